Context: an optimization exercise on an open-source flow, tuned for small area. The choices shown serve that exercise and are no tape-out recipe.
In this exercise RTL edits were held to simulation tests only and were not proved equivalent to the original.
The runs stand in the order in which they began. Some may have run side by side, so a run need not build on the results above it, and the first need not be the original design.
Not every run is shown, and edits may drop behaviour that the tests do not exercise.
No activity file was given, so power comes from the tool's default toggle rates.

$ cat flow/design.v
`timescale 1ns/10ps
module ff #(parameter WIDTH = 8) (
    input clk,
    input n_reset,
    input we,
    input [WIDTH-1:0] d,
    output reg [WIDTH-1:0] q
);
always @(posedge clk, negedge n_reset) begin
    if (n_reset == 1'b0)
        q <= {WIDTH{1'b0}};
    else if (we)
        q <= d;
end
endmodule
`timescale 1ns/10ps
module alu (
    input [37-1:0] mode,
    input [15:0] op_a,
    input [15:0] op_b,
    input [5:0] flags_in,
    input iff2,
    input [2:0] bitselect,
    output reg [15:0] data_out,
    output reg [5:0] flags_out
);
localparam ALU_MODE_ADD       = 37'h0000000000;
localparam ALU_MODE_ADC       = 37'h0000000001;
localparam ALU_MODE_SUB       = 37'h0000000002;
localparam ALU_MODE_SBC       = 37'h0000000004;
localparam ALU_MODE_ADD_16BIT = 37'h0000000008;
localparam ALU_MODE_ADC_16BIT = 37'h0000000010;
localparam ALU_MODE_SBC_16BIT = 37'h0000000020;
localparam ALU_MODE_AND       = 37'h0000000040;
localparam ALU_MODE_OR        = 37'h0000000080;
localparam ALU_MODE_XOR       = 37'h0000000100;
localparam ALU_MODE_CP        = 37'h0000000200;
localparam ALU_MODE_INC       = 37'h0000000400;
localparam ALU_MODE_DEC       = 37'h0000000800;
localparam ALU_MODE_CPL       = 37'h0000001000;
localparam ALU_MODE_NEG       = 37'h0000002000;
localparam ALU_MODE_CCF       = 37'h0000004000;
localparam ALU_MODE_SCF       = 37'h0000008000;
localparam ALU_MODE_RLCA      = 37'h0000010000;
localparam ALU_MODE_RLA       = 37'h0000020000;
localparam ALU_MODE_RRCA      = 37'h0000040000;
localparam ALU_MODE_RRA       = 37'h0000080000;
localparam ALU_MODE_RLC       = 37'h0000100000;
localparam ALU_MODE_RL        = 37'h0000200000;
localparam ALU_MODE_RRC       = 37'h0000400000;
localparam ALU_MODE_RR        = 37'h0000800000;
localparam ALU_MODE_SLA       = 37'h0001000000;
localparam ALU_MODE_SRA       = 37'h0002000000;
localparam ALU_MODE_SRL       = 37'h0004000000;
localparam ALU_MODE_RLD       = 37'h0008000000;
localparam ALU_MODE_RRD       = 37'h0010000000;
localparam ALU_MODE_BIT       = 37'h0020000000;
localparam ALU_MODE_SET       = 37'h0040000000;
localparam ALU_MODE_RES       = 37'h0080000000;
localparam ALU_MODE_IN        = 37'h0100000000;
localparam ALU_MODE_INI       = 37'h0200000000;
localparam ALU_MODE_LDAI      = 37'h0400000000;
localparam ALU_MODE_CPB       = 37'h0800000000;
localparam ALU_MODE_DAA       = 37'h1000000000;
localparam FLAG_IDX_S  = 5;
localparam FLAG_IDX_Z  = 4;
localparam FLAG_IDX_H  = 3;
localparam FLAG_IDX_PV = 2;
localparam FLAG_IDX_N  = 1;
localparam FLAG_IDX_C  = 0;
reg [15:0] a, b;
reg sub, carry;
reg cin, cin0, cout3, cin7, cout7, cout11, cin15, cout15;
reg [15:0] daa_tmp;
always @* begin
    a = op_a;
    b = op_b;
    case (mode)
        ALU_MODE_SUB,
        ALU_MODE_SBC,
        ALU_MODE_SBC_16BIT,
        ALU_MODE_CP,
        ALU_MODE_CPB: begin
            b = ~op_b;
        end
        ALU_MODE_INC: begin
            b = 16'h0001;
        end
        ALU_MODE_DEC,
        ALU_MODE_INI: begin
            b = 16'hFFFF;
        end
        ALU_MODE_NEG: begin
            a = 16'h00;
            b = ~op_b;
        end
        default: begin
            a = op_a;
            b = op_b;
        end
    endcase
    daa_tmp = op_a;
    data_out = op_a;
    flags_out[FLAG_IDX_S]  = flags_in[FLAG_IDX_S];
    flags_out[FLAG_IDX_Z]  = flags_in[FLAG_IDX_Z];
    flags_out[FLAG_IDX_H]  = flags_in[FLAG_IDX_H];
    flags_out[FLAG_IDX_PV] = flags_in[FLAG_IDX_PV];
    flags_out[FLAG_IDX_N]  = flags_in[FLAG_IDX_N];
    flags_out[FLAG_IDX_C]  = flags_in[FLAG_IDX_C];
    sub = ((mode == ALU_MODE_SUB)       || (mode == ALU_MODE_SBC) ||
           (mode == ALU_MODE_SBC_16BIT) || (mode == ALU_MODE_CP)  ||
           (mode == ALU_MODE_NEG)       || (mode == ALU_MODE_CPB));
    carry = ((mode == ALU_MODE_ADC) || (mode == ALU_MODE_ADC_16BIT) ||
             (mode == ALU_MODE_SBC) || (mode == ALU_MODE_SBC_16BIT));
    cin    = flags_in[FLAG_IDX_C];
    cin0   = sub ^ (carry && cin);
    cout3  = 1'b0;
    cin7   = 1'b0;
    cout7  = 1'b0;
    cout11 = 1'b0;
    cin15  = 1'b0;
    cout15 = 1'b0;
    case (mode)
        default: begin
            { cout3, data_out[3:0] } =
                { 1'b0, a[3:0] } + { 1'b0, b[3:0] } + { 4'b0000, cin0 };
            { cin7, data_out[6:4] } =
                { 1'b0, a[6:4] } + { 1'b0, b[6:4] } + { 3'b000, cout3 };
            data_out[7] = (a[7] ^ b[7]) ^ cin7;
            cout7 = (cin7 & (a[7] ^ b[7])) | (a[7] & b[7]);
            { cout11, data_out[11:8] } =
                { 1'b0, a[11:8] } + { 1'b0, b[11:8] } + { 4'b0000, cout7 };
            { cin15, data_out[14:12] } =
                { 1'b0, a[14:12] } + { 1'b0, b[14:12] } + { 3'b000, cout11 };
            data_out[15] = (a[15] ^ b[15]) ^ cin15;
            cout15 = (cin15 & (a[15] ^ b[15])) | (a[15] & b[15]);
        end
        ALU_MODE_AND:
            data_out = a & b;
        ALU_MODE_OR:
            data_out = a | b;
        ALU_MODE_XOR:
            data_out = a ^ b;
        ALU_MODE_RLCA,
        ALU_MODE_RLC:
            data_out = { a[6:0], a[7] };
        ALU_MODE_RLA,
        ALU_MODE_RL:
            data_out = { a[6:0], cin };
        ALU_MODE_RRCA,
        ALU_MODE_RRC:
            data_out = { a[0], a[7:1] };
        ALU_MODE_RRA,
        ALU_MODE_RR:
            data_out = { cin, a[7:1] };
        ALU_MODE_SLA:
            data_out = { a[6:0], 1'b0 };
        ALU_MODE_SRA:
            data_out = { a[7], a[7:1] };
        ALU_MODE_SRL:
            data_out = { 1'b0, a[7:1] };
        ALU_MODE_SET: begin
            case (bitselect)
                3'b000: data_out = a | 16'h0001;
                3'b001: data_out = a | 16'h0002;
                3'b010: data_out = a | 16'h0004;
                3'b011: data_out = a | 16'h0008;
                3'b100: data_out = a | 16'h0010;
                3'b101: data_out = a | 16'h0020;
                3'b110: data_out = a | 16'h0040;
                3'b111: data_out = a | 16'h0080;
            endcase
        end
        ALU_MODE_RES: begin
            case (bitselect)
                3'b000: data_out = a & ~16'h0001;
                3'b001: data_out = a & ~16'h0002;
                3'b010: data_out = a & ~16'h0004;
                3'b011: data_out = a & ~16'h0008;
                3'b100: data_out = a & ~16'h0010;
                3'b101: data_out = a & ~16'h0020;
                3'b110: data_out = a & ~16'h0040;
                3'b111: data_out = a & ~16'h0080;
            endcase
        end
        ALU_MODE_CPL:
            data_out = a ^ 16'hFFFF;
        ALU_MODE_RLD:
            data_out = { b[3:0], a[3:0], a[7:4], b[7:4] };
        ALU_MODE_RRD:
            data_out = { a[3:0], b[7:4], a[7:4], b[3:0] };
        ALU_MODE_DAA: begin
            if (flags_in[FLAG_IDX_N]) begin
                if (a[3:0] > 4'h9 || flags_in[FLAG_IDX_H]) begin
                    flags_out[FLAG_IDX_H] = (a[3:0] < 4'h6);
                    daa_tmp = a + 16'hfffa;
                end
                else begin
                    daa_tmp = a;
                end
                if (daa_tmp[7:4] > 4'h9 || flags_in[FLAG_IDX_C]) begin
                    data_out = daa_tmp + 16'hffa0;
                    if (daa_tmp[15] || daa_tmp[7:0] < 8'h60)
                        flags_out[FLAG_IDX_C] = 1'b1;
                end
                else begin
                    data_out = daa_tmp;
                end
            end
            else begin
                if (a[3:0] > 4'h9 || flags_in[FLAG_IDX_H]) begin
                    flags_out[FLAG_IDX_H] = (a[3:0] > 4'h9);
                    daa_tmp = a + 16'h0006;
                end
                else begin
                    daa_tmp = a;
                end
                if (daa_tmp[7:4] > 4'h9 || flags_in[FLAG_IDX_C]) begin
                    data_out = daa_tmp + 16'h0060;
                    if (daa_tmp[8] || daa_tmp[7:4] > 4'h9)
                        flags_out[FLAG_IDX_C] = 1'b1;
                end
                else begin
                    data_out = daa_tmp;
                end
            end
        end
    endcase
    case (mode)
        default: begin
            flags_out[FLAG_IDX_S]  = data_out[7];
            flags_out[FLAG_IDX_Z]  = ~|data_out[7:0];
            flags_out[FLAG_IDX_H]  = cout3;
            flags_out[FLAG_IDX_PV] = cin7 ^ cout7;
            flags_out[FLAG_IDX_N]  = 1'b0;
            flags_out[FLAG_IDX_C]  = cout7;
        end
        ALU_MODE_INC: begin
            flags_out[FLAG_IDX_S]  = data_out[7];
            flags_out[FLAG_IDX_Z]  = ~|data_out[7:0];
            flags_out[FLAG_IDX_H]  = cout3;
            flags_out[FLAG_IDX_PV] = cin7 ^ cout7;
            flags_out[FLAG_IDX_N]  = 1'b0;
        end
        ALU_MODE_SUB,
        ALU_MODE_CP,
        ALU_MODE_NEG,
        ALU_MODE_SBC: begin
            flags_out[FLAG_IDX_S]  = data_out[7];
            flags_out[FLAG_IDX_Z]  = ~|data_out[7:0];
            flags_out[FLAG_IDX_H]  = ~cout3;
            flags_out[FLAG_IDX_PV] = cin7 ^ cout7;
            flags_out[FLAG_IDX_N]  = 1'b1;
            flags_out[FLAG_IDX_C]  = ~cout7;
        end
        ALU_MODE_DEC: begin
            flags_out[FLAG_IDX_S]  = data_out[7];
            flags_out[FLAG_IDX_Z]  = ~|data_out[7:0];
            flags_out[FLAG_IDX_H]  = (a[3:0] == 4'h0);
            flags_out[FLAG_IDX_PV] = cin7 ^ cout7;
            flags_out[FLAG_IDX_N]  = 1'b1;
        end
        ALU_MODE_ADD_16BIT: begin
            flags_out[FLAG_IDX_H] = cout11;
            flags_out[FLAG_IDX_N] = 1'b0;
            flags_out[FLAG_IDX_C] = cout15;
        end
        ALU_MODE_ADC_16BIT: begin
            flags_out[FLAG_IDX_S]  = data_out[15];
            flags_out[FLAG_IDX_Z]  = ~|data_out;
            flags_out[FLAG_IDX_H]  = cout11;
            flags_out[FLAG_IDX_PV] = cin15 ^ cout15;
            flags_out[FLAG_IDX_N]  = 1'b0;
            flags_out[FLAG_IDX_C]  = cout15;
        end
        ALU_MODE_SBC_16BIT: begin
            flags_out[FLAG_IDX_S]  = data_out[15];
            flags_out[FLAG_IDX_Z]  = ~|data_out;
            flags_out[FLAG_IDX_H]  = ~cout11;
            flags_out[FLAG_IDX_PV] = cin15 ^ cout15;
            flags_out[FLAG_IDX_N]  = 1'b1;
            flags_out[FLAG_IDX_C]  = ~cout15;
        end
        ALU_MODE_AND: begin
            flags_out[FLAG_IDX_S]  = data_out[7];
            flags_out[FLAG_IDX_Z]  = ~|data_out[7:0];
            flags_out[FLAG_IDX_H]  = 1'b1;
            flags_out[FLAG_IDX_PV] = ~^data_out[7:0];
            flags_out[FLAG_IDX_N]  = 1'b0;
            flags_out[FLAG_IDX_C]  = 1'b0;
        end
        ALU_MODE_OR,
        ALU_MODE_XOR: begin
            flags_out[FLAG_IDX_S]  = data_out[7];
            flags_out[FLAG_IDX_Z]  = ~|data_out[7:0];
            flags_out[FLAG_IDX_H]  = 1'b0;
            flags_out[FLAG_IDX_PV] = ~^data_out[7:0];
            flags_out[FLAG_IDX_N]  = 1'b0;
            flags_out[FLAG_IDX_C]  = 1'b0;
        end
        ALU_MODE_RLCA,
        ALU_MODE_RLA: begin
            flags_out[FLAG_IDX_H] = 1'b0;
            flags_out[FLAG_IDX_N] = 1'b0;
            flags_out[FLAG_IDX_C] = a[7];
        end
        ALU_MODE_RRCA,
        ALU_MODE_RRA: begin
            flags_out[FLAG_IDX_H] = 1'b0;
            flags_out[FLAG_IDX_N] = 1'b0;
            flags_out[FLAG_IDX_C] = a[0];
        end
        ALU_MODE_RLC,
        ALU_MODE_RL,
        ALU_MODE_SLA: begin
            flags_out[FLAG_IDX_S]  = data_out[7];
            flags_out[FLAG_IDX_Z]  = ~|data_out[7:0];
            flags_out[FLAG_IDX_H]  = 1'b0;
            flags_out[FLAG_IDX_PV] = ~^data_out[7:0];
            flags_out[FLAG_IDX_N]  = 1'b0;
            flags_out[FLAG_IDX_C]  = a[7];
        end
        ALU_MODE_RRC,
        ALU_MODE_RR,
        ALU_MODE_SRA,
        ALU_MODE_SRL: begin
            flags_out[FLAG_IDX_S]  = data_out[7];
            flags_out[FLAG_IDX_Z]  = ~|data_out[7:0];
            flags_out[FLAG_IDX_H]  = 1'b0;
            flags_out[FLAG_IDX_PV] = ~^data_out[7:0];
            flags_out[FLAG_IDX_N]  = 1'b0;
            flags_out[FLAG_IDX_C]  = a[0];
        end
        ALU_MODE_BIT: begin
            flags_out[FLAG_IDX_Z] = (a[{ 1'b0, bitselect }] == 1'b0);
            flags_out[FLAG_IDX_H] = 1'b1;
            flags_out[FLAG_IDX_N] = 1'b0;
        end
        ALU_MODE_DAA: begin
            flags_out[FLAG_IDX_S] = data_out[7];
            flags_out[FLAG_IDX_Z] = ~|data_out[7:0];
            flags_out[FLAG_IDX_PV] = ~^data_out[7:0];
        end
        ALU_MODE_LDAI: begin
            flags_out[FLAG_IDX_S]  = a[7];
            flags_out[FLAG_IDX_Z]  = ~|a[7:0];
            flags_out[FLAG_IDX_H]  = 1'b0;
            flags_out[FLAG_IDX_PV] = iff2;
            flags_out[FLAG_IDX_N]  = 1'b0;
        end
        ALU_MODE_CPB: begin
            flags_out[FLAG_IDX_S] = data_out[7];
            flags_out[FLAG_IDX_Z] = ~|data_out[7:0];
            flags_out[FLAG_IDX_H] = ~cout3;
            flags_out[FLAG_IDX_N] = 1'b1;
        end
        ALU_MODE_CPL: begin
            flags_out[FLAG_IDX_H] = 1'b1;
            flags_out[FLAG_IDX_N] = 1'b1;
        end
        ALU_MODE_CCF: begin
            flags_out[FLAG_IDX_H] = flags_in[FLAG_IDX_C];
            flags_out[FLAG_IDX_N] = 1'b0;
            flags_out[FLAG_IDX_C] = ~flags_in[FLAG_IDX_C];
        end
        ALU_MODE_SCF: begin
            flags_out[FLAG_IDX_H] = 1'b0;
            flags_out[FLAG_IDX_N] = 1'b0;
            flags_out[FLAG_IDX_C] = 1'b1;
        end
        ALU_MODE_RLD,
        ALU_MODE_RRD: begin
            flags_out[FLAG_IDX_S]  = data_out[7];
            flags_out[FLAG_IDX_Z]  = ~|data_out[7:0];
            flags_out[FLAG_IDX_H]  = 1'b0;
            flags_out[FLAG_IDX_PV] = ~^data_out[7:0];
            flags_out[FLAG_IDX_N]  = 1'b0;
        end
        ALU_MODE_IN: begin
            flags_out[FLAG_IDX_S]  = a[7];
            flags_out[FLAG_IDX_Z]  = ~|a[7:0];
            flags_out[FLAG_IDX_H]  = 1'b0;
            flags_out[FLAG_IDX_PV] = ~^a[7:0];
            flags_out[FLAG_IDX_N]  = 1'b0;
        end
        ALU_MODE_INI: begin
            flags_out[FLAG_IDX_Z] = ~|data_out;
            flags_out[FLAG_IDX_N] = 1'b1;
        end
    endcase
end
endmodule
`timescale 1ns/10ps
module regfile (
    input clk,
    input n_reset,
    input [1:0] bc_dec,
    input [2:0] ex,
    input [5:0] flags_in,
    input flags_we,
    input [15:0] reg_in,
    input [7-1:0] reg_read_addr_8bit_a,
    input [7-1:0] reg_read_addr_16bit_a,
    input [7-1:0] reg_read_addr_8bit_b,
    input [7-1:0] reg_read_addr_16bit_b,
    input reg_we,
    input [14-1:0] reg_write_addr,
    output b_zero,
    output bc_zero,
    output [5:0] flags_out,
    output reg [7:0] reg_out_8bit_a,
    output reg [7:0] reg_out_8bit_b,
    output reg [15:0] reg_out_16bit_a,
    output reg [15:0] reg_out_16bit_b
);
localparam REG_SELECT_8BIT_IDX_A  = 0;
localparam REG_SELECT_8BIT_IDX_B  = 1;
localparam REG_SELECT_8BIT_IDX_C  = 2;
localparam REG_SELECT_8BIT_IDX_D  = 3;
localparam REG_SELECT_8BIT_IDX_E  = 4;
localparam REG_SELECT_8BIT_IDX_H  = 5;
localparam REG_SELECT_8BIT_IDX_L  = 6;
localparam REG_SELECT_16BIT_IDX_BC = 0;
localparam REG_SELECT_16BIT_IDX_DE = 1;
localparam REG_SELECT_16BIT_IDX_HL = 2;
localparam REG_SELECT_16BIT_IDX_AF = 3;
localparam REG_SELECT_16BIT_IDX_IX = 4;
localparam REG_SELECT_16BIT_IDX_IY = 5;
localparam REG_SELECT_16BIT_IDX_SP = 6;
localparam REG_SELECT_IDX_A  = 0;
localparam REG_SELECT_IDX_B  = 1;
localparam REG_SELECT_IDX_C  = 2;
localparam REG_SELECT_IDX_D  = 3;
localparam REG_SELECT_IDX_E  = 4;
localparam REG_SELECT_IDX_H  = 5;
localparam REG_SELECT_IDX_L  = 6;
localparam REG_SELECT_IDX_AF = 7;
localparam REG_SELECT_IDX_BC = 8;
localparam REG_SELECT_IDX_DE = 9;
localparam REG_SELECT_IDX_HL = 10;
localparam REG_SELECT_IDX_IX = 11;
localparam REG_SELECT_IDX_IY = 12;
localparam REG_SELECT_IDX_SP = 13;
localparam BC_DEC_IDX_LD = 0;
localparam BC_DEC_IDX_CP = 1;
localparam EX_IDX_DE_HL = 0;
localparam EX_IDX_AF    = 1;
localparam EX_IDX_EXX   = 2;
reg [7:0] a, ap;
reg [7:0] f, fp;
reg [7:0] b, c, bp, cp;
reg [7:0] d, e, dp, ep;
reg [7:0] h, l, hp, lp;
reg [15:0] ix;
reg [15:0] iy;
reg [15:0] sp;
reg [7:0] reg_out_8bit_a_1, reg_out_8bit_b_1;
reg [7:0] reg_out_8bit_a_2, reg_out_8bit_b_2;
reg [7:0] reg_out_8bit_a_3, reg_out_8bit_b_3;
reg [7:0] reg_out_8bit_a_4, reg_out_8bit_b_4;
reg [7:0] reg_out_8bit_a_5, reg_out_8bit_b_5;
reg [7:0] reg_out_8bit_a_6, reg_out_8bit_b_6;
reg [7:0] reg_out_8bit_a_7, reg_out_8bit_b_7;
reg [15:0] reg_out_16bit_a_1, reg_out_16bit_b_1;
reg [15:0] reg_out_16bit_a_2, reg_out_16bit_b_2;
reg [15:0] reg_out_16bit_a_3, reg_out_16bit_b_3;
reg [15:0] reg_out_16bit_a_4, reg_out_16bit_b_4;
reg [15:0] reg_out_16bit_a_5, reg_out_16bit_b_5;
reg [15:0] reg_out_16bit_a_6, reg_out_16bit_b_6;
reg [15:0] reg_out_16bit_a_7, reg_out_16bit_b_7;
assign b_zero = ~|b;
assign bc_zero = ~|{ b, c };
assign flags_out = { f[7:6], f[4], f[2:0] };
always @* begin
    reg_out_8bit_a = reg_out_8bit_a_1 | reg_out_8bit_a_2 |
                     reg_out_8bit_a_3 | reg_out_8bit_a_4 |
                     reg_out_8bit_a_5 | reg_out_8bit_a_6 |
                     reg_out_8bit_a_7;
end
always @* begin
    reg_out_8bit_b = reg_out_8bit_b_1 | reg_out_8bit_b_2 |
                     reg_out_8bit_b_3 | reg_out_8bit_b_4 |
                     reg_out_8bit_b_5 | reg_out_8bit_b_6 |
                     reg_out_8bit_b_7;
end
always @* begin
    reg_out_16bit_a = reg_out_16bit_a_1 | reg_out_16bit_a_2 |
                      reg_out_16bit_a_3 | reg_out_16bit_a_4 |
                      reg_out_16bit_a_5 | reg_out_16bit_a_6 |
                      reg_out_16bit_a_7;
end
always @* begin
    reg_out_16bit_b = reg_out_16bit_b_1 | reg_out_16bit_b_2 |
                      reg_out_16bit_b_3 | reg_out_16bit_b_4 |
                      reg_out_16bit_b_5 | reg_out_16bit_b_6 |
                      reg_out_16bit_b_7;
end
always @* begin
    reg_out_8bit_a_1 = 8'h00;
    reg_out_8bit_a_2 = 8'h00;
    reg_out_8bit_a_3 = 8'h00;
    reg_out_8bit_a_4 = 8'h00;
    reg_out_8bit_a_5 = 8'h00;
    reg_out_8bit_a_6 = 8'h00;
    reg_out_8bit_a_7 = 8'h00;
    if (reg_read_addr_8bit_a[REG_SELECT_8BIT_IDX_A])
        reg_out_8bit_a_1 = a;
    if (reg_read_addr_8bit_a[REG_SELECT_8BIT_IDX_B])
        reg_out_8bit_a_2 = b;
    if (reg_read_addr_8bit_a[REG_SELECT_8BIT_IDX_C])
        reg_out_8bit_a_3 = c;
    if (reg_read_addr_8bit_a[REG_SELECT_8BIT_IDX_D])
        reg_out_8bit_a_4 = d;
    if (reg_read_addr_8bit_a[REG_SELECT_8BIT_IDX_E])
        reg_out_8bit_a_5 = e;
    if (reg_read_addr_8bit_a[REG_SELECT_8BIT_IDX_H])
        reg_out_8bit_a_6 = h;
    if (reg_read_addr_8bit_a[REG_SELECT_8BIT_IDX_L])
        reg_out_8bit_a_7 = l;
end
always @* begin
    reg_out_16bit_a_1 = 16'h0000;
    reg_out_16bit_a_2 = 16'h0000;
    reg_out_16bit_a_3 = 16'h0000;
    reg_out_16bit_a_4 = 16'h0000;
    reg_out_16bit_a_5 = 16'h0000;
    reg_out_16bit_a_6 = 16'h0000;
    reg_out_16bit_a_7 = 16'h0000;
    if (reg_read_addr_16bit_a[REG_SELECT_16BIT_IDX_BC])
        reg_out_16bit_a_1 = { b, c };
    if (reg_read_addr_16bit_a[REG_SELECT_16BIT_IDX_DE])
        reg_out_16bit_a_2 = { d, e };
    if (reg_read_addr_16bit_a[REG_SELECT_16BIT_IDX_HL])
        reg_out_16bit_a_3 = { h, l };
    if (reg_read_addr_16bit_a[REG_SELECT_16BIT_IDX_IX])
        reg_out_16bit_a_5 = ix;
    if (reg_read_addr_16bit_a[REG_SELECT_16BIT_IDX_IY])
        reg_out_16bit_a_6 = iy;
    if (reg_read_addr_16bit_a[REG_SELECT_16BIT_IDX_SP])
        reg_out_16bit_a_7 = sp;
end
always @* begin
    reg_out_8bit_b_1 = 8'h00;
    reg_out_8bit_b_2 = 8'h00;
    reg_out_8bit_b_3 = 8'h00;
    reg_out_8bit_b_4 = 8'h00;
    reg_out_8bit_b_5 = 8'h00;
    reg_out_8bit_b_6 = 8'h00;
    reg_out_8bit_b_7 = 8'h00;
    if (reg_read_addr_8bit_b[REG_SELECT_8BIT_IDX_A])
        reg_out_8bit_b_1 = a;
    if (reg_read_addr_8bit_b[REG_SELECT_8BIT_IDX_B])
        reg_out_8bit_b_2 = b;
    if (reg_read_addr_8bit_b[REG_SELECT_8BIT_IDX_C])
        reg_out_8bit_b_3 = c;
    if (reg_read_addr_8bit_b[REG_SELECT_8BIT_IDX_D])
        reg_out_8bit_b_4 = d;
    if (reg_read_addr_8bit_b[REG_SELECT_8BIT_IDX_E])
        reg_out_8bit_b_5 = e;
    if (reg_read_addr_8bit_b[REG_SELECT_8BIT_IDX_H])
        reg_out_8bit_b_6 = h;
    if (reg_read_addr_8bit_b[REG_SELECT_8BIT_IDX_L])
        reg_out_8bit_b_7 = l;
end
always @* begin
    reg_out_16bit_b_1 = 16'h0000;
    reg_out_16bit_b_2 = 16'h0000;
    reg_out_16bit_b_3 = 16'h0000;
    reg_out_16bit_b_4 = 16'h0000;
    reg_out_16bit_b_5 = 16'h0000;
    reg_out_16bit_b_6 = 16'h0000;
    reg_out_16bit_b_7 = 16'h0000;
    if (reg_read_addr_16bit_b[REG_SELECT_16BIT_IDX_AF])
        reg_out_16bit_b_4 = { a, f };
    if (reg_read_addr_16bit_b[REG_SELECT_16BIT_IDX_BC])
         reg_out_16bit_b_1 = { b, c };
    if (reg_read_addr_16bit_b[REG_SELECT_16BIT_IDX_DE])
        reg_out_16bit_b_2 = { d, e };
    if (reg_read_addr_16bit_b[REG_SELECT_16BIT_IDX_HL])
        reg_out_16bit_b_3 = { h, l };
    if (reg_read_addr_16bit_b[REG_SELECT_16BIT_IDX_IX])
        reg_out_16bit_b_5 = ix;
    if (reg_read_addr_16bit_b[REG_SELECT_16BIT_IDX_IY])
        reg_out_16bit_b_6 = iy;
    if (reg_read_addr_16bit_b[REG_SELECT_16BIT_IDX_SP])
        reg_out_16bit_b_7 = sp;
end
always @(posedge clk or negedge n_reset) begin
    if (n_reset == 1'b0) begin
        a  <= 8'h00;
        ap <= 8'h00;
        f  <= 8'h00;
        fp <= 8'h00;
        b  <= 8'h00;
        bp <= 8'h00;
        c  <= 8'h00;
        cp <= 8'h00;
        d  <= 8'h00;
        dp <= 8'h00;
        e  <= 8'h00;
        ep <= 8'h00;
        h  <= 8'h00;
        hp <= 8'h00;
        l  <= 8'h00;
        lp <= 8'h00;
        ix <= 16'h0000;
        iy <= 16'h0000;
        sp <= 16'h0000;
    end
    else begin
        if (flags_we) begin
            f <= { flags_in[5:4], 1'b0, flags_in[3], 1'b0, flags_in[2:0] };
        end
        if (reg_we && reg_write_addr[REG_SELECT_IDX_A])
            a <= reg_in[7:0];
        if (reg_we && reg_write_addr[REG_SELECT_IDX_B])
            b <= reg_in[7:0];
        if (reg_we && reg_write_addr[REG_SELECT_IDX_C])
            c <= reg_in[7:0];
        if (reg_we && reg_write_addr[REG_SELECT_IDX_D])
            d <= reg_in[7:0];
        if (reg_we && reg_write_addr[REG_SELECT_IDX_E])
            e <= reg_in[7:0];
        if (reg_we && reg_write_addr[REG_SELECT_IDX_H])
            h <= reg_in[7:0];
        if (reg_we && reg_write_addr[REG_SELECT_IDX_L])
            l <= reg_in[7:0];
        if (reg_we && reg_write_addr[REG_SELECT_IDX_AF])
            { a, f } <= reg_in;
        if (reg_we && reg_write_addr[REG_SELECT_IDX_BC])
            { b, c } <= reg_in;
        if (reg_we && reg_write_addr[REG_SELECT_IDX_DE])
            { d, e } <= reg_in;
        if (reg_we && reg_write_addr[REG_SELECT_IDX_HL])
            { h, l } <= reg_in;
        if (reg_we && reg_write_addr[REG_SELECT_IDX_IX])
            ix <= reg_in;
        if (reg_we && reg_write_addr[REG_SELECT_IDX_IY])
            iy <= reg_in;
        if (reg_we && reg_write_addr[REG_SELECT_IDX_SP])
            sp <= reg_in;
        if (bc_dec[BC_DEC_IDX_LD]) begin
            f[4] <= 1'b0;
            f[2] <= ~({ b, c } == 16'h0001);
            f[1] <= 1'b0;
            { b, c } <= { b, c } - 16'h0001;
        end
        if (bc_dec[BC_DEC_IDX_CP]) begin
            f[2] <= ~({ b, c } == 16'h0001);
            { b, c } <= { b, c } - 16'h0001;
        end
        if (ex[EX_IDX_DE_HL]) begin
            { d, e } <= { h, l };
            { h, l } <= { d, e };
        end
        if (ex[EX_IDX_AF]) begin
            a  <= ap;
            f  <= fp;
            ap <= a;
            fp <= f;
        end
        if (ex[EX_IDX_EXX]) begin
            b  <= bp;
            c  <= cp;
            bp <= b;
            cp <= c;
            d  <= dp;
            e  <= ep;
            dp <= d;
            ep <= e;
            h  <= hp;
            l  <= lp;
            hp <= h;
            lp <= l;
        end
    end
end
endmodule
`timescale 1ns/10ps
module mux_alu_op_a (
    input [5-1:0] data_select,
    input [7:0] regfile_out_8bit_a,
    input [15:0] regfile_out_16bit_a,
    input [15:0] reg_mem_addr,
    input [7:0] reg_mem_din_hi,
    input [7:0] reg_mem_din_lo,
    input [15:0] reg_pc,
    input [7:0] reg_int_ctrl,
    output reg [15:0] data_out
);
localparam MUX_ALU_OP_A_IDX_REGFILE_OUT_16BIT_A  = 0;
localparam MUX_ALU_OP_A_IDX_REG_MEM_ADDR         = 1;
localparam MUX_ALU_OP_A_IDX_REG_MEM_DIN          = 2;
localparam MUX_ALU_OP_A_IDX_REG_PC               = 3;
localparam MUX_ALU_OP_A_IDX_REG_INT_CTRL         = 4;
always @* begin
    data_out = { 8'h00, regfile_out_8bit_a };
    if (data_select[MUX_ALU_OP_A_IDX_REGFILE_OUT_16BIT_A])
        data_out = regfile_out_16bit_a;
    if (data_select[MUX_ALU_OP_A_IDX_REG_MEM_ADDR])
        data_out = reg_mem_addr;
    if (data_select[MUX_ALU_OP_A_IDX_REG_MEM_DIN])
        data_out = { reg_mem_din_hi, reg_mem_din_lo };
    if (data_select[MUX_ALU_OP_A_IDX_REG_PC])
        data_out = reg_pc;
    if (data_select[MUX_ALU_OP_A_IDX_REG_INT_CTRL])
        data_out = { 8'h00, reg_int_ctrl };
end
endmodule
`timescale 1ns/10ps
module mux_alu_op_b (
    input [4-1:0] data_select,
    input [7:0] regfile_out_8bit_b,
    input [15:0] regfile_out_16bit_b,
    input [7:0] reg_mem_din_hi,
    input [7:0] reg_mem_din_lo,
    output reg [15:0] data_out
);
localparam MUX_ALU_OP_B_IDX_REGFILE_OUT_16BIT_B    = 0;
localparam MUX_ALU_OP_B_IDX_REG_MEM_DIN            = 1;
localparam MUX_ALU_OP_B_IDX_REG_MEM_DIN_LO_SGN_EXT = 2;
localparam MUX_ALU_OP_B_IDX_CONST2                 = 3;
always @* begin
    data_out = { 8'h00, regfile_out_8bit_b };
    if (data_select[MUX_ALU_OP_B_IDX_REGFILE_OUT_16BIT_B])
        data_out = regfile_out_16bit_b;
    if (data_select[MUX_ALU_OP_B_IDX_REG_MEM_DIN])
        data_out = { reg_mem_din_hi, reg_mem_din_lo };
    if (data_select[MUX_ALU_OP_B_IDX_REG_MEM_DIN_LO_SGN_EXT])
        data_out = { {8{reg_mem_din_lo[7]}}, reg_mem_din_lo };
    if (data_select[MUX_ALU_OP_B_IDX_CONST2])
        data_out = 16'h0002;
end
endmodule
`timescale 1ns/10ps
module mux_int_bus (
    input [7-1:0] data_select,
    input [15:0] alu_out,
    input [7:0] reg_int_ctrl,
    input [7:0] reg_mem_din_lo,
    input [7:0] reg_mem_din_hi,
    input [15:0] reg_pc,
    input [7:0] reg_pc_lo_direct,
    input [7:0] regfile_out_8bit_a,
    input [15:0] regfile_out_16bit_a,
    input [15:0] regfile_out_16bit_b,
    output reg [15:0] data_out
);
localparam MUX_INT_BUS_IDX_REG_INT_CTRL        = 0;
localparam MUX_INT_BUS_IDX_REG_MEM_DIN         = 1;
localparam MUX_INT_BUS_IDX_REG_PC              = 2;
localparam MUX_INT_BUS_IDX_REG_PC_DIRECT       = 3;
localparam MUX_INT_BUS_IDX_REGFILE_OUT_8BIT_A  = 4;
localparam MUX_INT_BUS_IDX_REGFILE_OUT_16BIT_A = 5;
localparam MUX_INT_BUS_IDX_REGFILE_OUT_16BIT_B = 6;
always @* begin
    data_out = alu_out;
    if (data_select[MUX_INT_BUS_IDX_REG_INT_CTRL])
        data_out = { 8'h00, reg_int_ctrl };
    if (data_select[MUX_INT_BUS_IDX_REG_MEM_DIN])
        data_out = { reg_mem_din_hi, reg_mem_din_lo };
    if (data_select[MUX_INT_BUS_IDX_REG_PC])
        data_out = reg_pc;
    if (data_select[MUX_INT_BUS_IDX_REG_PC_DIRECT])
        data_out = { 8'h00, reg_pc_lo_direct };
    if (data_select[MUX_INT_BUS_IDX_REGFILE_OUT_8BIT_A])
        data_out = regfile_out_8bit_a;
    if (data_select[MUX_INT_BUS_IDX_REGFILE_OUT_16BIT_A])
        data_out = regfile_out_16bit_a;
    if (data_select[MUX_INT_BUS_IDX_REGFILE_OUT_16BIT_B])
        data_out = regfile_out_16bit_b;
end
endmodule
`timescale 1ns/10ps
module mux_mem_addr (
    input [6-1:0] data_select,
    input [15:0] alu_out,
    input [7:0] reg_int_ctrl,
    input [15:0] reg_mem_addr,
    input [7:0] reg_mem_din_hi,
    input [7:0] reg_mem_din_lo,
    input [15:0] reg_pc,
    input [7:0] regfile_out_8bit_b,
    input [15:0] regfile_out_16bit_b,
    output reg [15:0] data_out
);
localparam MUX_MEM_ADDR_IDX_INT_ADDR            = 0;
localparam MUX_MEM_ADDR_IDX_REG_IMM             = 1;
localparam MUX_MEM_ADDR_IDX_REG_MEM_DIN         = 2;
localparam MUX_MEM_ADDR_IDX_REG_MEM_ADDR        = 3;
localparam MUX_MEM_ADDR_IDX_REG_PC              = 4;
localparam MUX_MEM_ADDR_IDX_REGFILE_OUT_16BIT_B = 5;
always @* begin
    data_out = alu_out;
    if (data_select[MUX_MEM_ADDR_IDX_INT_ADDR])
        data_out = { reg_int_ctrl, reg_mem_din_lo[7:1], 1'b0 };
    if (data_select[MUX_MEM_ADDR_IDX_REG_IMM])
        data_out = { regfile_out_8bit_b, reg_mem_din_lo };
    if (data_select[MUX_MEM_ADDR_IDX_REG_MEM_ADDR])
        data_out = reg_mem_addr;
    if (data_select[MUX_MEM_ADDR_IDX_REG_MEM_DIN])
        data_out = { reg_mem_din_hi, reg_mem_din_lo };
    if (data_select[MUX_MEM_ADDR_IDX_REG_PC])
        data_out = reg_pc;
    if (data_select[MUX_MEM_ADDR_IDX_REGFILE_OUT_16BIT_B])
        data_out = regfile_out_16bit_b;
end
endmodule
`timescale 1ns/10ps
module mux_mem_dout (
    input [6-1:0] data_select,
    input [15:0] reg_mem_dout,
    input [7:0] reg_mem_din_lo,
    input [15:0] reg_pc,
    input [7:0] regfile_out_8bit_a,
    input [15:0] regfile_out_16bit_a,
    output reg [7:0] data_out
);
localparam MUX_MEM_DOUT_IDX_REG_MEM_DOUT_HI        = 0;
localparam MUX_MEM_DOUT_IDX_REG_MEM_DIN_LO         = 1;
localparam MUX_MEM_DOUT_IDX_REG_PC_LO              = 2;
localparam MUX_MEM_DOUT_IDX_REG_PC_HI              = 3;
localparam MUX_MEM_DOUT_IDX_REGFILE_OUT_8BIT_A     = 4;
localparam MUX_MEM_DOUT_IDX_REGFILE_OUT_16BIT_A_LO = 5;
always @* begin
    data_out = reg_mem_dout[7:0];
    if (data_select[MUX_MEM_DOUT_IDX_REG_MEM_DOUT_HI])
        data_out = reg_mem_dout[15:8];
    if (data_select[MUX_MEM_DOUT_IDX_REG_MEM_DIN_LO])
        data_out = reg_mem_din_lo;
    if (data_select[MUX_MEM_DOUT_IDX_REG_PC_LO])
        data_out = reg_pc[7:0];
    if (data_select[MUX_MEM_DOUT_IDX_REG_PC_HI])
        data_out = reg_pc[15:8];
    if (data_select[MUX_MEM_DOUT_IDX_REGFILE_OUT_8BIT_A])
        data_out = regfile_out_8bit_a;
    if (data_select[MUX_MEM_DOUT_IDX_REGFILE_OUT_16BIT_A_LO])
        data_out = regfile_out_16bit_a[7:0];
end
endmodule
`timescale 1ns/10ps
module datapath (
    input clk,
    input n_reset,
    input [2:0] alu_bitselect,
    input alu_iff2,
    input [37-1:0] alu_mode,
    input [7:0] mem_din,
    input [5-1:0] mux_alu_op_a_sel,
    input [4-1:0] mux_alu_op_b_sel,
    input [7-1:0] mux_int_bus_sel,
    input [6-1:0] mux_mem_addr_sel,
    input [6-1:0] mux_mem_dout_sel,
    input reg_alu_addr_we,
    input reg_int_ctrl_we,
    input reg_instr_we,
    input reg_mem_addr_we,
    input reg_mem_din_hi_we,
    input reg_mem_din_lo_we,
    input reg_mem_dout_we,
    input [7-1:0] reg_op_prefix_next,
    input reg_op_prefix_we,
    input [7:0] reg_pc_lo_direct,
    input reg_pc_we,
    input [1:0] regfile_bc_dec,
    input [2:0] regfile_ex,
    input regfile_flags_we,
    input [7-1:0] regfile_read_addr_8bit_a,
    input [7-1:0] regfile_read_addr_16bit_a,
    input [7-1:0] regfile_read_addr_8bit_b,
    input [7-1:0] regfile_read_addr_16bit_b,
    input regfile_we,
    input [14-1:0] regfile_write_addr,
    output regfile_b_zero,
    output regfile_bc_zero,
    output regfile_flag_s,
    output regfile_flag_z,
    output regfile_flag_pv,
    output regfile_flag_c,
    output [15:0] mem_addr,
    output [7:0] mem_dout,
    output [7:0] reg_instr,
    output [7-1:0] reg_op_prefix
);
localparam FLAG_IDX_S  = 5;
localparam FLAG_IDX_Z  = 4;
localparam FLAG_IDX_H  = 3;
localparam FLAG_IDX_PV = 2;
localparam FLAG_IDX_N  = 1;
localparam FLAG_IDX_C  = 0;
wire [5:0] alu_flags;
wire [15:0] alu_op_a;
wire [15:0] alu_op_b;
wire [15:0] alu_out;
wire [15:0] int_bus;
wire [7:0] reg_int_ctrl;
wire [15:0] reg_mem_addr;
wire [15:0] reg_alu_addr;
wire [7:0] reg_mem_din_hi;
wire [7:0] reg_mem_din_lo;
wire [15:0] reg_mem_dout;
wire [15:0] reg_pc;
wire [5:0] regfile_flags;
wire [7:0] regfile_out_8bit_a;
wire [7:0] regfile_out_8bit_b;
wire [15:0] regfile_out_16bit_a;
wire [15:0] regfile_out_16bit_b;
assign regfile_flag_s  = regfile_flags[FLAG_IDX_S];
assign regfile_flag_z  = regfile_flags[FLAG_IDX_Z];
assign regfile_flag_pv = regfile_flags[FLAG_IDX_PV];
assign regfile_flag_c  = regfile_flags[FLAG_IDX_C];
mux_int_bus mux_int_bus_i (
    .data_select(mux_int_bus_sel),
    .alu_out(alu_out),
    .reg_int_ctrl(reg_int_ctrl),
    .reg_mem_din_hi(reg_mem_din_hi),
    .reg_mem_din_lo(reg_mem_din_lo),
    .reg_pc(reg_pc),
    .reg_pc_lo_direct(reg_pc_lo_direct),
    .regfile_out_8bit_a(regfile_out_8bit_a),
    .regfile_out_16bit_a(regfile_out_16bit_a),
    .regfile_out_16bit_b(regfile_out_16bit_b),
    .data_out(int_bus)
);
ff #(.WIDTH(16)) reg_mem_addr_i (
    .clk(clk),
    .n_reset(n_reset),
    .we(reg_mem_addr_we),
    .d(mem_addr),
    .q(reg_mem_addr)
);
ff #(.WIDTH(8)) reg_mem_din_hi_i (
    .clk(clk),
    .n_reset(n_reset),
    .we(reg_mem_din_hi_we),
    .d(mem_din),
    .q(reg_mem_din_hi)
);
ff #(.WIDTH(8)) reg_mem_din_lo_i (
    .clk(clk),
    .n_reset(n_reset),
    .we(reg_mem_din_lo_we),
    .d(mem_din),
    .q(reg_mem_din_lo)
);
ff #(.WIDTH(16)) reg_mem_dout_i (
    .clk(clk),
    .n_reset(n_reset),
    .we(reg_mem_dout_we),
    .d(int_bus),
    .q(reg_mem_dout)
);
ff #(.WIDTH(16)) reg_alu_addr_i (
    .clk(clk),
    .n_reset(n_reset),
    .we(reg_alu_addr_we),
    .d(alu_out),
    .q(reg_alu_addr)
);
mux_mem_addr mux_mem_addr_i (
    .data_select(mux_mem_addr_sel),
    .alu_out(reg_alu_addr),
    .reg_int_ctrl(reg_int_ctrl),
    .reg_mem_addr(reg_mem_addr),
    .reg_mem_din_hi(reg_mem_din_hi),
    .reg_mem_din_lo(reg_mem_din_lo),
    .reg_pc(reg_pc),
    .regfile_out_8bit_b(regfile_out_8bit_b),
    .regfile_out_16bit_b(regfile_out_16bit_b),
    .data_out(mem_addr)
);
mux_mem_dout mux_mem_dout_i (
    .data_select(mux_mem_dout_sel),
    .reg_mem_dout(reg_mem_dout),
    .reg_mem_din_lo(reg_mem_din_lo),
    .reg_pc(reg_pc),
    .regfile_out_8bit_a(regfile_out_8bit_a),
    .regfile_out_16bit_a(regfile_out_16bit_a),
    .data_out(mem_dout)
);
ff #(.WIDTH(16)) reg_pc_i (
    .clk(clk),
    .n_reset(n_reset),
    .we(reg_pc_we),
    .d(int_bus),
    .q(reg_pc)
);
ff #(.WIDTH(7)) reg_op_prefix_i (
    .clk(clk),
    .n_reset(n_reset),
    .we(reg_op_prefix_we),
    .d(reg_op_prefix_next),
    .q(reg_op_prefix)
);
ff #(.WIDTH(8)) reg_instr_i (
    .clk(clk),
    .n_reset(n_reset),
    .we(reg_instr_we),
    .d(mem_din),
    .q(reg_instr)
);
ff #(.WIDTH(8)) reg_int_ctrl_i (
    .clk(clk),
    .n_reset(n_reset),
    .we(reg_int_ctrl_we),
    .d(int_bus[7:0]),
    .q(reg_int_ctrl)
);
regfile regfile_i (
    .clk(clk),
    .n_reset(n_reset),
    .bc_dec(regfile_bc_dec),
    .ex(regfile_ex),
    .flags_in(alu_flags),
    .flags_we(regfile_flags_we),
    .reg_in(int_bus),
    .reg_read_addr_8bit_a(regfile_read_addr_8bit_a),
    .reg_read_addr_16bit_a(regfile_read_addr_16bit_a),
    .reg_read_addr_8bit_b(regfile_read_addr_8bit_b),
    .reg_read_addr_16bit_b(regfile_read_addr_16bit_b),
    .reg_we(regfile_we),
    .reg_write_addr(regfile_write_addr),
    .b_zero(regfile_b_zero),
    .bc_zero(regfile_bc_zero),
    .flags_out(regfile_flags),
    .reg_out_8bit_a(regfile_out_8bit_a),
    .reg_out_8bit_b(regfile_out_8bit_b),
    .reg_out_16bit_a(regfile_out_16bit_a),
    .reg_out_16bit_b(regfile_out_16bit_b)
);
mux_alu_op_a mux_alu_op_a_i (
    .data_select(mux_alu_op_a_sel),
    .regfile_out_8bit_a(regfile_out_8bit_a),
    .regfile_out_16bit_a(regfile_out_16bit_a),
    .reg_mem_addr(reg_mem_addr),
    .reg_mem_din_hi(reg_mem_din_hi),
    .reg_mem_din_lo(reg_mem_din_lo),
    .reg_pc(reg_pc),
    .reg_int_ctrl(reg_int_ctrl),
    .data_out(alu_op_a)
);
mux_alu_op_b mux_alu_op_b_i (
    .data_select(mux_alu_op_b_sel),
    .regfile_out_8bit_b(regfile_out_8bit_b),
    .regfile_out_16bit_b(regfile_out_16bit_b),
    .reg_mem_din_hi(reg_mem_din_hi),
    .reg_mem_din_lo(reg_mem_din_lo),
    .data_out(alu_op_b)
);
alu alu_i (
    .mode(alu_mode),
    .op_a(alu_op_a),
    .op_b(alu_op_b),
    .flags_in(regfile_flags),
    .iff2(alu_iff2),
    .bitselect(alu_bitselect),
    .data_out(alu_out),
    .flags_out(alu_flags)
);
endmodule
`timescale 1ns/10ps
module fsm (
    input clk,
    input n_reset,
    input ipram_loaded,
    input int_disable,
    input int_enable,
    input int_mode_change,
    input [2-1:0] int_mode_next,
    input int_request_int,
    input int_request_nmi,
    input int_restore,
    input [7:0] reg_instr,
    input [7-1:0] reg_op_prefix,
    input regfile_flag_s,
    input regfile_flag_z,
    input regfile_flag_pv,
    input regfile_flag_c,
    output reg halt_n_halt,
    output reg halt_n_halt_we,
    output reg int_active_int,
    output reg int_active_nmi,
    output reg int_iff2,
    output reg int_sampled_int,
    output reg int_sampled_nmi,
    output reg [2-1:0] int_mode,
    output reg [46-1:0] state
);
localparam FSM_STATE_IDLE              = 46'h000000000000;
localparam FSM_STATE_INSTR_FETCH1_1    = 46'h000000000003;
localparam FSM_STATE_INSTR_FETCH1_2    = 46'h000000000005;
localparam FSM_STATE_INSTR_FETCH1_3    = 46'h000000000009;
localparam FSM_STATE_INSTR_FETCH2_1    = 46'h000000000011;
localparam FSM_STATE_INSTR_FETCH2_2    = 46'h000000000021;
localparam FSM_STATE_INSTR_FETCH2_3    = 46'h000000000041;
localparam FSM_STATE_INSTR_FETCH3_1    = 46'h000000000081;
localparam FSM_STATE_INSTR_FETCH3_2    = 46'h000000000101;
localparam FSM_STATE_INSTR_FETCH3_3    = 46'h000000000201;
localparam FSM_STATE_OP_FETCH1_1       = 46'h000000000401;
localparam FSM_STATE_OP_FETCH1_2       = 46'h000000000801;
localparam FSM_STATE_OP_FETCH1_3       = 46'h000000001001;
localparam FSM_STATE_OP_FETCH2_1       = 46'h000000002001;
localparam FSM_STATE_OP_FETCH2_2       = 46'h000000004001;
localparam FSM_STATE_OP_FETCH2_3       = 46'h000000008001;
localparam FSM_STATE_MEM_READ1_1       = 46'h000000010001;
localparam FSM_STATE_MEM_READ1_2       = 46'h000000020001;
localparam FSM_STATE_MEM_READ1_3       = 46'h000000040001;
localparam FSM_STATE_MEM_READ2_1       = 46'h000000080001;
localparam FSM_STATE_MEM_READ2_2       = 46'h000000100001;
localparam FSM_STATE_MEM_READ2_3       = 46'h000000200001;
localparam FSM_STATE_MEM_WRITE1_1      = 46'h000000400001;
localparam FSM_STATE_MEM_WRITE1_2      = 46'h000000800001;
localparam FSM_STATE_MEM_WRITE1_3      = 46'h000001000001;
localparam FSM_STATE_MEM_WRITE2_1      = 46'h000002000001;
localparam FSM_STATE_MEM_WRITE2_2      = 46'h000004000001;
localparam FSM_STATE_MEM_WRITE2_3      = 46'h000008000001;
localparam FSM_STATE_IO_READ_1         = 46'h000010000001;
localparam FSM_STATE_IO_READ_2         = 46'h000020000001;
localparam FSM_STATE_IO_READ_3         = 46'h000040000001;
localparam FSM_STATE_IO_WRITE_1        = 46'h000080000001;
localparam FSM_STATE_IO_WRITE_2        = 46'h000100000001;
localparam FSM_STATE_IO_WRITE_3        = 46'h000200000001;
localparam FSM_STATE_ACK_INT_1         = 46'h000400000001;
localparam FSM_STATE_ACK_INT_2         = 46'h000800000001;
localparam FSM_STATE_ACK_INT_3         = 46'h001000000001;
localparam FSM_STATE_ACK_INT_4         = 46'h002000000001;
localparam FSM_STATE_ACK_NMI_1         = 46'h004000000001;
localparam FSM_STATE_ACK_NMI_2         = 46'h008000000001;
localparam FSM_STATE_PRE_INSTR_FETCH_1 = 46'h010000000001;
localparam FSM_STATE_PRE_MEM_READ_1    = 46'h020000000001;
localparam FSM_STATE_PRE_MEM_READ_2    = 46'h040000000001;
localparam FSM_STATE_PRE_MEM_WRITE_1   = 46'h080000000001;
localparam FSM_STATE_PRE_MEM_WRITE_2   = 46'h100000000001;
localparam FSM_STATE_BLOCK_TRANSFER    = 46'h200000000001;
localparam INT_MODE_0 = 2'b00;
localparam INT_MODE_1 = 2'b01;
localparam INT_MODE_2 = 2'b10;
localparam OP_PREFIX_NONE  = 7'h00;
localparam OP_PREFIX_DD    = 7'h03;
localparam OP_PREFIX_FD    = 7'h05;
localparam OP_PREFIX_ED    = 7'h09;
localparam OP_PREFIX_CB    = 7'h11;
localparam OP_PREFIX_DD_CB = 7'h21;
localparam OP_PREFIX_FD_CB = 7'h41;
reg int_done;
reg int_enable_buf;
reg int_iff1;
reg int_sample;
reg int_suppress;
reg cond;
reg [46-1:0] state_next;
always @(posedge clk or negedge n_reset) begin
    if (n_reset == 1'b0) begin
        state <= FSM_STATE_IDLE;
        int_active_int  <= 1'b0;
        int_active_nmi  <= 1'b0;
        int_enable_buf  <= 1'b0;
        int_iff1        <= 1'b0;
        int_iff2        <= 1'b0;
        int_mode        <= INT_MODE_0;
        int_sampled_int <= 1'b0;
        int_sampled_nmi <= 1'b0;
    end
    else begin
        if (int_sample) begin
            state <= state_next;
            if (int_request_nmi) begin
                int_sampled_nmi <= 1'b1;
            end
            else if (int_iff1 && !int_enable_buf && int_request_int) begin
                int_sampled_int <= 1'b1;
            end
            if (int_enable_buf)
                int_enable_buf <= 1'b0;
        end
        else begin
            if (!int_suppress && int_sampled_nmi) begin
                state <= FSM_STATE_ACK_NMI_1;
                int_active_nmi <= 1'b1;
            end
            else if (!int_suppress && !int_disable && !int_enable &&
                     int_sampled_int) begin
                state <= FSM_STATE_ACK_INT_1;
                int_active_int <= 1'b1;
            end
            else begin
                state <= state_next;
                if (int_done) begin
                    int_active_int <= 1'b0;
                    int_active_nmi <= 1'b0;
                end
            end
            if (int_disable) begin
                int_iff1 <= 1'b0;
                int_iff2 <= 1'b0;
            end
            else if (int_enable) begin
                int_iff1 <= 1'b1;
                int_iff2 <= 1'b1;
            end
            else if (int_restore) begin
                if (!int_suppress && int_sampled_nmi)
                    int_iff1 <= 1'b0;
                else
                    int_iff1 <= int_iff2;
            end
            else if (!int_suppress && int_sampled_nmi) begin
                int_iff2 <= int_iff1;
                int_iff1 <= 1'b0;
            end
            if (int_enable)
                int_enable_buf <= 1'b1;
            if (int_mode_change) begin
                int_mode <= int_mode_next;
            end
            int_sampled_int <= 1'b0;
            int_sampled_nmi <= 1'b0;
        end
    end
end
always @* begin
    case (reg_instr[5:3])
        3'b000: cond = !regfile_flag_z;
        3'b001: cond =  regfile_flag_z;
        3'b010: cond = !regfile_flag_c;
        3'b011: cond =  regfile_flag_c;
        3'b100: cond = !regfile_flag_pv;
        3'b101: cond =  regfile_flag_pv;
        3'b110: cond = !regfile_flag_s;
        3'b111: cond =  regfile_flag_s;
    endcase
end
always @* begin
    halt_n_halt    = 1'b1;
    halt_n_halt_we = 1'b0;
    int_done       = 1'b0;
    int_sample     = 1'b0;
    int_suppress   = 1'b0;
    state_next     = FSM_STATE_IDLE;
    case (state)
        FSM_STATE_IDLE: begin
            if (ipram_loaded == 1'b1) begin
                state_next = FSM_STATE_INSTR_FETCH1_1;
            end else begin
                state_next = FSM_STATE_IDLE;
            end
        end
        FSM_STATE_INSTR_FETCH1_1: begin
            state_next = FSM_STATE_INSTR_FETCH1_2;
        end
        FSM_STATE_INSTR_FETCH1_2: begin
            state_next = FSM_STATE_INSTR_FETCH1_3;
            int_sample = 1'b1;
        end
        FSM_STATE_INSTR_FETCH1_3: begin
            casez (reg_instr)
                8'hDD, 8'hFD, 8'hED, 8'hCB:  
                begin
                    state_next   = FSM_STATE_INSTR_FETCH2_1;
                    int_suppress = 1'b1;
                end
                8'b01110110:  
                begin
                    state_next     = FSM_STATE_INSTR_FETCH1_1;
                    halt_n_halt    = int_sampled_int;
                    halt_n_halt_we = 1'b1;
                end
                8'b00101010,  
                8'b00100010,  
                8'b00110010,  
                8'b00110110,  
                8'b00111010,  
                8'b00???110,  
                8'b00??0001,  
                8'b11???110,  
                8'b11000011,  
                8'b11???010,  
                8'b00011000,  
                8'b00111000,  
                8'b00110000,  
                8'b00101000,  
                8'b00100000,  
                8'b00010000,  
                8'b11001101,  
                8'b11011011,  
                8'b11010011:  
                begin
                    state_next   = FSM_STATE_OP_FETCH1_1;
                    int_suppress = 1'b1;
                end
                8'b11??0001,  
                8'b000?1010,  
                8'b11100011,  
                8'b0011010?,  
                8'b01???110,  
                8'b10???110,  
                8'b11001001:  
                begin
                    state_next   = FSM_STATE_MEM_READ1_1;
                    int_suppress = 1'b1;
                end
                8'b11??0101,  
                8'b11???111:  
                begin
                    state_next   = FSM_STATE_PRE_MEM_WRITE_1;
                    int_suppress = 1'b1;
                end
                8'b000?0010,  
                8'b01110???:  
                begin
                    state_next   = FSM_STATE_MEM_WRITE1_1;
                    int_suppress = 1'b1;
                end
                8'b11???100:  
                begin
                    if (cond) begin
                        state_next   = FSM_STATE_OP_FETCH1_1;
                        int_suppress = 1'b1;
                    end
                    else begin
                        state_next = FSM_STATE_PRE_INSTR_FETCH_1;
                    end
                end
                8'b11???000:  
                begin
                    if (cond) begin
                        state_next   = FSM_STATE_MEM_READ1_1;
                        int_suppress = 1'b1;
                    end
                    else begin
                        state_next = FSM_STATE_INSTR_FETCH1_1;
                    end
                end
                default: begin
                    state_next = FSM_STATE_INSTR_FETCH1_1;
                end
            endcase
        end
        FSM_STATE_INSTR_FETCH2_1: begin
            state_next = FSM_STATE_INSTR_FETCH2_2;
        end
        FSM_STATE_INSTR_FETCH2_2: begin
            state_next = FSM_STATE_INSTR_FETCH2_3;
            int_sample = 1'b1;
        end
        FSM_STATE_INSTR_FETCH2_3: begin
            casez ({ reg_op_prefix, reg_instr })
                { OP_PREFIX_DD, 8'b00100001 },  
                { OP_PREFIX_DD, 8'b00100010 },  
                { OP_PREFIX_DD, 8'b00101010 },  
                { OP_PREFIX_DD, 8'b0011010? },  
                { OP_PREFIX_DD, 8'b00110110 },  
                { OP_PREFIX_DD, 8'b01110??? },  
                { OP_PREFIX_DD, 8'b01???110 },  
                { OP_PREFIX_DD, 8'b10???110 },  
                { OP_PREFIX_DD, 8'b11001011 },  
                { OP_PREFIX_ED, 8'b01??0011 },  
                { OP_PREFIX_ED, 8'b01??1011 },  
                { OP_PREFIX_FD, 8'b00100001 },  
                { OP_PREFIX_FD, 8'b00100010 },  
                { OP_PREFIX_FD, 8'b00101010 },  
                { OP_PREFIX_FD, 8'b0011010? },  
                { OP_PREFIX_FD, 8'b00110110 },  
                { OP_PREFIX_FD, 8'b01110??? },  
                { OP_PREFIX_FD, 8'b01???110 },  
                { OP_PREFIX_FD, 8'b10???110 },  
                { OP_PREFIX_FD, 8'b11001011 }:  
                begin
                    state_next   = FSM_STATE_OP_FETCH1_1;
                    int_suppress = 1'b1;
                end
                { OP_PREFIX_CB,   8'b?????110 },  
                { OP_PREFIX_DD,   8'b11100011 },  
                { OP_PREFIX_DD,   8'b11100001 },  
                { OP_PREFIX_ED,   8'b101??000 },  
                { OP_PREFIX_ED,   8'b101??001 },  
                { OP_PREFIX_ED,   8'b0110?111 },  
                { OP_PREFIX_ED,   8'b0100?101 },  
                { OP_PREFIX_FD,   8'b11100011 },  
                { OP_PREFIX_ED,   8'b101??011 },  
                { OP_PREFIX_FD,   8'b11100001 }:  
                begin
                    state_next   = FSM_STATE_MEM_READ1_1;
                    int_suppress = 1'b1;
                end
                { OP_PREFIX_DD, 8'b11100101 },  
                { OP_PREFIX_FD, 8'b11100101 }:  
                begin
                    state_next   = FSM_STATE_PRE_MEM_WRITE_1;
                    int_suppress = 1'b1;
                end
                { OP_PREFIX_ED, 8'b01???000 },  
                { OP_PREFIX_ED, 8'b101??010 }:  
                begin
                    state_next   = FSM_STATE_IO_READ_1;
                    int_suppress = 1'b1;
                end
                { OP_PREFIX_ED, 8'b01???001 }:  
                begin
                    state_next   = FSM_STATE_IO_WRITE_1;
                    int_suppress = 1'b1;
                end
                default: begin
                    state_next = FSM_STATE_INSTR_FETCH1_1;
                end
            endcase
        end
        FSM_STATE_INSTR_FETCH3_1: begin
            state_next = FSM_STATE_INSTR_FETCH3_2;
        end
        FSM_STATE_INSTR_FETCH3_2: begin
            state_next = FSM_STATE_INSTR_FETCH3_3;
            int_sample = 1'b1;
        end
        FSM_STATE_INSTR_FETCH3_3: begin
            state_next   = FSM_STATE_PRE_MEM_READ_1;
            int_suppress = 1'b1;
        end
        FSM_STATE_OP_FETCH1_1: begin
            state_next = FSM_STATE_OP_FETCH1_2;
        end
        FSM_STATE_OP_FETCH1_2: begin
            state_next = FSM_STATE_OP_FETCH1_3;
            casez ({ reg_op_prefix, reg_instr })
                { OP_PREFIX_NONE,  8'b00100010 },  
                { OP_PREFIX_NONE,  8'b00101010 },  
                { OP_PREFIX_NONE,  8'b00110010 },  
                { OP_PREFIX_NONE,  8'b00110110 },  
                { OP_PREFIX_NONE,  8'b00111010 },  
                { OP_PREFIX_NONE,  8'b11000011 },  
                { OP_PREFIX_NONE,  8'b11001101 },  
                { OP_PREFIX_NONE,  8'b11010011 },  
                { OP_PREFIX_NONE,  8'b11011011 },  
                { OP_PREFIX_NONE,  8'b11???010 },  
                { OP_PREFIX_NONE,  8'b11???100 },  
                { OP_PREFIX_CB,    8'b00???110 },  
                { OP_PREFIX_DD,    8'b00100010 },  
                { OP_PREFIX_DD,    8'b00100001 },  
                { OP_PREFIX_DD,    8'b00101010 },  
                { OP_PREFIX_DD,    8'b0011010? },  
                { OP_PREFIX_DD,    8'b00110110 },  
                { OP_PREFIX_DD,    8'b01110??? },  
                { OP_PREFIX_DD,    8'b01???110 },  
                { OP_PREFIX_DD,    8'b10???110 },  
                { OP_PREFIX_ED,    8'b01??0011 },  
                { OP_PREFIX_ED,    8'b01??1011 },  
                { OP_PREFIX_FD,    8'b00100001 },  
                { OP_PREFIX_FD,    8'b00100010 },  
                { OP_PREFIX_FD,    8'b00101010 },  
                { OP_PREFIX_FD,    8'b0011010? },  
                { OP_PREFIX_FD,    8'b00110110 },  
                { OP_PREFIX_FD,    8'b01110??? },  
                { OP_PREFIX_FD,    8'b01???110 },  
                { OP_PREFIX_FD,    8'b10???110 },  
                { OP_PREFIX_DD_CB, 8'b?????110 },  
                { OP_PREFIX_FD_CB, 8'b?????110 }:  
                begin
                    int_sample = 1'b0;
                end
                default: begin
                    int_sample = 1'b1;
                end
            endcase
        end
        FSM_STATE_OP_FETCH1_3: begin
            casez ({ reg_op_prefix, reg_instr })
                { OP_PREFIX_DD_CB, 8'b???????? },  
                { OP_PREFIX_FD_CB, 8'b???????? }:  
                begin
                    state_next = FSM_STATE_INSTR_FETCH3_1;
                end
                { OP_PREFIX_NONE, 8'b00100010 },  
                { OP_PREFIX_NONE, 8'b00101010 },  
                { OP_PREFIX_NONE, 8'b00110010 },  
                { OP_PREFIX_NONE, 8'b00111010 },  
                { OP_PREFIX_NONE, 8'b00??0001 },  
                { OP_PREFIX_NONE, 8'b11000011 },  
                { OP_PREFIX_NONE, 8'b11001101 },  
                { OP_PREFIX_NONE, 8'b11???010 },  
                { OP_PREFIX_NONE, 8'b11???100 },  
                { OP_PREFIX_DD,   8'b00100001 },  
                { OP_PREFIX_DD,   8'b00100010 },  
                { OP_PREFIX_DD,   8'b00101010 },  
                { OP_PREFIX_DD,   8'b00110110 },  
                { OP_PREFIX_ED,   8'b01??0011 },  
                { OP_PREFIX_ED,   8'b01??1011 },  
                { OP_PREFIX_FD,   8'b00100001 },  
                { OP_PREFIX_FD,   8'b00100010 },  
                { OP_PREFIX_FD,   8'b00101010 },  
                { OP_PREFIX_FD,   8'b00110110 }:  
                begin
                    state_next = FSM_STATE_OP_FETCH2_1;
                end
                { OP_PREFIX_DD, 8'b01???110 },  
                { OP_PREFIX_DD, 8'b10???110 },  
                { OP_PREFIX_DD, 8'b0011010? },  
                { OP_PREFIX_FD, 8'b01???110 },  
                { OP_PREFIX_FD, 8'b10???110 },  
                { OP_PREFIX_FD, 8'b0011010? }:  
                begin
                    state_next = FSM_STATE_PRE_MEM_READ_1;
                end
                { OP_PREFIX_DD, 8'b01110??? },  
                { OP_PREFIX_FD, 8'b01110??? }:  
                begin
                    state_next = FSM_STATE_PRE_MEM_WRITE_1;
                end
                { OP_PREFIX_NONE, 8'b00110110 }:  
                begin
                    state_next = FSM_STATE_MEM_WRITE1_1;
                end
                { OP_PREFIX_NONE, 8'b11011011 }:  
                begin
                    state_next = FSM_STATE_IO_READ_1;
                end
                { OP_PREFIX_NONE, 8'b11010011 }:  
                begin
                    state_next = FSM_STATE_IO_WRITE_1;
                end
                default: begin
                    state_next = FSM_STATE_INSTR_FETCH1_1;
                end
            endcase
        end
        FSM_STATE_OP_FETCH2_1: begin
            state_next = FSM_STATE_OP_FETCH2_2;
        end
        FSM_STATE_OP_FETCH2_2: begin
            state_next = FSM_STATE_OP_FETCH2_3;
            casez ({ reg_op_prefix, reg_instr })
                { OP_PREFIX_NONE, 8'b00100010 },  
                { OP_PREFIX_NONE, 8'b00101010 },  
                { OP_PREFIX_NONE, 8'b00110010 },  
                { OP_PREFIX_NONE, 8'b00111010 },  
                { OP_PREFIX_NONE, 8'b11001101 },  
                { OP_PREFIX_NONE, 8'b11???100 },  
                { OP_PREFIX_DD,   8'b00100010 },  
                { OP_PREFIX_DD,   8'b00101010 },  
                { OP_PREFIX_DD,   8'b00110110 },  
                { OP_PREFIX_ED,   8'b01??0011 },  
                { OP_PREFIX_ED,   8'b01??1011 },  
                { OP_PREFIX_FD,   8'b00100010 },  
                { OP_PREFIX_FD,   8'b00101010 },  
                { OP_PREFIX_FD,   8'b00110110 }:  
                begin
                    int_sample = 1'b0;
                end
                default: begin
                    int_sample = 1'b1;
                end
            endcase
        end
        FSM_STATE_OP_FETCH2_3: begin
            casez ({ reg_op_prefix, reg_instr })
                { OP_PREFIX_NONE, 8'b00101010 },  
                { OP_PREFIX_NONE, 8'b00111010 },  
                { OP_PREFIX_DD,   8'b00101010 },  
                { OP_PREFIX_ED,   8'b01??1011 },  
                { OP_PREFIX_FD,   8'b00101010 }:  
                begin
                    state_next = FSM_STATE_MEM_READ1_1;
                end
                { OP_PREFIX_DD, 8'b00110110 },  
                { OP_PREFIX_FD, 8'b00110110 }:  
                begin
                    state_next = FSM_STATE_PRE_MEM_WRITE_1;
                end
                { OP_PREFIX_NONE, 8'b00100010 },  
                { OP_PREFIX_NONE, 8'b00110010 },  
                { OP_PREFIX_NONE, 8'b11001101 },  
                { OP_PREFIX_NONE, 8'b11???100 },  
                { OP_PREFIX_DD,   8'b00100010 },  
                { OP_PREFIX_ED,   8'b01??0011 },  
                { OP_PREFIX_FD,   8'b00100010 }:  
                begin
                    state_next = FSM_STATE_MEM_WRITE1_1;
                end
                default: begin
                    state_next = FSM_STATE_INSTR_FETCH1_1;
                end
            endcase
        end
        FSM_STATE_MEM_READ1_1: begin
            state_next = FSM_STATE_MEM_READ1_2;
        end
        FSM_STATE_MEM_READ1_2: begin
            state_next = FSM_STATE_MEM_READ1_3;
            if (int_active_int && int_mode == INT_MODE_2) begin
                int_sample = 1'b0;
            end
            else begin
                casez ({ reg_op_prefix, reg_instr })
                    { OP_PREFIX_NONE,  8'b11??0001 },  
                    { OP_PREFIX_NONE,  8'b00101010 },  
                    { OP_PREFIX_NONE,  8'b0011010? },  
                    { OP_PREFIX_NONE,  8'b11001001 },  
                    { OP_PREFIX_NONE,  8'b11100011 },  
                    { OP_PREFIX_NONE,  8'b11???000 },  
                    { OP_PREFIX_CB,    8'b00???110 },  
                    { OP_PREFIX_CB,    8'b1????110 },  
                    { OP_PREFIX_DD,    8'b00101010 },  
                    { OP_PREFIX_DD,    8'b11100001 },  
                    { OP_PREFIX_DD,    8'b0011010? },  
                    { OP_PREFIX_DD,    8'b11100011 },  
                    { OP_PREFIX_ED,    8'b0100?101 },  
                    { OP_PREFIX_ED,    8'b0110?111 },  
                    { OP_PREFIX_ED,    8'b01??1011 },  
                    { OP_PREFIX_ED,    8'b101??000 },  
                    { OP_PREFIX_ED,    8'b1011?001 },  
                    { OP_PREFIX_FD,    8'b00101010 },  
                    { OP_PREFIX_FD,    8'b11100001 },  
                    { OP_PREFIX_FD,    8'b0011010? },  
                    { OP_PREFIX_FD,    8'b11100011 },  
                    { OP_PREFIX_DD_CB, 8'b00???110 },  
                    { OP_PREFIX_DD_CB, 8'b1????110 },  
                    { OP_PREFIX_FD_CB, 8'b00???110 },  
                    { OP_PREFIX_FD_CB, 8'b1????110 }:  
                    begin
                        int_sample = 1'b0;
                    end
                    default: begin
                        int_sample = 1'b1;
                    end
                endcase
            end
        end
        FSM_STATE_MEM_READ1_3: begin
            if (int_active_int && int_mode == INT_MODE_2) begin
                state_next = FSM_STATE_PRE_MEM_READ_2;
            end
            else begin
                casez ({ reg_op_prefix, reg_instr })
                    { OP_PREFIX_NONE, 8'b00101010 },  
                    { OP_PREFIX_NONE, 8'b11??0001 },  
                    { OP_PREFIX_DD,   8'b00101010 },  
                    { OP_PREFIX_DD,   8'b11100001 },  
                    { OP_PREFIX_ED,   8'b01??1011 },  
                    { OP_PREFIX_FD,   8'b00101010 },  
                    { OP_PREFIX_FD,   8'b11100001 }:  
                    begin
                        state_next = FSM_STATE_PRE_MEM_READ_2;
                    end
                    { OP_PREFIX_NONE, 8'b11001001 },  
                    { OP_PREFIX_NONE, 8'b11???000 },  
                    { OP_PREFIX_ED,   8'b0100?101 }:  
                    begin
                        state_next = FSM_STATE_MEM_READ2_1;
                    end
                    { OP_PREFIX_NONE,  8'b0011010? },  
                    { OP_PREFIX_CB,    8'b00???110 },  
                    { OP_PREFIX_CB,    8'b1????110 },  
                    { OP_PREFIX_DD,    8'b0011010? },  
                    { OP_PREFIX_ED,    8'b0110?111 },  
                    { OP_PREFIX_FD,    8'b0011010? },  
                    { OP_PREFIX_DD_CB, 8'b00???110 },  
                    { OP_PREFIX_DD_CB, 8'b1????110 },  
                    { OP_PREFIX_FD_CB, 8'b00???110 },  
                    { OP_PREFIX_FD_CB, 8'b1????110 }:  
                    begin
                        state_next = FSM_STATE_PRE_MEM_WRITE_1;
                    end
                    { OP_PREFIX_NONE, 8'b11100011 },  
                    { OP_PREFIX_DD,   8'b11100011 },  
                    { OP_PREFIX_ED,   8'b101??000 },  
                    { OP_PREFIX_FD,   8'b11100011 }:  
                    begin
                        state_next = FSM_STATE_MEM_WRITE1_1;
                    end
                    { OP_PREFIX_ED, 8'b101??011 }:  
                    begin
                        state_next = FSM_STATE_IO_WRITE_1;
                    end
                    { OP_PREFIX_ED, 8'b1011?001 }:  
                    begin
                        state_next = FSM_STATE_BLOCK_TRANSFER;
                        int_sample = 1'b1;
                    end
                    default: begin
                        state_next = FSM_STATE_INSTR_FETCH1_1;
                    end
                endcase
            end
        end
        FSM_STATE_MEM_READ2_1: begin
            state_next = FSM_STATE_MEM_READ2_2;
        end
        FSM_STATE_MEM_READ2_2: begin
            state_next = FSM_STATE_MEM_READ2_3;
            if (int_active_int && int_mode == INT_MODE_2) begin
                int_sample = 1'b1;
            end
            else begin
                case ({ reg_op_prefix, reg_instr })
                    { OP_PREFIX_NONE, 8'b11100011 },  
                    { OP_PREFIX_DD,   8'b11100011 },  
                    { OP_PREFIX_FD,   8'b11100011 }:  
                    begin
                        int_sample = 1'b0;
                    end
                    default: begin
                        int_sample = 1'b1;
                    end
                endcase
            end
        end
        FSM_STATE_MEM_READ2_3: begin
            if (int_active_int && int_mode == INT_MODE_2) begin
                state_next = FSM_STATE_INSTR_FETCH1_1;
                int_done = 1'b1;
            end
            else begin
                case ({ reg_op_prefix, reg_instr })
                    { OP_PREFIX_NONE, 8'b11100011 },  
                    { OP_PREFIX_DD,   8'b11100011 },  
                    { OP_PREFIX_FD,   8'b11100011 }:  
                    begin
                        state_next = FSM_STATE_MEM_WRITE2_1;
                    end
                    default: begin
                        state_next = FSM_STATE_INSTR_FETCH1_1;
                    end
                endcase
            end
            if (int_active_int && int_mode == INT_MODE_2)
                int_done = 1'b1;
        end
        FSM_STATE_MEM_WRITE1_1: begin
            state_next = FSM_STATE_MEM_WRITE1_2;
        end
        FSM_STATE_MEM_WRITE1_2: begin
            state_next = FSM_STATE_MEM_WRITE1_3;
            if (int_active_int || int_active_nmi) begin
                int_sample = 1'b0;
            end
            else begin
                casez ({ reg_op_prefix, reg_instr })
                    { OP_PREFIX_NONE, 8'b00100010 },  
                    { OP_PREFIX_NONE, 8'b11??0101 },  
                    { OP_PREFIX_NONE, 8'b11100011 },  
                    { OP_PREFIX_NONE, 8'b11???100 },  
                    { OP_PREFIX_NONE, 8'b11???111 },  
                    { OP_PREFIX_DD,   8'b00100010 },  
                    { OP_PREFIX_DD,   8'b11100101 },  
                    { OP_PREFIX_DD,   8'b11100011 },  
                    { OP_PREFIX_ED,   8'b01??0011 },  
                    { OP_PREFIX_FD,   8'b00100010 },  
                    { OP_PREFIX_FD,   8'b11100101 },  
                    { OP_PREFIX_FD,   8'b11100011 }:  
                    begin
                        int_sample = 1'b0;
                    end
                    default: begin
                        int_sample = 1'b1;
                    end
                endcase
            end
        end
        FSM_STATE_MEM_WRITE1_3: begin
            if (int_active_nmi || (int_active_int && int_mode != INT_MODE_0)) begin
                state_next = FSM_STATE_PRE_MEM_WRITE_2;
            end
            else begin
                casez ({ reg_op_prefix, reg_instr })
                    { OP_PREFIX_NONE, 8'b11100011 },  
                    { OP_PREFIX_DD,   8'b11100011 },  
                    { OP_PREFIX_FD,   8'b11100011 }:  
                    begin
                        state_next = FSM_STATE_PRE_MEM_READ_2;
                    end
                    { OP_PREFIX_ED, 8'b1011?010 }:  
                    begin
                        if (!regfile_flag_z)
                            state_next = FSM_STATE_PRE_MEM_READ_1;
                    end
                    { OP_PREFIX_NONE, 8'b00100010 },  
                    { OP_PREFIX_NONE, 8'b11??0101 },  
                    { OP_PREFIX_NONE, 8'b11???100 },  
                    { OP_PREFIX_NONE, 8'b11001101 },  
                    { OP_PREFIX_NONE, 8'b11???111 },  
                    { OP_PREFIX_DD,   8'b00100010 },  
                    { OP_PREFIX_DD,   8'b11100101 },  
                    { OP_PREFIX_ED,   8'b01??0011 },  
                    { OP_PREFIX_FD,   8'b00100010 },  
                    { OP_PREFIX_FD,   8'b11100101 }:  
                    begin
                        state_next = FSM_STATE_PRE_MEM_WRITE_2;
                    end
                    default: begin
                        int_sample = 1'b1;
                        state_next = FSM_STATE_INSTR_FETCH1_1;
                    end
                endcase
            end
        end
        FSM_STATE_MEM_WRITE2_1: begin
            state_next = FSM_STATE_MEM_WRITE2_2;
        end
        FSM_STATE_MEM_WRITE2_2: begin
            state_next = FSM_STATE_MEM_WRITE2_3;
            if ((int_active_int && (int_mode != INT_MODE_2)) || int_active_nmi)
                int_sample = 1'b0;
            else
                int_sample = 1'b1;
        end
        FSM_STATE_MEM_WRITE2_3: begin
            if (int_active_int && int_mode == INT_MODE_2)
                state_next = FSM_STATE_MEM_READ1_1;
            else
                state_next = FSM_STATE_INSTR_FETCH1_1;
            if ((int_active_int && int_mode != INT_MODE_2) || int_active_nmi)
                int_done = 1'b1;
        end
        FSM_STATE_IO_READ_1: begin
            state_next = FSM_STATE_IO_READ_2;
        end
        FSM_STATE_IO_READ_2: begin
            state_next = FSM_STATE_IO_READ_3;
            casez ({ reg_op_prefix, reg_instr })
                { OP_PREFIX_ED, 8'b101??010 }:  
                begin
                    int_sample = 1'b0;
                end
                default: begin
                    int_sample = 1'b1;
                end
            endcase
        end
        FSM_STATE_IO_READ_3: begin
            casez ({ reg_op_prefix, reg_instr })
                { OP_PREFIX_ED, 8'b101??010 }:  
                begin
                    state_next = FSM_STATE_MEM_WRITE1_1;
                end
                default: begin
                    state_next = FSM_STATE_INSTR_FETCH1_1;
                end
            endcase
        end
        FSM_STATE_IO_WRITE_1: begin
            state_next = FSM_STATE_IO_WRITE_2;
        end
        FSM_STATE_IO_WRITE_2: begin
            state_next = FSM_STATE_IO_WRITE_3;
            int_sample = 1'b1;
        end
        FSM_STATE_IO_WRITE_3: begin
            casez ({ reg_op_prefix, reg_instr })
                { OP_PREFIX_ED, 8'b1010?011 }:  
                begin
                    state_next = FSM_STATE_INSTR_FETCH1_1;
                end
                { OP_PREFIX_ED, 8'b1011?011 }:  
                begin
                    if (!regfile_flag_z)
                        state_next = FSM_STATE_PRE_INSTR_FETCH_1;
                    else
                        state_next = FSM_STATE_INSTR_FETCH1_1;
                end
            endcase
        end
        FSM_STATE_ACK_INT_1: begin
            state_next = FSM_STATE_ACK_INT_2;
        end
        FSM_STATE_ACK_INT_2: begin
            state_next = FSM_STATE_ACK_INT_3;
        end
        FSM_STATE_ACK_INT_3: begin
            state_next = FSM_STATE_ACK_INT_4;
        end
        FSM_STATE_ACK_INT_4: begin
            case (int_mode)
                INT_MODE_0: begin
                    state_next = FSM_STATE_INSTR_FETCH1_3;
                    int_done = 1'b1;
                end
                INT_MODE_1,
                INT_MODE_2: begin
                    state_next = FSM_STATE_PRE_MEM_WRITE_1;
                end
            endcase
        end
        FSM_STATE_ACK_NMI_1: begin
            state_next = FSM_STATE_ACK_NMI_2;
        end
        FSM_STATE_ACK_NMI_2: begin
            state_next = FSM_STATE_PRE_MEM_WRITE_1;
        end
        FSM_STATE_PRE_INSTR_FETCH_1: begin
            state_next = FSM_STATE_INSTR_FETCH1_1;
        end
        FSM_STATE_PRE_MEM_READ_1: begin
            state_next = FSM_STATE_MEM_READ1_1;
        end
        FSM_STATE_PRE_MEM_READ_2: begin
            state_next = FSM_STATE_MEM_READ2_1;
        end
        FSM_STATE_PRE_MEM_WRITE_1: begin
            state_next = FSM_STATE_MEM_WRITE1_1;
        end
        FSM_STATE_PRE_MEM_WRITE_2: begin
            state_next = FSM_STATE_MEM_WRITE2_1;
        end
        FSM_STATE_BLOCK_TRANSFER: begin
            state_next = FSM_STATE_INSTR_FETCH1_1;
        end
    endcase
end
endmodule
`timescale 1ns/10ps
module decoder (
    input int_active_int,
    input int_active_nmi,
    input int_iff2,
    input int_sampled_int,
    input int_sampled_nmi,
    input [2-1:0] int_mode,
    input [7:0] reg_instr,
    input [7-1:0] reg_op_prefix,
    input regfile_b_zero,
    input regfile_bc_zero,
    input regfile_flag_s,
    input regfile_flag_z,
    input regfile_flag_pv,
    input regfile_flag_c,
    input [46-1:0] state,
    output reg [2:0] alu_bitselect,
    output reg alu_iff2,
    output reg [37-1:0] alu_mode,
    output reg int_disable,
    output reg int_enable,
    output reg int_mode_change,
    output reg [2-1:0] int_mode_next,
    output reg int_restore,
    output reg io_n_iorq,
    output reg mem_dout_en,
    output reg mem_n_pmem,
    output reg mem_n_m1,
    output reg mem_n_mreq,
    output reg mem_n_rd,
    output reg mem_n_wr,
    output reg [5-1:0] mux_alu_op_a_sel,
    output reg [4-1:0] mux_alu_op_b_sel,
    output reg [7-1:0] mux_int_bus_sel,
    output reg [6-1:0] mux_mem_addr_sel,
    output reg [6-1:0] mux_mem_dout_sel,
    output reg reg_alu_addr_we,
    output reg reg_int_ctrl_we,
    output reg reg_instr_we,
    output reg reg_mem_addr_we,
    output reg reg_mem_din_hi_we,
    output reg reg_mem_din_lo_we,
    output reg reg_mem_dout_we,
    output reg [7-1:0] reg_op_prefix_next,
    output reg reg_op_prefix_we,
    output reg [7:0] reg_pc_lo_direct,
    output reg reg_pc_we,
    output reg [1:0] regfile_bc_dec,
    output reg [2:0] regfile_ex,
    output reg regfile_flags_we,
    output reg [7-1:0] regfile_read_addr_8bit_a,
    output reg [7-1:0] regfile_read_addr_16bit_a,
    output reg [7-1:0] regfile_read_addr_8bit_b,
    output reg [7-1:0] regfile_read_addr_16bit_b,
    output reg regfile_we,
    output reg [14-1:0] regfile_write_addr
);
localparam ALU_MODE_ADD       = 37'h0000000000;
localparam ALU_MODE_ADC       = 37'h0000000001;
localparam ALU_MODE_SUB       = 37'h0000000002;
localparam ALU_MODE_SBC       = 37'h0000000004;
localparam ALU_MODE_ADD_16BIT = 37'h0000000008;
localparam ALU_MODE_ADC_16BIT = 37'h0000000010;
localparam ALU_MODE_SBC_16BIT = 37'h0000000020;
localparam ALU_MODE_AND       = 37'h0000000040;
localparam ALU_MODE_OR        = 37'h0000000080;
localparam ALU_MODE_XOR       = 37'h0000000100;
localparam ALU_MODE_CP        = 37'h0000000200;
localparam ALU_MODE_INC       = 37'h0000000400;
localparam ALU_MODE_DEC       = 37'h0000000800;
localparam ALU_MODE_CPL       = 37'h0000001000;
localparam ALU_MODE_NEG       = 37'h0000002000;
localparam ALU_MODE_CCF       = 37'h0000004000;
localparam ALU_MODE_SCF       = 37'h0000008000;
localparam ALU_MODE_RLCA      = 37'h0000010000;
localparam ALU_MODE_RLA       = 37'h0000020000;
localparam ALU_MODE_RRCA      = 37'h0000040000;
localparam ALU_MODE_RRA       = 37'h0000080000;
localparam ALU_MODE_RLC       = 37'h0000100000;
localparam ALU_MODE_RL        = 37'h0000200000;
localparam ALU_MODE_RRC       = 37'h0000400000;
localparam ALU_MODE_RR        = 37'h0000800000;
localparam ALU_MODE_SLA       = 37'h0001000000;
localparam ALU_MODE_SRA       = 37'h0002000000;
localparam ALU_MODE_SRL       = 37'h0004000000;
localparam ALU_MODE_RLD       = 37'h0008000000;
localparam ALU_MODE_RRD       = 37'h0010000000;
localparam ALU_MODE_BIT       = 37'h0020000000;
localparam ALU_MODE_SET       = 37'h0040000000;
localparam ALU_MODE_RES       = 37'h0080000000;
localparam ALU_MODE_IN        = 37'h0100000000;
localparam ALU_MODE_INI       = 37'h0200000000;
localparam ALU_MODE_LDAI      = 37'h0400000000;
localparam ALU_MODE_CPB       = 37'h0800000000;
localparam ALU_MODE_DAA       = 37'h1000000000;
localparam FSM_STATE_IDLE              = 46'h000000000000;
localparam FSM_STATE_INSTR_FETCH1_1    = 46'h000000000003;
localparam FSM_STATE_INSTR_FETCH1_2    = 46'h000000000005;
localparam FSM_STATE_INSTR_FETCH1_3    = 46'h000000000009;
localparam FSM_STATE_INSTR_FETCH2_1    = 46'h000000000011;
localparam FSM_STATE_INSTR_FETCH2_2    = 46'h000000000021;
localparam FSM_STATE_INSTR_FETCH2_3    = 46'h000000000041;
localparam FSM_STATE_INSTR_FETCH3_1    = 46'h000000000081;
localparam FSM_STATE_INSTR_FETCH3_2    = 46'h000000000101;
localparam FSM_STATE_INSTR_FETCH3_3    = 46'h000000000201;
localparam FSM_STATE_OP_FETCH1_1       = 46'h000000000401;
localparam FSM_STATE_OP_FETCH1_2       = 46'h000000000801;
localparam FSM_STATE_OP_FETCH1_3       = 46'h000000001001;
localparam FSM_STATE_OP_FETCH2_1       = 46'h000000002001;
localparam FSM_STATE_OP_FETCH2_2       = 46'h000000004001;
localparam FSM_STATE_OP_FETCH2_3       = 46'h000000008001;
localparam FSM_STATE_MEM_READ1_1       = 46'h000000010001;
localparam FSM_STATE_MEM_READ1_2       = 46'h000000020001;
localparam FSM_STATE_MEM_READ1_3       = 46'h000000040001;
localparam FSM_STATE_MEM_READ2_1       = 46'h000000080001;
localparam FSM_STATE_MEM_READ2_2       = 46'h000000100001;
localparam FSM_STATE_MEM_READ2_3       = 46'h000000200001;
localparam FSM_STATE_MEM_WRITE1_1      = 46'h000000400001;
localparam FSM_STATE_MEM_WRITE1_2      = 46'h000000800001;
localparam FSM_STATE_MEM_WRITE1_3      = 46'h000001000001;
localparam FSM_STATE_MEM_WRITE2_1      = 46'h000002000001;
localparam FSM_STATE_MEM_WRITE2_2      = 46'h000004000001;
localparam FSM_STATE_MEM_WRITE2_3      = 46'h000008000001;
localparam FSM_STATE_IO_READ_1         = 46'h000010000001;
localparam FSM_STATE_IO_READ_2         = 46'h000020000001;
localparam FSM_STATE_IO_READ_3         = 46'h000040000001;
localparam FSM_STATE_IO_WRITE_1        = 46'h000080000001;
localparam FSM_STATE_IO_WRITE_2        = 46'h000100000001;
localparam FSM_STATE_IO_WRITE_3        = 46'h000200000001;
localparam FSM_STATE_ACK_INT_1         = 46'h000400000001;
localparam FSM_STATE_ACK_INT_2         = 46'h000800000001;
localparam FSM_STATE_ACK_INT_3         = 46'h001000000001;
localparam FSM_STATE_ACK_INT_4         = 46'h002000000001;
localparam FSM_STATE_ACK_NMI_1         = 46'h004000000001;
localparam FSM_STATE_ACK_NMI_2         = 46'h008000000001;
localparam FSM_STATE_PRE_INSTR_FETCH_1 = 46'h010000000001;
localparam FSM_STATE_PRE_MEM_READ_1    = 46'h020000000001;
localparam FSM_STATE_PRE_MEM_READ_2    = 46'h040000000001;
localparam FSM_STATE_PRE_MEM_WRITE_1   = 46'h080000000001;
localparam FSM_STATE_PRE_MEM_WRITE_2   = 46'h100000000001;
localparam FSM_STATE_BLOCK_TRANSFER    = 46'h200000000001;
localparam INT_MODE_0 = 2'b00;
localparam INT_MODE_1 = 2'b01;
localparam INT_MODE_2 = 2'b10;
localparam MUX_ALU_OP_A_SEL_REGFILE_OUT_8BIT_A  = 5'h00;
localparam MUX_ALU_OP_A_SEL_REGFILE_OUT_16BIT_A = 5'h01;
localparam MUX_ALU_OP_A_SEL_REG_MEM_ADDR        = 5'h02;
localparam MUX_ALU_OP_A_SEL_REG_MEM_DIN         = 5'h04;
localparam MUX_ALU_OP_A_SEL_REG_PC              = 5'h08;
localparam MUX_ALU_OP_A_SEL_REG_INT_CTRL        = 5'h10;
localparam MUX_ALU_OP_B_SEL_REGFILE_OUT_8BIT_B     = 4'h0;
localparam MUX_ALU_OP_B_SEL_REGFILE_OUT_16BIT_B    = 4'h1;
localparam MUX_ALU_OP_B_SEL_REG_MEM_DIN            = 4'h2;
localparam MUX_ALU_OP_B_SEL_REG_MEM_DIN_LO_SGN_EXT = 4'h4;
localparam MUX_ALU_OP_B_SEL_CONST2                 = 4'h8;
localparam MUX_INT_BUS_SEL_ALU_OUT             = 7'h00;
localparam MUX_INT_BUS_SEL_REG_INT_CTRL        = 7'h01;
localparam MUX_INT_BUS_SEL_REG_MEM_DIN         = 7'h02;
localparam MUX_INT_BUS_SEL_REG_PC              = 7'h04;
localparam MUX_INT_BUS_SEL_REG_PC_DIRECT       = 7'h08;
localparam MUX_INT_BUS_SEL_REGFILE_OUT_8BIT_A  = 7'h10;
localparam MUX_INT_BUS_SEL_REGFILE_OUT_16BIT_A = 7'h20;
localparam MUX_INT_BUS_SEL_REGFILE_OUT_16BIT_B = 7'h40;
localparam MUX_MEM_ADDR_SEL_ALU_ADDR            = 6'h00;
localparam MUX_MEM_ADDR_SEL_INT_ADDR            = 6'h01;
localparam MUX_MEM_ADDR_SEL_REG_IMM             = 6'h02;
localparam MUX_MEM_ADDR_SEL_REG_MEM_DIN         = 6'h04;
localparam MUX_MEM_ADDR_SEL_REG_MEM_ADDR        = 6'h08;
localparam MUX_MEM_ADDR_SEL_REG_PC              = 6'h10;
localparam MUX_MEM_ADDR_SEL_REGFILE_OUT_16BIT_B = 6'h20;
localparam MUX_MEM_DOUT_SEL_REG_MEM_DOUT_LO        = 6'h00;
localparam MUX_MEM_DOUT_SEL_REG_MEM_DOUT_HI        = 6'h01;
localparam MUX_MEM_DOUT_SEL_REG_MEM_DIN_LO         = 6'h02;
localparam MUX_MEM_DOUT_SEL_REG_PC_LO              = 6'h04;
localparam MUX_MEM_DOUT_SEL_REG_PC_HI              = 6'h08;
localparam MUX_MEM_DOUT_SEL_REGFILE_OUT_8BIT_A     = 6'h10;
localparam MUX_MEM_DOUT_SEL_REGFILE_OUT_16BIT_A_LO = 6'h20;
localparam OP_PREFIX_NONE  = 7'h00;
localparam OP_PREFIX_DD    = 7'h03;
localparam OP_PREFIX_FD    = 7'h05;
localparam OP_PREFIX_ED    = 7'h09;
localparam OP_PREFIX_CB    = 7'h11;
localparam OP_PREFIX_DD_CB = 7'h21;
localparam OP_PREFIX_FD_CB = 7'h41;
localparam REG_SELECT_8BIT_A = 7'h01;
localparam REG_SELECT_8BIT_B = 7'h02;
localparam REG_SELECT_8BIT_C = 7'h04;
localparam REG_SELECT_8BIT_D = 7'h08;
localparam REG_SELECT_8BIT_E = 7'h10;
localparam REG_SELECT_8BIT_H = 7'h20;
localparam REG_SELECT_8BIT_L = 7'h40;
localparam REG_SELECT_16BIT_BC = 7'h01;
localparam REG_SELECT_16BIT_DE = 7'h02;
localparam REG_SELECT_16BIT_HL = 7'h04;
localparam REG_SELECT_16BIT_AF = 7'h08;
localparam REG_SELECT_16BIT_IX = 7'h10;
localparam REG_SELECT_16BIT_IY = 7'h20;
localparam REG_SELECT_16BIT_SP = 7'h40;
localparam REG_SELECT_A  = 14'h0001;
localparam REG_SELECT_B  = 14'h0002;
localparam REG_SELECT_C  = 14'h0004;
localparam REG_SELECT_D  = 14'h0008;
localparam REG_SELECT_E  = 14'h0010;
localparam REG_SELECT_H  = 14'h0020;
localparam REG_SELECT_L  = 14'h0040;
localparam REG_SELECT_AF = 14'h0080;
localparam REG_SELECT_BC = 14'h0100;
localparam REG_SELECT_DE = 14'h0200;
localparam REG_SELECT_HL = 14'h0400;
localparam REG_SELECT_IX = 14'h0800;
localparam REG_SELECT_IY = 14'h1000;
localparam REG_SELECT_SP = 14'h2000;
localparam BC_DEC_NONE = 2'b00;
localparam BC_DEC_LD   = 2'b01;
localparam BC_DEC_CP   = 2'b10;
localparam EX_NONE  = 3'h0;
localparam EX_DE_HL = 3'h1;
localparam EX_AF    = 3'h2;
localparam EX_EXX   = 3'h4;
reg cond;
reg [7-1:0] reg_select_8bit_1;
reg [14-1:0] reg_select_8bit_write_1;
reg [7-1:0] reg_select_8bit_2;
reg [14-1:0] reg_select_8bit_write_2;
reg [7-1:0] reg_select_16bit;
reg [14-1:0] reg_select_16bit_write;
reg [37-1:0] alu_mode_select;
always @* begin
    case (reg_instr[5:3])
        3'b000: cond = !regfile_flag_z;
        3'b001: cond =  regfile_flag_z;
        3'b010: cond = !regfile_flag_c;
        3'b011: cond =  regfile_flag_c;
        3'b100: cond = !regfile_flag_pv;
        3'b101: cond =  regfile_flag_pv;
        3'b110: cond = !regfile_flag_s;
        3'b111: cond =  regfile_flag_s;
    endcase
    case (reg_instr[5:3])
        3'b000: begin
            reg_select_8bit_1 = REG_SELECT_8BIT_B;
            reg_select_8bit_write_1 = REG_SELECT_B;
        end
        3'b001: begin
            reg_select_8bit_1 = REG_SELECT_8BIT_C;
            reg_select_8bit_write_1 = REG_SELECT_C;
        end
        3'b010: begin
            reg_select_8bit_1 = REG_SELECT_8BIT_D;
            reg_select_8bit_write_1 = REG_SELECT_D;
        end
        3'b011: begin
            reg_select_8bit_1 = REG_SELECT_8BIT_E;
            reg_select_8bit_write_1 = REG_SELECT_E;
        end
        3'b100: begin
            reg_select_8bit_1 = REG_SELECT_8BIT_H;
            reg_select_8bit_write_1 = REG_SELECT_H;
        end
        3'b101: begin
            reg_select_8bit_1 = REG_SELECT_8BIT_L;
            reg_select_8bit_write_1 = REG_SELECT_L;
        end
        default: begin
            reg_select_8bit_1 = REG_SELECT_8BIT_A;
            reg_select_8bit_write_1 = REG_SELECT_A;
        end
    endcase
    case (reg_instr[2:0])
        3'b000: begin
            reg_select_8bit_2 = REG_SELECT_8BIT_B;
            reg_select_8bit_write_2 = REG_SELECT_B;
        end
        3'b001: begin
            reg_select_8bit_2 = REG_SELECT_8BIT_C;
            reg_select_8bit_write_2 = REG_SELECT_C;
        end
        3'b010: begin
            reg_select_8bit_2 = REG_SELECT_8BIT_D;
            reg_select_8bit_write_2 = REG_SELECT_D;
        end
        3'b011: begin
            reg_select_8bit_2 = REG_SELECT_8BIT_E;
            reg_select_8bit_write_2 = REG_SELECT_E;
        end
        3'b100: begin
            reg_select_8bit_2 = REG_SELECT_8BIT_H;
            reg_select_8bit_write_2 = REG_SELECT_H;
        end
        3'b101: begin
            reg_select_8bit_2 = REG_SELECT_8BIT_L;
            reg_select_8bit_write_2 = REG_SELECT_L;
        end
        default: begin
            reg_select_8bit_2 = REG_SELECT_8BIT_A;
            reg_select_8bit_write_2 = REG_SELECT_A;
        end
    endcase
    case (reg_instr[5:4])
        2'b00: begin
            reg_select_16bit = REG_SELECT_16BIT_BC;
            reg_select_16bit_write = REG_SELECT_BC;
        end
        2'b01: begin
            reg_select_16bit = REG_SELECT_16BIT_DE;
            reg_select_16bit_write = REG_SELECT_DE;
        end
        2'b10: begin
            reg_select_16bit = REG_SELECT_16BIT_HL;
            reg_select_16bit_write = REG_SELECT_HL;
        end
        2'b11: begin
            reg_select_16bit = REG_SELECT_16BIT_SP;
            reg_select_16bit_write = REG_SELECT_SP;
        end
    endcase
    case (reg_instr[5:3])
        3'b000: alu_mode_select = ALU_MODE_ADD;
        3'b001: alu_mode_select = ALU_MODE_ADC;
        3'b010: alu_mode_select = ALU_MODE_SUB;
        3'b011: alu_mode_select = ALU_MODE_SBC;
        3'b100: alu_mode_select = ALU_MODE_AND;
        3'b101: alu_mode_select = ALU_MODE_XOR;
        3'b110: alu_mode_select = ALU_MODE_OR;
        3'b111: alu_mode_select = ALU_MODE_CP;
    endcase
end
always @* begin
    alu_bitselect             = 3'b000;
    alu_iff2                  = 1'b0;
    alu_mode                  = ALU_MODE_ADD;
    int_disable               = 1'b0;
    int_enable                = 1'b0;
    int_mode_change           = 1'b0;
    int_mode_next             = INT_MODE_0;
    int_restore               = 1'b0;
    io_n_iorq                 = 1'b1;
    mem_dout_en               = 1'b0;
    mem_n_pmem                = 1'b1;
    mem_n_m1                  = 1'b1;
    mem_n_mreq                = 1'b1;
    mem_n_rd                  = 1'b1;
    mem_n_wr                  = 1'b1;
    mux_alu_op_a_sel          = MUX_ALU_OP_A_SEL_REGFILE_OUT_8BIT_A;
    mux_alu_op_b_sel          = MUX_ALU_OP_B_SEL_REGFILE_OUT_8BIT_B;
    mux_int_bus_sel           = MUX_INT_BUS_SEL_ALU_OUT;
    mux_mem_addr_sel          = MUX_MEM_ADDR_SEL_REG_PC;
    mux_mem_dout_sel          = MUX_MEM_DOUT_SEL_REG_MEM_DOUT_LO;
    reg_alu_addr_we           = 1'b0;
    reg_int_ctrl_we           = 1'b0;
    reg_instr_we              = 1'b0;
    reg_mem_addr_we           = 1'b0;
    reg_mem_din_hi_we         = 1'b0;
    reg_mem_din_lo_we         = 1'b0;
    reg_mem_dout_we           = 1'b0;
    reg_op_prefix_next        = OP_PREFIX_NONE;
    reg_op_prefix_we          = 1'b0;
    reg_pc_lo_direct          = 8'h00;
    reg_pc_we                 = 1'b0;
    regfile_bc_dec            = BC_DEC_NONE;
    regfile_ex                = EX_NONE;
    regfile_flags_we          = 1'b0;
    regfile_read_addr_8bit_a  = REG_SELECT_8BIT_A;
    regfile_read_addr_8bit_b  = REG_SELECT_8BIT_A;
    regfile_read_addr_16bit_a = REG_SELECT_16BIT_BC;
    regfile_read_addr_16bit_b = REG_SELECT_16BIT_BC;
    regfile_we                = 1'b0;
    regfile_write_addr        = REG_SELECT_A;
    case (state)
        FSM_STATE_INSTR_FETCH1_1,
        FSM_STATE_INSTR_FETCH2_1,
        FSM_STATE_INSTR_FETCH3_1: begin
            mem_n_m1         = 1'b0;
            mem_n_pmem       = 1'b0;
            mem_n_mreq       = 1'b0;
            mem_n_rd         = 1'b0;
            mux_mem_addr_sel = MUX_MEM_ADDR_SEL_REG_PC;
        end
        FSM_STATE_INSTR_FETCH1_2,
        FSM_STATE_INSTR_FETCH2_2,
        FSM_STATE_INSTR_FETCH3_2: begin
            mem_n_m1         = 1'b0;
            mem_n_pmem       = 1'b0;
            mem_n_mreq       = 1'b0;
            mem_n_rd         = 1'b0;
            mux_mem_addr_sel = MUX_MEM_ADDR_SEL_REG_PC;
            alu_mode         = ALU_MODE_INC;
            mux_alu_op_a_sel = MUX_ALU_OP_A_SEL_REG_PC;
            mux_int_bus_sel  = MUX_INT_BUS_SEL_ALU_OUT;
            reg_pc_we        = 1'b1;
            reg_instr_we = 1'b1;
        end
        FSM_STATE_INSTR_FETCH1_3: begin
            reg_op_prefix_next = OP_PREFIX_NONE;
            reg_op_prefix_we   = 1'b1;
            casez (reg_instr)
                8'b01110110:  
                begin
                    alu_mode         = ALU_MODE_DEC;
                    mux_alu_op_a_sel = MUX_ALU_OP_A_SEL_REG_PC;
                    mux_int_bus_sel  = MUX_INT_BUS_SEL_ALU_OUT;
                    reg_pc_we        = 1'b1;
                end
                8'hDD: reg_op_prefix_next = OP_PREFIX_DD;
                8'hFD: reg_op_prefix_next = OP_PREFIX_FD;
                8'hED: reg_op_prefix_next = OP_PREFIX_ED;
                8'hCB: reg_op_prefix_next = OP_PREFIX_CB;
                8'b01???110:  
                begin
                    mux_mem_addr_sel          = MUX_MEM_ADDR_SEL_REGFILE_OUT_16BIT_B;
                    reg_mem_addr_we           = 1'b1;
                    regfile_read_addr_16bit_b = REG_SELECT_16BIT_HL;
                end
                8'b000?0010:  
                begin
                    mem_dout_en              = 1'b1;
                    mux_int_bus_sel          = MUX_INT_BUS_SEL_REGFILE_OUT_8BIT_A;
                    mux_mem_addr_sel         = MUX_MEM_ADDR_SEL_REGFILE_OUT_16BIT_B;
                    mux_mem_dout_sel         = MUX_MEM_DOUT_SEL_REGFILE_OUT_8BIT_A;
                    reg_mem_addr_we          = 1'b1;
                    reg_mem_dout_we          = 1'b1;
                    regfile_read_addr_8bit_a = REG_SELECT_8BIT_A;
                    case (reg_instr[4])
                        1'b0: regfile_read_addr_16bit_b = REG_SELECT_16BIT_BC;
                        1'b1: regfile_read_addr_16bit_b = REG_SELECT_16BIT_DE;
                    endcase
                end
                8'b01110???:  
                begin
                    mem_dout_en               = 1'b1;
                    mux_int_bus_sel           = MUX_INT_BUS_SEL_REGFILE_OUT_8BIT_A;
                    mux_mem_addr_sel          = MUX_MEM_ADDR_SEL_REGFILE_OUT_16BIT_B;
                    mux_mem_dout_sel          = MUX_MEM_DOUT_SEL_REGFILE_OUT_8BIT_A;
                    reg_mem_addr_we           = 1'b1;
                    reg_mem_dout_we           = 1'b1;
                    regfile_read_addr_16bit_b = REG_SELECT_16BIT_HL;
                    regfile_read_addr_8bit_a  = reg_select_8bit_2;
                end
                8'b01??????:  
                begin
                    mux_int_bus_sel          = MUX_INT_BUS_SEL_REGFILE_OUT_8BIT_A;
                    regfile_read_addr_8bit_a = reg_select_8bit_2;
                    regfile_we               = 1'b1;
                    regfile_write_addr       = reg_select_8bit_write_1;
                end
                8'b00001010:  
                begin
                    mux_mem_addr_sel          = MUX_MEM_ADDR_SEL_REGFILE_OUT_16BIT_B;
                    reg_mem_addr_we           = 1'b1;
                    regfile_read_addr_16bit_b = REG_SELECT_16BIT_BC;
                end
                8'b00011010:  
                begin
                    mux_mem_addr_sel          = MUX_MEM_ADDR_SEL_REGFILE_OUT_16BIT_B;
                    reg_mem_addr_we           = 1'b1;
                    regfile_read_addr_16bit_b = REG_SELECT_16BIT_DE;
                end
                8'b11111001:  
                begin
                    mux_int_bus_sel           = MUX_INT_BUS_SEL_REGFILE_OUT_16BIT_A;
                    regfile_read_addr_16bit_a = REG_SELECT_16BIT_HL;
                    regfile_we                = 1'b1;
                    regfile_write_addr        = REG_SELECT_SP;
                end
                8'b11??0101:  
                begin
                    alu_mode                  = ALU_MODE_DEC;
                    mux_alu_op_a_sel          = MUX_ALU_OP_A_SEL_REGFILE_OUT_16BIT_A;
                    mux_int_bus_sel           = MUX_INT_BUS_SEL_REGFILE_OUT_16BIT_B;
                    reg_alu_addr_we           = 1'b1;
                    reg_mem_dout_we           = 1'b1;
                    regfile_read_addr_16bit_a = REG_SELECT_16BIT_SP;
                    case (reg_instr[5:4])
                        2'b00: regfile_read_addr_16bit_b = REG_SELECT_16BIT_BC;
                        2'b01: regfile_read_addr_16bit_b = REG_SELECT_16BIT_DE;
                        2'b10: regfile_read_addr_16bit_b = REG_SELECT_16BIT_HL;
                        2'b11: regfile_read_addr_16bit_b = REG_SELECT_16BIT_AF;
                    endcase
                end
                8'b11??0001:  
                begin
                    mux_mem_addr_sel          = MUX_MEM_ADDR_SEL_REGFILE_OUT_16BIT_B;
                    regfile_read_addr_16bit_b = REG_SELECT_16BIT_SP;
                    reg_mem_addr_we           = 1'b1;
                end
                8'b11101011:  
                begin
                    regfile_ex = EX_DE_HL;
                end
                8'b00001000:  
                begin
                    regfile_ex = EX_AF;
                end
                8'b11011001:  
                begin
                    regfile_ex = EX_EXX;
                end
                8'b11100011:  
                begin
                    mux_int_bus_sel           = MUX_INT_BUS_SEL_REGFILE_OUT_16BIT_A;
                    mux_mem_addr_sel          = MUX_MEM_ADDR_SEL_REGFILE_OUT_16BIT_B;
                    reg_mem_addr_we           = 1'b1;
                    reg_mem_dout_we           = 1'b1;
                    regfile_read_addr_16bit_a = REG_SELECT_16BIT_HL;
                    regfile_read_addr_16bit_b = REG_SELECT_16BIT_SP;
                end
                8'b10???110:  
                begin
                    mux_mem_addr_sel          = MUX_MEM_ADDR_SEL_REGFILE_OUT_16BIT_B;
                    regfile_read_addr_16bit_b = REG_SELECT_16BIT_HL;
                    reg_mem_addr_we           = 1'b1;
                end
                8'b10??????: begin  
                    alu_mode                 = alu_mode_select;
                    mux_alu_op_a_sel         = MUX_ALU_OP_A_SEL_REGFILE_OUT_8BIT_A;
                    mux_alu_op_b_sel         = MUX_ALU_OP_B_SEL_REGFILE_OUT_8BIT_B;
                    mux_int_bus_sel          = MUX_INT_BUS_SEL_ALU_OUT;
                    regfile_flags_we         = 1'b1;
                    regfile_read_addr_8bit_a = REG_SELECT_8BIT_A;
                    regfile_read_addr_8bit_b = reg_select_8bit_2;
                    if (alu_mode_select != ALU_MODE_CP) begin
                        regfile_we         = 1'b1;
                        regfile_write_addr = REG_SELECT_A;
                    end
                end
                8'b0011010?:  
                begin
                    mux_mem_addr_sel          = MUX_MEM_ADDR_SEL_REGFILE_OUT_16BIT_B;
                    reg_mem_addr_we           = 1'b1;
                     regfile_read_addr_16bit_b = REG_SELECT_16BIT_HL;
                end
                8'b00???10?:  
                begin
                    case (reg_instr[0])
                        1'b0: alu_mode = ALU_MODE_INC;
                        1'b1: alu_mode = ALU_MODE_DEC;
                    endcase
                    mux_alu_op_a_sel         = MUX_ALU_OP_A_SEL_REGFILE_OUT_8BIT_A;
                    mux_int_bus_sel          = MUX_INT_BUS_SEL_ALU_OUT;
                    regfile_flags_we         = 1'b1;
                    regfile_read_addr_8bit_a = reg_select_8bit_1;
                    regfile_we               = 1'b1;
                    regfile_write_addr       = reg_select_8bit_write_1;
                end
                8'b00100111:  
                begin
                    alu_mode                 = ALU_MODE_DAA;
                    mux_alu_op_a_sel         = MUX_ALU_OP_A_SEL_REGFILE_OUT_8BIT_A;
                    mux_int_bus_sel          = MUX_INT_BUS_SEL_ALU_OUT;
                    regfile_flags_we         = 1'b1;
                    regfile_read_addr_8bit_a = REG_SELECT_8BIT_A;
                    regfile_we               = 1'b1;
                    regfile_write_addr       = REG_SELECT_A;
                end
                8'b00101111:  
                begin
                    alu_mode                 = ALU_MODE_CPL;
                    mux_alu_op_b_sel         = MUX_ALU_OP_B_SEL_REGFILE_OUT_8BIT_B;
                    mux_int_bus_sel          = MUX_INT_BUS_SEL_ALU_OUT;
                    regfile_flags_we         = 1'b1;
                    regfile_read_addr_8bit_b = REG_SELECT_8BIT_A;
                    regfile_we               = 1'b1;
                    regfile_write_addr       = REG_SELECT_A;
                end
                8'b00111111:  
                begin
                    alu_mode         = ALU_MODE_CCF;
                    regfile_flags_we = 1'b1;
                end
                8'b00110111:  
                begin
                    alu_mode         = ALU_MODE_SCF;
                    regfile_flags_we = 1'b1;
                end
                8'b11110011:  
                begin
                    int_disable = 1'b1;
                end
                8'b11111011:  
                begin
                    int_enable = 1'b1;
                end
                8'b00??1001:  
                begin
                    alu_mode                  = ALU_MODE_ADD_16BIT;
                    mux_alu_op_a_sel          = MUX_ALU_OP_A_SEL_REGFILE_OUT_16BIT_A;
                    mux_alu_op_b_sel          = MUX_ALU_OP_B_SEL_REGFILE_OUT_16BIT_B;
                    mux_int_bus_sel           = MUX_INT_BUS_SEL_ALU_OUT;
                    regfile_flags_we          = 1'b1;
                    regfile_read_addr_16bit_a = REG_SELECT_16BIT_HL;
                    regfile_read_addr_16bit_b = reg_select_16bit;
                    regfile_we                = 1'b1;
                    regfile_write_addr        = REG_SELECT_HL;
                end
                 8'b00??0011,  
                 8'b00??1011:  
                begin
                    case (reg_instr[3])
                        1'b0: alu_mode = ALU_MODE_INC;
                        1'b1: alu_mode = ALU_MODE_DEC;
                    endcase
                    mux_alu_op_a_sel          = MUX_ALU_OP_A_SEL_REGFILE_OUT_16BIT_A;
                    mux_int_bus_sel           = MUX_INT_BUS_SEL_ALU_OUT;
                    regfile_read_addr_16bit_a = reg_select_16bit;
                    regfile_we                = 1'b1;
                    regfile_write_addr        = reg_select_16bit_write;
                end
                8'b000??111:  
                begin
                    case (reg_instr[4:3])
                        2'b00: alu_mode = ALU_MODE_RLCA;
                        2'b10: alu_mode = ALU_MODE_RLA;
                        2'b01: alu_mode = ALU_MODE_RRCA;
                        2'b11: alu_mode = ALU_MODE_RRA;
                    endcase
                    mux_alu_op_a_sel         = MUX_ALU_OP_A_SEL_REGFILE_OUT_8BIT_A;
                    mux_int_bus_sel          = MUX_INT_BUS_SEL_ALU_OUT;
                    regfile_flags_we         = 1'b1;
                    regfile_read_addr_8bit_a = REG_SELECT_8BIT_A;
                    regfile_we               = 1'b1;
                    regfile_write_addr       = REG_SELECT_A;
                end
                8'b11101001:  
                begin
                    mux_int_bus_sel           = MUX_INT_BUS_SEL_REGFILE_OUT_16BIT_A;
                    regfile_read_addr_16bit_a = REG_SELECT_16BIT_HL;
                    reg_pc_we                 = 1'b1;
                end
                8'b00010000:  
                begin
                    alu_mode                 = ALU_MODE_DEC;
                    mux_alu_op_a_sel         = MUX_ALU_OP_A_SEL_REGFILE_OUT_8BIT_A;
                    mux_int_bus_sel          = MUX_INT_BUS_SEL_ALU_OUT;
                    regfile_read_addr_8bit_a = REG_SELECT_8BIT_B;
                    regfile_we               = 1'b1;
                    regfile_write_addr       = REG_SELECT_B;
                end
                8'b11???100:  
                begin
                    if (!cond) begin
                        alu_mode         = ALU_MODE_ADD_16BIT;
                        mux_alu_op_a_sel = MUX_ALU_OP_A_SEL_REG_PC;
                        mux_alu_op_b_sel = MUX_ALU_OP_B_SEL_CONST2;
                        mux_int_bus_sel  = MUX_INT_BUS_SEL_ALU_OUT;
                        reg_alu_addr_we  = 1'b1;
                        reg_pc_we        = 1'b1;
                    end
                end
                8'b11001001:  
                begin
                    alu_mode                  = ALU_MODE_INC;
                    mux_alu_op_a_sel          = MUX_ALU_OP_A_SEL_REGFILE_OUT_16BIT_A;
                    mux_alu_op_b_sel          = MUX_ALU_OP_B_SEL_REGFILE_OUT_16BIT_B;
                    mux_int_bus_sel           = MUX_INT_BUS_SEL_ALU_OUT;
                    mux_mem_addr_sel          = MUX_MEM_ADDR_SEL_REGFILE_OUT_16BIT_B;
                    reg_mem_addr_we           = 1'b1;
                    regfile_read_addr_16bit_a = REG_SELECT_16BIT_SP;
                    regfile_read_addr_16bit_b = REG_SELECT_16BIT_SP;
                    regfile_we                = 1'b1;
                    regfile_write_addr        = REG_SELECT_SP;
                end
                8'b11???000:  
                begin
                    if (cond) begin
                        alu_mode                  = ALU_MODE_INC;
                        mux_alu_op_a_sel          = MUX_ALU_OP_A_SEL_REGFILE_OUT_16BIT_A;
                        mux_alu_op_b_sel          = MUX_ALU_OP_B_SEL_REGFILE_OUT_16BIT_B;
                        mux_int_bus_sel           = MUX_INT_BUS_SEL_ALU_OUT;
                        mux_mem_addr_sel          = MUX_MEM_ADDR_SEL_REGFILE_OUT_16BIT_B;
                        reg_mem_addr_we           = 1'b1;
                        regfile_read_addr_16bit_a = REG_SELECT_16BIT_SP;
                        regfile_read_addr_16bit_b = REG_SELECT_16BIT_SP;
                        regfile_we                = 1'b1;
                        regfile_write_addr        = REG_SELECT_SP;
                    end
                end
                8'b11???111:  
                begin
                    alu_mode                  = ALU_MODE_DEC;
                    mux_alu_op_a_sel          = MUX_ALU_OP_A_SEL_REGFILE_OUT_16BIT_A;
                    mux_int_bus_sel           = MUX_INT_BUS_SEL_ALU_OUT;
                    reg_alu_addr_we           = 1'b1;
                    regfile_read_addr_16bit_a = REG_SELECT_16BIT_SP;
                    regfile_we                = 1'b1;
                    regfile_write_addr        = REG_SELECT_SP;
                end
                8'b11010011:  
                begin
                    mux_int_bus_sel          = MUX_INT_BUS_SEL_REGFILE_OUT_8BIT_A;
                    mux_mem_dout_sel         = MUX_MEM_DOUT_SEL_REGFILE_OUT_8BIT_A;
                    reg_mem_dout_we          = 1'b1;
                    regfile_read_addr_8bit_a = REG_SELECT_8BIT_A;
                end
            endcase
        end
        FSM_STATE_INSTR_FETCH2_3: begin
            casez ({ reg_op_prefix, reg_instr })
                { OP_PREFIX_DD, 8'hCB }: begin
                    reg_op_prefix_next = OP_PREFIX_DD_CB;
                    reg_op_prefix_we   = 1'b1;
                end
                { OP_PREFIX_FD, 8'hCB }: begin
                    reg_op_prefix_next = OP_PREFIX_FD_CB;
                    reg_op_prefix_we   = 1'b1;
                end
                { OP_PREFIX_ED, 8'b01010111 }:  
                begin
                    alu_iff2 = int_iff2 & (~int_sampled_nmi || ~int_sampled_int);
                    alu_mode           = ALU_MODE_LDAI;
                    mux_alu_op_a_sel   = MUX_ALU_OP_A_SEL_REG_INT_CTRL;
                    mux_int_bus_sel    = MUX_INT_BUS_SEL_REG_INT_CTRL;
                    regfile_flags_we   = 1'b1;
                    regfile_we         = 1'b1;
                    regfile_write_addr = REG_SELECT_A;
                end
                { OP_PREFIX_ED, 8'b01000111 }:  
                begin
                    mux_int_bus_sel          = MUX_INT_BUS_SEL_REGFILE_OUT_8BIT_A;
                    regfile_read_addr_8bit_a = REG_SELECT_8BIT_A;
                    regfile_we               = 1'b1;
                    reg_int_ctrl_we          = 1'b1;
                end
                { OP_PREFIX_DD, 8'b01110??? },  
                { OP_PREFIX_FD, 8'b01110??? }:  
                begin
                    mux_int_bus_sel          = MUX_INT_BUS_SEL_REGFILE_OUT_8BIT_A;
                    reg_mem_dout_we          = 1'b1;
                    regfile_read_addr_8bit_a = reg_select_8bit_2;
                end
                { OP_PREFIX_DD, 8'b11111001 },  
                { OP_PREFIX_FD, 8'b11111001 }:  
                begin
                    mux_int_bus_sel = MUX_INT_BUS_SEL_REGFILE_OUT_16BIT_A;
                    case (reg_op_prefix)
                        OP_PREFIX_DD: regfile_read_addr_16bit_a = REG_SELECT_16BIT_IX;
                        OP_PREFIX_FD: regfile_read_addr_16bit_a = REG_SELECT_16BIT_IY;
                    endcase
                    regfile_we         = 1'b1;
                    regfile_write_addr = REG_SELECT_SP;
                end
                { OP_PREFIX_DD, 8'b11100101 },  
                { OP_PREFIX_FD, 8'b11100101 }:  
                begin
                    alu_mode                  = ALU_MODE_DEC;
                    mux_alu_op_a_sel          = MUX_ALU_OP_A_SEL_REGFILE_OUT_16BIT_A;
                    mux_int_bus_sel           = MUX_INT_BUS_SEL_REGFILE_OUT_16BIT_B;
                    reg_alu_addr_we           = 1'b1;
                    reg_mem_dout_we           = 1'b1;
                    regfile_read_addr_16bit_a = REG_SELECT_16BIT_SP;
                    case (reg_op_prefix)
                        OP_PREFIX_DD: regfile_read_addr_16bit_b = REG_SELECT_16BIT_IX;
                        OP_PREFIX_FD: regfile_read_addr_16bit_b = REG_SELECT_16BIT_IY;
                    endcase
                end
                { OP_PREFIX_DD, 8'b11100001 },  
                { OP_PREFIX_FD, 8'b11100001 }:  
                begin
                    mux_mem_addr_sel    = MUX_MEM_ADDR_SEL_REGFILE_OUT_16BIT_B;
                    regfile_read_addr_16bit_b = REG_SELECT_16BIT_SP;
                    reg_mem_addr_we     = 1'b1;
                end
                { OP_PREFIX_DD, 8'b11100011 },  
                { OP_PREFIX_FD, 8'b11100011 }:  
                begin
                    mux_int_bus_sel  = MUX_INT_BUS_SEL_REGFILE_OUT_16BIT_A;
                    mux_mem_addr_sel = MUX_MEM_ADDR_SEL_REGFILE_OUT_16BIT_B;
                    reg_mem_addr_we  = 1'b1;
                    reg_mem_dout_we  = 1'b1;
                    case (reg_op_prefix)
                        OP_PREFIX_DD: regfile_read_addr_16bit_a = REG_SELECT_16BIT_IX;
                        OP_PREFIX_FD: regfile_read_addr_16bit_a = REG_SELECT_16BIT_IY;
                    endcase
                    regfile_read_addr_16bit_b = REG_SELECT_16BIT_SP;
                end
                { OP_PREFIX_ED, 8'b10100000 },  
                { OP_PREFIX_ED, 8'b10110000 },  
                { OP_PREFIX_ED, 8'b10101000 },  
                { OP_PREFIX_ED, 8'b10111000 }:  
                begin
                    case (reg_instr[3])
                        1'b0: alu_mode = ALU_MODE_INC;
                        1'b1: alu_mode = ALU_MODE_DEC;
                    endcase
                    mux_alu_op_a_sel          = MUX_ALU_OP_A_SEL_REGFILE_OUT_16BIT_A;
                    mux_int_bus_sel           = MUX_INT_BUS_SEL_ALU_OUT;
                    mux_mem_addr_sel          = MUX_MEM_ADDR_SEL_REGFILE_OUT_16BIT_B;
                    reg_mem_addr_we           = 1'b1;
                    regfile_read_addr_16bit_a = REG_SELECT_16BIT_HL;
                    regfile_read_addr_16bit_b = REG_SELECT_16BIT_HL;
                    regfile_we                = 1'b1;
                    regfile_write_addr        = REG_SELECT_HL;
                end
                { OP_PREFIX_ED, 8'b10100001 },  
                { OP_PREFIX_ED, 8'b10110001 },  
                { OP_PREFIX_ED, 8'b10101001 },  
                { OP_PREFIX_ED, 8'b10111001 }:  
                begin
                    case (reg_instr[3])
                        1'b0: alu_mode = ALU_MODE_INC;
                        1'b1: alu_mode = ALU_MODE_DEC;
                    endcase
                    mux_alu_op_a_sel          = MUX_ALU_OP_A_SEL_REGFILE_OUT_16BIT_A;
                    mux_int_bus_sel           = MUX_INT_BUS_SEL_ALU_OUT;
                    mux_mem_addr_sel          = MUX_MEM_ADDR_SEL_REGFILE_OUT_16BIT_B;
                    reg_mem_addr_we           = 1'b1;
                    regfile_bc_dec            = BC_DEC_CP;
                    regfile_read_addr_16bit_a = REG_SELECT_16BIT_HL;
                    regfile_read_addr_16bit_b = REG_SELECT_16BIT_HL;
                    regfile_we                = 1'b1;
                    regfile_write_addr        = REG_SELECT_HL;
                end
                { OP_PREFIX_ED, 8'b01000100 }:  
                begin
                    alu_mode                 = ALU_MODE_NEG;
                    mux_alu_op_b_sel         = MUX_ALU_OP_B_SEL_REGFILE_OUT_8BIT_B;
                    mux_int_bus_sel          = MUX_INT_BUS_SEL_ALU_OUT;
                    regfile_flags_we         = 1'b1;
                    regfile_read_addr_8bit_b = REG_SELECT_8BIT_A;
                    regfile_we               = 1'b1;
                    regfile_write_addr       = REG_SELECT_A;
                end
                { OP_PREFIX_ED, 8'b01000110 }:  
                begin
                    int_mode_change = 1'b1;
                    int_mode_next   = INT_MODE_0;
                end
                { OP_PREFIX_ED, 8'b01010110 }:  
                begin
                    int_mode_change = 1'b1;
                    int_mode_next   = INT_MODE_1;
                end
                { OP_PREFIX_ED, 8'b01011110 }:  
                begin
                    int_mode_change = 1'b1;
                    int_mode_next   = INT_MODE_2;
                end
                { OP_PREFIX_ED, 8'b01??1010 },  
                { OP_PREFIX_ED, 8'b01??0010 }:  
                begin
                    case (reg_instr[3:0])
                        4'b1010: alu_mode = ALU_MODE_ADC_16BIT;
                        4'b0010: alu_mode = ALU_MODE_SBC_16BIT;
                    endcase
                    mux_alu_op_a_sel          = MUX_ALU_OP_A_SEL_REGFILE_OUT_16BIT_A;
                    mux_alu_op_b_sel          = MUX_ALU_OP_B_SEL_REGFILE_OUT_16BIT_B;
                    mux_int_bus_sel           = MUX_INT_BUS_SEL_ALU_OUT;
                    regfile_flags_we          = 1'b1;
                    regfile_read_addr_16bit_a = REG_SELECT_16BIT_HL;
                    regfile_read_addr_16bit_b = reg_select_16bit;
                    regfile_we                = 1'b1;
                    regfile_write_addr        = REG_SELECT_HL;
                end
                { OP_PREFIX_DD, 8'b00??1001 },  
                { OP_PREFIX_FD, 8'b00??1001 }:  
                begin
                    alu_mode         = ALU_MODE_ADD_16BIT;
                    mux_alu_op_a_sel = MUX_ALU_OP_A_SEL_REGFILE_OUT_16BIT_A;
                    mux_alu_op_b_sel = MUX_ALU_OP_B_SEL_REGFILE_OUT_16BIT_B;
                    mux_int_bus_sel  = MUX_INT_BUS_SEL_ALU_OUT;
                    regfile_flags_we = 1'b1;
                    regfile_we       = 1'b1;
                    case (reg_op_prefix)
                        OP_PREFIX_DD: begin
                            regfile_read_addr_16bit_a = REG_SELECT_16BIT_IX;
                            regfile_write_addr        = REG_SELECT_IX;
                        end
                        OP_PREFIX_FD: begin
                            regfile_read_addr_16bit_a = REG_SELECT_16BIT_IY;
                            regfile_write_addr        = REG_SELECT_IY;
                        end
                    endcase
                    case (reg_instr[5:4])
                        2'b00: regfile_read_addr_16bit_b = REG_SELECT_16BIT_BC;
                        2'b01: regfile_read_addr_16bit_b = REG_SELECT_16BIT_DE;
                        2'b10: regfile_read_addr_16bit_b = regfile_read_addr_16bit_a;
                        2'b11: regfile_read_addr_16bit_b = REG_SELECT_16BIT_SP;
                    endcase
                end
                 { OP_PREFIX_DD, 8'b0010?011 },  
                 { OP_PREFIX_FD, 8'b0010?011 }:  
                begin
                    case (reg_instr[3])
                        1'b0: alu_mode = ALU_MODE_INC;
                        1'b1: alu_mode = ALU_MODE_DEC;
                    endcase
                    mux_alu_op_a_sel = MUX_ALU_OP_A_SEL_REGFILE_OUT_16BIT_A;
                    mux_int_bus_sel  = MUX_INT_BUS_SEL_ALU_OUT;
                    regfile_we       = 1'b1;
                    case (reg_op_prefix)
                        OP_PREFIX_DD: begin
                            regfile_read_addr_16bit_a = REG_SELECT_16BIT_IX;
                            regfile_write_addr        = REG_SELECT_IX;
                        end
                        OP_PREFIX_FD: begin
                            regfile_read_addr_16bit_a = REG_SELECT_16BIT_IY;
                            regfile_write_addr        = REG_SELECT_IY;
                        end
                    endcase
                end
                { OP_PREFIX_CB, 8'b00???110 }:  
                begin
                    mux_mem_addr_sel          = MUX_MEM_ADDR_SEL_REGFILE_OUT_16BIT_B;
                    regfile_read_addr_16bit_b = REG_SELECT_16BIT_HL;
                    reg_mem_addr_we           = 1'b1;
                end
                { OP_PREFIX_CB, 8'b00?????? }:  
                begin
                    case (reg_instr[5:3])
                        3'b000: alu_mode = ALU_MODE_RLC;
                        3'b010: alu_mode = ALU_MODE_RL;
                        3'b001: alu_mode = ALU_MODE_RRC;
                        3'b011: alu_mode = ALU_MODE_RR;
                        3'b100: alu_mode = ALU_MODE_SLA;
                        3'b101: alu_mode = ALU_MODE_SRA;
                        3'b111: alu_mode = ALU_MODE_SRL;
                    endcase
                    mux_alu_op_a_sel         = MUX_ALU_OP_A_SEL_REGFILE_OUT_8BIT_A;
                    mux_int_bus_sel          = MUX_INT_BUS_SEL_ALU_OUT;
                    regfile_flags_we         = 1'b1;
                    regfile_read_addr_8bit_a = reg_select_8bit_2;
                    regfile_we               = 1'b1;
                    regfile_write_addr       = reg_select_8bit_write_2;
                end
                { OP_PREFIX_ED, 8'b0110?111 }:  
                begin
                    mux_mem_addr_sel          = MUX_MEM_ADDR_SEL_REGFILE_OUT_16BIT_B;
                    reg_mem_addr_we           = 1'b1;
                    regfile_read_addr_16bit_b = REG_SELECT_16BIT_HL;
                end
                { OP_PREFIX_CB, 8'b01???110 },  
                { OP_PREFIX_CB, 8'b11???110 },  
                { OP_PREFIX_CB, 8'b10???110 }:  
                begin
                    mux_mem_addr_sel          = MUX_MEM_ADDR_SEL_REGFILE_OUT_16BIT_B;
                    reg_mem_addr_we           = 1'b1;
                    regfile_read_addr_16bit_b = REG_SELECT_16BIT_HL;
                end
                { OP_PREFIX_CB, 8'b01?????? }:  
                begin
                    alu_bitselect            = reg_instr[5:3];
                    alu_mode                 = ALU_MODE_BIT;
                    mux_alu_op_a_sel         = MUX_ALU_OP_A_SEL_REGFILE_OUT_8BIT_A;
                    regfile_flags_we         = 1'b1;
                    regfile_read_addr_8bit_a = reg_select_8bit_2;
                end
                { OP_PREFIX_CB, 8'b11?????? },  
                { OP_PREFIX_CB, 8'b10?????? }:  
                begin
                    alu_bitselect = reg_instr[5:3];
                    case (reg_instr[7:6])
                        2'b11: alu_mode = ALU_MODE_SET;
                        2'b10: alu_mode = ALU_MODE_RES;
                    endcase
                    mux_alu_op_a_sel         = MUX_ALU_OP_A_SEL_REGFILE_OUT_8BIT_A;
                    mux_int_bus_sel          = MUX_INT_BUS_SEL_ALU_OUT;
                    regfile_read_addr_8bit_a = reg_select_8bit_2;
                    regfile_we               = 1'b1;
                    regfile_write_addr       = reg_select_8bit_write_2;
                end
                { OP_PREFIX_DD, 8'b11101001 },  
                { OP_PREFIX_FD, 8'b11101001 }:  
                begin
                    mux_int_bus_sel = MUX_INT_BUS_SEL_REGFILE_OUT_16BIT_A;
                    reg_pc_we       = 1'b1;
                    case (reg_op_prefix)
                        OP_PREFIX_DD: regfile_read_addr_16bit_a = REG_SELECT_16BIT_IX;
                        OP_PREFIX_FD: regfile_read_addr_16bit_a = REG_SELECT_16BIT_IY;
                    endcase
                end
                { OP_PREFIX_ED, 8'b01001101 },  
                { OP_PREFIX_ED, 8'b01000101 }:  
                begin
                    alu_mode                  = ALU_MODE_INC;
                    mux_alu_op_a_sel          = MUX_ALU_OP_A_SEL_REGFILE_OUT_16BIT_A;
                    mux_alu_op_b_sel          = MUX_ALU_OP_B_SEL_REGFILE_OUT_16BIT_B;
                    mux_int_bus_sel           = MUX_INT_BUS_SEL_ALU_OUT;
                    mux_mem_addr_sel          = MUX_MEM_ADDR_SEL_REGFILE_OUT_16BIT_B;
                    reg_mem_addr_we           = 1'b1;
                    regfile_read_addr_16bit_a = REG_SELECT_16BIT_SP;
                    regfile_read_addr_16bit_b = REG_SELECT_16BIT_SP;
                    regfile_we                = 1'b1;
                    regfile_write_addr        = REG_SELECT_SP;
                end
                { OP_PREFIX_ED, 8'b01???000 }:  
                begin
                    mux_mem_addr_sel          = MUX_MEM_ADDR_SEL_REGFILE_OUT_16BIT_B;
                    reg_mem_addr_we           = 1'b1;
                    regfile_read_addr_16bit_b = REG_SELECT_16BIT_BC;
                end
                { OP_PREFIX_ED, 8'b01???001 }:  
                begin
                    mem_dout_en               = 1'b1;
                    mux_mem_addr_sel          = MUX_MEM_ADDR_SEL_REGFILE_OUT_16BIT_B;
                    mux_mem_dout_sel          = MUX_MEM_DOUT_SEL_REGFILE_OUT_8BIT_A;
                    reg_mem_addr_we           = 1'b1;
                    reg_mem_dout_we           = 1'b1;
                    regfile_read_addr_8bit_a  = reg_select_8bit_1;
                    regfile_read_addr_16bit_b = REG_SELECT_16BIT_BC;
                end
                { OP_PREFIX_ED, 8'b101??010 },  
                { OP_PREFIX_ED, 8'b101??011 }:  
                begin
                    alu_mode                 = ALU_MODE_INI;
                    mux_alu_op_a_sel         = MUX_ALU_OP_A_SEL_REGFILE_OUT_8BIT_A;
                    mux_int_bus_sel          = MUX_INT_BUS_SEL_ALU_OUT;
                    mux_mem_addr_sel         = MUX_MEM_ADDR_SEL_REGFILE_OUT_16BIT_B;
                    reg_mem_addr_we          = 1'b1;
                    regfile_flags_we         = 1'b1;
                    regfile_read_addr_8bit_a = REG_SELECT_8BIT_B;
                    case (reg_instr[0])
                        1'b0: regfile_read_addr_16bit_b = REG_SELECT_16BIT_BC;  
                        1'b1: regfile_read_addr_16bit_b = REG_SELECT_16BIT_HL;  
                    endcase
                    regfile_we         = 1'b1;
                    regfile_write_addr = REG_SELECT_B;
                end
            endcase
        end
        FSM_STATE_INSTR_FETCH3_3: begin
            casez ({ reg_op_prefix, reg_instr })
                { OP_PREFIX_DD_CB, 8'b???????? },  
                { OP_PREFIX_FD_CB, 8'b???????? }:  
                begin
                    alu_mode         = ALU_MODE_ADD_16BIT;
                    mux_alu_op_a_sel = MUX_ALU_OP_A_SEL_REGFILE_OUT_16BIT_A;
                    mux_alu_op_b_sel = MUX_ALU_OP_B_SEL_REG_MEM_DIN_LO_SGN_EXT;
                    reg_alu_addr_we  = 1'b1;
                    case (reg_op_prefix)
                        OP_PREFIX_DD_CB: regfile_read_addr_16bit_a = REG_SELECT_16BIT_IX;
                        OP_PREFIX_FD_CB: regfile_read_addr_16bit_a = REG_SELECT_16BIT_IY;
                    endcase
                end
            endcase
        end
        FSM_STATE_OP_FETCH1_1,
        FSM_STATE_OP_FETCH2_1: begin
            mem_n_pmem       = 1'b0;
            mem_n_mreq       = 1'b0;
            mem_n_rd         = 1'b0;
            mux_mem_addr_sel = MUX_MEM_ADDR_SEL_REG_PC;
        end
        FSM_STATE_OP_FETCH1_2,
        FSM_STATE_OP_FETCH2_2: begin
            mem_n_pmem       = 1'b0;
            mem_n_mreq       = 1'b0;
            mem_n_rd         = 1'b0;
            mux_mem_addr_sel = MUX_MEM_ADDR_SEL_REG_PC;
            alu_mode         = ALU_MODE_INC;
            mux_alu_op_a_sel = MUX_ALU_OP_A_SEL_REG_PC;
            mux_int_bus_sel  = MUX_INT_BUS_SEL_ALU_OUT;
            reg_pc_we        = 1'b1;
            case (state)
                FSM_STATE_OP_FETCH1_2: reg_mem_din_lo_we = 1'b1;
                FSM_STATE_OP_FETCH2_2: reg_mem_din_hi_we = 1'b1;
            endcase
        end
        FSM_STATE_OP_FETCH1_3: begin
            casez ({ reg_op_prefix, reg_instr })
                { OP_PREFIX_NONE, 8'b00110110 }:  
                begin
                    mem_dout_en               = 1'b1;
                    mux_mem_dout_sel          = MUX_MEM_DOUT_SEL_REG_MEM_DIN_LO;
                    mux_int_bus_sel           = MUX_INT_BUS_SEL_REG_MEM_DIN;
                    mux_mem_addr_sel          = MUX_MEM_ADDR_SEL_REGFILE_OUT_16BIT_B;
                    reg_mem_addr_we           = 1'b1;
                    reg_mem_dout_we           = 1'b1;
                    regfile_read_addr_16bit_b = REG_SELECT_16BIT_HL;
                end
                { OP_PREFIX_NONE, 8'b00???110 }:  
                begin
                    mux_int_bus_sel    = MUX_INT_BUS_SEL_REG_MEM_DIN;
                    regfile_write_addr = reg_select_8bit_write_1;
                    regfile_we         = 1'b1;
                end
                { OP_PREFIX_DD, 8'b01110??? },  
                { OP_PREFIX_FD, 8'b01110??? }:  
                begin
                    alu_mode         = ALU_MODE_ADD_16BIT;
                    mux_alu_op_a_sel = MUX_ALU_OP_A_SEL_REGFILE_OUT_16BIT_A;
                    mux_alu_op_b_sel = MUX_ALU_OP_B_SEL_REG_MEM_DIN_LO_SGN_EXT;
                    mux_int_bus_sel  = MUX_INT_BUS_SEL_REGFILE_OUT_16BIT_A;
                    reg_alu_addr_we  = 1'b1;
                    case (reg_op_prefix)
                        OP_PREFIX_DD: regfile_read_addr_16bit_a = REG_SELECT_16BIT_IX;
                        OP_PREFIX_FD: regfile_read_addr_16bit_a = REG_SELECT_16BIT_IY;
                    endcase
                end
                { OP_PREFIX_DD, 8'b01???110 },  
                { OP_PREFIX_FD, 8'b01???110 }:  
                begin
                    alu_mode         = ALU_MODE_ADD_16BIT;
                    mux_alu_op_a_sel = MUX_ALU_OP_A_SEL_REGFILE_OUT_16BIT_A;
                    mux_alu_op_b_sel = MUX_ALU_OP_B_SEL_REG_MEM_DIN_LO_SGN_EXT;
                    reg_alu_addr_we  = 1'b1;
                    case (reg_op_prefix)
                        OP_PREFIX_DD: regfile_read_addr_16bit_a = REG_SELECT_16BIT_IX;
                        OP_PREFIX_FD: regfile_read_addr_16bit_a = REG_SELECT_16BIT_IY;
                    endcase
                end
                { OP_PREFIX_NONE, 8'b11???110 }:  
                begin
                    alu_mode                 = alu_mode_select;
                    mux_alu_op_a_sel         = MUX_ALU_OP_A_SEL_REGFILE_OUT_8BIT_A;
                    mux_alu_op_b_sel         = MUX_ALU_OP_B_SEL_REG_MEM_DIN;
                    mux_int_bus_sel          = MUX_INT_BUS_SEL_ALU_OUT;
                    regfile_flags_we         = 1'b1;
                    regfile_read_addr_8bit_a = REG_SELECT_8BIT_A;
                    if (alu_mode_select != ALU_MODE_CP) begin
                        regfile_we         = 1'b1;
                        regfile_write_addr = REG_SELECT_A;
                    end
                end
                { OP_PREFIX_DD, 8'b10???110 },  
                { OP_PREFIX_DD, 8'b0011010? },  
                { OP_PREFIX_FD, 8'b10???110 },  
                { OP_PREFIX_FD, 8'b0011010? }:  
                begin
                    alu_mode         = ALU_MODE_ADD_16BIT;
                    mux_alu_op_a_sel = MUX_ALU_OP_A_SEL_REGFILE_OUT_16BIT_A;
                    mux_alu_op_b_sel = MUX_ALU_OP_B_SEL_REG_MEM_DIN_LO_SGN_EXT;
                    reg_alu_addr_we  = 1'b1;
                    case (reg_op_prefix)
                        OP_PREFIX_DD: regfile_read_addr_16bit_a = REG_SELECT_16BIT_IX;
                        OP_PREFIX_FD: regfile_read_addr_16bit_a = REG_SELECT_16BIT_IY;
                    endcase
                end
                { OP_PREFIX_NONE, 8'b00011000 },  
                { OP_PREFIX_NONE, 8'b00111000 },  
                { OP_PREFIX_NONE, 8'b00110000 },  
                { OP_PREFIX_NONE, 8'b00101000 },  
                { OP_PREFIX_NONE, 8'b00100000 }:  
                begin
                    alu_mode         = ALU_MODE_ADD_16BIT;
                    mux_alu_op_a_sel = MUX_ALU_OP_A_SEL_REG_PC;
                    mux_alu_op_b_sel = MUX_ALU_OP_B_SEL_REG_MEM_DIN_LO_SGN_EXT;
                    mux_int_bus_sel  = MUX_INT_BUS_SEL_ALU_OUT;
                    case (reg_instr[5:3])
                        3'b011: reg_pc_we = 1'b1;
                        3'b111: reg_pc_we =  regfile_flag_c;
                        3'b110: reg_pc_we = ~regfile_flag_c;
                        3'b101: reg_pc_we =  regfile_flag_z;
                        3'b100: reg_pc_we = ~regfile_flag_z;
                    endcase
                end
                { OP_PREFIX_NONE, 8'b00010000 }:  
                begin
                    if (!regfile_b_zero) begin
                        alu_mode         = ALU_MODE_ADD_16BIT;
                        mux_alu_op_a_sel = MUX_ALU_OP_A_SEL_REG_PC;
                        mux_alu_op_b_sel = MUX_ALU_OP_B_SEL_REG_MEM_DIN_LO_SGN_EXT;
                        mux_int_bus_sel  = MUX_INT_BUS_SEL_ALU_OUT;
                        reg_pc_we        = 1'b1;
                    end
                end
                { OP_PREFIX_NONE, 8'b11001101 },  
                { OP_PREFIX_NONE, 8'b11???100 }:  
                begin
                    alu_mode                  = ALU_MODE_DEC;
                    mux_alu_op_a_sel          = MUX_ALU_OP_A_SEL_REGFILE_OUT_16BIT_A;
                    mux_int_bus_sel           = MUX_INT_BUS_SEL_ALU_OUT;
                    regfile_read_addr_16bit_a = REG_SELECT_16BIT_SP;
                    regfile_we                = 1'b1;
                    regfile_write_addr        = REG_SELECT_SP;
                end
                { OP_PREFIX_NONE, 8'b11011011 },  
                { OP_PREFIX_NONE, 8'b11010011 }:  
                begin
                    mem_dout_en              = 1'b1;
                    mux_mem_addr_sel         = MUX_MEM_ADDR_SEL_REG_IMM;
                    mux_mem_dout_sel         = MUX_MEM_DOUT_SEL_REG_MEM_DOUT_LO;
                    reg_mem_addr_we          = 1'b1;
                    regfile_read_addr_8bit_b = REG_SELECT_8BIT_A;
                end
            endcase
        end
        FSM_STATE_OP_FETCH2_3: begin
            casez ({ reg_op_prefix, reg_instr })
                { OP_PREFIX_NONE, 8'b00110010 }:  
                begin
                    mem_dout_en              = 1'b1;
                    mux_int_bus_sel          = MUX_INT_BUS_SEL_REGFILE_OUT_8BIT_A;
                    mux_mem_addr_sel         = MUX_MEM_ADDR_SEL_REG_MEM_DIN;
                    mux_mem_dout_sel         = MUX_MEM_DOUT_SEL_REGFILE_OUT_8BIT_A;
                    reg_mem_addr_we          = 1'b1;
                    reg_mem_dout_we          = 1'b1;
                    regfile_read_addr_8bit_a = REG_SELECT_8BIT_A;
                end
                { OP_PREFIX_DD, 8'b00110110 },  
                { OP_PREFIX_FD, 8'b00110110 }:  
                begin
                    alu_mode         = ALU_MODE_ADD_16BIT;
                    mux_alu_op_a_sel = MUX_ALU_OP_A_SEL_REGFILE_OUT_16BIT_A;
                    mux_alu_op_b_sel = MUX_ALU_OP_B_SEL_REG_MEM_DIN_LO_SGN_EXT;
                    mux_int_bus_sel  = MUX_INT_BUS_SEL_REG_MEM_DIN;
                    reg_alu_addr_we  = 1'b1;
                    reg_mem_dout_we  = 1'b1;
                    case (reg_op_prefix)
                        OP_PREFIX_DD: regfile_read_addr_16bit_a = REG_SELECT_16BIT_IX;
                        OP_PREFIX_FD: regfile_read_addr_16bit_a = REG_SELECT_16BIT_IY;
                    endcase
                end
                { OP_PREFIX_NONE, 8'b00111010 }:  
                begin
                    mux_mem_addr_sel = MUX_MEM_ADDR_SEL_REG_MEM_DIN;
                    reg_mem_addr_we  = 1'b1;
                end
                { OP_PREFIX_NONE, 8'b00??0001 },  
                { OP_PREFIX_DD,   8'b00100001 },  
                { OP_PREFIX_FD,   8'b00100001 }:  
                begin
                    mux_int_bus_sel = MUX_INT_BUS_SEL_REG_MEM_DIN;
                    regfile_we      = 1'b1;
                    case (reg_op_prefix)
                        OP_PREFIX_DD:
                            regfile_write_addr = REG_SELECT_IX;
                        OP_PREFIX_FD:
                            regfile_write_addr = REG_SELECT_IY;
                        OP_PREFIX_NONE:
                            regfile_write_addr = reg_select_16bit_write;
                    endcase
                end
                { OP_PREFIX_NONE, 8'b00101010 },  
                { OP_PREFIX_ED,   8'b01??1011 },  
                { OP_PREFIX_DD,   8'b00101010 },  
                { OP_PREFIX_FD,   8'b00101010 }:  
                begin
                    mux_int_bus_sel  = MUX_INT_BUS_SEL_REG_MEM_DIN;
                    mux_mem_addr_sel = MUX_MEM_ADDR_SEL_REG_MEM_DIN;
                    reg_mem_addr_we  = 1'b1;
                end
                { OP_PREFIX_NONE, 8'b00100010 },  
                { OP_PREFIX_ED,   8'b01??0011 },  
                { OP_PREFIX_DD,   8'b00100010 },  
                { OP_PREFIX_FD,   8'b00100010 }:  
                begin
                    mem_dout_en      = 1'b1;
                    mux_int_bus_sel  = MUX_INT_BUS_SEL_REGFILE_OUT_16BIT_A;
                    mux_mem_addr_sel = MUX_MEM_ADDR_SEL_REG_MEM_DIN;
                    mux_mem_dout_sel = MUX_MEM_DOUT_SEL_REGFILE_OUT_16BIT_A_LO;
                    reg_mem_addr_we  = 1'b1;
                    reg_mem_dout_we  = 1'b1;
                    case (reg_op_prefix)
                        OP_PREFIX_DD:
                            regfile_read_addr_16bit_a = REG_SELECT_16BIT_IX;
                        OP_PREFIX_FD:
                            regfile_read_addr_16bit_a = REG_SELECT_16BIT_IY;
                        OP_PREFIX_NONE,
                        OP_PREFIX_ED:
                            regfile_read_addr_16bit_a = reg_select_16bit;
                    endcase
                end
                { OP_PREFIX_NONE, 8'b11000011 }:  
                begin
                    mux_int_bus_sel = MUX_INT_BUS_SEL_REG_MEM_DIN;
                    reg_pc_we       = 1'b1;
                end
                { OP_PREFIX_NONE, 8'b11???010 }:  
                begin
                    mux_int_bus_sel = MUX_INT_BUS_SEL_REG_MEM_DIN;
                    case (reg_instr[5:3])
                        3'b000: reg_pc_we = ~regfile_flag_z;
                        3'b001: reg_pc_we =  regfile_flag_z;
                        3'b010: reg_pc_we = ~regfile_flag_c;
                        3'b011: reg_pc_we =  regfile_flag_c;
                        3'b100: reg_pc_we = ~regfile_flag_pv;
                        3'b101: reg_pc_we =  regfile_flag_pv;
                        3'b110: reg_pc_we = ~regfile_flag_s;
                        3'b111: reg_pc_we =  regfile_flag_s;
                    endcase
                end
                { OP_PREFIX_NONE, 8'b11001101 },  
                { OP_PREFIX_NONE, 8'b11???100 }:  
                begin
                    mem_dout_en               = 1'b1;
                    mux_mem_addr_sel          = MUX_MEM_ADDR_SEL_REGFILE_OUT_16BIT_B;
                    mux_mem_dout_sel          = MUX_MEM_DOUT_SEL_REG_PC_HI;
                    reg_mem_addr_we           = 1'b1;
                    reg_mem_dout_we           = 1'b1;
                    regfile_read_addr_16bit_b = REG_SELECT_16BIT_SP;
                end
            endcase
        end
        FSM_STATE_MEM_READ1_1,
        FSM_STATE_MEM_READ2_1: begin
            mem_n_mreq       = 1'b0;
            mem_n_rd         = 1'b0;
            mux_mem_addr_sel = MUX_MEM_ADDR_SEL_REG_MEM_ADDR;
        end
        FSM_STATE_MEM_READ1_2,
        FSM_STATE_MEM_READ2_2: begin
            mem_n_mreq       = 1'b0;
            mem_n_rd         = 1'b0;
            mux_mem_addr_sel = MUX_MEM_ADDR_SEL_REG_MEM_ADDR;
            case (state)
                FSM_STATE_MEM_READ1_2: reg_mem_din_lo_we = 1'b1;
                FSM_STATE_MEM_READ2_2: reg_mem_din_hi_we = 1'b1;
            endcase
            casez ({ reg_op_prefix, reg_instr })
                { OP_PREFIX_NONE, 8'b11??0001 },  
                { OP_PREFIX_DD,   8'b11100001 },  
                { OP_PREFIX_FD,   8'b11100001 }:  
                begin
                    alu_mode           = ALU_MODE_INC;
                    mux_alu_op_a_sel   = MUX_ALU_OP_A_SEL_REG_MEM_ADDR;
                    regfile_we         = 1'b1;
                    regfile_write_addr = REG_SELECT_SP;
                end
            endcase
        end
        FSM_STATE_MEM_READ1_3: begin
            if (int_active_int && int_mode == INT_MODE_2) begin
                alu_mode         = ALU_MODE_INC;
                mux_alu_op_a_sel = MUX_ALU_OP_A_SEL_REG_MEM_ADDR;
                reg_alu_addr_we  = 1'b1;
            end
            else begin
                casez ({ reg_op_prefix, reg_instr })
                    { OP_PREFIX_NONE, 8'b01???110 },  
                    { OP_PREFIX_DD,   8'b01???110 },  
                    { OP_PREFIX_FD,   8'b01???110 }:  
                    begin
                        mux_int_bus_sel    = MUX_INT_BUS_SEL_REG_MEM_DIN;
                        regfile_we         = 1'b1;
                        regfile_write_addr = reg_select_8bit_write_1;
                    end
                    { OP_PREFIX_NONE, 8'b00001010 },  
                    { OP_PREFIX_NONE, 8'b00011010 }:  
                    begin
                        mux_int_bus_sel    = MUX_INT_BUS_SEL_REG_MEM_DIN;
                        regfile_we         = 1'b1;
                        regfile_write_addr = REG_SELECT_A;
                    end
                    { OP_PREFIX_NONE, 8'b00111010 }: begin  
                        mux_int_bus_sel    = MUX_INT_BUS_SEL_REG_MEM_DIN;
                        regfile_we         = 1'b1;
                        regfile_write_addr = REG_SELECT_A;
                    end
                    { OP_PREFIX_NONE, 8'b00101010 },  
                    { OP_PREFIX_DD,   8'b00101010 },  
                    { OP_PREFIX_ED,   8'b01??1011 },  
                    { OP_PREFIX_FD,   8'b00101010 }:  
                    begin
                        alu_mode         = ALU_MODE_INC;
                        mux_alu_op_a_sel = MUX_ALU_OP_A_SEL_REG_MEM_ADDR;
                        mux_int_bus_sel  = MUX_INT_BUS_SEL_ALU_OUT;
                        reg_alu_addr_we  = 1'b1;
                    end
                    { OP_PREFIX_NONE, 8'b11??0001 },  
                    { OP_PREFIX_DD,   8'b11100001 },  
                    { OP_PREFIX_FD,   8'b11100001 }:  
                    begin
                        alu_mode         = ALU_MODE_INC;
                        mux_alu_op_a_sel = MUX_ALU_OP_A_SEL_REG_MEM_ADDR;
                        reg_alu_addr_we  = 1'b1;
                    end
                    { OP_PREFIX_NONE, 8'b11100011 },  
                    { OP_PREFIX_DD,   8'b11100011 },  
                    { OP_PREFIX_FD,   8'b11100011 }:  
                    begin
                        mem_dout_en      = 1'b1;
                        mux_mem_addr_sel = MUX_MEM_ADDR_SEL_REG_MEM_ADDR;
                        mux_mem_dout_sel = MUX_MEM_DOUT_SEL_REG_MEM_DOUT_LO;
                    end
                    { OP_PREFIX_ED, 8'b101??000 }:  
                    begin
                        case (reg_instr[3])
                            1'b0: alu_mode = ALU_MODE_INC;
                            1'b1: alu_mode = ALU_MODE_DEC;
                        endcase
                        mem_dout_en               = 1'b1;
                        mux_alu_op_a_sel          = MUX_ALU_OP_A_SEL_REGFILE_OUT_16BIT_A;
                        mux_int_bus_sel           = MUX_INT_BUS_SEL_ALU_OUT;
                        mux_mem_addr_sel          = MUX_MEM_ADDR_SEL_REGFILE_OUT_16BIT_B;
                        mux_mem_dout_sel          = MUX_MEM_DOUT_SEL_REG_MEM_DIN_LO;
                        reg_mem_addr_we           = 1'b1;
                        reg_mem_dout_we           = 1'b1;
                        regfile_bc_dec            = BC_DEC_LD;
                        regfile_read_addr_16bit_a = REG_SELECT_16BIT_DE;
                        regfile_read_addr_16bit_b = REG_SELECT_16BIT_DE;
                        regfile_we                = 1'b1;
                        regfile_write_addr        = REG_SELECT_DE;
                    end
                    { OP_PREFIX_ED, 8'b101??001 }:  
                    begin
                        alu_mode                 = ALU_MODE_CPB;
                        mux_alu_op_a_sel         = MUX_ALU_OP_A_SEL_REGFILE_OUT_8BIT_A;
                        mux_alu_op_b_sel         = MUX_ALU_OP_B_SEL_REG_MEM_DIN;
                        regfile_flags_we         = 1'b1;
                        regfile_read_addr_8bit_a = REG_SELECT_8BIT_A;
                    end
                    { OP_PREFIX_NONE, 8'b10???110 },  
                    { OP_PREFIX_DD,   8'b10???110 },  
                    { OP_PREFIX_FD,   8'b10???110 }:  
                    begin
                        alu_mode                 = alu_mode_select;
                        mem_dout_en              = 1'b1;
                        mux_alu_op_a_sel         = MUX_ALU_OP_A_SEL_REGFILE_OUT_8BIT_A;
                        mux_alu_op_b_sel         = MUX_ALU_OP_B_SEL_REG_MEM_DIN;
                        mux_int_bus_sel          = MUX_INT_BUS_SEL_ALU_OUT;
                        regfile_flags_we         = 1'b1;
                        regfile_read_addr_8bit_a = REG_SELECT_8BIT_A;
                        if (alu_mode_select != ALU_MODE_CP) begin
                            regfile_we         = 1'b1;
                            regfile_write_addr = REG_SELECT_A;
                        end
                    end
                    { OP_PREFIX_NONE, 8'b0011010? },  
                    { OP_PREFIX_DD,   8'b0011010? },  
                    { OP_PREFIX_FD,   8'b0011010? }:  
                    begin
                        case (reg_instr[0])
                            1'b0: alu_mode = ALU_MODE_INC;
                            1'b1: alu_mode = ALU_MODE_DEC;
                        endcase
                        mux_alu_op_a_sel = MUX_ALU_OP_A_SEL_REG_MEM_DIN;
                        mux_int_bus_sel  = MUX_INT_BUS_SEL_ALU_OUT;
                        reg_mem_dout_we  = 1'b1;
                        regfile_flags_we = 1'b1;
                    end
                    { OP_PREFIX_CB,    8'b00???110 },  
                    { OP_PREFIX_DD_CB, 8'b00???110 },  
                    { OP_PREFIX_FD_CB, 8'b00???110 }:  
                    begin
                        case (reg_instr[5:3])
                            3'b000: alu_mode = ALU_MODE_RLC;
                            3'b010: alu_mode = ALU_MODE_RL;
                            3'b001: alu_mode = ALU_MODE_RRC;
                            3'b011: alu_mode = ALU_MODE_RR;
                            3'b100: alu_mode = ALU_MODE_SLA;
                            3'b101: alu_mode = ALU_MODE_SRA;
                            3'b111: alu_mode = ALU_MODE_SRL;
                        endcase
                        mux_alu_op_a_sel = MUX_ALU_OP_A_SEL_REG_MEM_DIN;
                        mux_int_bus_sel  = MUX_INT_BUS_SEL_ALU_OUT;
                        reg_mem_dout_we  = 1'b1;
                        regfile_flags_we = 1'b1;
                    end
                    { OP_PREFIX_ED, 8'b0110?111 }:  
                    begin
                        case (reg_instr[3])
                            1'b1: alu_mode = ALU_MODE_RLD;
                            1'b0: alu_mode = ALU_MODE_RRD;
                        endcase
                        mux_alu_op_a_sel          = MUX_ALU_OP_A_SEL_REGFILE_OUT_8BIT_A;
                        mux_alu_op_b_sel          = MUX_ALU_OP_B_SEL_REG_MEM_DIN;
                        mux_int_bus_sel           = MUX_INT_BUS_SEL_ALU_OUT;
                        reg_mem_dout_we           = 1'b1;
                        regfile_flags_we          = 1'b1;
                        regfile_read_addr_8bit_a  = REG_SELECT_8BIT_A;
                        regfile_read_addr_16bit_b = REG_SELECT_16BIT_HL;
                        regfile_we                = 1'b1;
                        regfile_write_addr        = REG_SELECT_A;
                    end
                    { OP_PREFIX_CB,    8'b01???110 },  
                    { OP_PREFIX_DD_CB, 8'b01???110 },  
                    { OP_PREFIX_FD_CB, 8'b01???110 }:  
                    begin
                        alu_bitselect             = reg_instr[5:3];
                        alu_mode                  = ALU_MODE_BIT;
                        mux_alu_op_a_sel          = MUX_ALU_OP_A_SEL_REG_MEM_DIN;
                        regfile_flags_we          = 1'b1;
                        regfile_read_addr_16bit_a = REG_SELECT_16BIT_HL;
                    end
                    { OP_PREFIX_CB,    8'b1????110 },  
                    { OP_PREFIX_DD_CB, 8'b1????110 },  
                    { OP_PREFIX_FD_CB, 8'b1????110 }:  
                    begin
                        alu_bitselect = reg_instr[5:3];
                        case (reg_instr[7:6])
                            2'b11: alu_mode = ALU_MODE_SET;
                            2'b10: alu_mode = ALU_MODE_RES;
                        endcase
                        mux_alu_op_a_sel = MUX_ALU_OP_A_SEL_REG_MEM_DIN;
                        mux_int_bus_sel  = MUX_INT_BUS_SEL_ALU_OUT;
                        reg_mem_dout_we  = 1'b1;
                    end
                    { OP_PREFIX_NONE, 8'b11001001 },  
                    { OP_PREFIX_NONE, 8'b11???000 },  
                    { OP_PREFIX_ED,   8'b0100?101 }:  
                    begin
                        alu_mode                  = ALU_MODE_INC;
                        mux_alu_op_a_sel          = MUX_ALU_OP_A_SEL_REGFILE_OUT_16BIT_A;
                        mux_int_bus_sel           = MUX_INT_BUS_SEL_ALU_OUT;
                        mux_mem_addr_sel          = MUX_MEM_ADDR_SEL_REGFILE_OUT_16BIT_B;
                        reg_mem_addr_we           = 1'b1;
                        regfile_read_addr_16bit_a = REG_SELECT_16BIT_SP;
                        regfile_read_addr_16bit_b = REG_SELECT_16BIT_SP;
                        regfile_we                = 1'b1;
                        regfile_write_addr        = REG_SELECT_SP;
                    end
                    { OP_PREFIX_ED, 8'b101??011 }:  
                    begin
                        case (reg_instr[3])
                            1'b0: alu_mode = ALU_MODE_INC;
                            1'b1: alu_mode = ALU_MODE_DEC;
                        endcase
                        mem_dout_en               = 1'b1;
                        mux_alu_op_a_sel          = MUX_ALU_OP_A_SEL_REGFILE_OUT_16BIT_A;
                        mux_int_bus_sel           = MUX_INT_BUS_SEL_ALU_OUT;
                        mux_mem_addr_sel          = MUX_MEM_ADDR_SEL_REGFILE_OUT_16BIT_B;
                        mux_mem_dout_sel          = MUX_MEM_DOUT_SEL_REG_MEM_DIN_LO;
                        reg_mem_addr_we           = 1'b1;
                        regfile_read_addr_16bit_a = REG_SELECT_16BIT_HL;
                        regfile_read_addr_16bit_b = REG_SELECT_16BIT_BC;
                        regfile_we                = 1'b1;
                        regfile_write_addr        = REG_SELECT_HL;
                    end
                endcase
            end
        end
        FSM_STATE_MEM_READ2_3: begin
            if (int_active_int && int_mode == INT_MODE_2) begin
                mux_int_bus_sel  = MUX_INT_BUS_SEL_REG_MEM_DIN;
                mux_mem_addr_sel = MUX_MEM_ADDR_SEL_REG_MEM_DIN;
                reg_pc_we        = 1'b1;
            end
            else begin
                casez ({ reg_op_prefix, reg_instr })
                    { OP_PREFIX_NONE, 8'b00101010 },  
                    { OP_PREFIX_DD,   8'b00101010 },  
                    { OP_PREFIX_FD,   8'b00101010 },  
                    { OP_PREFIX_ED,   8'b01??1011 }:  
                    begin
                        mux_int_bus_sel = MUX_INT_BUS_SEL_REG_MEM_DIN;
                        regfile_we      = 1'b1;
                        case (reg_op_prefix)
                            OP_PREFIX_DD:
                                regfile_write_addr = REG_SELECT_IX;
                            OP_PREFIX_FD:
                                regfile_write_addr = REG_SELECT_IY;
                             OP_PREFIX_NONE,
                            OP_PREFIX_ED:
                                regfile_write_addr = reg_select_16bit_write;
                        endcase
                    end
                    { OP_PREFIX_NONE, 8'b11??0001 },  
                    { OP_PREFIX_DD,   8'b11100001 },  
                    { OP_PREFIX_FD,   8'b11100001 }:  
                    begin
                        mux_int_bus_sel = MUX_INT_BUS_SEL_REG_MEM_DIN;
                        regfile_we      = 1'b1;
                        case (reg_op_prefix)
                            OP_PREFIX_DD:
                                regfile_write_addr = REG_SELECT_IX;
                            OP_PREFIX_FD:
                                regfile_write_addr = REG_SELECT_IY;
                            OP_PREFIX_NONE: begin
                                case (reg_instr[5:4])
                                    2'b00: regfile_write_addr = REG_SELECT_BC;
                                    2'b01: regfile_write_addr = REG_SELECT_DE;
                                    2'b10: regfile_write_addr = REG_SELECT_HL;
                                    2'b11: regfile_write_addr = REG_SELECT_AF;
                                endcase
                            end
                        endcase
                    end
                    { OP_PREFIX_NONE, 8'b11100011 },  
                    { OP_PREFIX_DD,   8'b11100011 },  
                    { OP_PREFIX_FD,   8'b11100011 }:  
                    begin
                        mem_dout_en      = 1'b1;
                        mux_int_bus_sel  = MUX_INT_BUS_SEL_REG_MEM_DIN;
                        mux_mem_addr_sel = MUX_MEM_ADDR_SEL_REG_MEM_ADDR;
                        mux_mem_dout_sel = MUX_MEM_DOUT_SEL_REG_MEM_DOUT_HI;
                        regfile_we       = 1'b1;
                        case (reg_op_prefix)
                            OP_PREFIX_NONE: regfile_write_addr = REG_SELECT_HL;
                            OP_PREFIX_DD:   regfile_write_addr = REG_SELECT_IX;
                            OP_PREFIX_FD:   regfile_write_addr = REG_SELECT_IY;
                        endcase
                    end
                    { OP_PREFIX_NONE, 8'b11001001 },  
                    { OP_PREFIX_NONE, 8'b11???000 },  
                    { OP_PREFIX_ED,   8'b01001101 }:  
                    begin
                        mux_int_bus_sel  = MUX_INT_BUS_SEL_REG_MEM_DIN;
                        mux_mem_addr_sel = MUX_MEM_ADDR_SEL_REG_MEM_DIN;
                        reg_pc_we        = 1'b1;
                    end
                    { OP_PREFIX_ED, 8'b01000101 }:  
                    begin
                        int_restore      = 1'b1;
                        mux_int_bus_sel  = MUX_INT_BUS_SEL_REG_MEM_DIN;
                        mux_mem_addr_sel = MUX_MEM_ADDR_SEL_REG_MEM_DIN;
                        reg_pc_we        = 1'b1;
                    end
                endcase
            end
        end
        FSM_STATE_MEM_WRITE1_1,
        FSM_STATE_MEM_WRITE1_2: begin
            mem_n_mreq       = 1'b0;
            mem_dout_en      = 1'b1;
            mux_mem_addr_sel = MUX_MEM_ADDR_SEL_REG_MEM_ADDR;
            if (state == FSM_STATE_MEM_WRITE1_1)
                mem_n_wr = 1'b0;
            if (int_active_nmi || (int_active_int && int_mode != INT_MODE_0)) begin
                mux_mem_dout_sel = MUX_MEM_DOUT_SEL_REG_PC_HI;
            end
            else begin
                casez ({ reg_op_prefix, reg_instr })
                    { OP_PREFIX_NONE, 8'b11??0101 },  
                    { OP_PREFIX_DD,   8'b11100101 },  
                    { OP_PREFIX_DD,   8'b00110110 },  
                    { OP_PREFIX_FD,   8'b00110110 },  
                    { OP_PREFIX_FD,   8'b11100101 },  
                    { OP_PREFIX_ED,   8'b0110?111 }:  
                    begin
                        mux_mem_dout_sel = MUX_MEM_DOUT_SEL_REG_MEM_DOUT_HI;
                    end
                    { OP_PREFIX_ED, 8'b101??000 },  
                    { OP_PREFIX_ED, 8'b101??010 }:  
                    begin
                        mux_mem_dout_sel = MUX_MEM_DOUT_SEL_REG_MEM_DIN_LO;
                    end
                    { OP_PREFIX_NONE, 8'b11001101 },  
                    { OP_PREFIX_NONE, 8'b11???100 },  
                    { OP_PREFIX_NONE, 8'b11???111 }:  
                    begin
                        mux_mem_dout_sel = MUX_MEM_DOUT_SEL_REG_PC_HI;
                    end
                    default: begin
                        mux_mem_dout_sel = MUX_MEM_DOUT_SEL_REG_MEM_DOUT_LO;
                    end
                endcase
            end
        end
        FSM_STATE_MEM_WRITE2_1,
        FSM_STATE_MEM_WRITE2_2: begin
            mem_n_mreq       = 1'b0;
            mem_dout_en      = 1'b1;
            mux_mem_addr_sel = MUX_MEM_ADDR_SEL_REG_MEM_ADDR;
            if (state == FSM_STATE_MEM_WRITE2_1)
                mem_n_wr = 1'b0;
            if (int_active_nmi || (int_active_int && int_mode != INT_MODE_0)) begin
                mux_mem_dout_sel = MUX_MEM_DOUT_SEL_REG_PC_LO;
            end
            else begin
                casez ({ reg_op_prefix, reg_instr })
                    { OP_PREFIX_NONE, 8'b00100010 },  
                    { OP_PREFIX_NONE, 8'b11100011 },  
                    { OP_PREFIX_DD,   8'b00100010 },  
                    { OP_PREFIX_DD,   8'b11100011 },  
                    { OP_PREFIX_ED,   8'b01??0011 },  
                    { OP_PREFIX_FD,   8'b00100010 },  
                    { OP_PREFIX_FD,   8'b11100011 }:  
                    begin
                        mux_mem_dout_sel = MUX_MEM_DOUT_SEL_REG_MEM_DOUT_HI;
                    end
                    { OP_PREFIX_NONE, 8'b11???100 },  
                    { OP_PREFIX_NONE, 8'b11001101 },  
                    { OP_PREFIX_NONE, 8'b11???111 }:  
                    begin
                        mux_mem_dout_sel = MUX_MEM_DOUT_SEL_REG_PC_LO;
                    end
                    default: begin
                        mux_mem_dout_sel = MUX_MEM_DOUT_SEL_REG_MEM_DOUT_LO;
                    end
                endcase
            end
        end
        FSM_STATE_MEM_WRITE1_3: begin
            if (int_active_nmi || (int_active_int && int_mode != INT_MODE_0)) begin
                alu_mode                  = ALU_MODE_DEC;
                mux_alu_op_a_sel          = MUX_ALU_OP_A_SEL_REGFILE_OUT_16BIT_A;
                mux_int_bus_sel           = MUX_INT_BUS_SEL_ALU_OUT;
                reg_alu_addr_we           = 1'b1;
                regfile_read_addr_16bit_a = REG_SELECT_16BIT_SP;
                regfile_we                = 1'b1;
                regfile_write_addr        = REG_SELECT_SP;
            end
            else begin
                casez ({ reg_op_prefix, reg_instr })
                    { OP_PREFIX_NONE, 8'b00100010 },  
                    { OP_PREFIX_DD,   8'b00100010 },  
                    { OP_PREFIX_ED,   8'b01??0011 },  
                    { OP_PREFIX_FD,   8'b00100010 }:  
                    begin
                        alu_mode         = ALU_MODE_INC;
                        mux_alu_op_a_sel = MUX_ALU_OP_A_SEL_REG_MEM_ADDR;
                        reg_alu_addr_we  = 1'b1;
                    end
                    { OP_PREFIX_NONE, 8'b11??0101 },  
                    { OP_PREFIX_DD,   8'b11100101 },  
                    { OP_PREFIX_FD,   8'b11100101 }:  
                    begin
                        alu_mode           = ALU_MODE_DEC;
                        mux_alu_op_a_sel   = MUX_ALU_OP_A_SEL_REG_MEM_ADDR;
                        mux_int_bus_sel    = MUX_INT_BUS_SEL_ALU_OUT;
                        reg_alu_addr_we    = 1'b1;
                        regfile_we         = 1'b1;
                        regfile_write_addr = REG_SELECT_SP;
                    end
                    { OP_PREFIX_NONE, 8'b11100011 },  
                    { OP_PREFIX_DD,   8'b11100011 },  
                    { OP_PREFIX_FD,   8'b11100011 }:  
                    begin
                        alu_mode                  = ALU_MODE_INC;
                        mux_alu_op_a_sel          = MUX_ALU_OP_A_SEL_REGFILE_OUT_16BIT_A;
                        mux_int_bus_sel           = MUX_INT_BUS_SEL_ALU_OUT;
                        reg_alu_addr_we           = 1'b1;
                        regfile_read_addr_16bit_a = REG_SELECT_16BIT_SP;
                    end
                    { OP_PREFIX_ED, 8'b1011?000 }:  
                    begin
                        if (!regfile_bc_zero) begin
                            alu_mode         = ALU_MODE_SUB;
                            mux_alu_op_a_sel = MUX_ALU_OP_A_SEL_REG_PC;
                            mux_alu_op_b_sel = MUX_ALU_OP_B_SEL_CONST2;
                            mux_int_bus_sel  = MUX_INT_BUS_SEL_ALU_OUT;
                            reg_pc_we        = 1'b1;
                        end
                    end
                    { OP_PREFIX_NONE, 8'b11001101 },  
                    { OP_PREFIX_NONE, 8'b11???100 },  
                    { OP_PREFIX_NONE, 8'b11???111 }:  
                    begin
                        alu_mode                  = ALU_MODE_DEC;
                        mem_dout_en               = 1'b1;
                        mux_alu_op_a_sel          = MUX_ALU_OP_A_SEL_REGFILE_OUT_16BIT_A;
                        mux_int_bus_sel           = MUX_INT_BUS_SEL_ALU_OUT;
                        mux_mem_dout_sel          = MUX_MEM_DOUT_SEL_REG_PC_LO;
                        reg_alu_addr_we           = 1'b1;
                        regfile_read_addr_16bit_a = REG_SELECT_16BIT_SP;
                        regfile_we                = 1'b1;
                        regfile_write_addr        = REG_SELECT_SP;
                    end
                    { OP_PREFIX_ED, 8'b1011?010 }:  
                    begin
                        if (!regfile_flag_z) begin
                            alu_mode         = ALU_MODE_SUB;
                            mux_alu_op_a_sel = MUX_ALU_OP_A_SEL_REG_PC;
                            mux_alu_op_b_sel = MUX_ALU_OP_B_SEL_CONST2;
                            mux_int_bus_sel  = MUX_INT_BUS_SEL_ALU_OUT;
                            reg_alu_addr_we  = 1'b1;
                            reg_pc_we        = 1'b1;
                        end
                    end
                endcase
            end
        end
        FSM_STATE_MEM_WRITE2_3: begin
            if (int_active_nmi) begin
                mux_int_bus_sel  = MUX_INT_BUS_SEL_REG_PC_DIRECT;
                reg_pc_lo_direct = 8'h66;
                reg_pc_we        = 1'b1;
            end
            else if (int_active_int && int_mode == INT_MODE_1) begin
                mux_int_bus_sel  = MUX_INT_BUS_SEL_REG_PC_DIRECT;
                reg_pc_lo_direct = 8'h38;
                reg_pc_we        = 1'b1;
            end
            else if (int_active_int && int_mode == INT_MODE_2) begin
                mux_mem_addr_sel = MUX_MEM_ADDR_SEL_INT_ADDR;
                reg_mem_addr_we  = 1'b1;
            end
            else begin
                casez ({ reg_op_prefix, reg_instr })
                    { OP_PREFIX_NONE, 8'b11001101 },  
                    { OP_PREFIX_NONE, 8'b11???100 }:  
                    begin
                        mux_int_bus_sel = MUX_INT_BUS_SEL_REG_MEM_DIN;
                        reg_pc_we       = 1'b1;
                    end
                    { OP_PREFIX_NONE, 8'b11???111 }:  
                    begin
                        mux_int_bus_sel  = MUX_INT_BUS_SEL_REG_PC_DIRECT;
                        reg_pc_lo_direct = { 2'b00, reg_instr[5:3] } << 3;
                        reg_pc_we        = 1'b1;
                    end
                endcase
            end
        end
        FSM_STATE_IO_READ_1: begin
            io_n_iorq        = 1'b0;
            mem_n_rd         = 1'b0;
            mux_mem_addr_sel = MUX_MEM_ADDR_SEL_REG_MEM_ADDR;
        end
        FSM_STATE_IO_READ_2: begin
            io_n_iorq         = 1'b0;
            mem_n_rd          = 1'b0;
            mux_mem_addr_sel  = MUX_MEM_ADDR_SEL_REG_MEM_ADDR;
            reg_mem_din_lo_we = 1'b1;
        end
        FSM_STATE_IO_READ_3: begin
            casez ({ reg_op_prefix, reg_instr })
                { OP_PREFIX_NONE, 8'b11011011 }:  
                begin
                    mux_int_bus_sel    = MUX_INT_BUS_SEL_REG_MEM_DIN;
                    regfile_we         = 1'b1;
                    regfile_write_addr = REG_SELECT_A;
                end
                { OP_PREFIX_ED, 8'b01???000 }:  
                begin
                    alu_mode         = ALU_MODE_IN;
                    mux_alu_op_a_sel = MUX_ALU_OP_A_SEL_REG_MEM_DIN;
                    regfile_flags_we = 1'b1;
                    if (reg_instr[5:3] != 3'b110) begin
                        mux_int_bus_sel    = MUX_INT_BUS_SEL_REG_MEM_DIN;
                        regfile_we         = 1'b1;
                        regfile_write_addr = reg_select_8bit_write_1;
                    end
                end
                { OP_PREFIX_ED, 8'b101??010 }:  
                begin
                    case (reg_instr[3])
                        1'b0: alu_mode = ALU_MODE_INC;
                        1'b1: alu_mode = ALU_MODE_DEC;
                    endcase
                    mux_alu_op_a_sel          = MUX_ALU_OP_A_SEL_REGFILE_OUT_16BIT_A;
                    mux_int_bus_sel           = MUX_INT_BUS_SEL_ALU_OUT;
                    mux_mem_addr_sel          = MUX_MEM_ADDR_SEL_REGFILE_OUT_16BIT_B;
                    mux_mem_dout_sel          = MUX_MEM_DOUT_SEL_REG_MEM_DIN_LO;
                    reg_mem_addr_we           = 1'b1;
                    reg_mem_dout_we           = 1'b1;
                     regfile_read_addr_16bit_a = REG_SELECT_16BIT_HL;
                     regfile_read_addr_16bit_b = REG_SELECT_16BIT_HL;
                     regfile_we                = 1'b1;
                     regfile_write_addr        = REG_SELECT_HL;
                end
            endcase
        end
        FSM_STATE_IO_WRITE_1,
        FSM_STATE_IO_WRITE_2: begin
            io_n_iorq        = 1'b0;
            mem_dout_en      = 1'b1;
            mux_mem_addr_sel = MUX_MEM_ADDR_SEL_REG_MEM_ADDR;
            if (state == FSM_STATE_IO_WRITE_1)
                mem_n_wr = 1'b0;
            casez ({ reg_op_prefix, reg_instr })
                { OP_PREFIX_ED, 8'b101??011 }:  
                begin
                    mux_mem_dout_sel = MUX_MEM_DOUT_SEL_REG_MEM_DIN_LO;
                end
                default: begin
                    mux_mem_dout_sel = MUX_MEM_DOUT_SEL_REG_MEM_DOUT_LO;
                end
            endcase
        end
        FSM_STATE_IO_WRITE_3: begin
            casez ({ reg_op_prefix, reg_instr })
                { OP_PREFIX_ED, 8'b101??011 }:  
                begin
                    if (!regfile_flag_z) begin
                        alu_mode         = ALU_MODE_SUB;
                        mux_alu_op_a_sel = MUX_ALU_OP_A_SEL_REG_PC;
                        mux_alu_op_b_sel = MUX_ALU_OP_B_SEL_CONST2;
                        mux_int_bus_sel  = MUX_INT_BUS_SEL_ALU_OUT;
                        reg_alu_addr_we  = 1'b1;
                        reg_pc_we        = 1'b1;
                    end
                end
            endcase
        end
        FSM_STATE_ACK_INT_1: begin
            mem_n_m1         = 1'b0;
            mux_mem_addr_sel = MUX_MEM_ADDR_SEL_REG_PC;
        end
        FSM_STATE_ACK_INT_2: begin
            io_n_iorq        = 1'b0;
            mem_n_m1         = 1'b0;
            mux_mem_addr_sel = MUX_MEM_ADDR_SEL_REG_PC;
        end
        FSM_STATE_ACK_INT_3: begin
            io_n_iorq        = 1'b0;
            mem_n_m1         = 1'b0;
            mux_mem_addr_sel = MUX_MEM_ADDR_SEL_REG_PC;
            if (int_mode == INT_MODE_0)
                reg_instr_we = 1'b1;
            if (int_mode == INT_MODE_2)
                reg_mem_din_lo_we = 1'b1;
        end
        FSM_STATE_ACK_INT_4: begin
            if (int_mode == INT_MODE_1 || int_mode == INT_MODE_2) begin
                alu_mode                  = ALU_MODE_DEC;
                mux_alu_op_a_sel          = MUX_ALU_OP_A_SEL_REGFILE_OUT_16BIT_A;
                mux_int_bus_sel           = MUX_INT_BUS_SEL_ALU_OUT;
                reg_alu_addr_we           = 1'b1;
                regfile_read_addr_16bit_a = REG_SELECT_16BIT_SP;
                regfile_we                = 1'b1;
                regfile_write_addr        = REG_SELECT_SP;
            end
        end
        FSM_STATE_ACK_NMI_1: begin
            mem_n_m1         = 1'b0;
            mem_n_mreq       = 1'b0;
            mem_n_rd         = 1'b0;
            mux_mem_addr_sel = MUX_MEM_ADDR_SEL_REG_PC;
        end
        FSM_STATE_ACK_NMI_2: begin
            alu_mode                  = ALU_MODE_DEC;
            mux_alu_op_a_sel          = MUX_ALU_OP_A_SEL_REGFILE_OUT_16BIT_A;
            mux_int_bus_sel           = MUX_INT_BUS_SEL_ALU_OUT;
            reg_alu_addr_we           = 1'b1;
            regfile_read_addr_16bit_a = REG_SELECT_16BIT_SP;
            regfile_we                = 1'b1;
            regfile_write_addr        = REG_SELECT_SP;
        end
        FSM_STATE_PRE_INSTR_FETCH_1,
        FSM_STATE_PRE_MEM_READ_1,
        FSM_STATE_PRE_MEM_READ_2: begin
            mux_mem_addr_sel = MUX_MEM_ADDR_SEL_ALU_ADDR;
            reg_mem_addr_we = 1'b1;
        end
        FSM_STATE_PRE_MEM_WRITE_1: begin
            mem_dout_en = 1'b1;
            casez ({ reg_op_prefix, reg_instr })
                { OP_PREFIX_NONE, 8'b0011010? },  
                { OP_PREFIX_ED,   8'b0110?111 },  
                { OP_PREFIX_CB,   8'b???????? }:  
                begin
                    mux_mem_addr_sel = MUX_MEM_ADDR_SEL_REG_MEM_ADDR;
                end
                default: begin
                    mux_mem_addr_sel = MUX_MEM_ADDR_SEL_ALU_ADDR;
                end
            endcase
            if (int_active_nmi || (int_active_int && int_mode != INT_MODE_0)) begin
                mux_mem_dout_sel = MUX_MEM_DOUT_SEL_REG_PC_LO;
            end
            else begin
                casez ({ reg_op_prefix, reg_instr })
                    { OP_PREFIX_NONE, 8'b11??0101 },  
                    { OP_PREFIX_DD,   8'b00110110 },  
                    { OP_PREFIX_DD,   8'b11100101 },  
                    { OP_PREFIX_ED,   8'b0110?111 },  
                    { OP_PREFIX_FD,   8'b00110110 },  
                    { OP_PREFIX_FD,   8'b11100101 }:  
                    begin
                        mux_mem_dout_sel = MUX_MEM_DOUT_SEL_REG_MEM_DOUT_HI;
                    end
                    { OP_PREFIX_NONE, 8'b11???111 }:  
                    begin
                        mux_mem_dout_sel = MUX_MEM_DOUT_SEL_REG_PC_HI;
                    end
                    default: begin
                        mux_mem_dout_sel = MUX_MEM_DOUT_SEL_REG_MEM_DOUT_LO;
                    end
                endcase
            end
            reg_mem_addr_we = 1'b1;
        end
        FSM_STATE_PRE_MEM_WRITE_2: begin
            mem_dout_en = 1'b1;
            mux_mem_addr_sel = MUX_MEM_ADDR_SEL_ALU_ADDR;
            if (int_active_nmi || (int_active_int && int_mode != INT_MODE_0)) begin
                mux_mem_dout_sel = MUX_MEM_DOUT_SEL_REG_PC_LO;
            end
            else begin
                casez ({ reg_op_prefix, reg_instr })
                    { OP_PREFIX_NONE, 8'b11??0101 },  
                    { OP_PREFIX_DD,   8'b11100101 },  
                    { OP_PREFIX_FD,   8'b11100101 }:  
                    begin
                        mux_mem_dout_sel = MUX_MEM_DOUT_SEL_REG_MEM_DOUT_LO;
                    end
                    { OP_PREFIX_NONE, 8'b11???100 },  
                    { OP_PREFIX_NONE, 8'b11001101 },  
                    { OP_PREFIX_NONE, 8'b11???111 }:  
                    begin
                        mux_mem_dout_sel = MUX_MEM_DOUT_SEL_REG_PC_LO;
                    end
                    default: begin
                        mux_mem_dout_sel = MUX_MEM_DOUT_SEL_REG_MEM_DOUT_HI;
                    end
                endcase
            end
            reg_mem_addr_we  = 1'b1;
        end
        FSM_STATE_BLOCK_TRANSFER: begin
            if (!regfile_bc_zero && !regfile_flag_z) begin
                alu_mode         = ALU_MODE_SUB;
                mux_alu_op_a_sel = MUX_ALU_OP_A_SEL_REG_PC;
                mux_alu_op_b_sel = MUX_ALU_OP_B_SEL_CONST2;
                mux_int_bus_sel  = MUX_INT_BUS_SEL_ALU_OUT;
                reg_pc_we        = 1'b1;
            end
        end
    endcase
end
endmodule
`timescale 1ns/10ps
module controller (
    input clk,
    input n_reset,
    input ipram_loaded,
    input int_request_int,
    input int_request_nmi,
    input [7:0] reg_instr,
    input [7-1:0] reg_op_prefix,
    input regfile_b_zero,
    input regfile_bc_zero,
    input regfile_flag_s,
    input regfile_flag_z,
    input regfile_flag_pv,
    input regfile_flag_c,
    output [2:0] alu_bitselect,
    output alu_iff2,
    output [37-1:0] alu_mode,
    output halt_n_halt,
    output halt_n_halt_we,
    output io_n_iorq,
    output mem_dout_en,
    output mem_n_pmem,
    output mem_n_m1,
    output mem_n_mreq,
    output mem_n_rd,
    output mem_n_wr,
    output [5-1:0] mux_alu_op_a_sel,
    output [4-1:0] mux_alu_op_b_sel,
    output [7-1:0] mux_int_bus_sel,
    output [6-1:0] mux_mem_addr_sel,
    output [6-1:0] mux_mem_dout_sel,
    output reg_alu_addr_we,
    output reg_int_ctrl_we,
    output reg_instr_we,
    output reg_mem_addr_we,
    output reg_mem_din_hi_we,
    output reg_mem_din_lo_we,
    output reg_mem_dout_we,
    output [7-1:0] reg_op_prefix_next,
    output reg_op_prefix_we,
    output [7:0] reg_pc_lo_direct,
    output reg_pc_we,
    output [1:0] regfile_bc_dec,
    output [2:0] regfile_ex,
    output regfile_flags_we,
    output [7-1:0] regfile_read_addr_8bit_a,
    output [7-1:0] regfile_read_addr_16bit_a,
    output [7-1:0] regfile_read_addr_8bit_b,
    output [7-1:0] regfile_read_addr_16bit_b,
    output regfile_we,
    output [14-1:0] regfile_write_addr
);
wire int_active_int;
wire int_active_nmi;
wire int_iff2;
wire int_sampled_int;
wire int_sampled_nmi;
wire int_disable;
wire int_enable;
wire [2-1:0] int_mode;
wire int_mode_change;
wire [2-1:0] int_mode_next;
wire int_restore;
wire [46-1:0] state;
fsm fsm_i (
    .clk(clk),
    .n_reset(n_reset),
    .ipram_loaded(ipram_loaded),
    .int_disable(int_disable),
    .int_enable(int_enable),
    .int_mode_change(int_mode_change),
    .int_mode_next(int_mode_next),
    .int_request_int(int_request_int),
    .int_request_nmi(int_request_nmi),
    .int_restore(int_restore),
    .reg_instr(reg_instr),
    .reg_op_prefix(reg_op_prefix),
    .regfile_flag_s(regfile_flag_s),
    .regfile_flag_z(regfile_flag_z),
    .regfile_flag_pv(regfile_flag_pv),
    .regfile_flag_c(regfile_flag_c),
    .halt_n_halt(halt_n_halt),
    .halt_n_halt_we(halt_n_halt_we),
    .int_active_int(int_active_int),
    .int_active_nmi(int_active_nmi),
    .int_iff2(int_iff2),
    .int_sampled_int(int_sampled_int),
    .int_sampled_nmi(int_sampled_nmi),
    .int_mode(int_mode),
    .state(state)
);
decoder decoder_i (
    .int_active_int(int_active_int),
    .int_active_nmi(int_active_nmi),
    .int_iff2(int_iff2),
    .int_sampled_int(int_sampled_int),
    .int_sampled_nmi(int_sampled_nmi),
    .int_mode(int_mode),
    .reg_instr(reg_instr),
    .reg_op_prefix(reg_op_prefix),
    .regfile_b_zero(regfile_b_zero),
    .regfile_bc_zero(regfile_bc_zero),
    .regfile_flag_s(regfile_flag_s),
    .regfile_flag_z(regfile_flag_z),
    .regfile_flag_pv(regfile_flag_pv),
    .regfile_flag_c(regfile_flag_c),
    .state(state),
    .alu_bitselect(alu_bitselect),
    .alu_iff2(alu_iff2),
    .alu_mode(alu_mode),
    .int_disable(int_disable),
    .int_enable(int_enable),
    .int_mode_change(int_mode_change),
    .int_mode_next(int_mode_next),
    .int_restore(int_restore),
    .io_n_iorq(io_n_iorq),
    .mem_dout_en(mem_dout_en),
    .mem_n_pmem(mem_n_pmem),
    .mem_n_m1(mem_n_m1),
    .mem_n_mreq(mem_n_mreq),
    .mem_n_rd(mem_n_rd),
    .mem_n_wr(mem_n_wr),
    .mux_alu_op_a_sel(mux_alu_op_a_sel),
    .mux_alu_op_b_sel(mux_alu_op_b_sel),
    .mux_int_bus_sel(mux_int_bus_sel),
    .mux_mem_addr_sel(mux_mem_addr_sel),
    .mux_mem_dout_sel(mux_mem_dout_sel),
    .reg_alu_addr_we(reg_alu_addr_we),
    .reg_int_ctrl_we(reg_int_ctrl_we),
    .reg_instr_we(reg_instr_we),
    .reg_mem_addr_we(reg_mem_addr_we),
    .reg_mem_din_hi_we(reg_mem_din_hi_we),
    .reg_mem_din_lo_we(reg_mem_din_lo_we),
    .reg_mem_dout_we(reg_mem_dout_we),
    .reg_op_prefix_next(reg_op_prefix_next),
    .reg_op_prefix_we(reg_op_prefix_we),
    .reg_pc_lo_direct(reg_pc_lo_direct),
    .reg_pc_we(reg_pc_we),
    .regfile_bc_dec(regfile_bc_dec),
    .regfile_ex(regfile_ex),
    .regfile_flags_we(regfile_flags_we),
    .regfile_read_addr_8bit_a(regfile_read_addr_8bit_a),
    .regfile_read_addr_16bit_a(regfile_read_addr_16bit_a),
    .regfile_read_addr_8bit_b(regfile_read_addr_8bit_b),
    .regfile_read_addr_16bit_b(regfile_read_addr_16bit_b),
    .regfile_we(regfile_we),
    .regfile_write_addr(regfile_write_addr)
);
endmodule
`timescale 1ns/10ps
module cpu (
    input clk,
    input n_reset,
    input ipram_loaded,
    input int_n_int,
    input int_n_nmi,
    input [7:0] mem_din,
    output halt_n_halt,
    output halt_n_halt_we,
    output io_n_iorq,
    output mem_n_pmem,
    output mem_n_m1,
    output mem_n_mreq,
    output mem_n_rd,
    output mem_n_wr,
    output [15:0] mem_addr,
    output [7:0] mem_dout,
    output mem_dout_en
);
wire [2:0] alu_bitselect;
wire alu_iff2;
wire [37-1:0] alu_mode;
wire [5-1:0] mux_alu_op_a_sel;
wire [4-1:0] mux_alu_op_b_sel;
wire [7-1:0] mux_int_bus_sel;
wire [6-1:0] mux_mem_addr_sel;
wire [6-1:0] mux_mem_dout_sel;
wire [7:0] reg_instr;
wire reg_alu_addr_we;
wire reg_int_ctrl_we;
wire reg_instr_we;
wire reg_mem_addr_we;
wire reg_mem_din_hi_we;
wire reg_mem_din_lo_we;
wire reg_mem_dout_we;
wire [7-1:0] reg_op_prefix;
wire [7-1:0] reg_op_prefix_next;
wire reg_op_prefix_we;
wire [7:0] reg_pc_lo_direct;
wire reg_pc_we;
wire [1:0] regfile_bc_dec;
wire regfile_b_zero;
wire regfile_bc_zero;
wire [2:0] regfile_ex;
wire regfile_flag_s;
wire regfile_flag_z;
wire regfile_flag_pv;
wire regfile_flag_c;
wire regfile_flags_we;
wire [7-1:0] regfile_read_addr_8bit_a;
wire [7-1:0] regfile_read_addr_16bit_a;
wire [7-1:0] regfile_read_addr_8bit_b;
wire [7-1:0] regfile_read_addr_16bit_b;
wire regfile_we;
wire [14-1:0] regfile_write_addr;
controller controller_i (
    .clk(clk),
    .n_reset(n_reset),
    .ipram_loaded(ipram_loaded),
    .int_request_int(~int_n_int),
    .int_request_nmi(~int_n_nmi),
    .reg_instr(reg_instr),
    .reg_op_prefix(reg_op_prefix),
    .regfile_b_zero(regfile_b_zero),
    .regfile_bc_zero(regfile_bc_zero),
    .regfile_flag_s(regfile_flag_s),
    .regfile_flag_z(regfile_flag_z),
    .regfile_flag_pv(regfile_flag_pv),
    .regfile_flag_c(regfile_flag_c),
    .alu_bitselect(alu_bitselect),
    .alu_iff2(alu_iff2),
    .alu_mode(alu_mode),
    .halt_n_halt(halt_n_halt),
    .halt_n_halt_we(halt_n_halt_we),
    .io_n_iorq(io_n_iorq),
    .mem_dout_en(mem_dout_en),
    .mem_n_pmem(mem_n_pmem),
    .mem_n_m1(mem_n_m1),
    .mem_n_mreq(mem_n_mreq),
    .mem_n_rd(mem_n_rd),
    .mem_n_wr(mem_n_wr),
    .mux_alu_op_a_sel(mux_alu_op_a_sel),
    .mux_alu_op_b_sel(mux_alu_op_b_sel),
    .mux_int_bus_sel(mux_int_bus_sel),
    .mux_mem_addr_sel(mux_mem_addr_sel),
    .mux_mem_dout_sel(mux_mem_dout_sel),
    .reg_alu_addr_we(reg_alu_addr_we),
    .reg_int_ctrl_we(reg_int_ctrl_we),
    .reg_instr_we(reg_instr_we),
    .reg_mem_addr_we(reg_mem_addr_we),
    .reg_mem_din_hi_we(reg_mem_din_hi_we),
    .reg_mem_din_lo_we(reg_mem_din_lo_we),
    .reg_mem_dout_we(reg_mem_dout_we),
    .reg_op_prefix_next(reg_op_prefix_next),
    .reg_op_prefix_we(reg_op_prefix_we),
    .reg_pc_lo_direct(reg_pc_lo_direct),
    .reg_pc_we(reg_pc_we),
    .regfile_bc_dec(regfile_bc_dec),
    .regfile_ex(regfile_ex),
    .regfile_flags_we(regfile_flags_we),
    .regfile_read_addr_8bit_a(regfile_read_addr_8bit_a),
    .regfile_read_addr_16bit_a(regfile_read_addr_16bit_a),
    .regfile_read_addr_8bit_b(regfile_read_addr_8bit_b),
    .regfile_read_addr_16bit_b(regfile_read_addr_16bit_b),
    .regfile_we(regfile_we),
    .regfile_write_addr(regfile_write_addr)
);
datapath datapath_i (
    .clk(clk),
    .n_reset(n_reset),
    .alu_bitselect(alu_bitselect),
    .alu_iff2(alu_iff2),
    .alu_mode(alu_mode),
    .mem_din(mem_din),
    .mux_alu_op_a_sel(mux_alu_op_a_sel),
    .mux_alu_op_b_sel(mux_alu_op_b_sel),
    .mux_int_bus_sel(mux_int_bus_sel),
    .mux_mem_addr_sel(mux_mem_addr_sel),
    .mux_mem_dout_sel(mux_mem_dout_sel),
    .reg_alu_addr_we(reg_alu_addr_we),
    .reg_int_ctrl_we(reg_int_ctrl_we),
    .reg_instr_we(reg_instr_we),
    .reg_mem_addr_we(reg_mem_addr_we),
    .reg_mem_din_hi_we(reg_mem_din_hi_we),
    .reg_mem_din_lo_we(reg_mem_din_lo_we),
    .reg_mem_dout_we(reg_mem_dout_we),
    .reg_op_prefix_next(reg_op_prefix_next),
    .reg_op_prefix_we(reg_op_prefix_we),
    .reg_pc_lo_direct(reg_pc_lo_direct),
    .reg_pc_we(reg_pc_we),
    .regfile_bc_dec(regfile_bc_dec),
    .regfile_ex(regfile_ex),
    .regfile_flags_we(regfile_flags_we),
    .regfile_read_addr_8bit_a(regfile_read_addr_8bit_a),
    .regfile_read_addr_16bit_a(regfile_read_addr_16bit_a),
    .regfile_read_addr_8bit_b(regfile_read_addr_8bit_b),
    .regfile_read_addr_16bit_b(regfile_read_addr_16bit_b),
    .regfile_we(regfile_we),
    .regfile_write_addr(regfile_write_addr),
    .mem_addr(mem_addr),
    .mem_dout(mem_dout),
    .regfile_b_zero(regfile_b_zero),
    .regfile_bc_zero(regfile_bc_zero),
    .regfile_flag_s(regfile_flag_s),
    .regfile_flag_z(regfile_flag_z),
    .regfile_flag_pv(regfile_flag_pv),
    .regfile_flag_c(regfile_flag_c),
    .reg_instr(reg_instr),
    .reg_op_prefix(reg_op_prefix)
);
endmodule
`timescale 1ns/10ps
module memory_control (
    input clk,
    input n_reset,
    input int_n_iorq,
    input int_n_pmem,
    input int_n_m1,
    input int_n_mreq,
    input int_n_rd,
    input int_n_wr,
    input [15:0] int_addr,
    input [7:0] int_din,
    input [7:0] ext_din,
    output int_ipram_loaded,
    output reg [7:0] int_dout,
    output reg ext_n_mreq,
    output reg ext_n_rd,
    output reg ext_n_wr
);
assign int_ipram_loaded = 1'b1;
always @* begin
    ext_n_mreq = 1'b1;
    ext_n_rd   = 1'b1;
    ext_n_wr   = 1'b1;
    int_dout   = ext_din;
    if (!int_n_iorq) begin
        if (int_n_m1 && !int_n_rd && int_n_wr) begin
            ext_n_rd = 1'b0;
        end
        if (!int_n_wr && int_n_rd) begin
            ext_n_wr = 1'b0;
        end
    end
    else if (!int_n_mreq) begin
        if (!int_n_pmem) begin
            if (!int_n_rd && int_n_wr) begin
                ext_n_mreq = 1'b0;
                ext_n_rd   = 1'b0;
            end
        end
        else if (!int_n_m1) begin  
            ext_n_mreq = int_n_mreq;
            ext_n_rd   = int_n_rd;
        end
        else begin
            ext_n_mreq = 1'b0;
            if (!int_n_rd && int_n_wr) begin
                ext_n_rd   = 1'b0;
            end
            if (!int_n_wr && int_n_rd) begin
                ext_n_wr    = 1'b0;
            end
        end
    end
end
endmodule
`timescale 1ns/10ps
module z80 (
    input clk,
    input n_reset,
    input n_int,
    input n_nmi,
    input [7:0] din,
    output reg n_iorq,
    output reg n_halt,
    output reg n_m1,
    output reg n_mreq,
    output reg n_rd,
    output reg n_wr,
    output reg [15:0] addr,
    output reg [7:0] dout,
    output reg dout_en
);
wire cpu_n_halt;
wire cpu_n_halt_we;
wire cpu_n_iorq;
wire cpu_n_pmem;
wire cpu_n_m1;
wire cpu_n_mreq;
wire cpu_n_rd;
wire cpu_n_wr;
wire [15:0] cpu_addr;
wire [7:0] cpu_din;
wire [7:0] cpu_dout;
wire cpu_dout_en;
wire ext_n_mreq;
wire ext_n_rd;
wire ext_n_wr;
wire ipram_loaded;
always @(posedge clk or negedge n_reset) begin
    if (!n_reset) begin
        n_halt  <= 1'b1;
        n_iorq  <= 1'b1;
        n_m1    <= 1'b1;
        n_mreq  <= 1'b1;
        n_rd    <= 1'b1;
        n_wr    <= 1'b1;
        addr    <= 16'h0000;
        dout    <= 8'h00;
        dout_en <= 1'b0;
    end
    else begin
        if (cpu_n_halt_we)
            n_halt <= cpu_n_halt;
        n_iorq  <= cpu_n_iorq;
        n_m1    <= cpu_n_m1;
        n_mreq  <= ext_n_mreq;
        n_rd    <= ext_n_rd;
        n_wr    <= ext_n_wr;
        addr    <= cpu_addr;
        dout <= cpu_dout;
        dout_en <= cpu_dout_en;
    end
end
cpu cpu_i (
    .clk(clk),
    .n_reset(n_reset),
    .ipram_loaded(ipram_loaded),
    .int_n_int(n_int),
    .int_n_nmi(n_nmi),
    .mem_din(cpu_din),
    .halt_n_halt(cpu_n_halt),
    .halt_n_halt_we(cpu_n_halt_we),
    .io_n_iorq(cpu_n_iorq),
    .mem_n_pmem(cpu_n_pmem),
    .mem_n_m1(cpu_n_m1),
    .mem_n_mreq(cpu_n_mreq),
    .mem_n_rd(cpu_n_rd),
    .mem_n_wr(cpu_n_wr),
    .mem_addr(cpu_addr),
    .mem_dout(cpu_dout),
    .mem_dout_en(cpu_dout_en)
);
memory_control memory_control_i (
    .clk(clk),
    .n_reset(n_reset),
    .int_n_iorq(cpu_n_iorq),
    .int_n_pmem(cpu_n_pmem),
    .int_n_m1(cpu_n_m1),
    .int_n_mreq(cpu_n_mreq),
    .int_n_rd(cpu_n_rd),
    .int_n_wr(cpu_n_wr),
    .int_addr(cpu_addr),
    .int_din(cpu_dout),
    .ext_din(din),
    .int_ipram_loaded(ipram_loaded),
    .int_dout(cpu_din),
    .ext_n_mreq(ext_n_mreq),
    .ext_n_rd(ext_n_rd),
    .ext_n_wr(ext_n_wr)
);
endmodule
$ cat flow/run.sh
#!/bin/bash
# synth_recipe.tcl (not shown) runs the flow's synth.tcl, then flattens the netlist and writes it again
# the make line also repeats each setting of config.mk as NAME=value (left out here)
make -C /OpenROAD-flow-scripts/flow DESIGN_CONFIG=/design/flow/config.mk WORK_HOME=/design/flow/orfs CLKGATE_MAP_FILE= SYNTH_SCRIPT=/design/flow/synth_recipe.tcl finish
$ cat flow/config.mk
export PLATFORM = sky130hd
export DESIGN_NAME = z80
export DESIGN_NICKNAME = z80
export VERILOG_FILES = /design/flow/design.v
export SDC_FILE = /design/flow/constraint.sdc
export NUM_CORES = 4
export LEC_CHECK = 0
export CAP_MARGIN = 20
export CORE_MARGIN = 2
export CORE_UTILIZATION = 30
export SLEW_MARGIN = 20
$ cat flow/constraint.sdc
create_clock -name core_clock -period 12.0 [get_ports {clk}]
set_input_delay 2.4000 -clock core_clock [delete_from_list [all_inputs] [get_ports {clk}]]
set_output_delay 2.4000 -clock core_clock [all_outputs]
set_load 0.01 [all_outputs]
==> impl_metrics.env, run 1 <==
export IMPL_status="no timing/DRC/antenna violations"
export IMPL_htreeDepth=2
export IMPL_grt_pass1_wl_mm=407
export IMPL_drtPass1Iterations=10
export IMPL_vias=47525
export IMPL_finalHoldViolCount=0
export IMPL_drcViolationCount=0
export IMPL_core_um2=116000
export IMPL_synth_xor_area_frac=0.0162
export IMPL_slew_violations=0
export IMPL_drive_gt1_frac=0.168
export IMPL_leakage_nw=17.6
export IMPL_clockBufferDepth=3
export IMPL_synth_seq_cells=365
export IMPL_grt_max_degree=162
export IMPL_netlist_area_um2=35000
export IMPL_clkSlewWorstSetupHoldPaths_ps=60
export IMPL_die_w_um=346
export IMPL_rsz0062_at_grt="false"
export IMPL_yosysSeqAreaShare=0.261
export IMPL_cts_setup_buffers=0
export IMPL_hold_path_depth=2
export IMPL_synth_main_ff_cell="dfrtp_1"
export IMPL_critical_path_required_ps=12560
export IMPL_antenna_found_initial=31
export IMPL_track_usage=0.497
export IMPL_synthCells=4763
export IMPL_crit_arrival_ps=11900
export IMPL_synth_top_area_share=0.256
export IMPL_setup_worst_path_start_class="flop"
export IMPL_synth_compound_gate_area_share=0.296
export IMPL_p_per_area_nw_per_um2=166
export IMPL_syn_avg_cell_area_um2=7.36
export IMPL_rows=125
export IMPL_fp_dieH_um=346
export IMPL_clock_fmax_mhz=88.3
export IMPL_crit_cells=39
export IMPL_dpl_hpwl_mm=246
export IMPL_synthArstFlopShare=1.00
export IMPL_synth_fa_ha_area_frac=0.0268
export IMPL_start_util=0.302
export IMPL_total_power_mw=6.97
export IMPL_cts_buffers=47
export IMPL_path_class="reg -> reg"
export IMPL_synth_top_family_by_area="simple AND/OR/NAND/NOR gates"
export IMPL_finalSetupViolations=0
export IMPL_syn_to_final_growth_pct=19.8
export IMPL_ys_warn_count=14
export IMPL_wl_per_cell_um=46.8
export IMPL_hp_class="reg -> reg"
export IMPL_synth_top_cell_by_area="dfrtp_1"
export IMPL_io_pins=43
export IMPL_tns_ps=0
export IMPL_first_iter_violations=8708
export IMPL_max_stage_delay_ps=940
export IMPL_vias_per_cell=7.21
export IMPL_worstSetupEndpointType="flop"
export IMPL_die_area_um2=120000
export IMPL_cp_slowest_cell="dfrtp_1"
export IMPL_clk_latency_ps=730
export IMPL_postRouteAntennaNets=0
export IMPL_cap_viol_max_count=0
export IMPL_grt_pass1_vias=43583
export IMPL_synthSimpleGateAreaFrac=0.313
export IMPL_wirelength_mm=308
export IMPL_n_fill_cell=12469
export IMPL_synthMuxAreaShare=0.0327
export IMPL_min_period_over_period=0.944
export IMPL_synth_cell_types=121
export IMPL_ff2ff_path_depth=39
export IMPL_placedCellCount=6489
export IMPL_crit_buf_inv=10
export IMPL_fin_worst_skew_ps=71.5
export IMPL_worst_path_most_repeated_cell="fa_1"
export IMPL_cp_max_fo=20
export IMPL_cts_resized=0
export IMPL_gp_congestion=1.15
export IMPL_ctsHoldBuffers=0
export IMPL_holdWs_ps=458
export IMPL_ir_worst_vdd_v=0.000127
export IMPL_synth_area_top_cells="dfrtp_1 (26%), nand2_1 (7.9%), nor2_1 (5.2%)"
export IMPL_tightestPinTransition_ps=1330
export IMPL_root_buffer="clkbuf_16"
export IMPL_cts_tree="done"
export IMPL_slew_headroom=0.103
export IMPL_path_delay_family="adder cells"
export IMPL_clkSinkCount=365
export IMPL_instances_no_fill=6591
export IMPL_grt_ovfl_total=0
export IMPL_period_minus_slack_ps=11330
export IMPL_syn_nets=4844
export IMPL_port_buffers=42
export IMPL_synth_edff_count=0
export IMPL_finalNetCount=5098
==> routing by layer <==
metal,up-vias,GRT usage,wire length [um]
met5,-,0.00800,132
met4,22,0.404,32100
met3,1264,0.210,43600
met2,4320,0.681,119000
met1,23422,0.602,114000
li1,18497,-,-
==> where the power goes <==
| part | leakage, nW | switching, mW | internal [mW] |
|---|---|---|---|
| Clock | 0.827 | 0.679 | 0.927 |
| Sequential | 4.77 | 0.291 | 1.36 |
| Combinational | 12.0 | 2.69 | 1.02 |
==> tightest hold or removal path, stage by stage, from the launching register on <==
cell     delay, ps
dfrtp_1        330
nand2_1         50
nand2_1         50
==> placed cells by master (no fill, tap or decap), types with 40 or more instances in the layout <==
master	instances
buf_4	489
o22ai_1	40
and3_1	45
o21ai_1	40
o211ai_1	41
a21oi_1	315
mux2i_1	48
nor3_1	151
nand4_1	86
nand3_1	189
a222oi_1	47
and2_1	41
a221oi_1	60
clkbuf_16	47
nor4_1	76
inv_1	102
nand2_1	739
clkdlybuf4s50_1	41
nor2_1	475
a22oi_1	75
o21ai_0	325
ha_1	59
nand2b_1	42
dfrtp_1	355
a31oi_1	55
a211oi_1	47
mux2_2	55
==> layout make-up <==
cell class | instances | area (um^2) | share of cell area
timing repair buffer | 549 | 4420 | 0.105
clock buffer | 65 | 1350 | 0.0322
inverter | 108 | 410 | 0.00977
multi-input combinational | 3946 | 24400 | 0.581
tap | 1524 | 1910 | 0.0454
sequential | 365 | 9150 | 0.218
clock inverter | 22 | 349 | 0.00831
antenna | 12 | 30.0 | 0.000715
==> flip-flops by register name, indices dropped and copies added (netlist names), 16 cells and up <==
signal,count
cpu_i.datapath_i.regfile_i.iy,16
addr,16
cpu_i.datapath_i.reg_mem_dout_i.q,16
cpu_i.datapath_i.reg_pc_i.q,16
cpu_i.datapath_i.regfile_i.sp,16
cpu_i.datapath_i.regfile_i.ix,16
cpu_i.controller_i.fsm_i.state,46
cpu_i.datapath_i.reg_alu_addr_i.q,16
cpu_i.datapath_i.reg_mem_addr_i.q,16
==> kinds of logic after synthesis <==
kind of cell	after synthesis
flops	365
buf+inv	452
simple gates	2201
xor+xnor	64
mux	105
compound gates	1507
fa+ha+maj	69
==> cell usage after synthesis, drive strengths merged, types with 18 or more instances <==
library cell / instances
a22oi: 75
a221oi: 66
nand3: 192
or3: 39
o22ai: 40
clkbuf: 232
a2111oi: 32
o21ai: 369
and3: 45
o32ai: 18
mux2: 55
a222oi: 47
ha: 59
nand2b: 42
buf: 112
a22o: 21
a21o: 38
o211ai: 41
nand3b: 25
nor2: 487
o21a: 24
xor2: 25
inv: 106
nand4: 86
xnor2: 39
a211o: 31
o2111ai: 31
and2: 42
nor2b: 31
or4: 35
a31oi: 59
nor4: 112
nor3b: 18
a21oi: 323
mux2i: 48
o31ai: 33
a221o: 33
nor3: 160
nor4b: 19
nand2: 740
a211oi: 52
o221ai: 22
dfrtp: 359
or2: 38
==> path summary, 6_finish.rpt <==
path | from | endpoint | slack, ps
worst max register to register | cpu_i.datapath_i.reg_op_prefix_i.q[2]$_DFFE_PN0P_ | cpu_i.datapath_i.regfile_i.b[5]$_DFFE_PN0P_ | 670
worst min-delay path | cpu_i.datapath_i.regfile_i.ep[3]$_DFFE_PN0P_ | cpu_i.datapath_i.regfile_i.ep[3]$_DFFE_PN0P_ | 460
max in group asynchronous | n_reset | cpu_i.datapath_i.reg_mem_addr_i.q[15]$_DFFE_PN0P_ | 8590
worst min register to register | cpu_i.datapath_i.regfile_i.ep[3]$_DFFE_PN0P_ | cpu_i.datapath_i.regfile_i.ep[3]$_DFFE_PN0P_ | 460
min in group asynchronous | n_reset | cpu_i.controller_i.fsm_i.int_mode[0]$_DFFE_PN0P_ | 1690
worst max-delay path | cpu_i.datapath_i.reg_op_prefix_i.q[2]$_DFFE_PN0P_ | cpu_i.datapath_i.regfile_i.b[5]$_DFFE_PN0P_ | 670
==> stage by stage <==
stage | worst slack (ps) | util | instance area (um^2)
final | 669 | 0.362 | 42000
after global routing | 396 | 0.362 | 42000
after CTS | 1060 | 0.361 | 41900
after detailed placement | 1100 | 0.346 | 40200
after global placement | 1000 | 0.346 | 40100
after floorplan | 2830 | - | 35000
==> run 2: changes to the inputs <==
--- a/flow/design.v
+++ b/flow/design.v
@@ -16,5 +16,5 @@
 `timescale 1ns/10ps
 module alu (
-    input [37-1:0] mode,
+    input [6-1:0] mode,
     input [15:0] op_a,
     input [15:0] op_b,
@@ -25,42 +25,42 @@
     output reg [5:0] flags_out
 );
-localparam ALU_MODE_ADD       = 37'h0000000000;
-localparam ALU_MODE_ADC       = 37'h0000000001;
-localparam ALU_MODE_SUB       = 37'h0000000002;
-localparam ALU_MODE_SBC       = 37'h0000000004;
-localparam ALU_MODE_ADD_16BIT = 37'h0000000008;
-localparam ALU_MODE_ADC_16BIT = 37'h0000000010;
-localparam ALU_MODE_SBC_16BIT = 37'h0000000020;
-localparam ALU_MODE_AND       = 37'h0000000040;
-localparam ALU_MODE_OR        = 37'h0000000080;
-localparam ALU_MODE_XOR       = 37'h0000000100;
-localparam ALU_MODE_CP        = 37'h0000000200;
-localparam ALU_MODE_INC       = 37'h0000000400;
-localparam ALU_MODE_DEC       = 37'h0000000800;
-localparam ALU_MODE_CPL       = 37'h0000001000;
-localparam ALU_MODE_NEG       = 37'h0000002000;
-localparam ALU_MODE_CCF       = 37'h0000004000;
-localparam ALU_MODE_SCF       = 37'h0000008000;
-localparam ALU_MODE_RLCA      = 37'h0000010000;
-localparam ALU_MODE_RLA       = 37'h0000020000;
-localparam ALU_MODE_RRCA      = 37'h0000040000;
-localparam ALU_MODE_RRA       = 37'h0000080000;
-localparam ALU_MODE_RLC       = 37'h0000100000;
-localparam ALU_MODE_RL        = 37'h0000200000;
-localparam ALU_MODE_RRC       = 37'h0000400000;
-localparam ALU_MODE_RR        = 37'h0000800000;
-localparam ALU_MODE_SLA       = 37'h0001000000;
-localparam ALU_MODE_SRA       = 37'h0002000000;
-localparam ALU_MODE_SRL       = 37'h0004000000;
-localparam ALU_MODE_RLD       = 37'h0008000000;
-localparam ALU_MODE_RRD       = 37'h0010000000;
-localparam ALU_MODE_BIT       = 37'h0020000000;
-localparam ALU_MODE_SET       = 37'h0040000000;
-localparam ALU_MODE_RES       = 37'h0080000000;
-localparam ALU_MODE_IN        = 37'h0100000000;
-localparam ALU_MODE_INI       = 37'h0200000000;
-localparam ALU_MODE_LDAI      = 37'h0400000000;
-localparam ALU_MODE_CPB       = 37'h0800000000;
-localparam ALU_MODE_DAA       = 37'h1000000000;
+localparam ALU_MODE_ADD       = 6'd0;
+localparam ALU_MODE_ADC       = 6'd1;
+localparam ALU_MODE_SUB       = 6'd2;
+localparam ALU_MODE_SBC       = 6'd3;
+localparam ALU_MODE_ADD_16BIT = 6'd4;
+localparam ALU_MODE_ADC_16BIT = 6'd5;
+localparam ALU_MODE_SBC_16BIT = 6'd6;
+localparam ALU_MODE_AND       = 6'd7;
+localparam ALU_MODE_OR        = 6'd8;
+localparam ALU_MODE_XOR       = 6'd9;
+localparam ALU_MODE_CP        = 6'd10;
+localparam ALU_MODE_INC       = 6'd11;
+localparam ALU_MODE_DEC       = 6'd12;
+localparam ALU_MODE_CPL       = 6'd13;
+localparam ALU_MODE_NEG       = 6'd14;
+localparam ALU_MODE_CCF       = 6'd15;
+localparam ALU_MODE_SCF       = 6'd16;
+localparam ALU_MODE_RLCA      = 6'd17;
+localparam ALU_MODE_RLA       = 6'd18;
+localparam ALU_MODE_RRCA      = 6'd19;
+localparam ALU_MODE_RRA       = 6'd20;
+localparam ALU_MODE_RLC       = 6'd21;
+localparam ALU_MODE_RL        = 6'd22;
+localparam ALU_MODE_RRC       = 6'd23;
+localparam ALU_MODE_RR        = 6'd24;
+localparam ALU_MODE_SLA       = 6'd25;
+localparam ALU_MODE_SRA       = 6'd26;
+localparam ALU_MODE_SRL       = 6'd27;
+localparam ALU_MODE_RLD       = 6'd28;
+localparam ALU_MODE_RRD       = 6'd29;
+localparam ALU_MODE_BIT       = 6'd30;
+localparam ALU_MODE_SET       = 6'd31;
+localparam ALU_MODE_RES       = 6'd32;
+localparam ALU_MODE_IN        = 6'd33;
+localparam ALU_MODE_INI       = 6'd34;
+localparam ALU_MODE_LDAI      = 6'd35;
+localparam ALU_MODE_CPB       = 6'd36;
+localparam ALU_MODE_DAA       = 6'd37;
 localparam FLAG_IDX_S  = 5;
 localparam FLAG_IDX_Z  = 4;
@@ -69,171 +69,97 @@
 localparam FLAG_IDX_N  = 1;
 localparam FLAG_IDX_C  = 0;
-reg [15:0] a, b;
-reg sub, carry;
-reg cin, cin0, cout3, cin7, cout7, cout11, cin15, cout15;
-reg [15:0] daa_tmp;
+wire m_adc   = (mode == ALU_MODE_ADC);
+wire m_sub   = (mode == ALU_MODE_SUB);
+wire m_sbc   = (mode == ALU_MODE_SBC);
+wire m_add16 = (mode == ALU_MODE_ADD_16BIT);
+wire m_adc16 = (mode == ALU_MODE_ADC_16BIT);
+wire m_sbc16 = (mode == ALU_MODE_SBC_16BIT);
+wire m_and   = (mode == ALU_MODE_AND);
+wire m_or    = (mode == ALU_MODE_OR);
+wire m_xor   = (mode == ALU_MODE_XOR);
+wire m_cp    = (mode == ALU_MODE_CP);
+wire m_inc   = (mode == ALU_MODE_INC);
+wire m_dec   = (mode == ALU_MODE_DEC);
+wire m_cpl   = (mode == ALU_MODE_CPL);
+wire m_neg   = (mode == ALU_MODE_NEG);
+wire m_ccf   = (mode == ALU_MODE_CCF);
+wire m_scf   = (mode == ALU_MODE_SCF);
+wire m_rlca  = (mode == ALU_MODE_RLCA);
+wire m_rla   = (mode == ALU_MODE_RLA);
+wire m_rrca  = (mode == ALU_MODE_RRCA);
+wire m_rra   = (mode == ALU_MODE_RRA);
+wire m_rlc   = (mode == ALU_MODE_RLC);
+wire m_rl    = (mode == ALU_MODE_RL);
+wire m_rrc   = (mode == ALU_MODE_RRC);
+wire m_rr    = (mode == ALU_MODE_RR);
+wire m_sla   = (mode == ALU_MODE_SLA);
+wire m_sra   = (mode == ALU_MODE_SRA);
+wire m_srl   = (mode == ALU_MODE_SRL);
+wire m_rld   = (mode == ALU_MODE_RLD);
+wire m_rrd   = (mode == ALU_MODE_RRD);
+wire m_bit   = (mode == ALU_MODE_BIT);
+wire m_set   = (mode == ALU_MODE_SET);
+wire m_res   = (mode == ALU_MODE_RES);
+wire m_in    = (mode == ALU_MODE_IN);
+wire m_ini   = (mode == ALU_MODE_INI);
+wire m_ldai  = (mode == ALU_MODE_LDAI);
+wire m_cpb   = (mode == ALU_MODE_CPB);
+wire m_daa   = (mode == ALU_MODE_DAA);
+wire cin = flags_in[FLAG_IDX_C];
+wire m_logic = m_and | m_or | m_xor;
+wire m_rotl  = m_rlca | m_rlc | m_rla | m_rl | m_sla;
+wire m_rotr  = m_rrca | m_rrc | m_rra | m_rr | m_sra | m_srl;
+wire m_arith = ~(m_logic | m_rotl | m_rotr | m_set | m_res | m_cpl |
+                 m_rld | m_rrd | m_daa);
+wire sub   = m_sub | m_sbc | m_sbc16 | m_cp | m_neg | m_cpb;
+wire carry = m_adc | m_adc16 | m_sbc | m_sbc16;
+wire cin0  = sub ^ (carry & cin);
+wire [15:0] add_a = m_neg ? 16'h0000 : op_a;
+wire [15:0] add_b = sub ? ~op_b :
+                    m_inc ? 16'h0001 :
+                    (m_dec | m_ini) ? 16'hFFFF : op_b;
+wire [4:0] s0 = { 1'b0, add_a[3:0] } + { 1'b0, add_b[3:0] } + { 4'b0000, cin0 };
+wire [3:0] s1 = { 1'b0, add_a[6:4] } + { 1'b0, add_b[6:4] } + { 3'b000, s0[4] };
+wire       s7 = add_a[7] ^ add_b[7] ^ s1[3];
+wire       c7 = (s1[3] & (add_a[7] ^ add_b[7])) | (add_a[7] & add_b[7]);
+wire [4:0] s2 = { 1'b0, add_a[11:8] } + { 1'b0, add_b[11:8] } + { 4'b0000, c7 };
+wire [3:0] s3 = { 1'b0, add_a[14:12] } + { 1'b0, add_b[14:12] } + { 3'b000, s2[4] };
+wire       s15 = add_a[15] ^ add_b[15] ^ s3[3];
+wire       c15 = (s3[3] & (add_a[15] ^ add_b[15])) | (add_a[15] & add_b[15]);
+wire [15:0] sum = { s15, s3[2:0], s2[3:0], s7, s1[2:0], s0[3:0] };
+wire cout3  = s0[4] & m_arith;
+wire cin7   = s1[3] & m_arith;
+wire cout7  = c7 & m_arith;
+wire cout11 = s2[4] & m_arith;
+wire cin15  = s3[3] & m_arith;
+wire cout15 = c15 & m_arith;
+wire [7:0] bitmask = 8'h01 << bitselect;
+wire [7:0] da = op_a[7:0];
+wire       daa_n = flags_in[FLAG_IDX_N];
+wire       daa_lo = (da[3:0] > 4'h9) | flags_in[FLAG_IDX_H];
+wire [7:0] daa_t = daa_lo ? (daa_n ? da - 8'h06 : da + 8'h06) : da;
+wire       daa_tc = daa_lo & (daa_n ? (da < 8'h06) : (da >= 8'hFA));
+wire       daa_hi = (daa_t[7:4] > 4'h9) | cin;
+wire [7:0] daa_out = daa_hi ? { daa_n ? daa_t[7:4] - 4'h6 : daa_t[7:4] + 4'h6, daa_t[3:0] } : daa_t;
+wire       daa_c = cin | (daa_hi & (daa_tc | (daa_n ? (daa_t < 8'h60) : (daa_t[7:4] > 4'h9))));
+wire       daa_h = daa_lo ? (daa_n ? (da[3:0] < 4'h6) : (da[3:0] > 4'h9)) : flags_in[FLAG_IDX_H];
 always @* begin
-    a = op_a;
-    b = op_b;
+    data_out = ({16{m_arith}} & sum)
+             | ({16{m_and}} & (op_a & op_b))
+             | ({16{m_or}}  & (op_a | op_b))
+             | ({16{m_xor}} & (op_a ^ op_b))
+             | ({16{m_cpl}} & ~op_a)
+             | ({16{m_set}} & (op_a | { 8'h00, bitmask }))
+             | ({16{m_res}} & (op_a & { 8'hFF, ~bitmask }))
+             | ({16{m_rld}} & { op_b[3:0], op_a[3:0], op_a[7:4], op_b[7:4] })
+             | ({16{m_rrd}} & { op_a[3:0], op_b[7:4], op_a[7:4], op_b[3:0] })
+             | ({16{m_daa}} & { 8'h00, daa_out })
+             | ({16{m_rotl}} & { 8'h00, op_a[6:0],
+                   (m_rlca | m_rlc) & op_a[7] | (m_rla | m_rl) & cin })
+             | ({16{m_rotr}} & { 8'h00,
+                   (m_rrca | m_rrc) & op_a[0] | (m_rra | m_rr) & cin | m_sra & op_a[7],
+                   op_a[7:1] });
+    flags_out = flags_in;
     case (mode)
-        ALU_MODE_SUB,
-        ALU_MODE_SBC,
-        ALU_MODE_SBC_16BIT,
-        ALU_MODE_CP,
-        ALU_MODE_CPB: begin
-            b = ~op_b;
-        end
-        ALU_MODE_INC: begin
-            b = 16'h0001;
-        end
-        ALU_MODE_DEC,
-        ALU_MODE_INI: begin
-            b = 16'hFFFF;
-        end
-        ALU_MODE_NEG: begin
-            a = 16'h00;
-            b = ~op_b;
-        end
-        default: begin
-            a = op_a;
-            b = op_b;
-        end
-    endcase
-    daa_tmp = op_a;
-    data_out = op_a;
-    flags_out[FLAG_IDX_S]  = flags_in[FLAG_IDX_S];
-    flags_out[FLAG_IDX_Z]  = flags_in[FLAG_IDX_Z];
-    flags_out[FLAG_IDX_H]  = flags_in[FLAG_IDX_H];
-    flags_out[FLAG_IDX_PV] = flags_in[FLAG_IDX_PV];
-    flags_out[FLAG_IDX_N]  = flags_in[FLAG_IDX_N];
-    flags_out[FLAG_IDX_C]  = flags_in[FLAG_IDX_C];
-    sub = ((mode == ALU_MODE_SUB)       || (mode == ALU_MODE_SBC) ||
-           (mode == ALU_MODE_SBC_16BIT) || (mode == ALU_MODE_CP)  ||
-           (mode == ALU_MODE_NEG)       || (mode == ALU_MODE_CPB));
-    carry = ((mode == ALU_MODE_ADC) || (mode == ALU_MODE_ADC_16BIT) ||
-             (mode == ALU_MODE_SBC) || (mode == ALU_MODE_SBC_16BIT));
-    cin    = flags_in[FLAG_IDX_C];
-    cin0   = sub ^ (carry && cin);
-    cout3  = 1'b0;
-    cin7   = 1'b0;
-    cout7  = 1'b0;
-    cout11 = 1'b0;
-    cin15  = 1'b0;
-    cout15 = 1'b0;
-    case (mode)
-        default: begin
-            { cout3, data_out[3:0] } =
-                { 1'b0, a[3:0] } + { 1'b0, b[3:0] } + { 4'b0000, cin0 };
-            { cin7, data_out[6:4] } =
-                { 1'b0, a[6:4] } + { 1'b0, b[6:4] } + { 3'b000, cout3 };
-            data_out[7] = (a[7] ^ b[7]) ^ cin7;
-            cout7 = (cin7 & (a[7] ^ b[7])) | (a[7] & b[7]);
-            { cout11, data_out[11:8] } =
-                { 1'b0, a[11:8] } + { 1'b0, b[11:8] } + { 4'b0000, cout7 };
-            { cin15, data_out[14:12] } =
-                { 1'b0, a[14:12] } + { 1'b0, b[14:12] } + { 3'b000, cout11 };
-            data_out[15] = (a[15] ^ b[15]) ^ cin15;
-            cout15 = (cin15 & (a[15] ^ b[15])) | (a[15] & b[15]);
-        end
-        ALU_MODE_AND:
-            data_out = a & b;
-        ALU_MODE_OR:
-            data_out = a | b;
-        ALU_MODE_XOR:
-            data_out = a ^ b;
-        ALU_MODE_RLCA,
-        ALU_MODE_RLC:
-            data_out = { a[6:0], a[7] };
-        ALU_MODE_RLA,
-        ALU_MODE_RL:
-            data_out = { a[6:0], cin };
-        ALU_MODE_RRCA,
-        ALU_MODE_RRC:
-            data_out = { a[0], a[7:1] };
-        ALU_MODE_RRA,
-        ALU_MODE_RR:
-            data_out = { cin, a[7:1] };
-        ALU_MODE_SLA:
-            data_out = { a[6:0], 1'b0 };
-        ALU_MODE_SRA:
-            data_out = { a[7], a[7:1] };
-        ALU_MODE_SRL:
-            data_out = { 1'b0, a[7:1] };
-        ALU_MODE_SET: begin
-            case (bitselect)
-                3'b000: data_out = a | 16'h0001;
-                3'b001: data_out = a | 16'h0002;
-                3'b010: data_out = a | 16'h0004;
-                3'b011: data_out = a | 16'h0008;
-                3'b100: data_out = a | 16'h0010;
-                3'b101: data_out = a | 16'h0020;
-                3'b110: data_out = a | 16'h0040;
-                3'b111: data_out = a | 16'h0080;
-            endcase
-        end
-        ALU_MODE_RES: begin
-            case (bitselect)
-                3'b000: data_out = a & ~16'h0001;
-                3'b001: data_out = a & ~16'h0002;
-                3'b010: data_out = a & ~16'h0004;
-                3'b011: data_out = a & ~16'h0008;
-                3'b100: data_out = a & ~16'h0010;
-                3'b101: data_out = a & ~16'h0020;
-                3'b110: data_out = a & ~16'h0040;
-                3'b111: data_out = a & ~16'h0080;
-            endcase
-        end
-        ALU_MODE_CPL:
-            data_out = a ^ 16'hFFFF;
-        ALU_MODE_RLD:
-            data_out = { b[3:0], a[3:0], a[7:4], b[7:4] };
-        ALU_MODE_RRD:
-            data_out = { a[3:0], b[7:4], a[7:4], b[3:0] };
-        ALU_MODE_DAA: begin
-            if (flags_in[FLAG_IDX_N]) begin
-                if (a[3:0] > 4'h9 || flags_in[FLAG_IDX_H]) begin
-                    flags_out[FLAG_IDX_H] = (a[3:0] < 4'h6);
-                    daa_tmp = a + 16'hfffa;
-                end
-                else begin
-                    daa_tmp = a;
-                end
-                if (daa_tmp[7:4] > 4'h9 || flags_in[FLAG_IDX_C]) begin
-                    data_out = daa_tmp + 16'hffa0;
-                    if (daa_tmp[15] || daa_tmp[7:0] < 8'h60)
-                        flags_out[FLAG_IDX_C] = 1'b1;
-                end
-                else begin
-                    data_out = daa_tmp;
-                end
-            end
-            else begin
-                if (a[3:0] > 4'h9 || flags_in[FLAG_IDX_H]) begin
-                    flags_out[FLAG_IDX_H] = (a[3:0] > 4'h9);
-                    daa_tmp = a + 16'h0006;
-                end
-                else begin
-                    daa_tmp = a;
-                end
-                if (daa_tmp[7:4] > 4'h9 || flags_in[FLAG_IDX_C]) begin
-                    data_out = daa_tmp + 16'h0060;
-                    if (daa_tmp[8] || daa_tmp[7:4] > 4'h9)
-                        flags_out[FLAG_IDX_C] = 1'b1;
-                end
-                else begin
-                    data_out = daa_tmp;
-                end
-            end
-        end
-    endcase
-    case (mode)
-        default: begin
-            flags_out[FLAG_IDX_S]  = data_out[7];
-            flags_out[FLAG_IDX_Z]  = ~|data_out[7:0];
-            flags_out[FLAG_IDX_H]  = cout3;
-            flags_out[FLAG_IDX_PV] = cin7 ^ cout7;
-            flags_out[FLAG_IDX_N]  = 1'b0;
-            flags_out[FLAG_IDX_C]  = cout7;
-        end
         ALU_MODE_INC: begin
             flags_out[FLAG_IDX_S]  = data_out[7];
@@ -257,5 +183,5 @@
             flags_out[FLAG_IDX_S]  = data_out[7];
             flags_out[FLAG_IDX_Z]  = ~|data_out[7:0];
-            flags_out[FLAG_IDX_H]  = (a[3:0] == 4'h0);
+            flags_out[FLAG_IDX_H]  = (op_a[3:0] == 4'h0);
             flags_out[FLAG_IDX_PV] = cin7 ^ cout7;
             flags_out[FLAG_IDX_N]  = 1'b1;
@@ -303,5 +229,5 @@
             flags_out[FLAG_IDX_H] = 1'b0;
             flags_out[FLAG_IDX_N] = 1'b0;
-            flags_out[FLAG_IDX_C] = a[7];
+            flags_out[FLAG_IDX_C] = op_a[7];
         end
         ALU_MODE_RRCA,
@@ -309,5 +235,5 @@
             flags_out[FLAG_IDX_H] = 1'b0;
             flags_out[FLAG_IDX_N] = 1'b0;
-            flags_out[FLAG_IDX_C] = a[0];
+            flags_out[FLAG_IDX_C] = op_a[0];
         end
         ALU_MODE_RLC,
@@ -319,5 +245,5 @@
             flags_out[FLAG_IDX_PV] = ~^data_out[7:0];
             flags_out[FLAG_IDX_N]  = 1'b0;
-            flags_out[FLAG_IDX_C]  = a[7];
+            flags_out[FLAG_IDX_C]  = op_a[7];
         end
         ALU_MODE_RRC,
@@ -330,19 +256,21 @@
             flags_out[FLAG_IDX_PV] = ~^data_out[7:0];
             flags_out[FLAG_IDX_N]  = 1'b0;
-            flags_out[FLAG_IDX_C]  = a[0];
+            flags_out[FLAG_IDX_C]  = op_a[0];
         end
         ALU_MODE_BIT: begin
-            flags_out[FLAG_IDX_Z] = (a[{ 1'b0, bitselect }] == 1'b0);
+            flags_out[FLAG_IDX_Z] = ~|(op_a[7:0] & bitmask);
             flags_out[FLAG_IDX_H] = 1'b1;
             flags_out[FLAG_IDX_N] = 1'b0;
         end
         ALU_MODE_DAA: begin
-            flags_out[FLAG_IDX_S] = data_out[7];
-            flags_out[FLAG_IDX_Z] = ~|data_out[7:0];
+            flags_out[FLAG_IDX_S]  = data_out[7];
+            flags_out[FLAG_IDX_Z]  = ~|data_out[7:0];
+            flags_out[FLAG_IDX_H]  = daa_h;
             flags_out[FLAG_IDX_PV] = ~^data_out[7:0];
+            flags_out[FLAG_IDX_C]  = daa_c;
         end
         ALU_MODE_LDAI: begin
-            flags_out[FLAG_IDX_S]  = a[7];
-            flags_out[FLAG_IDX_Z]  = ~|a[7:0];
+            flags_out[FLAG_IDX_S]  = op_a[7];
+            flags_out[FLAG_IDX_Z]  = ~|op_a[7:0];
             flags_out[FLAG_IDX_H]  = 1'b0;
             flags_out[FLAG_IDX_PV] = iff2;
@@ -360,7 +288,7 @@
         end
         ALU_MODE_CCF: begin
-            flags_out[FLAG_IDX_H] = flags_in[FLAG_IDX_C];
+            flags_out[FLAG_IDX_H] = cin;
             flags_out[FLAG_IDX_N] = 1'b0;
-            flags_out[FLAG_IDX_C] = ~flags_in[FLAG_IDX_C];
+            flags_out[FLAG_IDX_C] = ~cin;
         end
         ALU_MODE_SCF: begin
@@ -378,8 +306,8 @@
         end
         ALU_MODE_IN: begin
-            flags_out[FLAG_IDX_S]  = a[7];
-            flags_out[FLAG_IDX_Z]  = ~|a[7:0];
+            flags_out[FLAG_IDX_S]  = op_a[7];
+            flags_out[FLAG_IDX_Z]  = ~|op_a[7:0];
             flags_out[FLAG_IDX_H]  = 1'b0;
-            flags_out[FLAG_IDX_PV] = ~^a[7:0];
+            flags_out[FLAG_IDX_PV] = ~^op_a[7:0];
             flags_out[FLAG_IDX_N]  = 1'b0;
         end
@@ -388,4 +316,12 @@
             flags_out[FLAG_IDX_N] = 1'b1;
         end
+        default: begin  
+            flags_out[FLAG_IDX_S]  = data_out[7];
+            flags_out[FLAG_IDX_Z]  = ~|data_out[7:0];
+            flags_out[FLAG_IDX_H]  = cout3;
+            flags_out[FLAG_IDX_PV] = cin7 ^ cout7;
+            flags_out[FLAG_IDX_N]  = 1'b0;
+            flags_out[FLAG_IDX_C]  = cout7;
+        end
     endcase
 end
@@ -694,16 +630,12 @@
 localparam MUX_ALU_OP_A_IDX_REG_PC               = 3;
 localparam MUX_ALU_OP_A_IDX_REG_INT_CTRL         = 4;
+wire sel_8bit = ~|data_select;
 always @* begin
-    data_out = { 8'h00, regfile_out_8bit_a };
-    if (data_select[MUX_ALU_OP_A_IDX_REGFILE_OUT_16BIT_A])
-        data_out = regfile_out_16bit_a;
-    if (data_select[MUX_ALU_OP_A_IDX_REG_MEM_ADDR])
-        data_out = reg_mem_addr;
-    if (data_select[MUX_ALU_OP_A_IDX_REG_MEM_DIN])
-        data_out = { reg_mem_din_hi, reg_mem_din_lo };
-    if (data_select[MUX_ALU_OP_A_IDX_REG_PC])
-        data_out = reg_pc;
-    if (data_select[MUX_ALU_OP_A_IDX_REG_INT_CTRL])
-        data_out = { 8'h00, reg_int_ctrl };
+    data_out = ({16{sel_8bit}} & { 8'h00, regfile_out_8bit_a })
+             | ({16{data_select[MUX_ALU_OP_A_IDX_REGFILE_OUT_16BIT_A]}} & regfile_out_16bit_a)
+             | ({16{data_select[MUX_ALU_OP_A_IDX_REG_MEM_ADDR]}} & reg_mem_addr)
+             | ({16{data_select[MUX_ALU_OP_A_IDX_REG_MEM_DIN]}} & { reg_mem_din_hi, reg_mem_din_lo })
+             | ({16{data_select[MUX_ALU_OP_A_IDX_REG_PC]}} & reg_pc)
+             | ({16{data_select[MUX_ALU_OP_A_IDX_REG_INT_CTRL]}} & { 8'h00, reg_int_ctrl });
 end
 endmodule
@@ -721,14 +653,11 @@
 localparam MUX_ALU_OP_B_IDX_REG_MEM_DIN_LO_SGN_EXT = 2;
 localparam MUX_ALU_OP_B_IDX_CONST2                 = 3;
+wire sel_8bit = ~|data_select;
 always @* begin
-    data_out = { 8'h00, regfile_out_8bit_b };
-    if (data_select[MUX_ALU_OP_B_IDX_REGFILE_OUT_16BIT_B])
-        data_out = regfile_out_16bit_b;
-    if (data_select[MUX_ALU_OP_B_IDX_REG_MEM_DIN])
-        data_out = { reg_mem_din_hi, reg_mem_din_lo };
-    if (data_select[MUX_ALU_OP_B_IDX_REG_MEM_DIN_LO_SGN_EXT])
-        data_out = { {8{reg_mem_din_lo[7]}}, reg_mem_din_lo };
-    if (data_select[MUX_ALU_OP_B_IDX_CONST2])
-        data_out = 16'h0002;
+    data_out = ({16{sel_8bit}} & { 8'h00, regfile_out_8bit_b })
+             | ({16{data_select[MUX_ALU_OP_B_IDX_REGFILE_OUT_16BIT_B]}} & regfile_out_16bit_b)
+             | ({16{data_select[MUX_ALU_OP_B_IDX_REG_MEM_DIN]}} & { reg_mem_din_hi, reg_mem_din_lo })
+             | ({16{data_select[MUX_ALU_OP_B_IDX_REG_MEM_DIN_LO_SGN_EXT]}} & { {8{reg_mem_din_lo[7]}}, reg_mem_din_lo })
+             | ({16{data_select[MUX_ALU_OP_B_IDX_CONST2]}} & 16'h0002);
 end
 endmodule
@@ -754,20 +683,14 @@
 localparam MUX_INT_BUS_IDX_REGFILE_OUT_16BIT_A = 5;
 localparam MUX_INT_BUS_IDX_REGFILE_OUT_16BIT_B = 6;
+wire sel_alu = ~|data_select;
 always @* begin
-    data_out = alu_out;
-    if (data_select[MUX_INT_BUS_IDX_REG_INT_CTRL])
-        data_out = { 8'h00, reg_int_ctrl };
-    if (data_select[MUX_INT_BUS_IDX_REG_MEM_DIN])
-        data_out = { reg_mem_din_hi, reg_mem_din_lo };
-    if (data_select[MUX_INT_BUS_IDX_REG_PC])
-        data_out = reg_pc;
-    if (data_select[MUX_INT_BUS_IDX_REG_PC_DIRECT])
-        data_out = { 8'h00, reg_pc_lo_direct };
-    if (data_select[MUX_INT_BUS_IDX_REGFILE_OUT_8BIT_A])
-        data_out = regfile_out_8bit_a;
-    if (data_select[MUX_INT_BUS_IDX_REGFILE_OUT_16BIT_A])
-        data_out = regfile_out_16bit_a;
-    if (data_select[MUX_INT_BUS_IDX_REGFILE_OUT_16BIT_B])
-        data_out = regfile_out_16bit_b;
+    data_out = ({16{sel_alu}} & alu_out)
+             | ({16{data_select[MUX_INT_BUS_IDX_REG_INT_CTRL]}} & { 8'h00, reg_int_ctrl })
+             | ({16{data_select[MUX_INT_BUS_IDX_REG_MEM_DIN]}} & { reg_mem_din_hi, reg_mem_din_lo })
+             | ({16{data_select[MUX_INT_BUS_IDX_REG_PC]}} & reg_pc)
+             | ({16{data_select[MUX_INT_BUS_IDX_REG_PC_DIRECT]}} & { 8'h00, reg_pc_lo_direct })
+             | ({16{data_select[MUX_INT_BUS_IDX_REGFILE_OUT_8BIT_A]}} & { 8'h00, regfile_out_8bit_a })
+             | ({16{data_select[MUX_INT_BUS_IDX_REGFILE_OUT_16BIT_A]}} & regfile_out_16bit_a)
+             | ({16{data_select[MUX_INT_BUS_IDX_REGFILE_OUT_16BIT_B]}} & regfile_out_16bit_b);
 end
 endmodule
@@ -791,18 +714,13 @@
 localparam MUX_MEM_ADDR_IDX_REG_PC              = 4;
 localparam MUX_MEM_ADDR_IDX_REGFILE_OUT_16BIT_B = 5;
+wire sel_alu = ~|data_select;
 always @* begin
-    data_out = alu_out;
-    if (data_select[MUX_MEM_ADDR_IDX_INT_ADDR])
-        data_out = { reg_int_ctrl, reg_mem_din_lo[7:1], 1'b0 };
-    if (data_select[MUX_MEM_ADDR_IDX_REG_IMM])
-        data_out = { regfile_out_8bit_b, reg_mem_din_lo };
-    if (data_select[MUX_MEM_ADDR_IDX_REG_MEM_ADDR])
-        data_out = reg_mem_addr;
-    if (data_select[MUX_MEM_ADDR_IDX_REG_MEM_DIN])
-        data_out = { reg_mem_din_hi, reg_mem_din_lo };
-    if (data_select[MUX_MEM_ADDR_IDX_REG_PC])
-        data_out = reg_pc;
-    if (data_select[MUX_MEM_ADDR_IDX_REGFILE_OUT_16BIT_B])
-        data_out = regfile_out_16bit_b;
+    data_out = ({16{sel_alu}} & alu_out)
+             | ({16{data_select[MUX_MEM_ADDR_IDX_INT_ADDR]}} & { reg_int_ctrl, reg_mem_din_lo[7:1], 1'b0 })
+             | ({16{data_select[MUX_MEM_ADDR_IDX_REG_IMM]}} & { regfile_out_8bit_b, reg_mem_din_lo })
+             | ({16{data_select[MUX_MEM_ADDR_IDX_REG_MEM_ADDR]}} & reg_mem_addr)
+             | ({16{data_select[MUX_MEM_ADDR_IDX_REG_MEM_DIN]}} & { reg_mem_din_hi, reg_mem_din_lo })
+             | ({16{data_select[MUX_MEM_ADDR_IDX_REG_PC]}} & reg_pc)
+             | ({16{data_select[MUX_MEM_ADDR_IDX_REGFILE_OUT_16BIT_B]}} & regfile_out_16bit_b);
 end
 endmodule
@@ -823,18 +741,13 @@
 localparam MUX_MEM_DOUT_IDX_REGFILE_OUT_8BIT_A     = 4;
 localparam MUX_MEM_DOUT_IDX_REGFILE_OUT_16BIT_A_LO = 5;
+wire sel_lo = ~|data_select;
 always @* begin
-    data_out = reg_mem_dout[7:0];
-    if (data_select[MUX_MEM_DOUT_IDX_REG_MEM_DOUT_HI])
-        data_out = reg_mem_dout[15:8];
-    if (data_select[MUX_MEM_DOUT_IDX_REG_MEM_DIN_LO])
-        data_out = reg_mem_din_lo;
-    if (data_select[MUX_MEM_DOUT_IDX_REG_PC_LO])
-        data_out = reg_pc[7:0];
-    if (data_select[MUX_MEM_DOUT_IDX_REG_PC_HI])
-        data_out = reg_pc[15:8];
-    if (data_select[MUX_MEM_DOUT_IDX_REGFILE_OUT_8BIT_A])
-        data_out = regfile_out_8bit_a;
-    if (data_select[MUX_MEM_DOUT_IDX_REGFILE_OUT_16BIT_A_LO])
-        data_out = regfile_out_16bit_a[7:0];
+    data_out = ({8{sel_lo}} & reg_mem_dout[7:0])
+             | ({8{data_select[MUX_MEM_DOUT_IDX_REG_MEM_DOUT_HI]}} & reg_mem_dout[15:8])
+             | ({8{data_select[MUX_MEM_DOUT_IDX_REG_MEM_DIN_LO]}} & reg_mem_din_lo)
+             | ({8{data_select[MUX_MEM_DOUT_IDX_REG_PC_LO]}} & reg_pc[7:0])
+             | ({8{data_select[MUX_MEM_DOUT_IDX_REG_PC_HI]}} & reg_pc[15:8])
+             | ({8{data_select[MUX_MEM_DOUT_IDX_REGFILE_OUT_8BIT_A]}} & regfile_out_8bit_a)
+             | ({8{data_select[MUX_MEM_DOUT_IDX_REGFILE_OUT_16BIT_A_LO]}} & regfile_out_16bit_a[7:0]);
 end
 endmodule
@@ -845,5 +758,5 @@
     input [2:0] alu_bitselect,
     input alu_iff2,
-    input [37-1:0] alu_mode,
+    input [6-1:0] alu_mode,
     input [7:0] mem_din,
     input [5-1:0] mux_alu_op_a_sel,
@@ -859,5 +772,5 @@
     input reg_mem_din_lo_we,
     input reg_mem_dout_we,
-    input [7-1:0] reg_op_prefix_next,
+    input [3-1:0] reg_op_prefix_next,
     input reg_op_prefix_we,
     input [7:0] reg_pc_lo_direct,
@@ -881,5 +794,5 @@
     output [7:0] mem_dout,
     output [7:0] reg_instr,
-    output [7-1:0] reg_op_prefix
+    output [3-1:0] reg_op_prefix
 );
 localparam FLAG_IDX_S  = 5;
@@ -986,5 +899,5 @@
     .q(reg_pc)
 );
-ff #(.WIDTH(7)) reg_op_prefix_i (
+ff #(.WIDTH(3)) reg_op_prefix_i (
     .clk(clk),
     .n_reset(n_reset),
@@ -1072,5 +985,5 @@
     input int_restore,
     input [7:0] reg_instr,
-    input [7-1:0] reg_op_prefix,
+    input [3-1:0] reg_op_prefix,
     input regfile_flag_s,
     input regfile_flag_z,
@@ -1085,62 +998,62 @@
     output reg int_sampled_nmi,
     output reg [2-1:0] int_mode,
-    output reg [46-1:0] state
+    output reg [6-1:0] state
 );
-localparam FSM_STATE_IDLE              = 46'h000000000000;
-localparam FSM_STATE_INSTR_FETCH1_1    = 46'h000000000003;
-localparam FSM_STATE_INSTR_FETCH1_2    = 46'h000000000005;
-localparam FSM_STATE_INSTR_FETCH1_3    = 46'h000000000009;
-localparam FSM_STATE_INSTR_FETCH2_1    = 46'h000000000011;
-localparam FSM_STATE_INSTR_FETCH2_2    = 46'h000000000021;
-localparam FSM_STATE_INSTR_FETCH2_3    = 46'h000000000041;
-localparam FSM_STATE_INSTR_FETCH3_1    = 46'h000000000081;
-localparam FSM_STATE_INSTR_FETCH3_2    = 46'h000000000101;
-localparam FSM_STATE_INSTR_FETCH3_3    = 46'h000000000201;
-localparam FSM_STATE_OP_FETCH1_1       = 46'h000000000401;
-localparam FSM_STATE_OP_FETCH1_2       = 46'h000000000801;
-localparam FSM_STATE_OP_FETCH1_3       = 46'h000000001001;
-localparam FSM_STATE_OP_FETCH2_1       = 46'h000000002001;
-localparam FSM_STATE_OP_FETCH2_2       = 46'h000000004001;
-localparam FSM_STATE_OP_FETCH2_3       = 46'h000000008001;
-localparam FSM_STATE_MEM_READ1_1       = 46'h000000010001;
-localparam FSM_STATE_MEM_READ1_2       = 46'h000000020001;
-localparam FSM_STATE_MEM_READ1_3       = 46'h000000040001;
-localparam FSM_STATE_MEM_READ2_1       = 46'h000000080001;
-localparam FSM_STATE_MEM_READ2_2       = 46'h000000100001;
-localparam FSM_STATE_MEM_READ2_3       = 46'h000000200001;
-localparam FSM_STATE_MEM_WRITE1_1      = 46'h000000400001;
-localparam FSM_STATE_MEM_WRITE1_2      = 46'h000000800001;
-localparam FSM_STATE_MEM_WRITE1_3      = 46'h000001000001;
-localparam FSM_STATE_MEM_WRITE2_1      = 46'h000002000001;
-localparam FSM_STATE_MEM_WRITE2_2      = 46'h000004000001;
-localparam FSM_STATE_MEM_WRITE2_3      = 46'h000008000001;
-localparam FSM_STATE_IO_READ_1         = 46'h000010000001;
-localparam FSM_STATE_IO_READ_2         = 46'h000020000001;
-localparam FSM_STATE_IO_READ_3         = 46'h000040000001;
-localparam FSM_STATE_IO_WRITE_1        = 46'h000080000001;
-localparam FSM_STATE_IO_WRITE_2        = 46'h000100000001;
-localparam FSM_STATE_IO_WRITE_3        = 46'h000200000001;
-localparam FSM_STATE_ACK_INT_1         = 46'h000400000001;
-localparam FSM_STATE_ACK_INT_2         = 46'h000800000001;
-localparam FSM_STATE_ACK_INT_3         = 46'h001000000001;
-localparam FSM_STATE_ACK_INT_4         = 46'h002000000001;
-localparam FSM_STATE_ACK_NMI_1         = 46'h004000000001;
-localparam FSM_STATE_ACK_NMI_2         = 46'h008000000001;
-localparam FSM_STATE_PRE_INSTR_FETCH_1 = 46'h010000000001;
-localparam FSM_STATE_PRE_MEM_READ_1    = 46'h020000000001;
-localparam FSM_STATE_PRE_MEM_READ_2    = 46'h040000000001;
-localparam FSM_STATE_PRE_MEM_WRITE_1   = 46'h080000000001;
-localparam FSM_STATE_PRE_MEM_WRITE_2   = 46'h100000000001;
-localparam FSM_STATE_BLOCK_TRANSFER    = 46'h200000000001;
+localparam FSM_STATE_IDLE              = 6'd0;
+localparam FSM_STATE_INSTR_FETCH1_1    = 6'd1;
+localparam FSM_STATE_INSTR_FETCH1_2    = 6'd2;
+localparam FSM_STATE_INSTR_FETCH1_3    = 6'd3;
+localparam FSM_STATE_INSTR_FETCH2_1    = 6'd4;
+localparam FSM_STATE_INSTR_FETCH2_2    = 6'd5;
+localparam FSM_STATE_INSTR_FETCH2_3    = 6'd6;
+localparam FSM_STATE_INSTR_FETCH3_1    = 6'd7;
+localparam FSM_STATE_INSTR_FETCH3_2    = 6'd8;
+localparam FSM_STATE_INSTR_FETCH3_3    = 6'd9;
+localparam FSM_STATE_OP_FETCH1_1       = 6'd10;
+localparam FSM_STATE_OP_FETCH1_2       = 6'd11;
+localparam FSM_STATE_OP_FETCH1_3       = 6'd12;
+localparam FSM_STATE_OP_FETCH2_1       = 6'd13;
+localparam FSM_STATE_OP_FETCH2_2       = 6'd14;
+localparam FSM_STATE_OP_FETCH2_3       = 6'd15;
+localparam FSM_STATE_MEM_READ1_1       = 6'd16;
+localparam FSM_STATE_MEM_READ1_2       = 6'd17;
+localparam FSM_STATE_MEM_READ1_3       = 6'd18;
+localparam FSM_STATE_MEM_READ2_1       = 6'd19;
+localparam FSM_STATE_MEM_READ2_2       = 6'd20;
+localparam FSM_STATE_MEM_READ2_3       = 6'd21;
+localparam FSM_STATE_MEM_WRITE1_1      = 6'd22;
+localparam FSM_STATE_MEM_WRITE1_2      = 6'd23;
+localparam FSM_STATE_MEM_WRITE1_3      = 6'd24;
+localparam FSM_STATE_MEM_WRITE2_1      = 6'd25;
+localparam FSM_STATE_MEM_WRITE2_2      = 6'd26;
+localparam FSM_STATE_MEM_WRITE2_3      = 6'd27;
+localparam FSM_STATE_IO_READ_1         = 6'd28;
+localparam FSM_STATE_IO_READ_2         = 6'd29;
+localparam FSM_STATE_IO_READ_3         = 6'd30;
+localparam FSM_STATE_IO_WRITE_1        = 6'd31;
+localparam FSM_STATE_IO_WRITE_2        = 6'd32;
+localparam FSM_STATE_IO_WRITE_3        = 6'd33;
+localparam FSM_STATE_ACK_INT_1         = 6'd34;
+localparam FSM_STATE_ACK_INT_2         = 6'd35;
+localparam FSM_STATE_ACK_INT_3         = 6'd36;
+localparam FSM_STATE_ACK_INT_4         = 6'd37;
+localparam FSM_STATE_ACK_NMI_1         = 6'd38;
+localparam FSM_STATE_ACK_NMI_2         = 6'd39;
+localparam FSM_STATE_PRE_INSTR_FETCH_1 = 6'd40;
+localparam FSM_STATE_PRE_MEM_READ_1    = 6'd41;
+localparam FSM_STATE_PRE_MEM_READ_2    = 6'd42;
+localparam FSM_STATE_PRE_MEM_WRITE_1   = 6'd43;
+localparam FSM_STATE_PRE_MEM_WRITE_2   = 6'd44;
+localparam FSM_STATE_BLOCK_TRANSFER    = 6'd45;
 localparam INT_MODE_0 = 2'b00;
 localparam INT_MODE_1 = 2'b01;
 localparam INT_MODE_2 = 2'b10;
-localparam OP_PREFIX_NONE  = 7'h00;
-localparam OP_PREFIX_DD    = 7'h03;
-localparam OP_PREFIX_FD    = 7'h05;
-localparam OP_PREFIX_ED    = 7'h09;
-localparam OP_PREFIX_CB    = 7'h11;
-localparam OP_PREFIX_DD_CB = 7'h21;
-localparam OP_PREFIX_FD_CB = 7'h41;
+localparam OP_PREFIX_NONE  = 3'd0;
+localparam OP_PREFIX_DD    = 3'd1;
+localparam OP_PREFIX_FD    = 3'd2;
+localparam OP_PREFIX_ED    = 3'd3;
+localparam OP_PREFIX_CB    = 3'd4;
+localparam OP_PREFIX_DD_CB = 3'd5;
+localparam OP_PREFIX_FD_CB = 3'd6;
 reg int_done;
 reg int_enable_buf;
@@ -1149,5 +1062,5 @@
 reg int_suppress;
 reg cond;
-reg [46-1:0] state_next;
+reg [6-1:0] state_next;
 always @(posedge clk or negedge n_reset) begin
     if (n_reset == 1'b0) begin
@@ -1916,5 +1829,5 @@
     input [2-1:0] int_mode,
     input [7:0] reg_instr,
-    input [7-1:0] reg_op_prefix,
+    input [3-1:0] reg_op_prefix,
     input regfile_b_zero,
     input regfile_bc_zero,
@@ -1923,8 +1836,8 @@
     input regfile_flag_pv,
     input regfile_flag_c,
-    input [46-1:0] state,
+    input [6-1:0] state,
     output reg [2:0] alu_bitselect,
     output reg alu_iff2,
-    output reg [37-1:0] alu_mode,
+    output reg [6-1:0] alu_mode,
     output reg int_disable,
     output reg int_enable,
@@ -1951,5 +1864,5 @@
     output reg reg_mem_din_lo_we,
     output reg reg_mem_dout_we,
-    output reg [7-1:0] reg_op_prefix_next,
+    output reg [3-1:0] reg_op_prefix_next,
     output reg reg_op_prefix_we,
     output reg [7:0] reg_pc_lo_direct,
@@ -1965,88 +1878,88 @@
     output reg [14-1:0] regfile_write_addr
 );
-localparam ALU_MODE_ADD       = 37'h0000000000;
-localparam ALU_MODE_ADC       = 37'h0000000001;
-localparam ALU_MODE_SUB       = 37'h0000000002;
-localparam ALU_MODE_SBC       = 37'h0000000004;
-localparam ALU_MODE_ADD_16BIT = 37'h0000000008;
-localparam ALU_MODE_ADC_16BIT = 37'h0000000010;
-localparam ALU_MODE_SBC_16BIT = 37'h0000000020;
-localparam ALU_MODE_AND       = 37'h0000000040;
-localparam ALU_MODE_OR        = 37'h0000000080;
-localparam ALU_MODE_XOR       = 37'h0000000100;
-localparam ALU_MODE_CP        = 37'h0000000200;
-localparam ALU_MODE_INC       = 37'h0000000400;
-localparam ALU_MODE_DEC       = 37'h0000000800;
-localparam ALU_MODE_CPL       = 37'h0000001000;
-localparam ALU_MODE_NEG       = 37'h0000002000;
-localparam ALU_MODE_CCF       = 37'h0000004000;
-localparam ALU_MODE_SCF       = 37'h0000008000;
-localparam ALU_MODE_RLCA      = 37'h0000010000;
-localparam ALU_MODE_RLA       = 37'h0000020000;
-localparam ALU_MODE_RRCA      = 37'h0000040000;
-localparam ALU_MODE_RRA       = 37'h0000080000;
-localparam ALU_MODE_RLC       = 37'h0000100000;
-localparam ALU_MODE_RL        = 37'h0000200000;
-localparam ALU_MODE_RRC       = 37'h0000400000;
-localparam ALU_MODE_RR        = 37'h0000800000;
-localparam ALU_MODE_SLA       = 37'h0001000000;
-localparam ALU_MODE_SRA       = 37'h0002000000;
-localparam ALU_MODE_SRL       = 37'h0004000000;
-localparam ALU_MODE_RLD       = 37'h0008000000;
-localparam ALU_MODE_RRD       = 37'h0010000000;
-localparam ALU_MODE_BIT       = 37'h0020000000;
-localparam ALU_MODE_SET       = 37'h0040000000;
-localparam ALU_MODE_RES       = 37'h0080000000;
-localparam ALU_MODE_IN        = 37'h0100000000;
-localparam ALU_MODE_INI       = 37'h0200000000;
-localparam ALU_MODE_LDAI      = 37'h0400000000;
-localparam ALU_MODE_CPB       = 37'h0800000000;
-localparam ALU_MODE_DAA       = 37'h1000000000;
-localparam FSM_STATE_IDLE              = 46'h000000000000;
-localparam FSM_STATE_INSTR_FETCH1_1    = 46'h000000000003;
-localparam FSM_STATE_INSTR_FETCH1_2    = 46'h000000000005;
-localparam FSM_STATE_INSTR_FETCH1_3    = 46'h000000000009;
-localparam FSM_STATE_INSTR_FETCH2_1    = 46'h000000000011;
-localparam FSM_STATE_INSTR_FETCH2_2    = 46'h000000000021;
-localparam FSM_STATE_INSTR_FETCH2_3    = 46'h000000000041;
-localparam FSM_STATE_INSTR_FETCH3_1    = 46'h000000000081;
-localparam FSM_STATE_INSTR_FETCH3_2    = 46'h000000000101;
-localparam FSM_STATE_INSTR_FETCH3_3    = 46'h000000000201;
-localparam FSM_STATE_OP_FETCH1_1       = 46'h000000000401;
-localparam FSM_STATE_OP_FETCH1_2       = 46'h000000000801;
-localparam FSM_STATE_OP_FETCH1_3       = 46'h000000001001;
-localparam FSM_STATE_OP_FETCH2_1       = 46'h000000002001;
-localparam FSM_STATE_OP_FETCH2_2       = 46'h000000004001;
-localparam FSM_STATE_OP_FETCH2_3       = 46'h000000008001;
-localparam FSM_STATE_MEM_READ1_1       = 46'h000000010001;
-localparam FSM_STATE_MEM_READ1_2       = 46'h000000020001;
-localparam FSM_STATE_MEM_READ1_3       = 46'h000000040001;
-localparam FSM_STATE_MEM_READ2_1       = 46'h000000080001;
-localparam FSM_STATE_MEM_READ2_2       = 46'h000000100001;
-localparam FSM_STATE_MEM_READ2_3       = 46'h000000200001;
-localparam FSM_STATE_MEM_WRITE1_1      = 46'h000000400001;
-localparam FSM_STATE_MEM_WRITE1_2      = 46'h000000800001;
-localparam FSM_STATE_MEM_WRITE1_3      = 46'h000001000001;
-localparam FSM_STATE_MEM_WRITE2_1      = 46'h000002000001;
-localparam FSM_STATE_MEM_WRITE2_2      = 46'h000004000001;
-localparam FSM_STATE_MEM_WRITE2_3      = 46'h000008000001;
-localparam FSM_STATE_IO_READ_1         = 46'h000010000001;
-localparam FSM_STATE_IO_READ_2         = 46'h000020000001;
-localparam FSM_STATE_IO_READ_3         = 46'h000040000001;
-localparam FSM_STATE_IO_WRITE_1        = 46'h000080000001;
-localparam FSM_STATE_IO_WRITE_2        = 46'h000100000001;
-localparam FSM_STATE_IO_WRITE_3        = 46'h000200000001;
-localparam FSM_STATE_ACK_INT_1         = 46'h000400000001;
-localparam FSM_STATE_ACK_INT_2         = 46'h000800000001;
-localparam FSM_STATE_ACK_INT_3         = 46'h001000000001;
-localparam FSM_STATE_ACK_INT_4         = 46'h002000000001;
-localparam FSM_STATE_ACK_NMI_1         = 46'h004000000001;
-localparam FSM_STATE_ACK_NMI_2         = 46'h008000000001;
-localparam FSM_STATE_PRE_INSTR_FETCH_1 = 46'h010000000001;
-localparam FSM_STATE_PRE_MEM_READ_1    = 46'h020000000001;
-localparam FSM_STATE_PRE_MEM_READ_2    = 46'h040000000001;
-localparam FSM_STATE_PRE_MEM_WRITE_1   = 46'h080000000001;
-localparam FSM_STATE_PRE_MEM_WRITE_2   = 46'h100000000001;
-localparam FSM_STATE_BLOCK_TRANSFER    = 46'h200000000001;
+localparam ALU_MODE_ADD       = 6'd0;
+localparam ALU_MODE_ADC       = 6'd1;
+localparam ALU_MODE_SUB       = 6'd2;
+localparam ALU_MODE_SBC       = 6'd3;
+localparam ALU_MODE_ADD_16BIT = 6'd4;
+localparam ALU_MODE_ADC_16BIT = 6'd5;
+localparam ALU_MODE_SBC_16BIT = 6'd6;
+localparam ALU_MODE_AND       = 6'd7;
+localparam ALU_MODE_OR        = 6'd8;
+localparam ALU_MODE_XOR       = 6'd9;
+localparam ALU_MODE_CP        = 6'd10;
+localparam ALU_MODE_INC       = 6'd11;
+localparam ALU_MODE_DEC       = 6'd12;
+localparam ALU_MODE_CPL       = 6'd13;
+localparam ALU_MODE_NEG       = 6'd14;
+localparam ALU_MODE_CCF       = 6'd15;
+localparam ALU_MODE_SCF       = 6'd16;
+localparam ALU_MODE_RLCA      = 6'd17;
+localparam ALU_MODE_RLA       = 6'd18;
+localparam ALU_MODE_RRCA      = 6'd19;
+localparam ALU_MODE_RRA       = 6'd20;
+localparam ALU_MODE_RLC       = 6'd21;
+localparam ALU_MODE_RL        = 6'd22;
+localparam ALU_MODE_RRC       = 6'd23;
+localparam ALU_MODE_RR        = 6'd24;
+localparam ALU_MODE_SLA       = 6'd25;
+localparam ALU_MODE_SRA       = 6'd26;
+localparam ALU_MODE_SRL       = 6'd27;
+localparam ALU_MODE_RLD       = 6'd28;
+localparam ALU_MODE_RRD       = 6'd29;
+localparam ALU_MODE_BIT       = 6'd30;
+localparam ALU_MODE_SET       = 6'd31;
+localparam ALU_MODE_RES       = 6'd32;
+localparam ALU_MODE_IN        = 6'd33;
+localparam ALU_MODE_INI       = 6'd34;
+localparam ALU_MODE_LDAI      = 6'd35;
+localparam ALU_MODE_CPB       = 6'd36;
+localparam ALU_MODE_DAA       = 6'd37;
+localparam FSM_STATE_IDLE              = 6'd0;
+localparam FSM_STATE_INSTR_FETCH1_1    = 6'd1;
+localparam FSM_STATE_INSTR_FETCH1_2    = 6'd2;
+localparam FSM_STATE_INSTR_FETCH1_3    = 6'd3;
+localparam FSM_STATE_INSTR_FETCH2_1    = 6'd4;
+localparam FSM_STATE_INSTR_FETCH2_2    = 6'd5;
+localparam FSM_STATE_INSTR_FETCH2_3    = 6'd6;
+localparam FSM_STATE_INSTR_FETCH3_1    = 6'd7;
+localparam FSM_STATE_INSTR_FETCH3_2    = 6'd8;
+localparam FSM_STATE_INSTR_FETCH3_3    = 6'd9;
+localparam FSM_STATE_OP_FETCH1_1       = 6'd10;
+localparam FSM_STATE_OP_FETCH1_2       = 6'd11;
+localparam FSM_STATE_OP_FETCH1_3       = 6'd12;
+localparam FSM_STATE_OP_FETCH2_1       = 6'd13;
+localparam FSM_STATE_OP_FETCH2_2       = 6'd14;
+localparam FSM_STATE_OP_FETCH2_3       = 6'd15;
+localparam FSM_STATE_MEM_READ1_1       = 6'd16;
+localparam FSM_STATE_MEM_READ1_2       = 6'd17;
+localparam FSM_STATE_MEM_READ1_3       = 6'd18;
+localparam FSM_STATE_MEM_READ2_1       = 6'd19;
+localparam FSM_STATE_MEM_READ2_2       = 6'd20;
+localparam FSM_STATE_MEM_READ2_3       = 6'd21;
+localparam FSM_STATE_MEM_WRITE1_1      = 6'd22;
+localparam FSM_STATE_MEM_WRITE1_2      = 6'd23;
+localparam FSM_STATE_MEM_WRITE1_3      = 6'd24;
+localparam FSM_STATE_MEM_WRITE2_1      = 6'd25;
+localparam FSM_STATE_MEM_WRITE2_2      = 6'd26;
+localparam FSM_STATE_MEM_WRITE2_3      = 6'd27;
+localparam FSM_STATE_IO_READ_1         = 6'd28;
+localparam FSM_STATE_IO_READ_2         = 6'd29;
+localparam FSM_STATE_IO_READ_3         = 6'd30;
+localparam FSM_STATE_IO_WRITE_1        = 6'd31;
+localparam FSM_STATE_IO_WRITE_2        = 6'd32;
+localparam FSM_STATE_IO_WRITE_3        = 6'd33;
+localparam FSM_STATE_ACK_INT_1         = 6'd34;
+localparam FSM_STATE_ACK_INT_2         = 6'd35;
+localparam FSM_STATE_ACK_INT_3         = 6'd36;
+localparam FSM_STATE_ACK_INT_4         = 6'd37;
+localparam FSM_STATE_ACK_NMI_1         = 6'd38;
+localparam FSM_STATE_ACK_NMI_2         = 6'd39;
+localparam FSM_STATE_PRE_INSTR_FETCH_1 = 6'd40;
+localparam FSM_STATE_PRE_MEM_READ_1    = 6'd41;
+localparam FSM_STATE_PRE_MEM_READ_2    = 6'd42;
+localparam FSM_STATE_PRE_MEM_WRITE_1   = 6'd43;
+localparam FSM_STATE_PRE_MEM_WRITE_2   = 6'd44;
+localparam FSM_STATE_BLOCK_TRANSFER    = 6'd45;
 localparam INT_MODE_0 = 2'b00;
 localparam INT_MODE_1 = 2'b01;
@@ -2085,11 +1998,11 @@
 localparam MUX_MEM_DOUT_SEL_REGFILE_OUT_8BIT_A     = 6'h10;
 localparam MUX_MEM_DOUT_SEL_REGFILE_OUT_16BIT_A_LO = 6'h20;
-localparam OP_PREFIX_NONE  = 7'h00;
-localparam OP_PREFIX_DD    = 7'h03;
-localparam OP_PREFIX_FD    = 7'h05;
-localparam OP_PREFIX_ED    = 7'h09;
-localparam OP_PREFIX_CB    = 7'h11;
-localparam OP_PREFIX_DD_CB = 7'h21;
-localparam OP_PREFIX_FD_CB = 7'h41;
+localparam OP_PREFIX_NONE  = 3'd0;
+localparam OP_PREFIX_DD    = 3'd1;
+localparam OP_PREFIX_FD    = 3'd2;
+localparam OP_PREFIX_ED    = 3'd3;
+localparam OP_PREFIX_CB    = 3'd4;
+localparam OP_PREFIX_DD_CB = 3'd5;
+localparam OP_PREFIX_FD_CB = 3'd6;
 localparam REG_SELECT_8BIT_A = 7'h01;
 localparam REG_SELECT_8BIT_B = 7'h02;
@@ -2134,5 +2047,5 @@
 reg [7-1:0] reg_select_16bit;
 reg [14-1:0] reg_select_16bit_write;
-reg [37-1:0] alu_mode_select;
+reg [6-1:0] alu_mode_select;
 always @* begin
     case (reg_instr[5:3])
@@ -3897,5 +3810,5 @@
     input int_request_nmi,
     input [7:0] reg_instr,
-    input [7-1:0] reg_op_prefix,
+    input [3-1:0] reg_op_prefix,
     input regfile_b_zero,
     input regfile_bc_zero,
@@ -3906,5 +3819,5 @@
     output [2:0] alu_bitselect,
     output alu_iff2,
-    output [37-1:0] alu_mode,
+    output [6-1:0] alu_mode,
     output halt_n_halt,
     output halt_n_halt_we,
@@ -3928,5 +3841,5 @@
     output reg_mem_din_lo_we,
     output reg_mem_dout_we,
-    output [7-1:0] reg_op_prefix_next,
+    output [3-1:0] reg_op_prefix_next,
     output reg_op_prefix_we,
     output [7:0] reg_pc_lo_direct,
@@ -3953,5 +3866,5 @@
 wire [2-1:0] int_mode_next;
 wire int_restore;
-wire [46-1:0] state;
+wire [6-1:0] state;
 fsm fsm_i (
     .clk(clk),
@@ -4061,5 +3974,5 @@
 wire [2:0] alu_bitselect;
 wire alu_iff2;
-wire [37-1:0] alu_mode;
+wire [6-1:0] alu_mode;
 wire [5-1:0] mux_alu_op_a_sel;
 wire [4-1:0] mux_alu_op_b_sel;
@@ -4075,6 +3988,6 @@
 wire reg_mem_din_lo_we;
 wire reg_mem_dout_we;
-wire [7-1:0] reg_op_prefix;
-wire [7-1:0] reg_op_prefix_next;
+wire [3-1:0] reg_op_prefix;
+wire [3-1:0] reg_op_prefix_next;
 wire reg_op_prefix_we;
 wire [7:0] reg_pc_lo_direct;
--- a/flow/config.mk
+++ b/flow/config.mk
@@ -6,6 +6,7 @@
 export NUM_CORES = 4
 export LEC_CHECK = 0
-export CAP_MARGIN = 20
+export ABC_AREA = 1
+export CAP_MARGIN = 10
 export CORE_MARGIN = 2
-export CORE_UTILIZATION = 30
-export SLEW_MARGIN = 20
+export CORE_UTILIZATION = 55
+export SLEW_MARGIN = 10
==> run 2 against run 1 <==
- the flow now stops in global routing (5_1_grt)
- synthesized area down 15%
- synthesized cell count fell by 2.2%
==> impl_metrics.env, run 2 <==
export IMPL_syn_nets=4755
export IMPL_place_area_um2=31100
export IMPL_synth_top_cell_by_area="dfrtp_1"
export IMPL_htreeDepth=2
export IMPL_stop_stage="global routing (5_1_grt)"
export IMPL_yosysSeqAreaShare=0.270
export IMPL_synth_cell_types=87
export IMPL_port_buffers=42
export IMPL_post_synth_top_count_cell="nand2_1"
export IMPL_cts_buffers=37
export IMPL_tool_error="[ERROR GRT-0116] Global routing finished with congestion. Check the congestion regions in the DRC Viewer."
export IMPL_grt_max_degree=162
export IMPL_ys_warn_count=14
export IMPL_cts_resized=0
export IMPL_ctsHoldBuffers=0
export IMPL_synth_common_cells="nand2_1 (1168), inv_1 (558), nor2_1 (510)"
export IMPL_synth_seq_cells=321
export IMPL_dpl_hpwl_mm=139
export IMPL_cts_setup_buffers=0
export IMPL_root_buffer="clkbuf_16"
export IMPL_fp_dieH_um=237
export IMPL_gp_congestion=1.39
export IMPL_place_ws_ps=952
export IMPL_synth_edff_count=0
export IMPL_synth_top_area_share=0.264
export IMPL_synth_area_top_cells="dfrtp_1 (26%), nand2_1 (15%), o21ai_0 (7.2%)"
export IMPL_io_pins=43
export IMPL_syn_avg_cell_area_um2=6.40
export IMPL_synthArstFlopShare=1.00
export IMPL_clockBufferDepth=3
export IMPL_rows=85
export IMPL_netlist_area_um2=29800
export IMPL_status="did not finish"
export IMPL_synthCells=4660
export IMPL_die_w_um=237
export IMPL_clkSinkCount=321
export IMPL_synth_main_ff_cell="dfrtp_1"
export IMPL_start_util=0.555
-- run 2: worst min-delay path by stage --
stage                                                            start                                            to  slack (ps)  cells after the start
after global placement    cpu_i.datapath_i.regfile_i.cp[0]$_DFFE_PN0P_  cpu_i.datapath_i.regfile_i.cp[0]$_DFFE_PN0P_         460                      2
after CTS                 cpu_i.datapath_i.regfile_i.ap[7]$_DFFE_PN0P_  cpu_i.datapath_i.regfile_i.ap[7]$_DFFE_PN0P_         480                      2
after detailed placement  cpu_i.datapath_i.regfile_i.ap[7]$_DFFE_PN0P_  cpu_i.datapath_i.regfile_i.ap[7]$_DFFE_PN0P_         470                      2
after floorplan           cpu_i.datapath_i.regfile_i.cp[5]$_DFFE_PN0P_  cpu_i.datapath_i.regfile_i.cp[5]$_DFFE_PN0P_         440                      2
-- run 2: per-stage QoR --
stage,cells,hold slack (ps),utilization
CTS,5400,484,0.602
detailed placement,5334,467,0.578
global placement,5334,461,0.578
floorplan,4660,442,-
-- run 2: logic make-up after synthesis --
logic type,share of synthesized area
and+or+nand+nor,0.350
AOI/OAI and AO/OA,0.233
buffers and inverters,0.104
DFF,0.270
adders and majority gates,0.0373
xor gates and xnor gates,0.00529
muxes,0.00185
==> run 3: changes to the inputs <==
--- a/flow/design.v
+++ b/flow/design.v
@@ -336,10 +336,10 @@
     input flags_we,
     input [15:0] reg_in,
-    input [7-1:0] reg_read_addr_8bit_a,
-    input [7-1:0] reg_read_addr_16bit_a,
-    input [7-1:0] reg_read_addr_8bit_b,
-    input [7-1:0] reg_read_addr_16bit_b,
+    input [3-1:0] reg_read_addr_8bit_a,
+    input [3-1:0] reg_read_addr_16bit_a,
+    input [3-1:0] reg_read_addr_8bit_b,
+    input [3-1:0] reg_read_addr_16bit_b,
     input reg_we,
-    input [14-1:0] reg_write_addr,
+    input [4-1:0] reg_write_addr,
     output b_zero,
     output bc_zero,
@@ -350,4 +350,9 @@
     output reg [15:0] reg_out_16bit_b
 );
+wire [13:0] reg_write_addr_oh = 14'd1 << reg_write_addr >> 0;
+wire [6:0] reg_read_addr_16bit_b_oh = 7'd1 << reg_read_addr_16bit_b >> 0;
+wire [6:0] reg_read_addr_16bit_a_oh = 7'd1 << reg_read_addr_16bit_a >> 0;
+wire [6:0] reg_read_addr_8bit_b_oh = 7'd1 << reg_read_addr_8bit_b >> 0;
+wire [6:0] reg_read_addr_8bit_a_oh = 7'd1 << reg_read_addr_8bit_a >> 0;
 localparam REG_SELECT_8BIT_IDX_A  = 0;
 localparam REG_SELECT_8BIT_IDX_B  = 1;
@@ -440,17 +445,17 @@
     reg_out_8bit_a_6 = 8'h00;
     reg_out_8bit_a_7 = 8'h00;
-    if (reg_read_addr_8bit_a[REG_SELECT_8BIT_IDX_A])
+    if (reg_read_addr_8bit_a_oh[REG_SELECT_8BIT_IDX_A])
         reg_out_8bit_a_1 = a;
-    if (reg_read_addr_8bit_a[REG_SELECT_8BIT_IDX_B])
+    if (reg_read_addr_8bit_a_oh[REG_SELECT_8BIT_IDX_B])
         reg_out_8bit_a_2 = b;
-    if (reg_read_addr_8bit_a[REG_SELECT_8BIT_IDX_C])
+    if (reg_read_addr_8bit_a_oh[REG_SELECT_8BIT_IDX_C])
         reg_out_8bit_a_3 = c;
-    if (reg_read_addr_8bit_a[REG_SELECT_8BIT_IDX_D])
+    if (reg_read_addr_8bit_a_oh[REG_SELECT_8BIT_IDX_D])
         reg_out_8bit_a_4 = d;
-    if (reg_read_addr_8bit_a[REG_SELECT_8BIT_IDX_E])
+    if (reg_read_addr_8bit_a_oh[REG_SELECT_8BIT_IDX_E])
         reg_out_8bit_a_5 = e;
-    if (reg_read_addr_8bit_a[REG_SELECT_8BIT_IDX_H])
+    if (reg_read_addr_8bit_a_oh[REG_SELECT_8BIT_IDX_H])
         reg_out_8bit_a_6 = h;
-    if (reg_read_addr_8bit_a[REG_SELECT_8BIT_IDX_L])
+    if (reg_read_addr_8bit_a_oh[REG_SELECT_8BIT_IDX_L])
         reg_out_8bit_a_7 = l;
 end
@@ -463,15 +468,15 @@
     reg_out_16bit_a_6 = 16'h0000;
     reg_out_16bit_a_7 = 16'h0000;
-    if (reg_read_addr_16bit_a[REG_SELECT_16BIT_IDX_BC])
+    if (reg_read_addr_16bit_a_oh[REG_SELECT_16BIT_IDX_BC])
         reg_out_16bit_a_1 = { b, c };
-    if (reg_read_addr_16bit_a[REG_SELECT_16BIT_IDX_DE])
+    if (reg_read_addr_16bit_a_oh[REG_SELECT_16BIT_IDX_DE])
         reg_out_16bit_a_2 = { d, e };
-    if (reg_read_addr_16bit_a[REG_SELECT_16BIT_IDX_HL])
+    if (reg_read_addr_16bit_a_oh[REG_SELECT_16BIT_IDX_HL])
         reg_out_16bit_a_3 = { h, l };
-    if (reg_read_addr_16bit_a[REG_SELECT_16BIT_IDX_IX])
+    if (reg_read_addr_16bit_a_oh[REG_SELECT_16BIT_IDX_IX])
         reg_out_16bit_a_5 = ix;
-    if (reg_read_addr_16bit_a[REG_SELECT_16BIT_IDX_IY])
+    if (reg_read_addr_16bit_a_oh[REG_SELECT_16BIT_IDX_IY])
         reg_out_16bit_a_6 = iy;
-    if (reg_read_addr_16bit_a[REG_SELECT_16BIT_IDX_SP])
+    if (reg_read_addr_16bit_a_oh[REG_SELECT_16BIT_IDX_SP])
         reg_out_16bit_a_7 = sp;
 end
@@ -484,17 +489,17 @@
     reg_out_8bit_b_6 = 8'h00;
     reg_out_8bit_b_7 = 8'h00;
-    if (reg_read_addr_8bit_b[REG_SELECT_8BIT_IDX_A])
+    if (reg_read_addr_8bit_b_oh[REG_SELECT_8BIT_IDX_A])
         reg_out_8bit_b_1 = a;
-    if (reg_read_addr_8bit_b[REG_SELECT_8BIT_IDX_B])
+    if (reg_read_addr_8bit_b_oh[REG_SELECT_8BIT_IDX_B])
         reg_out_8bit_b_2 = b;
-    if (reg_read_addr_8bit_b[REG_SELECT_8BIT_IDX_C])
+    if (reg_read_addr_8bit_b_oh[REG_SELECT_8BIT_IDX_C])
         reg_out_8bit_b_3 = c;
-    if (reg_read_addr_8bit_b[REG_SELECT_8BIT_IDX_D])
+    if (reg_read_addr_8bit_b_oh[REG_SELECT_8BIT_IDX_D])
         reg_out_8bit_b_4 = d;
-    if (reg_read_addr_8bit_b[REG_SELECT_8BIT_IDX_E])
+    if (reg_read_addr_8bit_b_oh[REG_SELECT_8BIT_IDX_E])
         reg_out_8bit_b_5 = e;
-    if (reg_read_addr_8bit_b[REG_SELECT_8BIT_IDX_H])
+    if (reg_read_addr_8bit_b_oh[REG_SELECT_8BIT_IDX_H])
         reg_out_8bit_b_6 = h;
-    if (reg_read_addr_8bit_b[REG_SELECT_8BIT_IDX_L])
+    if (reg_read_addr_8bit_b_oh[REG_SELECT_8BIT_IDX_L])
         reg_out_8bit_b_7 = l;
 end
@@ -507,17 +512,17 @@
     reg_out_16bit_b_6 = 16'h0000;
     reg_out_16bit_b_7 = 16'h0000;
-    if (reg_read_addr_16bit_b[REG_SELECT_16BIT_IDX_AF])
+    if (reg_read_addr_16bit_b_oh[REG_SELECT_16BIT_IDX_AF])
         reg_out_16bit_b_4 = { a, f };
-    if (reg_read_addr_16bit_b[REG_SELECT_16BIT_IDX_BC])
+    if (reg_read_addr_16bit_b_oh[REG_SELECT_16BIT_IDX_BC])
          reg_out_16bit_b_1 = { b, c };
-    if (reg_read_addr_16bit_b[REG_SELECT_16BIT_IDX_DE])
+    if (reg_read_addr_16bit_b_oh[REG_SELECT_16BIT_IDX_DE])
         reg_out_16bit_b_2 = { d, e };
-    if (reg_read_addr_16bit_b[REG_SELECT_16BIT_IDX_HL])
+    if (reg_read_addr_16bit_b_oh[REG_SELECT_16BIT_IDX_HL])
         reg_out_16bit_b_3 = { h, l };
-    if (reg_read_addr_16bit_b[REG_SELECT_16BIT_IDX_IX])
+    if (reg_read_addr_16bit_b_oh[REG_SELECT_16BIT_IDX_IX])
         reg_out_16bit_b_5 = ix;
-    if (reg_read_addr_16bit_b[REG_SELECT_16BIT_IDX_IY])
+    if (reg_read_addr_16bit_b_oh[REG_SELECT_16BIT_IDX_IY])
         reg_out_16bit_b_6 = iy;
-    if (reg_read_addr_16bit_b[REG_SELECT_16BIT_IDX_SP])
+    if (reg_read_addr_16bit_b_oh[REG_SELECT_16BIT_IDX_SP])
         reg_out_16bit_b_7 = sp;
 end
@@ -548,31 +553,31 @@
             f <= { flags_in[5:4], 1'b0, flags_in[3], 1'b0, flags_in[2:0] };
         end
-        if (reg_we && reg_write_addr[REG_SELECT_IDX_A])
+        if (reg_we && reg_write_addr_oh[REG_SELECT_IDX_A])
             a <= reg_in[7:0];
-        if (reg_we && reg_write_addr[REG_SELECT_IDX_B])
+        if (reg_we && reg_write_addr_oh[REG_SELECT_IDX_B])
             b <= reg_in[7:0];
-        if (reg_we && reg_write_addr[REG_SELECT_IDX_C])
+        if (reg_we && reg_write_addr_oh[REG_SELECT_IDX_C])
             c <= reg_in[7:0];
-        if (reg_we && reg_write_addr[REG_SELECT_IDX_D])
+        if (reg_we && reg_write_addr_oh[REG_SELECT_IDX_D])
             d <= reg_in[7:0];
-        if (reg_we && reg_write_addr[REG_SELECT_IDX_E])
+        if (reg_we && reg_write_addr_oh[REG_SELECT_IDX_E])
             e <= reg_in[7:0];
-        if (reg_we && reg_write_addr[REG_SELECT_IDX_H])
+        if (reg_we && reg_write_addr_oh[REG_SELECT_IDX_H])
             h <= reg_in[7:0];
-        if (reg_we && reg_write_addr[REG_SELECT_IDX_L])
+        if (reg_we && reg_write_addr_oh[REG_SELECT_IDX_L])
             l <= reg_in[7:0];
-        if (reg_we && reg_write_addr[REG_SELECT_IDX_AF])
+        if (reg_we && reg_write_addr_oh[REG_SELECT_IDX_AF])
             { a, f } <= reg_in;
-        if (reg_we && reg_write_addr[REG_SELECT_IDX_BC])
+        if (reg_we && reg_write_addr_oh[REG_SELECT_IDX_BC])
             { b, c } <= reg_in;
-        if (reg_we && reg_write_addr[REG_SELECT_IDX_DE])
+        if (reg_we && reg_write_addr_oh[REG_SELECT_IDX_DE])
             { d, e } <= reg_in;
-        if (reg_we && reg_write_addr[REG_SELECT_IDX_HL])
+        if (reg_we && reg_write_addr_oh[REG_SELECT_IDX_HL])
             { h, l } <= reg_in;
-        if (reg_we && reg_write_addr[REG_SELECT_IDX_IX])
+        if (reg_we && reg_write_addr_oh[REG_SELECT_IDX_IX])
             ix <= reg_in;
-        if (reg_we && reg_write_addr[REG_SELECT_IDX_IY])
+        if (reg_we && reg_write_addr_oh[REG_SELECT_IDX_IY])
             iy <= reg_in;
-        if (reg_we && reg_write_addr[REG_SELECT_IDX_SP])
+        if (reg_we && reg_write_addr_oh[REG_SELECT_IDX_SP])
             sp <= reg_in;
         if (bc_dec[BC_DEC_IDX_LD]) begin
@@ -615,5 +620,5 @@
 `timescale 1ns/10ps
 module mux_alu_op_a (
-    input [5-1:0] data_select,
+    input [3-1:0] data_select,
     input [7:0] regfile_out_8bit_a,
     input [15:0] regfile_out_16bit_a,
@@ -625,4 +630,5 @@
     output reg [15:0] data_out
 );
+wire [4:0] data_select_oh = 6'd1 << data_select >> 1;
 localparam MUX_ALU_OP_A_IDX_REGFILE_OUT_16BIT_A  = 0;
 localparam MUX_ALU_OP_A_IDX_REG_MEM_ADDR         = 1;
@@ -630,17 +636,17 @@
 localparam MUX_ALU_OP_A_IDX_REG_PC               = 3;
 localparam MUX_ALU_OP_A_IDX_REG_INT_CTRL         = 4;
-wire sel_8bit = ~|data_select;
+wire sel_8bit = ~|data_select_oh;
 always @* begin
     data_out = ({16{sel_8bit}} & { 8'h00, regfile_out_8bit_a })
-             | ({16{data_select[MUX_ALU_OP_A_IDX_REGFILE_OUT_16BIT_A]}} & regfile_out_16bit_a)
-             | ({16{data_select[MUX_ALU_OP_A_IDX_REG_MEM_ADDR]}} & reg_mem_addr)
-             | ({16{data_select[MUX_ALU_OP_A_IDX_REG_MEM_DIN]}} & { reg_mem_din_hi, reg_mem_din_lo })
-             | ({16{data_select[MUX_ALU_OP_A_IDX_REG_PC]}} & reg_pc)
-             | ({16{data_select[MUX_ALU_OP_A_IDX_REG_INT_CTRL]}} & { 8'h00, reg_int_ctrl });
+             | ({16{data_select_oh[MUX_ALU_OP_A_IDX_REGFILE_OUT_16BIT_A]}} & regfile_out_16bit_a)
+             | ({16{data_select_oh[MUX_ALU_OP_A_IDX_REG_MEM_ADDR]}} & reg_mem_addr)
+             | ({16{data_select_oh[MUX_ALU_OP_A_IDX_REG_MEM_DIN]}} & { reg_mem_din_hi, reg_mem_din_lo })
+             | ({16{data_select_oh[MUX_ALU_OP_A_IDX_REG_PC]}} & reg_pc)
+             | ({16{data_select_oh[MUX_ALU_OP_A_IDX_REG_INT_CTRL]}} & { 8'h00, reg_int_ctrl });
 end
 endmodule
 `timescale 1ns/10ps
 module mux_alu_op_b (
-    input [4-1:0] data_select,
+    input [3-1:0] data_select,
     input [7:0] regfile_out_8bit_b,
     input [15:0] regfile_out_16bit_b,
@@ -649,20 +655,21 @@
     output reg [15:0] data_out
 );
+wire [3:0] data_select_oh = 5'd1 << data_select >> 1;
 localparam MUX_ALU_OP_B_IDX_REGFILE_OUT_16BIT_B    = 0;
 localparam MUX_ALU_OP_B_IDX_REG_MEM_DIN            = 1;
 localparam MUX_ALU_OP_B_IDX_REG_MEM_DIN_LO_SGN_EXT = 2;
 localparam MUX_ALU_OP_B_IDX_CONST2                 = 3;
-wire sel_8bit = ~|data_select;
+wire sel_8bit = ~|data_select_oh;
 always @* begin
     data_out = ({16{sel_8bit}} & { 8'h00, regfile_out_8bit_b })
-             | ({16{data_select[MUX_ALU_OP_B_IDX_REGFILE_OUT_16BIT_B]}} & regfile_out_16bit_b)
-             | ({16{data_select[MUX_ALU_OP_B_IDX_REG_MEM_DIN]}} & { reg_mem_din_hi, reg_mem_din_lo })
-             | ({16{data_select[MUX_ALU_OP_B_IDX_REG_MEM_DIN_LO_SGN_EXT]}} & { {8{reg_mem_din_lo[7]}}, reg_mem_din_lo })
-             | ({16{data_select[MUX_ALU_OP_B_IDX_CONST2]}} & 16'h0002);
+             | ({16{data_select_oh[MUX_ALU_OP_B_IDX_REGFILE_OUT_16BIT_B]}} & regfile_out_16bit_b)
+             | ({16{data_select_oh[MUX_ALU_OP_B_IDX_REG_MEM_DIN]}} & { reg_mem_din_hi, reg_mem_din_lo })
+             | ({16{data_select_oh[MUX_ALU_OP_B_IDX_REG_MEM_DIN_LO_SGN_EXT]}} & { {8{reg_mem_din_lo[7]}}, reg_mem_din_lo })
+             | ({16{data_select_oh[MUX_ALU_OP_B_IDX_CONST2]}} & 16'h0002);
 end
 endmodule
 `timescale 1ns/10ps
 module mux_int_bus (
-    input [7-1:0] data_select,
+    input [3-1:0] data_select,
     input [15:0] alu_out,
     input [7:0] reg_int_ctrl,
@@ -676,4 +683,5 @@
     output reg [15:0] data_out
 );
+wire [6:0] data_select_oh = 8'd1 << data_select >> 1;
 localparam MUX_INT_BUS_IDX_REG_INT_CTRL        = 0;
 localparam MUX_INT_BUS_IDX_REG_MEM_DIN         = 1;
@@ -683,19 +691,19 @@
 localparam MUX_INT_BUS_IDX_REGFILE_OUT_16BIT_A = 5;
 localparam MUX_INT_BUS_IDX_REGFILE_OUT_16BIT_B = 6;
-wire sel_alu = ~|data_select;
+wire sel_alu = ~|data_select_oh;
 always @* begin
     data_out = ({16{sel_alu}} & alu_out)
-             | ({16{data_select[MUX_INT_BUS_IDX_REG_INT_CTRL]}} & { 8'h00, reg_int_ctrl })
-             | ({16{data_select[MUX_INT_BUS_IDX_REG_MEM_DIN]}} & { reg_mem_din_hi, reg_mem_din_lo })
-             | ({16{data_select[MUX_INT_BUS_IDX_REG_PC]}} & reg_pc)
-             | ({16{data_select[MUX_INT_BUS_IDX_REG_PC_DIRECT]}} & { 8'h00, reg_pc_lo_direct })
-             | ({16{data_select[MUX_INT_BUS_IDX_REGFILE_OUT_8BIT_A]}} & { 8'h00, regfile_out_8bit_a })
-             | ({16{data_select[MUX_INT_BUS_IDX_REGFILE_OUT_16BIT_A]}} & regfile_out_16bit_a)
-             | ({16{data_select[MUX_INT_BUS_IDX_REGFILE_OUT_16BIT_B]}} & regfile_out_16bit_b);
+             | ({16{data_select_oh[MUX_INT_BUS_IDX_REG_INT_CTRL]}} & { 8'h00, reg_int_ctrl })
+             | ({16{data_select_oh[MUX_INT_BUS_IDX_REG_MEM_DIN]}} & { reg_mem_din_hi, reg_mem_din_lo })
+             | ({16{data_select_oh[MUX_INT_BUS_IDX_REG_PC]}} & reg_pc)
+             | ({16{data_select_oh[MUX_INT_BUS_IDX_REG_PC_DIRECT]}} & { 8'h00, reg_pc_lo_direct })
+             | ({16{data_select_oh[MUX_INT_BUS_IDX_REGFILE_OUT_8BIT_A]}} & { 8'h00, regfile_out_8bit_a })
+             | ({16{data_select_oh[MUX_INT_BUS_IDX_REGFILE_OUT_16BIT_A]}} & regfile_out_16bit_a)
+             | ({16{data_select_oh[MUX_INT_BUS_IDX_REGFILE_OUT_16BIT_B]}} & regfile_out_16bit_b);
 end
 endmodule
 `timescale 1ns/10ps
 module mux_mem_addr (
-    input [6-1:0] data_select,
+    input [3-1:0] data_select,
     input [15:0] alu_out,
     input [7:0] reg_int_ctrl,
@@ -708,4 +716,5 @@
     output reg [15:0] data_out
 );
+wire [5:0] data_select_oh = 7'd1 << data_select >> 1;
 localparam MUX_MEM_ADDR_IDX_INT_ADDR            = 0;
 localparam MUX_MEM_ADDR_IDX_REG_IMM             = 1;
@@ -714,18 +723,18 @@
 localparam MUX_MEM_ADDR_IDX_REG_PC              = 4;
 localparam MUX_MEM_ADDR_IDX_REGFILE_OUT_16BIT_B = 5;
-wire sel_alu = ~|data_select;
+wire sel_alu = ~|data_select_oh;
 always @* begin
     data_out = ({16{sel_alu}} & alu_out)
-             | ({16{data_select[MUX_MEM_ADDR_IDX_INT_ADDR]}} & { reg_int_ctrl, reg_mem_din_lo[7:1], 1'b0 })
-             | ({16{data_select[MUX_MEM_ADDR_IDX_REG_IMM]}} & { regfile_out_8bit_b, reg_mem_din_lo })
-             | ({16{data_select[MUX_MEM_ADDR_IDX_REG_MEM_ADDR]}} & reg_mem_addr)
-             | ({16{data_select[MUX_MEM_ADDR_IDX_REG_MEM_DIN]}} & { reg_mem_din_hi, reg_mem_din_lo })
-             | ({16{data_select[MUX_MEM_ADDR_IDX_REG_PC]}} & reg_pc)
-             | ({16{data_select[MUX_MEM_ADDR_IDX_REGFILE_OUT_16BIT_B]}} & regfile_out_16bit_b);
+             | ({16{data_select_oh[MUX_MEM_ADDR_IDX_INT_ADDR]}} & { reg_int_ctrl, reg_mem_din_lo[7:1], 1'b0 })
+             | ({16{data_select_oh[MUX_MEM_ADDR_IDX_REG_IMM]}} & { regfile_out_8bit_b, reg_mem_din_lo })
+             | ({16{data_select_oh[MUX_MEM_ADDR_IDX_REG_MEM_ADDR]}} & reg_mem_addr)
+             | ({16{data_select_oh[MUX_MEM_ADDR_IDX_REG_MEM_DIN]}} & { reg_mem_din_hi, reg_mem_din_lo })
+             | ({16{data_select_oh[MUX_MEM_ADDR_IDX_REG_PC]}} & reg_pc)
+             | ({16{data_select_oh[MUX_MEM_ADDR_IDX_REGFILE_OUT_16BIT_B]}} & regfile_out_16bit_b);
 end
 endmodule
 `timescale 1ns/10ps
 module mux_mem_dout (
-    input [6-1:0] data_select,
+    input [3-1:0] data_select,
     input [15:0] reg_mem_dout,
     input [7:0] reg_mem_din_lo,
@@ -735,4 +744,5 @@
     output reg [7:0] data_out
 );
+wire [5:0] data_select_oh = 7'd1 << data_select >> 1;
 localparam MUX_MEM_DOUT_IDX_REG_MEM_DOUT_HI        = 0;
 localparam MUX_MEM_DOUT_IDX_REG_MEM_DIN_LO         = 1;
@@ -741,13 +751,13 @@
 localparam MUX_MEM_DOUT_IDX_REGFILE_OUT_8BIT_A     = 4;
 localparam MUX_MEM_DOUT_IDX_REGFILE_OUT_16BIT_A_LO = 5;
-wire sel_lo = ~|data_select;
+wire sel_lo = ~|data_select_oh;
 always @* begin
     data_out = ({8{sel_lo}} & reg_mem_dout[7:0])
-             | ({8{data_select[MUX_MEM_DOUT_IDX_REG_MEM_DOUT_HI]}} & reg_mem_dout[15:8])
-             | ({8{data_select[MUX_MEM_DOUT_IDX_REG_MEM_DIN_LO]}} & reg_mem_din_lo)
-             | ({8{data_select[MUX_MEM_DOUT_IDX_REG_PC_LO]}} & reg_pc[7:0])
-             | ({8{data_select[MUX_MEM_DOUT_IDX_REG_PC_HI]}} & reg_pc[15:8])
-             | ({8{data_select[MUX_MEM_DOUT_IDX_REGFILE_OUT_8BIT_A]}} & regfile_out_8bit_a)
-             | ({8{data_select[MUX_MEM_DOUT_IDX_REGFILE_OUT_16BIT_A_LO]}} & regfile_out_16bit_a[7:0]);
+             | ({8{data_select_oh[MUX_MEM_DOUT_IDX_REG_MEM_DOUT_HI]}} & reg_mem_dout[15:8])
+             | ({8{data_select_oh[MUX_MEM_DOUT_IDX_REG_MEM_DIN_LO]}} & reg_mem_din_lo)
+             | ({8{data_select_oh[MUX_MEM_DOUT_IDX_REG_PC_LO]}} & reg_pc[7:0])
+             | ({8{data_select_oh[MUX_MEM_DOUT_IDX_REG_PC_HI]}} & reg_pc[15:8])
+             | ({8{data_select_oh[MUX_MEM_DOUT_IDX_REGFILE_OUT_8BIT_A]}} & regfile_out_8bit_a)
+             | ({8{data_select_oh[MUX_MEM_DOUT_IDX_REGFILE_OUT_16BIT_A_LO]}} & regfile_out_16bit_a[7:0]);
 end
 endmodule
@@ -760,9 +770,9 @@
     input [6-1:0] alu_mode,
     input [7:0] mem_din,
-    input [5-1:0] mux_alu_op_a_sel,
-    input [4-1:0] mux_alu_op_b_sel,
-    input [7-1:0] mux_int_bus_sel,
-    input [6-1:0] mux_mem_addr_sel,
-    input [6-1:0] mux_mem_dout_sel,
+    input [3-1:0] mux_alu_op_a_sel,
+    input [3-1:0] mux_alu_op_b_sel,
+    input [3-1:0] mux_int_bus_sel,
+    input [3-1:0] mux_mem_addr_sel,
+    input [3-1:0] mux_mem_dout_sel,
     input reg_alu_addr_we,
     input reg_int_ctrl_we,
@@ -779,10 +789,10 @@
     input [2:0] regfile_ex,
     input regfile_flags_we,
-    input [7-1:0] regfile_read_addr_8bit_a,
-    input [7-1:0] regfile_read_addr_16bit_a,
-    input [7-1:0] regfile_read_addr_8bit_b,
-    input [7-1:0] regfile_read_addr_16bit_b,
+    input [3-1:0] regfile_read_addr_8bit_a,
+    input [3-1:0] regfile_read_addr_16bit_a,
+    input [3-1:0] regfile_read_addr_8bit_b,
+    input [3-1:0] regfile_read_addr_16bit_b,
     input regfile_we,
-    input [14-1:0] regfile_write_addr,
+    input [4-1:0] regfile_write_addr,
     output regfile_b_zero,
     output regfile_bc_zero,
@@ -1852,9 +1862,9 @@
     output reg mem_n_rd,
     output reg mem_n_wr,
-    output reg [5-1:0] mux_alu_op_a_sel,
-    output reg [4-1:0] mux_alu_op_b_sel,
-    output reg [7-1:0] mux_int_bus_sel,
-    output reg [6-1:0] mux_mem_addr_sel,
-    output reg [6-1:0] mux_mem_dout_sel,
+    output reg [3-1:0] mux_alu_op_a_sel,
+    output reg [3-1:0] mux_alu_op_b_sel,
+    output reg [3-1:0] mux_int_bus_sel,
+    output reg [3-1:0] mux_mem_addr_sel,
+    output reg [3-1:0] mux_mem_dout_sel,
     output reg reg_alu_addr_we,
     output reg reg_int_ctrl_we,
@@ -1871,10 +1881,10 @@
     output reg [2:0] regfile_ex,
     output reg regfile_flags_we,
-    output reg [7-1:0] regfile_read_addr_8bit_a,
-    output reg [7-1:0] regfile_read_addr_16bit_a,
-    output reg [7-1:0] regfile_read_addr_8bit_b,
-    output reg [7-1:0] regfile_read_addr_16bit_b,
+    output reg [3-1:0] regfile_read_addr_8bit_a,
+    output reg [3-1:0] regfile_read_addr_16bit_a,
+    output reg [3-1:0] regfile_read_addr_8bit_b,
+    output reg [3-1:0] regfile_read_addr_16bit_b,
     output reg regfile_we,
-    output reg [14-1:0] regfile_write_addr
+    output reg [4-1:0] regfile_write_addr
 );
 localparam ALU_MODE_ADD       = 6'd0;
@@ -1965,37 +1975,37 @@
 localparam INT_MODE_1 = 2'b01;
 localparam INT_MODE_2 = 2'b10;
-localparam MUX_ALU_OP_A_SEL_REGFILE_OUT_8BIT_A  = 5'h00;
-localparam MUX_ALU_OP_A_SEL_REGFILE_OUT_16BIT_A = 5'h01;
-localparam MUX_ALU_OP_A_SEL_REG_MEM_ADDR        = 5'h02;
-localparam MUX_ALU_OP_A_SEL_REG_MEM_DIN         = 5'h04;
-localparam MUX_ALU_OP_A_SEL_REG_PC              = 5'h08;
-localparam MUX_ALU_OP_A_SEL_REG_INT_CTRL        = 5'h10;
-localparam MUX_ALU_OP_B_SEL_REGFILE_OUT_8BIT_B     = 4'h0;
-localparam MUX_ALU_OP_B_SEL_REGFILE_OUT_16BIT_B    = 4'h1;
-localparam MUX_ALU_OP_B_SEL_REG_MEM_DIN            = 4'h2;
-localparam MUX_ALU_OP_B_SEL_REG_MEM_DIN_LO_SGN_EXT = 4'h4;
-localparam MUX_ALU_OP_B_SEL_CONST2                 = 4'h8;
-localparam MUX_INT_BUS_SEL_ALU_OUT             = 7'h00;
-localparam MUX_INT_BUS_SEL_REG_INT_CTRL        = 7'h01;
-localparam MUX_INT_BUS_SEL_REG_MEM_DIN         = 7'h02;
-localparam MUX_INT_BUS_SEL_REG_PC              = 7'h04;
-localparam MUX_INT_BUS_SEL_REG_PC_DIRECT       = 7'h08;
-localparam MUX_INT_BUS_SEL_REGFILE_OUT_8BIT_A  = 7'h10;
-localparam MUX_INT_BUS_SEL_REGFILE_OUT_16BIT_A = 7'h20;
-localparam MUX_INT_BUS_SEL_REGFILE_OUT_16BIT_B = 7'h40;
-localparam MUX_MEM_ADDR_SEL_ALU_ADDR            = 6'h00;
-localparam MUX_MEM_ADDR_SEL_INT_ADDR            = 6'h01;
-localparam MUX_MEM_ADDR_SEL_REG_IMM             = 6'h02;
-localparam MUX_MEM_ADDR_SEL_REG_MEM_DIN         = 6'h04;
-localparam MUX_MEM_ADDR_SEL_REG_MEM_ADDR        = 6'h08;
-localparam MUX_MEM_ADDR_SEL_REG_PC              = 6'h10;
-localparam MUX_MEM_ADDR_SEL_REGFILE_OUT_16BIT_B = 6'h20;
-localparam MUX_MEM_DOUT_SEL_REG_MEM_DOUT_LO        = 6'h00;
-localparam MUX_MEM_DOUT_SEL_REG_MEM_DOUT_HI        = 6'h01;
-localparam MUX_MEM_DOUT_SEL_REG_MEM_DIN_LO         = 6'h02;
-localparam MUX_MEM_DOUT_SEL_REG_PC_LO              = 6'h04;
-localparam MUX_MEM_DOUT_SEL_REG_PC_HI              = 6'h08;
-localparam MUX_MEM_DOUT_SEL_REGFILE_OUT_8BIT_A     = 6'h10;
-localparam MUX_MEM_DOUT_SEL_REGFILE_OUT_16BIT_A_LO = 6'h20;
+localparam MUX_ALU_OP_A_SEL_REGFILE_OUT_8BIT_A  = 3'd0;
+localparam MUX_ALU_OP_A_SEL_REGFILE_OUT_16BIT_A = 3'd1;
+localparam MUX_ALU_OP_A_SEL_REG_MEM_ADDR        = 3'd2;
+localparam MUX_ALU_OP_A_SEL_REG_MEM_DIN         = 3'd3;
+localparam MUX_ALU_OP_A_SEL_REG_PC              = 3'd4;
+localparam MUX_ALU_OP_A_SEL_REG_INT_CTRL        = 3'd5;
+localparam MUX_ALU_OP_B_SEL_REGFILE_OUT_8BIT_B     = 3'd0;
+localparam MUX_ALU_OP_B_SEL_REGFILE_OUT_16BIT_B    = 3'd1;
+localparam MUX_ALU_OP_B_SEL_REG_MEM_DIN            = 3'd2;
+localparam MUX_ALU_OP_B_SEL_REG_MEM_DIN_LO_SGN_EXT = 3'd3;
+localparam MUX_ALU_OP_B_SEL_CONST2                 = 3'd4;
+localparam MUX_INT_BUS_SEL_ALU_OUT             = 3'd0;
+localparam MUX_INT_BUS_SEL_REG_INT_CTRL        = 3'd1;
+localparam MUX_INT_BUS_SEL_REG_MEM_DIN         = 3'd2;
+localparam MUX_INT_BUS_SEL_REG_PC              = 3'd3;
+localparam MUX_INT_BUS_SEL_REG_PC_DIRECT       = 3'd4;
+localparam MUX_INT_BUS_SEL_REGFILE_OUT_8BIT_A  = 3'd5;
+localparam MUX_INT_BUS_SEL_REGFILE_OUT_16BIT_A = 3'd6;
+localparam MUX_INT_BUS_SEL_REGFILE_OUT_16BIT_B = 3'd7;
+localparam MUX_MEM_ADDR_SEL_ALU_ADDR            = 3'd0;
+localparam MUX_MEM_ADDR_SEL_INT_ADDR            = 3'd1;
+localparam MUX_MEM_ADDR_SEL_REG_IMM             = 3'd2;
+localparam MUX_MEM_ADDR_SEL_REG_MEM_DIN         = 3'd3;
+localparam MUX_MEM_ADDR_SEL_REG_MEM_ADDR        = 3'd4;
+localparam MUX_MEM_ADDR_SEL_REG_PC              = 3'd5;
+localparam MUX_MEM_ADDR_SEL_REGFILE_OUT_16BIT_B = 3'd6;
+localparam MUX_MEM_DOUT_SEL_REG_MEM_DOUT_LO        = 3'd0;
+localparam MUX_MEM_DOUT_SEL_REG_MEM_DOUT_HI        = 3'd1;
+localparam MUX_MEM_DOUT_SEL_REG_MEM_DIN_LO         = 3'd2;
+localparam MUX_MEM_DOUT_SEL_REG_PC_LO              = 3'd3;
+localparam MUX_MEM_DOUT_SEL_REG_PC_HI              = 3'd4;
+localparam MUX_MEM_DOUT_SEL_REGFILE_OUT_8BIT_A     = 3'd5;
+localparam MUX_MEM_DOUT_SEL_REGFILE_OUT_16BIT_A_LO = 3'd6;
 localparam OP_PREFIX_NONE  = 3'd0;
 localparam OP_PREFIX_DD    = 3'd1;
@@ -2005,32 +2015,32 @@
 localparam OP_PREFIX_DD_CB = 3'd5;
 localparam OP_PREFIX_FD_CB = 3'd6;
-localparam REG_SELECT_8BIT_A = 7'h01;
-localparam REG_SELECT_8BIT_B = 7'h02;
-localparam REG_SELECT_8BIT_C = 7'h04;
-localparam REG_SELECT_8BIT_D = 7'h08;
-localparam REG_SELECT_8BIT_E = 7'h10;
-localparam REG_SELECT_8BIT_H = 7'h20;
-localparam REG_SELECT_8BIT_L = 7'h40;
-localparam REG_SELECT_16BIT_BC = 7'h01;
-localparam REG_SELECT_16BIT_DE = 7'h02;
-localparam REG_SELECT_16BIT_HL = 7'h04;
-localparam REG_SELECT_16BIT_AF = 7'h08;
-localparam REG_SELECT_16BIT_IX = 7'h10;
-localparam REG_SELECT_16BIT_IY = 7'h20;
-localparam REG_SELECT_16BIT_SP = 7'h40;
-localparam REG_SELECT_A  = 14'h0001;
-localparam REG_SELECT_B  = 14'h0002;
-localparam REG_SELECT_C  = 14'h0004;
-localparam REG_SELECT_D  = 14'h0008;
-localparam REG_SELECT_E  = 14'h0010;
-localparam REG_SELECT_H  = 14'h0020;
-localparam REG_SELECT_L  = 14'h0040;
-localparam REG_SELECT_AF = 14'h0080;
-localparam REG_SELECT_BC = 14'h0100;
-localparam REG_SELECT_DE = 14'h0200;
-localparam REG_SELECT_HL = 14'h0400;
-localparam REG_SELECT_IX = 14'h0800;
-localparam REG_SELECT_IY = 14'h1000;
-localparam REG_SELECT_SP = 14'h2000;
+localparam REG_SELECT_8BIT_A = 3'd0;
+localparam REG_SELECT_8BIT_B = 3'd1;
+localparam REG_SELECT_8BIT_C = 3'd2;
+localparam REG_SELECT_8BIT_D = 3'd3;
+localparam REG_SELECT_8BIT_E = 3'd4;
+localparam REG_SELECT_8BIT_H = 3'd5;
+localparam REG_SELECT_8BIT_L = 3'd6;
+localparam REG_SELECT_16BIT_BC = 3'd0;
+localparam REG_SELECT_16BIT_DE = 3'd1;
+localparam REG_SELECT_16BIT_HL = 3'd2;
+localparam REG_SELECT_16BIT_AF = 3'd3;
+localparam REG_SELECT_16BIT_IX = 3'd4;
+localparam REG_SELECT_16BIT_IY = 3'd5;
+localparam REG_SELECT_16BIT_SP = 3'd6;
+localparam REG_SELECT_A  = 4'd0;
+localparam REG_SELECT_B  = 4'd1;
+localparam REG_SELECT_C  = 4'd2;
+localparam REG_SELECT_D  = 4'd3;
+localparam REG_SELECT_E  = 4'd4;
+localparam REG_SELECT_H  = 4'd5;
+localparam REG_SELECT_L  = 4'd6;
+localparam REG_SELECT_AF = 4'd7;
+localparam REG_SELECT_BC = 4'd8;
+localparam REG_SELECT_DE = 4'd9;
+localparam REG_SELECT_HL = 4'd10;
+localparam REG_SELECT_IX = 4'd11;
+localparam REG_SELECT_IY = 4'd12;
+localparam REG_SELECT_SP = 4'd13;
 localparam BC_DEC_NONE = 2'b00;
 localparam BC_DEC_LD   = 2'b01;
@@ -2041,10 +2051,10 @@
 localparam EX_EXX   = 3'h4;
 reg cond;
-reg [7-1:0] reg_select_8bit_1;
-reg [14-1:0] reg_select_8bit_write_1;
-reg [7-1:0] reg_select_8bit_2;
-reg [14-1:0] reg_select_8bit_write_2;
-reg [7-1:0] reg_select_16bit;
-reg [14-1:0] reg_select_16bit_write;
+reg [3-1:0] reg_select_8bit_1;
+reg [4-1:0] reg_select_8bit_write_1;
+reg [3-1:0] reg_select_8bit_2;
+reg [4-1:0] reg_select_8bit_write_2;
+reg [3-1:0] reg_select_16bit;
+reg [4-1:0] reg_select_16bit_write;
 reg [6-1:0] alu_mode_select;
 always @* begin
@@ -3829,9 +3839,9 @@
     output mem_n_rd,
     output mem_n_wr,
-    output [5-1:0] mux_alu_op_a_sel,
-    output [4-1:0] mux_alu_op_b_sel,
-    output [7-1:0] mux_int_bus_sel,
-    output [6-1:0] mux_mem_addr_sel,
-    output [6-1:0] mux_mem_dout_sel,
+    output [3-1:0] mux_alu_op_a_sel,
+    output [3-1:0] mux_alu_op_b_sel,
+    output [3-1:0] mux_int_bus_sel,
+    output [3-1:0] mux_mem_addr_sel,
+    output [3-1:0] mux_mem_dout_sel,
     output reg_alu_addr_we,
     output reg_int_ctrl_we,
@@ -3848,10 +3858,10 @@
     output [2:0] regfile_ex,
     output regfile_flags_we,
-    output [7-1:0] regfile_read_addr_8bit_a,
-    output [7-1:0] regfile_read_addr_16bit_a,
-    output [7-1:0] regfile_read_addr_8bit_b,
-    output [7-1:0] regfile_read_addr_16bit_b,
+    output [3-1:0] regfile_read_addr_8bit_a,
+    output [3-1:0] regfile_read_addr_16bit_a,
+    output [3-1:0] regfile_read_addr_8bit_b,
+    output [3-1:0] regfile_read_addr_16bit_b,
     output regfile_we,
-    output [14-1:0] regfile_write_addr
+    output [4-1:0] regfile_write_addr
 );
 wire int_active_int;
@@ -3975,9 +3985,9 @@
 wire alu_iff2;
 wire [6-1:0] alu_mode;
-wire [5-1:0] mux_alu_op_a_sel;
-wire [4-1:0] mux_alu_op_b_sel;
-wire [7-1:0] mux_int_bus_sel;
-wire [6-1:0] mux_mem_addr_sel;
-wire [6-1:0] mux_mem_dout_sel;
+wire [3-1:0] mux_alu_op_a_sel;
+wire [3-1:0] mux_alu_op_b_sel;
+wire [3-1:0] mux_int_bus_sel;
+wire [3-1:0] mux_mem_addr_sel;
+wire [3-1:0] mux_mem_dout_sel;
 wire [7:0] reg_instr;
 wire reg_alu_addr_we;
@@ -4002,10 +4012,10 @@
 wire regfile_flag_c;
 wire regfile_flags_we;
-wire [7-1:0] regfile_read_addr_8bit_a;
-wire [7-1:0] regfile_read_addr_16bit_a;
-wire [7-1:0] regfile_read_addr_8bit_b;
-wire [7-1:0] regfile_read_addr_16bit_b;
+wire [3-1:0] regfile_read_addr_8bit_a;
+wire [3-1:0] regfile_read_addr_16bit_a;
+wire [3-1:0] regfile_read_addr_8bit_b;
+wire [3-1:0] regfile_read_addr_16bit_b;
 wire regfile_we;
-wire [14-1:0] regfile_write_addr;
+wire [4-1:0] regfile_write_addr;
 controller controller_i (
     .clk(clk),
==> flow/flow/run.sh (new file) <==
#!/bin/bash
# Own layout flow: the standard ORFS flow, with one change in synthesis:
# the ABC technology-mapping script (flow/abc.script) replaces ORFS's
# abc_speed/abc_area script. Everything before and after ABC (including
# dfflibmap, so every register keeps its name and cell type) is the standard flow's
# standard synthesis (synth_recipe.tcl) unchanged.
set -euo pipefail
W=$PWD
F=$W/flow

# Synthesis script: synth_recipe.tcl with a hook, inserted after its first
# line, that points ABC at flow/abc.script.
{
  head -n 1 synth_recipe.tcl
  cat <<EOT
set ::own_abc_script {$F/abc.script}
proc own_abc_hook {args} {
  set i [lsearch -exact \$::abc_args -script]
  if {\$i >= 0 && [lindex \$::abc_args [expr {\$i + 1}]] ne \$::own_abc_script} {
    set ::abc_args [lreplace \$::abc_args [expr {\$i + 1}] [expr {\$i + 1}] \$::own_abc_script]
  }
}
trace add variable ::abc_args write own_abc_hook
EOT
  tail -n +2 synth_recipe.tcl
} > own_synth.tcl

sed "s#SYNTH_SCRIPT=[^ ]*#SYNTH_SCRIPT=$W/own_synth.tcl#" standard.sh > own_standard.sh
grep -q "SYNTH_SCRIPT=$W/own_synth.tcl" own_standard.sh

bash own_standard.sh synth > synth.log 2>&1
grep -q "own_abc_script\|$F/abc.script" orfs/logs/*/z80/base/1_2_yosys.log
bash own_standard.sh > layout.log 2>&1
test -s out/final.def
==> flow/flow/abc.script (new file) <==
strash
&get -n
&deepsyn -T 240
&put
dch -f
amap
topo
stime -c
==> flow/standard.sh (new file) <==
#!/bin/bash
# synth_recipe.tcl (not shown) runs the flow's synth.tcl, then flattens the netlist and writes it again
# the make line also repeats each setting of config.mk as NAME=value (left out here)
make -C /OpenROAD-flow-scripts/flow DESIGN_CONFIG=/design/flow/config.mk WORK_HOME=/design/flow/orfs CLKGATE_MAP_FILE= SYNTH_SCRIPT=/design/flow/synth_recipe.tcl "${@:-finish}"
--- a/flow/config.mk
+++ b/flow/config.mk
@@ -6,7 +6,6 @@
 export NUM_CORES = 4
 export LEC_CHECK = 0
-export ABC_AREA = 1
 export CAP_MARGIN = 10
 export CORE_MARGIN = 2
-export CORE_UTILIZATION = 55
+export CORE_UTILIZATION = 40
 export SLEW_MARGIN = 10
removed: flow/run.sh
==> run 3 against run 2 <==
- synthesized area decreased by 22%
- synthesized cell count down 32%
- the run now finishes clean
==> impl_metrics.env, run 3 <==
export IMPL_status="no timing/DRC/antenna violations"
export IMPL_cts_buffers=39
export IMPL_yosysSeqAreaShare=0.347
export IMPL_gp_congestion=1.20
export IMPL_port_buffers=42
export IMPL_syn_nets=3251
export IMPL_drcViolationCount=0
export IMPL_synth_seq_cells=321
export IMPL_core_um2=57500
export IMPL_cp_max_fo=13
export IMPL_n_fill_cell=5749
export IMPL_clockBufferDepth=3
export IMPL_wirelength_mm=145
export IMPL_place_area_um2=26800
export IMPL_worstSetupEndpointType="flop"
export IMPL_clk_latency_ps=620
export IMPL_stdcell_area_um2=28600
export IMPL_clock_fmax_mhz=86.0
export IMPL_wl_per_cell_um=33.3
export IMPL_cp_slowest_cell="a2111oi_0"
export IMPL_vias=30701
export IMPL_synth_common_cells="nor2_1 (582), clkinv_1 (505), o22ai_1 (340)"
export IMPL_cts_tree="done"
export IMPL_synth_area_top_cells="dfrtp_1 (34%), nor2_1 (9.4%), o22ai_1 (9.2%)"
export IMPL_rows=88
export IMPL_cap_viol_max_count=0
export IMPL_worst_path_most_repeated_cell="clkinv_1"
export IMPL_hold_start="n_halt$_DFFE_PN1P_"
export IMPL_min_period_over_period=0.970
export IMPL_drive_gt1_frac=0.135
export IMPL_track_usage=0.476
export IMPL_synthCells=3172
export IMPL_io_pins=43
export IMPL_clkSlewWorstSetupHoldPaths_ps=70
export IMPL_grt_ovfl_total=0
export IMPL_vias_per_cell=7.04
export IMPL_path_class="reg -> reg"
export IMPL_layout_common_cells="nor2_1 (557), clkinv_1 (487), o22ai_1 (339)"
export IMPL_finalSetupViolations=0
export IMPL_fin_worst_skew_ps=39.4
export IMPL_dpl_hpwl_mm=113
export IMPL_htreeDepth=2
export IMPL_critPathLaunch="cpu_i.datapath_i.reg_instr_i.q[5]$_DFFE_PN0P_"
export IMPL_netlist_area_um2=23200
export IMPL_fp_dieH_um=245
export IMPL_clkSinkCount=321
export IMPL_setup_worst_path_start_class="flop"
export IMPL_grt_pass1_wl_mm=207
export IMPL_first_iter_violations=5546
export IMPL_synthArstFlopShare=1.00
export IMPL_ys_warn_count=14
export IMPL_die_w_um=245
export IMPL_drtPass1Iterations=12
export IMPL_antenna_found_initial=5
export IMPL_synth_cell_types=60
export IMPL_start_util=0.403
export IMPL_postRouteAntennaNets=0
export IMPL_tns_ps=0
export IMPL_synth_edff_count=0
export IMPL_synth_main_ff_cell="dfrtp_1"
export IMPL_max_stage_delay_ps=620
export IMPL_grt_pass1_vias=28938
export IMPL_synth_top_area_share=0.340
export IMPL_critical_path_required_ps=12530
export IMPL_grt_max_degree=83
export IMPL_slew_violations=0
export IMPL_root_buffer="clkbuf_16"
export IMPL_finalNetCount=3643
export IMPL_syn_avg_cell_area_um2=7.30
export IMPL_tightestPinTransition_ps=1360
export IMPL_hold_path_depth=2
export IMPL_period_minus_slack_ps=11630
export IMPL_reg2reg_from="cpu_i.datapath_i.reg_instr_i.q[5]$_DFFE_PN0P_"
export IMPL_final_common_cell="nor2_1"
export IMPL_post_synth_top_count_cell="nor2_1"
export IMPL_ff2ff_path_depth=49
export IMPL_crit_arrival_ps=12160
export IMPL_finalHoldViolCount=0
export IMPL_die_area_um2=59800
export IMPL_slew_headroom=0.0812
export IMPL_hp_class="reg -> reg"
export IMPL_syn_to_final_growth_pct=23.7
export IMPL_synth_top_cell_by_area="dfrtp_1"
run 3: final timing paths:
| check | endpoint | slack [ps] |
|---|---|---|
| setup / recovery | cpu_i.datapath_i.regfile_i.f[6]$_DFFE_PN0P_ | 370 |
| hold / removal | n_halt$_DFFE_PN1P_ | 480 |
| setup reg to reg | cpu_i.datapath_i.regfile_i.f[6]$_DFFE_PN0P_ | 370 |
| hold reg to reg | n_halt$_DFFE_PN1P_ | 480 |
| max in group asynchronous | cpu_i.datapath_i.reg_mem_addr_i.q[10]$_DFFE_PN0P_ | 8180 |
| min in group asynchronous | cpu_i.controller_i.fsm_i.int_mode[1]$_DFFE_PN0P_ | 1770 |
run 3: metal layers:
metal / global-route usage / part of all wire / vias up
li1: - / - / 12508
met1: 0.589 / 0.36 / 14465
met2: 0.666 / 0.39 / 2884
met3: 0.203 / 0.16 / 838
met4: 0.326 / 0.094 / 6
met5: 0 / 0.00025 / -
run 3: stage by stage:
step / std cells / setup WS, ps / utilization / hold slack, ps
3_5_place_dp: 4275 / -377 / 0.467 / 476
2_1_floorplan: 3172 / 18.1 / - / 445
4_1_cts: 4344 / 16.7 / 0.490 / 486
6_report: 4360 / 366 / 0.498 / 482
5_1_grt: 4357 / -76.1 / 0.498 / 492
3_3_place_gp: 4275 / -335 / 0.467 / 460
run 3: what timing repair did:
item / 4_1_cts / 5_1_grt
pin swaps: 0 / 7
setup endpoints to repair: 12 / 32
resized for setup: 5 / 109
hold buffers: 0 / 0
setup buffers: 0 / 12
run 3: critical path, delay by kind of cell, from the launching register on:
kind / cells / cell delay [ps]
compound gates: 15 / 3270
fa+ha+maj: 8 / 3210
buf+inv: 12 / 1930
flops: 1 / 460
simple gates: 14 / 2650
run 3: kinds of logic (layout without fill, tap and decap cells):
logic type / Yosys count / count (layout) / share of synthesized area
AND/OR/NAND/NOR: 1147 / 1147 / 0.216
flip-flops: 321 / 321 / 0.347
other: 0 / 3 / 0
adder cells (fa/ha/maj): 67 / 67 / 0.0394
XOR/XNOR: 1 / 1 / 0.000378
AO/OA/AOI/OAI: 1128 / 1128 / 0.314
buffers and inverters: 508 / 928 / 0.0823
run 3: area by class of cell:
type | instances | area, um^2 | area share
multi-input cells | 2343 | 13600 | 0.476
flip-flops and latches | 321 | 8050 | 0.281
repair buffers | 354 | 2770 | 0.0969
inverters | 505 | 1910 | 0.0666
clock buffers | 53 | 1090 | 0.0380
well taps | 765 | 957 | 0.0334
clock inverters | 16 | 214 | 0.00747
diodes | 3 | 7.51 | 0.000262
Power of run 3 is not shown: the default activity estimate is doubtful for this run.
==> run 4: changes to the inputs <==
==> flow/run.sh (new file) <==
#!/bin/bash
# synth_recipe.tcl (not shown) runs the flow's synth.tcl, then flattens the netlist and writes it again
# the make line also repeats each setting of config.mk as NAME=value (left out here)
make -C /OpenROAD-flow-scripts/flow DESIGN_CONFIG=/design/flow/config.mk WORK_HOME=/design/flow/orfs CLKGATE_MAP_FILE= SYNTH_SCRIPT=/design/flow/synth_recipe.tcl finish
--- a/flow/config.mk
+++ b/flow/config.mk
@@ -6,4 +6,5 @@
 export NUM_CORES = 4
 export LEC_CHECK = 0
+export ABC_AREA = 1
 export CAP_MARGIN = 10
 export CORE_MARGIN = 2
removed: flow/flow/run.sh
removed: flow/flow/abc.script
removed: flow/standard.sh
==> run 4 against run 3 <==
- non-clock buffer count fell by 192
- clock-buffer cell count up 4
- first-iteration DRC count rose by 13%
- synthesized cell count is 48% higher
- register-to-register slack improved by 380 ps
- global-route usage is 0.33 points lower
- sequential share of layout area down 3.8 points
- design area up 16%
- critical path type unchanged
- highest routed layer unchanged
==> impl_metrics.env, run 4 <==
export IMPL_cp_slowest_cell="dfrtp_1"
export IMPL_max_stage_delay_ps=910
export IMPL_ys_warn_count=14
export IMPL_tns_ps=0
export IMPL_syn_to_final_growth_pct=10.9
export IMPL_worstSetupEndpointType="flop"
export IMPL_synth_seq_cells=321
export IMPL_place_area_um2=31700
export IMPL_synth_top_area_share=0.264
export IMPL_worst_path_most_repeated_cell="nand2_1"
export IMPL_synth_top_cell_by_area="dfrtp_1"
export IMPL_path_class="reg -> reg"
export IMPL_start_util=0.402
export IMPL_multi_input_area_um2=18600
export IMPL_wl_per_cell_um=32.3
export IMPL_synth_edff_count=0
export IMPL_cap_viol_max_count=0
export IMPL_grt_max_degree=89
export IMPL_rows=100
export IMPL_antenna_found_initial=11
export IMPL_die_w_um=277
export IMPL_n_fill_cell=8141
export IMPL_track_usage=0.473
export IMPL_post_synth_top_count_cell="nand2_1"
export IMPL_syn_nets=4803
export IMPL_cts_setup_buffers=0
export IMPL_setup_worst_path_start_class="flop"
export IMPL_crit_arrival_ps=11670
export IMPL_netlist_area_um2=29800
export IMPL_drcViolationCount=0
export IMPL_first_iter_violations=6281
export IMPL_ctsHoldBuffers=0
export IMPL_critical_path_required_ps=12420
export IMPL_wirelength_mm=187
export IMPL_io_pins=43
export IMPL_gp_congestion=1.12
export IMPL_cts_resized=0
export IMPL_yosysSeqAreaShare=0.270
export IMPL_status="no timing/DRC/antenna violations"
export IMPL_layout_common_cells="nand2_1 (1161), inv_1 (566), nor2_1 (540)"
export IMPL_finalSetupViolations=0
export IMPL_synth_area_top_cells="dfrtp_1 (26%), nand2_1 (15%), inv_1 (7.1%)"
export IMPL_clkSinkCount=321
export IMPL_grt_pass1_vias=34814
export IMPL_slew_violations=0
export IMPL_synth_cell_types=77
export IMPL_die_area_um2=76800
export IMPL_regArea_um2=8040
export IMPL_final_common_cell="nand2_1"
export IMPL_period_minus_slack_ps=11250
export IMPL_min_period_over_period=0.938
export IMPL_finalHoldViolCount=0
export IMPL_vias=37835
export IMPL_stdcell_area_um2=33100
export IMPL_slew_headroom=0.0797
export IMPL_drtPass1Iterations=10
export IMPL_vias_per_cell=6.55
export IMPL_grt_ovfl_total=0
export IMPL_port_buffers=42
export IMPL_synthArstFlopShare=1.00
export IMPL_fin_worst_skew_ps=33.2
export IMPL_drive_gt1_frac=0.102
export IMPL_postRouteAntennaNets=0
export IMPL_clk_latency_ps=610
export IMPL_cts_tree="done"
export IMPL_clkSlewWorstSetupHoldPaths_ps=60
export IMPL_synth_common_cells="nand2_1 (1161), inv_1 (567), nor2_1 (543)"
export IMPL_clock_fmax_mhz=88.9
export IMPL_rsz0062_at_grt="false"
export IMPL_synthCells=4708
export IMPL_fp_dieH_um=277
export IMPL_hp_class="reg -> reg"
export IMPL_dpl_hpwl_mm=149
export IMPL_cp_max_fo=13
export IMPL_tightestPinTransition_ps=1380
export IMPL_synth_main_ff_cell="dfrtp_1"
export IMPL_htreeDepth=2
export IMPL_core_um2=74200
export IMPL_cts_buffers=40
export IMPL_finalNetCount=4863
export IMPL_grt_pass1_wl_mm=262
export IMPL_root_buffer="clkbuf_16"
export IMPL_syn_avg_cell_area_um2=6.34
export IMPL_clockBufferDepth=3
run 4: final cells by class:
class | count | area share
inverter | 667 | 0.0761
timing repair buffer | 162 | 0.0401
multi-input combinational | 3576 | 0.561
sequential | 321 | 0.243
tap | 969 | 0.0366
antenna | 9 | 0.000681
clock inverter | 16 | 0.00802
clock buffer | 57 | 0.0346
run 4: cells by family after synthesis:
family / synth area share
AOI/OAI and AO/OA: 0.218
xor gates and xnor gates: 0.00616
muxes: 0.00453
DFF: 0.270
adders and majority gates: 0.0373
and+or+nand+nor: 0.355
buffers and inverters: 0.110
run 4: path summary, 6_finish.rpt:
kind                                                                   start  cells after the start                                                 to  slack (ps)
setup / recovery           cpu_i.datapath_i.reg_op_prefix_i.q[0]$_DFFE_PN0P_                     50      cpu_i.datapath_i.regfile_i.ix[15]$_DFFE_PN0P_         750
hold / removal                  cpu_i.datapath_i.regfile_i.ep[7]$_DFFE_PN0P_                      2       cpu_i.datapath_i.regfile_i.ep[7]$_DFFE_PN0P_         480
setup reg to reg           cpu_i.datapath_i.reg_op_prefix_i.q[0]$_DFFE_PN0P_                     50      cpu_i.datapath_i.regfile_i.ix[15]$_DFFE_PN0P_         750
hold reg to reg                 cpu_i.datapath_i.regfile_i.ep[7]$_DFFE_PN0P_                      2       cpu_i.datapath_i.regfile_i.ep[7]$_DFFE_PN0P_         480
max in group asynchronous                                            n_reset                      3   cpu_i.datapath_i.reg_alu_addr_i.q[8]$_DFFE_PN0P_        7930
min in group asynchronous                                            n_reset                      1  cpu_i.datapath_i.reg_op_prefix_i.q[2]$_DFFE_PN0P_        1820
run 4: critical path: cells and delay by family, from the launching register on:
family          cells  cell delay [ps]
flops               1              910
simple gates       29             4820
compound gates      5              950
buf+inv             8             1020
fa+ha+maj           8             3290
run 4: per-stage QoR:
stage | std cells | hold WS, ps | worst slack [ps] | utilization
after global placement | 5695 | 462 | 1260 | 0.427
after floorplan | 4708 | 446 | 3050 | -
after detailed placement | 5695 | 469 | 1170 | 0.427
after CTS | 5768 | 482 | 1120 | 0.446
after global routing | 5768 | 496 | 216 | 0.446
final | 5777 | 478 | 747 | 0.446
run 4: metal layers:
layer  GRT usage  part of all wire  vias to the layer above
met5           0           0.00028                        -
met4       0.243             0.063                        8
met3       0.187              0.15                      655
met2       0.648              0.39                     3216
met1       0.636              0.39                    17947
li1            -                 -                    16009
Power of run 4 is not shown: the default activity estimate is doubtful for this run.
==> run 5: changes to the inputs <==
--- a/flow/design.v
+++ b/flow/design.v
@@ -123,6 +123,10 @@
 wire       s7 = add_a[7] ^ add_b[7] ^ s1[3];
 wire       c7 = (s1[3] & (add_a[7] ^ add_b[7])) | (add_a[7] & add_b[7]);
-wire [4:0] s2 = { 1'b0, add_a[11:8] } + { 1'b0, add_b[11:8] } + { 4'b0000, c7 };
-wire [3:0] s3 = { 1'b0, add_a[14:12] } + { 1'b0, add_b[14:12] } + { 3'b000, s2[4] };
+wire [4:0] s2_0 = { 1'b0, add_a[11:8] } + { 1'b0, add_b[11:8] };
+wire [3:0] s3_0 = { 1'b0, add_a[14:12] } + { 1'b0, add_b[14:12] } + { 3'b000, s2_0[4] };
+wire [4:0] s2_1 = { 1'b0, add_a[11:8] } + { 1'b0, add_b[11:8] } + 5'd1;
+wire [3:0] s3_1 = { 1'b0, add_a[14:12] } + { 1'b0, add_b[14:12] } + { 3'b000, s2_1[4] };
+wire [4:0] s2 = c7 ? s2_1 : s2_0;
+wire [3:0] s3 = c7 ? s3_1 : s3_0;
 wire       s15 = add_a[15] ^ add_b[15] ^ s3[3];
 wire       c15 = (s3[3] & (add_a[15] ^ add_b[15])) | (add_a[15] & add_b[15]);
@@ -1012,48 +1016,48 @@
 localparam FSM_STATE_IDLE              = 6'd0;
 localparam FSM_STATE_INSTR_FETCH1_1    = 6'd1;
-localparam FSM_STATE_INSTR_FETCH1_2    = 6'd2;
-localparam FSM_STATE_INSTR_FETCH1_3    = 6'd3;
-localparam FSM_STATE_INSTR_FETCH2_1    = 6'd4;
-localparam FSM_STATE_INSTR_FETCH2_2    = 6'd5;
+localparam FSM_STATE_INSTR_FETCH1_2    = 6'd3;
+localparam FSM_STATE_INSTR_FETCH1_3    = 6'd2;
+localparam FSM_STATE_INSTR_FETCH2_1    = 6'd5;
+localparam FSM_STATE_INSTR_FETCH2_2    = 6'd7;
 localparam FSM_STATE_INSTR_FETCH2_3    = 6'd6;
-localparam FSM_STATE_INSTR_FETCH3_1    = 6'd7;
-localparam FSM_STATE_INSTR_FETCH3_2    = 6'd8;
-localparam FSM_STATE_INSTR_FETCH3_3    = 6'd9;
-localparam FSM_STATE_OP_FETCH1_1       = 6'd10;
-localparam FSM_STATE_OP_FETCH1_2       = 6'd11;
-localparam FSM_STATE_OP_FETCH1_3       = 6'd12;
-localparam FSM_STATE_OP_FETCH2_1       = 6'd13;
-localparam FSM_STATE_OP_FETCH2_2       = 6'd14;
-localparam FSM_STATE_OP_FETCH2_3       = 6'd15;
-localparam FSM_STATE_MEM_READ1_1       = 6'd16;
-localparam FSM_STATE_MEM_READ1_2       = 6'd17;
-localparam FSM_STATE_MEM_READ1_3       = 6'd18;
-localparam FSM_STATE_MEM_READ2_1       = 6'd19;
-localparam FSM_STATE_MEM_READ2_2       = 6'd20;
-localparam FSM_STATE_MEM_READ2_3       = 6'd21;
-localparam FSM_STATE_MEM_WRITE1_1      = 6'd22;
-localparam FSM_STATE_MEM_WRITE1_2      = 6'd23;
-localparam FSM_STATE_MEM_WRITE1_3      = 6'd24;
-localparam FSM_STATE_MEM_WRITE2_1      = 6'd25;
-localparam FSM_STATE_MEM_WRITE2_2      = 6'd26;
-localparam FSM_STATE_MEM_WRITE2_3      = 6'd27;
-localparam FSM_STATE_IO_READ_1         = 6'd28;
-localparam FSM_STATE_IO_READ_2         = 6'd29;
-localparam FSM_STATE_IO_READ_3         = 6'd30;
-localparam FSM_STATE_IO_WRITE_1        = 6'd31;
-localparam FSM_STATE_IO_WRITE_2        = 6'd32;
-localparam FSM_STATE_IO_WRITE_3        = 6'd33;
-localparam FSM_STATE_ACK_INT_1         = 6'd34;
-localparam FSM_STATE_ACK_INT_2         = 6'd35;
-localparam FSM_STATE_ACK_INT_3         = 6'd36;
-localparam FSM_STATE_ACK_INT_4         = 6'd37;
-localparam FSM_STATE_ACK_NMI_1         = 6'd38;
-localparam FSM_STATE_ACK_NMI_2         = 6'd39;
-localparam FSM_STATE_PRE_INSTR_FETCH_1 = 6'd40;
-localparam FSM_STATE_PRE_MEM_READ_1    = 6'd41;
-localparam FSM_STATE_PRE_MEM_READ_2    = 6'd42;
-localparam FSM_STATE_PRE_MEM_WRITE_1   = 6'd43;
+localparam FSM_STATE_INSTR_FETCH3_1    = 6'd9;
+localparam FSM_STATE_INSTR_FETCH3_2    = 6'd11;
+localparam FSM_STATE_INSTR_FETCH3_3    = 6'd10;
+localparam FSM_STATE_OP_FETCH1_1       = 6'd13;
+localparam FSM_STATE_OP_FETCH1_2       = 6'd15;
+localparam FSM_STATE_OP_FETCH1_3       = 6'd14;
+localparam FSM_STATE_OP_FETCH2_1       = 6'd17;
+localparam FSM_STATE_OP_FETCH2_2       = 6'd19;
+localparam FSM_STATE_OP_FETCH2_3       = 6'd18;
+localparam FSM_STATE_MEM_READ1_1       = 6'd21;
+localparam FSM_STATE_MEM_READ1_2       = 6'd23;
+localparam FSM_STATE_MEM_READ1_3       = 6'd22;
+localparam FSM_STATE_MEM_READ2_1       = 6'd25;
+localparam FSM_STATE_MEM_READ2_2       = 6'd27;
+localparam FSM_STATE_MEM_READ2_3       = 6'd26;
+localparam FSM_STATE_MEM_WRITE1_1      = 6'd29;
+localparam FSM_STATE_MEM_WRITE1_2      = 6'd31;
+localparam FSM_STATE_MEM_WRITE1_3      = 6'd30;
+localparam FSM_STATE_MEM_WRITE2_1      = 6'd33;
+localparam FSM_STATE_MEM_WRITE2_2      = 6'd35;
+localparam FSM_STATE_MEM_WRITE2_3      = 6'd34;
+localparam FSM_STATE_IO_READ_1         = 6'd37;
+localparam FSM_STATE_IO_READ_2         = 6'd39;
+localparam FSM_STATE_IO_READ_3         = 6'd38;
+localparam FSM_STATE_IO_WRITE_1        = 6'd41;
+localparam FSM_STATE_IO_WRITE_2        = 6'd43;
+localparam FSM_STATE_IO_WRITE_3        = 6'd42;
+localparam FSM_STATE_ACK_INT_1         = 6'd4;
+localparam FSM_STATE_ACK_INT_2         = 6'd8;
+localparam FSM_STATE_ACK_INT_3         = 6'd12;
+localparam FSM_STATE_ACK_INT_4         = 6'd16;
+localparam FSM_STATE_ACK_NMI_1         = 6'd20;
+localparam FSM_STATE_ACK_NMI_2         = 6'd24;
+localparam FSM_STATE_PRE_INSTR_FETCH_1 = 6'd28;
+localparam FSM_STATE_PRE_MEM_READ_1    = 6'd32;
+localparam FSM_STATE_PRE_MEM_READ_2    = 6'd36;
+localparam FSM_STATE_PRE_MEM_WRITE_1   = 6'd40;
 localparam FSM_STATE_PRE_MEM_WRITE_2   = 6'd44;
-localparam FSM_STATE_BLOCK_TRANSFER    = 6'd45;
+localparam FSM_STATE_BLOCK_TRANSFER    = 6'd48;
 localparam INT_MODE_0 = 2'b00;
 localparam INT_MODE_1 = 2'b01;
@@ -1928,48 +1932,48 @@
 localparam FSM_STATE_IDLE              = 6'd0;
 localparam FSM_STATE_INSTR_FETCH1_1    = 6'd1;
-localparam FSM_STATE_INSTR_FETCH1_2    = 6'd2;
-localparam FSM_STATE_INSTR_FETCH1_3    = 6'd3;
-localparam FSM_STATE_INSTR_FETCH2_1    = 6'd4;
-localparam FSM_STATE_INSTR_FETCH2_2    = 6'd5;
+localparam FSM_STATE_INSTR_FETCH1_2    = 6'd3;
+localparam FSM_STATE_INSTR_FETCH1_3    = 6'd2;
+localparam FSM_STATE_INSTR_FETCH2_1    = 6'd5;
+localparam FSM_STATE_INSTR_FETCH2_2    = 6'd7;
 localparam FSM_STATE_INSTR_FETCH2_3    = 6'd6;
-localparam FSM_STATE_INSTR_FETCH3_1    = 6'd7;
-localparam FSM_STATE_INSTR_FETCH3_2    = 6'd8;
-localparam FSM_STATE_INSTR_FETCH3_3    = 6'd9;
-localparam FSM_STATE_OP_FETCH1_1       = 6'd10;
-localparam FSM_STATE_OP_FETCH1_2       = 6'd11;
-localparam FSM_STATE_OP_FETCH1_3       = 6'd12;
-localparam FSM_STATE_OP_FETCH2_1       = 6'd13;
-localparam FSM_STATE_OP_FETCH2_2       = 6'd14;
-localparam FSM_STATE_OP_FETCH2_3       = 6'd15;
-localparam FSM_STATE_MEM_READ1_1       = 6'd16;
-localparam FSM_STATE_MEM_READ1_2       = 6'd17;
-localparam FSM_STATE_MEM_READ1_3       = 6'd18;
-localparam FSM_STATE_MEM_READ2_1       = 6'd19;
-localparam FSM_STATE_MEM_READ2_2       = 6'd20;
-localparam FSM_STATE_MEM_READ2_3       = 6'd21;
-localparam FSM_STATE_MEM_WRITE1_1      = 6'd22;
-localparam FSM_STATE_MEM_WRITE1_2      = 6'd23;
-localparam FSM_STATE_MEM_WRITE1_3      = 6'd24;
-localparam FSM_STATE_MEM_WRITE2_1      = 6'd25;
-localparam FSM_STATE_MEM_WRITE2_2      = 6'd26;
-localparam FSM_STATE_MEM_WRITE2_3      = 6'd27;
-localparam FSM_STATE_IO_READ_1         = 6'd28;
-localparam FSM_STATE_IO_READ_2         = 6'd29;
-localparam FSM_STATE_IO_READ_3         = 6'd30;
-localparam FSM_STATE_IO_WRITE_1        = 6'd31;
-localparam FSM_STATE_IO_WRITE_2        = 6'd32;
-localparam FSM_STATE_IO_WRITE_3        = 6'd33;
-localparam FSM_STATE_ACK_INT_1         = 6'd34;
-localparam FSM_STATE_ACK_INT_2         = 6'd35;
-localparam FSM_STATE_ACK_INT_3         = 6'd36;
-localparam FSM_STATE_ACK_INT_4         = 6'd37;
-localparam FSM_STATE_ACK_NMI_1         = 6'd38;
-localparam FSM_STATE_ACK_NMI_2         = 6'd39;
-localparam FSM_STATE_PRE_INSTR_FETCH_1 = 6'd40;
-localparam FSM_STATE_PRE_MEM_READ_1    = 6'd41;
-localparam FSM_STATE_PRE_MEM_READ_2    = 6'd42;
-localparam FSM_STATE_PRE_MEM_WRITE_1   = 6'd43;
+localparam FSM_STATE_INSTR_FETCH3_1    = 6'd9;
+localparam FSM_STATE_INSTR_FETCH3_2    = 6'd11;
+localparam FSM_STATE_INSTR_FETCH3_3    = 6'd10;
+localparam FSM_STATE_OP_FETCH1_1       = 6'd13;
+localparam FSM_STATE_OP_FETCH1_2       = 6'd15;
+localparam FSM_STATE_OP_FETCH1_3       = 6'd14;
+localparam FSM_STATE_OP_FETCH2_1       = 6'd17;
+localparam FSM_STATE_OP_FETCH2_2       = 6'd19;
+localparam FSM_STATE_OP_FETCH2_3       = 6'd18;
+localparam FSM_STATE_MEM_READ1_1       = 6'd21;
+localparam FSM_STATE_MEM_READ1_2       = 6'd23;
+localparam FSM_STATE_MEM_READ1_3       = 6'd22;
+localparam FSM_STATE_MEM_READ2_1       = 6'd25;
+localparam FSM_STATE_MEM_READ2_2       = 6'd27;
+localparam FSM_STATE_MEM_READ2_3       = 6'd26;
+localparam FSM_STATE_MEM_WRITE1_1      = 6'd29;
+localparam FSM_STATE_MEM_WRITE1_2      = 6'd31;
+localparam FSM_STATE_MEM_WRITE1_3      = 6'd30;
+localparam FSM_STATE_MEM_WRITE2_1      = 6'd33;
+localparam FSM_STATE_MEM_WRITE2_2      = 6'd35;
+localparam FSM_STATE_MEM_WRITE2_3      = 6'd34;
+localparam FSM_STATE_IO_READ_1         = 6'd37;
+localparam FSM_STATE_IO_READ_2         = 6'd39;
+localparam FSM_STATE_IO_READ_3         = 6'd38;
+localparam FSM_STATE_IO_WRITE_1        = 6'd41;
+localparam FSM_STATE_IO_WRITE_2        = 6'd43;
+localparam FSM_STATE_IO_WRITE_3        = 6'd42;
+localparam FSM_STATE_ACK_INT_1         = 6'd4;
+localparam FSM_STATE_ACK_INT_2         = 6'd8;
+localparam FSM_STATE_ACK_INT_3         = 6'd12;
+localparam FSM_STATE_ACK_INT_4         = 6'd16;
+localparam FSM_STATE_ACK_NMI_1         = 6'd20;
+localparam FSM_STATE_ACK_NMI_2         = 6'd24;
+localparam FSM_STATE_PRE_INSTR_FETCH_1 = 6'd28;
+localparam FSM_STATE_PRE_MEM_READ_1    = 6'd32;
+localparam FSM_STATE_PRE_MEM_READ_2    = 6'd36;
+localparam FSM_STATE_PRE_MEM_WRITE_1   = 6'd40;
 localparam FSM_STATE_PRE_MEM_WRITE_2   = 6'd44;
-localparam FSM_STATE_BLOCK_TRANSFER    = 6'd45;
+localparam FSM_STATE_BLOCK_TRANSFER    = 6'd48;
 localparam INT_MODE_0 = 2'b00;
 localparam INT_MODE_1 = 2'b01;
@@ -4204,27 +4208,18 @@
 wire ipram_loaded;
 always @(posedge clk or negedge n_reset) begin
-    if (!n_reset) begin
-        n_halt  <= 1'b1;
-        n_iorq  <= 1'b1;
-        n_m1    <= 1'b1;
-        n_mreq  <= 1'b1;
-        n_rd    <= 1'b1;
-        n_wr    <= 1'b1;
-        addr    <= 16'h0000;
-        dout    <= 8'h00;
-        dout_en <= 1'b0;
-    end
-    else begin
-        if (cpu_n_halt_we)
-            n_halt <= cpu_n_halt;
-        n_iorq  <= cpu_n_iorq;
-        n_m1    <= cpu_n_m1;
-        n_mreq  <= ext_n_mreq;
-        n_rd    <= ext_n_rd;
-        n_wr    <= ext_n_wr;
-        addr    <= cpu_addr;
-        dout <= cpu_dout;
-        dout_en <= cpu_dout_en;
-    end
+    if (!n_reset)
+        n_halt <= 1'b1;
+    else if (cpu_n_halt_we)
+        n_halt <= cpu_n_halt;
+end
+always @(posedge clk) begin
+    n_iorq  <= cpu_n_iorq;
+    n_m1    <= cpu_n_m1;
+    n_mreq  <= ext_n_mreq;
+    n_rd    <= ext_n_rd;
+    n_wr    <= ext_n_wr;
+    addr    <= cpu_addr;
+    dout <= cpu_dout;
+    dout_en <= cpu_dout_en;
 end
 cpu cpu_i (
==> flow/flow/run.sh (new file) <==
#!/bin/bash
# Own layout flow: the standard ORFS flow, with one change in synthesis:
# the ABC technology-mapping script (flow/abc.script) replaces ORFS's
# abc_speed/abc_area script. Everything before and after ABC (including
# dfflibmap, so every register keeps its name and cell type) is the standard flow's
# standard synthesis (synth_recipe.tcl) unchanged.
set -euo pipefail
W=$PWD
F=$W/flow

# Synthesis script: synth_recipe.tcl with a hook, inserted after its first
# line, that points ABC at flow/abc.script.
{
  head -n 1 synth_recipe.tcl
  cat <<EOT
set ::own_abc_script {$F/abc.script}
proc own_abc_hook {args} {
  set i [lsearch -exact \$::abc_args -script]
  if {\$i >= 0 && [lindex \$::abc_args [expr {\$i + 1}]] ne \$::own_abc_script} {
    set ::abc_args [lreplace \$::abc_args [expr {\$i + 1}] [expr {\$i + 1}] \$::own_abc_script]
  }
}
trace add variable ::abc_args write own_abc_hook
EOT
  tail -n +2 synth_recipe.tcl
} > own_synth.tcl

sed "s#SYNTH_SCRIPT=[^ ]*#SYNTH_SCRIPT=$W/own_synth.tcl#" standard.sh > own_standard.sh
grep -q "SYNTH_SCRIPT=$W/own_synth.tcl" own_standard.sh

# Extra ORFS make variables for the layout steps, one VAR=VALUE per line.
EXTRA=()
if [[ -f $F/make_vars.txt ]]; then
  while IFS= read -r line; do
    [[ -z "$line" || "$line" == \#* ]] && continue
    EXTRA+=("$line")
  done < "$F/make_vars.txt"
fi

bash own_standard.sh synth > synth.log 2>&1
grep -q "own_abc_script\|$F/abc.script" orfs/logs/*/z80/base/1_2_yosys.log
bash own_standard.sh "${EXTRA[@]}" finish > layout.log 2>&1
test -s out/final.def
==> flow/flow/abc.script (new file) <==
strash
&get -n
&deepsyn -T 300
&put
dch -f
amap -F 4 -A 8
topo
stime -c
==> flow/flow/make_vars.txt (new file) <==
CTS_ARGS=-sink_clustering_enable -repair_clock_nets -buf_list {sky130_fd_sc_hd__clkbuf_4 sky130_fd_sc_hd__clkbuf_8} -dont_use_dummy_load
BUFFER_PORTS_ARGS=-buffer_cell sky130_fd_sc_hd__buf_1
GPL_KEEP_OVERFLOW=0
==> flow/standard.sh (new file) <==
#!/bin/bash
# synth_recipe.tcl (not shown) runs the flow's synth.tcl, then flattens the netlist and writes it again
# the make line also repeats each setting of config.mk as NAME=value (left out here)
make -C /OpenROAD-flow-scripts/flow DESIGN_CONFIG=/design/flow/config.mk WORK_HOME=/design/flow/orfs CLKGATE_MAP_FILE= SYNTH_SCRIPT=/design/flow/synth_recipe.tcl "${@:-finish}"
--- a/flow/config.mk
+++ b/flow/config.mk
@@ -6,7 +6,7 @@
 export NUM_CORES = 4
 export LEC_CHECK = 0
-export ABC_AREA = 1
-export CAP_MARGIN = 10
+export CAP_MARGIN = 20
 export CORE_MARGIN = 2
 export CORE_UTILIZATION = 40
-export SLEW_MARGIN = 10
+export SETUP_SLACK_MARGIN = 0.5
+export SLEW_MARGIN = 20
removed: flow/run.sh
==> run 5 against run 4 <==
- die area down 25%
- critical path depth down 16
- sequential share of layout area up 5.2 points
- critical endpoint is now cpu_i.datapath_i.regfile_i.f[7]$_DFFE_PN0P_
- final cell count down 32%
- via count down 23%
- routed wire length down 21%
- core utilization up 3.9 points
- highest routed layer unchanged
- global-route usage up 2.8 points
- setup slack worse by 32 ps
- synthesized area down 25%
- clock-buffer cell count up 1
- non-clock buffer count up 1
==> impl_metrics.env, run 5 <==
export IMPL_finalSetupViolations=0
export IMPL_die_w_um=240
export IMPL_die_area_um2=57800
export IMPL_place_ws_ps=-3090
export IMPL_fp_dieH_um=240
export IMPL_synth_top_area_share=0.325
export IMPL_syn_avg_cell_area_um2=7.64
export IMPL_synth_area_top_cells="dfrtp_1 (32%), nor2_1 (8.4%), clkinv_1 (8.0%)"
export IMPL_synth_seq_cells=321
export IMPL_critical_path_required_ps=12560
export IMPL_slew_violations=0
export IMPL_yosysSeqAreaShare=0.353
export IMPL_cts_buffers=58
export IMPL_core_um2=55200
export IMPL_drtPass1Iterations=12
export IMPL_max_stage_delay_ps=1170
export IMPL_slew_headroom=0.123
export IMPL_cp_slowest_cell="o221ai_1"
export IMPL_antenna_found_initial=3
export IMPL_clk_latency_ps=700
export IMPL_htreeDepth=2
export IMPL_status="no timing/DRC/antenna violations"
export IMPL_n_fill_cell=5559
export IMPL_synth_top_cell_by_area="dfrtp_1"
export IMPL_grt_pass1_vias=27029
export IMPL_setup_ws_ps=715
export IMPL_ctsHoldBuffers=0
export IMPL_drive_gt1_frac=0.145
export IMPL_tightestPinTransition_ps=1320
export IMPL_clkSinkCount=321
export IMPL_io_pins=43
export IMPL_clockBufferDepth=3
export IMPL_clkSlewWorstSetupHoldPaths_ps=50
export IMPL_hp_class="reg -> reg"
export IMPL_grt_ovfl_total=0
export IMPL_port_buffers=42
export IMPL_instances_no_fill=3905
export IMPL_grt_max_degree=39
export IMPL_cp_max_fo=17
export IMPL_cts_tree="done"
export IMPL_postRouteAntennaNets=0
export IMPL_synthArstFlopShare=0.907
export IMPL_dpl_hpwl_mm=114
export IMPL_synthCells=2926
export IMPL_min_period_over_period=0.940
export IMPL_layout_common_cells="nor2_1 (430), clkinv_1 (415), dfrtp_1 (279)"
export IMPL_wirelength_mm=148
export IMPL_rsz0062_at_grt="false"
export IMPL_gp_congestion=1.17
export IMPL_setup_worst_path_start_class="flop"
export IMPL_crit_arrival_ps=11850
export IMPL_start_util=0.405
export IMPL_final_common_cell="nor2_1"
export IMPL_syn_to_final_growth_pct=19.7
export IMPL_synth_common_cells="nor2_1 (502), clkinv_1 (475), dfrtp_1 (290)"
export IMPL_track_usage=0.500
export IMPL_period_minus_slack_ps=11290
export IMPL_syn_nets=3007
export IMPL_utilization=0.485
export IMPL_grt_pass1_wl_mm=203
export IMPL_synth_cell_types=56
export IMPL_vias=29221
export IMPL_synth_main_ff_cell="dfrtp_1"
export IMPL_clock_fmax_mhz=88.6
export IMPL_wl_per_cell_um=37.9
export IMPL_placedCellCount=3770
export IMPL_tns_ps=0
export IMPL_ys_warn_count=14
export IMPL_vias_per_cell=7.48
export IMPL_netlist_area_um2=22400
export IMPL_finalNetCount=3229
export IMPL_worst_path_most_repeated_cell="clkinv_1"
export IMPL_rows=86
export IMPL_synth_edff_count=0
export IMPL_root_buffer="clkbuf_8"
export IMPL_cap_viol_max_count=0
export IMPL_path_class="reg -> reg"
export IMPL_fin_worst_skew_ps=55.0
export IMPL_drcViolationCount=0
export IMPL_worstSetupEndpointType="flop"
export IMPL_finalHoldViolCount=0
export IMPL_first_iter_violations=5771
export IMPL_post_synth_top_count_cell="nor2_1"
## run 5: layout make-up
type	count	area (um^2)	share of cell area
Timing Repair Buffer	163	1260	0.0473
Clock buffer	58	798	0.0298
Antenna cell	11	27.5	0.00103
Inverter	475	1910	0.0715
Sequential cell	321	7910	0.295
Multi-Input combinational cell	2129	13900	0.520
Tap cell	748	936	0.0350
## run 5: metal layers
layer / vias to the layer above / part of all wire / global-route usage / wire length, um
li1: 11537 / - / - / -
met1: 14053 / 0.36 / 0.622 / 53900
met2: 2823 / 0.38 / 0.669 / 56300
met3: 796 / 0.17 / 0.258 / 25100
met4: 12 / 0.083 / 0.318 / 12200
met5: - / 0.0022 / 0.0346 / 331
## run 5: final timing paths
| kind | startpoint | end | slack, ps | cells past startpoint |
|---|---|---|---|---|
| max | cpu_i.datapath_i.reg_instr_i.q[3]$_DFFE_PN0P_ | cpu_i.datapath_i.regfile_i.f[7]$_DFFE_PN0P_ | 710 | 34 |
| min in group asynchronous | n_reset | cpu_i.datapath_i.reg_op_prefix_i.q[2]$_DFFE_PN0P_ | 1780 | 1 |
| max reg2reg | cpu_i.datapath_i.reg_instr_i.q[3]$_DFFE_PN0P_ | cpu_i.datapath_i.regfile_i.f[7]$_DFFE_PN0P_ | 710 | 34 |
| min reg2reg | cpu_i.datapath_i.reg_mem_dout_i.q[9]$_DFFE_PN0P_ | cpu_i.datapath_i.reg_mem_dout_i.q[9]$_DFFE_PN0P_ | 490 | 2 |
| max in group asynchronous | n_reset | cpu_i.datapath_i.regfile_i.lp[3]$_DFFE_PN0P_ | 8880 | 5 |
| min | cpu_i.datapath_i.reg_mem_dout_i.q[9]$_DFFE_PN0P_ | cpu_i.datapath_i.reg_mem_dout_i.q[9]$_DFFE_PN0P_ | 490 | 2 |
## run 5: cell families (layout without fill, tap and decap cells)
group | count (synthesis) | in the layout | synth area share
AOI/OAI and AO/OA | 1142 | 1142 | 0.351
and+or+nand+nor | 916 | 916 | 0.175
adders and majority gates | 69 | 69 | 0.0413
buffers and inverters | 476 | 696 | 0.0799
other | 0 | 11 | 0
xor gates and xnor gates | 2 | 2 | 0.000783
DFF | 321 | 321 | 0.353
## run 5: through the flow
stage                     hold WS (ps)  area, um^2
after floorplan                    439       22400
after global placement             462       23500
after detailed placement           467       24400
after CTS                          482       26200
after global routing               516       26700
final                              492       26800
## run 5: critical path, delay by kind of cell, from the launching register on
family                   cells  cell delay, ps
flip-flops                   1             500
adder cells (fa/ha/maj)      2             740
buffers and inverters        8            2930
AND/OR/NAND/NOR             12            2570
AO/OA/AOI/OAI               12            4420
## run 5: what timing repair did
action | in CTS | in global routing
buffers inserted | 33 | 32
pin swaps | 16 | 23
endpoints found under the setup margin | 166 | 48
gates resized for setup | 220 | 97
Power of run 5 is not shown: the default activity estimate is doubtful for this run.
==> run 6: changes to the inputs <==
==> flow/flow/make_vars.txt (replaced) <==
CTS_ARGS=-sink_clustering_enable -repair_clock_nets -buf_list {sky130_fd_sc_hd__clkbuf_8} -dont_use_dummy_load -sink_clustering_size 20 -sink_clustering_max_diameter 50
BUFFER_PORTS_ARGS=-buffer_cell sky130_fd_sc_hd__buf_1
GPL_KEEP_OVERFLOW=0
==> run 6 against run 5 <==
- still clean on timing, DRC and antenna
- via count is 0.87% lower
- setup slack worse by 79 ps
- design area shrank 1.1%
- core utilization decreased by 0.55 points
- routed wire length fell by 0.57%
- clock skew is 62 ps higher
- critical path depth up 11
==> impl_metrics.env, run 6 <==
export IMPL_status="no timing/DRC/antenna violations"
export IMPL_setup_worst_path_start_class="flop"
export IMPL_antenna_found_initial=7
export IMPL_syn_to_final_growth_pct=18.3
export IMPL_io_pins=43
export IMPL_post_synth_top_count_cell="nor2_1"
export IMPL_cp_max_fo=12
export IMPL_synth_main_ff_cell="dfrtp_1"
export IMPL_fin_worst_skew_ps=117
export IMPL_finalHoldViolCount=0
export IMPL_instances_no_fill=3883
export IMPL_period_minus_slack_ps=11360
export IMPL_wirelength_mm=147
export IMPL_die_area_um2=57800
export IMPL_die_w_um=240
export IMPL_cp_endpoint="cpu_i.datapath_i.regfile_i.f[6]$_DFFE_PN0P_"
export IMPL_vias=28967
export IMPL_final_common_cell="nor2_1"
export IMPL_crit_arrival_ps=11910
export IMPL_ctsHoldBuffers=0
export IMPL_synth_cell_types=56
export IMPL_vias_per_cell=7.46
export IMPL_place_area_um2=24400
export IMPL_core_um2=55200
export IMPL_rr_endpoint="cpu_i.datapath_i.regfile_i.f[6]$_DFFE_PN0P_"
export IMPL_cts_buffers=44
export IMPL_synth_edff_count=0
export IMPL_cap_viol_max_count=0
export IMPL_hp_class="reg -> reg"
export IMPL_stdcell_area_um2=26500
export IMPL_root_buffer="clkbuf_8"
export IMPL_synth_seq_cells=321
export IMPL_postRouteAntennaNets=0
export IMPL_track_usage=0.498
export IMPL_drtPass1Iterations=13
export IMPL_critical_path_required_ps=12550
export IMPL_layout_common_cells="nor2_1 (438), clkinv_1 (421), dfrtp_1 (280)"
export IMPL_syn_nets=3007
export IMPL_cp_slowest_cell="or4_1"
export IMPL_cts_tree="done"
export IMPL_finalNetCount=3214
export IMPL_clock_fmax_mhz=88.0
export IMPL_slew_violations=0
export IMPL_ff2ff_path_depth=45
export IMPL_clkSlewWorstSetupHoldPaths_ps=90
export IMPL_port_buffers=42
export IMPL_grt_max_degree=39
export IMPL_rows=86
export IMPL_place_ws_ps=-3090
export IMPL_slew_headroom=0.171
export IMPL_dpl_hpwl_mm=114
export IMPL_synth_top_cell_by_area="dfrtp_1"
export IMPL_placedCellCount=3770
export IMPL_htreeDepth=2
export IMPL_grt_ovfl_total=0
export IMPL_start_util=0.405
export IMPL_grt_pass1_vias=26755
export IMPL_min_period_over_period=0.947
export IMPL_clockBufferDepth=3
export IMPL_critPathLaunch="cpu_i.datapath_i.regfile_i.b[2]$_DFFE_PN0P_"
export IMPL_yosysSeqAreaShare=0.353
export IMPL_path_class="reg -> reg"
export IMPL_fp_dieH_um=240
export IMPL_synth_top_area_share=0.325
export IMPL_netlist_area_um2=22400
export IMPL_worst_path_most_repeated_cell="clkinv_1"
export IMPL_setup_ws_ps=635
export IMPL_clkSinkCount=321
export IMPL_synth_area_top_cells="dfrtp_1 (32%), nor2_1 (8.4%), clkinv_1 (8.0%)"
export IMPL_synth_common_cells="nor2_1 (502), clkinv_1 (475), dfrtp_1 (290)"
export IMPL_wl_per_cell_um=37.9
export IMPL_r2r_slack_ps=640
export IMPL_first_iter_violations=6297
export IMPL_tightestPinTransition_ps=1240
export IMPL_drive_gt1_frac=0.133
export IMPL_drcViolationCount=0
export IMPL_synthCells=2926
export IMPL_max_stage_delay_ps=680
export IMPL_finalSetupViolations=0
export IMPL_grt_pass1_wl_mm=203
export IMPL_syn_avg_cell_area_um2=7.64
export IMPL_rsz0062_at_grt="false"
export IMPL_reg2reg_from="cpu_i.datapath_i.regfile_i.b[2]$_DFFE_PN0P_"
export IMPL_gp_congestion=1.17
export IMPL_clk_latency_ps=730
export IMPL_worstSetupEndpointType="flop"
export IMPL_synthArstFlopShare=0.907
export IMPL_ys_warn_count=14
[run 6: cell counts after synthesis]
Identical to the previous run, type by type.
[run 6: how the worst min path moves through the flow]
| stage | endpoint | startpoint | cells after the start |
|---|---|---|---|
| after CTS | cpu_i.datapath_i.regfile_i.a[7]$_DFFE_PN0P_ | cpu_i.datapath_i.regfile_i.ap[7]$_DFFE_PN0P_ | 2 |
| after floorplan | cpu_i.datapath_i.regfile_i.a[7]$_DFFE_PN0P_ | cpu_i.datapath_i.regfile_i.ap[7]$_DFFE_PN0P_ | 2 |
| after detailed placement | cpu_i.datapath_i.regfile_i.a[7]$_DFFE_PN0P_ | cpu_i.datapath_i.regfile_i.ap[7]$_DFFE_PN0P_ | 2 |
| final | cpu_i.datapath_i.regfile_i.e[5]$_DFFE_PN0P_ | cpu_i.datapath_i.regfile_i.ep[5]$_DFFE_PN0P_ | 2 |
| after global placement | cpu_i.datapath_i.reg_mem_dout_i.q[8]$_DFFE_PN0P_ | cpu_i.datapath_i.reg_mem_dout_i.q[8]$_DFFE_PN0P_ | 2 |
| after global routing | cpu_i.datapath_i.reg_alu_addr_i.q[7]$_DFFE_PN0P_ | cpu_i.datapath_i.reg_alu_addr_i.q[7]$_DFFE_PN0P_ | 2 |
[run 6: critical path, delay by kind of cell, from the launching register on]
kind / cells / cell delay, ps
AO/OA/AOI/OAI: 13 / 2840
AND/OR/NAND/NOR: 16 / 4120
buffers and inverters: 10 / 1960
XOR/XNOR: 1 / 120
flip-flops: 1 / 520
adder cells (fa/ha/maj): 5 / 1630
[run 6: logic make-up (layout without fill, tap and decap cells)]
logic type | Yosys count | count (layout) | share of synthesized area
compound gates | 1142 | 1142 | 0.351
simple gates | 916 | 916 | 0.175
flops | 321 | 321 | 0.353
xor+xnor | 2 | 2 | 0.000783
fa+ha+maj | 69 | 69 | 0.0413
other cells | 0 | 4 | 0
buf+inv | 476 | 681 | 0.0799
[run 6: what timing repair did]
action / in CTS / in global routing
setup endpoints to repair: 166 / 41
setup buffers: 28 / 35
gates resized for setup: 225 / 66
pin swaps: 14 / 18
[run 6: metrics by stage]
stage	setup TNS, ps	utilization	hold slack [ps]
floorplan	0	-	439
global placement	-2802120	0.425	462
detailed placement	-232170	0.441	467
CTS	0	0.470	481
global route	0	0.479	522
finish	0	0.479	487
[run 6: area by class of cell]
class	count	area, um^2
tap	748	936
antenna	4	10.0
sequential	321	7900
timing repair buffer	162	1240
inverter	475	1910
fill	5549	28700
clock buffer	44	606
multi-input combinational	2129	13800
[run 6: per-layer routing]
metal / vias up / global-route usage / wire length (um) / part of all wire
met2: 2859 / 0.669 / 56500 / 0.38
met5: - / 0 / 70 / 0.00048
met1: 13872 / 0.634 / 53800 / 0.37
li1: 11460 / - / - / -
met4: 6 / 0.307 / 11800 / 0.081
met3: 770 / 0.239 / 24900 / 0.17
Power of run 6 is not shown: the default activity estimate is doubtful for this run.
==> run 7: changes to the inputs <==
==> flow/flow/abc.script (replaced) <==
strash
&get -n
&deepsyn -T 600
&put
dch -f
amap -F 4 -A 8
topo
stime -c
==> flow/flow/make_vars.txt (replaced) <==
CTS_ARGS=-sink_clustering_enable -repair_clock_nets -buf_list {sky130_fd_sc_hd__clkbuf_4 sky130_fd_sc_hd__clkbuf_8} -dont_use_dummy_load
BUFFER_PORTS_ARGS=-buffer_cell sky130_fd_sc_hd__buf_1
GPL_KEEP_OVERFLOW=0
--- a/flow/config.mk
+++ b/flow/config.mk
@@ -9,4 +9,4 @@
 export CORE_MARGIN = 2
 export CORE_UTILIZATION = 40
-export SETUP_SLACK_MARGIN = 0.5
+export SETUP_SLACK_MARGIN = 0.35
 export SLEW_MARGIN = 20
==> run 7 against run 6 <==
- clock skew shrank 11 ps
- highest routed layer unchanged
- first-iteration DRC count fell by 2.1%
- critical path depth is 1 lower
- routed wire length is 2.9% higher
- setup slack worse by 110 ps
- final cell count fell by 0.15%
- die area fell by 0.64%
- still clean on timing, DRC and antenna
- maximum frequency down 0.95%
- non-clock buffer count up 16
- sequential share of layout area fell by 0.43 points
- design area is 1.5% higher
- synthesized cell count is 1.4% lower
==> impl_metrics.env, run 7 <==
export IMPL_status="no timing/DRC/antenna violations"
export IMPL_syn_to_final_growth_pct=20.9
export IMPL_ctsHoldBuffers=0
export IMPL_post_synth_top_count_cell="nor2_1"
export IMPL_slew_violations=0
export IMPL_clock_fmax_mhz=87.2
export IMPL_rows=86
export IMPL_die_w_um=240
export IMPL_cp_slowest_cell="a211oi_1"
export IMPL_min_period_over_period=0.956
export IMPL_vias=29429
export IMPL_vias_per_cell=7.59
export IMPL_htreeDepth=2
export IMPL_postRouteAntennaNets=0
export IMPL_dpl_hpwl_mm=117
export IMPL_path_class="reg -> reg"
export IMPL_fp_dieH_um=240
export IMPL_finalHoldViolCount=0
export IMPL_syn_avg_cell_area_um2=7.70
export IMPL_root_buffer="clkbuf_8"
export IMPL_placedCellCount=3755
export IMPL_synth_main_ff_cell="dfrtp_1"
export IMPL_synth_fa_ha_area_frac=0.0416
export IMPL_rsz0062_at_grt="false"
export IMPL_grt_pass1_wl_mm=209
export IMPL_synth_common_cells="nor2_1 (501), clkinv_1 (463), dfrtp_1 (290)"
export IMPL_clkSinkCount=321
export IMPL_wl_per_cell_um=39.0
export IMPL_start_util=0.404
export IMPL_synth_top_family_by_area="compound AO/OA/AOI/OAI gates"
export IMPL_cp_max_fo=14
export IMPL_critical_path_required_ps=12560
export IMPL_drtPass1Iterations=14
export IMPL_period_minus_slack_ps=11470
export IMPL_yosysSeqAreaShare=0.355
export IMPL_final_common_cell="nor2_1"
export IMPL_track_usage=0.517
export IMPL_slew_headroom=0.0880
export IMPL_finalSetupViolations=0
export IMPL_io_pins=43
export IMPL_grt_ovfl_total=0
export IMPL_antenna_found_initial=8
export IMPL_syn_nets=2967
export IMPL_layout_common_cells="nor2_1 (430), clkinv_1 (412), dfrtp_1 (278)"
export IMPL_finalNetCount=3203
export IMPL_synth_area_top_cells="dfrtp_1 (33%), nor2_1 (8.5%), clkinv_1 (7.8%)"
export IMPL_wirelength_mm=151
export IMPL_first_iter_violations=6167
export IMPL_clockBufferDepth=3
export IMPL_cts_tree="done"
export IMPL_synthArstFlopShare=0.907
export IMPL_die_area_um2=57400
export IMPL_synthCells=2886
export IMPL_instances_no_fill=3877
export IMPL_setup_worst_path_start_class="flop"
export IMPL_grt_pass1_vias=27312
export IMPL_synth_compound_gate_area_share=0.347
export IMPL_gp_congestion=1.20
export IMPL_port_buffers=42
export IMPL_ys_warn_count=14
export IMPL_netlist_area_um2=22200
export IMPL_fin_worst_skew_ps=107
export IMPL_drive_gt1_frac=0.151
export IMPL_clk_latency_ps=710
export IMPL_crit_arrival_ps=12030
export IMPL_tightestPinTransition_ps=1370
export IMPL_synth_edff_count=0
export IMPL_synth_seq_cells=321
export IMPL_grt_max_degree=37
export IMPL_core_um2=55000
export IMPL_clkSlewWorstSetupHoldPaths_ps=60
export IMPL_cap_viol_max_count=0
export IMPL_drcViolationCount=0
export IMPL_max_stage_delay_ps=660
export IMPL_hp_class="reg -> reg"
export IMPL_synth_top_cell_by_area="dfrtp_1"
export IMPL_synth_top_area_share=0.327
export IMPL_synthMuxAreaShare=0
export IMPL_cts_buffers=57
export IMPL_worstSetupEndpointType="flop"
export IMPL_synth_cell_types=58
export IMPL_synth_xor_area_frac=0.00118
export IMPL_synthSimpleGateAreaFrac=0.177
## run 7: worst max-delay path, delay by kind of cell, from the launching register on
family                   cells  cell delay (ps)
AND/OR/NAND/NOR             12             2120
flip-flops                   1              470
adder cells (fa/ha/maj)      6             2430
AO/OA/AOI/OAI               17             4630
buffers and inverters        9             1760
## run 7: path summary, 6_finish.rpt
path / start / to / slack (ps) / cells after the start
worst max-delay path: cpu_i.datapath_i.reg_op_prefix_i.q[1]$_DFFE_PN0P_ / cpu_i.datapath_i.regfile_i.a[7]$_DFFE_PN0P_ / 530 / 44
worst min-delay path: cpu_i.datapath_i.regfile_i.ap[4]$_DFFE_PN0P_ / cpu_i.datapath_i.regfile_i.a[4]$_DFFE_PN0P_ / 480 / 2
worst max register to register: cpu_i.datapath_i.reg_op_prefix_i.q[1]$_DFFE_PN0P_ / cpu_i.datapath_i.regfile_i.a[7]$_DFFE_PN0P_ / 530 / 44
worst min register to register: cpu_i.datapath_i.regfile_i.ap[4]$_DFFE_PN0P_ / cpu_i.datapath_i.regfile_i.a[4]$_DFFE_PN0P_ / 480 / 2
max in group asynchronous: n_reset / n_halt$_DFFE_PN1P_ / 8710 / 5
min in group asynchronous: n_reset / cpu_i.datapath_i.reg_mem_din_lo_i.q[3]$_DFFE_PN0P_ / 1740 / 1
## run 7: cell families (layout without fill, tap and decap cells)
logic type      Yosys count  after routing
simple gates            909            909
other cells               0              9
fa+ha+maj                69             69
flops                   321            321
compound gates         1120           1120
xor+xnor                  3              3
buf+inv                 464            698
## run 7: final cells by class
type                       instances  area, um^2
antenna                            9        22.5
inverter                         463        1870
fill                            5413       28100
clock buffer                      57         785
sequential                       321        7910
timing repair buffer             178        1390
tap                              748         936
multi-input combinational       2101       14000
## run 7: per-layer routing
layer	part of all wire	global-route usage	vias up
met5	0.0018	0.0260	-
met4	0.11	0.420	12
met3	0.16	0.219	931
met2	0.39	0.712	3146
met1	0.34	0.622	13927
li1	-	-	11413
## run 7: what timing repair did
action	in CTS	in global routing
setup endpoints to repair	164	36
pin swaps	6	12
resized for setup	161	135
buffers inserted	10	44
## run 7: through the flow
stage	utilization	worst slack, ps	instance area (um^2)	setup TNS (ps)	hold slack [ps]
final	0.488	526	26900	0	476
after global routing	0.488	306	26800	0	522
after CTS	0.472	357	25900	0	489
after detailed placement	0.446	-3980	24500	-258850	476
after global placement	0.424	-6650	23300	-2610180	463
after floorplan	-	1470	22200	0	449
Power of run 7 is not shown: the default activity estimate is doubtful for this run.
==> run 8: changes to the inputs <==
==> flow/flow/make_vars.txt (replaced) <==
CTS_ARGS=-sink_clustering_enable -repair_clock_nets -buf_list {sky130_fd_sc_hd__clkbuf_8} -dont_use_dummy_load -sink_clustering_size 20 -sink_clustering_max_diameter 50
BUFFER_PORTS_ARGS=-buffer_cell sky130_fd_sc_hd__buf_1
GPL_KEEP_OVERFLOW=0
==> run 8 against run 7 <==
- routed wire length down 0.69%
- synthesized cell count unchanged
- still clean
- clock-buffer cell count down 14
- critical path type unchanged
==> impl_metrics.env, run 8 <==
export IMPL_status="no timing/DRC/antenna violations"
export IMPL_clockBufferDepth=3
export IMPL_fin_worst_skew_ps=101
export IMPL_slew_headroom=0.141
export IMPL_vias=29338
export IMPL_regArea_um2=7910
export IMPL_final_common_cell="nor2_1"
export IMPL_setup_worst_path_start_class="flop"
export IMPL_cp_max_fo=10
export IMPL_cap_viol_max_count=0
export IMPL_finalHoldViolCount=0
export IMPL_cp_slowest_cell="fa_1"
export IMPL_clkSinkCount=321
export IMPL_yosysSeqAreaShare=0.355
export IMPL_synth_top_area_share=0.327
export IMPL_antenna_found_initial=14
export IMPL_synth_common_cells="nor2_1 (501), clkinv_1 (463), dfrtp_1 (290)"
export IMPL_port_buffers=42
export IMPL_setup_ws_ps=632
export IMPL_synthCells=2886
export IMPL_min_period_over_period=0.947
export IMPL_syn_to_final_growth_pct=18.9
export IMPL_grt_max_degree=37
export IMPL_netlist_area_um2=22200
export IMPL_rsz0062_at_grt="false"
export IMPL_crit_arrival_ps=11910
export IMPL_hp_class="reg -> reg"
export IMPL_max_stage_delay_ps=540
export IMPL_first_iter_violations=6088
export IMPL_drcViolationCount=0
export IMPL_rows=86
export IMPL_drive_gt1_frac=0.137
export IMPL_finalNetCount=3169
export IMPL_clk_latency_ps=690
export IMPL_path_class="reg -> reg"
export IMPL_cts_buffers=43
export IMPL_core_um2=55000
export IMPL_clock_fmax_mhz=88.0
export IMPL_worstSetupEndpointType="flop"
export IMPL_vias_per_cell=7.63
export IMPL_htreeDepth=2
export IMPL_synth_cell_types=58
export IMPL_holdWs_ps=487
export IMPL_fp_dieH_um=240
export IMPL_grt_pass1_wl_mm=208
export IMPL_critical_path_required_ps=12540
export IMPL_n_fill_cell=5404
export IMPL_synth_edff_count=0
export IMPL_synth_area_top_cells="dfrtp_1 (33%), nor2_1 (8.5%), clkinv_1 (7.8%)"
export IMPL_place_ws_ps=-3980
export IMPL_start_util=0.404
export IMPL_root_buffer="clkbuf_8"
export IMPL_clkSlewWorstSetupHoldPaths_ps=90
export IMPL_synthArstFlopShare=0.907
export IMPL_post_synth_top_count_cell="nor2_1"
export IMPL_ys_warn_count=14
export IMPL_dpl_hpwl_mm=117
export IMPL_gp_congestion=1.20
export IMPL_layout_common_cells="nor2_1 (433), clkinv_1 (416), dfrtp_1 (280)"
export IMPL_grt_pass1_vias=27224
export IMPL_syn_avg_cell_area_um2=7.70
export IMPL_postRouteAntennaNets=0
export IMPL_track_usage=0.517
export IMPL_die_area_um2=57400
export IMPL_drtPass1Iterations=12
export IMPL_synth_seq_cells=321
export IMPL_grt_ovfl_total=0
export IMPL_io_pins=43
export IMPL_wirelength_mm=150
export IMPL_slew_violations=0
export IMPL_synth_top_cell_by_area="dfrtp_1"
export IMPL_tightestPinTransition_ps=1280
export IMPL_synth_main_ff_cell="dfrtp_1"
export IMPL_syn_nets=2967
export IMPL_die_w_um=240
export IMPL_period_minus_slack_ps=11370
export IMPL_cts_tree="done"
export IMPL_finalSetupViolations=0
export IMPL_multi_input_area_um2=13900
export IMPL_wl_per_cell_um=39.1
[run 8: cell counts after synthesis]
Identical to the previous run, type by type.
[run 8: final timing paths]
check | from | to | slack [ps] | cells after the start
worst min register to register | cpu_i.datapath_i.regfile_i.ap[4]$_DFFE_PN0P_ | cpu_i.datapath_i.regfile_i.a[4]$_DFFE_PN0P_ | 490 | 2
worst max-delay path | cpu_i.datapath_i.reg_op_prefix_i.q[1]$_DFFE_PN0P_ | cpu_i.datapath_i.regfile_i.a[7]$_DFFE_PN0P_ | 630 | 45
max in group asynchronous | n_reset | n_halt$_DFFE_PN1P_ | 8680 | 5
min in group asynchronous | n_reset | cpu_i.datapath_i.reg_mem_din_lo_i.q[3]$_DFFE_PN0P_ | 1750 | 1
worst min-delay path | cpu_i.datapath_i.regfile_i.ap[4]$_DFFE_PN0P_ | cpu_i.datapath_i.regfile_i.a[4]$_DFFE_PN0P_ | 490 | 2
worst max register to register | cpu_i.datapath_i.reg_op_prefix_i.q[1]$_DFFE_PN0P_ | cpu_i.datapath_i.regfile_i.a[7]$_DFFE_PN0P_ | 630 | 45
[run 8: through the flow]
step,cell area [um^2],utilization,setup TNS (ps),cells
detailed placement,24500,0.446,-258850,3755
floorplan,22200,-,0,2886
finish,26400,0.481,0,3843
global route,26400,0.480,0,3835
CTS,25800,0.469,0,3809
global placement,23300,0.424,-2610180,3675
[run 8: cell type report]
| class | instances | area share |
|---|---|---|
| inverters | 463 | 0.0699 |
| clock buffers | 43 | 0.0224 |
| flip-flops and latches | 321 | 0.299 |
| multi-input cells | 2101 | 0.525 |
| repair buffers | 158 | 0.0468 |
| well taps | 748 | 0.0354 |
| diodes | 9 | 0.000852 |
[run 8: repair_timing]
action | CTS | global route
endpoints found under the setup margin | 165 | 36
setup buffers | 11 | 23
hold buffers | 0 | 0
pin swaps | 6 | 10
resized for setup | 163 | 109
[run 8: cell families (layout without fill, tap and decap cells)]
kind of cell	count (synthesis)	after routing	synth area share
AO/OA/AOI/OAI	1120	1120	0.347
XOR/XNOR	3	3	0.00118
adder cells (fa/ha/maj)	69	69	0.0416
buffers and inverters	464	664	0.0784
flip-flops	321	321	0.355
other	0	9	0
AND/OR/NAND/NOR	909	909	0.177
[run 8: per-layer routing]
layer,vias to the layer above,share of wire,global-route usage
met5,-,0.00065,0.00693
met4,10,0.11,0.407
met3,976,0.16,0.227
met2,3172,0.39,0.716
met1,13855,0.34,0.619
li1,11325,-,-
[run 8: worst max-delay path: cells and delay by family, from the launching register on]
| kind | cells | cell delay (ps) |
|---|---|---|
| AOI/OAI and AO/OA | 15 | 3280 |
| adders and majority gates | 6 | 2410 |
| and+or+nand+nor | 17 | 3660 |
| DFF | 1 | 460 |
| buffers and inverters | 7 | 1440 |
Power of run 8 is not shown: the default activity estimate is doubtful for this run.

==> re-timing with driven ports <==
In the flow no input, the clock included, has a driving cell. The finished layouts below were timed again as built, in two steps. Step 1 (the two cells are an assumption about what drives the block):
set clk [get_ports {clk}]
set_driving_cell -lib_cell sky130_fd_sc_hd__clkbuf_16 $clk
set_driving_cell -lib_cell sky130_fd_sc_hd__buf_2 [delete_from_list [all_inputs] $clk]
Step 2, shift: input delay + t, output delay - t, t = (earliest + latest rising clock arrival at the registers) / 2. This alone moves slack from input paths to output paths. Slacks: ideal ports / drivers / drivers and shift; pairs: ideal ports / drivers.
run | t (ns) | setup slack, ns | worst slew at a driven data input, ns | cell pins on the clock port's net
run 1 | 0.780 | 0.669 / 0.669 / 0.669 | 0.05 | 1
run 3 | 0.672 | 0.366 / 0.366 / 0.366 | 0.05 | 1
run 4 | 0.663 | 0.747 / 0.747 / 0.747 | 0.05 | 1
run 5 | 0.746 | 0.715 / 0.715 / 0.715 | 0.04 | 1
run 6 | 0.729 | 0.635 / 0.635 / 0.635 | 0.04 | 1
run 7 | 0.720 | 0.526 / 0.526 / 0.526 | 0.05 | 1
run 8 | 0.697 | 0.632 / 0.632 / 0.632 | 0.05 | 1
After both steps setup and hold are still met in every run listed.
